From an optimization exercise on the open Yosys and OpenROAD flow, aimed at small area and a short achievable clock period; shortcuts taken in it are not production practice.
At most, simulation tests tie the RTL to the original design; equivalence was not proved.
Runs are listed by start time; runs that overlapped did not see each other's results, and the first one shown may already differ from the original design.
Not every run is shown, and edits may drop behaviour that the tests do not exercise.
No functional check of the RTL was part of runs 1 to 10, 22, 24, 25, 37 and 39.

<file path="flow/design.v">
`timescale 1 ns / 1 ns
module Integrator
          (clk,
           reset,
           In,
           Out);
  input   clk;
  input   reset;
  input   signed [21:0] In;   
  output  signed [21:0] Out;   
  wire [10:0] Constant_out1;   
  wire signed [11:0] Product_cast;   
  wire signed [33:0] Product_mul_temp;   
  wire signed [32:0] Product_cast_1;   
  wire signed [20:0] Product_out1;   
  wire [10:0] Constant1_out1;   
  reg signed [21:0] Delay_out1;   
  wire [10:0] Constant2_out1;   
  wire signed [11:0] Product1_cast;   
  wire signed [33:0] Product1_mul_temp;   
  wire signed [32:0] Product1_cast_1;   
  wire signed [20:0] Product1_out1;   
  wire signed [31:0] Sum_add_cast;   
  wire signed [31:0] Sum_add_cast_1;   
  wire signed [31:0] Sum_add_temp;   
  wire signed [20:0] Sum_out1;   
  reg signed [21:0] Delay1_out1;   
  wire signed [11:0] Product2_cast;   
  wire signed [33:0] Product2_mul_temp;   
  wire signed [32:0] Product2_cast_1;   
  wire signed [20:0] Product2_out1;   
  wire signed [20:0] Sum2_out1;   
  wire signed [21:0] out_1;   
  reg signed [21:0] Delay2_reg [0:1];   
  wire signed [21:0] Delay2_reg_next [0:1];   
  wire signed [21:0] Delay2_out1;   
  wire signed [31:0] Sum1_add_cast;   
  wire signed [31:0] Sum1_add_cast_1;   
  wire signed [31:0] Sum1_add_temp;   
  assign Constant_out1 = 11'b00101101111;
  assign Product_cast = {1'b0, Constant_out1};
  assign Product_mul_temp = Product_cast * In;
  assign Product_cast_1 = Product_mul_temp[32:0];
  assign Product_out1 = Product_cast_1[20:0];
  assign Constant1_out1 = 11'b10100100010;
  always @(posedge clk or posedge reset)
    begin : Delay_process
      if (reset == 1'b1) begin
        Delay_out1 <= 22'sb0000000000000000000000;
	Delay1_out1 <= 22'sb0000000000000000000000;
        Delay2_reg[0] <= 22'sb0000000000000000000000;
        Delay2_reg[1] <= 22'sb0000000000000000000000;
      end
      else begin
        Delay_out1 <= In;
        Delay1_out1 <= Delay_out1;
        Delay2_reg[0] <= Delay2_reg_next[0];
        Delay2_reg[1] <= Delay2_reg_next[1];
      end
    end
  assign Constant2_out1 = 11'b00101101111;
  assign Product1_cast = {1'b0, Constant1_out1};
  assign Product1_mul_temp = Product1_cast * Delay_out1;
  assign Product1_cast_1 = Product1_mul_temp[32:0];
  assign Product1_out1 = Product1_cast_1[20:0];
  assign Sum_add_cast = {{11{Product_out1[20]}}, Product_out1};
  assign Sum_add_cast_1 = {{11{Product1_out1[20]}}, Product1_out1};
  assign Sum_add_temp = Sum_add_cast + Sum_add_cast_1;
  assign Sum_out1 = Sum_add_temp[20:0];
  assign Product2_cast = {1'b0, Constant2_out1};
  assign Product2_mul_temp = Product2_cast * Delay1_out1;
  assign Product2_cast_1 = Product2_mul_temp[32:0];
  assign Product2_out1 = Product2_cast_1[20:0];
  assign Sum2_out1 = Sum_out1 + Product2_out1;
  assign Delay2_out1 = Delay2_reg[1];
  assign Delay2_reg_next[0] = out_1;
  assign Delay2_reg_next[1] = Delay2_reg[0];
  assign Sum1_add_cast = {{11{Sum2_out1[20]}}, Sum2_out1};
  assign Sum1_add_cast_1 = {{10{Delay2_out1[21]}}, Delay2_out1};
  assign Sum1_add_temp = Sum1_add_cast + Sum1_add_cast_1;
  assign out_1 = Sum1_add_temp[21:0];
  assign Out = out_1;
endmodule   
</file>
<file path="flow/run.sh">
#!/bin/bash
# synth_recipe.tcl (not shown) runs the flow's synth.tcl, then flattens the netlist and writes it again
# the make line also repeats each setting of config.mk as NAME=value (left out here)
make -C /OpenROAD-flow-scripts/flow DESIGN_CONFIG=/design/flow/config.mk WORK_HOME=/design/flow/orfs CLKGATE_MAP_FILE= SYNTH_SCRIPT=/design/flow/synth_recipe.tcl finish
</file>
<file path="flow/config.mk">
export PLATFORM = sky130hd
export DESIGN_NAME = Integrator
export DESIGN_NICKNAME = Integrator
export VERILOG_FILES = /design/flow/design.v
export SDC_FILE = /design/flow/constraint.sdc
export NUM_CORES = 4
export LEC_CHECK = 0
export CAP_MARGIN = 20
export CORE_MARGIN = 2
export CORE_UTILIZATION = 40
export SLEW_MARGIN = 20
</file>
<file path="flow/constraint.sdc">
create_clock -name core_clock -period 14.0 [get_ports {clk}]
set_input_delay 2.8000 -clock core_clock [delete_from_list [all_inputs] [get_ports {clk}]]
set_output_delay 2.8000 -clock core_clock [all_outputs]
set_load 0.01 [all_outputs]
</file>
==> qor.json, run 1 <==
{
  "slowest_cell_on_the_critical_path": "sky130_fd_sc_hd__clkdlybuf4s50_1",
  "layout-drive-gt1-share_pct": 4.502,
  "cts.htree.levels": 3,
  "grtUsageTotal_pct": 17.23,
  "clkTransAtPathRegs_ns": 0.07,
  "report.final.hold_viol_count": 0,
  "clk-insertion-delay-late_ns": 0.36,
  "netlist-cell-type-count": 41,
  "finalCriticalPeriod_ns": 13.51,
  "holdBufCountCts": 0,
  "wire_per_inst_um": 15.19,
  "setup_ws_ns": 0.4883,
  "max_cap_violations": 0,
  "synth_fa_ha_area_share_pct": 55.45,
  "area_growth_pct": 12.09,
  "crit_path_start_kind": "primary input",
  "diodes": 0,
  "core-area_um2": 28700,
  "synth.ff_latch_count": 86,
  "nets_finish": 1561,
  "syn-cell-area_um2": 11670,
  "timing.final.crit_share_pct": 96.51,
  "crit_path_max_fanout": 4,
  "type_of_destination_of_the_critical_path": "output pin",
  "via_per_instance_ratio": 4.494,
  "initial_utilization_pct": 40.66,
  "n_fill_cell": 2753,
  "synth_compound_gate_area_share_pct": 5.908,
  "grt_start_max_net_pins": 58,
  "critical-path-max-stage-delay_ns": 0.59,
  "ys.warnings.count": 2,
  "dr.pass1.iters": 4,
  "vias": 6917,
  "status": "no timing/DRC/antenna violations",
  "worstMarginPinSlew_ns": 0.7430,
  "hold_path_class": "flop to flop",
  "pre_cts_ws_ns": 0.1458,
  "congestion_overflow_gr": 0,
  "final.setup.tns_ns": 0,
  "io_buffers": 44,
  "xor_xnor_share_of_the_synthesized_area_pct": 6.487,
  "synth.area.mux_share_pct": 0,
  "synth_edf_count": 0,
  "worst_slew_slack_as_a_fraction_of_its_limit_pct": 50.47,
  "max_freq_mhz": 74.01,
  "seq_area_um2": 2152,
  "core.rowCount": 62,
  "ctsLongestPathBuffers": 2,
  "yosysSeqAreaShare_pct": 18.44,
  "worst-endpoint-arrival_ns": 10.71,
  "synthCells": 1076,
  "critical-path-top-cell-by-count": "sky130_fd_sc_hd__fa_1",
  "dr.first_iter.drc_count": 216,
  "finalInstanceArea_um2": 13080,
  "synth_top_family_by_area": "adder cells",
  "ios": 46,
  "synth_area_per_cell_um2": 10.85,
  "antenna_left": 0,
  "height_of_the_die_um": 174.8,
  "cts-root-buf": "sky130_fd_sc_hd__clkbuf_16",
  "ys.flop_type": "sky130_fd_sc_hd__dfrtp_1",
  "path_class": "primary input to output pin",
  "combined_area_of_the_multi_input_logic_cells_um2": 8138,
  "tritoncts_num_sinks": 86,
  "yosys.area_share.simple_pct": 1.833,
  "dp.final_hpwl_um": 20260,
  "grt_pass1_wl_um": 40490,
  "placedInstanceArea_um2": 12730,
  "setup-violations-final": 0,
  "rsz0062_at_grt": "no",
  "worst_ep_required_time_ns": 11.20,
  "tritoncts_clock_tree": "done",
  "die-width_um": 174.8,
  "largest_register_ff_count": 44,
  "clock-skew-final_ns": 0.009220,
  "residual_drc": 0,
  "cts-buffers-inserted": 9,
  "timing_max_transition_violations_final": 0,
  "place.gp.congestion": 0.8438,
  "first_global_vias": 7639,
  "grt_antenna_before_repair": 0,
  "drt_wl_total_um": 23380,
  "die_area_um2": 30560,
  "synth_async_sr_flop_share_pct": 100.0
}
-- worst paths after layout --
kind	from	end	slack (ns)	cells past startpoint
min	Delay2_reg[0][15]	Delay2_reg[1][15]	0.34	0
max	In[2]	Out[20]	0.49	30
max in group asynchronous	reset	Delay_out1[3]	10.09	3
min in group asynchronous	reset	Delay2_reg[0][20]	2.79	2
max reg2reg	Delay_out1[1]	Delay2_reg[0][21]	4.42	37
min reg2reg	Delay2_reg[0][15]	Delay2_reg[1][15]	0.34	0
-- kinds of logic (layout without fill, tap and decap cells) --
| family | count (synthesis) | after routing |
|---|---|---|
| fa+ha+maj | 387 | 387 |
| buf+inv | 369 | 448 |
| compound gates | 106 | 106 |
| flops | 86 | 86 |
| xor+xnor | 83 | 83 |
| simple gates | 45 | 45 |
-- cell usage in the layout, fill, tap and decap left out, types with 2 or more instances in the layout --
cell type and count:
sky130_fd_sc_hd__a21boi_1 2, sky130_fd_sc_hd__inv_1 367, sky130_fd_sc_hd__ha_1 170, sky130_fd_sc_hd__dfrtp_1 86, sky130_fd_sc_hd__inv_6 3, sky130_fd_sc_hd__and3_1 2
sky130_fd_sc_hd__nand2_1 18, sky130_fd_sc_hd__dlymetal6s2s_1 5, sky130_fd_sc_hd__nor2_1 6, sky130_fd_sc_hd__a21oi_1 39, sky130_fd_sc_hd__nor3_1 5, sky130_fd_sc_hd__clkinv_2 3
sky130_fd_sc_hd__nand2b_1 5, sky130_fd_sc_hd__o21ai_0 12, sky130_fd_sc_hd__or2_2 2, sky130_fd_sc_hd__a211oi_1 3, sky130_fd_sc_hd__a31oi_1 3, sky130_fd_sc_hd__nor2b_1 5
sky130_fd_sc_hd__clkbuf_16 9, sky130_fd_sc_hd__xnor2_2 4, sky130_fd_sc_hd__xnor2_1 56, sky130_fd_sc_hd__a21o_1 13, sky130_fd_sc_hd__xor2_1 23, sky130_fd_sc_hd__o21bai_1 8
sky130_fd_sc_hd__o31ai_1 2, sky130_fd_sc_hd__fa_1 217, sky130_fd_sc_hd__a21oi_2 2, sky130_fd_sc_hd__bufinv_16 2, sky130_fd_sc_hd__clkdlybuf4s50_1 39, sky130_fd_sc_hd__buf_4 19
sky130_fd_sc_hd__o21ai_1 8
-- critical path, delay by kind of cell --
family | cells | cell delay, ns
XOR/XNOR | 2 | 0.43
adder cells (fa/ha/maj) | 9 | 3.78
AND/OR/NAND/NOR | 1 | 0.19
buffers and inverters | 7 | 1.50
AO/OA/AOI/OAI | 11 | 2.01
-- synthesized netlist by cell type (all sizes together) (2+ instances only) --
| master | n | area share, % |
|---|---|---|
| inv | 368 | 12 |
| fa | 217 | 37 |
| ha | 170 | 18 |
| dfrtp | 86 | 18 |
| xnor2 | 60 | 4.8 |
| a21oi | 42 | 2.0 |
| xor2 | 23 | 1.7 |
| o21ai | 21 | 0.93 |
| nand2 | 18 | 0.58 |
| a21o | 13 | 0.84 |
| o21bai | 8 | 0.51 |
| nor2 | 6 | 0.19 |
| nand2b | 5 | 0.27 |
| nor2b | 5 | 0.27 |
| nor3 | 5 | 0.21 |
| a211oi | 4 | 0.30 |
| a21boi | 3 | 0.19 |
| a31oi | 3 | 0.16 |
| and3 | 2 | 0.11 |
| o31ai | 2 | 0.13 |
| or2 | 2 | 0.11 |
-- what timing repair did --
| action | 4_1_cts | 5_1_grt |
|---|---|---|
| gates resized for setup | 0 | 6 |
| setup endpoints to repair | 0 | 3 |
| buffers inserted | 0 | 0 |
-- stage by stage --
stage | cells | util [%] | hold slack, ns
floorplan | 1076 | - | 0.3312
global placement | 1523 | 44.37 | 0.3318
detailed placement | 1523 | 44.37 | 0.3347
global route | 1539 | 45.58 | 0.3409
CTS | 1539 | 45.51 | 0.3444
finish | 1539 | 45.58 | 0.3406
-- metal layers --
metal	wire [um]	vias to the layer above	track usage (%)
li1	-	3345	-
met2	11470	63	28.16
met5	0	-	0
met1	10940	3490	24.25
met4	372	0	3.889
met3	599	19	2.763
-- cell type report --
type | count | share of cell area [%]
Tap cell | 384 | 3.673
Multi-Input combinational cell | 621 | 62.21
Timing Repair Buffer | 63 | 4.553
Sequential cell | 86 | 16.45
Clock inverter | 7 | 0.7843
Clock buffer | 9 | 1.722
Inverter | 369 | 10.61
Power of run 1 is left out: the tool's default activity adds up to more than one toggle a clock period on the data nets, which glitch-free logic cannot reach.
==> run 2: changes to the inputs <==
==> flow/design.v (replaced) <==
`timescale 1 ns / 1 ns
module Integrator
          (clk,
           reset,
           In,
           Out);
  input   clk;
  input   reset;
  input   signed [21:0] In;
  output  signed [21:0] Out;
  reg  [20:0] rk;
  reg  [20:0] u;
  reg  [21:0] y1;
  reg  [21:0] y2;
  wire [20:0] x = In[20:0];
  wire [20:0] p = {x[11:0], 9'b0} + {~x[13:0], 7'b0} + {~x[16:0], 4'b0} + ~x + rk;
  wire [21:0] y = {p[20], p} + y2;
  wire [20:0] ax = p + ~rk + 21'd146;
  wire [20:0] rk_next = {x[10:0], 10'b0} + {x[12:0], 8'b0} + {x[15:0], 5'b0} + {x[19:0], 1'b0} + u + 21'd145;
  always @(posedge clk or posedge reset) begin
    if (reset) begin
      rk <= 21'd145;
      u  <= 21'd0;
      y1 <= 22'd0;
      y2 <= 22'd0;
    end else begin
      rk <= rk_next;
      u  <= ax;
      y1 <= y;
      y2 <= y1;
    end
  end
  assign Out = y;
endmodule   
==> run 2 against run 1 <==
Still clean. Register-to-register slack improved by 4.0 ns. Synthesized cell count decreased by 26%. Final cell count is 27% lower. Global-route usage shrank 0.44 points. Fmax up 11%. Wire length is 26% lower.
==> qor.json, run 2 <==
{
  "critical_path.reg2reg.startpoint": "rk[7]",
  "cts-root-buf": "sky130_fd_sc_hd__clkbuf_16",
  "r2r.worst_path.cells": 22,
  "ys.flop_type": "sky130_fd_sc_hd__dfrtp_1",
  "path_class": "primary input to output pin",
  "yosysSeqAreaShare_pct": 25.62,
  "ys.warnings.count": 1,
  "worst_path_cell_chain": "clkdlybuf4s50_1 -> inv_1 -> fa_1 -> inv_1 -> fa_1 -> inv_1 -> fa_1 -> ha_1 -> and2_1 -> a22o_1 -> a311oi_2 -> nor2_1 -> xor2_1 -> ha_1 -> and3_1 -> nand3_1 -> a21boi_0 -> o21ai_0 -> o41ai_2 -> a221oi_2 -> xor2_1 -> clkdlybuf4s50_1",
  "ctsLongestPathBuffers": 2,
  "clock-skew-final_ns": 0.01072,
  "drt_wl_total_um": 17300,
  "cts-buffers-inserted": 9,
  "postCtsResizedCells": 0,
  "crit_path_max_fanout": 7,
  "report.final.hold_viol_count": 0,
  "synth_edf_count": 0,
  "synth_async_sr_flop_share_pct": 100.0,
  "rrSetupSlack_ns": 8.39,
  "timing.final.crit_share_pct": 87.04,
  "finalCriticalPeriod_ns": 12.19,
  "cts.htree.levels": 3,
  "max_cap_violations": 0,
  "mostFrequentLayoutCells": "129 x sky130_fd_sc_hd__ha_1, 115 x sky130_fd_sc_hd__inv_1, 83 x sky130_fd_sc_hd__dfrtp_1, 81 x sky130_fd_sc_hd__fa_1, 55 x sky130_fd_sc_hd__xnor2_1",
  "worstMarginPinSlew_ns": 0.7756,
  "setup-violations-final": 0,
  "type_of_destination_of_the_critical_path": "output pin",
  "dr.first_iter.drc_count": 236,
  "tritoncts_num_sinks": 86,
  "cts_setup_buffers": 0,
  "cell_types_with_the_highest_counts_after_synthesis": "129 x sky130_fd_sc_hd__ha_1, 116 x sky130_fd_sc_hd__inv_1, 83 x sky130_fd_sc_hd__dfrtp_1",
  "grtUsageTotal_pct": 16.79,
  "initial_utilization_pct": 40.42,
  "final_common_cell": "sky130_fd_sc_hd__ha_1",
  "ys_top_cells_by_area": "sky130_fd_sc_hd__dfrtp_1 25%, sky130_fd_sc_hd__fa_1 19%, sky130_fd_sc_hd__ha_1 19%",
  "antenna_left": 0,
  "slowest_cell_on_the_critical_path": "sky130_fd_sc_hd__clkdlybuf4s50_1",
  "layout-drive-gt1-share_pct": 5.862,
  "ios": 46,
  "clkTransAtPathRegs_ns": 0.06,
  "netlist-cell-type-count": 71,
  "synthCells": 791,
  "congestion_overflow_gr": 0,
  "area_growth_pct": 13.10,
  "post-synth-top-area-fraction_pct": 24.68,
  "die-width_um": 149.1,
  "core-area_um2": 20820,
  "clk-insertion-delay-late_ns": 0.35,
  "worst_ep_required_time_ns": 11.20,
  "place.gp.congestion": 0.8573,
  "hold_path_class": "flop to flop",
  "syn-cell-area_um2": 8416,
  "rsz0062_at_grt": "no",
  "post-synth-top-area-cell": "sky130_fd_sc_hd__dfrtp_1",
  "holdBufCountCts": 0,
  "hold_path_depth": 0,
  "status": "no timing/DRC/antenna violations",
  "diodes": 0,
  "synth_area_per_cell_um2": 10.64,
  "nets_finish": 1082,
  "via_per_instance_ratio": 4.991,
  "crit_path_start_kind": "primary input",
  "height_of_the_die_um": 149.1,
  "wire_per_inst_um": 15.33,
  "critical-path-max-stage-delay_ns": 0.84,
  "worst_slew_slack_as_a_fraction_of_its_limit_pct": 48.29,
  "first_global_vias": 5863,
  "worst_hold_startpoint": "y1[9]",
  "cell_with_the_most_instances_after_synthesis": "sky130_fd_sc_hd__ha_1",
  "io_buffers": 44,
  "dp.final_hpwl_um": 13830,
  "vias": 5630,
  "dr.pass1.iters": 4,
  "grt_pass1_wl_um": 28950,
  "worst-endpoint-arrival_ns": 9.39,
  "die_area_um2": 22220,
  "critical_path.reg2reg.endpoint": "u[20]",
  "final.setup.tns_ns": 0,
  "grt_antenna_before_repair": 0,
  "timing_max_transition_violations_final": 0,
  "tritoncts_clock_tree": "done",
  "residual_drc": 0,
  "max_freq_mhz": 82.06,
  "core.rowCount": 53,
  "grt_start_max_net_pins": 87,
  "worstHoldEndpoint": "y2[9]",
  "synth.ff_latch_count": 86
}
## run 2: changes by cell type after synthesis, sizes merged, moves of 7 or more
cell	delta
ha	-41
a21o	+8
inv	-252
nand3	+18
nand2	+8
fa	-136
o21a	+7
nor3	+14
nor2	+33
## run 2: cell families after synthesis
kind of cell / share of synthesized area, %
AOI/OAI and AO/OA: 13.04
DFF: 25.62
adders and majority gates: 38.45
and+or+nand+nor: 9.352
buffers and inverters: 5.219
xor gates and xnor gates: 8.326
## run 2: worst max-delay path, delay by kind of cell
| kind | cells | cell delay (ns) |
|---|---|---|
| AO/OA/AOI/OAI | 6 | 1.58 |
| XOR/XNOR | 2 | 0.44 |
| adder cells (fa/ha/maj) | 5 | 2.17 |
| buffers and inverters | 5 | 1.76 |
| AND/OR/NAND/NOR | 4 | 0.62 |
## run 2: final cells by class
| type | count | area, um2 |
|---|---|---|
| Tap cell | 275 | 344.1 |
| Timing Repair Buffer | 47 | 466.7 |
| Fill cell | 2025 | 11300 |
| Multi-Input combinational cell | 588 | 5821 |
| Sequential cell | 86 | 2156 |
| Inverter | 116 | 436.7 |
| Clock buffer | 12 | 246.5 |
| Clock inverter | 4 | 47.55 |
## run 2: per-layer routing
metal | track usage, % | vias up | share of wire (%)
met3 | 1.896 | 19 | 2.0
met2 | 25.41 | 74 | 43
met4 | 5.905 | 0 | 1.8
met5 | 0 | - | 0
li1 | - | 2815 | -
met1 | 24.95 | 2722 | 53
## run 2: through the flow
stage / area (um2) / util [%] / hold WS (ns) / worst slack, ns / cells
floorplan: 8416 / - / 0.3312 / 3.870 / 791
global placement: 9220 / 44.28 / 0.3313 / 1.773 / 1112
detailed placement: 9220 / 44.28 / 0.3347 / 1.779 / 1112
CTS: 9514 / 45.69 / 0.3490 / 1.687 / 1128
global route: 9518 / 45.71 / 0.3539 / 1.329 / 1128
finish: 9518 / 45.71 / 0.3461 / 1.814 / 1128
## run 2: how the worst max path moves through the flow
stage	from	to	slack, ns	cells past startpoint
floorplan	In[2]	Out[21]	3.87	20
global placement	In[4]	Out[21]	1.77	22
detailed placement	In[4]	Out[21]	1.78	22
CTS	In[4]	Out[21]	1.69	22
global route	In[4]	Out[21]	1.33	22
finish	In[4]	Out[21]	1.81	22
Power of run 2 is left out for the same reason.
==> run 3: changes to the inputs <==
==> flow/design.v (replaced) <==
`timescale 1 ns / 1 ns
module Integrator
          (clk,
           reset,
           In,
           Out);
  input   clk;
  input   reset;
  input   signed [21:0] In;
  output  signed [21:0] Out;
  reg  [20:0] x1;
  reg  [20:0] x2;
  reg  [21:0] y1;
  reg  [21:0] y2;
  wire [20:0] x = In[20:0];
  wire fs0 = 1'b1 ^ x1[0] ^ ~x2[1];
  wire fc0 = (1'b1 & x1[0]) | (1'b1 & ~x2[1]) | (x1[0] & ~x2[1]);
  wire fs1 = x1[1] ^ ~x2[2] ^ fc0;
  wire fc1 = (x1[1] & ~x2[2]) | (x1[1] & fc0) | (~x2[2] & fc0);
  wire fs2 = x1[2] ^ ~x2[3] ^ fc1;
  wire fc2 = (x1[2] & ~x2[3]) | (x1[2] & fc1) | (~x2[3] & fc1);
  wire fs3 = x1[3] ^ ~x2[0] ^ ~x2[4];
  wire fc3 = (x1[3] & ~x2[0]) | (x1[3] & ~x2[4]) | (~x2[0] & ~x2[4]);
  wire fs4 = fs3 ^ fc2 ^ ~x[0];
  wire fc4 = (fs3 & fc2) | (fs3 & ~x[0]) | (fc2 & ~x[0]);
  wire fs5 = 1'b1 ^ x1[0] ^ x1[4];
  wire fc5 = (1'b1 & x1[0]) | (1'b1 & x1[4]) | (x1[0] & x1[4]);
  wire fs6 = ~x2[1] ^ ~x2[5] ^ fc3;
  wire fc6 = (~x2[1] & ~x2[5]) | (~x2[1] & fc3) | (~x2[5] & fc3);
  wire fs7 = fs5 ^ fs6 ^ ~x[1];
  wire fc7 = (fs5 & fs6) | (fs5 & ~x[1]) | (fs6 & ~x[1]);
  wire fs8 = ~x[5] ^ fc4 ^ fs7;
  wire fc8 = (~x[5] & fc4) | (~x[5] & fs7) | (fc4 & fs7);
  wire fs9 = x1[1] ^ x1[5] ^ ~x2[2];
  wire fc9 = (x1[1] & x1[5]) | (x1[1] & ~x2[2]) | (x1[5] & ~x2[2]);
  wire fs10 = ~x2[6] ^ fc5 ^ fs9;
  wire fc10 = (~x2[6] & fc5) | (~x2[6] & fs9) | (fc5 & fs9);
  wire fs11 = fc6 ^ fs10 ^ ~x[2];
  wire fc11 = (fc6 & fs10) | (fc6 & ~x[2]) | (fs10 & ~x[2]);
  wire fs12 = ~x[6] ^ fc7 ^ fs11;
  wire fc12 = (~x[6] & fc7) | (~x[6] & fs11) | (fc7 & fs11);
  wire fs13 = x1[2] ^ x1[6] ^ ~x2[0];
  wire fc13 = (x1[2] & x1[6]) | (x1[2] & ~x2[0]) | (x1[6] & ~x2[0]);
  wire fs14 = ~x2[3] ^ ~x2[7] ^ fc9;
  wire fc14 = (~x2[3] & ~x2[7]) | (~x2[3] & fc9) | (~x2[7] & fc9);
  wire fs15 = fs13 ^ fc10 ^ fs14;
  wire fc15 = (fs13 & fc10) | (fs13 & fs14) | (fc10 & fs14);
  wire fs16 = x[0] ^ x[3] ^ x[7];
  wire fc16 = (x[0] & x[3]) | (x[0] & x[7]) | (x[3] & x[7]);
  wire fs17 = fs15 ^ fc11 ^ ~fs16;
  wire fc17 = (fs15 & fc11) | (fs15 & ~fs16) | (fc11 & ~fs16);
  wire fs18 = 1'b1 ^ x1[0] ^ x1[3];
  wire fc18 = (1'b1 & x1[0]) | (1'b1 & x1[3]) | (x1[0] & x1[3]);
  wire fs19 = x2[1] ^ x2[4] ^ x2[8];
  wire fc19 = (x2[1] & x2[4]) | (x2[1] & x2[8]) | (x2[4] & x2[8]);
  wire fs20 = x1[7] ^ fc13 ^ fs18;
  wire fc20 = (x1[7] & fc13) | (x1[7] & fs18) | (fc13 & fs18);
  wire fs21 = ~fs19 ^ fc14 ^ fs20;
  wire fc21 = (~fs19 & fc14) | (~fs19 & fs20) | (fc14 & fs20);
  wire fs22 = fc15 ^ fs21 ^ ~x[1];
  wire fc22 = (fc15 & fs21) | (fc15 & ~x[1]) | (fs21 & ~x[1]);
  wire fs23 = x[4] ^ x[8] ^ fc16;
  wire fc23 = (x[4] & x[8]) | (x[4] & fc16) | (x[8] & fc16);
  wire fs24 = fs22 ^ fc17 ^ ~fs23;
  wire fc24 = (fs22 & fc17) | (fs22 & ~fs23) | (fc17 & ~fs23);
  wire fs25 = x1[1] ^ x1[4] ^ x1[8];
  wire fc25 = (x1[1] & x1[4]) | (x1[1] & x1[8]) | (x1[4] & x1[8]);
  wire fs26 = x2[2] ^ x2[5] ^ x2[9];
  wire fc26 = (x2[2] & x2[5]) | (x2[2] & x2[9]) | (x2[5] & x2[9]);
  wire fs27 = x2[0] ^ fc18 ^ ~fc19;
  wire fc27 = (x2[0] & fc18) | (x2[0] & ~fc19) | (fc18 & ~fc19);
  wire fs28 = fs25 ^ fc20 ^ fs27;
  wire fc28 = (fs25 & fc20) | (fs25 & fs27) | (fc20 & fs27);
  wire fs29 = ~fs26 ^ fc21 ^ fs28;
  wire fc29 = (~fs26 & fc21) | (~fs26 & fs28) | (fc21 & fs28);
  wire fs30 = fs29 ^ x[0] ^ ~x[2];
  wire fc30 = (fs29 & x[0]) | (fs29 & ~x[2]) | (x[0] & ~x[2]);
  wire fs31 = ~x[5] ^ ~x[9] ^ fc22;
  wire fc31 = (~x[5] & ~x[9]) | (~x[5] & fc22) | (~x[9] & fc22);
  wire fs32 = fs30 ^ ~fc23 ^ fs31;
  wire fc32 = (fs30 & ~fc23) | (fs30 & fs31) | (~fc23 & fs31);
  wire fs33 = x1[0] ^ x1[2] ^ x1[5];
  wire fc33 = (x1[0] & x1[2]) | (x1[0] & x1[5]) | (x1[2] & x1[5]);
  wire fs34 = x1[9] ^ x2[1] ^ ~x2[3];
  wire fc34 = (x1[9] & x2[1]) | (x1[9] & ~x2[3]) | (x2[1] & ~x2[3]);
  wire fs35 = x2[6] ^ x2[10] ^ fc26;
  wire fc35 = (x2[6] & x2[10]) | (x2[6] & fc26) | (x2[10] & fc26);
  wire fs36 = fc25 ^ fs33 ^ fs34;
  wire fc36 = (fc25 & fs33) | (fc25 & fs34) | (fs33 & fs34);
  wire fs37 = fc27 ^ ~fs35 ^ fs36;
  wire fc37 = (fc27 & ~fs35) | (fc27 & fs36) | (~fs35 & fs36);
  wire fs38 = fc28 ^ fs37 ^ fc29;
  wire fc38 = (fc28 & fs37) | (fc28 & fc29) | (fs37 & fc29);
  wire fs39 = fs38 ^ x[1] ^ ~x[3];
  wire fc39 = (fs38 & x[1]) | (fs38 & ~x[3]) | (x[1] & ~x[3]);
  wire fs40 = ~x[6] ^ ~x[10] ^ fc30;
  wire fc40 = (~x[6] & ~x[10]) | (~x[6] & fc30) | (~x[10] & fc30);
  wire fs41 = fs39 ^ fc31 ^ fs40;
  wire fc41 = (fs39 & fc31) | (fs39 & fs40) | (fc31 & fs40);
  wire fs42 = x1[1] ^ x1[3] ^ x1[6];
  wire fc42 = (x1[1] & x1[3]) | (x1[1] & x1[6]) | (x1[3] & x1[6]);
  wire fs43 = x1[10] ^ x2[2] ^ ~x2[4];
  wire fc43 = (x1[10] & x2[2]) | (x1[10] & ~x2[4]) | (x2[2] & ~x2[4]);
  wire fs44 = ~x2[7] ^ ~x2[11] ^ fc33;
  wire fc44 = (~x2[7] & ~x2[11]) | (~x2[7] & fc33) | (~x2[11] & fc33);
  wire fs45 = fc34 ^ fs42 ^ fs43;
  wire fc45 = (fc34 & fs42) | (fc34 & fs43) | (fs42 & fs43);
  wire fs46 = ~fc35 ^ fc36 ^ fs44;
  wire fc46 = (~fc35 & fc36) | (~fc35 & fs44) | (fc36 & fs44);
  wire fs47 = fs45 ^ fc37 ^ fs46;
  wire fc47 = (fs45 & fc37) | (fs45 & fs46) | (fc37 & fs46);
  wire fs48 = fs47 ^ fc38 ^ x[2];
  wire fc48 = (fs47 & fc38) | (fs47 & x[2]) | (fc38 & x[2]);
  wire fs49 = x[4] ^ x[7] ^ x[11];
  wire fc49 = (x[4] & x[7]) | (x[4] & x[11]) | (x[7] & x[11]);
  wire fs50 = fc39 ^ fs48 ^ ~fs49;
  wire fc50 = (fc39 & fs48) | (fc39 & ~fs49) | (fs48 & ~fs49);
  wire fs51 = fc40 ^ fs50 ^ fc41;
  wire fc51 = (fc40 & fs50) | (fc40 & fc41) | (fs50 & fc41);
  wire fs52 = x1[2] ^ x1[4] ^ x1[7];
  wire fc52 = (x1[2] & x1[4]) | (x1[2] & x1[7]) | (x1[4] & x1[7]);
  wire fs53 = x1[11] ^ x2[3] ^ ~x2[5];
  wire fc53 = (x1[11] & x2[3]) | (x1[11] & ~x2[5]) | (x2[3] & ~x2[5]);
  wire fs54 = ~x2[8] ^ ~x2[12] ^ fc42;
  wire fc54 = (~x2[8] & ~x2[12]) | (~x2[8] & fc42) | (~x2[12] & fc42);
  wire fs55 = fc43 ^ fs52 ^ fs53;
  wire fc55 = (fc43 & fs52) | (fc43 & fs53) | (fs52 & fs53);
  wire fs56 = fc44 ^ fc45 ^ fs54;
  wire fc56 = (fc44 & fc45) | (fc44 & fs54) | (fc45 & fs54);
  wire fs57 = fs55 ^ fc46 ^ fs56;
  wire fc57 = (fs55 & fc46) | (fs55 & fs56) | (fc46 & fs56);
  wire fs58 = fc47 ^ fs57 ^ x[3];
  wire fc58 = (fc47 & fs57) | (fc47 & x[3]) | (fs57 & x[3]);
  wire fs59 = x[5] ^ x[8] ^ x[12];
  wire fc59 = (x[5] & x[8]) | (x[5] & x[12]) | (x[8] & x[12]);
  wire fs60 = fc48 ^ ~fc49 ^ fs58;
  wire fc60 = (fc48 & ~fc49) | (fc48 & fs58) | (~fc49 & fs58);
  wire fs61 = ~fs59 ^ fc50 ^ fs60;
  wire fc61 = (~fs59 & fc50) | (~fs59 & fs60) | (fc50 & fs60);
  wire fs62 = x1[3] ^ x1[5] ^ x1[8];
  wire fc62 = (x1[3] & x1[5]) | (x1[3] & x1[8]) | (x1[5] & x1[8]);
  wire fs63 = x1[12] ^ x2[4] ^ ~x2[6];
  wire fc63 = (x1[12] & x2[4]) | (x1[12] & ~x2[6]) | (x2[4] & ~x2[6]);
  wire fs64 = ~x2[9] ^ ~x2[13] ^ fc52;
  wire fc64 = (~x2[9] & ~x2[13]) | (~x2[9] & fc52) | (~x2[13] & fc52);
  wire fs65 = fc53 ^ fs62 ^ fs63;
  wire fc65 = (fc53 & fs62) | (fc53 & fs63) | (fs62 & fs63);
  wire fs66 = fc54 ^ fc55 ^ fs64;
  wire fc66 = (fc54 & fc55) | (fc54 & fs64) | (fc55 & fs64);
  wire fs67 = fs65 ^ fc56 ^ fs66;
  wire fc67 = (fs65 & fc56) | (fs65 & fs66) | (fc56 & fs66);
  wire fs68 = fc57 ^ fs67 ^ x[4];
  wire fc68 = (fc57 & fs67) | (fc57 & x[4]) | (fs67 & x[4]);
  wire fs69 = x[6] ^ x[9] ^ x[13];
  wire fc69 = (x[6] & x[9]) | (x[6] & x[13]) | (x[9] & x[13]);
  wire fs70 = fc58 ^ ~fc59 ^ fs68;
  wire fc70 = (fc58 & ~fc59) | (fc58 & fs68) | (~fc59 & fs68);
  wire fs71 = ~fs69 ^ fc60 ^ fs70;
  wire fc71 = (~fs69 & fc60) | (~fs69 & fs70) | (fc60 & fs70);
  wire fs72 = x1[4] ^ x1[6] ^ x1[9];
  wire fc72 = (x1[4] & x1[6]) | (x1[4] & x1[9]) | (x1[6] & x1[9]);
  wire fs73 = x1[13] ^ x2[5] ^ ~x2[7];
  wire fc73 = (x1[13] & x2[5]) | (x1[13] & ~x2[7]) | (x2[5] & ~x2[7]);
  wire fs74 = ~x2[10] ^ ~x2[14] ^ fc62;
  wire fc74 = (~x2[10] & ~x2[14]) | (~x2[10] & fc62) | (~x2[14] & fc62);
  wire fs75 = fc63 ^ fs72 ^ fs73;
  wire fc75 = (fc63 & fs72) | (fc63 & fs73) | (fs72 & fs73);
  wire fs76 = fc64 ^ fc65 ^ fs74;
  wire fc76 = (fc64 & fc65) | (fc64 & fs74) | (fc65 & fs74);
  wire fs77 = fs75 ^ fc66 ^ fs76;
  wire fc77 = (fs75 & fc66) | (fs75 & fs76) | (fc66 & fs76);
  wire fs78 = fc67 ^ fs77 ^ x[5];
  wire fc78 = (fc67 & fs77) | (fc67 & x[5]) | (fs77 & x[5]);
  wire fs79 = x[7] ^ x[10] ^ x[14];
  wire fc79 = (x[7] & x[10]) | (x[7] & x[14]) | (x[10] & x[14]);
  wire fs80 = fc68 ^ ~fc69 ^ fs78;
  wire fc80 = (fc68 & ~fc69) | (fc68 & fs78) | (~fc69 & fs78);
  wire fs81 = ~fs79 ^ fc70 ^ fs80;
  wire fc81 = (~fs79 & fc70) | (~fs79 & fs80) | (fc70 & fs80);
  wire fs82 = x1[5] ^ x1[7] ^ x1[10];
  wire fc82 = (x1[5] & x1[7]) | (x1[5] & x1[10]) | (x1[7] & x1[10]);
  wire fs83 = x1[14] ^ x2[6] ^ ~x2[8];
  wire fc83 = (x1[14] & x2[6]) | (x1[14] & ~x2[8]) | (x2[6] & ~x2[8]);
  wire fs84 = ~x2[11] ^ ~x2[15] ^ fc72;
  wire fc84 = (~x2[11] & ~x2[15]) | (~x2[11] & fc72) | (~x2[15] & fc72);
  wire fs85 = fc73 ^ fs82 ^ fs83;
  wire fc85 = (fc73 & fs82) | (fc73 & fs83) | (fs82 & fs83);
  wire fs86 = fc74 ^ fc75 ^ fs84;
  wire fc86 = (fc74 & fc75) | (fc74 & fs84) | (fc75 & fs84);
  wire fs87 = fs85 ^ fc76 ^ fs86;
  wire fc87 = (fs85 & fc76) | (fs85 & fs86) | (fc76 & fs86);
  wire fs88 = fc77 ^ fs87 ^ x[6];
  wire fc88 = (fc77 & fs87) | (fc77 & x[6]) | (fs87 & x[6]);
  wire fs89 = x[8] ^ x[11] ^ x[15];
  wire fc89 = (x[8] & x[11]) | (x[8] & x[15]) | (x[11] & x[15]);
  wire fs90 = fc78 ^ ~fc79 ^ fs88;
  wire fc90 = (fc78 & ~fc79) | (fc78 & fs88) | (~fc79 & fs88);
  wire fs91 = ~fs89 ^ fc80 ^ fs90;
  wire fc91 = (~fs89 & fc80) | (~fs89 & fs90) | (fc80 & fs90);
  wire fs92 = x1[6] ^ x1[8] ^ x1[11];
  wire fc92 = (x1[6] & x1[8]) | (x1[6] & x1[11]) | (x1[8] & x1[11]);
  wire fs93 = x1[15] ^ x2[7] ^ ~x2[9];
  wire fc93 = (x1[15] & x2[7]) | (x1[15] & ~x2[9]) | (x2[7] & ~x2[9]);
  wire fs94 = ~x2[12] ^ ~x2[16] ^ fc82;
  wire fc94 = (~x2[12] & ~x2[16]) | (~x2[12] & fc82) | (~x2[16] & fc82);
  wire fs95 = fc83 ^ fs92 ^ fs93;
  wire fc95 = (fc83 & fs92) | (fc83 & fs93) | (fs92 & fs93);
  wire fs96 = fc84 ^ fc85 ^ fs94;
  wire fc96 = (fc84 & fc85) | (fc84 & fs94) | (fc85 & fs94);
  wire fs97 = fs95 ^ fc86 ^ fs96;
  wire fc97 = (fs95 & fc86) | (fs95 & fs96) | (fc86 & fs96);
  wire fs98 = fc87 ^ fs97 ^ x[7];
  wire fc98 = (fc87 & fs97) | (fc87 & x[7]) | (fs97 & x[7]);
  wire fs99 = x[9] ^ x[12] ^ x[16];
  wire fc99 = (x[9] & x[12]) | (x[9] & x[16]) | (x[12] & x[16]);
  wire fs100 = fc88 ^ ~fc89 ^ fs98;
  wire fc100 = (fc88 & ~fc89) | (fc88 & fs98) | (~fc89 & fs98);
  wire fs101 = ~fs99 ^ fc90 ^ fs100;
  wire fc101 = (~fs99 & fc90) | (~fs99 & fs100) | (fc90 & fs100);
  wire fs102 = x1[7] ^ x1[9] ^ x1[12];
  wire fc102 = (x1[7] & x1[9]) | (x1[7] & x1[12]) | (x1[9] & x1[12]);
  wire fs103 = x1[16] ^ x2[8] ^ ~x2[10];
  wire fc103 = (x1[16] & x2[8]) | (x1[16] & ~x2[10]) | (x2[8] & ~x2[10]);
  wire fs104 = ~x2[13] ^ ~x2[17] ^ fc92;
  wire fc104 = (~x2[13] & ~x2[17]) | (~x2[13] & fc92) | (~x2[17] & fc92);
  wire fs105 = fc93 ^ fs102 ^ fs103;
  wire fc105 = (fc93 & fs102) | (fc93 & fs103) | (fs102 & fs103);
  wire fs106 = fc94 ^ fc95 ^ fs104;
  wire fc106 = (fc94 & fc95) | (fc94 & fs104) | (fc95 & fs104);
  wire fs107 = fs105 ^ fc96 ^ fs106;
  wire fc107 = (fs105 & fc96) | (fs105 & fs106) | (fc96 & fs106);
  wire fs108 = fc97 ^ fs107 ^ x[8];
  wire fc108 = (fc97 & fs107) | (fc97 & x[8]) | (fs107 & x[8]);
  wire fs109 = x[10] ^ x[13] ^ x[17];
  wire fc109 = (x[10] & x[13]) | (x[10] & x[17]) | (x[13] & x[17]);
  wire fs110 = fc98 ^ ~fc99 ^ fs108;
  wire fc110 = (fc98 & ~fc99) | (fc98 & fs108) | (~fc99 & fs108);
  wire fs111 = ~fs109 ^ fc100 ^ fs110;
  wire fc111 = (~fs109 & fc100) | (~fs109 & fs110) | (fc100 & fs110);
  wire fs112 = x1[8] ^ x1[10] ^ x1[13];
  wire fc112 = (x1[8] & x1[10]) | (x1[8] & x1[13]) | (x1[10] & x1[13]);
  wire fs113 = x1[17] ^ x2[9] ^ ~x2[11];
  wire fc113 = (x1[17] & x2[9]) | (x1[17] & ~x2[11]) | (x2[9] & ~x2[11]);
  wire fs114 = ~x2[14] ^ ~x2[18] ^ fc102;
  wire fc114 = (~x2[14] & ~x2[18]) | (~x2[14] & fc102) | (~x2[18] & fc102);
  wire fs115 = fc103 ^ fs112 ^ fs113;
  wire fc115 = (fc103 & fs112) | (fc103 & fs113) | (fs112 & fs113);
  wire fs116 = fc104 ^ fc105 ^ fs114;
  wire fc116 = (fc104 & fc105) | (fc104 & fs114) | (fc105 & fs114);
  wire fs117 = fs115 ^ fc106 ^ fs116;
  wire fc117 = (fs115 & fc106) | (fs115 & fs116) | (fc106 & fs116);
  wire fs118 = fc107 ^ fs117 ^ x[9];
  wire fc118 = (fc107 & fs117) | (fc107 & x[9]) | (fs117 & x[9]);
  wire fs119 = x[11] ^ x[14] ^ x[18];
  wire fc119 = (x[11] & x[14]) | (x[11] & x[18]) | (x[14] & x[18]);
  wire fs120 = fc108 ^ ~fc109 ^ fs118;
  wire fc120 = (fc108 & ~fc109) | (fc108 & fs118) | (~fc109 & fs118);
  wire fs121 = ~fs119 ^ fc110 ^ fs120;
  wire fc121 = (~fs119 & fc110) | (~fs119 & fs120) | (fc110 & fs120);
  wire fs122 = x1[9] ^ x1[11] ^ x1[14];
  wire fc122 = (x1[9] & x1[11]) | (x1[9] & x1[14]) | (x1[11] & x1[14]);
  wire fs123 = x1[18] ^ x2[10] ^ ~x2[12];
  wire fc123 = (x1[18] & x2[10]) | (x1[18] & ~x2[12]) | (x2[10] & ~x2[12]);
  wire fs124 = ~x2[15] ^ ~x2[19] ^ fc112;
  wire fc124 = (~x2[15] & ~x2[19]) | (~x2[15] & fc112) | (~x2[19] & fc112);
  wire fs125 = fc113 ^ fs122 ^ fs123;
  wire fc125 = (fc113 & fs122) | (fc113 & fs123) | (fs122 & fs123);
  wire fs126 = fc114 ^ fc115 ^ fs124;
  wire fc126 = (fc114 & fc115) | (fc114 & fs124) | (fc115 & fs124);
  wire fs127 = fs125 ^ fc116 ^ fs126;
  wire fc127 = (fs125 & fc116) | (fs125 & fs126) | (fc116 & fs126);
  wire fs128 = fc117 ^ fs127 ^ x[10];
  wire fc128 = (fc117 & fs127) | (fc117 & x[10]) | (fs127 & x[10]);
  wire fs129 = x[12] ^ x[15] ^ x[19];
  wire fc129 = (x[12] & x[15]) | (x[12] & x[19]) | (x[15] & x[19]);
  wire fs130 = fc118 ^ ~fc119 ^ fs128;
  wire fc130 = (fc118 & ~fc119) | (fc118 & fs128) | (~fc119 & fs128);
  wire fs131 = ~fs129 ^ fc120 ^ fs130;
  wire fc131 = (~fs129 & fc120) | (~fs129 & fs130) | (fc120 & fs130);
  wire fs132 = x1[10] ^ x1[12] ^ x1[15];
  wire fc132 = (x1[10] & x1[12]) | (x1[10] & x1[15]) | (x1[12] & x1[15]);
  wire fs133 = x1[19] ^ x2[11] ^ ~x2[13];
  wire fc133 = (x1[19] & x2[11]) | (x1[19] & ~x2[13]) | (x2[11] & ~x2[13]);
  wire fs134 = ~x2[16] ^ ~x2[20] ^ fc122;
  wire fc134 = (~x2[16] & ~x2[20]) | (~x2[16] & fc122) | (~x2[20] & fc122);
  wire fs135 = fc123 ^ fs132 ^ fs133;
  wire fc135 = (fc123 & fs132) | (fc123 & fs133) | (fs132 & fs133);
  wire fs136 = fc124 ^ fc125 ^ fs134;
  wire fc136 = (fc124 & fc125) | (fc124 & fs134) | (fc125 & fs134);
  wire fs137 = fs135 ^ fc126 ^ fs136;
  wire fc137 = (fs135 & fc126) | (fs135 & fs136) | (fc126 & fs136);
  wire fs138 = fc127 ^ fs137 ^ x[11];
  wire fc138 = (fc127 & fs137) | (fc127 & x[11]) | (fs137 & x[11]);
  wire fs139 = x[13] ^ x[16] ^ x[20];
  wire fc139 = (x[13] & x[16]) | (x[13] & x[20]) | (x[16] & x[20]);
  wire fs140 = fc128 ^ ~fc129 ^ fs138;
  wire fc140 = (fc128 & ~fc129) | (fc128 & fs138) | (~fc129 & fs138);
  wire fs141 = ~fs139 ^ fc130 ^ fs140;
  wire fc141 = (~fs139 & fc130) | (~fs139 & fs140) | (fc130 & fs140);
  wire [20:0] ts = {fc131, fc121, fc111, fc101, fc91, fc81, fc71, fc61, fc51, fs51, fc32, fc24, fs24, fc12, fc8, fs8, ~x[4], ~x[3], ~x[2], ~x[1], ~x[0]};
  wire [20:0] tc = {fs141, fs131, fs121, fs111, fs101, fs91, fs81, fs71, fs61, 1'b0, fs41, fs32, 1'b0, fs17, fs12, 1'b0, fs4, fs2, fs1, fs0, ~x2[0]};
  wire [21:0] rs = {y2[21], ts ^ tc ^ y2[20:0]};
  wire [21:0] rc = {(ts & tc) | (ts & y2[20:0]) | (tc & y2[20:0]), 1'b0};
  wire [21:0] sum = rs + rc;
  wire [20:0] low = {1'b0, ts[19:0]} + {1'b0, tc[19:0]};
  wire c20 = low[20];
  wire flip = (ts[20] ^ tc[20]) | (c20 ^ ts[20]);
  wire [21:0] y = {sum[21] ^ flip, sum[20:0]};
  always @(posedge clk or posedge reset) begin
    if (reset) begin
      x1 <= 21'd0;
      x2 <= 21'd0;
      y1 <= 22'd0;
      y2 <= 22'd0;
    end else begin
      x1 <= x;
      x2 <= x1;
      y1 <= y;
      y2 <= y1;
    end
  end
  assign Out = y;
endmodule   
==> run 3 against run 2 <==
Synthesized area fell by 12%. Setup slack better by 1.2 ns. Via count is 25% lower. Final area fell by 11%. Hold slack about the same. Final cell count decreased by 20%. Flip-flop and latch count did not move. Still clean.
==> qor.json, run 3 <==
{
  "status": "no timing/DRC/antenna violations",
  "critical-path-top-cell-by-count": "sky130_fd_sc_hd__fa_1",
  "core.rowCount": 49,
  "critical-path-max-stage-delay_ns": 0.63,
  "grt_start_max_net_pins": 56,
  "crit_path_start_kind": "primary input",
  "post-synth-top-area-cell": "sky130_fd_sc_hd__fa_1",
  "yosysSeqAreaShare_pct": 29.22,
  "die_area_um2": 19510,
  "cts-root-buf": "sky130_fd_sc_hd__clkbuf_16",
  "placedInstanceArea_um2": 8093,
  "type_of_destination_of_the_critical_path": "output pin",
  "ys.warnings.count": 1,
  "combined_area_of_the_multi_input_logic_cells_um2": 4526,
  "synth_async_sr_flop_share_pct": 100.0,
  "io_buffers": 44,
  "diodes": 0,
  "slowest_cell_on_the_critical_path": "sky130_fd_sc_hd__clkdlybuf4s50_1",
  "syn-cell-area_um2": 7365,
  "congestion_overflow_gr": 0,
  "hold_path_class": "flop to flop",
  "finalCriticalPeriod_ns": 11.02,
  "antenna_left": 0,
  "mostFrequentLayoutCells": "180 x sky130_fd_sc_hd__inv_1, 148 x sky130_fd_sc_hd__fa_1, 86 x sky130_fd_sc_hd__dfrtp_1, 44 x sky130_fd_sc_hd__ha_1, 44 x sky130_fd_sc_hd__clkdlybuf4s50_1",
  "critical_path.reg2reg.startpoint": "x2[1]",
  "worst_hold_startpoint": "y1[3]",
  "ios": 46,
  "final.setup.tns_ns": 0,
  "worst_path_cell_chain": "clkdlybuf4s50_1 -> inv_1 -> fa_1 -> fa_1 -> inv_1 -> fa_1 -> fa_1 -> inv_1 -> ha_1 -> nand3_1 -> a211oi_1 -> o31ai_2 -> a21oi_2 -> a221oi_2 -> o21ai_1 -> a31oi_1 -> xnor2_1 -> clkdlybuf4s50_1",
  "dr.first_iter.drc_count": 142,
  "path_class": "primary input to output pin",
  "vias": 4213,
  "worst-endpoint-arrival_ns": 8.22,
  "height_of_the_die_um": 139.7,
  "via_per_instance_ratio": 4.697,
  "residual_drc": 0,
  "die-width_um": 139.7,
  "netlist-cell-type-count": 43,
  "grt_pass1_wl_um": 26080,
  "dr.pass1.iters": 4,
  "first_global_vias": 4906,
  "drt_wl_total_um": 15000,
  "ctsLongestPathBuffers": 2,
  "area_growth_pct": 14.41,
  "ys.flop_type": "sky130_fd_sc_hd__dfrtp_1",
  "worst_slew_slack_as_a_fraction_of_its_limit_pct": 51.08,
  "clk-insertion-delay-late_ns": 0.35,
  "wire_per_inst_um": 16.72,
  "timing_max_transition_violations_final": 0,
  "synth_edf_count": 0,
  "cts.htree.levels": 3,
  "worst_ep_required_time_ns": 11.20,
  "crit_path_start": "In[3]",
  "critPathBufInv": 5,
  "cell_with_the_most_instances_after_synthesis": "sky130_fd_sc_hd__inv_1",
  "finalInstanceArea_um2": 8426,
  "dp.final_hpwl_um": 12720,
  "synthCells": 608,
  "pre_cts_ws_ns": 2.943,
  "cell_types_with_the_highest_counts_after_synthesis": "181 x sky130_fd_sc_hd__inv_1, 148 x sky130_fd_sc_hd__fa_1, 86 x sky130_fd_sc_hd__dfrtp_1",
  "clock-skew-final_ns": 0.004290,
  "synth.ff_latch_count": 86,
  "nets_finish": 879,
  "cts-buffers-inserted": 9,
  "ys_top_cells_by_area": "sky130_fd_sc_hd__fa_1 40%, sky130_fd_sc_hd__dfrtp_1 29%, sky130_fd_sc_hd__inv_1 9.2%",
  "report.final.hold_viol_count": 0,
  "cpLargestDelayFamily": "adder cells",
  "holdBufCountCts": 0,
  "tritoncts_clock_tree": "done",
  "grt_antenna_before_repair": 0,
  "synth_area_per_cell_um2": 12.11,
  "rsz0062_at_grt": "no",
  "setup_ws_ns": 2.981,
  "max_cap_violations": 0,
  "timing.final.crit_share_pct": 78.71,
  "final_common_cell": "sky130_fd_sc_hd__inv_1",
  "grtUsageTotal_pct": 17.37,
  "crit_path_max_fanout": 5,
  "seq_area_um2": 2152,
  "clkTransAtPathRegs_ns": 0.07,
  "layout-drive-gt1-share_pct": 3.892,
  "max_freq_mhz": 90.75,
  "tritoncts_num_sinks": 86,
  "postCtsResizedCells": 0,
  "n_fill_cell": 1668,
  "cts_setup_buffers": 0,
  "core-area_um2": 18020,
  "setup-violations-final": 0,
  "place.gp.congestion": 0.8767,
  "post-synth-top-area-fraction_pct": 40.23,
  "initial_utilization_pct": 40.86,
  "worstMarginPinSlew_ns": 0.7339
}
==> run 3: changes by cell type after synthesis, moves of 16 or more <==
cell | before | now
sky130_fd_sc_hd__inv_1 | 116 | 181
sky130_fd_sc_hd__nor2_1 | 38 | 13
sky130_fd_sc_hd__nor3_1 | 18 | 2
sky130_fd_sc_hd__a21oi_1 | 39 | 18
sky130_fd_sc_hd__xnor2_1 | 55 | 27
sky130_fd_sc_hd__xor2_1 | 25 | 7
sky130_fd_sc_hd__nand2_1 | 25 | 9
sky130_fd_sc_hd__ha_1 | 129 | 44
sky130_fd_sc_hd__fa_1 | 81 | 148
==> run 3: stage by stage <==
| step | instances | util [%] | hold slack (ns) |
|---|---|---|---|
| global route | 897 | 46.74 | 0.3528 |
| floorplan | 608 | - | 0.3312 |
| finish | 897 | 46.74 | 0.3456 |
| global placement | 881 | 44.90 | 0.3326 |
| CTS | 897 | 46.74 | 0.3467 |
| detailed placement | 881 | 44.90 | 0.3355 |
==> run 3: worst paths after layout <==
check	endpoint	slack [ns]	cells past startpoint
max	Out[21]	2.98	18
min	y2[3]	0.35	0
max reg2reg	y1[21]	7.00	23
min reg2reg	y2[3]	0.35	0
max in group asynchronous	x1[15]	10.08	3
min in group asynchronous	y1[8]	2.80	2
==> run 3: area by class of cell <==
| cell class | count | area share [%] |
|---|---|---|
| repair buffers | 45 | 5.316 |
| well taps | 229 | 3.401 |
| multi-input cells | 340 | 53.71 |
| clock inverters | 6 | 1.114 |
| inverters | 181 | 8.078 |
| clock buffers | 10 | 2.836 |
| flip-flops and latches | 86 | 25.54 |
==> run 3: cells by family after synthesis <==
logic type	Yosys count	share of synthesized area [%]
flip-flops	86	29.22
XOR/XNOR	34	4.044
multiplexers	2	0.2718
AO/OA/AOI/OAI	67	6.303
adder cells (fa/ha/maj)	192	47.71
buffers and inverters	182	9.327
AND/OR/NAND/NOR	45	3.126
==> run 3: layer usage <==
| metal | track usage [%] | wire (um) | vias to the layer above |
|---|---|---|---|
| li1 | - | - | 1929 |
| met1 | 23.41 | 6612 | 2201 |
| met2 | 28.93 | 7629 | 59 |
| met3 | 1.858 | 336 | 24 |
| met4 | 7.158 | 418 | 0 |
| met5 | 0 | 0 | - |
Power of run 3 is left out for the same reason.
==> run 4: changes to the inputs <==
--- a/flow/config.mk
+++ b/flow/config.mk
@@ -5,7 +5,9 @@
 export SDC_FILE = /design/flow/constraint.sdc
 export NUM_CORES = 4
 export LEC_CHECK = 0
+export ABC_CLOCK_PERIOD_IN_PS = 5000
 export CAP_MARGIN = 20
 export CORE_MARGIN = 2
 export CORE_UTILIZATION = 40
+export SETUP_SLACK_MARGIN = 5
 export SLEW_MARGIN = 20
==> run 4 against run 3 <==
Synthesized cell count is the same. Global-route usage grew 0.078 points. Fmax grew 14%. Count of clock-buffer cells in the layout is the same. Die area is the same. Synthesized area is the same. Largest cell class unchanged.
==> qor.json, run 4 <==
{
  "status": "no timing/DRC/antenna violations",
  "max_freq_mhz": 103.5,
  "worst-endpoint-arrival_ns": 6.86,
  "synthCells": 608,
  "initial_utilization_pct": 40.86,
  "layout-drive-gt1-share_pct": 23.72,
  "antenna_left": 0,
  "yosysSeqAreaShare_pct": 29.22,
  "type_of_destination_of_the_critical_path": "output pin",
  "crit_path_start": "In[3]",
  "dr.pass1.iters": 4,
  "critical_path.reg2reg.startpoint": "x2[1]",
  "finalCriticalPeriod_ns": 9.660,
  "first_global_vias": 5056,
  "cts-root-buf": "sky130_fd_sc_hd__clkbuf_16",
  "cpLargestDelayFamily": "adder cells",
  "ys_top_cells_by_area": "sky130_fd_sc_hd__fa_1 40%, sky130_fd_sc_hd__dfrtp_1 29%, sky130_fd_sc_hd__inv_1 9.2%",
  "clock-skew-final_ns": 0.006617,
  "syn-cell-area_um2": 7365,
  "holdBufCountCts": 0,
  "synth_edf_count": 0,
  "grt_antenna_before_repair": 0,
  "cts.htree.levels": 3,
  "crit_path_start_kind": "primary input",
  "die_area_um2": 19510,
  "worst_ep_required_time_ns": 11.20,
  "ios": 46,
  "area_growth_pct": 23.17,
  "io_buffers": 44,
  "hold_path_class": "flop to flop",
  "post-synth-top-area-fraction_pct": 40.23,
  "netlist-cell-type-count": 43,
  "tritoncts_num_sinks": 86,
  "cell_types_with_the_highest_counts_after_synthesis": "181 x sky130_fd_sc_hd__inv_1, 148 x sky130_fd_sc_hd__fa_1, 86 x sky130_fd_sc_hd__dfrtp_1",
  "dr.first_iter.drc_count": 132,
  "place.gp.congestion": 0.8524,
  "core-area_um2": 18020,
  "rsz0062_at_grt": "yes",
  "critPathBufInv": 4,
  "clk-insertion-delay-late_ns": 0.35,
  "diodes": 0,
  "path_class": "primary input to output pin",
  "timing_max_transition_violations_final": 0,
  "drt_wl_total_um": 15550,
  "synth_async_sr_flop_share_pct": 100.0,
  "max_cap_violations": 0,
  "grt_pass1_wl_um": 26520,
  "ys.warnings.count": 1,
  "die-width_um": 139.7,
  "ctsLongestPathBuffers": 2,
  "mostFrequentLayoutCells": "162 x sky130_fd_sc_hd__inv_1, 139 x sky130_fd_sc_hd__fa_1, 79 x sky130_fd_sc_hd__dfrtp_1, 35 x sky130_fd_sc_hd__buf_4, 30 x sky130_fd_sc_hd__ha_1",
  "vias": 4397,
  "synth.ff_latch_count": 86,
  "final.setup.tns_ns": 0,
  "cell_with_the_most_instances_after_synthesis": "sky130_fd_sc_hd__inv_1",
  "wire_per_inst_um": 16.66,
  "dp.final_hpwl_um": 12600,
  "grt_start_max_net_pins": 56,
  "worst_hold_startpoint": "y1[5]",
  "report.final.hold_viol_count": 0,
  "residual_drc": 0,
  "cts-buffers-inserted": 9,
  "tritoncts_clock_tree": "done",
  "critical-path-max-stage-delay_ns": 0.57,
  "timing.final.crit_share_pct": 69.00,
  "clkTransAtPathRegs_ns": 0.06,
  "crit_path_max_fanout": 4,
  "grtUsageTotal_pct": 17.45,
  "nets_finish": 915,
  "slowest_cell_on_the_critical_path": "sky130_fd_sc_hd__fa_2",
  "synth_area_per_cell_um2": 12.11,
  "congestion_overflow_gr": 0,
  "worst_slew_slack_as_a_fraction_of_its_limit_pct": 50.80,
  "final_common_cell": "sky130_fd_sc_hd__inv_1",
  "ys.flop_type": "sky130_fd_sc_hd__dfrtp_1",
  "final_core_utilization_pct": 50.33,
  "core.rowCount": 49,
  "worst_path_cell_chain": "buf_2 -> fa_2 -> inv_1 -> fa_1 -> fa_1 -> fa_1 -> inv_2 -> ha_4 -> nand3_4 -> a211oi_4 -> o31ai_4 -> a21oi_2 -> a221oi_4 -> o21ai_2 -> a31oi_2 -> xnor2_1 -> buf_2",
  "setup-violations-final": 0,
  "height_of_the_die_um": 139.7,
  "critical-path-top-cell-by-count": "sky130_fd_sc_hd__fa_1",
  "worstMarginPinSlew_ns": 0.7379,
  "post-synth-top-area-cell": "sky130_fd_sc_hd__fa_1",
  "via_per_instance_ratio": 4.713
}
==> run 4: cell counts after synthesis <==
No cell type changed its count.
==> run 4: layout make-up <==
class                   instances  area [um2]
flip-flops and latches         86        2161
inverters                     181       691.9
well taps                     229       286.5
fillers                      1565        8954
multi-input cells             340        4954
clock buffers                  10       229.0
clock inverters                 6       52.55
repair buffers                 81       696.9
==> run 4: what timing repair did <==
action,CTS,global route
pin swaps,41,28
setup endpoints to repair,17,15
gates cloned,0,0
resized for setup,164,50
buffers inserted,21,15
==> run 4: stage by stage <==
step / cell area [um2] / setup slack, ns / instances / hold slack, ns
floorplan: 7440 / 4.722 / 608 / 0.3312
global placement: 8168 / 3.215 / 881 / 0.3314
detailed placement: 8168 / 3.243 / 881 / 0.3347
CTS: 8797 / 4.282 / 918 / 0.3497
global route: 9071 / 4.171 / 933 / 0.3566
finish: 9071 / 4.340 / 933 / 0.3476
==> run 4: worst reg2reg max path, delay by kind of cell (launching register included) <==
kind,cells,cell delay [ns]
adders and majority gates,10,4.24
AOI/OAI and AO/OA,6,1.04
DFF,1,0.38
buffers and inverters,6,0.45
and+or+nand+nor,1,0.09
xor gates and xnor gates,1,0.15
==> run 4: logic make-up after synthesis <==
group                    count (synthesis)  share of synthesized area, %
buffers and inverters                  182                         9.327
flip-flops                              86                         29.22
adder cells (fa/ha/maj)                192                         47.71
XOR/XNOR                                34                         4.044
multiplexers                             2                        0.2718
AND/OR/NAND/NOR                         45                         3.126
AO/OA/AOI/OAI                           67                         6.303
==> run 4: metal layers <==
| metal | up-vias | wire length, um | GRT usage, % | part of all wire (%) |
|---|---|---|---|---|
| met3 | 26 | 246 | 1.445 | 1.6 |
| met1 | 2296 | 6796 | 24.07 | 44 |
| li1 | 2002 | - | - | - |
| met2 | 73 | 8061 | 29.11 | 52 |
| met5 | - | 0 | 0 | 0 |
| met4 | 0 | 444 | 6.474 | 2.9 |
==> run 4: worst paths after layout <==
check	end	slack (ns)	cells past startpoint
max	Out[21]	4.34	17
min	y2[5]	0.35	0
max reg2reg	y1[21]	7.56	24
min reg2reg	y2[5]	0.35	0
max in group asynchronous	x1[10]	10.02	3
min in group asynchronous	y1[7]	2.81	2
Power of run 4 is left out for the same reason.
==> run 5: changes to the inputs <==
==> flow/design.v (replaced) <==
`timescale 1 ns / 1 ns
module Integrator
          (clk,
           reset,
           In,
           Out);
  input   clk;
  input   reset;
  input   signed [21:0] In;
  output  signed [21:0] Out;
  reg  [20:0] x1;
  reg  [20:0] x2;
  reg  [21:0] y1;
  reg  [21:0] y2;
  wire [20:0] x = In[20:0];
  wire fs0, fc0;
  Integrator_fa u_fa0 (.a(1'b1), .b(x1[0]), .c(~x2[1]), .s(fs0), .co(fc0));
  wire fs1, fc1;
  Integrator_fa u_fa1 (.a(x1[1]), .b(~x2[2]), .c(fc0), .s(fs1), .co(fc1));
  wire fs2, fc2;
  Integrator_fa u_fa2 (.a(x1[2]), .b(~x2[3]), .c(fc1), .s(fs2), .co(fc2));
  wire fs3, fc3;
  Integrator_fa u_fa3 (.a(x1[3]), .b(~x2[0]), .c(~x2[4]), .s(fs3), .co(fc3));
  wire fs4, fc4;
  Integrator_fa u_fa4 (.a(fs3), .b(fc2), .c(~x[0]), .s(fs4), .co(fc4));
  wire fs5, fc5;
  Integrator_fa u_fa5 (.a(1'b1), .b(x1[0]), .c(x1[4]), .s(fs5), .co(fc5));
  wire fs6, fc6;
  Integrator_fa u_fa6 (.a(~x2[1]), .b(~x2[5]), .c(fc3), .s(fs6), .co(fc6));
  wire fs7, fc7;
  Integrator_fa u_fa7 (.a(fs5), .b(fs6), .c(~x[1]), .s(fs7), .co(fc7));
  wire fs8, fc8;
  Integrator_fa u_fa8 (.a(~x[5]), .b(fc4), .c(fs7), .s(fs8), .co(fc8));
  wire fs9, fc9;
  Integrator_fa u_fa9 (.a(x1[1]), .b(x1[5]), .c(~x2[2]), .s(fs9), .co(fc9));
  wire fs10, fc10;
  Integrator_fa u_fa10 (.a(~x2[6]), .b(fc5), .c(fs9), .s(fs10), .co(fc10));
  wire fs11, fc11;
  Integrator_fa u_fa11 (.a(fc6), .b(fs10), .c(~x[2]), .s(fs11), .co(fc11));
  wire fs12, fc12;
  Integrator_fa u_fa12 (.a(~x[6]), .b(fc7), .c(fs11), .s(fs12), .co(fc12));
  wire fs13, fc13;
  Integrator_fa u_fa13 (.a(x1[2]), .b(x1[6]), .c(~x2[0]), .s(fs13), .co(fc13));
  wire fs14, fc14;
  Integrator_fa u_fa14 (.a(~x2[3]), .b(~x2[7]), .c(fc9), .s(fs14), .co(fc14));
  wire fs15, fc15;
  Integrator_fa u_fa15 (.a(fs13), .b(fc10), .c(fs14), .s(fs15), .co(fc15));
  wire fs16, fc16;
  Integrator_fa u_fa16 (.a(fs15), .b(~x[0]), .c(~x[3]), .s(fs16), .co(fc16));
  wire fs17, fc17;
  Integrator_fa u_fa17 (.a(~x[7]), .b(fc11), .c(fs16), .s(fs17), .co(fc17));
  wire fs18, fc18;
  Integrator_fa u_fa18 (.a(1'b1), .b(x1[0]), .c(x1[3]), .s(fs18), .co(fc18));
  wire fs19, fc19;
  Integrator_fa u_fa19 (.a(x1[7]), .b(~x2[1]), .c(~x2[4]), .s(fs19), .co(fc19));
  wire fs20, fc20;
  Integrator_fa u_fa20 (.a(~x2[8]), .b(fc13), .c(fs18), .s(fs20), .co(fc20));
  wire fs21, fc21;
  Integrator_fa u_fa21 (.a(fs19), .b(fc14), .c(fs20), .s(fs21), .co(fc21));
  wire fs22, fc22;
  Integrator_fa u_fa22 (.a(fc15), .b(fs21), .c(~x[1]), .s(fs22), .co(fc22));
  wire fs23, fc23;
  Integrator_fa u_fa23 (.a(~x[4]), .b(~x[8]), .c(fc16), .s(fs23), .co(fc23));
  wire fs24, fc24;
  Integrator_fa u_fa24 (.a(fs22), .b(fc17), .c(fs23), .s(fs24), .co(fc24));
  wire fs25, fc25;
  Integrator_fa u_fa25 (.a(x1[1]), .b(x1[4]), .c(x1[8]), .s(fs25), .co(fc25));
  wire fs26, fc26;
  Integrator_fa u_fa26 (.a(x2[0]), .b(~x2[2]), .c(~x2[5]), .s(fs26), .co(fc26));
  wire fs27, fc27;
  Integrator_fa u_fa27 (.a(~x2[9]), .b(fc18), .c(fc19), .s(fs27), .co(fc27));
  wire fs28, fc28;
  Integrator_fa u_fa28 (.a(fs25), .b(fs26), .c(fc20), .s(fs28), .co(fc28));
  wire fs29, fc29;
  Integrator_fa u_fa29 (.a(fs27), .b(fc21), .c(fs28), .s(fs29), .co(fc29));
  wire fs30, fc30;
  Integrator_fa u_fa30 (.a(fs29), .b(x[0]), .c(~x[2]), .s(fs30), .co(fc30));
  wire fs31, fc31;
  Integrator_fa u_fa31 (.a(~x[5]), .b(~x[9]), .c(fc22), .s(fs31), .co(fc31));
  wire fs32, fc32;
  Integrator_fa u_fa32 (.a(fs30), .b(fc23), .c(fs31), .s(fs32), .co(fc32));
  wire fs33, fc33;
  Integrator_fa u_fa33 (.a(x1[0]), .b(x1[2]), .c(x1[5]), .s(fs33), .co(fc33));
  wire fs34, fc34;
  Integrator_fa u_fa34 (.a(x1[9]), .b(x2[1]), .c(~x2[3]), .s(fs34), .co(fc34));
  wire fs35, fc35;
  Integrator_fa u_fa35 (.a(~x2[6]), .b(~x2[10]), .c(fc25), .s(fs35), .co(fc35));
  wire fs36, fc36;
  Integrator_fa u_fa36 (.a(fc26), .b(fs33), .c(fs34), .s(fs36), .co(fc36));
  wire fs37, fc37;
  Integrator_fa u_fa37 (.a(fc27), .b(fs35), .c(fs36), .s(fs37), .co(fc37));
  wire fs38, fc38;
  Integrator_fa u_fa38 (.a(fc28), .b(fs37), .c(fc29), .s(fs38), .co(fc38));
  wire fs39, fc39;
  Integrator_fa u_fa39 (.a(fs38), .b(x[1]), .c(~x[3]), .s(fs39), .co(fc39));
  wire fs40, fc40;
  Integrator_fa u_fa40 (.a(~x[6]), .b(~x[10]), .c(fc30), .s(fs40), .co(fc40));
  wire fs41, fc41;
  Integrator_fa u_fa41 (.a(fs39), .b(fc31), .c(fs40), .s(fs41), .co(fc41));
  wire fs42, fc42;
  Integrator_fa u_fa42 (.a(x1[1]), .b(x1[3]), .c(x1[6]), .s(fs42), .co(fc42));
  wire fs43, fc43;
  Integrator_fa u_fa43 (.a(x1[10]), .b(x2[2]), .c(~x2[4]), .s(fs43), .co(fc43));
  wire fs44, fc44;
  Integrator_fa u_fa44 (.a(~x2[7]), .b(~x2[11]), .c(fc33), .s(fs44), .co(fc44));
  wire fs45, fc45;
  Integrator_fa u_fa45 (.a(fc34), .b(fs42), .c(fs43), .s(fs45), .co(fc45));
  wire fs46, fc46;
  Integrator_fa u_fa46 (.a(fc35), .b(fc36), .c(fs44), .s(fs46), .co(fc46));
  wire fs47, fc47;
  Integrator_fa u_fa47 (.a(fs45), .b(fc37), .c(fs46), .s(fs47), .co(fc47));
  wire fs48, fc48;
  Integrator_fa u_fa48 (.a(fs47), .b(fc38), .c(x[2]), .s(fs48), .co(fc48));
  wire fs49, fc49;
  Integrator_fa u_fa49 (.a(~x[4]), .b(~x[7]), .c(~x[11]), .s(fs49), .co(fc49));
  wire fs50, fc50;
  Integrator_fa u_fa50 (.a(fc39), .b(fs48), .c(fs49), .s(fs50), .co(fc50));
  wire fs51, fc51;
  Integrator_fa u_fa51 (.a(fc40), .b(fs50), .c(fc41), .s(fs51), .co(fc51));
  wire fs52, fc52;
  Integrator_fa u_fa52 (.a(x1[2]), .b(x1[4]), .c(x1[7]), .s(fs52), .co(fc52));
  wire fs53, fc53;
  Integrator_fa u_fa53 (.a(x1[11]), .b(x2[3]), .c(~x2[5]), .s(fs53), .co(fc53));
  wire fs54, fc54;
  Integrator_fa u_fa54 (.a(~x2[8]), .b(~x2[12]), .c(fc42), .s(fs54), .co(fc54));
  wire fs55, fc55;
  Integrator_fa u_fa55 (.a(fc43), .b(fs52), .c(fs53), .s(fs55), .co(fc55));
  wire fs56, fc56;
  Integrator_fa u_fa56 (.a(fc44), .b(fc45), .c(fs54), .s(fs56), .co(fc56));
  wire fs57, fc57;
  Integrator_fa u_fa57 (.a(fs55), .b(fc46), .c(fs56), .s(fs57), .co(fc57));
  wire fs58, fc58;
  Integrator_fa u_fa58 (.a(fc47), .b(fs57), .c(x[3]), .s(fs58), .co(fc58));
  wire fs59, fc59;
  Integrator_fa u_fa59 (.a(~x[5]), .b(~x[8]), .c(~x[12]), .s(fs59), .co(fc59));
  wire fs60, fc60;
  Integrator_fa u_fa60 (.a(fc48), .b(fc49), .c(fs58), .s(fs60), .co(fc60));
  wire fs61, fc61;
  Integrator_fa u_fa61 (.a(fs59), .b(fc50), .c(fs60), .s(fs61), .co(fc61));
  wire fs62, fc62;
  Integrator_fa u_fa62 (.a(x1[3]), .b(x1[5]), .c(x1[8]), .s(fs62), .co(fc62));
  wire fs63, fc63;
  Integrator_fa u_fa63 (.a(x1[12]), .b(x2[4]), .c(~x2[6]), .s(fs63), .co(fc63));
  wire fs64, fc64;
  Integrator_fa u_fa64 (.a(~x2[9]), .b(~x2[13]), .c(fc52), .s(fs64), .co(fc64));
  wire fs65, fc65;
  Integrator_fa u_fa65 (.a(fc53), .b(fs62), .c(fs63), .s(fs65), .co(fc65));
  wire fs66, fc66;
  Integrator_fa u_fa66 (.a(fc54), .b(fc55), .c(fs64), .s(fs66), .co(fc66));
  wire fs67, fc67;
  Integrator_fa u_fa67 (.a(fs65), .b(fc56), .c(fs66), .s(fs67), .co(fc67));
  wire fs68, fc68;
  Integrator_fa u_fa68 (.a(fc57), .b(fs67), .c(x[4]), .s(fs68), .co(fc68));
  wire fs69, fc69;
  Integrator_fa u_fa69 (.a(~x[6]), .b(~x[9]), .c(~x[13]), .s(fs69), .co(fc69));
  wire fs70, fc70;
  Integrator_fa u_fa70 (.a(fc58), .b(fc59), .c(fs68), .s(fs70), .co(fc70));
  wire fs71, fc71;
  Integrator_fa u_fa71 (.a(fs69), .b(fc60), .c(fs70), .s(fs71), .co(fc71));
  wire fs72, fc72;
  Integrator_fa u_fa72 (.a(x1[4]), .b(x1[6]), .c(x1[9]), .s(fs72), .co(fc72));
  wire fs73, fc73;
  Integrator_fa u_fa73 (.a(x1[13]), .b(x2[5]), .c(~x2[7]), .s(fs73), .co(fc73));
  wire fs74, fc74;
  Integrator_fa u_fa74 (.a(~x2[10]), .b(~x2[14]), .c(fc62), .s(fs74), .co(fc74));
  wire fs75, fc75;
  Integrator_fa u_fa75 (.a(fc63), .b(fs72), .c(fs73), .s(fs75), .co(fc75));
  wire fs76, fc76;
  Integrator_fa u_fa76 (.a(fc64), .b(fc65), .c(fs74), .s(fs76), .co(fc76));
  wire fs77, fc77;
  Integrator_fa u_fa77 (.a(fs75), .b(fc66), .c(fs76), .s(fs77), .co(fc77));
  wire fs78, fc78;
  Integrator_fa u_fa78 (.a(fc67), .b(fs77), .c(x[5]), .s(fs78), .co(fc78));
  wire fs79, fc79;
  Integrator_fa u_fa79 (.a(~x[7]), .b(~x[10]), .c(~x[14]), .s(fs79), .co(fc79));
  wire fs80, fc80;
  Integrator_fa u_fa80 (.a(fc68), .b(fc69), .c(fs78), .s(fs80), .co(fc80));
  wire fs81, fc81;
  Integrator_fa u_fa81 (.a(fs79), .b(fc70), .c(fs80), .s(fs81), .co(fc81));
  wire fs82, fc82;
  Integrator_fa u_fa82 (.a(x1[5]), .b(x1[7]), .c(x1[10]), .s(fs82), .co(fc82));
  wire fs83, fc83;
  Integrator_fa u_fa83 (.a(x1[14]), .b(x2[6]), .c(~x2[8]), .s(fs83), .co(fc83));
  wire fs84, fc84;
  Integrator_fa u_fa84 (.a(~x2[11]), .b(~x2[15]), .c(fc72), .s(fs84), .co(fc84));
  wire fs85, fc85;
  Integrator_fa u_fa85 (.a(fc73), .b(fs82), .c(fs83), .s(fs85), .co(fc85));
  wire fs86, fc86;
  Integrator_fa u_fa86 (.a(fc74), .b(fc75), .c(fs84), .s(fs86), .co(fc86));
  wire fs87, fc87;
  Integrator_fa u_fa87 (.a(fs85), .b(fc76), .c(fs86), .s(fs87), .co(fc87));
  wire fs88, fc88;
  Integrator_fa u_fa88 (.a(fc77), .b(fs87), .c(x[6]), .s(fs88), .co(fc88));
  wire fs89, fc89;
  Integrator_fa u_fa89 (.a(~x[8]), .b(~x[11]), .c(~x[15]), .s(fs89), .co(fc89));
  wire fs90, fc90;
  Integrator_fa u_fa90 (.a(fc78), .b(fc79), .c(fs88), .s(fs90), .co(fc90));
  wire fs91, fc91;
  Integrator_fa u_fa91 (.a(fs89), .b(fc80), .c(fs90), .s(fs91), .co(fc91));
  wire fs92, fc92;
  Integrator_fa u_fa92 (.a(x1[6]), .b(x1[8]), .c(x1[11]), .s(fs92), .co(fc92));
  wire fs93, fc93;
  Integrator_fa u_fa93 (.a(x1[15]), .b(x2[7]), .c(~x2[9]), .s(fs93), .co(fc93));
  wire fs94, fc94;
  Integrator_fa u_fa94 (.a(~x2[12]), .b(~x2[16]), .c(fc82), .s(fs94), .co(fc94));
  wire fs95, fc95;
  Integrator_fa u_fa95 (.a(fc83), .b(fs92), .c(fs93), .s(fs95), .co(fc95));
  wire fs96, fc96;
  Integrator_fa u_fa96 (.a(fc84), .b(fc85), .c(fs94), .s(fs96), .co(fc96));
  wire fs97, fc97;
  Integrator_fa u_fa97 (.a(fs95), .b(fc86), .c(fs96), .s(fs97), .co(fc97));
  wire fs98, fc98;
  Integrator_fa u_fa98 (.a(fc87), .b(fs97), .c(x[7]), .s(fs98), .co(fc98));
  wire fs99, fc99;
  Integrator_fa u_fa99 (.a(~x[9]), .b(~x[12]), .c(~x[16]), .s(fs99), .co(fc99));
  wire fs100, fc100;
  Integrator_fa u_fa100 (.a(fc88), .b(fc89), .c(fs98), .s(fs100), .co(fc100));
  wire fs101, fc101;
  Integrator_fa u_fa101 (.a(fs99), .b(fc90), .c(fs100), .s(fs101), .co(fc101));
  wire fs102, fc102;
  Integrator_fa u_fa102 (.a(x1[7]), .b(x1[9]), .c(x1[12]), .s(fs102), .co(fc102));
  wire fs103, fc103;
  Integrator_fa u_fa103 (.a(x1[16]), .b(x2[8]), .c(~x2[10]), .s(fs103), .co(fc103));
  wire fs104, fc104;
  Integrator_fa u_fa104 (.a(~x2[13]), .b(~x2[17]), .c(fc92), .s(fs104), .co(fc104));
  wire fs105, fc105;
  Integrator_fa u_fa105 (.a(fc93), .b(fs102), .c(fs103), .s(fs105), .co(fc105));
  wire fs106, fc106;
  Integrator_fa u_fa106 (.a(fc94), .b(fc95), .c(fs104), .s(fs106), .co(fc106));
  wire fs107, fc107;
  Integrator_fa u_fa107 (.a(fs105), .b(fc96), .c(fs106), .s(fs107), .co(fc107));
  wire fs108, fc108;
  Integrator_fa u_fa108 (.a(fc97), .b(fs107), .c(x[8]), .s(fs108), .co(fc108));
  wire fs109, fc109;
  Integrator_fa u_fa109 (.a(~x[10]), .b(~x[13]), .c(~x[17]), .s(fs109), .co(fc109));
  wire fs110, fc110;
  Integrator_fa u_fa110 (.a(fc98), .b(fc99), .c(fs108), .s(fs110), .co(fc110));
  wire fs111, fc111;
  Integrator_fa u_fa111 (.a(fs109), .b(fc100), .c(fs110), .s(fs111), .co(fc111));
  wire fs112, fc112;
  Integrator_fa u_fa112 (.a(x1[8]), .b(x1[10]), .c(x1[13]), .s(fs112), .co(fc112));
  wire fs113, fc113;
  Integrator_fa u_fa113 (.a(x1[17]), .b(x2[9]), .c(~x2[11]), .s(fs113), .co(fc113));
  wire fs114, fc114;
  Integrator_fa u_fa114 (.a(~x2[14]), .b(~x2[18]), .c(fc102), .s(fs114), .co(fc114));
  wire fs115, fc115;
  Integrator_fa u_fa115 (.a(fc103), .b(fs112), .c(fs113), .s(fs115), .co(fc115));
  wire fs116, fc116;
  Integrator_fa u_fa116 (.a(fc104), .b(fc105), .c(fs114), .s(fs116), .co(fc116));
  wire fs117, fc117;
  Integrator_fa u_fa117 (.a(fs115), .b(fc106), .c(fs116), .s(fs117), .co(fc117));
  wire fs118, fc118;
  Integrator_fa u_fa118 (.a(fc107), .b(fs117), .c(x[9]), .s(fs118), .co(fc118));
  wire fs119, fc119;
  Integrator_fa u_fa119 (.a(~x[11]), .b(~x[14]), .c(~x[18]), .s(fs119), .co(fc119));
  wire fs120, fc120;
  Integrator_fa u_fa120 (.a(fc108), .b(fc109), .c(fs118), .s(fs120), .co(fc120));
  wire fs121, fc121;
  Integrator_fa u_fa121 (.a(fs119), .b(fc110), .c(fs120), .s(fs121), .co(fc121));
  wire fs122, fc122;
  Integrator_fa u_fa122 (.a(x1[9]), .b(x1[11]), .c(x1[14]), .s(fs122), .co(fc122));
  wire fs123, fc123;
  Integrator_fa u_fa123 (.a(x1[18]), .b(x2[10]), .c(~x2[12]), .s(fs123), .co(fc123));
  wire fs124, fc124;
  Integrator_fa u_fa124 (.a(~x2[15]), .b(~x2[19]), .c(fc112), .s(fs124), .co(fc124));
  wire fs125, fc125;
  Integrator_fa u_fa125 (.a(fc113), .b(fs122), .c(fs123), .s(fs125), .co(fc125));
  wire fs126, fc126;
  Integrator_fa u_fa126 (.a(fc114), .b(fc115), .c(fs124), .s(fs126), .co(fc126));
  wire fs127, fc127;
  Integrator_fa u_fa127 (.a(fs125), .b(fc116), .c(fs126), .s(fs127), .co(fc127));
  wire fs128, fc128;
  Integrator_fa u_fa128 (.a(fc117), .b(fs127), .c(x[10]), .s(fs128), .co(fc128));
  wire fs129, fc129;
  Integrator_fa u_fa129 (.a(~x[12]), .b(~x[15]), .c(~x[19]), .s(fs129), .co(fc129));
  wire fs130, fc130;
  Integrator_fa u_fa130 (.a(fc118), .b(fc119), .c(fs128), .s(fs130), .co(fc130));
  wire fs131, fc131;
  Integrator_fa u_fa131 (.a(fs129), .b(fc120), .c(fs130), .s(fs131), .co(fc131));
  wire fs132, fc132;
  Integrator_fa u_fa132 (.a(x1[10]), .b(x1[12]), .c(x1[15]), .s(fs132), .co(fc132));
  wire fs133, fc133;
  Integrator_fa u_fa133 (.a(x1[19]), .b(x2[11]), .c(~x2[13]), .s(fs133), .co(fc133));
  wire fs134, fc134;
  Integrator_fa u_fa134 (.a(~x2[16]), .b(~x2[20]), .c(fc122), .s(fs134), .co(fc134));
  wire fs135, fc135;
  Integrator_fa u_fa135 (.a(fc123), .b(fs132), .c(fs133), .s(fs135), .co(fc135));
  wire fs136, fc136;
  Integrator_fa u_fa136 (.a(fc124), .b(fc125), .c(fs134), .s(fs136), .co(fc136));
  wire fs137, fc137;
  Integrator_fa u_fa137 (.a(fs135), .b(fc126), .c(fs136), .s(fs137), .co(fc137));
  wire fs138, fc138;
  Integrator_fa u_fa138 (.a(fc127), .b(fs137), .c(x[11]), .s(fs138), .co(fc138));
  wire fs139, fc139;
  Integrator_fa u_fa139 (.a(~x[13]), .b(~x[16]), .c(~x[20]), .s(fs139), .co(fc139));
  wire fs140, fc140;
  Integrator_fa u_fa140 (.a(fc128), .b(fc129), .c(fs138), .s(fs140), .co(fc140));
  wire fs141, fc141;
  Integrator_fa u_fa141 (.a(fs139), .b(fc130), .c(fs140), .s(fs141), .co(fc141));
  wire [20:0] ts = {fc131, fc121, fc111, fc101, fc91, fc81, fc71, fc61, fc51, fs51, fc32, fc24, fs24, fc12, fc8, fs8, ~x[4], ~x[3], ~x[2], ~x[1], ~x[0]};
  wire [20:0] tc = {fs141, fs131, fs121, fs111, fs101, fs91, fs81, fs71, fs61, 1'b0, fs41, fs32, 1'b0, fs17, fs12, 1'b0, fs4, fs2, fs1, fs0, ~x2[0]};
  wire [21:0] rs = {y2[21], ts ^ tc ^ y2[20:0]};
  wire [21:0] rc = {(ts & tc) | (ts & y2[20:0]) | (tc & y2[20:0]), 1'b0};
  wire [21:0] sum = rs + rc;
  wire [20:0] low = {1'b0, ts[19:0]} + {1'b0, tc[19:0]};
  wire c20 = low[20];
  wire flip = (ts[20] ^ tc[20]) | (c20 ^ ts[20]);
  wire [21:0] y = {sum[21] ^ flip, sum[20:0]};
  always @(posedge clk or posedge reset) begin
    if (reset) begin
      x1 <= 21'd0;
      x2 <= 21'd0;
      y1 <= 22'd0;
      y2 <= 22'd0;
    end else begin
      x1 <= x;
      x2 <= x1;
      y1 <= y;
      y2 <= y1;
    end
  end
  assign Out = y;
endmodule   
module Integrator_fa (a, b, c, s, co);
  input a, b, c;
  output s, co;
  assign s = a ^ b ^ c;
  assign co = (a & b) | (a & c) | (b & c);
endmodule
--- a/flow/config.mk
+++ b/flow/config.mk
@@ -5,9 +5,10 @@
 export SDC_FILE = /design/flow/constraint.sdc
 export NUM_CORES = 4
 export LEC_CHECK = 0
-export ABC_CLOCK_PERIOD_IN_PS = 5000
 export CAP_MARGIN = 20
 export CORE_MARGIN = 2
 export CORE_UTILIZATION = 40
 export SETUP_SLACK_MARGIN = 5
 export SLEW_MARGIN = 20
+export SYNTH_HIERARCHICAL = 1
+export SYNTH_MINIMUM_KEEP_SIZE = 0
==> run 5 against run 4 <==
Synthesized area is 3.0% lower. Final cell count is 6.4% lower. Setup slack better by 0.31 ns. Critical path depth shrank 1. Clock skew barely moved. Highest routed layer unchanged. Core utilization increased by 2.6 points. Count of clock-buffer cells in the layout up 4. First-iteration DRC count is 120% higher. Still clean. Wire length up 6.2%. Critical endpoint is now Out[20]. Hold slack hardly changed.
==> qor.json, run 5 <==
{
  "status": "no timing/DRC/antenna violations",
  "antenna_left": 0,
  "crit_path_start": "In[0]",
  "r2r.worst_path.cells": 40,
  "synthCells": 514,
  "vias": 4317,
  "syn-cell-area_um2": 7144,
  "dr.first_iter.drc_count": 285,
  "ctsLongestPathBuffers": 2,
  "path_class": "primary input to output pin",
  "worst_hold_startpoint": "y1[14]",
  "core.rowCount": 48,
  "worst-endpoint-arrival_ns": 6.55,
  "final_core_utilization_pct": 52.97,
  "critical_path.reg2reg.endpoint": "y1[10]",
  "final.setup.tns_ns": 0,
  "grt_pass1_wl_um": 27990,
  "synth.ff_latch_count": 86,
  "clkTransAtPathRegs_ns": 0.06,
  "post-synth-top-area-fraction_pct": 45.11,
  "dr.pass1.iters": 4,
  "diodes": 0,
  "cts.htree.levels": 3,
  "ys.flop_type": "sky130_fd_sc_hd__dfrtp_1",
  "crit_path_start_kind": "primary input",
  "type_of_destination_of_the_critical_path": "output pin",
  "timing.critical_path.to": "Out[20]",
  "worst_ep_required_time_ns": 11.20,
  "report.final.hold_viol_count": 0,
  "clock-skew-final_ns": 0.006828,
  "first_global_vias": 5083,
  "drt_wl_total_um": 16510,
  "placedInstanceArea_um2": 7936,
  "congestion_overflow_gr": 0,
  "rsz0062_at_grt": "yes",
  "residual_drc": 0,
  "synth_async_sr_flop_share_pct": 100.0,
  "wire_per_inst_um": 18.91,
  "max_freq_mhz": 107.0,
  "worst_slew_slack_as_a_fraction_of_its_limit_pct": 54.53,
  "timing_max_transition_violations_final": 0,
  "synth_area_per_cell_um2": 13.90,
  "io_buffers": 44,
  "worstMarginPinSlew_ns": 0.6820,
  "tritoncts_num_sinks": 86,
  "cts-root-buf": "sky130_fd_sc_hd__clkbuf_16",
  "grt_start_max_net_pins": 50,
  "synth_edf_count": 0,
  "holdBufCountCts": 0,
  "crit_path_max_fanout": 4,
  "core-area_um2": 17360,
  "instances_no_fill": 873,
  "height_of_the_die_um": 137.6,
  "final_common_cell": "sky130_fd_sc_hd__fa_1",
  "cell_types_with_the_highest_counts_after_synthesis": "161 x sky130_fd_sc_hd__fa_1, 86 x sky130_fd_sc_hd__dfrtp_1, 74 x sky130_fd_sc_hd__inv_1",
  "die_area_um2": 18950,
  "clk-insertion-delay-late_ns": 0.35,
  "setup-violations-final": 0,
  "mostFrequentLayoutCells": "137 x sky130_fd_sc_hd__fa_1, 79 x sky130_fd_sc_hd__dfrtp_1, 72 x sky130_fd_sc_hd__buf_4, 54 x sky130_fd_sc_hd__inv_1, 25 x sky130_fd_sc_hd__ha_1",
  "count_of_placed_standard_cells_including_taps": 781,
  "ys_top_cells_by_area": "sky130_fd_sc_hd__fa_1 45%, sky130_fd_sc_hd__dfrtp_1 30%, sky130_fd_sc_hd__ha_1 7.2%",
  "grt_antenna_before_repair": 0,
  "via_per_instance_ratio": 4.945,
  "cell_with_the_most_instances_after_synthesis": "sky130_fd_sc_hd__fa_1",
  "finalCriticalPeriod_ns": 9.348,
  "finalInstanceArea_um2": 9194,
  "post-synth-top-area-cell": "sky130_fd_sc_hd__fa_1",
  "tritoncts_clock_tree": "done",
  "netlist-cell-type-count": 45,
  "critical_path.reg2reg.startpoint": "x1[0]",
  "rrSetupSlack_ns": 5.21,
  "max_cap_violations": 0,
  "area_growth_pct": 28.69,
  "dp.final_hpwl_um": 12720,
  "yosysSeqAreaShare_pct": 30.12,
  "layout-drive-gt1-share_pct": 34.26,
  "hold_path_class": "flop to flop",
  "ios": 46,
  "ys.warnings.count": 7,
  "cts-buffers-inserted": 9,
  "die-width_um": 137.6,
  "grtUsageTotal_pct": 20.30,
  "nets_finish": 870,
  "timing.final.crit_share_pct": 66.77,
  "initial_utilization_pct": 41.16,
  "place.gp.congestion": 0.8660
}
[run 5: cell count changes after synthesis, moves of 5 or more]
cell                      delta
sky130_fd_sc_hd__a21oi_1     +6
sky130_fd_sc_hd__fa_1       +13
sky130_fd_sc_hd__inv_1     -107
sky130_fd_sc_hd__nand2_1     +5
sky130_fd_sc_hd__xnor2_1    -18
[run 5: worst max-delay path, stage by stage]
cell and delay, ns:
sky130_fd_sc_hd__buf_12 0.11, sky130_fd_sc_hd__buf_4 0.13, sky130_fd_sc_hd__inv_4 0.06, sky130_fd_sc_hd__fa_1 0.45, sky130_fd_sc_hd__fa_2 0.37, sky130_fd_sc_hd__fa_2 0.39
sky130_fd_sc_hd__fa_1 0.56, sky130_fd_sc_hd__ha_4 0.23, sky130_fd_sc_hd__a21o_1 0.17, sky130_fd_sc_hd__a21o_1 0.20, sky130_fd_sc_hd__a211oi_2 0.26, sky130_fd_sc_hd__o31a_4 0.24
sky130_fd_sc_hd__o21bai_4 0.08, sky130_fd_sc_hd__a31oi_4 0.21, sky130_fd_sc_hd__xnor2_2 0.14, sky130_fd_sc_hd__buf_2 0.15
[run 5: logic make-up (layout without fill, tap and decap cells)]
| group | count (synthesis) | count (layout) | share of synthesized area, % |
|---|---|---|---|
| adders and majority gates | 202 | 202 | 52.29 |
| DFF | 86 | 86 | 30.12 |
| buffers and inverters | 80 | 212 | 4.378 |
| AOI/OAI and AO/OA | 69 | 69 | 6.760 |
| and+or+nand+nor | 57 | 57 | 3.958 |
| xor gates and xnor gates | 16 | 16 | 1.962 |
| muxes | 3 | 3 | 0.4728 |
| other | 1 | 3 | 0.05249 |
[run 5: layout make-up]
cell class | count | area, um2
Clock buffer | 14 | 264.0
Clock inverter | 1 | 5.005
Fill cell | 1410 | 8163
Inverter | 75 | 312.8
Multi-Input combinational cell | 350 | 5170
Sequential cell | 86 | 2161
Tap cell | 225 | 281.5
Timing Repair Buffer | 122 | 999.7
[run 5: repair_timing]
item,CTS,global route
gates resized for setup,220,27
pin swaps,83,28
endpoints found under the setup margin,16,14
setup buffers,66,11
[run 5: worst min-delay path by stage]
stage,to,slack (ns),cells after the start
2_1_floorplan,x2[20],0.33,0
3_3_place_gp,y2[9],0.33,0
3_5_place_dp,y2[14],0.33,0
4_1_cts,y2[14],0.35,0
5_1_grt,x2[20],0.35,0
6_report,y2[14],0.35,0
[run 5: Yosys stat by module, one instance, submodules excluded]
module         flip-flops and latches  copies in the design  area [um2]  cells inside
Integrator_fa                       0                   142       20.02             1
Integrator                         86                     1        4302           372
[run 5: per-stage QoR]
step / hold slack, ns / setup WS (ns)
global route: 0.3549 / 4.518
detailed placement: 0.3347 / 3.314
finish: 0.3474 / 4.652
global placement: 0.3324 / 3.366
floorplan: 0.3312 / 4.937
CTS: 0.3488 / 4.674
[run 5: per-layer routing]
metal  track usage (%)  vias up  wire [um]
met5                 0        -          0
met4             5.670        0        247
met3             3.679       16        620
met2             33.53       88       8509
met1             27.73     2328       7132
li1                  -     1885          -
Power of run 5 is left out for the same reason.
==> run 6: changes to the inputs <==
--- a/flow/config.mk
+++ b/flow/config.mk
@@ -8,6 +8,9 @@
 export CAP_MARGIN = 20
 export CORE_MARGIN = 2
 export CORE_UTILIZATION = 40
+export CTS_BUF_LIST = sky130_fd_sc_hd__clkbuf_4 sky130_fd_sc_hd__clkbuf_8
+export CTS_CLUSTER_DIAMETER = 100
+export CTS_CLUSTER_SIZE = 30
 export SETUP_SLACK_MARGIN = 5
 export SLEW_MARGIN = 20
 export SYNTH_HIERARCHICAL = 1
==> run 6 against run 5 <==
Die area unchanged. Clock skew up 0.0050 ns. Hold slack better by 0.0085 ns. Register-to-register slack about the same. Fmax up 0.27%. Synthesized cell count unchanged. Core utilization down 0.27 points.
==> qor.json, run 6 <==
{
  "yosysSeqAreaShare_pct": 30.12,
  "worst_slew_slack_as_a_fraction_of_its_limit_pct": 54.05,
  "cts-root-buf": "sky130_fd_sc_hd__clkbuf_8",
  "path_class": "primary input to output pin",
  "final_common_cell": "sky130_fd_sc_hd__fa_1",
  "cell_types_with_the_highest_counts_after_synthesis": "161 x sky130_fd_sc_hd__fa_1, 86 x sky130_fd_sc_hd__dfrtp_1, 74 x sky130_fd_sc_hd__inv_1",
  "residual_drc": 0,
  "dr.pass1.iters": 4,
  "cell_with_the_most_instances_after_synthesis": "sky130_fd_sc_hd__fa_1",
  "cts.htree.levels": 3,
  "height_of_the_die_um": 137.6,
  "timing_max_transition_violations_final": 0,
  "layout-drive-gt1-share_pct": 37.12,
  "worst_ep_required_time_ns": 11.20,
  "finalCriticalPeriod_ns": 9.322,
  "place.gp.congestion": 0.8660,
  "final.setup.tns_ns": 0,
  "type_of_destination_of_the_critical_path": "output pin",
  "n_fill_cell": 1434,
  "diodes": 0,
  "io_buffers": 44,
  "wire_per_inst_um": 18.76,
  "grtUsageTotal_pct": 20.14,
  "core-area_um2": 17360,
  "mostFrequentLayoutCells": "127 x sky130_fd_sc_hd__fa_1, 76 x sky130_fd_sc_hd__buf_4, 75 x sky130_fd_sc_hd__dfrtp_1, 53 x sky130_fd_sc_hd__inv_1, 34 x sky130_fd_sc_hd__fa_2",
  "congestion_overflow_gr": 0,
  "ys.flop_type": "sky130_fd_sc_hd__dfrtp_1",
  "synth_edf_count": 0,
  "via_per_instance_ratio": 4.927,
  "dp.final_hpwl_um": 12720,
  "initial_utilization_pct": 41.16,
  "die-width_um": 137.6,
  "max_freq_mhz": 107.3,
  "crit_path_start_kind": "primary input",
  "grt_pass1_wl_um": 27920,
  "vias": 4321,
  "dr.first_iter.drc_count": 219,
  "status": "no timing/DRC/antenna violations",
  "core.rowCount": 48,
  "synth.ff_latch_count": 86,
  "cts-buffers-inserted": 9,
  "max_cap_violations": 0,
  "grt_antenna_before_repair": 0,
  "post-synth-top-area-fraction_pct": 45.11,
  "clock-skew-final_ns": 0.01181,
  "clkTransAtPathRegs_ns": 0.08,
  "syn-cell-area_um2": 7144,
  "netlist-cell-type-count": 45,
  "post-synth-top-area-cell": "sky130_fd_sc_hd__fa_1",
  "clk-insertion-delay-late_ns": 0.38,
  "area_growth_pct": 28.04,
  "report.final.hold_viol_count": 0,
  "ctsLongestPathBuffers": 2,
  "setup-violations-final": 0,
  "worst-endpoint-arrival_ns": 6.52,
  "ys.warnings.count": 7,
  "tritoncts_num_sinks": 86,
  "synth_async_sr_flop_share_pct": 100.0,
  "tritoncts_clock_tree": "done",
  "hold_path_class": "flop to flop",
  "drt_wl_total_um": 16450,
  "timing.final.crit_share_pct": 66.59,
  "synthCells": 514,
  "antenna_left": 0,
  "synth_area_per_cell_um2": 13.90,
  "crit_path_max_fanout": 4,
  "worstMarginPinSlew_ns": 0.6893,
  "ios": 46,
  "nets_finish": 874,
  "first_global_vias": 5073,
  "die_area_um2": 18950,
  "holdBufCountCts": 0,
  "rsz0062_at_grt": "yes",
  "grt_start_max_net_pins": 50,
  "ys_top_cells_by_area": "sky130_fd_sc_hd__fa_1 45%, sky130_fd_sc_hd__dfrtp_1 30%, sky130_fd_sc_hd__ha_1 7.2%"
}
-- run 6: cell counts after synthesis --
No cell type changed its count.
-- run 6: final timing paths --
| kind | depth (start not counted) | startpoint | slack [ns] | end |
|---|---|---|---|---|
| min in group asynchronous | 2 | reset | 2.80 | y1[10] |
| hold / removal | 0 | y1[12] | 0.36 | y2[12] |
| setup / recovery | 16 | In[0] | 4.68 | Out[20] |
| max in group asynchronous | 3 | reset | 10.06 | x1[10] |
| hold reg to reg | 0 | y1[12] | 0.36 | y2[12] |
| setup reg to reg | 41 | x1[6] | 5.20 | y1[10] |
-- run 6: cell type report --
cell class | count | area, um2 | area share [%]
inverters | 75 | 312.8 | 3.420
multi-input cells | 350 | 5179 | 56.61
clock inverters | 1 | 5.005 | 0.05471
well taps | 225 | 281.5 | 3.078
clock buffers | 14 | 173.9 | 1.901
repair buffers | 126 | 1030 | 11.26
flip-flops and latches | 86 | 2166 | 23.68
-- run 6: metrics by stage --
step | hold WS (ns) | utilization (%) | area (um2) | worst slack, ns | std cells
floorplan | 0.3312 | - | 7247 | 4.937 | 516
global placement | 0.3324 | 45.73 | 7936 | 3.366 | 781
detailed placement | 0.3347 | 45.73 | 7936 | 3.314 | 781
CTS | 0.3544 | 51.55 | 8947 | 4.674 | 864
global route | 0.3619 | 52.70 | 9148 | 4.521 | 877
finish | 0.3559 | 52.70 | 9148 | 4.678 | 877
-- run 6: worst max-delay path: stages --
cell,delay [ns]
sky130_fd_sc_hd__buf_12,0.11
sky130_fd_sc_hd__buf_4,0.12
sky130_fd_sc_hd__inv_2,0.08
sky130_fd_sc_hd__fa_1,0.45
sky130_fd_sc_hd__fa_2,0.36
sky130_fd_sc_hd__fa_2,0.37
sky130_fd_sc_hd__fa_1,0.56
sky130_fd_sc_hd__ha_4,0.23
sky130_fd_sc_hd__a21o_1,0.17
sky130_fd_sc_hd__a21o_1,0.20
sky130_fd_sc_hd__a211oi_2,0.26
sky130_fd_sc_hd__o31a_4,0.23
sky130_fd_sc_hd__o21bai_4,0.08
sky130_fd_sc_hd__a31oi_4,0.21
sky130_fd_sc_hd__xnor2_2,0.14
sky130_fd_sc_hd__buf_2,0.15
-- run 6: kinds of logic (layout without fill, tap and decap cells) --
group	count (synthesis)	after routing	synth area share, %
adders and majority gates	202	202	52.29
and+or+nand+nor	57	57	3.958
muxes	3	3	0.4728
other	1	3	0.05249
DFF	86	86	30.12
buffers and inverters	80	216	4.378
AOI/OAI and AO/OA	69	69	6.760
xor gates and xnor gates	16	16	1.962
-- run 6: modules after synthesis, one instance, submodules excluded --
module         cell area (um2)  flip-flops and latches  cells inside
Integrator                4302                      86           372
Integrator_fa            20.02                       0             1
-- run 6: layer usage --
| layer | GRT usage (%) | share of wire, % | vias up |
|---|---|---|---|
| li1 | - | - | 1898 |
| met1 | 27.36 | 42 | 2306 |
| met2 | 33.28 | 51 | 95 |
| met3 | 4.268 | 4.6 | 22 |
| met4 | 4.983 | 1.7 | 0 |
| met5 | 0 | 0 | - |
-- run 6: repair_timing --
| action | 4_1_cts | 5_1_grt |
|---|---|---|
| pin swaps | 87 | 42 |
| setup endpoints to repair | 16 | 14 |
| setup buffers | 68 | 13 |
| resized for setup | 230 | 30 |
Power of run 6 is left out for the same reason.
==> run 7: changes to the inputs <==
--- a/flow/config.mk
+++ b/flow/config.mk
@@ -11,7 +11,7 @@
 export CTS_BUF_LIST = sky130_fd_sc_hd__clkbuf_4 sky130_fd_sc_hd__clkbuf_8
 export CTS_CLUSTER_DIAMETER = 100
 export CTS_CLUSTER_SIZE = 30
-export SETUP_SLACK_MARGIN = 5
+export SETUP_SLACK_MARGIN = 4
 export SLEW_MARGIN = 20
 export SYNTH_HIERARCHICAL = 1
 export SYNTH_MINIMUM_KEEP_SIZE = 0
==> run 7 against run 6 <==
Still clean. Count of clock-buffer cells in the layout decreased by 5. Synthesized cell count unchanged. Core utilization is 5.9 points lower. Global-route usage decreased by 1.7 points. Sequential share of layout area rose by 2.8 points. Via count decreased by 8.5%. Hold slack got worse by 0.0039 ns. Setup slack worse by 0.55 ns.
==> qor.json, run 7 <==
{
  "status": "no timing/DRC/antenna violations",
  "synth_async_sr_flop_share_pct": 100.0,
  "layout-drive-gt1-share_pct": 10.98,
  "dp.final_hpwl_um": 12620,
  "yosys.area_share.simple_pct": 3.958,
  "synth.area.mux_share_pct": 0.4729,
  "setup-violations-final": 0,
  "final_common_cell": "sky130_fd_sc_hd__fa_1",
  "synth_edf_count": 0,
  "cell_types_with_the_highest_counts_after_synthesis": "161 x sky130_fd_sc_hd__fa_1, 86 x sky130_fd_sc_hd__dfrtp_1, 74 x sky130_fd_sc_hd__inv_1",
  "area_growth_pct": 13.68,
  "crit_path_max_fanout": 7,
  "timing.final.crit_share_pct": 70.51,
  "grt_start_max_net_pins": 50,
  "worst_slew_slack_as_a_fraction_of_its_limit_pct": 55.09,
  "tritoncts_clock_tree": "done",
  "synth_compound_gate_area_share_pct": 6.760,
  "cts.htree.levels": 3,
  "syn-cell-area_um2": 7144,
  "via_per_instance_ratio": 4.946,
  "synth_area_per_cell_um2": 13.90,
  "clock-skew-final_ns": 0.01752,
  "nets_finish": 795,
  "drt_wl_total_um": 14840,
  "yosysSeqAreaShare_pct": 30.12,
  "worstMarginPinSlew_ns": 0.6736,
  "report.final.hold_viol_count": 0,
  "place.gp.congestion": 0.8689,
  "post-synth-top-area-cell": "sky130_fd_sc_hd__fa_1",
  "residual_drc": 0,
  "cts-buffers-inserted": 9,
  "type_of_destination_of_the_critical_path": "output pin",
  "tritoncts_num_sinks": 86,
  "dr.pass1.iters": 4,
  "io_buffers": 44,
  "ys.flop_type": "sky130_fd_sc_hd__dfrtp_1",
  "ys.warnings.count": 7,
  "cell_with_the_most_instances_after_synthesis": "sky130_fd_sc_hd__fa_1",
  "synth_fa_ha_area_share_pct": 52.29,
  "grt_pass1_wl_um": 25390,
  "clk-insertion-delay-late_ns": 0.40,
  "grtUsageTotal_pct": 18.41,
  "post-synth-top-area-fraction_pct": 45.11,
  "initial_utilization_pct": 41.16,
  "congestion_overflow_gr": 0,
  "synth.ff_latch_count": 86,
  "synth_top_family_by_area": "adder cells",
  "core.rowCount": 48,
  "crit_path_start_kind": "primary input",
  "path_class": "primary input to output pin",
  "netlist-cell-type-count": 45,
  "xor_xnor_share_of_the_synthesized_area_pct": 1.961,
  "die-width_um": 137.6,
  "grt_antenna_before_repair": 0,
  "mostFrequentLayoutCells": "158 x sky130_fd_sc_hd__fa_1, 86 x sky130_fd_sc_hd__dfrtp_1, 67 x sky130_fd_sc_hd__inv_1, 34 x sky130_fd_sc_hd__ha_1, 25 x sky130_fd_sc_hd__clkdlybuf4s50_1",
  "height_of_the_die_um": 137.6,
  "hold_path_class": "flop to flop",
  "antenna_left": 0,
  "max_freq_mhz": 101.3,
  "worst-endpoint-arrival_ns": 7.07,
  "cts-root-buf": "sky130_fd_sc_hd__clkbuf_8",
  "holdBufCountCts": 0,
  "worst_ep_required_time_ns": 11.20,
  "first_global_vias": 4731,
  "dr.first_iter.drc_count": 181,
  "max_cap_violations": 0,
  "vias": 3952,
  "ys_top_cells_by_area": "sky130_fd_sc_hd__fa_1 45%, sky130_fd_sc_hd__dfrtp_1 30%, sky130_fd_sc_hd__ha_1 7.2%",
  "final.setup.tns_ns": 0,
  "finalCriticalPeriod_ns": 9.872,
  "core-area_um2": 17360,
  "synthCells": 514,
  "die_area_um2": 18950,
  "wire_per_inst_um": 18.57,
  "ios": 46,
  "ctsLongestPathBuffers": 2,
  "timing_max_transition_violations_final": 0,
  "clkTransAtPathRegs_ns": 0.10,
  "rsz0062_at_grt": "no",
  "diodes": 0,
  "hold_slack_ns": 0.3521
}
## run 7: cell counts after synthesis
Identical to the previous run, type by type.
## run 7: worst paths after layout
path	start	to	slack, ns	cells past startpoint
worst max-delay path	In[11]	Out[19]	4.13	15
worst min-delay path	y1[13]	y2[13]	0.35	0
worst max register to register	x1[0]	y1[19]	7.59	17
worst min register to register	y1[13]	y2[13]	0.35	0
max in group asynchronous	reset	x2[4]	10.14	3
min in group asynchronous	reset	y1[14]	2.80	2
## run 7: worst max-delay path: stages
cell                              delay, ns
sky130_fd_sc_hd__clkdlybuf4s50_1       0.54
sky130_fd_sc_hd__inv_2                 0.11
sky130_fd_sc_hd__fa_1                  0.40
sky130_fd_sc_hd__fa_1                  0.53
sky130_fd_sc_hd__fa_2                  0.47
sky130_fd_sc_hd__fa_1                  0.50
sky130_fd_sc_hd__ha_2                  0.32
sky130_fd_sc_hd__a21o_1                0.24
sky130_fd_sc_hd__a21o_1                0.19
sky130_fd_sc_hd__a21oi_1               0.14
sky130_fd_sc_hd__o21ai_0               0.11
sky130_fd_sc_hd__a21oi_1               0.24
sky130_fd_sc_hd__nand4b_1              0.16
sky130_fd_sc_hd__o311ai_2              0.12
sky130_fd_sc_hd__buf_2                 0.18
## run 7: per-stage QoR
stage | cells | instance area [um2] | setup slack [ns] | util [%]
after floorplan | 516 | 7152 | 4.799 | -
after global placement | 781 | 7851 | 3.325 | 45.24
after detailed placement | 781 | 7851 | 3.285 | 45.24
after CTS | 798 | 8095 | 3.987 | 46.64
after global routing | 799 | 8122 | 3.948 | 46.79
final | 799 | 8122 | 4.128 | 46.79
## run 7: what timing repair did
action	4_1_cts	5_1_grt
buffers inserted	1	1
resized for setup	41	23
pin swaps	2	5
setup endpoints to repair	11	7
## run 7: per-layer routing
metal | vias up | track usage [%] | routed length, um
met5 | - | 0 | 0
met4 | 0 | 5.498 | 238
met3 | 20 | 4.709 | 784
met2 | 94 | 29.16 | 7517
met1 | 2104 | 25.17 | 6295
li1 | 1734 | - | -
## run 7: cell families after synthesis
logic type | after synthesis
compound gates | 69
xor+xnor | 16
fa+ha+maj | 202
buf+inv | 80
flops | 86
mux | 3
other cells | 1
simple gates | 57
## run 7: per-module statistics from Yosys (local to each module, per instance)
module	cell area, um2	times used
Integrator	4302	1
Integrator_fa	20.02	142
## run 7: final cells by class
| class | instances | area, um2 |
|---|---|---|
| Clock buffer | 9 | 123.9 |
| Inverter | 75 | 282.8 |
| Fill cell | 1530 | 9235 |
| Sequential cell | 86 | 2152 |
| Timing Repair Buffer | 47 | 427.9 |
| Tap cell | 225 | 281.5 |
| Multi-Input combinational cell | 350 | 4778 |
| Clock inverter | 7 | 75.07 |
Power of run 7 is left out for the same reason.
==> run 8: changes to the inputs <==
--- a/flow/config.mk
+++ b/flow/config.mk
@@ -11,7 +11,7 @@
 export CTS_BUF_LIST = sky130_fd_sc_hd__clkbuf_4 sky130_fd_sc_hd__clkbuf_8
 export CTS_CLUSTER_DIAMETER = 100
 export CTS_CLUSTER_SIZE = 30
-export SETUP_SLACK_MARGIN = 4
+export SETUP_SLACK_MARGIN = 3
 export SLEW_MARGIN = 20
 export SYNTH_HIERARCHICAL = 1
 export SYNTH_MINIMUM_KEEP_SIZE = 0
==> run 8 against run 7 <==
Synthesized cell count is the same. Final cell count shrank 0.25%. First-iteration DRC count shrank 7.7%. Critical path type unchanged. Global-route usage shrank 0.18 points. Still clean on timing, DRC and antenna. Non-clock buffer count shrank 2.
==> qor.json, run 8 <==
{
  "residual_drc": 0,
  "area_growth_pct": 12.68,
  "height_of_the_die_um": 137.6,
  "first_global_vias": 4687,
  "worst_slew_slack_as_a_fraction_of_its_limit_pct": 54.84,
  "ys.warnings.count": 7,
  "wire_per_inst_um": 18.43,
  "timing_max_transition_violations_final": 0,
  "diodes": 0,
  "vias": 3936,
  "slowest_cell_on_the_critical_path": "sky130_fd_sc_hd__clkdlybuf4s50_1",
  "final_common_cell": "sky130_fd_sc_hd__fa_1",
  "grt_pass1_wl_um": 25150,
  "initial_utilization_pct": 41.16,
  "netlist-cell-type-count": 45,
  "cell_types_with_the_highest_counts_after_synthesis": "161 x sky130_fd_sc_hd__fa_1, 86 x sky130_fd_sc_hd__dfrtp_1, 74 x sky130_fd_sc_hd__inv_1",
  "cts_setup_buffers": 0,
  "type_of_destination_of_the_critical_path": "output pin",
  "dr.first_iter.drc_count": 167,
  "cts-buffers-inserted": 9,
  "core-area_um2": 17360,
  "worst-endpoint-arrival_ns": 7.91,
  "die_area_um2": 18950,
  "grt_antenna_before_repair": 0,
  "clock-skew-final_ns": 0.01588,
  "report.final.hold_viol_count": 0,
  "n_fill_cell": 1528,
  "tritoncts_num_sinks": 86,
  "nets_finish": 793,
  "holdBufCountCts": 0,
  "io_buffers": 44,
  "path_class": "primary input to output pin",
  "antenna_left": 0,
  "hold_path_class": "flop to flop",
  "core.rowCount": 48,
  "ctsLongestPathBuffers": 2,
  "via_per_instance_ratio": 4.939,
  "final.setup.tns_ns": 0,
  "grt_start_max_net_pins": 50,
  "post-synth-top-area-fraction_pct": 45.11,
  "status": "no timing/DRC/antenna violations",
  "clkTransAtPathRegs_ns": 0.10,
  "synth.ff_latch_count": 86,
  "setup-violations-final": 0,
  "layout-drive-gt1-share_pct": 5.594,
  "tritoncts_clock_tree": "done",
  "congestion_overflow_gr": 0,
  "die-width_um": 137.6,
  "ys.flop_type": "sky130_fd_sc_hd__dfrtp_1",
  "rsz0062_at_grt": "no",
  "worst_path_cell_chain": "clkdlybuf4s50_1 -> inv_1 -> fa_1 -> fa_1 -> fa_1 -> fa_1 -> fa_1 -> ha_1 -> a21o_1 -> a21o_1 -> a21oi_1 -> o21ai_0 -> a21oi_1 -> nand4b_1 -> o311ai_1 -> clkdlybuf4s50_1",
  "place.gp.congestion": 0.8689,
  "postCtsResizedCells": 0,
  "worst_ep_required_time_ns": 11.20,
  "cts-root-buf": "sky130_fd_sc_hd__clkbuf_8",
  "synth_area_per_cell_um2": 13.90,
  "max_freq_mhz": 93.39,
  "dp.final_hpwl_um": 12620,
  "critical-path-top-cell-by-count": "sky130_fd_sc_hd__fa_1",
  "crit_path_max_fanout": 7,
  "yosysSeqAreaShare_pct": 30.12,
  "cts.htree.levels": 3,
  "dr.pass1.iters": 4,
  "placedInstanceArea_um2": 7851,
  "grtUsageTotal_pct": 18.23,
  "finalInstanceArea_um2": 8050,
  "cell_with_the_most_instances_after_synthesis": "sky130_fd_sc_hd__fa_1",
  "ios": 46,
  "critical-path-max-stage-delay_ns": 0.61,
  "worstMarginPinSlew_ns": 0.6774,
  "timing.final.crit_share_pct": 76.49,
  "crit_path_start_kind": "primary input",
  "drt_wl_total_um": 14690,
  "finalCriticalPeriod_ns": 10.71,
  "ys_top_cells_by_area": "sky130_fd_sc_hd__fa_1 45%, sky130_fd_sc_hd__dfrtp_1 30%, sky130_fd_sc_hd__ha_1 7.2%",
  "synth_edf_count": 0,
  "mostFrequentLayoutCells": "161 x sky130_fd_sc_hd__fa_1, 86 x sky130_fd_sc_hd__dfrtp_1, 73 x sky130_fd_sc_hd__inv_1, 44 x sky130_fd_sc_hd__clkdlybuf4s50_1, 41 x sky130_fd_sc_hd__ha_1",
  "syn-cell-area_um2": 7144,
  "synthCells": 514,
  "clk-insertion-delay-late_ns": 0.40,
  "max_cap_violations": 0,
  "post-synth-top-area-cell": "sky130_fd_sc_hd__fa_1",
  "synth_async_sr_flop_share_pct": 100.0
}
## run 8: final cells by class
type / count / area [um2] / share of cell area (%)
sequential: 86 / 2152 / 26.73
clock inverter: 7 / 75.07 / 0.9325
tap: 225 / 281.5 / 3.497
timing repair buffer: 45 / 447.9 / 5.564
multi-input combinational: 350 / 4687 / 58.22
inverter: 75 / 282.8 / 3.513
clock buffer: 9 / 123.9 / 1.539
## run 8: metal layers
layer  track usage [%]  share of wire (%)  vias to the layer above
li1                  -                  -                     1735
met1             25.10                 44                     2115
met2             28.80                 50                       70
met3             4.709                4.5                       16
met4             5.097                1.5                        0
met5                 0                  0                        -
## run 8: cells by family after synthesis
logic type               count (synthesis)  share of synthesized area [%]
adder cells (fa/ha/maj)                202                          52.29
multiplexers                             3                         0.4728
AO/OA/AOI/OAI                           69                          6.760
other                                    1                        0.05249
AND/OR/NAND/NOR                         57                          3.958
buffers and inverters                   80                          4.378
XOR/XNOR                                16                          1.962
flip-flops                              86                          30.12
## run 8: critical path, delay by kind of cell
kind            cells  cell delay [ns]
buf+inv             3             1.37
compound gates      6             1.02
fa+ha+maj           6             2.60
simple gates        1             0.12
## run 8: per-module statistics from Yosys, one instance, submodules excluded
module / times used / cells
Integrator: 1 / 372
Integrator_fa: 142 / 1
## run 8: metrics by stage
stage | setup slack [ns] | hold WS (ns) | util, % | std cells
after floorplan | 4.799 | 0.3312 | - | 516
final | 3.292 | 0.3486 | 46.38 | 797
after global routing | 3.023 | 0.3519 | 46.38 | 797
after detailed placement | 3.285 | 0.3362 | 45.24 | 781
after global placement | 3.325 | 0.3327 | 45.24 | 781
after CTS | 3.276 | 0.3496 | 46.38 | 797
## run 8: final timing paths
check                            start       to  slack [ns]  cells past startpoint
min in group asynchronous        reset   y1[14]        2.79                      2
max in group asynchronous        reset    x2[4]       10.15                      3
worst min-delay path            y1[13]   y2[13]        0.35                      0
worst min register to register  y1[13]   y2[13]        0.35                      0
worst max-delay path             In[2]  Out[19]        3.29                     16
worst max register to register   x1[0]   y1[19]        7.57                     17
Power of run 8 is left out for the same reason.
==> run 9: changes to the inputs <==
--- a/flow/config.mk
+++ b/flow/config.mk
@@ -7,11 +7,11 @@
 export LEC_CHECK = 0
 export CAP_MARGIN = 20
 export CORE_MARGIN = 2
-export CORE_UTILIZATION = 40
+export CORE_UTILIZATION = 60
 export CTS_BUF_LIST = sky130_fd_sc_hd__clkbuf_4 sky130_fd_sc_hd__clkbuf_8
 export CTS_CLUSTER_DIAMETER = 100
 export CTS_CLUSTER_SIZE = 30
-export SETUP_SLACK_MARGIN = 3
+export SETUP_SLACK_MARGIN = 4.5
 export SLEW_MARGIN = 20
 export SYNTH_HIERARCHICAL = 1
 export SYNTH_MINIMUM_KEEP_SIZE = 0
==> run 9 against run 8 <==
Still clean on timing, DRC and antenna. Via count up 5.2%. Fmax up 14%. Final cell count down 6.3%. Critical path depth unchanged. Count of clock-buffer cells in the layout unchanged. Sequential share of layout area down 1.3 points. First-iteration DRC count up 26%. Critical endpoint unchanged. Highest routed layer unchanged.
==> qor.json, run 9 <==
{
  "status": "no timing/DRC/antenna violations",
  "layout-drive-gt1-share_pct": 25.66,
  "final_core_utilization_pct": 73.76,
  "io_buffers": 44,
  "grt_pass1_wl_um": 24780,
  "worst_hold_startpoint": "y1[19]",
  "synth.ff_latch_count": 86,
  "critical-path-max-stage-delay_ns": 0.53,
  "crit_path_max_fanout": 7,
  "antenna_left": 0,
  "residual_drc": 0,
  "rrSetupSlack_ns": 7.72,
  "diodes": 0,
  "ctsLongestPathBuffers": 2,
  "critical_path.reg2reg.startpoint": "x1[2]",
  "cell_types_with_the_highest_counts_after_synthesis": "161 x sky130_fd_sc_hd__fa_1, 86 x sky130_fd_sc_hd__dfrtp_1, 74 x sky130_fd_sc_hd__inv_1",
  "type_of_destination_of_the_critical_path": "output pin",
  "place.gp.congestion": 0.8966,
  "dr.pass1.iters": 15,
  "synth_edf_count": 0,
  "setup_ws_ns": 4.596,
  "worstHoldEndpoint": "y2[19]",
  "report.final.hold_viol_count": 0,
  "synthCells": 514,
  "max_cap_violations": 0,
  "timing.final.crit_share_pct": 67.17,
  "area_growth_pct": 18.90,
  "ys.warnings.count": 7,
  "clkTransAtPathRegs_ns": 0.10,
  "congestion_overflow_gr": 0,
  "clk-insertion-delay-late_ns": 0.39,
  "tritoncts_num_sinks": 86,
  "met1_track_usage_gr_pct": 35.21,
  "worst-endpoint-arrival_ns": 6.60,
  "die-width_um": 113.1,
  "height_of_the_die_um": 113.1,
  "critical-path-top-cell-by-count": "sky130_fd_sc_hd__fa_2",
  "cts.htree.levels": 3,
  "mostFrequentLayoutCells": "141 x sky130_fd_sc_hd__fa_1, 80 x sky130_fd_sc_hd__dfrtp_1, 55 x sky130_fd_sc_hd__inv_1, 34 x sky130_fd_sc_hd__buf_4, 25 x sky130_fd_sc_hd__ha_1",
  "slowest_cell_on_the_critical_path": "sky130_fd_sc_hd__fa_1",
  "post-synth-top-area-cell": "sky130_fd_sc_hd__fa_1",
  "core.rowCount": 39,
  "path_class": "primary input to output pin",
  "hold_path_class": "flop to flop",
  "cts-root-buf": "sky130_fd_sc_hd__clkbuf_8",
  "wire_per_inst_um": 20.26,
  "setup-violations-final": 0,
  "crit_path_start_kind": "primary input",
  "pre_cts_ws_ns": 3.198,
  "ios": 46,
  "final_common_cell": "sky130_fd_sc_hd__fa_1",
  "grt_start_max_net_pins": 52,
  "dp.final_hpwl_um": 12110,
  "worst_path_cell_chain": "buf_6 -> inv_2 -> fa_2 -> fa_1 -> fa_2 -> fa_2 -> fa_1 -> ha_4 -> a21o_1 -> a21o_1 -> a21oi_2 -> o21ai_2 -> a21oi_2 -> nand4b_1 -> o311ai_4 -> buf_2",
  "grtUsageTotal_pct": 26.36,
  "cts-buffers-inserted": 9,
  "first_global_vias": 4811,
  "grt_antenna_before_repair": 0,
  "met3_usage_pct": 4.446,
  "vias": 4139,
  "globalRoute.busiestLayer": "met2",
  "netlist-cell-type-count": 45,
  "worst_ep_required_time_ns": 11.20,
  "via_per_instance_ratio": 5.541,
  "ys.flop_type": "sky130_fd_sc_hd__dfrtp_1",
  "synth_area_per_cell_um2": 13.90,
  "ys_top_cells_by_area": "sky130_fd_sc_hd__fa_1 45%, sky130_fd_sc_hd__dfrtp_1 30%, sky130_fd_sc_hd__ha_1 7.2%",
  "syn-cell-area_um2": 7144,
  "worst_slew_slack_as_a_fraction_of_its_limit_pct": 55.32,
  "tritoncts_clock_tree": "done",
  "clock-skew-final_ns": 0.01831,
  "yosysSeqAreaShare_pct": 30.12,
  "n_fill_cell": 779,
  "max_freq_mhz": 106.3,
  "dr.first_iter.drc_count": 211,
  "rsz0062_at_grt": "yes",
  "final.setup.tns_ns": 0,
  "die_area_um2": 12800,
  "timing_max_transition_violations_final": 0,
  "met2_usage_pct": 44.87,
  "finalCriticalPeriod_ns": 9.404,
  "drt_wl_total_um": 15130,
  "holdBufCountCts": 0,
  "synth_async_sr_flop_share_pct": 100.0,
  "hold_path_depth": 0,
  "critical_path.reg2reg.endpoint": "y1[18]",
  "worstMarginPinSlew_ns": 0.6701,
  "nets_finish": 825,
  "r2r.worst_path.cells": 20,
  "hold_slack_ns": 0.3548,
  "post-synth-top-area-fraction_pct": 45.11,
  "core-area_um2": 11520,
  "cell_with_the_most_instances_after_synthesis": "sky130_fd_sc_hd__fa_1",
  "initial_utilization_pct": 62.04
}
-- run 9: cell families after synthesis --
kind of cell	synth area share (%)
multiplexers	0.4728
flip-flops	30.12
buffers and inverters	4.378
XOR/XNOR	1.962
AND/OR/NAND/NOR	3.958
AO/OA/AOI/OAI	6.760
adder cells (fa/ha/maj)	52.29
other	0.05249
-- run 9: layer usage --
metal / wire, um / vias up
met5: 0 / -
met4: 262 / 0
met3: 439 / 22
met2: 8268 / 84
met1: 6163 / 2234
li1: - / 1799
-- run 9: worst max-delay path by stage --
stage	start	to	slack, ns	cells past startpoint
final	In[2]	Out[19]	4.60	16
after global routing	In[4]	Out[19]	4.40	15
after CTS	x1[3]	Out[19]	4.38	18
after detailed placement	In[1]	Out[19]	3.20	16
after global placement	In[1]	Out[19]	3.30	16
after floorplan	In[2]	Out[19]	4.80	14
-- run 9: what timing repair did --
action / 4_1_cts / 5_1_grt
cloned: 0 / 0
setup endpoints to repair: 14 / 10
resized for setup: 116 / 52
pin swaps: 25 / 35
endpoints found under the hold margin: 0 / 0
setup buffers: 16 / 16
-- run 9: per-stage QoR --
stage	std cells	instance area, um2
6_report	747	8494
5_1_grt	747	8494
3_3_place_gp	699	7749
3_5_place_dp	699	7749
4_1_cts	731	8219
2_1_floorplan	516	7152
-- run 9: worst max-delay path: cells and delay by family --
kind / cells / cell delay, ns
buffers and inverters: 3 / 0.35
adder cells (fa/ha/maj): 6 / 2.30
AND/OR/NAND/NOR: 1 / 0.19
AO/OA/AOI/OAI: 6 / 0.95
-- run 9: area by class of cell --
| class | count | area, um2 | area share, % |
|---|---|---|---|
| clock buffers | 9 | 123.9 | 1.458 |
| flip-flops and latches | 86 | 2160 | 25.42 |
| well taps | 143 | 178.9 | 2.106 |
| clock inverters | 7 | 57.56 | 0.6776 |
| multi-input cells | 350 | 5052 | 59.48 |
| inverters | 75 | 285.3 | 3.358 |
| repair buffers | 77 | 636.9 | 7.497 |
-- run 9: per-module statistics from Yosys (local to each module, per instance) --
module / area, um2 / cells inside / times used / flip-flops and latches
Integrator: 4302 / 372 / 1 / 86
Integrator_fa: 20.02 / 1 / 142 / 0
Power of run 9 is left out for the same reason.
==> run 10: changes to the inputs <==
--- a/flow/config.mk
+++ b/flow/config.mk
@@ -11,7 +11,7 @@
 export CTS_BUF_LIST = sky130_fd_sc_hd__clkbuf_4 sky130_fd_sc_hd__clkbuf_8
 export CTS_CLUSTER_DIAMETER = 100
 export CTS_CLUSTER_SIZE = 30
-export SETUP_SLACK_MARGIN = 4.5
+export SETUP_SLACK_MARGIN = 4
 export SLEW_MARGIN = 20
 export SYNTH_HIERARCHICAL = 1
 export SYNTH_MINIMUM_KEEP_SIZE = 0
==> run 10 against run 9 <==
Count of clock-buffer cells in the layout did not move. Final area shrank 5.0%. Global-route usage fell by 0.73 points. Clock skew is 0.0010 ns higher. Non-clock buffer count is 25 lower. Synthesized area unchanged. Setup slack worse by 0.44 ns. Critical path type unchanged. Highest routed layer unchanged.
==> qor.json, run 10 <==
{
  "cts-buffers-inserted": 9,
  "final_common_cell": "sky130_fd_sc_hd__fa_1",
  "nets_finish": 800,
  "crit_path_start_kind": "primary input",
  "layout-drive-gt1-share_pct": 11.74,
  "dr.first_iter.drc_count": 221,
  "ys_top_cells_by_area": "sky130_fd_sc_hd__fa_1 45%, sky130_fd_sc_hd__dfrtp_1 30%, sky130_fd_sc_hd__ha_1 7.2%",
  "tritoncts_num_sinks": 86,
  "final.setup.tns_ns": 0,
  "height_of_the_die_um": 113.1,
  "hold_path_class": "flop to flop",
  "first_global_vias": 4711,
  "cell_with_the_most_instances_after_synthesis": "sky130_fd_sc_hd__fa_1",
  "synthCells": 514,
  "holdBufCountCts": 0,
  "grt_antenna_before_repair": 0,
  "netlist-cell-type-count": 45,
  "max_freq_mhz": 101.6,
  "ios": 46,
  "worst_ep_required_time_ns": 11.20,
  "crit_path_max_fanout": 6,
  "congestion_overflow_gr": 0,
  "cts-root-buf": "sky130_fd_sc_hd__clkbuf_8",
  "die-width_um": 113.1,
  "cts.htree.levels": 3,
  "grtUsageTotal_pct": 25.63,
  "synth_async_sr_flop_share_pct": 100.0,
  "worstMarginPinSlew_ns": 0.6746,
  "residual_drc": 0,
  "setup-violations-final": 0,
  "synth.ff_latch_count": 86,
  "worst_hold_startpoint": "y1[1]",
  "core-area_um2": 11520,
  "synth_edf_count": 0,
  "synth_area_per_cell_um2": 13.90,
  "dr.pass1.iters": 15,
  "critical_path.reg2reg.startpoint": "x1[3]",
  "clock-skew-final_ns": 0.01933,
  "timing.final.crit_share_pct": 70.29,
  "rrSetupSlack_ns": 7.35,
  "timing_max_transition_violations_final": 0,
  "grt_start_max_net_pins": 52,
  "post-synth-top-area-fraction_pct": 45.11,
  "place.gp.congestion": 0.8966,
  "initial_utilization_pct": 62.04,
  "status": "no timing/DRC/antenna violations",
  "area_growth_pct": 12.99,
  "clkTransAtPathRegs_ns": 0.09,
  "rsz0062_at_grt": "no",
  "diodes": 0,
  "syn-cell-area_um2": 7144,
  "io_buffers": 44,
  "crit_path_start": "In[12]",
  "path_class": "primary input to output pin",
  "ctsLongestPathBuffers": 2,
  "yosysSeqAreaShare_pct": 30.12,
  "cell_types_with_the_highest_counts_after_synthesis": "161 x sky130_fd_sc_hd__fa_1, 86 x sky130_fd_sc_hd__dfrtp_1, 74 x sky130_fd_sc_hd__inv_1",
  "die_area_um2": 12800,
  "report.final.hold_viol_count": 0,
  "tritoncts_clock_tree": "done",
  "mostFrequentLayoutCells": "160 x sky130_fd_sc_hd__fa_1, 86 x sky130_fd_sc_hd__dfrtp_1, 65 x sky130_fd_sc_hd__inv_1, 33 x sky130_fd_sc_hd__ha_1, 24 x sky130_fd_sc_hd__clkdlybuf4s50_1",
  "finalCriticalPeriod_ns": 9.841,
  "max_cap_violations": 0,
  "worst_slew_slack_as_a_fraction_of_its_limit_pct": 55.02,
  "core.rowCount": 39,
  "antenna_left": 0,
  "via_per_instance_ratio": 5.561,
  "vias": 4015,
  "post-synth-top-area-cell": "sky130_fd_sc_hd__fa_1",
  "ys.warnings.count": 7,
  "grt_pass1_wl_um": 24080,
  "wire_per_inst_um": 19.89,
  "type_of_destination_of_the_critical_path": "output pin",
  "worst-endpoint-arrival_ns": 7.04,
  "ys.flop_type": "sky130_fd_sc_hd__dfrtp_1",
  "dp.final_hpwl_um": 12110,
  "hold_slack_ns": 0.3545,
  "clk-insertion-delay-late_ns": 0.39,
  "drt_wl_total_um": 14360
}
## run 10: layout make-up
class | instances | area (um2)
timing repair buffer | 52 | 480.5
tap | 143 | 178.9
inverter | 75 | 282.8
fill | 835 | 3443
sequential | 86 | 2152
multi-input combinational | 350 | 4797
clock inverter | 7 | 57.56
clock buffer | 9 | 123.9
## run 10: per-layer routing
layer / GRT usage [%] / share of wire (%)
met5: 0 / 0
met4: 8.374 / 1.8
met3: 4.285 / 4.2
met2: 42.91 / 54
met1: 34.90 / 40
## run 10: final timing paths
path / endpoint / cells past startpoint
min in group asynchronous: y1[20] / 2
min: y2[1] / 0
min reg2reg: y2[1] / 0
max: Out[20] / 14
max reg2reg: y1[18] / 20
max in group asynchronous: y2[0] / 3
## run 10: critical path: stages
cell and delay (ns):
sky130_fd_sc_hd__clkdlybuf4s50_1 0.49, sky130_fd_sc_hd__inv_1 0.14, sky130_fd_sc_hd__fa_1 0.41, sky130_fd_sc_hd__fa_1 0.54, sky130_fd_sc_hd__fa_1 0.46, sky130_fd_sc_hd__fa_1 0.51, sky130_fd_sc_hd__ha_2 0.30, sky130_fd_sc_hd__a21o_1 0.20
sky130_fd_sc_hd__a21o_1 0.17, sky130_fd_sc_hd__a21o_1 0.19, sky130_fd_sc_hd__o21bai_4 0.19, sky130_fd_sc_hd__a31oi_4 0.21, sky130_fd_sc_hd__xnor2_2 0.14, sky130_fd_sc_hd__dlygate4sd2_1 0.29
## run 10: through the flow
step                      setup WS [ns]  instance area, um2  instances  utilization, %
final                             4.159                8073        722           70.10
after global routing              3.980                8073        722           70.10
after CTS                         3.924                7984        719           69.33
after detailed placement          3.198                7749        699           67.29
after global placement            3.303                7749        699           67.29
after floorplan                   4.799                7152        516               -
## run 10: cell families after synthesis
logic type	synth area share, %
compound gates	6.760
xor+xnor	1.962
fa+ha+maj	52.29
buf+inv	4.378
flops	30.12
mux	0.4728
other cells	0.05249
simple gates	3.958
## run 10: Yosys stat by module (local to each module, per instance)
module / flip-flops and latches / cell area (um2)
Integrator: 86 / 4302
Integrator_fa: 0 / 20.02
## run 10: repair_timing
item	in CTS	in global routing
setup buffers	4	3
gates resized for setup	38	29
setup endpoints to repair	11	8
pin swaps	3	6
Power of run 10 is left out for the same reason.
==> run 11: changes to the inputs <==
--- a/flow/design.v
+++ b/flow/design.v
@@ -299,13 +299,293 @@
   Integrator_fa u_fa141 (.a(fs139), .b(fc130), .c(fs140), .s(fs141), .co(fc141));
   wire [20:0] ts = {fc131, fc121, fc111, fc101, fc91, fc81, fc71, fc61, fc51, fs51, fc32, fc24, fs24, fc12, fc8, fs8, ~x[4], ~x[3], ~x[2], ~x[1], ~x[0]};
   wire [20:0] tc = {fs141, fs131, fs121, fs111, fs101, fs91, fs81, fs71, fs61, 1'b0, fs41, fs32, 1'b0, fs17, fs12, 1'b0, fs4, fs2, fs1, fs0, ~x2[0]};
-  wire [21:0] rs = {y2[21], ts ^ tc ^ y2[20:0]};
-  wire [21:0] rc = {(ts & tc) | (ts & y2[20:0]) | (tc & y2[20:0]), 1'b0};
-  wire [21:0] sum = rs + rc;
-  wire [20:0] low = {1'b0, ts[19:0]} + {1'b0, tc[19:0]};
-  wire c20 = low[20];
+  wire [21:0] ra = {y2[21], ts ^ tc ^ y2[20:0]};
+  wire [21:0] rb = {(ts & tc) | (ts & y2[20:0]) | (tc & y2[20:0]), 1'b0};
+  wire mp0 = ra[0] ^ rb[0];
+  wire mg0_0 = ra[0] & rb[0];
+  wire mt0_0 = mp0;
+  wire mp1 = ra[1] ^ rb[1];
+  wire mg1_0 = ra[1] & rb[1];
+  wire mt1_0 = mp1;
+  wire mp2 = ra[2] ^ rb[2];
+  wire mg2_0 = ra[2] & rb[2];
+  wire mt2_0 = mp2;
+  wire mp3 = ra[3] ^ rb[3];
+  wire mg3_0 = ra[3] & rb[3];
+  wire mt3_0 = mp3;
+  wire mp4 = ra[4] ^ rb[4];
+  wire mg4_0 = ra[4] & rb[4];
+  wire mt4_0 = mp4;
+  wire mp5 = ra[5] ^ rb[5];
+  wire mg5_0 = ra[5] & rb[5];
+  wire mt5_0 = mp5;
+  wire mp6 = ra[6] ^ rb[6];
+  wire mg6_0 = ra[6] & rb[6];
+  wire mt6_0 = mp6;
+  wire mp7 = ra[7] ^ rb[7];
+  wire mg7_0 = ra[7] & rb[7];
+  wire mt7_0 = mp7;
+  wire mp8 = ra[8] ^ rb[8];
+  wire mg8_0 = ra[8] & rb[8];
+  wire mt8_0 = mp8;
+  wire mp9 = ra[9] ^ rb[9];
+  wire mg9_0 = ra[9] & rb[9];
+  wire mt9_0 = mp9;
+  wire mp10 = ra[10] ^ rb[10];
+  wire mg10_0 = ra[10] & rb[10];
+  wire mt10_0 = mp10;
+  wire mp11 = ra[11] ^ rb[11];
+  wire mg11_0 = ra[11] & rb[11];
+  wire mt11_0 = mp11;
+  wire mp12 = ra[12] ^ rb[12];
+  wire mg12_0 = ra[12] & rb[12];
+  wire mt12_0 = mp12;
+  wire mp13 = ra[13] ^ rb[13];
+  wire mg13_0 = ra[13] & rb[13];
+  wire mt13_0 = mp13;
+  wire mp14 = ra[14] ^ rb[14];
+  wire mg14_0 = ra[14] & rb[14];
+  wire mt14_0 = mp14;
+  wire mp15 = ra[15] ^ rb[15];
+  wire mg15_0 = ra[15] & rb[15];
+  wire mt15_0 = mp15;
+  wire mp16 = ra[16] ^ rb[16];
+  wire mg16_0 = ra[16] & rb[16];
+  wire mt16_0 = mp16;
+  wire mp17 = ra[17] ^ rb[17];
+  wire mg17_0 = ra[17] & rb[17];
+  wire mt17_0 = mp17;
+  wire mp18 = ra[18] ^ rb[18];
+  wire mg18_0 = ra[18] & rb[18];
+  wire mt18_0 = mp18;
+  wire mp19 = ra[19] ^ rb[19];
+  wire mg19_0 = ra[19] & rb[19];
+  wire mt19_0 = mp19;
+  wire mp20 = ra[20] ^ rb[20];
+  wire mg20_0 = ra[20] & rb[20];
+  wire mt20_0 = mp20;
+  wire mp21 = ra[21] ^ rb[21];
+  wire mg21_0 = ra[21] & rb[21];
+  wire mt21_0 = mp21;
+  wire mg1_1 = mg1_0 | (mt1_0 & mg0_0);
+  wire mt1_1 = mt1_0 & mt0_0;
+  wire mg3_1 = mg3_0 | (mt3_0 & mg2_0);
+  wire mt3_1 = mt3_0 & mt2_0;
+  wire mg5_1 = mg5_0 | (mt5_0 & mg4_0);
+  wire mt5_1 = mt5_0 & mt4_0;
+  wire mg7_1 = mg7_0 | (mt7_0 & mg6_0);
+  wire mt7_1 = mt7_0 & mt6_0;
+  wire mg9_1 = mg9_0 | (mt9_0 & mg8_0);
+  wire mt9_1 = mt9_0 & mt8_0;
+  wire mg11_1 = mg11_0 | (mt11_0 & mg10_0);
+  wire mt11_1 = mt11_0 & mt10_0;
+  wire mg13_1 = mg13_0 | (mt13_0 & mg12_0);
+  wire mt13_1 = mt13_0 & mt12_0;
+  wire mg15_1 = mg15_0 | (mt15_0 & mg14_0);
+  wire mt15_1 = mt15_0 & mt14_0;
+  wire mg17_1 = mg17_0 | (mt17_0 & mg16_0);
+  wire mt17_1 = mt17_0 & mt16_0;
+  wire mg19_1 = mg19_0 | (mt19_0 & mg18_0);
+  wire mt19_1 = mt19_0 & mt18_0;
+  wire mg21_1 = mg21_0 | (mt21_0 & mg20_0);
+  wire mt21_1 = mt21_0 & mt20_0;
+  wire mg2_2 = mg2_0 | (mt2_0 & mg1_1);
+  wire mt2_2 = mt2_0 & mt1_1;
+  wire mg3_2 = mg3_1 | (mt3_1 & mg1_1);
+  wire mt3_2 = mt3_1 & mt1_1;
+  wire mg6_2 = mg6_0 | (mt6_0 & mg5_1);
+  wire mt6_2 = mt6_0 & mt5_1;
+  wire mg7_2 = mg7_1 | (mt7_1 & mg5_1);
+  wire mt7_2 = mt7_1 & mt5_1;
+  wire mg10_2 = mg10_0 | (mt10_0 & mg9_1);
+  wire mt10_2 = mt10_0 & mt9_1;
+  wire mg11_2 = mg11_1 | (mt11_1 & mg9_1);
+  wire mt11_2 = mt11_1 & mt9_1;
+  wire mg14_2 = mg14_0 | (mt14_0 & mg13_1);
+  wire mt14_2 = mt14_0 & mt13_1;
+  wire mg15_2 = mg15_1 | (mt15_1 & mg13_1);
+  wire mt15_2 = mt15_1 & mt13_1;
+  wire mg18_2 = mg18_0 | (mt18_0 & mg17_1);
+  wire mt18_2 = mt18_0 & mt17_1;
+  wire mg19_2 = mg19_1 | (mt19_1 & mg17_1);
+  wire mt19_2 = mt19_1 & mt17_1;
+  wire mg4_3 = mg4_0 | (mt4_0 & mg3_2);
+  wire mt4_3 = mt4_0 & mt3_2;
+  wire mg5_3 = mg5_1 | (mt5_1 & mg3_2);
+  wire mt5_3 = mt5_1 & mt3_2;
+  wire mg6_3 = mg6_2 | (mt6_2 & mg3_2);
+  wire mt6_3 = mt6_2 & mt3_2;
+  wire mg7_3 = mg7_2 | (mt7_2 & mg3_2);
+  wire mt7_3 = mt7_2 & mt3_2;
+  wire mg12_3 = mg12_0 | (mt12_0 & mg11_2);
+  wire mt12_3 = mt12_0 & mt11_2;
+  wire mg13_3 = mg13_1 | (mt13_1 & mg11_2);
+  wire mt13_3 = mt13_1 & mt11_2;
+  wire mg14_3 = mg14_2 | (mt14_2 & mg11_2);
+  wire mt14_3 = mt14_2 & mt11_2;
+  wire mg15_3 = mg15_2 | (mt15_2 & mg11_2);
+  wire mt15_3 = mt15_2 & mt11_2;
+  wire mg20_3 = mg20_0 | (mt20_0 & mg19_2);
+  wire mt20_3 = mt20_0 & mt19_2;
+  wire mg21_3 = mg21_1 | (mt21_1 & mg19_2);
+  wire mt21_3 = mt21_1 & mt19_2;
+  wire mg8_4 = mg8_0 | (mt8_0 & mg7_3);
+  wire mt8_4 = mt8_0 & mt7_3;
+  wire mg9_4 = mg9_1 | (mt9_1 & mg7_3);
+  wire mt9_4 = mt9_1 & mt7_3;
+  wire mg10_4 = mg10_2 | (mt10_2 & mg7_3);
+  wire mt10_4 = mt10_2 & mt7_3;
+  wire mg11_4 = mg11_2 | (mt11_2 & mg7_3);
+  wire mt11_4 = mt11_2 & mt7_3;
+  wire mg12_4 = mg12_3 | (mt12_3 & mg7_3);
+  wire mt12_4 = mt12_3 & mt7_3;
+  wire mg13_4 = mg13_3 | (mt13_3 & mg7_3);
+  wire mt13_4 = mt13_3 & mt7_3;
+  wire mg14_4 = mg14_3 | (mt14_3 & mg7_3);
+  wire mt14_4 = mt14_3 & mt7_3;
+  wire mg15_4 = mg15_3 | (mt15_3 & mg7_3);
+  wire mt15_4 = mt15_3 & mt7_3;
+  wire mg16_5 = mg16_0 | (mt16_0 & mg15_4);
+  wire mt16_5 = mt16_0 & mt15_4;
+  wire mg17_5 = mg17_1 | (mt17_1 & mg15_4);
+  wire mt17_5 = mt17_1 & mt15_4;
+  wire mg18_5 = mg18_2 | (mt18_2 & mg15_4);
+  wire mt18_5 = mt18_2 & mt15_4;
+  wire mg19_5 = mg19_2 | (mt19_2 & mg15_4);
+  wire mt19_5 = mt19_2 & mt15_4;
+  wire mg20_5 = mg20_3 | (mt20_3 & mg15_4);
+  wire mt20_5 = mt20_3 & mt15_4;
+  wire mg21_5 = mg21_3 | (mt21_3 & mg15_4);
+  wire mt21_5 = mt21_3 & mt15_4;
+  wire kp0 = ts[0] ^ tc[0];
+  wire kg0_0 = ts[0] & tc[0];
+  wire kt0_0 = kp0;
+  wire kp1 = ts[1] ^ tc[1];
+  wire kg1_0 = ts[1] & tc[1];
+  wire kt1_0 = kp1;
+  wire kp2 = ts[2] ^ tc[2];
+  wire kg2_0 = ts[2] & tc[2];
+  wire kt2_0 = kp2;
+  wire kp3 = ts[3] ^ tc[3];
+  wire kg3_0 = ts[3] & tc[3];
+  wire kt3_0 = kp3;
+  wire kp4 = ts[4] ^ tc[4];
+  wire kg4_0 = ts[4] & tc[4];
+  wire kt4_0 = kp4;
+  wire kp5 = ts[5] ^ tc[5];
+  wire kg5_0 = ts[5] & tc[5];
+  wire kt5_0 = kp5;
+  wire kp6 = ts[6] ^ tc[6];
+  wire kg6_0 = ts[6] & tc[6];
+  wire kt6_0 = kp6;
+  wire kp7 = ts[7] ^ tc[7];
+  wire kg7_0 = ts[7] & tc[7];
+  wire kt7_0 = kp7;
+  wire kp8 = ts[8] ^ tc[8];
+  wire kg8_0 = ts[8] & tc[8];
+  wire kt8_0 = kp8;
+  wire kp9 = ts[9] ^ tc[9];
+  wire kg9_0 = ts[9] & tc[9];
+  wire kt9_0 = kp9;
+  wire kp10 = ts[10] ^ tc[10];
+  wire kg10_0 = ts[10] & tc[10];
+  wire kt10_0 = kp10;
+  wire kp11 = ts[11] ^ tc[11];
+  wire kg11_0 = ts[11] & tc[11];
+  wire kt11_0 = kp11;
+  wire kp12 = ts[12] ^ tc[12];
+  wire kg12_0 = ts[12] & tc[12];
+  wire kt12_0 = kp12;
+  wire kp13 = ts[13] ^ tc[13];
+  wire kg13_0 = ts[13] & tc[13];
+  wire kt13_0 = kp13;
+  wire kp14 = ts[14] ^ tc[14];
+  wire kg14_0 = ts[14] & tc[14];
+  wire kt14_0 = kp14;
+  wire kp15 = ts[15] ^ tc[15];
+  wire kg15_0 = ts[15] & tc[15];
+  wire kt15_0 = kp15;
+  wire kp16 = ts[16] ^ tc[16];
+  wire kg16_0 = ts[16] & tc[16];
+  wire kt16_0 = kp16;
+  wire kp17 = ts[17] ^ tc[17];
+  wire kg17_0 = ts[17] & tc[17];
+  wire kt17_0 = kp17;
+  wire kp18 = ts[18] ^ tc[18];
+  wire kg18_0 = ts[18] & tc[18];
+  wire kt18_0 = kp18;
+  wire kp19 = ts[19] ^ tc[19];
+  wire kg19_0 = ts[19] & tc[19];
+  wire kt19_0 = kp19;
+  wire kg1_1 = kg1_0 | (kt1_0 & kg0_0);
+  wire kt1_1 = kt1_0 & kt0_0;
+  wire kg3_1 = kg3_0 | (kt3_0 & kg2_0);
+  wire kt3_1 = kt3_0 & kt2_0;
+  wire kg5_1 = kg5_0 | (kt5_0 & kg4_0);
+  wire kt5_1 = kt5_0 & kt4_0;
+  wire kg7_1 = kg7_0 | (kt7_0 & kg6_0);
+  wire kt7_1 = kt7_0 & kt6_0;
+  wire kg9_1 = kg9_0 | (kt9_0 & kg8_0);
+  wire kt9_1 = kt9_0 & kt8_0;
+  wire kg11_1 = kg11_0 | (kt11_0 & kg10_0);
+  wire kt11_1 = kt11_0 & kt10_0;
+  wire kg13_1 = kg13_0 | (kt13_0 & kg12_0);
+  wire kt13_1 = kt13_0 & kt12_0;
+  wire kg15_1 = kg15_0 | (kt15_0 & kg14_0);
+  wire kt15_1 = kt15_0 & kt14_0;
+  wire kg17_1 = kg17_0 | (kt17_0 & kg16_0);
+  wire kt17_1 = kt17_0 & kt16_0;
+  wire kg19_1 = kg19_0 | (kt19_0 & kg18_0);
+  wire kt19_1 = kt19_0 & kt18_0;
+  wire kg3_2 = kg3_1 | (kt3_1 & kg1_1);
+  wire kt3_2 = kt3_1 & kt1_1;
+  wire kg7_2 = kg7_1 | (kt7_1 & kg5_1);
+  wire kt7_2 = kt7_1 & kt5_1;
+  wire kg11_2 = kg11_1 | (kt11_1 & kg9_1);
+  wire kt11_2 = kt11_1 & kt9_1;
+  wire kg15_2 = kg15_1 | (kt15_1 & kg13_1);
+  wire kt15_2 = kt15_1 & kt13_1;
+  wire kg19_2 = kg19_1 | (kt19_1 & kg17_1);
+  wire kt19_2 = kt19_1 & kt17_1;
+  wire kg7_3 = kg7_2 | (kt7_2 & kg3_2);
+  wire kt7_3 = kt7_2 & kt3_2;
+  wire kg15_3 = kg15_2 | (kt15_2 & kg11_2);
+  wire kt15_3 = kt15_2 & kt11_2;
+  wire kg15_4 = kg15_3 | (kt15_3 & kg7_3);
+  wire kt15_4 = kt15_3 & kt7_3;
+  wire kg11_5 = kg11_2 | (kt11_2 & kg7_3);
+  wire kt11_5 = kt11_2 & kt7_3;
+  wire kg19_5 = kg19_2 | (kt19_2 & kg15_4);
+  wire kt19_5 = kt19_2 & kt15_4;
+  wire kg5_6 = kg5_1 | (kt5_1 & kg3_2);
+  wire kt5_6 = kt5_1 & kt3_2;
+  wire kg9_6 = kg9_1 | (kt9_1 & kg7_3);
+  wire kt9_6 = kt9_1 & kt7_3;
+  wire kg13_6 = kg13_1 | (kt13_1 & kg11_5);
+  wire kt13_6 = kt13_1 & kt11_5;
+  wire kg17_6 = kg17_1 | (kt17_1 & kg15_4);
+  wire kt17_6 = kt17_1 & kt15_4;
+  wire kg2_7 = kg2_0 | (kt2_0 & kg1_1);
+  wire kt2_7 = kt2_0 & kt1_1;
+  wire kg4_7 = kg4_0 | (kt4_0 & kg3_2);
+  wire kt4_7 = kt4_0 & kt3_2;
+  wire kg6_7 = kg6_0 | (kt6_0 & kg5_6);
+  wire kt6_7 = kt6_0 & kt5_6;
+  wire kg8_7 = kg8_0 | (kt8_0 & kg7_3);
+  wire kt8_7 = kt8_0 & kt7_3;
+  wire kg10_7 = kg10_0 | (kt10_0 & kg9_6);
+  wire kt10_7 = kt10_0 & kt9_6;
+  wire kg12_7 = kg12_0 | (kt12_0 & kg11_5);
+  wire kt12_7 = kt12_0 & kt11_5;
+  wire kg14_7 = kg14_0 | (kt14_0 & kg13_6);
+  wire kt14_7 = kt14_0 & kt13_6;
+  wire kg16_7 = kg16_0 | (kt16_0 & kg15_4);
+  wire kt16_7 = kt16_0 & kt15_4;
+  wire kg18_7 = kg18_0 | (kt18_0 & kg17_6);
+  wire kt18_7 = kt18_0 & kt17_6;
+  wire c20 = kg19_5;
   wire flip = (ts[20] ^ tc[20]) | (c20 ^ ts[20]);
-  wire [21:0] y = {sum[21] ^ flip, sum[20:0]};
+  wire [21:0] y = {(mp21 ^ mg20_5) ^ flip, (mp20 ^ mg19_5), (mp19 ^ mg18_5), (mp18 ^ mg17_5), (mp17 ^ mg16_5), (mp16 ^ mg15_4), (mp15 ^ mg14_4), (mp14 ^ mg13_4), (mp13 ^ mg12_4), (mp12 ^ mg11_4), (mp11 ^ mg10_4), (mp10 ^ mg9_4), (mp9 ^ mg8_4), (mp8 ^ mg7_3), (mp7 ^ mg6_3), (mp6 ^ mg5_3), (mp5 ^ mg4_3), (mp4 ^ mg3_2), (mp3 ^ mg2_2), (mp2 ^ mg1_1), (mp1 ^ mg0_0), (mp0)};
   always @(posedge clk or posedge reset) begin
     if (reset) begin
       x1 <= 21'd0;
--- a/flow/config.mk
+++ b/flow/config.mk
@@ -7,11 +7,11 @@
 export LEC_CHECK = 0
 export CAP_MARGIN = 20
 export CORE_MARGIN = 2
-export CORE_UTILIZATION = 60
+export CORE_UTILIZATION = 40
 export CTS_BUF_LIST = sky130_fd_sc_hd__clkbuf_4 sky130_fd_sc_hd__clkbuf_8
 export CTS_CLUSTER_DIAMETER = 100
 export CTS_CLUSTER_SIZE = 30
-export SETUP_SLACK_MARGIN = 4
+export SETUP_SLACK_MARGIN = 4.5
 export SLEW_MARGIN = 20
 export SYNTH_HIERARCHICAL = 1
 export SYNTH_MINIMUM_KEEP_SIZE = 0
==> run 11 against run 10 <==
Critical path depth up 3. Wire length down 1.2%. First-iteration DRC count down 48%. Count of clock-buffer cells in the layout unchanged. Fmax up 3.5%. Flip-flop and latch count unchanged. Via count down 7.2%. Final area up 3.3%. Die area up 43%. Synthesized area down 3.8%. Critical path type unchanged. Critical endpoint unchanged. Largest cell class unchanged.
==> qor.json, run 11 <==
{
  "place.gp.congestion": 0.8492,
  "worstMarginPinSlew_ns": 0.7040,
  "crit_path_start_kind": "primary input",
  "height_of_the_die_um": 135.1,
  "dr.pass1.iters": 4,
  "ys.warnings.count": 7,
  "yosysSeqAreaShare_pct": 31.30,
  "diodes": 0,
  "die-width_um": 135.1,
  "wire_per_inst_um": 18.27,
  "vias": 3727,
  "grt_start_max_net_pins": 54,
  "post-synth-top-area-cell": "sky130_fd_sc_hd__fa_1",
  "post-synth-top-area-fraction_pct": 47.75,
  "via_per_instance_ratio": 4.797,
  "placedInstanceArea_um2": 7592,
  "cts-root-buf": "sky130_fd_sc_hd__clkbuf_8",
  "synth_top_family_by_area": "adder cells",
  "report.final.hold_viol_count": 0,
  "die_area_um2": 18250,
  "layout-drive-gt1-share_pct": 27.83,
  "cell_types_with_the_highest_counts_after_synthesis": "164 x sky130_fd_sc_hd__fa_1, 86 x sky130_fd_sc_hd__dfrtp_1, 77 x sky130_fd_sc_hd__inv_1",
  "finalInstanceArea_um2": 8342,
  "ios": 46,
  "netlist-cell-type-count": 33,
  "grtUsageTotal_pct": 17.26,
  "dp.final_hpwl_um": 11470,
  "syn-cell-area_um2": 6875,
  "synth_fa_ha_area_share_pct": 55.21,
  "worst-endpoint-arrival_ns": 6.71,
  "rsz0062_at_grt": "yes",
  "area_growth_pct": 21.33,
  "nets_finish": 781,
  "dr.first_iter.drc_count": 114,
  "ys.flop_type": "sky130_fd_sc_hd__dfrtp_1",
  "drt_wl_total_um": 14200,
  "critical_path.reg2reg.startpoint": "x1[0]",
  "first_global_vias": 4404,
  "timing.critical_path.to": "Out[20]",
  "critical_path.reg2reg.endpoint": "y1[17]",
  "timing_max_transition_violations_final": 0,
  "final.setup.tns_ns": 0,
  "synth_async_sr_flop_share_pct": 100.0,
  "n_fill_cell": 1443,
  "xor_xnor_share_of_the_synthesized_area_pct": 2.293,
  "crit_path_start": "In[2]",
  "congestion_overflow_gr": 0,
  "tritoncts_clock_tree": "done",
  "count_of_placed_standard_cells_including_taps": 730,
  "path_class": "primary input to output pin",
  "core.rowCount": 47,
  "type_of_destination_of_the_critical_path": "output pin",
  "cell_with_the_most_instances_after_synthesis": "sky130_fd_sc_hd__fa_1",
  "max_freq_mhz": 105.2,
  "clkTransAtPathRegs_ns": 0.08,
  "worst_ep_required_time_ns": 11.20,
  "synth_compound_gate_area_share_pct": 4.386,
  "rrSetupSlack_ns": 7.82,
  "synth_edf_count": 0,
  "grt_antenna_before_repair": 0,
  "ys_top_cells_by_area": "sky130_fd_sc_hd__fa_1 48%, sky130_fd_sc_hd__dfrtp_1 31%, sky130_fd_sc_hd__ha_1 7.5%",
  "clk-insertion-delay-late_ns": 0.38,
  "synthCells": 465,
  "final_common_cell": "sky130_fd_sc_hd__fa_1",
  "residual_drc": 0,
  "timing.final.crit_share_pct": 67.91,
  "max_cap_violations": 0,
  "synth_area_per_cell_um2": 14.79,
  "grt_pass1_wl_um": 23190,
  "synth.area.mux_share_pct": 0,
  "hold_path_depth": 0,
  "ctsLongestPathBuffers": 2,
  "tritoncts_num_sinks": 86,
  "instances_no_fill": 777,
  "antenna_left": 0,
  "cts-buffers-inserted": 9,
  "worst_hold_startpoint": "y1[9]",
  "initial_utilization_pct": 41.17,
  "core-area_um2": 16700,
  "hold_path_class": "flop to flop",
  "worst_slew_slack_as_a_fraction_of_its_limit_pct": 53.07,
  "io_buffers": 44,
  "crit_path_max_fanout": 4,
  "clock-skew-final_ns": 0.007409,
  "setup-violations-final": 0,
  "synth.ff_latch_count": 86,
  "finalCriticalPeriod_ns": 9.507,
  "mostFrequentLayoutCells": "145 x sky130_fd_sc_hd__fa_1, 78 x sky130_fd_sc_hd__dfrtp_1, 56 x sky130_fd_sc_hd__inv_1, 29 x sky130_fd_sc_hd__ha_1, 29 x sky130_fd_sc_hd__buf_4",
  "cts.htree.levels": 3,
  "yosys.area_share.simple_pct": 2.329,
  "seq_area_um2": 2162,
  "combined_area_of_the_multi_input_logic_cells_um2": 4782,
  "status": "no timing/DRC/antenna violations",
  "r2r.worst_path.cells": 18
}
run 11: worst min path at each step:
stage | to | slack (ns)
after CTS | y2[9] | 0.36
after detailed placement | y2[17] | 0.34
after floorplan | x2[20] | 0.33
after global placement | y2[14] | 0.33
final | y2[9] | 0.35
after global routing | y2[0] | 0.36
run 11: kinds of logic after synthesis:
kind of cell | Yosys count
flip-flops | 86
XOR/XNOR | 18
other | 1
AO/OA/AOI/OAI | 45
AND/OR/NAND/NOR | 31
adder cells (fa/ha/maj) | 205
buffers and inverters | 79
run 11: per-stage QoR:
step	util [%]	worst slack, ns	hold slack, ns
final	49.95	4.493	0.3537
after global routing	49.95	4.356	0.3605
after CTS	48.01	4.397	0.3552
after detailed placement	45.46	3.128	0.3373
after global placement	45.46	3.149	0.3340
after floorplan	-	4.840	0.3312
run 11: area by class of cell:
| type | instances | area share [%] |
|---|---|---|
| clock buffer | 9 | 1.485 |
| clock inverter | 7 | 0.7050 |
| inverter | 77 | 3.660 |
| multi-input combinational | 302 | 57.33 |
| sequential | 86 | 25.92 |
| tap | 220 | 3.300 |
| timing repair buffer | 76 | 7.605 |
run 11: Yosys stat by module (local to each module, per instance):
module / flip-flops and latches / copies in the design / area, um2 / cells
Integrator: 86 / 1 / 4033 / 323
Integrator_fa: 0 / 142 / 20.02 / 1
run 11: critical path, stage by stage:
cell and delay (ns):
sky130_fd_sc_hd__buf_12 0.09, sky130_fd_sc_hd__inv_8 0.03, sky130_fd_sc_hd__fa_2 0.36, sky130_fd_sc_hd__fa_1 0.49
sky130_fd_sc_hd__fa_2 0.38, sky130_fd_sc_hd__fa_2 0.58, sky130_fd_sc_hd__ha_4 0.22, sky130_fd_sc_hd__ha_4 0.29
sky130_fd_sc_hd__and4_4 0.22, sky130_fd_sc_hd__a31oi_4 0.11, sky130_fd_sc_hd__buf_6 0.16, sky130_fd_sc_hd__buf_6 0.11
sky130_fd_sc_hd__o21ai_4 0.19, sky130_fd_sc_hd__a31o_4 0.22, sky130_fd_sc_hd__a21oi_2 0.08, sky130_fd_sc_hd__xnor2_2 0.21
sky130_fd_sc_hd__buf_2 0.16
run 11: what timing repair did:
action	in CTS	in global routing
hold buffers	0	0
gates cloned	0	0
pin swaps	23	39
setup buffers	9	22
resized for setup	120	75
setup endpoints to repair	14	13
run 11: per-layer routing:
| metal | GRT usage, % | share of wire (%) | vias up |
|---|---|---|---|
| li1 | - | - | 1605 |
| met1 | 23.45 | 43 | 2026 |
| met2 | 27.78 | 51 | 74 |
| met3 | 3.904 | 3.7 | 22 |
| met4 | 5.729 | 2.1 | 0 |
| met5 | 0 | 0 | - |
Power of run 11 is left out for the same reason.
==> run 12: changes to the inputs <==
--- a/flow/config.mk
+++ b/flow/config.mk
@@ -11,7 +11,7 @@
 export CTS_BUF_LIST = sky130_fd_sc_hd__clkbuf_4 sky130_fd_sc_hd__clkbuf_8
 export CTS_CLUSTER_DIAMETER = 100
 export CTS_CLUSTER_SIZE = 30
-export SETUP_SLACK_MARGIN = 4.5
+export SETUP_SLACK_MARGIN = 4
 export SLEW_MARGIN = 20
 export SYNTH_HIERARCHICAL = 1
 export SYNTH_MINIMUM_KEEP_SIZE = 0
==> run 12 against run 11 <==
Critical path depth is 2 lower. Sequential share of layout area grew 1.3 points. Final area is 5.1% lower. First-iteration DRC count up 32%. Core utilization shrank 2.6 points.
==> qor.json, run 12 <==
{
  "slowest_cell_on_the_critical_path": "sky130_fd_sc_hd__fa_1",
  "mostFrequentLayoutCells": "159 x sky130_fd_sc_hd__fa_1, 86 x sky130_fd_sc_hd__dfrtp_1, 64 x sky130_fd_sc_hd__inv_1, 36 x sky130_fd_sc_hd__ha_1, 24 x sky130_fd_sc_hd__clkdlybuf4s50_1",
  "critPathBufInv": 4,
  "worst-endpoint-arrival_ns": 6.97,
  "synthCells": 465,
  "max_freq_mhz": 102.3,
  "n_fill_cell": 1479,
  "path_class": "primary input to output pin",
  "timing_max_transition_violations_final": 0,
  "dr.first_iter.drc_count": 150,
  "height_of_the_die_um": 135.1,
  "place.gp.congestion": 0.8492,
  "synth.ff_latch_count": 86,
  "die-width_um": 135.1,
  "die_area_um2": 18250,
  "diodes": 0,
  "core.rowCount": 47,
  "post-synth-top-area-cell": "sky130_fd_sc_hd__fa_1",
  "rrSetupSlack_ns": 7.68,
  "status": "no timing/DRC/antenna violations",
  "ios": 46,
  "netlist-cell-type-count": 33,
  "clk-insertion-delay-late_ns": 0.38,
  "worstMarginPinSlew_ns": 0.7039,
  "cell_with_the_most_instances_after_synthesis": "sky130_fd_sc_hd__fa_1",
  "holdBufCountCts": 0,
  "ctsLongestPathBuffers": 2,
  "synth_edf_count": 0,
  "worstHoldEndpoint": "y2[9]",
  "cpLargestDelayFamily": "adder cells",
  "post-synth-top-area-fraction_pct": 47.75,
  "cell_types_with_the_highest_counts_after_synthesis": "164 x sky130_fd_sc_hd__fa_1, 86 x sky130_fd_sc_hd__dfrtp_1, 77 x sky130_fd_sc_hd__inv_1",
  "crit_path_start_kind": "primary input",
  "area_growth_pct": 15.10,
  "tritoncts_num_sinks": 86,
  "synth_area_per_cell_um2": 14.79,
  "timing.final.crit_share_pct": 69.81,
  "first_global_vias": 4370,
  "dr.pass1.iters": 4,
  "grt_start_max_net_pins": 54,
  "syn-cell-area_um2": 6875,
  "r2r.worst_path.cells": 18,
  "combined_area_of_the_multi_input_logic_cells_um2": 4531,
  "crit_path_start": "In[4]",
  "synth_async_sr_flop_share_pct": 100.0,
  "grt_antenna_before_repair": 0,
  "via_per_instance_ratio": 4.803,
  "layout-drive-gt1-share_pct": 12.95,
  "grt_pass1_wl_um": 23000,
  "crit_path_max_fanout": 4,
  "io_buffers": 44,
  "worst_ep_required_time_ns": 11.20,
  "hold_path_class": "flop to flop",
  "wire_per_inst_um": 18.02,
  "type_of_destination_of_the_critical_path": "output pin",
  "grtUsageTotal_pct": 17.11,
  "worst_hold_startpoint": "y1[9]",
  "cts-root-buf": "sky130_fd_sc_hd__clkbuf_8",
  "setup-violations-final": 0,
  "congestion_overflow_gr": 0,
  "clock-skew-final_ns": 0.007632,
  "yosysSeqAreaShare_pct": 31.30,
  "seq_area_um2": 2152,
  "dp.final_hpwl_um": 11470,
  "ys.warnings.count": 7,
  "cts.htree.levels": 3,
  "report.final.hold_viol_count": 0,
  "ys_top_cells_by_area": "sky130_fd_sc_hd__fa_1 48%, sky130_fd_sc_hd__dfrtp_1 31%, sky130_fd_sc_hd__ha_1 7.5%",
  "hold_path_depth": 0,
  "residual_drc": 0,
  "count_of_placed_standard_cells_including_taps": 730,
  "core-area_um2": 16700,
  "critical_path.reg2reg.startpoint": "x1[3]",
  "instances_no_fill": 753,
  "vias": 3617,
  "final_common_cell": "sky130_fd_sc_hd__fa_1",
  "worst_slew_slack_as_a_fraction_of_its_limit_pct": 53.07,
  "antenna_left": 0,
  "cts-buffers-inserted": 9,
  "drt_wl_total_um": 13570,
  "critical_path.reg2reg.endpoint": "y1[20]",
  "worst_path_cell_chain": "clkdlybuf4s15_2 -> inv_1 -> fa_1 -> fa_1 -> fa_2 -> ha_4 -> ha_4 -> a21oi_1 -> o21ai_0 -> a31oi_2 -> nor2b_2 -> buf_4 -> nor2_1 -> xnor2_1 -> clkdlybuf4s50_1",
  "finalCriticalPeriod_ns": 9.774,
  "nets_finish": 757,
  "ys.flop_type": "sky130_fd_sc_hd__dfrtp_1",
  "critical-path-max-stage-delay_ns": 0.58,
  "rsz0062_at_grt": "no",
  "final.setup.tns_ns": 0,
  "max_cap_violations": 0,
  "clkTransAtPathRegs_ns": 0.08,
  "initial_utilization_pct": 41.17,
  "tritoncts_clock_tree": "done"
}
run 12: per-module statistics from Yosys (local to each module, per instance):
module	cells	copies in the design	flip-flops and latches
Integrator	323	1	86
Integrator_fa	1	142	0
run 12: repair_timing:
item / 4_1_cts / 5_1_grt
endpoints found under the hold margin: 0 / 0
setup endpoints to repair: 11 / 8
gates resized for setup: 53 / 17
setup buffers: 6 / 1
pin swaps: 4 / 6
run 12: logic make-up after synthesis:
| group | share of synthesized area [%] |
|---|---|
| xor gates and xnor gates | 2.293 |
| other | 0.05454 |
| and+or+nand+nor | 2.329 |
| buffers and inverters | 4.422 |
| adders and majority gates | 55.21 |
| AOI/OAI and AO/OA | 4.386 |
| DFF | 31.30 |
run 12: worst max-delay path by stage:
stage | cells past startpoint | slack [ns] | to
2_1_floorplan | 14 | 4.84 | Out[17]
3_3_place_gp | 16 | 3.15 | Out[20]
3_5_place_dp | 16 | 3.13 | Out[20]
4_1_cts | 15 | 4.02 | Out[18]
5_1_grt | 16 | 4.03 | Out[20]
6_report | 15 | 4.23 | Out[13]
run 12: layout make-up:
class                           count  area share, %
Clock buffer                        9          1.565
Tap cell                          220          3.478
Clock inverter                      7         0.7431
Multi-Input combinational cell    302          57.25
Inverter                           77          3.668
Timing Repair Buffer               52          6.103
Sequential cell                    86          27.19
run 12: metrics by stage:
stage	cell area (um2)	hold WS, ns	util (%)	setup WS (ns)
6_report	7914	0.3535	47.39	4.226
2_1_floorplan	6883	0.3312	-	4.840
3_3_place_gp	7592	0.3340	45.46	3.149
5_1_grt	7914	0.3609	47.39	4.031
3_5_place_dp	7592	0.3373	45.46	3.128
4_1_cts	7893	0.3552	47.26	4.015
run 12: worst reg2reg max path, stage by stage, from the launching register on:
cell and delay (ns):
sky130_fd_sc_hd__dfrtp_1 0.57, sky130_fd_sc_hd__fa_1 0.50, sky130_fd_sc_hd__fa_1 0.46, sky130_fd_sc_hd__fa_1 0.40
sky130_fd_sc_hd__fa_1 0.42, sky130_fd_sc_hd__fa_1 0.47, sky130_fd_sc_hd__fa_1 0.46, sky130_fd_sc_hd__fa_1 0.58
sky130_fd_sc_hd__fa_2 0.47, sky130_fd_sc_hd__ha_4 0.30, sky130_fd_sc_hd__ha_4 0.21, sky130_fd_sc_hd__a21oi_1 0.13
sky130_fd_sc_hd__o21ai_0 0.12, sky130_fd_sc_hd__a31oi_2 0.28, sky130_fd_sc_hd__buf_4 0.17, sky130_fd_sc_hd__o21ai_2 0.07
sky130_fd_sc_hd__a31o_2 0.27, sky130_fd_sc_hd__a21oi_1 0.17, sky130_fd_sc_hd__xnor2_1 0.18
run 12: routing by layer:
metal | track usage, % | up-vias | routed length [um] | share of wire (%)
met4 | 5.729 | 0 | 274 | 2.0
met5 | 0 | - | 0 | 0
met2 | 27.47 | 72 | 6855 | 51
li1 | - | 1552 | - | -
met1 | 23.27 | 1974 | 5940 | 44
met3 | 3.904 | 19 | 499 | 3.7
Power of run 12 is left out for the same reason.
==> run 13: changes to the inputs <==
==> flow/flow/run.sh (new file) <==
#!/bin/bash
# Layout flow: the standard synthesis and ORFS layout (standard.sh), with
# one change: the input and output ports get plain buffer cells
# (buffer_ports -buffer_cell) instead of the delay cells buffer_ports picks by
# itself.  Each step's full output goes to a log file here.
set -euo pipefail
export BUFFER_PORTS_ARGS="-buffer_cell sky130_fd_sc_hd__buf_2"
bash standard.sh synth > run_synth.log 2>&1
bash standard.sh > run_layout.log 2>&1
==> flow/standard.sh (new file) <==
#!/bin/bash
# synth_recipe.tcl (not shown) runs the flow's synth.tcl, then flattens the netlist and writes it again
# the make line also repeats each setting of config.mk as NAME=value (left out here)
make -C /OpenROAD-flow-scripts/flow DESIGN_CONFIG=/design/flow/config.mk WORK_HOME=/design/flow/orfs CLKGATE_MAP_FILE= SYNTH_SCRIPT=/design/flow/synth_recipe.tcl "${@:-finish}"
removed: flow/run.sh
==> run 13 against run 12 <==
Final cell count shrank 0.80%. Register-to-register slack gained 0.02 ns. Hold slack is essentially flat. Still clean on timing, DRC and antenna. Critical path depth grew 1. Clock skew grew 0.0074 ns. Setup slack gained 0.023 ns. Fmax grew 0.24%. Largest cell class unchanged. Final area shrank 3.4%. Synthesized area is the same.
==> qor.json, run 13 <==
{
  "holdBufCountCts": 0,
  "dr.first_iter.drc_count": 173,
  "clkTransAtPathRegs_ns": 0.08,
  "synth_area_per_cell_um2": 14.79,
  "max_cap_violations": 0,
  "via_per_instance_ratio": 4.859,
  "grt_start_max_net_pins": 61,
  "setup-violations-final": 0,
  "ios": 46,
  "status": "no timing/DRC/antenna violations",
  "initial_utilization_pct": 41.17,
  "diodes": 0,
  "mostFrequentLayoutCells": "164 x sky130_fd_sc_hd__fa_1, 86 x sky130_fd_sc_hd__dfrtp_1, 75 x sky130_fd_sc_hd__inv_1, 44 x sky130_fd_sc_hd__buf_2, 40 x sky130_fd_sc_hd__ha_1",
  "worstMarginPinSlew_ns": 0.8062,
  "tritoncts_clock_tree": "done",
  "synthCells": 465,
  "clock-skew-final_ns": 0.01506,
  "synth_async_sr_flop_share_pct": 100.0,
  "congestion_overflow_gr": 0,
  "grt_antenna_before_repair": 0,
  "core.rowCount": 47,
  "io_buffers": 44,
  "yosysSeqAreaShare_pct": 31.30,
  "crit_path_max_fanout": 4,
  "max_freq_mhz": 102.6,
  "ys.warnings.count": 7,
  "height_of_the_die_um": 135.1,
  "dp.final_hpwl_um": 11510,
  "place.gp.congestion": 0.8604,
  "type_of_destination_of_the_critical_path": "output pin",
  "nets_finish": 751,
  "synth.ff_latch_count": 86,
  "timing.final.crit_share_pct": 69.65,
  "crit_path_start_kind": "primary input",
  "worst-endpoint-arrival_ns": 6.95,
  "layout-drive-gt1-share_pct": 14.42,
  "final.setup.tns_ns": 0,
  "rsz0062_at_grt": "no",
  "ys.flop_type": "sky130_fd_sc_hd__dfrtp_1",
  "report.final.hold_viol_count": 0,
  "finalInstanceArea_um2": 7649,
  "area_growth_pct": 11.25,
  "residual_drc": 0,
  "placedInstanceArea_um2": 7372,
  "ctsLongestPathBuffers": 2,
  "clk-insertion-delay-late_ns": 0.39,
  "netlist-cell-type-count": 33,
  "n_fill_cell": 1504,
  "post-synth-top-area-fraction_pct": 47.75,
  "setup_ws_ns": 4.249,
  "hold_path_class": "flop to flop",
  "worst_ep_required_time_ns": 11.20,
  "synth_edf_count": 0,
  "cts.htree.levels": 3,
  "ys_top_cells_by_area": "sky130_fd_sc_hd__fa_1 48%, sky130_fd_sc_hd__dfrtp_1 31%, sky130_fd_sc_hd__ha_1 7.5%",
  "vias": 3630,
  "seq_area_um2": 2152,
  "final_common_cell": "sky130_fd_sc_hd__fa_1",
  "tritoncts_num_sinks": 86,
  "syn-cell-area_um2": 6875,
  "grt_pass1_wl_um": 22490,
  "timing_max_transition_violations_final": 0,
  "wire_per_inst_um": 18.05,
  "cts-buffers-inserted": 9,
  "core-area_um2": 16700,
  "grtUsageTotal_pct": 16.86,
  "die_area_um2": 18250,
  "antenna_left": 0,
  "cts-root-buf": "sky130_fd_sc_hd__clkbuf_8",
  "die-width_um": 135.1,
  "cell_types_with_the_highest_counts_after_synthesis": "164 x sky130_fd_sc_hd__fa_1, 86 x sky130_fd_sc_hd__dfrtp_1, 77 x sky130_fd_sc_hd__inv_1",
  "pre_cts_ws_ns": 4.064,
  "first_global_vias": 4353,
  "path_class": "primary input to output pin",
  "drt_wl_total_um": 13480,
  "worst_slew_slack_as_a_fraction_of_its_limit_pct": 46.26,
  "rrSetupSlack_ns": 7.70,
  "post-synth-top-area-cell": "sky130_fd_sc_hd__fa_1",
  "dr.pass1.iters": 4,
  "combined_area_of_the_multi_input_logic_cells_um2": 4449,
  "cell_with_the_most_instances_after_synthesis": "sky130_fd_sc_hd__fa_1",
  "finalCriticalPeriod_ns": 9.751
}
[run 13: per-module statistics from Yosys (local to each module, per instance)]
module	cells	times used	flops+latches
Integrator_fa	1	142	0
Integrator	323	1	86
[run 13: path summary, 6_finish.rpt]
kind / from / to / depth (start not counted)
worst min-delay path: y1[7] / y2[7] / 0
worst max register to register: x1[3] / y1[20] / 17
worst min register to register: y1[7] / y2[7] / 0
worst max-delay path: In[2] / Out[20] / 16
min in group asynchronous: reset / y2[10] / 2
max in group asynchronous: reset / x1[17] / 3
[run 13: cell families (layout without fill, tap and decap cells)]
family	after synthesis	count (layout)	share of synthesized area [%]
AOI/OAI and AO/OA	45	45	4.386
DFF	86	86	31.30
and+or+nand+nor	31	31	2.329
xor gates and xnor gates	18	18	2.293
adders and majority gates	205	205	55.21
buffers and inverters	79	139	4.422
other	1	3	0.05454
[run 13: area by class of cell]
cell class | count | area share [%]
inverters | 77 | 3.795
repair buffers | 46 | 3.075
well taps | 220 | 3.599
clock buffers | 11 | 1.816
multi-input cells | 302 | 58.17
clock inverters | 5 | 1.407
flip-flops and latches | 86 | 28.14
[run 13: critical path, stage by stage]
cell and delay, ns:
sky130_fd_sc_hd__buf_2 0.20, sky130_fd_sc_hd__inv_2 0.10, sky130_fd_sc_hd__fa_1 0.41, sky130_fd_sc_hd__fa_1 0.47, sky130_fd_sc_hd__fa_1 0.39, sky130_fd_sc_hd__fa_1 0.49, sky130_fd_sc_hd__ha_1 0.34, sky130_fd_sc_hd__ha_4 0.27
sky130_fd_sc_hd__a21oi_1 0.12, sky130_fd_sc_hd__o21ai_0 0.11, sky130_fd_sc_hd__a31oi_2 0.29, sky130_fd_sc_hd__o21ai_2 0.15, sky130_fd_sc_hd__a31o_2 0.28, sky130_fd_sc_hd__a21oi_1 0.17, sky130_fd_sc_hd__xnor2_1 0.18, sky130_fd_sc_hd__buf_2 0.18
[run 13: metal layers]
metal,share of wire [%],vias to the layer above,GRT usage [%],wire [um]
met5,0,-,0,0
met4,2.3,0,6.539,308
met2,50,56,26.45,6710
li1,-,1548,-,-
met3,2.9,23,3.228,390
met1,45,2003,23.50,6072
[run 13: repair_timing]
action,CTS,global route
endpoints found under the setup margin,0,6
resized for setup,0,5
buffers inserted,0,1
[run 13: stage by stage]
stage	std cells	utilization [%]	hold slack [ns]
floorplan	467	-	0.3312
global placement	730	44.14	0.3345
detailed placement	730	44.14	0.3347
CTS	746	45.62	0.3569
global route	747	45.80	0.3615
finish	747	45.80	0.3537
Power of run 13 is left out for the same reason.
==> run 14: changes to the inputs <==
--- a/flow/config.mk
+++ b/flow/config.mk
@@ -11,7 +11,7 @@
 export CTS_BUF_LIST = sky130_fd_sc_hd__clkbuf_4 sky130_fd_sc_hd__clkbuf_8
 export CTS_CLUSTER_DIAMETER = 100
 export CTS_CLUSTER_SIZE = 30
-export SETUP_SLACK_MARGIN = 4
+export SETUP_SLACK_MARGIN = 5
 export SLEW_MARGIN = 20
 export SYNTH_HIERARCHICAL = 1
 export SYNTH_MINIMUM_KEEP_SIZE = 0
==> run 14 against run 13 <==
Sequential share of layout area shrank 2.9 points. Wire length increased by 5.7%. Flip-flop and latch count unchanged. Core utilization rose by 5.6 points. Register-to-register slack better by 0.19 ns. Highest routed layer unchanged. Setup slack gained 0.43 ns. Still clean. Clock skew is 0.0034 ns higher. Via count grew 6.1%.
==> qor.json, run 14 <==
{
  "clk-insertion-delay-late_ns": 0.39,
  "congestion_overflow_gr": 0,
  "yosysSeqAreaShare_pct": 31.30,
  "height_of_the_die_um": 135.1,
  "ios": 46,
  "n_fill_cell": 1428,
  "worst_hold_startpoint": "y1[13]",
  "synth_edf_count": 0,
  "synthCells": 465,
  "layout-drive-gt1-share_pct": 40.28,
  "hold_path_depth": 0,
  "cts.htree.levels": 3,
  "area_growth_pct": 24.73,
  "setup-violations-final": 0,
  "dr.pass1.iters": 4,
  "core.rowCount": 47,
  "worst_ep_required_time_ns": 11.20,
  "diodes": 0,
  "die_area_um2": 18250,
  "first_global_vias": 4585,
  "via_per_instance_ratio": 4.839,
  "vias": 3852,
  "timing.final.crit_share_pct": 66.57,
  "cts-root-buf": "sky130_fd_sc_hd__clkbuf_8",
  "netlist-cell-type-count": 33,
  "xor_xnor_share_of_the_synthesized_area_pct": 2.293,
  "final.setup.tns_ns": 0,
  "synth_async_sr_flop_share_pct": 100.0,
  "drt_wl_total_um": 14250,
  "antenna_left": 0,
  "ys.flop_type": "sky130_fd_sc_hd__dfrtp_1",
  "worstHoldEndpoint": "y2[13]",
  "finalCriticalPeriod_ns": 9.319,
  "dp.final_hpwl_um": 11430,
  "io_buffers": 44,
  "hold_path_class": "flop to flop",
  "clock-skew-final_ns": 0.01849,
  "die-width_um": 135.1,
  "final_core_utilization_pct": 51.35,
  "cell_with_the_most_instances_after_synthesis": "sky130_fd_sc_hd__fa_1",
  "syn-cell-area_um2": 6875,
  "grt_pass1_wl_um": 23560,
  "ys.warnings.count": 7,
  "tritoncts_clock_tree": "done",
  "type_of_destination_of_the_critical_path": "output pin",
  "ys_top_cells_by_area": "sky130_fd_sc_hd__fa_1 48%, sky130_fd_sc_hd__dfrtp_1 31%, sky130_fd_sc_hd__ha_1 7.5%",
  "r2r.worst_path.cells": 20,
  "worstMarginPinSlew_ns": 0.7064,
  "wire_per_inst_um": 17.90,
  "mostFrequentLayoutCells": "130 x sky130_fd_sc_hd__fa_1, 75 x sky130_fd_sc_hd__dfrtp_1, 56 x sky130_fd_sc_hd__inv_1, 52 x sky130_fd_sc_hd__buf_4, 34 x sky130_fd_sc_hd__fa_2",
  "synth.ff_latch_count": 86,
  "ctsLongestPathBuffers": 2,
  "max_freq_mhz": 107.3,
  "residual_drc": 0,
  "grt_antenna_before_repair": 0,
  "tritoncts_num_sinks": 86,
  "core-area_um2": 16700,
  "synth_area_per_cell_um2": 14.79,
  "post-synth-top-area-fraction_pct": 47.75,
  "nets_finish": 800,
  "crit_path_start_kind": "primary input",
  "synth_fa_ha_area_share_pct": 55.21,
  "status": "no timing/DRC/antenna violations",
  "yosys.area_share.simple_pct": 2.329,
  "max_cap_violations": 0,
  "grtUsageTotal_pct": 17.53,
  "post-synth-top-area-cell": "sky130_fd_sc_hd__fa_1",
  "worst_slew_slack_as_a_fraction_of_its_limit_pct": 52.91,
  "synth_top_family_by_area": "adder cells",
  "synth.area.mux_share_pct": 0,
  "dr.first_iter.drc_count": 89,
  "rsz0062_at_grt": "yes",
  "cell_types_with_the_highest_counts_after_synthesis": "164 x sky130_fd_sc_hd__fa_1, 86 x sky130_fd_sc_hd__dfrtp_1, 77 x sky130_fd_sc_hd__inv_1",
  "initial_utilization_pct": 41.17,
  "clkTransAtPathRegs_ns": 0.09,
  "report.final.hold_viol_count": 0,
  "place.gp.congestion": 0.8731,
  "crit_path_max_fanout": 3,
  "critical_path.reg2reg.startpoint": "x1[0]",
  "path_class": "primary input to output pin",
  "synth_compound_gate_area_share_pct": 4.386,
  "worst-endpoint-arrival_ns": 6.52,
  "rrSetupSlack_ns": 7.89,
  "critical_path.reg2reg.endpoint": "y1[15]",
  "grt_start_max_net_pins": 56,
  "final_common_cell": "sky130_fd_sc_hd__fa_1",
  "cts-buffers-inserted": 9,
  "timing_max_transition_violations_final": 0,
  "holdBufCountCts": 0
}
[run 14: area by class of cell]
type / count / area (um2) / area share, %
sequential: 86 / 2166 / 25.26
multi-input combinational: 302 / 4896 / 57.09
tap: 220 / 275.3 / 3.210
timing repair buffer: 95 / 695.7 / 8.112
clock buffer: 9 / 123.9 / 1.444
clock inverter: 7 / 85.08 / 0.9921
inverter: 77 / 334.1 / 3.896
[run 14: how the worst max path moves through the flow]
stage                       from      end  slack, ns  cells past startpoint
after floorplan            In[7]  Out[20]       5.01                     15
after global placement     In[2]  Out[20]       4.31                     16
after detailed placement   In[2]  Out[20]       4.26                     16
final                     In[11]  Out[21]       4.68                     15
after global routing      In[11]  Out[21]       4.57                     15
after CTS                  In[2]  Out[16]       4.63                     15
[run 14: metrics by stage]
| stage | setup WS [ns] | instances | area [um2] | hold WS [ns] |
|---|---|---|---|---|
| 6_report | 4.681 | 796 | 8576 | 0.3543 |
| 5_1_grt | 4.569 | 796 | 8576 | 0.3640 |
| 4_1_cts | 4.633 | 770 | 8178 | 0.3575 |
| 3_5_place_dp | 4.255 | 730 | 7430 | 0.3355 |
| 3_3_place_gp | 4.314 | 730 | 7430 | 0.3344 |
| 2_1_floorplan | 5.009 | 467 | 6940 | 0.3312 |
[run 14: worst max-delay path, cell delays in order]
cell	delay, ns
sky130_fd_sc_hd__buf_8	0.08
sky130_fd_sc_hd__clkinvlp_4	0.08
sky130_fd_sc_hd__buf_6	0.13
sky130_fd_sc_hd__fa_2	0.34
sky130_fd_sc_hd__fa_1	0.48
sky130_fd_sc_hd__fa_2	0.58
sky130_fd_sc_hd__ha_4	0.23
sky130_fd_sc_hd__a21oi_4	0.17
sky130_fd_sc_hd__o21ai_4	0.09
sky130_fd_sc_hd__a2111oi_4	0.33
sky130_fd_sc_hd__nand3b_1	0.24
sky130_fd_sc_hd__and3_4	0.24
sky130_fd_sc_hd__or3_4	0.37
sky130_fd_sc_hd__xnor2_2	0.19
sky130_fd_sc_hd__buf_2	0.16
[run 14: routing by layer]
layer / vias up / global-route usage [%] / share of wire [%]
li1: 1645 / - / -
met1: 2116 / 23.37 / 43
met2: 66 / 29.02 / 52
met3: 25 / 3.829 / 3.2
met4: 0 / 5.440 / 2.0
met5: - / 0 / 0
[run 14: logic make-up after synthesis]
logic type,after synthesis
fa+ha+maj,205
other cells,1
flops,86
buf+inv,79
compound gates,45
simple gates,31
xor+xnor,18
[run 14: Yosys stat by module (local to each module, per instance)]
module / copies in the design / cells
Integrator: 1 / 323
Integrator_fa: 142 / 1
[run 14: timing repair]
action,in CTS,in global routing
gates resized for setup,96,62
pin swaps,41,61
endpoints found under the setup margin,12,12
setup buffers,24,26
Power of run 14 is left out for the same reason.
==> run 15: changes to the inputs <==
--- a/flow/config.mk
+++ b/flow/config.mk
@@ -11,7 +11,7 @@
 export CTS_BUF_LIST = sky130_fd_sc_hd__clkbuf_4 sky130_fd_sc_hd__clkbuf_8
 export CTS_CLUSTER_DIAMETER = 100
 export CTS_CLUSTER_SIZE = 30
-export SETUP_SLACK_MARGIN = 5
+export SETUP_SLACK_MARGIN = 4.5
 export SLEW_MARGIN = 20
 export SYNTH_HIERARCHICAL = 1
 export SYNTH_MINIMUM_KEEP_SIZE = 0
==> run 15 against run 14 <==
Critical path depth rose by 1. Final cell count is 4.0% lower. Die area unchanged. Synthesized cell count stayed put. Core utilization down 3.5 points. Non-clock buffer count shrank 32. Clock skew is 0.0066 ns lower.
==> qor.json, run 15 <==
{
  "height_of_the_die_um": 135.1,
  "slowest_cell_on_the_critical_path": "sky130_fd_sc_hd__fa_2",
  "io_buffers": 44,
  "timing_max_transition_violations_final": 0,
  "worst_path_cell_chain": "buf_6 -> inv_2 -> fa_2 -> fa_1 -> fa_2 -> fa_2 -> ha_4 -> ha_4 -> and4_1 -> a31oi_2 -> buf_6 -> nor2b_4 -> a21oi_2 -> fa_2 -> inv_2 -> buf_6",
  "rsz0062_at_grt": "yes",
  "die_area_um2": 18250,
  "final_common_cell": "sky130_fd_sc_hd__fa_1",
  "core.rowCount": 47,
  "type_of_destination_of_the_critical_path": "output pin",
  "finalCriticalPeriod_ns": 9.462,
  "max_cap_violations": 0,
  "vias": 3740,
  "syn-cell-area_um2": 6875,
  "final.setup.tns_ns": 0,
  "hold_path_class": "flop to flop",
  "congestion_overflow_gr": 0,
  "setup-violations-final": 0,
  "ctsLongestPathBuffers": 2,
  "via_per_instance_ratio": 4.895,
  "synth_async_sr_flop_share_pct": 100.0,
  "synthCells": 465,
  "cell_with_the_most_instances_after_synthesis": "sky130_fd_sc_hd__fa_1",
  "instances_no_fill": 764,
  "path_class": "primary input to output pin",
  "grt_pass1_wl_um": 22810,
  "synth.ff_latch_count": 86,
  "n_fill_cell": 1472,
  "dr.first_iter.drc_count": 165,
  "worstMarginPinSlew_ns": 0.8031,
  "post-synth-top-area-cell": "sky130_fd_sc_hd__fa_1",
  "tritoncts_clock_tree": "done",
  "worst_slew_slack_as_a_fraction_of_its_limit_pct": 46.46,
  "die-width_um": 135.1,
  "clkTransAtPathRegs_ns": 0.08,
  "count_of_placed_standard_cells_including_taps": 730,
  "timing.final.crit_share_pct": 67.59,
  "worst-endpoint-arrival_ns": 6.66,
  "critical-path-top-cell-by-count": "sky130_fd_sc_hd__fa_2",
  "worst_ep_required_time_ns": 11.20,
  "grtUsageTotal_pct": 17.06,
  "initial_utilization_pct": 41.17,
  "yosysSeqAreaShare_pct": 31.30,
  "first_global_vias": 4409,
  "crit_path_start_kind": "primary input",
  "grt_antenna_before_repair": 0,
  "clk-insertion-delay-late_ns": 0.39,
  "cts-buffers-inserted": 9,
  "ys.flop_type": "sky130_fd_sc_hd__dfrtp_1",
  "cts-root-buf": "sky130_fd_sc_hd__clkbuf_8",
  "cell_types_with_the_highest_counts_after_synthesis": "164 x sky130_fd_sc_hd__fa_1, 86 x sky130_fd_sc_hd__dfrtp_1, 77 x sky130_fd_sc_hd__inv_1",
  "nets_finish": 768,
  "wire_per_inst_um": 18.15,
  "synth_edf_count": 0,
  "met1_track_usage_gr_pct": 23.33,
  "dr.pass1.iters": 4,
  "antenna_left": 0,
  "status": "no timing/DRC/antenna violations",
  "ios": 46,
  "core-area_um2": 16700,
  "met2_usage_pct": 27.21,
  "critical-path-max-stage-delay_ns": 0.58,
  "crit_path_max_fanout": 4,
  "mostFrequentLayoutCells": "151 x sky130_fd_sc_hd__fa_1, 80 x sky130_fd_sc_hd__dfrtp_1, 65 x sky130_fd_sc_hd__inv_1, 41 x sky130_fd_sc_hd__buf_2, 34 x sky130_fd_sc_hd__ha_1",
  "residual_drc": 0,
  "cts.htree.levels": 3,
  "ys_top_cells_by_area": "sky130_fd_sc_hd__fa_1 48%, sky130_fd_sc_hd__dfrtp_1 31%, sky130_fd_sc_hd__ha_1 7.5%",
  "clock-skew-final_ns": 0.01193,
  "globalRoute.busiestLayer": "met2",
  "layout-drive-gt1-share_pct": 24.82,
  "final_core_utilization_pct": 47.84,
  "post-synth-top-area-fraction_pct": 47.75,
  "drt_wl_total_um": 13860,
  "dp.final_hpwl_um": 11510,
  "met3_usage_pct": 3.341,
  "tritoncts_num_sinks": 86,
  "area_growth_pct": 16.21,
  "netlist-cell-type-count": 33,
  "grt_start_max_net_pins": 61,
  "max_freq_mhz": 105.7,
  "synth_area_per_cell_um2": 14.79,
  "diodes": 0,
  "report.final.hold_viol_count": 0,
  "place.gp.congestion": 0.8604,
  "ys.warnings.count": 7
}
-- run 15: routing by layer --
layer / wire length (um) / up-vias
li1: - / 1588
met2: 6951 / 88
met5: 0 / -
met3: 538 / 28
met1: 6004 / 2036
met4: 369 / 0
-- run 15: layout make-up --
class / count / area, um2 / share of cell area (%)
multi-input cells: 302 / 4608 / 57.67
well taps: 220 / 275.3 / 3.445
clock buffers: 11 / 138.9 / 1.738
clock inverters: 5 / 107.6 / 1.347
repair buffers: 63 / 392.9 / 4.917
flip-flops and latches: 86 / 2160 / 27.03
inverters: 77 / 307.8 / 3.852
-- run 15: modules after synthesis, one instance, submodules excluded --
module         copies in the design  flops+latches  cells inside  cell area (um2)
Integrator                        1             86           323             4033
Integrator_fa                   142              0             1            20.02
-- run 15: repair_timing --
item,in CTS,in global routing
endpoints found under the hold margin,0,0
cloned,0,0
setup endpoints to repair,9,7
pin swaps,10,16
setup buffers,9,9
hold buffers,0,0
gates resized for setup,36,25
-- run 15: final timing paths --
| check | slack [ns] | endpoint | startpoint | cells after the start |
|---|---|---|---|---|
| worst max-delay path | 4.54 | Out[16] | In[2] | 16 |
| worst min-delay path | 0.35 | y2[7] | y1[7] | 0 |
| worst max register to register | 7.82 | y1[16] | x1[0] | 17 |
| worst min register to register | 0.35 | y2[7] | y1[7] | 0 |
| max in group asynchronous | 10.41 | x1[6] | reset | 3 |
| min in group asynchronous | 2.40 | y2[10] | reset | 2 |
-- run 15: worst max-delay path: cells and delay by family --
kind	cells	cell delay, ns
and+or+nand+nor	2	0.33
adders and majority gates	7	2.83
buffers and inverters	5	0.50
AOI/OAI and AO/OA	2	0.18
-- run 15: through the flow --
step	hold WS, ns	area (um2)	worst slack (ns)
floorplan	0.3312	6883	4.840
global placement	0.3345	7372	4.124
detailed placement	0.3347	7372	4.064
CTS	0.3569	7820	4.502
global route	0.3619	7990	4.414
finish	0.3535	7990	4.538
-- run 15: logic make-up (layout without fill, tap and decap cells) --
family | count (synthesis) | in the layout | share of synthesized area, %
fa+ha+maj | 205 | 205 | 55.21
flops | 86 | 86 | 31.30
simple gates | 31 | 31 | 2.329
other cells | 1 | 3 | 0.05454
buf+inv | 79 | 156 | 4.422
xor+xnor | 18 | 18 | 2.293
compound gates | 45 | 45 | 4.386
Power of run 15 is left out for the same reason.
==> run 16: changes to the inputs <==
==> flow/config.mk (replaced) <==
export PLATFORM = sky130hd
export DESIGN_NAME = Integrator
export DESIGN_NICKNAME = Integrator
export VERILOG_FILES = /design/flow/design.v
export SDC_FILE = /design/flow/constraint.sdc
export NUM_CORES = 4
export LEC_CHECK = 0
export CAP_MARGIN = 0
export CORE_MARGIN = 2
export CORE_UTILIZATION = 40
export CTS_BUF_LIST = sky130_fd_sc_hd__clkbuf_4 sky130_fd_sc_hd__clkbuf_8
export CTS_CLUSTER_DIAMETER = 100
export CTS_CLUSTER_SIZE = 30
export SETUP_SLACK_MARGIN = 4
export SLEW_MARGIN = 0
export SYNTH_HIERARCHICAL = 1
export SYNTH_MINIMUM_KEEP_SIZE = 0
==> run 16 against run 15 <==
Global-route usage fell by 0.20 points. Synthesized cell count is the same. Core utilization fell by 2.0 points. Critical path depth is the same. Fmax shrank 3.0%. Highest routed layer unchanged. Die area is the same.
==> qor.json, run 16 <==
{
  "status": "no timing/DRC/antenna violations",
  "diodes": 0,
  "hold_path_depth": 0,
  "dp.final_hpwl_um": 11510,
  "final_common_cell": "sky130_fd_sc_hd__fa_1",
  "worst-endpoint-arrival_ns": 6.95,
  "die-width_um": 135.1,
  "worst_hold_startpoint": "y1[7]",
  "yosysSeqAreaShare_pct": 31.30,
  "core-area_um2": 16700,
  "max_cap_violations": 0,
  "cts.htree.levels": 3,
  "synthCells": 465,
  "cell_with_the_most_instances_after_synthesis": "sky130_fd_sc_hd__fa_1",
  "dr.first_iter.drc_count": 173,
  "crit_path_max_fanout": 4,
  "clkTransAtPathRegs_ns": 0.08,
  "post-synth-top-area-fraction_pct": 47.75,
  "critical_path.reg2reg.endpoint": "y1[20]",
  "crit_path_start_kind": "primary input",
  "timing_max_transition_violations_final": 0,
  "vias": 3630,
  "worst_ep_required_time_ns": 11.20,
  "via_per_instance_ratio": 4.859,
  "post-synth-top-area-cell": "sky130_fd_sc_hd__fa_1",
  "grt_pass1_wl_um": 22490,
  "ctsLongestPathBuffers": 2,
  "dr.pass1.iters": 4,
  "timing.final.crit_share_pct": 69.65,
  "residual_drc": 0,
  "worstMarginPinSlew_ns": 0.8062,
  "cts-buffers-inserted": 9,
  "nets_finish": 751,
  "max_freq_mhz": 102.6,
  "first_global_vias": 4353,
  "clk-insertion-delay-late_ns": 0.39,
  "mostFrequentLayoutCells": "164 x sky130_fd_sc_hd__fa_1, 86 x sky130_fd_sc_hd__dfrtp_1, 75 x sky130_fd_sc_hd__inv_1, 44 x sky130_fd_sc_hd__buf_2, 40 x sky130_fd_sc_hd__ha_1",
  "congestion_overflow_gr": 0,
  "synth_async_sr_flop_share_pct": 100.0,
  "netlist-cell-type-count": 33,
  "place.gp.congestion": 0.8604,
  "worstHoldEndpoint": "y2[7]",
  "critical_path.reg2reg.startpoint": "x1[3]",
  "worst_slew_slack_as_a_fraction_of_its_limit_pct": 46.26,
  "antenna_left": 0,
  "hold_path_class": "flop to flop",
  "syn-cell-area_um2": 6875,
  "drt_wl_total_um": 13480,
  "synth.ff_latch_count": 86,
  "cts-root-buf": "sky130_fd_sc_hd__clkbuf_8",
  "layout-drive-gt1-share_pct": 14.42,
  "initial_utilization_pct": 41.17,
  "ys.flop_type": "sky130_fd_sc_hd__dfrtp_1",
  "setup-violations-final": 0,
  "type_of_destination_of_the_critical_path": "output pin",
  "r2r.worst_path.cells": 17,
  "height_of_the_die_um": 135.1,
  "path_class": "primary input to output pin",
  "crit_path_start": "In[2]",
  "area_growth_pct": 11.25,
  "final.setup.tns_ns": 0,
  "core.rowCount": 47,
  "wire_per_inst_um": 18.05,
  "ys_top_cells_by_area": "sky130_fd_sc_hd__fa_1 48%, sky130_fd_sc_hd__dfrtp_1 31%, sky130_fd_sc_hd__ha_1 7.5%",
  "tritoncts_num_sinks": 86,
  "n_fill_cell": 1504,
  "ys.warnings.count": 7,
  "rrSetupSlack_ns": 7.70,
  "clock-skew-final_ns": 0.01506,
  "grtUsageTotal_pct": 16.86,
  "io_buffers": 44,
  "holdBufCountCts": 0,
  "cell_types_with_the_highest_counts_after_synthesis": "164 x sky130_fd_sc_hd__fa_1, 86 x sky130_fd_sc_hd__dfrtp_1, 77 x sky130_fd_sc_hd__inv_1",
  "rsz0062_at_grt": "no",
  "synth_edf_count": 0,
  "synth_area_per_cell_um2": 14.79,
  "tritoncts_clock_tree": "done",
  "report.final.hold_viol_count": 0,
  "grt_start_max_net_pins": 61,
  "ios": 46,
  "grt_antenna_before_repair": 0,
  "die_area_um2": 18250,
  "finalCriticalPeriod_ns": 9.751
}
==> run 16: per-module statistics from Yosys, one instance, submodules excluded <==
module         flip-flops and latches  times used  area (um2)
Integrator                         86           1        4033
Integrator_fa                       0         142       20.02
==> run 16: worst max path at each step <==
stage | to | cells after the start
after floorplan | Out[17] | 14
after global placement | Out[20] | 16
final | Out[20] | 16
after global routing | Out[20] | 16
after detailed placement | Out[20] | 16
after CTS | Out[20] | 16
==> run 16: kinds of logic after synthesis <==
| kind of cell | synth area share, % |
|---|---|
| other | 0.05454 |
| adders and majority gates | 55.21 |
| buffers and inverters | 4.422 |
| and+or+nand+nor | 2.329 |
| AOI/OAI and AO/OA | 4.386 |
| xor gates and xnor gates | 2.293 |
| DFF | 31.30 |
==> run 16: final cells by class <==
cell class	count	area, um2	share of cell area (%)
well taps	220	275.3	3.599
flip-flops and latches	86	2152	28.14
clock buffers	11	138.9	1.816
clock inverters	5	107.6	1.407
multi-input cells	302	4449	58.17
inverters	77	290.3	3.795
repair buffers	46	235.2	3.075
==> run 16: critical path, stage by stage <==
cell and delay (ns):
sky130_fd_sc_hd__buf_2 0.20, sky130_fd_sc_hd__inv_2 0.10, sky130_fd_sc_hd__fa_1 0.41, sky130_fd_sc_hd__fa_1 0.47
sky130_fd_sc_hd__fa_1 0.39, sky130_fd_sc_hd__fa_1 0.49, sky130_fd_sc_hd__ha_1 0.34, sky130_fd_sc_hd__ha_4 0.27
sky130_fd_sc_hd__a21oi_1 0.12, sky130_fd_sc_hd__o21ai_0 0.11, sky130_fd_sc_hd__a31oi_2 0.29, sky130_fd_sc_hd__o21ai_2 0.15
sky130_fd_sc_hd__a31o_2 0.28, sky130_fd_sc_hd__a21oi_1 0.17, sky130_fd_sc_hd__xnor2_1 0.18, sky130_fd_sc_hd__buf_2 0.18
==> run 16: metal layers <==
| metal | up-vias | routed length (um) | GRT usage (%) |
|---|---|---|---|
| li1 | 1548 | - | - |
| met1 | 2003 | 6072 | 23.50 |
| met2 | 56 | 6710 | 26.45 |
| met3 | 23 | 390 | 3.228 |
| met4 | 0 | 308 | 6.539 |
| met5 | - | 0 | 0 |
==> run 16: what timing repair did <==
item / in CTS / in global routing
gates resized for setup: 0 / 5
buffers inserted: 0 / 1
endpoints found under the setup margin: 0 / 6
==> run 16: through the flow <==
| stage | std cells | util, % | setup slack (ns) | hold WS, ns | cell area (um2) |
|---|---|---|---|---|---|
| finish | 747 | 45.80 | 4.249 | 0.3537 | 7649 |
| global route | 747 | 45.80 | 4.035 | 0.3615 | 7649 |
| CTS | 746 | 45.62 | 4.038 | 0.3569 | 7619 |
| detailed placement | 730 | 44.14 | 4.064 | 0.3347 | 7372 |
| global placement | 730 | 44.14 | 4.124 | 0.3345 | 7372 |
| floorplan | 467 | - | 4.840 | 0.3312 | 6883 |
Power of run 16 is left out for the same reason.
==> run 17: changes to the inputs <==
==> flow/flow/run.sh (replaced) <==
#!/bin/bash
# Layout flow: the standard synthesis and ORFS layout (standard.sh) with two
# changes to how the layout is made:
#  - the input and output ports get plain buffer cells (buffer_ports
#    -buffer_cell) instead of the delay cells buffer_ports picks by itself;
#  - clock tree synthesis adds no dummy loads (-dont_use_dummy_load); the
#    other CTS arguments are the ones ORFS builds from config.mk.
# Each step's full output goes to a log file here (ORFS keeps its own per-step
# logs under orfs/logs).
set -euo pipefail
export BUFFER_PORTS_ARGS="-buffer_cell sky130_fd_sc_hd__buf_2"
export CTS_ARGS="-sink_clustering_enable -repair_clock_nets -sink_clustering_size 30 -sink_clustering_max_diameter 100 -buf_list {sky130_fd_sc_hd__clkbuf_4 sky130_fd_sc_hd__clkbuf_8} -dont_use_dummy_load"
bash standard.sh synth > run_synth.log 2>&1
bash standard.sh > run_layout.log 2>&1
--- a/flow/config.mk
+++ b/flow/config.mk
@@ -5,13 +5,13 @@
 export SDC_FILE = /design/flow/constraint.sdc
 export NUM_CORES = 4
 export LEC_CHECK = 0
-export CAP_MARGIN = 0
+export CAP_MARGIN = 20
 export CORE_MARGIN = 2
 export CORE_UTILIZATION = 40
 export CTS_BUF_LIST = sky130_fd_sc_hd__clkbuf_4 sky130_fd_sc_hd__clkbuf_8
 export CTS_CLUSTER_DIAMETER = 100
 export CTS_CLUSTER_SIZE = 30
 export SETUP_SLACK_MARGIN = 4
-export SLEW_MARGIN = 0
+export SLEW_MARGIN = 20
 export SYNTH_HIERARCHICAL = 1
 export SYNTH_MINIMUM_KEEP_SIZE = 0
==> run 17 against run 16 <==
Clock skew grew 0.0093 ns. Final cell count shrank 0.94%. Setup slack lost 0.0026 ns. Sequential share of layout area grew 0.46 points. Count of clock-buffer cells in the layout shrank 2. Core utilization shrank 0.73 points. Synthesized cell count is the same. Still clean. Critical path depth is the same. Synthesized area is the same. Final area shrank 1.6%. Global-route usage shrank 0.11 points.
==> qor.json, run 17 <==
{
  "status": "no timing/DRC/antenna violations",
  "hold_path_class": "flop to flop",
  "netlist-cell-type-count": 33,
  "crit_path_start_kind": "primary input",
  "synth_async_sr_flop_share_pct": 100.0,
  "max_cap_violations": 0,
  "layout-drive-gt1-share_pct": 13.27,
  "type_of_destination_of_the_critical_path": "output pin",
  "ctsLongestPathBuffers": 2,
  "tritoncts_clock_tree": "done",
  "tritoncts_num_sinks": 86,
  "timing_max_transition_violations_final": 0,
  "clock-skew-final_ns": 0.02436,
  "rsz0062_at_grt": "no",
  "dp.final_hpwl_um": 11510,
  "critical_path.reg2reg.startpoint": "x1[3]",
  "worst_hold_startpoint": "y1[7]",
  "grt_antenna_before_repair": 0,
  "final_common_cell": "sky130_fd_sc_hd__fa_1",
  "final.setup.tns_ns": 0,
  "crit_path_start": "In[2]",
  "io_buffers": 44,
  "ys.flop_type": "sky130_fd_sc_hd__dfrtp_1",
  "yosysSeqAreaShare_pct": 31.30,
  "max_freq_mhz": 102.5,
  "cell_with_the_most_instances_after_synthesis": "sky130_fd_sc_hd__fa_1",
  "synth_edf_count": 0,
  "worst_path_cell_chain": "buf_2 -> inv_2 -> fa_1 -> fa_1 -> fa_1 -> fa_1 -> ha_1 -> ha_4 -> a21oi_1 -> o21ai_0 -> a31oi_2 -> o21ai_2 -> a31o_2 -> a21oi_1 -> xnor2_1 -> buf_2",
  "drt_wl_total_um": 13380,
  "initial_utilization_pct": 41.17,
  "critical_path.reg2reg.endpoint": "y1[21]",
  "worst_slew_slack_as_a_fraction_of_its_limit_pct": 46.45,
  "synthCells": 465,
  "congestion_overflow_gr": 0,
  "critical-path-max-stage-delay_ns": 0.49,
  "area_growth_pct": 9.463,
  "first_global_vias": 4310,
  "cts-buffers-inserted": 9,
  "finalCriticalPeriod_ns": 9.753,
  "residual_drc": 0,
  "worst-endpoint-arrival_ns": 6.95,
  "syn-cell-area_um2": 6875,
  "clk-insertion-delay-late_ns": 0.39,
  "timing.final.crit_share_pct": 69.67,
  "critical-path-top-cell-by-count": "sky130_fd_sc_hd__fa_1",
  "cell_types_with_the_highest_counts_after_synthesis": "164 x sky130_fd_sc_hd__fa_1, 86 x sky130_fd_sc_hd__dfrtp_1, 77 x sky130_fd_sc_hd__inv_1",
  "synth.ff_latch_count": 86,
  "report.final.hold_viol_count": 0,
  "antenna_left": 0,
  "core.rowCount": 47,
  "dr.first_iter.drc_count": 164,
  "synth_area_per_cell_um2": 14.79,
  "cts.htree.levels": 3,
  "setup-violations-final": 0,
  "worstMarginPinSlew_ns": 0.8032,
  "grt_pass1_wl_um": 22310,
  "core-area_um2": 16700,
  "timing.critical_path.to": "Out[20]",
  "height_of_the_die_um": 135.1,
  "clkTransAtPathRegs_ns": 0.06,
  "worst_ep_required_time_ns": 11.20,
  "place.gp.congestion": 0.8604,
  "dr.pass1.iters": 4,
  "diodes": 0,
  "die_area_um2": 18250,
  "crit_path_max_fanout": 4,
  "post-synth-top-area-fraction_pct": 47.75,
  "via_per_instance_ratio": 4.858,
  "mostFrequentLayoutCells": "164 x sky130_fd_sc_hd__fa_1, 86 x sky130_fd_sc_hd__dfrtp_1, 75 x sky130_fd_sc_hd__inv_1, 44 x sky130_fd_sc_hd__buf_2, 40 x sky130_fd_sc_hd__ha_1",
  "wire_per_inst_um": 18.07,
  "ys.warnings.count": 7,
  "path_class": "primary input to output pin",
  "grtUsageTotal_pct": 16.74,
  "final_core_utilization_pct": 45.06,
  "ios": 46,
  "cts-root-buf": "sky130_fd_sc_hd__clkbuf_8",
  "grt_start_max_net_pins": 61,
  "vias": 3595,
  "die-width_um": 135.1,
  "post-synth-top-area-cell": "sky130_fd_sc_hd__fa_1",
  "r2r.worst_path.cells": 16,
  "slowest_cell_on_the_critical_path": "sky130_fd_sc_hd__fa_1",
  "nets_finish": 751,
  "rrSetupSlack_ns": 7.70,
  "ys_top_cells_by_area": "sky130_fd_sc_hd__fa_1 48%, sky130_fd_sc_hd__dfrtp_1 31%, sky130_fd_sc_hd__ha_1 7.5%"
}
-- run 17: changes by cell type in the layout (fill, tap and decap cells not counted) --
cell	previous run	this run
sky130_fd_sc_hd__clkbuf_4	2	0
sky130_fd_sc_hd__bufinv_16	3	0
sky130_fd_sc_hd__clkinv_4	2	0
-- run 17: through the flow --
step / worst slack [ns] / hold WS [ns] / cell area (um2) / std cells
CTS: 4.038 / 0.3517 / 7496 / 739
floorplan: 4.840 / 0.3312 / 6883 / 467
global placement: 4.124 / 0.3345 / 7372 / 730
detailed placement: 4.064 / 0.3347 / 7372 / 730
finish: 4.247 / 0.3495 / 7526 / 740
global route: 4.036 / 0.3587 / 7526 / 740
-- run 17: routing by layer --
layer | track usage, % | share of wire, % | vias up
met3 | 3.191 | 3.0 | 20
met2 | 26.57 | 50 | 63
met1 | 23.32 | 45 | 1968
met5 | 0 | 0 | -
met4 | 5.961 | 1.9 | 0
li1 | - | - | 1544
-- run 17: per-module statistics from Yosys, one instance, submodules excluded --
| module | flops+latches | cells | area [um2] | times used |
|---|---|---|---|---|
| Integrator | 86 | 323 | 4033 | 1 |
| Integrator_fa | 0 | 1 | 20.02 | 142 |
-- run 17: worst min path at each step --
stage	end	cells after the start	slack [ns]
CTS	y2[0]	0	0.35
detailed placement	y2[18]	0	0.33
floorplan	x2[20]	0	0.33
global route	y2[10]	0	0.36
finish	y2[7]	0	0.35
global placement	y2[20]	0	0.33
-- run 17: layout make-up --
class,count,area [um2]
fillers,1519,9175
inverters,77,290.3
well taps,220,275.3
repair buffers,46,235.2
multi-input cells,302,4449
flip-flops and latches,86,2152
clock buffers,9,123.9
-- run 17: kinds of logic after synthesis --
| family | count (synthesis) | synth area share, % |
|---|---|---|
| AOI/OAI and AO/OA | 45 | 4.386 |
| other | 1 | 0.05454 |
| buffers and inverters | 79 | 4.422 |
| and+or+nand+nor | 31 | 2.329 |
| adders and majority gates | 205 | 55.21 |
| DFF | 86 | 31.30 |
| xor gates and xnor gates | 18 | 2.293 |
-- run 17: critical path, delay by kind of cell --
family	cells	cell delay [ns]
buffers and inverters	3	0.49
adder cells (fa/ha/maj)	6	2.37
XOR/XNOR	1	0.18
AO/OA/AOI/OAI	6	1.12
-- run 17: what timing repair did --
action / in CTS / in global routing
endpoints found under the setup margin: 0 / 6
gates resized for setup: 0 / 5
buffers inserted: 0 / 1
hold buffers: 0 / 0
Power of run 17 is left out for the same reason.
--- run 18: outline of the changes from run 17 ---
flow/design.v: 609 -> 1009 lines; modules unchanged: 1
  Integrator: edited, 602 -> 951 lines, not shown
  Integrator_ha: new, 6 lines, not shown
  Integrator_xor: new, 5 lines
  Integrator_maj: new, 5 lines
  Integrator_mux: new, 5 lines
  Integrator_aoi: new, 5 lines
  Integrator_inv: new, 5 lines
  Integrator_nand: new, 5 lines
  Integrator_nor: new, 5 lines
  Integrator_oai: new, 5 lines
  Integrator_xnor: new, 5 lines
==> module Integrator_xor as of run 18 <==
module Integrator_xor (a, b, y);
  input a, b;
  output y;
  assign y = a ^ b;
endmodule
==> module Integrator_maj as of run 18 <==
module Integrator_maj (a, b, c, y);
  input a, b, c;
  output y;
  assign y = (b & c) | (a & (b | c));
endmodule
==> module Integrator_mux as of run 18 <==
module Integrator_mux (s, a, b, y);
  input s, a, b;
  output y;
  assign y = s ? b : a;
endmodule
==> module Integrator_aoi as of run 18 <==
module Integrator_aoi (a, b, c, y);
  input a, b, c;
  output y;
  assign y = ~((a & b) | c);
endmodule
==> module Integrator_inv as of run 18 <==
module Integrator_inv (a, y);
  input a;
  output y;
  assign y = ~a;
endmodule
==> module Integrator_nand as of run 18 <==
module Integrator_nand (a, b, y);
  input a, b;
  output y;
  assign y = ~(a & b);
endmodule
==> module Integrator_nor as of run 18 <==
module Integrator_nor (a, b, y);
  input a, b;
  output y;
  assign y = ~(a | b);
endmodule
==> module Integrator_oai as of run 18 <==
module Integrator_oai (a, b, c, y);
  input a, b, c;
  output y;
  assign y = ~((a | b) & c);
endmodule
==> module Integrator_xnor as of run 18 <==
module Integrator_xnor (a, b, y);
  input a, b;
  output y;
  assign y = ~(a ^ b);
endmodule
==> run 18 against run 17 <==
Non-clock buffer count decreased by 1. Synthesized cell count up 20%. Clock skew is 0.0091 ns higher. Still clean on timing, DRC and antenna.
==> qor.json, run 18 <==
{
  "antenna_left": 0,
  "residual_drc": 0,
  "syn-cell-area_um2": 7025,
  "synthCells": 556,
  "die-width_um": 136.5,
  "core-area_um2": 17240,
  "worstMarginPinSlew_ns": 0.8128,
  "height_of_the_die_um": 136.5,
  "vias": 3859,
  "worstHoldEndpoint": "y2[2]",
  "rsz0062_at_grt": "no",
  "worst-endpoint-arrival_ns": 6.60,
  "core.rowCount": 48,
  "synth_async_sr_flop_share_pct": 100.0,
  "critical_path.reg2reg.endpoint": "y1[21]",
  "layout-drive-gt1-share_pct": 13.87,
  "hold_path_depth": 0,
  "highest_layer": "met4",
  "report.final.hold_viol_count": 0,
  "type_of_destination_of_the_critical_path": "output pin",
  "cell_types_with_the_highest_counts_after_synthesis": "160 x sky130_fd_sc_hd__fa_1, 86 x sky130_fd_sc_hd__dfrtp_1, 63 x sky130_fd_sc_hd__nor2_1",
  "grtUsageTotal_pct": 17.15,
  "worst_ep_required_time_ns": 11.20,
  "ys_top_cells_by_area": "sky130_fd_sc_hd__fa_1 46%, sky130_fd_sc_hd__dfrtp_1 31%, sky130_fd_sc_hd__xor2_1 4.4%",
  "crit_path_max_fanout": 5,
  "cts.htree.levels": 3,
  "dr.first_iter.drc_count": 132,
  "dr.pass1.iters": 5,
  "max_freq_mhz": 106.3,
  "rrSetupSlack_ns": 7.85,
  "worst_hold_startpoint": "y1[2]",
  "io_buffers": 44,
  "grt_start_max_net_pins": 55,
  "clock-skew-final_ns": 0.03343,
  "post-synth-top-area-cell": "sky130_fd_sc_hd__fa_1",
  "synth_edf_count": 0,
  "ios": 46,
  "critical_path.reg2reg.startpoint": "x1[3]",
  "worst_slew_slack_as_a_fraction_of_its_limit_pct": 45.45,
  "clk-insertion-delay-late_ns": 0.39,
  "hold_path_class": "flop to flop",
  "dp.final_hpwl_um": 11680,
  "ctsLongestPathBuffers": 2,
  "via_per_instance_ratio": 4.729,
  "detail_route.wirelength.met1_um": 5682,
  "post-synth-top-area-fraction_pct": 45.59,
  "synth_area_per_cell_um2": 12.64,
  "tritoncts_clock_tree": "done",
  "path_class": "flop to output pin",
  "met3_wirelength_um": 535,
  "first_global_vias": 4731,
  "crit_path_start_kind": "flop",
  "ys.flop_type": "sky130_fd_sc_hd__dfrtp_1",
  "final.setup.tns_ns": 0,
  "grt_pass1_wl_um": 23580,
  "r2r.worst_path.cells": 17,
  "cts-buffers-inserted": 9,
  "clkTransAtPathRegs_ns": 0.08,
  "timing.final.crit_share_pct": 67.17,
  "max_cap_violations": 0,
  "diodes": 0,
  "met2RoutedLength_um": 6873,
  "congestion_overflow_gr": 0,
  "mostFrequentLayoutCells": "160 x sky130_fd_sc_hd__fa_1, 86 x sky130_fd_sc_hd__dfrtp_1, 63 x sky130_fd_sc_hd__nor2_1, 60 x sky130_fd_sc_hd__inv_1, 53 x sky130_fd_sc_hd__nand2_1",
  "die_area_um2": 18640,
  "tritoncts_num_sinks": 86,
  "nets_finish": 780,
  "ys.warnings.count": 7,
  "final_common_cell": "sky130_fd_sc_hd__fa_1",
  "cts_setup_buffers": 0,
  "grt_antenna_before_repair": 0,
  "initial_utilization_pct": 40.76,
  "drt_wl_total_um": 13340,
  "area_growth_pct": 6.839,
  "status": "no timing/DRC/antenna violations",
  "finalCriticalPeriod_ns": 9.403,
  "place.gp.congestion": 0.8406,
  "holdBufCountCts": 0,
  "cts-root-buf": "sky130_fd_sc_hd__clkbuf_8",
  "setup-violations-final": 0,
  "synth.ff_latch_count": 86,
  "netlist-cell-type-count": 14,
  "cell_with_the_most_instances_after_synthesis": "sky130_fd_sc_hd__fa_1",
  "yosysSeqAreaShare_pct": 30.63,
  "postCtsResizedCells": 0,
  "timing_max_transition_violations_final": 0,
  "wire_per_inst_um": 16.34
}
==> run 18: changes by cell type after synthesis, sizes merged, moves of 4 or more <==
cell   delta
a21o      -4
xnor2     -4
nor2     +57
fa        -4
ha       -38
nand2    +45
nand3     -4
xor2     +29
inv      -16
buf      +20
a21oi     +4
o21ai    +26
==> run 18: Yosys stat by module (local to each module, per instance), a selection <==
module           cells  times used  cell area (um2)  flip-flops and latches
Integrator         156           1             2506                      86
Integrator_nand      1          53            3.754                       0
Integrator_xnor      1           8            8.758                       0
Integrator_fa        1         160            20.02                       0
Integrator_xor       1          35            8.758                       0
Integrator_aoi       1          26            8.758                       0
Integrator_nor       1          62            3.754                       0
Integrator_ha        1           3            12.51                       0
==> run 18: worst max path at each step <==
stage,start,end,slack [ns]
after floorplan,In[4],Out[18],5.19
after global placement,In[4],Out[20],4.71
after detailed placement,In[3],Out[21],4.62
after CTS,x1[3],Out[21],4.51
after global routing,x1[0],Out[21],4.21
final,x1[3],Out[21],4.60
==> run 18: kinds of logic after synthesis <==
group           share of synthesized area (%)
compound gates                          5.735
xor+xnor                                5.361
fa+ha+maj                               46.13
buf+inv                                 5.610
flops                                   30.63
other cells                            0.1069
simple gates                            6.429
==> run 18: per-layer routing <==
layer  up-vias  GRT usage [%]
met5         -              0
met4         0          5.266
met3        22          3.667
met2        66          29.08
met1      2047          22.19
li1       1724              -
==> run 18: area by class of cell <==
class                   count  area [um2]
multi-input cells         390        4491
well taps                 225       281.5
repair buffers             45       227.7
flip-flops and latches     86        2152
clock buffers               9       123.9
inverters                  61       230.2
fillers                  1627        9731
==> run 18: worst max-delay path: stages, from the launching register on <==
cell and delay [ns]:
sky130_fd_sc_hd__dfrtp_1 0.56, sky130_fd_sc_hd__fa_1 0.49, sky130_fd_sc_hd__fa_1 0.46, sky130_fd_sc_hd__fa_1 0.40, sky130_fd_sc_hd__fa_1 0.42, sky130_fd_sc_hd__fa_1 0.48, sky130_fd_sc_hd__fa_1 0.47, sky130_fd_sc_hd__fa_1 0.45
sky130_fd_sc_hd__fa_1 0.52, sky130_fd_sc_hd__fa_1 0.56, sky130_fd_sc_hd__nor2_1 0.08, sky130_fd_sc_hd__nor2_1 0.26, sky130_fd_sc_hd__nand2_1 0.11, sky130_fd_sc_hd__nor2_1 0.14, sky130_fd_sc_hd__a21oi_2 0.11, sky130_fd_sc_hd__inv_1 0.22
sky130_fd_sc_hd__a21oi_2 0.08, sky130_fd_sc_hd__xnor2_1 0.24, sky130_fd_sc_hd__buf_2 0.18
==> run 18: through the flow <==
step | utilization [%] | instances | instance area (um2) | hold slack (ns) | worst slack [ns]
floorplan | - | 559 | 7037 | 0.3312 | 5.187
global placement | 42.83 | 807 | 7382 | 0.3354 | 4.706
detailed placement | 42.83 | 807 | 7382 | 0.3347 | 4.615
CTS | 43.55 | 816 | 7506 | 0.3475 | 4.508
global route | 43.55 | 816 | 7506 | 0.3496 | 4.207
finish | 43.55 | 816 | 7506 | 0.3469 | 4.597
Power of run 18 is left out for the same reason.
==> run 19: too many edits to list; what changed since run 18 <==
flow/design.v: 1009 -> 967 lines; modules unchanged: 11
  Integrator: edited, 951 -> 909 lines, shown in part
==> module Integrator, changes in run 19, first 38 of 674 lines <==
@@ -8,296 +8,235 @@
   input   signed [21:0] In;
   output  signed [21:0] Out;
   reg  [20:0] x1;    
-  reg  [20:0] x2;    
+  reg  [20:0] v;     
+  reg         vc;    
   reg  [21:0] y1;    
   reg  [21:0] y2;    
   wire [20:0] x = In[20:0];
   wire ts0, tc0;
-  Integrator_fa u_fa0 (.a(1'b1), .b(x1[0]), .c(~x2[1]), .s(ts0), .co(tc0));
+  Integrator_fa u_fa0 (.a(1'b1), .b(~v[1]), .c(~v[5]), .s(ts0), .co(tc0));
   wire ts1, tc1;
-  Integrator_fa u_fa1 (.a(x1[1]), .b(~x2[2]), .c(tc0), .s(ts1), .co(tc1));
+  Integrator_fa u_fa1 (.a(~v[2]), .b(~v[6]), .c(tc0), .s(ts1), .co(tc1));
   wire ts2, tc2;
-  Integrator_fa u_fa2 (.a(x1[2]), .b(~x2[3]), .c(tc1), .s(ts2), .co(tc2));
+  Integrator_fa u_fa2 (.a(~v[0]), .b(~v[3]), .c(~v[7]), .s(ts2), .co(tc2));
   wire ts3, tc3;
-  Integrator_fa u_fa3 (.a(x1[3]), .b(~x2[0]), .c(~x2[4]), .s(ts3), .co(tc3));
+  Integrator_fa u_fa3 (.a(1'b1), .b(~v[1]), .c(~v[4]), .s(ts3), .co(tc3));
   wire ts4, tc4;
-  Integrator_fa u_fa4 (.a(ts3), .b(tc2), .c(~x[0]), .s(ts4), .co(tc4));
+  Integrator_fa u_fa4 (.a(~v[8]), .b(tc2), .c(ts3), .s(ts4), .co(tc4));
   wire ts5, tc5;
-  Integrator_fa u_fa5 (.a(1'b1), .b(x1[0]), .c(x1[4]), .s(ts5), .co(tc5));
+  Integrator_fa u_fa5 (.a(v[0]), .b(~v[2]), .c(~v[5]), .s(ts5), .co(tc5));
   wire ts6, tc6;
-  Integrator_fa u_fa6 (.a(~x2[1]), .b(~x2[5]), .c(tc3), .s(ts6), .co(tc6));
+  Integrator_fa u_fa6 (.a(~v[9]), .b(tc3), .c(ts5), .s(ts6), .co(tc6));
   wire ts7, tc7;
-  Integrator_fa u_fa7 (.a(ts5), .b(ts6), .c(~x[1]), .s(ts7), .co(tc7));
+  Integrator_fa u_fa7 (.a(v[1]), .b(~v[10]), .c(~v[3]), .s(ts7), .co(tc7));
   wire ts8, tc8;
-  Integrator_ha u_ha8 (.a(~x[5]), .b(tc4), .s(ts8), .co(tc8));
+  Integrator_fa u_fa8 (.a(~v[6]), .b(tc5), .c(ts7), .s(ts8), .co(tc8));
   wire ts9, tc9;
==> run 19 against run 18 <==
Register-to-register slack improved by 0.49 ns. Global-route usage decreased by 1.1 points. Via count decreased by 4.7%. Wire length decreased by 6.5%. Core utilization increased by 0.25 points. Hold slack improved by 0.0055 ns. Count of clock-buffer cells in the layout unchanged. First-iteration DRC count increased by 27%. Highest routed layer unchanged. Critical path depth decreased by 3. Critical path type is now primary input to output pin. Final cell count decreased by 0.98%. Clock skew decreased by 0.010 ns.
==> qor.json, run 19 <==
{
  "status": "no timing/DRC/antenna violations",
  "critical-path-max-stage-delay_ns": 0.66,
  "area_growth_pct": 7.191,
  "pre_cts_ws_ns": 4.495,
  "ys_top_cells_by_area": "sky130_fd_sc_hd__fa_1 41%, sky130_fd_sc_hd__dfrtp_1 32%, sky130_fd_sc_hd__xor2_1 4.5%",
  "ctsLongestPathBuffers": 2,
  "cts-root-buf": "sky130_fd_sc_hd__clkbuf_8",
  "grtUsageTotal_pct": 16.05,
  "critical_path_depth": 15,
  "worst_path_cell_chain": "buf_2 -> inv_1 -> fa_1 -> ha_1 -> ha_1 -> fa_1 -> nor2_1 -> nor2_1 -> nand2_1 -> o21ai_1 -> a21oi_2 -> inv_1 -> a21oi_2 -> xnor2_1 -> buf_2",
  "grt_start_max_net_pins": 54,
  "path_class": "primary input to output pin",
  "worst_ep_required_time_ns": 11.20,
  "dp.final_hpwl_um": 10730,
  "max_freq_mhz": 105.6,
  "holdBufCountCts": 0,
  "wire_per_inst_um": 15.43,
  "crit_path_start": "In[6]",
  "cts.htree.levels": 3,
  "setup-violations-final": 0,
  "initial_utilization_pct": 40.86,
  "height_of_the_die_um": 133.9,
  "dr.pass1.iters": 4,
  "vias": 3679,
  "cts-buffers-inserted": 9,
  "diodes": 0,
  "core-area_um2": 16520,
  "worst-endpoint-arrival_ns": 6.67,
  "final.setup.tns_ns": 0,
  "worst_slew_slack_as_a_fraction_of_its_limit_pct": 44.04,
  "nets_finish": 765,
  "synth.ff_latch_count": 87,
  "antenna_left": 0,
  "clk-insertion-delay-late_ns": 0.38,
  "core.rowCount": 47,
  "netlist-cell-type-count": 14,
  "r2r.worst_path.cells": 14,
  "slowest_cell_on_the_critical_path": "sky130_fd_sc_hd__o21ai_1",
  "synth_area_per_cell_um2": 12.28,
  "placedInstanceArea_um2": 7113,
  "post-synth-top-area-fraction_pct": 40.62,
  "clock-skew-final_ns": 0.02309,
  "synth_async_sr_flop_share_pct": 100.0,
  "residual_drc": 0,
  "timing.final.crit_share_pct": 67.67,
  "n_fill_cell": 1537,
  "dr.first_iter.drc_count": 168,
  "layout-drive-gt1-share_pct": 13.78,
  "report.final.hold_viol_count": 0,
  "crit_path_max_fanout": 7,
  "yosysSeqAreaShare_pct": 32.25,
  "hold_path_class": "flop to flop",
  "final_common_cell": "sky130_fd_sc_hd__fa_1",
  "die_area_um2": 17930,
  "cell_with_the_most_instances_after_synthesis": "sky130_fd_sc_hd__fa_1",
  "cpLargestDelayFamily": "adder cells",
  "setup_ws_ns": 4.527,
  "grt_pass1_wl_um": 21610,
  "io_buffers": 44,
  "congestion_overflow_gr": 0,
  "worstMarginPinSlew_ns": 0.8339,
  "synthCells": 550,
  "critPathBufInv": 4,
  "crit_path_start_kind": "primary input",
  "clkTransAtPathRegs_ns": 0.07,
  "finalCriticalPeriod_ns": 9.473,
  "via_per_instance_ratio": 4.553,
  "timing.critical_path.to": "Out[20]",
  "finalInstanceArea_um2": 7237,
  "tritoncts_clock_tree": "done",
  "cts_setup_buffers": 0,
  "place.gp.congestion": 0.8883,
  "type_of_destination_of_the_critical_path": "output pin",
  "tritoncts_num_sinks": 87,
  "cell_types_with_the_highest_counts_after_synthesis": "137 x sky130_fd_sc_hd__fa_1, 87 x sky130_fd_sc_hd__dfrtp_1, 64 x sky130_fd_sc_hd__inv_1",
  "post-synth-top-area-cell": "sky130_fd_sc_hd__fa_1",
  "postCtsResizedCells": 0,
  "critical_path.reg2reg.startpoint": "vc",
  "mostFrequentLayoutCells": "137 x sky130_fd_sc_hd__fa_1, 87 x sky130_fd_sc_hd__dfrtp_1, 63 x sky130_fd_sc_hd__inv_1, 63 x sky130_fd_sc_hd__nor2_1, 53 x sky130_fd_sc_hd__nand2_1",
  "drt_wl_total_um": 12470,
  "synth_edf_count": 0,
  "ys.flop_type": "sky130_fd_sc_hd__dfrtp_1",
  "syn-cell-area_um2": 6751,
  "grt_antenna_before_repair": 0,
  "die-width_um": 133.9,
  "ys.warnings.count": 7,
  "rsz0062_at_grt": "no",
  "timing_max_transition_violations_final": 0,
  "max_cap_violations": 0,
  "first_global_vias": 4279,
  "rrSetupSlack_ns": 8.34,
  "critical_path.reg2reg.endpoint": "y1[21]",
  "ios": 46
}
run 19: stage by stage:
| stage | instances | hold slack [ns] | utilization (%) |
|---|---|---|---|
| after floorplan | 556 | 0.3312 | - |
| after global placement | 799 | 0.3327 | 43.05 |
| after detailed placement | 799 | 0.3355 | 43.05 |
| after CTS | 808 | 0.3559 | 43.80 |
| after global routing | 808 | 0.3572 | 43.80 |
| final | 808 | 0.3524 | 43.80 |
run 19: cell type report:
cell class	instances	area (um2)	share of cell area, %
multi-input combinational	383	4192	57.92
sequential	87	2177	30.08
tap	220	275.3	3.804
inverter	64	241.5	3.337
timing repair buffer	45	227.7	3.147
clock buffer	9	123.9	1.712
run 19: worst reg2reg max path, stage by stage, from the launching register on:
cell	delay (ns)
sky130_fd_sc_hd__dfrtp_1	0.64
sky130_fd_sc_hd__fa_1	0.54
sky130_fd_sc_hd__fa_1	0.47
sky130_fd_sc_hd__fa_1	0.40
sky130_fd_sc_hd__fa_1	0.43
sky130_fd_sc_hd__fa_1	0.57
sky130_fd_sc_hd__fa_1	0.43
sky130_fd_sc_hd__fa_1	0.49
sky130_fd_sc_hd__fa_1	0.57
sky130_fd_sc_hd__nand2_1	0.09
sky130_fd_sc_hd__o21ai_1	0.36
sky130_fd_sc_hd__a21oi_2	0.11
sky130_fd_sc_hd__o21ai_1	0.18
sky130_fd_sc_hd__a21oi_2	0.05
sky130_fd_sc_hd__xnor2_1	0.24
run 19: modules after synthesis, one instance, submodules excluded:
module | flip-flops and latches | cells
Integrator_nand | 0 | 1
Integrator_aoi | 0 | 1
Integrator_ha | 0 | 1
Integrator | 87 | 163
Integrator_xor | 0 | 1
Integrator_fa | 0 | 1
Integrator_xnor | 0 | 1
Integrator_oai | 0 | 1
Integrator_nor | 0 | 1
Integrator_inv | 0 | 1
run 19: worst min-delay path by stage:
stage	start	to	slack (ns)	cells past startpoint
2_1_floorplan	y1[0]	y2[0]	0.33	0
3_3_place_gp	y1[0]	y2[0]	0.33	0
3_5_place_dp	y1[11]	y2[11]	0.34	0
4_1_cts	y1[16]	y2[16]	0.36	0
5_1_grt	y1[16]	y2[16]	0.36	0
6_report	y1[16]	y2[16]	0.35	0
run 19: metal layers:
layer  global-route usage, %  vias to the layer above  wire length, um
li1                        -                     1723                -
met1                   21.01                     1898             5474
met2                   27.26                       47             6441
met3                   3.477                       11              397
met4                   4.255                        0              157
met5                       0                        -                0
run 19: logic make-up (layout without fill, tap and decap cells):
kind of cell	after synthesis	count (layout)	share of synthesized area, %
and+or+nand+nor	118	118	6.616
DFF	87	87	32.25
buffers and inverters	86	118	6.004
other	2	8	0.1112
AOI/OAI and AO/OA	61	61	5.967
xor gates and xnor gates	45	45	5.838
adders and majority gates	151	151	43.22
Power of run 19 is left out for the same reason.
==> run 20: changes to the inputs <==
--- a/flow/config.mk
+++ b/flow/config.mk
@@ -11,7 +11,7 @@
 export CTS_BUF_LIST = sky130_fd_sc_hd__clkbuf_4 sky130_fd_sc_hd__clkbuf_8
 export CTS_CLUSTER_DIAMETER = 100
 export CTS_CLUSTER_SIZE = 30
-export SETUP_SLACK_MARGIN = 4
+export SETUP_SLACK_MARGIN = 5
 export SLEW_MARGIN = 20
 export SYNTH_HIERARCHICAL = 1
 export SYNTH_MINIMUM_KEEP_SIZE = 0
==> run 20 against run 19 <==
Highest routed layer unchanged. Clock skew down 0.0027 ns. Hold slack gained 0.0012 ns. Flip-flop and latch count unchanged. Via count up 5.6%. Sequential share of layout area decreased by 2.3 points. Count of clock-buffer cells in the layout stayed put. Non-clock buffer count rose by 44. Final area rose by 8.3%. Critical path depth increased by 1. Final cell count rose by 5.4%. Synthesized cell count stayed put. Critical path type unchanged.
==> qor.json, run 20 <==
{
  "timing_max_transition_violations_final": 0,
  "via_per_instance_ratio": 4.561,
  "synth_area_per_cell_um2": 12.28,
  "n_fill_cell": 1487,
  "layout-drive-gt1-share_pct": 28.32,
  "area_growth_pct": 16.05,
  "clock-skew-final_ns": 0.02035,
  "place.gp.congestion": 0.8883,
  "max_freq_mhz": 109.3,
  "critical-path-max-stage-delay_ns": 0.57,
  "hold_path_depth": 0,
  "worst_path_cell_chain": "buf_8 -> clkinvlp_4 -> buf_6 -> fa_2 -> fa_2 -> fa_2 -> fa_2 -> nor2_2 -> nor2_2 -> a21oi_2 -> o21ai_1 -> a21oi_2 -> inv_2 -> a21oi_4 -> xnor2_2 -> buf_2",
  "ys.flop_type": "sky130_fd_sc_hd__dfrtp_1",
  "seq_area_um2": 2177,
  "antenna_left": 0,
  "dp.final_hpwl_um": 10730,
  "path_class": "primary input to output pin",
  "cts-buffers-inserted": 9,
  "die-width_um": 133.9,
  "core.rowCount": 47,
  "crit_path_start_kind": "primary input",
  "post-synth-top-area-cell": "sky130_fd_sc_hd__fa_1",
  "cell_with_the_most_instances_after_synthesis": "sky130_fd_sc_hd__fa_1",
  "synth.ff_latch_count": 87,
  "finalCriticalPeriod_ns": 9.153,
  "worst_slew_slack_as_a_fraction_of_its_limit_pct": 56.30,
  "rrSetupSlack_ns": 8.28,
  "grtUsageTotal_pct": 16.71,
  "nets_finish": 809,
  "worstHoldEndpoint": "y2[16]",
  "cts.htree.levels": 3,
  "height_of_the_die_um": 133.9,
  "netlist-cell-type-count": 14,
  "critical_path.reg2reg.startpoint": "vc",
  "clkTransAtPathRegs_ns": 0.07,
  "crit_path_start": "In[9]",
  "hold_path_class": "flop to flop",
  "critical_path.reg2reg.endpoint": "y1[16]",
  "vias": 3886,
  "worstMarginPinSlew_ns": 0.6554,
  "holdBufCountCts": 0,
  "final.setup.tns_ns": 0,
  "synthCells": 550,
  "cell_types_with_the_highest_counts_after_synthesis": "137 x sky130_fd_sc_hd__fa_1, 87 x sky130_fd_sc_hd__dfrtp_1, 64 x sky130_fd_sc_hd__inv_1",
  "status": "no timing/DRC/antenna violations",
  "io_buffers": 44,
  "die_area_um2": 17930,
  "synth_edf_count": 0,
  "setup-violations-final": 0,
  "dr.first_iter.drc_count": 141,
  "mostFrequentLayoutCells": "125 x sky130_fd_sc_hd__fa_1, 87 x sky130_fd_sc_hd__dfrtp_1, 52 x sky130_fd_sc_hd__inv_1, 50 x sky130_fd_sc_hd__nand2_1, 49 x sky130_fd_sc_hd__nor2_1",
  "drt_wl_total_um": 13310,
  "cpLargestDelayFamily": "adder cells",
  "core-area_um2": 16520,
  "diodes": 0,
  "initial_utilization_pct": 40.86,
  "final_common_cell": "sky130_fd_sc_hd__fa_1",
  "critical-path-top-cell-by-count": "sky130_fd_sc_hd__fa_2",
  "wire_per_inst_um": 15.62,
  "ys.warnings.count": 7,
  "grt_pass1_wl_um": 22560,
  "worst_ep_required_time_ns": 11.20,
  "residual_drc": 0,
  "critPathBufInv": 5,
  "cts-root-buf": "sky130_fd_sc_hd__clkbuf_8",
  "type_of_destination_of_the_critical_path": "output pin",
  "report.final.hold_viol_count": 0,
  "worst_hold_startpoint": "y1[16]",
  "ctsLongestPathBuffers": 2,
  "clk-insertion-delay-late_ns": 0.38,
  "timing.final.crit_share_pct": 65.38,
  "r2r.worst_path.cells": 17,
  "syn-cell-area_um2": 6751,
  "ios": 46,
  "yosysSeqAreaShare_pct": 32.25,
  "slowest_cell_on_the_critical_path": "sky130_fd_sc_hd__fa_2",
  "final_core_utilization_pct": 47.41,
  "max_cap_violations": 0,
  "crit_path_max_fanout": 4,
  "grt_antenna_before_repair": 0,
  "ys_top_cells_by_area": "sky130_fd_sc_hd__fa_1 41%, sky130_fd_sc_hd__dfrtp_1 32%, sky130_fd_sc_hd__xor2_1 4.5%",
  "first_global_vias": 4458,
  "dr.pass1.iters": 4,
  "post-synth-top-area-fraction_pct": 40.62,
  "worst-endpoint-arrival_ns": 6.35,
  "synth_async_sr_flop_share_pct": 100.0,
  "tritoncts_clock_tree": "done",
  "tritoncts_num_sinks": 87,
  "rsz0062_at_grt": "yes",
  "grt_start_max_net_pins": 54,
  "combined_area_of_the_multi_input_logic_cells_um2": 4374,
  "congestion_overflow_gr": 0
}
-- run 20: worst max path at each step --
stage,end,slack [ns],depth (start not counted)
floorplan,Out[18],5.17,14
global placement,Out[20],4.67,15
detailed placement,Out[21],4.49,15
CTS,Out[21],4.81,15
global route,Out[18],4.66,16
finish,Out[21],4.85,16
-- run 20: cells by family after synthesis --
group / Yosys count / synth area share (%)
simple gates: 118 / 6.616
flops: 87 / 32.25
buf+inv: 86 / 6.004
other cells: 2 / 0.1112
xor+xnor: 45 / 5.838
compound gates: 61 / 5.967
fa+ha+maj: 151 / 43.22
-- run 20: repair_timing --
| item | CTS | global route |
|---|---|---|
| endpoints found under the setup margin | 13 | 13 |
| resized for setup | 42 | 32 |
| pin swaps | 28 | 27 |
| buffers inserted | 24 | 20 |
-- run 20: metal layers --
layer	track usage [%]	wire length (um)	share of wire [%]
met5	0	0	0
met4	4.137	170	1.3
met3	3.628	455	3.4
met2	28.86	7044	53
met1	21.57	5635	42
-- run 20: final cells by class --
| class | count | area share (%) |
|---|---|---|
| well taps | 220 | 3.513 |
| clock buffers | 9 | 1.581 |
| multi-input cells | 383 | 55.83 |
| flip-flops and latches | 87 | 27.79 |
| repair buffers | 89 | 7.745 |
| inverters | 64 | 3.545 |
-- run 20: Yosys stat by module (local to each module, per instance), a selection --
module / cell area (um2) / cells inside / flip-flops and latches
Integrator: 2567 / 163 / 87
Integrator_fa: 20.02 / 1 / 0
Integrator_ha: 12.51 / 1 / 0
Integrator_xnor: 8.758 / 1 / 0
Integrator_aoi: 8.758 / 1 / 0
Integrator_inv: 3.754 / 1 / 0
-- run 20: per-stage QoR --
step	hold slack, ns	setup WS (ns)	std cells	instance area, um2
floorplan	0.3312	5.172	556	6774
global placement	0.3327	4.668	799	7113
detailed placement	0.3355	4.495	799	7113
CTS	0.3559	4.808	832	7569
global route	0.3572	4.664	852	7835
finish	0.3536	4.847	852	7835
Power of run 20 is left out for the same reason.
==> run 21: changes to the inputs <==
--- a/flow/config.mk
+++ b/flow/config.mk
@@ -11,7 +11,7 @@
 export CTS_BUF_LIST = sky130_fd_sc_hd__clkbuf_4 sky130_fd_sc_hd__clkbuf_8
 export CTS_CLUSTER_DIAMETER = 100
 export CTS_CLUSTER_SIZE = 30
-export SETUP_SLACK_MARGIN = 5
+export SETUP_SLACK_MARGIN = 4.8
 export SLEW_MARGIN = 20
 export SYNTH_HIERARCHICAL = 1
 export SYNTH_MINIMUM_KEEP_SIZE = 0
==> run 21 against run 20 <==
Flip-flop and latch count is the same. Die area stayed put. Still clean on timing, DRC and antenna. Final area down 1.5%. Core utilization fell by 0.70 points. Synthesized area unchanged. Via count down 0.21%. Clock skew up 0.0034 ns. Count of clock-buffer cells in the layout did not move. Final cell count down 1.5%. Global-route usage shrank 0.25 points. Wire length decreased by 0.68%.
==> qor.json, run 21 <==
{
  "met3_wirelength_um": 528,
  "clkTransAtPathRegs_ns": 0.07,
  "critical-path-top-cell-by-count": "sky130_fd_sc_hd__fa_2",
  "rsz0062_at_grt": "yes",
  "max_cap_violations": 0,
  "worst_hold_startpoint": "y1[16]",
  "mostFrequentLayoutCells": "125 x sky130_fd_sc_hd__fa_1, 87 x sky130_fd_sc_hd__dfrtp_1, 55 x sky130_fd_sc_hd__inv_1, 50 x sky130_fd_sc_hd__nand2_1, 48 x sky130_fd_sc_hd__nor2_1",
  "met2RoutedLength_um": 6951,
  "core.rowCount": 47,
  "place.gp.congestion": 0.8883,
  "grt_pass1_wl_um": 22220,
  "vias": 3878,
  "synth_edf_count": 0,
  "via_per_instance_ratio": 4.622,
  "worst-endpoint-arrival_ns": 6.36,
  "layout-drive-gt1-share_pct": 25.69,
  "crit_path_max_fanout": 4,
  "finalCriticalPeriod_ns": 9.160,
  "holdBufCountCts": 0,
  "congestion_overflow_gr": 0,
  "grt_antenna_before_repair": 0,
  "die_area_um2": 17930,
  "timing.final.crit_share_pct": 65.43,
  "critical_path.reg2reg.startpoint": "vc",
  "wire_per_inst_um": 15.75,
  "critical-path-max-stage-delay_ns": 0.53,
  "count_of_placed_standard_cells_including_taps": 799,
  "synthCells": 550,
  "cell_with_the_most_instances_after_synthesis": "sky130_fd_sc_hd__fa_1",
  "status": "no timing/DRC/antenna violations",
  "ys.flop_type": "sky130_fd_sc_hd__dfrtp_1",
  "ys_top_cells_by_area": "sky130_fd_sc_hd__fa_1 41%, sky130_fd_sc_hd__dfrtp_1 32%, sky130_fd_sc_hd__xor2_1 4.5%",
  "worst_path_cell_chain": "buf_6 -> clkinvlp_4 -> buf_4 -> fa_2 -> fa_2 -> ha_1 -> fa_2 -> nor2_4 -> o21ai_4 -> a21oi_2 -> o21ai_1 -> a21oi_2 -> inv_2 -> a21oi_4 -> xnor2_2 -> buf_2",
  "post-synth-top-area-cell": "sky130_fd_sc_hd__fa_1",
  "grt_start_max_net_pins": 54,
  "synth_async_sr_flop_share_pct": 100.0,
  "worstMarginPinSlew_ns": 0.6568,
  "ys.warnings.count": 7,
  "setup-violations-final": 0,
  "cts-buffers-inserted": 9,
  "initial_utilization_pct": 40.86,
  "timing_max_transition_violations_final": 0,
  "cts.htree.levels": 3,
  "type_of_destination_of_the_critical_path": "output pin",
  "dp.final_hpwl_um": 10730,
  "slowest_cell_on_the_critical_path": "sky130_fd_sc_hd__fa_2",
  "residual_drc": 0,
  "io_buffers": 44,
  "syn-cell-area_um2": 6751,
  "first_global_vias": 4413,
  "final.setup.tns_ns": 0,
  "height_of_the_die_um": 133.9,
  "clk-insertion-delay-late_ns": 0.38,
  "yosysSeqAreaShare_pct": 32.25,
  "hold_path_depth": 0,
  "path_class": "primary input to output pin",
  "ios": 46,
  "synth_area_per_cell_um2": 12.28,
  "netlist-cell-type-count": 14,
  "cell_types_with_the_highest_counts_after_synthesis": "137 x sky130_fd_sc_hd__fa_1, 87 x sky130_fd_sc_hd__dfrtp_1, 64 x sky130_fd_sc_hd__inv_1",
  "final_common_cell": "sky130_fd_sc_hd__fa_1",
  "crit_path_start": "In[9]",
  "worst_ep_required_time_ns": 11.20,
  "tritoncts_num_sinks": 87,
  "hold_path_class": "flop to flop",
  "antenna_left": 0,
  "core-area_um2": 16520,
  "highest_layer": "met4",
  "post-synth-top-area-fraction_pct": 40.62,
  "report.final.hold_viol_count": 0,
  "clock-skew-final_ns": 0.02374,
  "r2r.worst_path.cells": 16,
  "drt_wl_total_um": 13210,
  "dr.first_iter.drc_count": 139,
  "cts-root-buf": "sky130_fd_sc_hd__clkbuf_8",
  "grtUsageTotal_pct": 16.46,
  "instances_no_fill": 839,
  "die-width_um": 133.9,
  "dr.pass1.iters": 4,
  "crit_path_start_kind": "primary input",
  "area_growth_pct": 14.34,
  "ctsLongestPathBuffers": 2,
  "max_freq_mhz": 109.2,
  "tritoncts_clock_tree": "done",
  "synth.ff_latch_count": 87,
  "diodes": 0,
  "detail_route.wirelength.met1_um": 5554,
  "worst_slew_slack_as_a_fraction_of_its_limit_pct": 56.22,
  "nets_finish": 796
}
## run 21: cell counts after synthesis
No cell type changed its count.
## run 21: timing repair
item / in CTS / in global routing
gates resized for setup: 28 / 42
setup endpoints to repair: 9 / 11
buffers inserted: 20 / 11
pin swaps: 20 / 16
## run 21: cells by family after synthesis
| logic type | Yosys count | synth area share (%) |
|---|---|---|
| buffers and inverters | 86 | 6.004 |
| adder cells (fa/ha/maj) | 151 | 43.22 |
| AO/OA/AOI/OAI | 61 | 5.967 |
| other | 2 | 0.1112 |
| AND/OR/NAND/NOR | 118 | 6.616 |
| flip-flops | 87 | 32.25 |
| XOR/XNOR | 45 | 5.838 |
## run 21: layer usage
layer / up-vias / GRT usage, %
li1: 1782 / -
met1: 1998 / 21.31
met5: - / 0
met3: 15 / 3.628
met2: 83 / 28.29
met4: 0 / 4.137
## run 21: critical path: cells and delay by family
kind,cells,cell delay [ns]
compound gates,5,0.75
xor+xnor,1,0.15
fa+ha+maj,4,1.81
buf+inv,5,0.69
simple gates,1,0.17
## run 21: path summary, 6_finish.rpt
| path | slack, ns | end |
|---|---|---|
| min in group asynchronous | 2.47 | y2[18] |
| min reg2reg | 0.35 | y2[16] |
| min | 0.35 | y2[16] |
| max in group asynchronous | 10.47 | v[6] |
| max | 4.84 | Out[21] |
| max reg2reg | 8.40 | y1[16] |
## run 21: through the flow
stage | hold WS, ns | setup WS (ns) | util [%] | instance area (um2)
after global routing | 0.3572 | 4.669 | 46.72 | 7720
after floorplan | 0.3312 | 5.172 | - | 6774
after global placement | 0.3327 | 4.668 | 43.05 | 7113
final | 0.3524 | 4.840 | 46.72 | 7720
after CTS | 0.3559 | 4.801 | 45.29 | 7483
after detailed placement | 0.3355 | 4.495 | 43.05 | 7113
## run 21: Yosys stat by module, one instance, submodules excluded, a selection
| module | cells inside | cell area [um2] | flip-flops and latches |
|---|---|---|---|
| Integrator_ha | 1 | 12.51 | 0 |
| Integrator_xnor | 1 | 8.758 | 0 |
| Integrator_nor | 1 | 3.754 | 0 |
| Integrator | 163 | 2567 | 87 |
| Integrator_oai | 1 | 5.005 | 0 |
| Integrator_nand | 1 | 3.754 | 0 |
| Integrator_fa | 1 | 20.02 | 0 |
## run 21: final cells by class
class	instances	area, um2
clock buffers	9	123.9
fillers	1493	8805
inverters	64	267.8
multi-input cells	383	4378
flip-flops and latches	87	2177
well taps	220	275.3
repair buffers	76	498.0
Power of run 21 is left out for the same reason.
## Run 22: large edit since run 21, in outline
flow/design.v: 967 -> 981 lines; modules unchanged: 11
  Integrator: edited, 909 -> 923 lines, shown in part
==> module Integrator, changes in run 22, first 41 of 662 lines <==
@@ -512,341 +512,355 @@
   wire t_158;
   Integrator_nand u_t_158 (.a(t_127), .b(t_125), .y(t_158));
   wire g_159;
-  Integrator_oai u_g_159 (.a(mt4_54), .b(g_132), .c(mg4_53), .y(g_159));
-  wire n_160;
-  Integrator_inv u_n_160 (.a(g_132), .y(n_160));
+  Integrator_aoi u_g_159 (.a(t_111), .b(n_131), .c(g_110), .y(g_159));
+  wire g_160;
+  Integrator_aoi u_g_160 (.a(t_119), .b(g_116), .c(g_118), .y(g_160));
   wire g_161;
-  Integrator_aoi u_g_161 (.a(t_113), .b(n_160), .c(g_112), .y(g_161));
-  wire g_162;
-  Integrator_oai u_g_162 (.a(t_138), .b(g_132), .c(g_137), .y(g_162));
+  Integrator_oai u_g_161 (.a(mt4_54), .b(g_132), .c(mg4_53), .y(g_161));
+  wire n_162;
+  Integrator_inv u_n_162 (.a(g_132), .y(n_162));
   wire g_163;
-  Integrator_oai u_g_163 (.a(t_140), .b(g_132), .c(g_139), .y(g_163));
-  wire t_164;
-  Integrator_nor u_t_164 (.a(t_140), .b(t_134), .y(t_164));
+  Integrator_aoi u_g_163 (.a(t_113), .b(n_162), .c(g_112), .y(g_163));
+  wire g_164;
+  Integrator_oai u_g_164 (.a(t_138), .b(g_159), .c(g_137), .y(g_164));
   wire g_165;
-  Integrator_oai u_g_165 (.a(mt12_78), .b(g_145), .c(mg12_77), .y(g_165));
+  Integrator_oai u_g_165 (.a(t_140), .b(g_159), .c(g_139), .y(g_165));
   wire t_166;
-  Integrator_nor u_t_166 (.a(mt12_78), .b(t_146), .y(t_166));
-  wire n_167;
-  Integrator_inv u_n_167 (.a(g_145), .y(n_167));
-  wire g_168;
-  Integrator_aoi u_g_168 (.a(t_121), .b(n_167), .c(g_120), .y(g_168));
+  Integrator_nor u_t_166 (.a(t_140), .b(t_134), .y(t_166));
+  wire g_167;
+  Integrator_oai u_g_167 (.a(mt12_78), .b(g_145), .c(mg12_77), .y(g_167));
+  wire t_168;
+  Integrator_nor u_t_168 (.a(mt12_78), .b(t_146), .y(t_168));
   wire n_169;
-  Integrator_inv u_n_169 (.a(t_146), .y(n_169));
-  wire t_170;
--- a/flow/config.mk
+++ b/flow/config.mk
@@ -11,7 +11,7 @@
 export CTS_BUF_LIST = sky130_fd_sc_hd__clkbuf_4 sky130_fd_sc_hd__clkbuf_8
 export CTS_CLUSTER_DIAMETER = 100
 export CTS_CLUSTER_SIZE = 30
-export SETUP_SLACK_MARGIN = 4.8
+export SETUP_SLACK_MARGIN = 4
 export SLEW_MARGIN = 20
 export SYNTH_HIERARCHICAL = 1
 export SYNTH_MINIMUM_KEEP_SIZE = 0
==> run 22 against run 21 <==
Synthesized area increased by 0.48%. Flip-flop and latch count stayed put. Synthesized cell count rose by 0.91%. Via count shrank 2.4%. Wire length down 2.6%. Count of clock-buffer cells in the layout unchanged. Clock skew grew 0.0039 ns. Core utilization fell by 2.9 points. First-iteration DRC count is 34% higher. Hold slack got worse by 0.0082 ns. Highest routed layer unchanged. Setup slack worse by 0.28 ns. Die area up 0.46%.
==> qor.json, run 22 <==
{
  "status": "no timing/DRC/antenna violations",
  "ys.flop_type": "sky130_fd_sc_hd__dfrtp_1",
  "ys.warnings.count": 7,
  "cts-root-buf": "sky130_fd_sc_hd__clkbuf_8",
  "wire_per_inst_um": 15.84,
  "area_growth_pct": 7.156,
  "diodes": 0,
  "rsz0062_at_grt": "no",
  "grt_pass1_wl_um": 22580,
  "synth_edf_count": 0,
  "post-synth-top-area-fraction_pct": 40.43,
  "worst_ep_required_time_ns": 11.20,
  "finalInstanceArea_um2": 7269,
  "die-width_um": 134.2,
  "synth_async_sr_flop_share_pct": 100.0,
  "finalCriticalPeriod_ns": 9.435,
  "dr.pass1.iters": 4,
  "detail_route.wirelength.met1_um": 5964,
  "drt_wl_total_um": 12880,
  "nets_finish": 770,
  "grtUsageTotal_pct": 16.45,
  "max_freq_mhz": 106.0,
  "height_of_the_die_um": 134.2,
  "synthCells": 555,
  "max_cap_violations": 0,
  "crit_path_max_fanout": 4,
  "dp.final_hpwl_um": 11110,
  "via_per_instance_ratio": 4.653,
  "first_global_vias": 4322,
  "highest_layer": "met4",
  "clkTransAtPathRegs_ns": 0.08,
  "holdBufCountCts": 0,
  "syn-cell-area_um2": 6784,
  "postCtsResizedCells": 0,
  "tritoncts_num_sinks": 87,
  "ctsLongestPathBuffers": 2,
  "clk-insertion-delay-late_ns": 0.37,
  "synth_area_per_cell_um2": 12.22,
  "io_buffers": 44,
  "residual_drc": 0,
  "type_of_destination_of_the_critical_path": "output pin",
  "worstMarginPinSlew_ns": 0.7401,
  "cell_with_the_most_instances_after_synthesis": "sky130_fd_sc_hd__fa_1",
  "cell_types_with_the_highest_counts_after_synthesis": "137 x sky130_fd_sc_hd__fa_1, 87 x sky130_fd_sc_hd__dfrtp_1, 64 x sky130_fd_sc_hd__inv_1",
  "worst-endpoint-arrival_ns": 6.64,
  "ios": 46,
  "place.gp.congestion": 0.8674,
  "final_common_cell": "sky130_fd_sc_hd__fa_1",
  "r2r.worst_path.cells": 14,
  "report.final.hold_viol_count": 0,
  "placedInstanceArea_um2": 7146,
  "antenna_left": 0,
  "synth.ff_latch_count": 87,
  "final_core_utilization_pct": 43.84,
  "met3_wirelength_um": 470,
  "cts.htree.levels": 3,
  "dr.first_iter.drc_count": 186,
  "cts_setup_buffers": 0,
  "core-area_um2": 16580,
  "crit_path_start_kind": "primary input",
  "timing_max_transition_violations_final": 0,
  "post-synth-top-area-cell": "sky130_fd_sc_hd__fa_1",
  "yosysSeqAreaShare_pct": 32.09,
  "final.setup.tns_ns": 0,
  "netlist-cell-type-count": 14,
  "timing.final.crit_share_pct": 67.39,
  "setup-violations-final": 0,
  "initial_utilization_pct": 40.91,
  "path_class": "primary input to output pin",
  "instances_no_fill": 813,
  "vias": 3783,
  "count_of_placed_standard_cells_including_taps": 804,
  "clock-skew-final_ns": 0.02766,
  "grt_antenna_before_repair": 0,
  "die_area_um2": 18020,
  "congestion_overflow_gr": 0,
  "grt_start_max_net_pins": 60,
  "ys_top_cells_by_area": "sky130_fd_sc_hd__fa_1 40%, sky130_fd_sc_hd__dfrtp_1 32%, sky130_fd_sc_hd__xor2_1 4.6%",
  "hold_path_class": "flop to flop",
  "core.rowCount": 47,
  "worst_slew_slack_as_a_fraction_of_its_limit_pct": 50.66,
  "hold_path_depth": 0,
  "cts-buffers-inserted": 9,
  "met2RoutedLength_um": 6203,
  "mostFrequentLayoutCells": "137 x sky130_fd_sc_hd__fa_1, 87 x sky130_fd_sc_hd__dfrtp_1, 63 x sky130_fd_sc_hd__inv_1, 63 x sky130_fd_sc_hd__nor2_1, 53 x sky130_fd_sc_hd__nand2_1",
  "tritoncts_clock_tree": "done",
  "layout-drive-gt1-share_pct": 14.00
}
run 22: cell types whose count changed after synthesis, sizes merged:
| cell | before | now |
|---|---|---|
| xnor2 | 10 | 9 |
| o21ai | 35 | 38 |
| a21oi | 26 | 28 |
| xor2 | 35 | 36 |
run 22: cell type report:
| type | instances | area (um2) |
|---|---|---|
| repair buffers | 45 | 227.7 |
| inverters | 64 | 241.5 |
| fillers | 1570 | 9314 |
| clock buffers | 9 | 123.9 |
| multi-input cells | 388 | 4224 |
| flip-flops and latches | 87 | 2177 |
| well taps | 220 | 275.3 |
run 22: through the flow:
stage          hold slack, ns  worst slack (ns)
6_report               0.3442             4.565
5_1_grt                0.3583             4.219
4_1_cts                0.3502             4.550
3_5_place_dp           0.3347             4.587
3_3_place_gp           0.3317             4.620
2_1_floorplan          0.3312             5.158
run 22: kinds of logic (layout without fill, tap and decap cells):
family                   count (synthesis)  count (layout)  share of synthesized area, %
AO/OA/AOI/OAI                           66              66                         6.418
XOR/XNOR                                45              45                         5.810
adder cells (fa/ha/maj)                151             151                         43.01
buffers and inverters                   86             118                         5.976
flip-flops                              87              87                         32.09
other                                    2               8                        0.1107
AND/OR/NAND/NOR                        118             118                         6.584
run 22: path summary, 6_finish.rpt:
check	from	end	slack, ns
max	In[6]	Out[18]	4.56
min	y1[8]	y2[8]	0.34
max reg2reg	vc	y1[21]	8.31
min reg2reg	y1[8]	y2[8]	0.34
max in group asynchronous	reset	x1[5]	10.42
min in group asynchronous	reset	y1[13]	2.44
run 22: critical path, cell delays in order:
cell	delay [ns]
sky130_fd_sc_hd__buf_2	0.13
sky130_fd_sc_hd__inv_1	0.23
sky130_fd_sc_hd__fa_1	0.48
sky130_fd_sc_hd__fa_1	0.53
sky130_fd_sc_hd__fa_1	0.48
sky130_fd_sc_hd__fa_1	0.58
sky130_fd_sc_hd__nor2_1	0.08
sky130_fd_sc_hd__nor2_1	0.27
sky130_fd_sc_hd__nand2_1	0.13
sky130_fd_sc_hd__nor2_1	0.21
sky130_fd_sc_hd__a21oi_2	0.11
sky130_fd_sc_hd__inv_1	0.13
sky130_fd_sc_hd__a21oi_2	0.07
sky130_fd_sc_hd__xnor2_1	0.23
sky130_fd_sc_hd__buf_2	0.17
run 22: Yosys stat by module (local to each module, per instance):
| module | area (um2) | copies in the design | cells | flops+latches |
|---|---|---|---|---|
| Integrator | 2567 | 1 | 163 | 87 |
| Integrator_aoi | 8.758 | 28 | 1 | 0 |
| Integrator_fa | 20.02 | 137 | 1 | 0 |
| Integrator_ha | 12.51 | 13 | 1 | 0 |
| Integrator_inv | 3.754 | 18 | 1 | 0 |
| Integrator_nand | 3.754 | 53 | 1 | 0 |
| Integrator_nor | 3.754 | 62 | 1 | 0 |
| Integrator_oai | 5.005 | 38 | 1 | 0 |
| Integrator_xnor | 8.758 | 7 | 1 | 0 |
| Integrator_xor | 8.758 | 36 | 1 | 0 |
run 22: per-layer routing:
metal | vias to the layer above | global-route usage (%)
met5 | - | 0
met4 | 0 | 5.029
met3 | 17 | 4.006
met2 | 64 | 25.82
met1 | 1966 | 22.86
li1 | 1736 | -
Power of run 22 is left out for the same reason.
## Run 23: large edit since run 22, in outline
flow/design.v: 981 -> 975 lines; modules unchanged: 11
  Integrator: edited, 923 -> 917 lines, shown in part
==> module Integrator, changes in run 23, first 41 of 669 lines <==
@@ -512,355 +512,349 @@
   wire t_158;
   Integrator_nand u_t_158 (.a(t_127), .b(t_125), .y(t_158));
   wire g_159;
-  Integrator_aoi u_g_159 (.a(t_111), .b(n_131), .c(g_110), .y(g_159));
-  wire g_160;
-  Integrator_aoi u_g_160 (.a(t_119), .b(g_116), .c(g_118), .y(g_160));
+  Integrator_oai u_g_159 (.a(mt4_54), .b(g_132), .c(mg4_53), .y(g_159));
+  wire n_160;
+  Integrator_inv u_n_160 (.a(g_132), .y(n_160));
   wire g_161;
-  Integrator_oai u_g_161 (.a(mt4_54), .b(g_132), .c(mg4_53), .y(g_161));
-  wire n_162;
-  Integrator_inv u_n_162 (.a(g_132), .y(n_162));
+  Integrator_aoi u_g_161 (.a(t_113), .b(n_160), .c(g_112), .y(g_161));
+  wire g_162;
+  Integrator_oai u_g_162 (.a(t_138), .b(g_132), .c(g_137), .y(g_162));
   wire g_163;
-  Integrator_aoi u_g_163 (.a(t_113), .b(n_162), .c(g_112), .y(g_163));
-  wire g_164;
-  Integrator_oai u_g_164 (.a(t_138), .b(g_159), .c(g_137), .y(g_164));
+  Integrator_oai u_g_163 (.a(t_140), .b(g_132), .c(g_139), .y(g_163));
+  wire t_164;
+  Integrator_nor u_t_164 (.a(t_140), .b(t_134), .y(t_164));
   wire g_165;
-  Integrator_oai u_g_165 (.a(t_140), .b(g_159), .c(g_139), .y(g_165));
+  Integrator_oai u_g_165 (.a(mt12_78), .b(g_145), .c(mg12_77), .y(g_165));
   wire t_166;
-  Integrator_nor u_t_166 (.a(t_140), .b(t_134), .y(t_166));
-  wire g_167;
-  Integrator_oai u_g_167 (.a(mt12_78), .b(g_145), .c(mg12_77), .y(g_167));
-  wire t_168;
-  Integrator_nor u_t_168 (.a(mt12_78), .b(t_146), .y(t_168));
+  Integrator_nor u_t_166 (.a(mt12_78), .b(t_146), .y(t_166));
+  wire n_167;
+  Integrator_inv u_n_167 (.a(g_145), .y(n_167));
+  wire g_168;
+  Integrator_aoi u_g_168 (.a(t_121), .b(n_167), .c(g_120), .y(g_168));
   wire n_169;
-  Integrator_inv u_n_169 (.a(g_145), .y(n_169));
-  wire g_170;
==> run 23 against run 22 <==
Still clean. Wire length fell by 5.0%. Synthesized cell count down 0.54%. First-iteration DRC count shrank 38%. Final cell count is 0.37% lower. Global-route usage shrank 0.58 points. Core utilization barely moved. Fmax increased by 0.55%. Synthesized area fell by 0.33%. Flip-flop and latch count is the same. Register-to-register slack improved by 0.08 ns. Via count fell by 1.2%. Largest cell class unchanged.
==> qor.json, run 23 <==
{
  "clock-skew-final_ns": 0.03663,
  "synth_area_per_cell_um2": 12.25,
  "hold_slack_ns": 0.3467,
  "setup-violations-final": 0,
  "grt_pass1_wl_um": 21810,
  "nets_finish": 767,
  "worst_ep_required_time_ns": 11.20,
  "worstMarginPinSlew_ns": 0.7005,
  "seq_area_um2": 2177,
  "instances_no_fill": 810,
  "final_common_cell": "sky130_fd_sc_hd__fa_1",
  "rrSetupSlack_ns": 8.39,
  "finalCriticalPeriod_ns": 9.384,
  "dr.first_iter.drc_count": 116,
  "vias": 3739,
  "ios": 46,
  "area_growth_pct": 7.180,
  "synth_edf_count": 0,
  "critical-path-max-stage-delay_ns": 0.57,
  "first_global_vias": 4331,
  "ys_top_cells_by_area": "sky130_fd_sc_hd__fa_1 41%, sky130_fd_sc_hd__dfrtp_1 32%, sky130_fd_sc_hd__xor2_1 4.7%",
  "syn-cell-area_um2": 6761,
  "type_of_destination_of_the_critical_path": "output pin",
  "antenna_left": 0,
  "core-area_um2": 16520,
  "clk-insertion-delay-late_ns": 0.38,
  "synth_async_sr_flop_share_pct": 100.0,
  "cts_setup_buffers": 0,
  "n_fill_cell": 1534,
  "worst_slew_slack_as_a_fraction_of_its_limit_pct": 52.98,
  "slowest_cell_on_the_critical_path": "sky130_fd_sc_hd__fa_1",
  "cts.htree.levels": 3,
  "final.setup.tns_ns": 0,
  "worst_path_cell_chain": "buf_2 -> inv_1 -> fa_1 -> fa_1 -> fa_1 -> fa_1 -> nor2_1 -> nor2_1 -> nand2_1 -> nor2_1 -> a21oi_2 -> o21ai_1 -> xor2_1 -> buf_2",
  "cell_types_with_the_highest_counts_after_synthesis": "137 x sky130_fd_sc_hd__fa_1, 87 x sky130_fd_sc_hd__dfrtp_1, 64 x sky130_fd_sc_hd__inv_1",
  "yosysSeqAreaShare_pct": 32.20,
  "io_buffers": 44,
  "tritoncts_clock_tree": "done",
  "timing.final.crit_share_pct": 67.03,
  "netlist-cell-type-count": 14,
  "cell_with_the_most_instances_after_synthesis": "sky130_fd_sc_hd__fa_1",
  "ys.warnings.count": 7,
  "post-synth-top-area-cell": "sky130_fd_sc_hd__fa_1",
  "place.gp.congestion": 0.8682,
  "diodes": 0,
  "report.final.hold_viol_count": 0,
  "max_freq_mhz": 106.6,
  "grt_antenna_before_repair": 0,
  "residual_drc": 0,
  "combined_area_of_the_multi_input_logic_cells_um2": 4202,
  "initial_utilization_pct": 40.92,
  "cpLargestDelayFamily": "adder cells",
  "tritoncts_num_sinks": 87,
  "dr.pass1.iters": 4,
  "path_class": "primary input to output pin",
  "grt_start_max_net_pins": 49,
  "congestion_overflow_gr": 0,
  "via_per_instance_ratio": 4.616,
  "max_cap_violations": 0,
  "cts-root-buf": "sky130_fd_sc_hd__clkbuf_8",
  "rsz0062_at_grt": "no",
  "layout-drive-gt1-share_pct": 13.73,
  "hold_path_class": "flop to flop",
  "grtUsageTotal_pct": 15.87,
  "ctsLongestPathBuffers": 2,
  "holdBufCountCts": 0,
  "cts-buffers-inserted": 9,
  "timing_max_transition_violations_final": 0,
  "critPathBufInv": 3,
  "dp.final_hpwl_um": 10820,
  "post-synth-top-area-fraction_pct": 40.56,
  "die_area_um2": 17960,
  "crit_path_start_kind": "primary input",
  "die-width_um": 134.0,
  "status": "no timing/DRC/antenna violations",
  "count_of_placed_standard_cells_including_taps": 801,
  "postCtsResizedCells": 0,
  "synth.ff_latch_count": 87,
  "synthCells": 552,
  "height_of_the_die_um": 134.0,
  "final_core_utilization_pct": 43.86,
  "critical-path-top-cell-by-count": "sky130_fd_sc_hd__fa_1",
  "clkTransAtPathRegs_ns": 0.06,
  "worst-endpoint-arrival_ns": 6.58,
  "drt_wl_total_um": 12240,
  "ys.flop_type": "sky130_fd_sc_hd__dfrtp_1",
  "core.rowCount": 47,
  "crit_path_max_fanout": 4,
  "wire_per_inst_um": 15.11,
  "mostFrequentLayoutCells": "137 x sky130_fd_sc_hd__fa_1, 87 x sky130_fd_sc_hd__dfrtp_1, 63 x sky130_fd_sc_hd__inv_1, 63 x sky130_fd_sc_hd__nor2_1, 53 x sky130_fd_sc_hd__nand2_1"
}
-- run 23: modules after synthesis, one instance, submodules excluded, a selection --
module	copies in the design	area (um2)	flops+latches	cells
Integrator_xnor	7	8.758	0	1
Integrator_xor	36	8.758	0	1
Integrator_oai	37	5.005	0	1
Integrator_fa	137	20.02	0	1
Integrator_nor	62	3.754	0	1
Integrator_nand	53	3.754	0	1
-- run 23: cells by family after synthesis --
kind of cell	share of synthesized area [%]
AOI/OAI and AO/OA	6.107
xor gates and xnor gates	5.829
adders and majority gates	43.15
buffers and inverters	5.996
DFF	32.20
other	0.1111
and+or+nand+nor	6.606
-- run 23: path summary, 6_finish.rpt --
kind	startpoint	to	depth (start not counted)
hold / removal	y1[1]	y2[1]	0
hold reg to reg	y1[1]	y2[1]	0
setup reg to reg	vc	y1[19]	15
max in group asynchronous	reset	x1[0]	3
setup / recovery	In[9]	Out[19]	14
min in group asynchronous	reset	y1[18]	2
-- run 23: layer usage --
metal / global-route usage (%) / vias to the layer above / routed length [um]
met2: 26.64 / 60 / 6276
met4: 4.211 / 0 / 183
met1: 21.07 / 1948 / 5302
met3: 3.515 / 11 / 474
li1: - / 1720 / -
met5: 0 / - / 0
-- run 23: cell type report --
cell class                 count  share of cell area, %
multi-input combinational    385                  57.98
clock buffer                   9                  1.709
timing repair buffer          45                  3.142
sequential                    87                  30.04
tap                          220                  3.798
inverter                      64                  3.332
-- run 23: per-stage QoR --
stage | setup slack, ns | cell area [um2]
floorplan | 5.175 | 6784
global placement | 4.655 | 7123
detailed placement | 4.632 | 7123
CTS | 4.618 | 7247
global route | 4.353 | 7247
finish | 4.616 | 7247
Power of run 23 is left out for the same reason.
--- run 24: outline of the changes from run 23 ---
flow/design.v: 975 -> 933 lines; modules unchanged: 11
  Integrator: edited, 917 -> 875 lines, shown in part
==> module Integrator as of run 24, first 47 of 875 lines <==
module Integrator
          (clk,
           reset,
           In,
           Out);
  input   clk;
  input   reset;
  input   signed [21:0] In;
  output  signed [21:0] Out;
  reg  [20:0] x1;    
  reg  [20:0] v;     
  reg         vc;    
  reg  [21:0] y1;    
  reg  [21:0] y2;    
  wire [20:0] x = In[20:0];
  wire ts0, tc0;
  Integrator_fa u_fa0 (.a(1'b1), .b(~v[1]), .c(~v[5]), .s(ts0), .co(tc0));
  wire ts1, tc1;
  Integrator_fa u_fa1 (.a(~v[2]), .b(~v[6]), .c(tc0), .s(ts1), .co(tc1));
  wire ts2, tc2;
  Integrator_fa u_fa2 (.a(~v[0]), .b(~v[3]), .c(~v[7]), .s(ts2), .co(tc2));
  wire ts3, tc3;
  Integrator_fa u_fa3 (.a(1'b1), .b(~v[1]), .c(~v[4]), .s(ts3), .co(tc3));
  wire ts4, tc4;
  Integrator_fa u_fa4 (.a(~v[8]), .b(tc2), .c(ts3), .s(ts4), .co(tc4));
  wire ts5, tc5;
  Integrator_fa u_fa5 (.a(v[0]), .b(~v[2]), .c(~v[5]), .s(ts5), .co(tc5));
  wire ts6, tc6;
  Integrator_fa u_fa6 (.a(~v[9]), .b(tc3), .c(ts5), .s(ts6), .co(tc6));
  wire ts7, tc7;
  Integrator_fa u_fa7 (.a(v[1]), .b(~v[10]), .c(~v[3]), .s(ts7), .co(tc7));
  wire ts8, tc8;
  Integrator_fa u_fa8 (.a(~v[6]), .b(tc5), .c(ts7), .s(ts8), .co(tc8));
  wire ts9, tc9;
  Integrator_fa u_fa9 (.a(v[2]), .b(vc), .c(x1[0]), .s(ts9), .co(tc9));
  wire ts10, tc10;
  Integrator_fa u_fa10 (.a(~v[11]), .b(~v[4]), .c(~v[7]), .s(ts10), .co(tc10));
  wire ts11, tc11;
  Integrator_fa u_fa11 (.a(tc7), .b(ts10), .c(ts9), .s(ts11), .co(tc11));
  wire ts12, tc12;
  Integrator_fa u_fa12 (.a(v[3]), .b(vc), .c(x1[1]), .s(ts12), .co(tc12));
  wire ts13, tc13;
  Integrator_fa u_fa13 (.a(~v[12]), .b(~v[5]), .c(~v[8]), .s(ts13), .co(tc13));
  wire ts14, tc14;
  Integrator_fa u_fa14 (.a(tc10), .b(tc9), .c(ts12), .s(ts14), .co(tc14));
  wire ts15, tc15;
  Integrator_fa u_fa15 (.a(ts13), .b(tc11), .c(ts14), .s(ts15), .co(tc15));
==> run 24 against run 23 <==
Still clean on timing, DRC and antenna. Non-clock buffer count did not move. First-iteration DRC count rose by 12%. Global-route usage rose by 0.28 points. Hold slack improved by 0.00093 ns. Clock skew rose by 0.0053 ns. Final area fell by 0.16%. Count of clock-buffer cells in the layout did not move. Wire length rose by 3.6%. Fmax fell by 0.41%. Setup slack got worse by 0.038 ns. Via count rose by 1.0%. Die area fell by 0.16%. Largest cell class unchanged. Highest routed layer unchanged.
==> qor.json, run 24 <==
{
  "status": "no timing/DRC/antenna violations",
  "cts-root-buf": "sky130_fd_sc_hd__clkbuf_8",
  "timing_max_transition_violations_final": 0,
  "first_global_vias": 4319,
  "ys.flop_type": "sky130_fd_sc_hd__dfrtp_1",
  "rsz0062_at_grt": "no",
  "synth.ff_latch_count": 87,
  "height_of_the_die_um": 133.9,
  "synth.area.mux_share_pct": 0,
  "area_growth_pct": 7.192,
  "residual_drc": 0,
  "dr.first_iter.drc_count": 130,
  "path_class": "primary input to output pin",
  "synth_edf_count": 0,
  "cts.htree.levels": 3,
  "setup-violations-final": 0,
  "dp.final_hpwl_um": 11060,
  "synth_async_sr_flop_share_pct": 100.0,
  "max_cap_violations": 0,
  "max_freq_mhz": 106.1,
  "n_fill_cell": 1544,
  "worst_slew_slack_as_a_fraction_of_its_limit_pct": 51.07,
  "worst_ep_required_time_ns": 11.20,
  "clkTransAtPathRegs_ns": 0.06,
  "crit_path_start_kind": "primary input",
  "report.final.hold_viol_count": 0,
  "io_buffers": 44,
  "core-area_um2": 16520,
  "core.rowCount": 47,
  "die_area_um2": 17930,
  "cell_types_with_the_highest_counts_after_synthesis": "137 x sky130_fd_sc_hd__fa_1, 87 x sky130_fd_sc_hd__dfrtp_1, 63 x sky130_fd_sc_hd__nor2_1",
  "tritoncts_clock_tree": "done",
  "holdBufCountCts": 0,
  "netlist-cell-type-count": 14,
  "die-width_um": 133.9,
  "ys_top_cells_by_area": "sky130_fd_sc_hd__fa_1 41%, sky130_fd_sc_hd__dfrtp_1 32%, sky130_fd_sc_hd__xor2_1 4.7%",
  "congestion_overflow_gr": 0,
  "postCtsResizedCells": 0,
  "tritoncts_num_sinks": 87,
  "finalCriticalPeriod_ns": 9.422,
  "drt_wl_total_um": 12670,
  "final.setup.tns_ns": 0,
  "final_common_cell": "sky130_fd_sc_hd__fa_1",
  "worstMarginPinSlew_ns": 0.7290,
  "ys.warnings.count": 7,
  "timing.final.crit_share_pct": 67.30,
  "dr.pass1.iters": 4,
  "layout-drive-gt1-share_pct": 13.61,
  "cell_with_the_most_instances_after_synthesis": "sky130_fd_sc_hd__fa_1",
  "grt_pass1_wl_um": 21860,
  "vias": 3777,
  "synth_top_family_by_area": "adder cells",
  "nets_finish": 765,
  "syn-cell-area_um2": 6750,
  "synthCells": 550,
  "post-synth-top-area-fraction_pct": 40.63,
  "clk-insertion-delay-late_ns": 0.39,
  "clock-skew-final_ns": 0.04196,
  "synth_compound_gate_area_share_pct": 6.061,
  "cts-buffers-inserted": 9,
  "initial_utilization_pct": 40.85,
  "ctsLongestPathBuffers": 2,
  "grt_antenna_before_repair": 0,
  "ios": 46,
  "xor_xnor_share_of_the_synthesized_area_pct": 5.839,
  "cts_setup_buffers": 0,
  "wire_per_inst_um": 15.69,
  "type_of_destination_of_the_critical_path": "output pin",
  "rrSetupSlack_ns": 8.37,
  "yosysSeqAreaShare_pct": 32.25,
  "synth_area_per_cell_um2": 12.27,
  "post-synth-top-area-cell": "sky130_fd_sc_hd__fa_1",
  "worst-endpoint-arrival_ns": 6.62,
  "mostFrequentLayoutCells": "137 x sky130_fd_sc_hd__fa_1, 87 x sky130_fd_sc_hd__dfrtp_1, 63 x sky130_fd_sc_hd__nor2_1, 61 x sky130_fd_sc_hd__inv_1, 53 x sky130_fd_sc_hd__nand2_1",
  "diodes": 0,
  "hold_path_class": "flop to flop",
  "place.gp.congestion": 0.8632,
  "yosys.area_share.simple_pct": 6.617,
  "crit_path_max_fanout": 4,
  "antenna_left": 0,
  "via_per_instance_ratio": 4.675,
  "synth_fa_ha_area_share_pct": 43.23,
  "grtUsageTotal_pct": 16.15,
  "grt_start_max_net_pins": 53
}
[run 24: changes by cell type after synthesis]
| cell | delta |
|---|---|
| sky130_fd_sc_hd__inv_1 | -2 |
| sky130_fd_sc_hd__a21oi_2 | -1 |
| sky130_fd_sc_hd__o21ai_1 | +1 |
[run 24: Yosys stat by module (local to each module, per instance), excerpt]
module | flip-flops and latches | area [um2]
Integrator_aoi | 0 | 8.758
Integrator_inv | 0 | 3.754
Integrator_ha | 0 | 12.51
Integrator_xor | 0 | 8.758
Integrator_xnor | 0 | 8.758
Integrator | 87 | 2567
[run 24: critical path, cell delays in order]
cell                      delay, ns
sky130_fd_sc_hd__buf_2         0.14
sky130_fd_sc_hd__inv_1         0.26
sky130_fd_sc_hd__fa_1          0.49
sky130_fd_sc_hd__fa_1          0.51
sky130_fd_sc_hd__fa_1          0.46
sky130_fd_sc_hd__fa_1          0.56
sky130_fd_sc_hd__nor2_1        0.07
sky130_fd_sc_hd__nor2_1        0.24
sky130_fd_sc_hd__nand2_1       0.12
sky130_fd_sc_hd__nor2_1        0.21
sky130_fd_sc_hd__a21oi_2       0.12
sky130_fd_sc_hd__o21ai_1       0.20
sky130_fd_sc_hd__xor2_1        0.27
sky130_fd_sc_hd__buf_2         0.19
[run 24: cell families after synthesis]
logic type / count (synthesis)
fa+ha+maj: 151
simple gates: 118
flops: 87
compound gates: 63
buf+inv: 84
other cells: 2
xor+xnor: 45
[run 24: layer usage]
metal  GRT usage (%)  wire length [um]
met3           3.477               515
met5               0                 0
met4           4.078               146
met1           21.75              5510
met2           26.89              6502
[run 24: layout make-up]
class / instances / area (um2) / area share [%]
Clock buffer: 9 / 123.9 / 1.712
Inverter: 62 / 234.0 / 3.234
Tap cell: 220 / 275.3 / 3.804
Sequential cell: 87 / 2177 / 30.09
Multi-Input combinational cell: 385 / 4198 / 58.01
Timing Repair Buffer: 45 / 227.7 / 3.147
[run 24: metrics by stage]
| step | util [%] | area, um2 | hold WS, ns | setup WS [ns] | instances |
|---|---|---|---|---|---|
| floorplan | - | 6773 | 0.3312 | 5.175 | 556 |
| global placement | 43.04 | 7112 | 0.3323 | 4.659 | 799 |
| detailed placement | 43.04 | 7112 | 0.3363 | 4.582 | 799 |
| CTS | 43.79 | 7236 | 0.3510 | 4.569 | 808 |
| global route | 43.79 | 7236 | 0.3551 | 4.317 | 808 |
| finish | 43.79 | 7236 | 0.3477 | 4.578 | 808 |
[run 24: worst paths after layout]
path / depth (start not counted) / end / start
setup / recovery: 14 / Out[17] / In[6]
hold / removal: 0 / y2[9] / y1[9]
setup reg to reg: 15 / y1[17] / vc
hold reg to reg: 0 / y2[9] / y1[9]
max in group asynchronous: 3 / v[0] / reset
min in group asynchronous: 2 / y1[17] / reset
Power of run 24 is left out for the same reason.
==> run 25: changes to the inputs <==
--- a/flow/flow/run.sh
+++ b/flow/flow/run.sh
@@ -8,7 +8,7 @@
 # Each step's full output goes to a log file here (ORFS keeps its own per-step
 # logs under orfs/logs).
 set -euo pipefail
-export BUFFER_PORTS_ARGS="-buffer_cell sky130_fd_sc_hd__buf_2"
+export BUFFER_PORTS_ARGS="-buffer_cell sky130_fd_sc_hd__buf_1"
 export CTS_ARGS="-sink_clustering_enable -repair_clock_nets -sink_clustering_size 30 -sink_clustering_max_diameter 100 -buf_list {sky130_fd_sc_hd__clkbuf_4 sky130_fd_sc_hd__clkbuf_8} -dont_use_dummy_load"
 bash standard.sh synth > run_synth.log 2>&1
 bash standard.sh > run_layout.log 2>&1
==> run 25 against run 24 <==
Flip-flop and latch count is the same. Synthesized area unchanged. Critical path type unchanged. Highest routed layer unchanged. Final area is 0.76% lower. Wire length rose by 0.25%. Hold slack got worse by 0.017 ns. Critical path depth unchanged. Still clean. Non-clock buffer count unchanged.
==> qor.json, run 25 <==
{
  "critical-path-top-cell-by-count": "sky130_fd_sc_hd__fa_1",
  "die-width_um": 133.9,
  "tritoncts_num_sinks": 87,
  "cell_types_with_the_highest_counts_after_synthesis": "137 x sky130_fd_sc_hd__fa_1, 87 x sky130_fd_sc_hd__dfrtp_1, 63 x sky130_fd_sc_hd__nor2_1",
  "dp.final_hpwl_um": 11080,
  "final.setup.tns_ns": 0,
  "worst_slew_slack_as_a_fraction_of_its_limit_pct": 55.60,
  "worstMarginPinSlew_ns": 0.6660,
  "status": "no timing/DRC/antenna violations",
  "finalCriticalPeriod_ns": 9.526,
  "worst_path_cell_chain": "buf_1 -> inv_1 -> fa_1 -> fa_1 -> fa_1 -> fa_1 -> nor2_1 -> nor2_1 -> nand2_1 -> nor2_1 -> a21oi_2 -> o21ai_1 -> xor2_1 -> buf_1",
  "rsz0062_at_grt": "no",
  "postCtsResizedCells": 0,
  "timing_max_transition_violations_final": 0,
  "grt_start_max_net_pins": 54,
  "timing.final.crit_share_pct": 68.04,
  "io_buffers": 44,
  "post-synth-top-area-fraction_pct": 40.63,
  "congestion_overflow_gr": 0,
  "critical-path-max-stage-delay_ns": 0.58,
  "synth_edf_count": 0,
  "worst-endpoint-arrival_ns": 6.73,
  "core.rowCount": 47,
  "core-area_um2": 16520,
  "cts.htree.levels": 3,
  "report.final.hold_viol_count": 0,
  "yosysSeqAreaShare_pct": 32.25,
  "dr.first_iter.drc_count": 166,
  "grtUsageTotal_pct": 16.30,
  "met3_usage_pct": 3.628,
  "max_freq_mhz": 105.0,
  "clock-skew-final_ns": 0.04099,
  "final_common_cell": "sky130_fd_sc_hd__fa_1",
  "globalRoute.busiestLayer": "met2",
  "holdBufCountCts": 0,
  "ys_top_cells_by_area": "sky130_fd_sc_hd__fa_1 41%, sky130_fd_sc_hd__dfrtp_1 32%, sky130_fd_sc_hd__xor2_1 4.7%",
  "crit_path_start_kind": "primary input",
  "cpLargestDelayFamily": "adder cells",
  "ys.warnings.count": 7,
  "netlist-cell-type-count": 14,
  "cts-root-buf": "sky130_fd_sc_hd__clkbuf_8",
  "ctsLongestPathBuffers": 2,
  "type_of_destination_of_the_critical_path": "output pin",
  "first_global_vias": 4436,
  "met1_track_usage_gr_pct": 22.01,
  "grt_antenna_before_repair": 0,
  "dr.pass1.iters": 4,
  "diodes": 0,
  "ys.flop_type": "sky130_fd_sc_hd__dfrtp_1",
  "drt_wl_total_um": 12710,
  "residual_drc": 0,
  "tritoncts_clock_tree": "done",
  "clkTransAtPathRegs_ns": 0.09,
  "met2_usage_pct": 26.35,
  "worst_ep_required_time_ns": 11.20,
  "grt_pass1_wl_um": 22330,
  "vias": 3766,
  "area_growth_pct": 6.376,
  "place.gp.congestion": 0.8635,
  "hold_path_class": "flop to flop",
  "synth_area_per_cell_um2": 12.27,
  "critPathBufInv": 3,
  "slowest_cell_on_the_critical_path": "sky130_fd_sc_hd__fa_1",
  "crit_path_max_fanout": 4,
  "cell_with_the_most_instances_after_synthesis": "sky130_fd_sc_hd__fa_1",
  "rrSetupSlack_ns": 8.38,
  "cts-buffers-inserted": 9,
  "initial_utilization_pct": 40.85,
  "nets_finish": 765,
  "clk-insertion-delay-late_ns": 0.39,
  "antenna_left": 0,
  "synthCells": 550,
  "mostFrequentLayoutCells": "137 x sky130_fd_sc_hd__fa_1, 87 x sky130_fd_sc_hd__dfrtp_1, 63 x sky130_fd_sc_hd__nor2_1, 61 x sky130_fd_sc_hd__inv_1, 53 x sky130_fd_sc_hd__nand2_1",
  "via_per_instance_ratio": 4.661,
  "height_of_the_die_um": 133.9,
  "synth_async_sr_flop_share_pct": 100.0,
  "synth.ff_latch_count": 87,
  "post-synth-top-area-cell": "sky130_fd_sc_hd__fa_1",
  "cts_setup_buffers": 0,
  "n_fill_cell": 1556,
  "die_area_um2": 17930,
  "wire_per_inst_um": 15.73,
  "syn-cell-area_um2": 6750,
  "path_class": "primary input to output pin",
  "setup-violations-final": 0,
  "max_cap_violations": 0,
  "layout-drive-gt1-share_pct": 6.122,
  "ios": 46
}
run 25: cell types whose count changed in the layout (fill, tap and decap cells not counted):
cell and delta:
sky130_fd_sc_hd__buf_1 +44, sky130_fd_sc_hd__buf_2 -44
run 25: worst paths after layout:
| kind | from | endpoint | depth (start not counted) |
|---|---|---|---|
| hold / removal | y1[17] | y2[17] | 0 |
| min in group asynchronous | reset | y1[18] | 2 |
| setup / recovery | In[2] | Out[17] | 14 |
| max in group asynchronous | reset | y1[1] | 3 |
| hold reg to reg | y1[17] | y2[17] | 0 |
| setup reg to reg | vc | y1[17] | 15 |
run 25: stage by stage:
step                      hold WS (ns)  utilization (%)  std cells  area [um2]  setup slack, ns
after detailed placement        0.3364            42.70        799        7057            4.499
after global routing            0.3486            43.45        808        7181            4.187
after floorplan                 0.3312                -        556        6773            5.175
after CTS                       0.3436            43.45        808        7181            4.490
after global placement          0.3316            42.70        799        7057            4.559
final                           0.3309            43.45        808        7181            4.474
run 25: layout make-up:
cell class                      instances  area (um2)  area share, %
Multi-Input combinational cell        385        4198          58.46
Sequential cell                        87        2177          30.32
Tap cell                              220       275.3          3.833
Inverter                               62       234.0          3.258
Timing Repair Buffer                   45       172.7          2.405
Clock buffer                            9       123.9          1.725
run 25: Yosys stat by module (local to each module, per instance):
module           flip-flops and latches  area [um2]  times used
Integrator_oai                        0       5.005          38
Integrator_ha                         0       12.51          13
Integrator_aoi                        0       8.758          25
Integrator_nor                        0       3.754          62
Integrator_nand                       0       3.754          53
Integrator_fa                         0       20.02         137
Integrator_inv                        0       3.754          16
Integrator                           87        2567           1
Integrator_xnor                       0       8.758           7
Integrator_xor                        0       8.758          36
run 25: worst register-to-register path: stages, from the launching register on:
cell and delay [ns]:
sky130_fd_sc_hd__dfrtp_1 0.63, sky130_fd_sc_hd__fa_1 0.51, sky130_fd_sc_hd__fa_1 0.46, sky130_fd_sc_hd__fa_1 0.40, sky130_fd_sc_hd__fa_1 0.47, sky130_fd_sc_hd__ha_1 0.33
sky130_fd_sc_hd__fa_1 0.57, sky130_fd_sc_hd__fa_1 0.46, sky130_fd_sc_hd__fa_1 0.56, sky130_fd_sc_hd__nor2_1 0.07, sky130_fd_sc_hd__nor2_1 0.16, sky130_fd_sc_hd__nand2_1 0.10
sky130_fd_sc_hd__nor2_1 0.21, sky130_fd_sc_hd__a21oi_2 0.11, sky130_fd_sc_hd__o21ai_1 0.19, sky130_fd_sc_hd__xor2_1 0.27
run 25: cells by family (layout without fill, tap and decap cells):
| logic type | Yosys count | after routing | share of synthesized area, % |
|---|---|---|---|
| AO/OA/AOI/OAI | 63 | 63 | 6.061 |
| XOR/XNOR | 45 | 45 | 5.839 |
| adder cells (fa/ha/maj) | 151 | 151 | 43.23 |
| buffers and inverters | 84 | 116 | 5.894 |
| flip-flops | 87 | 87 | 32.25 |
| other | 2 | 8 | 0.1113 |
| AND/OR/NAND/NOR | 118 | 118 | 6.617 |
run 25: metal layers:
layer	routed length, um	share of wire, %
met1	5584	44
met2	6408	50
met3	463	3.6
met4	250	2.0
met5	0	0
Power of run 25 is left out for the same reason.
==> run 26: changes to the inputs <==
==> flow/design.v: back to that of run 23 <==
--- a/flow/flow/run.sh
+++ b/flow/flow/run.sh
@@ -8,7 +8,7 @@
 # Each step's full output goes to a log file here (ORFS keeps its own per-step
 # logs under orfs/logs).
 set -euo pipefail
-export BUFFER_PORTS_ARGS="-buffer_cell sky130_fd_sc_hd__buf_1"
+export BUFFER_PORTS_ARGS="-buffer_cell sky130_fd_sc_hd__buf_2"
 export CTS_ARGS="-sink_clustering_enable -repair_clock_nets -sink_clustering_size 30 -sink_clustering_max_diameter 100 -buf_list {sky130_fd_sc_hd__clkbuf_4 sky130_fd_sc_hd__clkbuf_8} -dont_use_dummy_load"
 bash standard.sh synth > run_synth.log 2>&1
 bash standard.sh > run_layout.log 2>&1
--- a/flow/config.mk
+++ b/flow/config.mk
@@ -7,10 +7,11 @@
 export LEC_CHECK = 0
 export CAP_MARGIN = 20
 export CORE_MARGIN = 2
-export CORE_UTILIZATION = 40
+export CORE_UTILIZATION = 55
 export CTS_BUF_LIST = sky130_fd_sc_hd__clkbuf_4 sky130_fd_sc_hd__clkbuf_8
 export CTS_CLUSTER_DIAMETER = 100
 export CTS_CLUSTER_SIZE = 30
+export PLACE_DENSITY = 0.8
 export SETUP_SLACK_MARGIN = 4
 export SLEW_MARGIN = 20
 export SYNTH_HIERARCHICAL = 1
==> run 26 against run 25 <==
Critical path depth is the same. Still clean. Critical path type unchanged. Largest cell class unchanged. Flip-flop and latch count is the same. Synthesized area grew 0.17%. Via count grew 2.0%.
==> qor.json, run 26 <==
{
  "worst_slew_slack_as_a_fraction_of_its_limit_pct": 47.07,
  "setup-violations-final": 0,
  "grt_pass1_wl_um": 21820,
  "netlist-cell-type-count": 14,
  "antenna_left": 0,
  "final_common_cell": "sky130_fd_sc_hd__fa_1",
  "ys.flop_type": "sky130_fd_sc_hd__dfrtp_1",
  "synth_area_per_cell_um2": 12.25,
  "postCtsResizedCells": 0,
  "core-area_um2": 12010,
  "die-width_um": 114.9,
  "grt_antenna_before_repair": 0,
  "final.setup.tns_ns": 0,
  "timing.final.crit_share_pct": 67.52,
  "vias": 3840,
  "clkTransAtPathRegs_ns": 0.07,
  "max_freq_mhz": 105.8,
  "cts-buffers-inserted": 9,
  "critical_path.reg2reg.startpoint": "vc",
  "critical-path-top-cell-by-count": "sky130_fd_sc_hd__fa_1",
  "cts_setup_buffers": 0,
  "worst_hold_startpoint": "y1[11]",
  "first_global_vias": 4398,
  "type_of_destination_of_the_critical_path": "output pin",
  "place.gp.congestion": 0.8667,
  "grt_start_max_net_pins": 88,
  "synth_async_sr_flop_share_pct": 100.0,
  "hold_path_class": "flop to flop",
  "crit_path_max_fanout": 4,
  "synth_compound_gate_area_share_pct": 6.107,
  "worst_path_cell_chain": "buf_2 -> inv_1 -> fa_1 -> fa_1 -> fa_1 -> fa_1 -> nor2_1 -> nor2_1 -> nand2_1 -> nor2_1 -> a21oi_2 -> o21ai_1 -> xor2_1 -> buf_2",
  "report.final.hold_viol_count": 0,
  "crit_path_start": "In[6]",
  "cell_with_the_most_instances_after_synthesis": "sky130_fd_sc_hd__fa_1",
  "rsz0062_at_grt": "no",
  "timing_max_transition_violations_final": 0,
  "crit_path_start_kind": "primary input",
  "height_of_the_die_um": 114.9,
  "initial_utilization_pct": 56.29,
  "clock-skew-final_ns": 0.02396,
  "io_buffers": 44,
  "synth_edf_count": 0,
  "worst_ep_required_time_ns": 11.20,
  "synth.area.mux_share_pct": 0,
  "finalCriticalPeriod_ns": 9.452,
  "dr.first_iter.drc_count": 208,
  "drt_wl_total_um": 12570,
  "slowest_cell_on_the_critical_path": "sky130_fd_sc_hd__fa_1",
  "cts-root-buf": "sky130_fd_sc_hd__clkbuf_8",
  "max_cap_violations": 0,
  "ios": 46,
  "dp.final_hpwl_um": 10710,
  "ys_top_cells_by_area": "sky130_fd_sc_hd__fa_1 41%, sky130_fd_sc_hd__dfrtp_1 32%, sky130_fd_sc_hd__xor2_1 4.7%",
  "residual_drc": 0,
  "cell_types_with_the_highest_counts_after_synthesis": "137 x sky130_fd_sc_hd__fa_1, 87 x sky130_fd_sc_hd__dfrtp_1, 64 x sky130_fd_sc_hd__inv_1",
  "core.rowCount": 40,
  "status": "no timing/DRC/antenna violations",
  "dr.pass1.iters": 4,
  "synth_top_family_by_area": "adder cells",
  "holdBufCountCts": 0,
  "xor_xnor_share_of_the_synthesized_area_pct": 5.829,
  "post-synth-top-area-fraction_pct": 40.56,
  "nets_finish": 767,
  "via_per_instance_ratio": 5.210,
  "ctsLongestPathBuffers": 2,
  "clk-insertion-delay-late_ns": 0.38,
  "tritoncts_clock_tree": "done",
  "syn-cell-area_um2": 6761,
  "yosysSeqAreaShare_pct": 32.20,
  "critical-path-max-stage-delay_ns": 0.58,
  "ys.warnings.count": 7,
  "worstMarginPinSlew_ns": 0.7940,
  "diodes": 0,
  "synth.ff_latch_count": 87,
  "path_class": "primary input to output pin",
  "cts.htree.levels": 3,
  "congestion_overflow_gr": 0,
  "tritoncts_num_sinks": 87,
  "rrSetupSlack_ns": 8.29,
  "layout-drive-gt1-share_pct": 13.73,
  "area_growth_pct": 5.885,
  "grtUsageTotal_pct": 22.21,
  "synthCells": 552,
  "wire_per_inst_um": 17.05,
  "yosys.area_share.simple_pct": 6.606,
  "synth_fa_ha_area_share_pct": 43.15,
  "post-synth-top-area-cell": "sky130_fd_sc_hd__fa_1",
  "mostFrequentLayoutCells": "137 x sky130_fd_sc_hd__fa_1, 87 x sky130_fd_sc_hd__dfrtp_1, 63 x sky130_fd_sc_hd__inv_1, 63 x sky130_fd_sc_hd__nor2_1, 53 x sky130_fd_sc_hd__nand2_1",
  "worst-endpoint-arrival_ns": 6.65,
  "die_area_um2": 13200,
  "n_fill_cell": 933
}
==> run 26: cells by family after synthesis <==
group	Yosys count
DFF	87
buffers and inverters	86
and+or+nand+nor	118
AOI/OAI and AO/OA	63
xor gates and xnor gates	45
other	2
adders and majority gates	151
==> run 26: critical path, delay by kind of cell <==
family | cells | cell delay, ns
AO/OA/AOI/OAI | 2 | 0.31
adder cells (fa/ha/maj) | 4 | 2.09
AND/OR/NAND/NOR | 4 | 0.66
buffers and inverters | 3 | 0.54
XOR/XNOR | 1 | 0.25
==> run 26: layout make-up <==
cell class / count / area (um2) / area share [%]
Clock buffer: 9 / 123.9 / 1.730
Inverter: 64 / 241.5 / 3.373
Multi-Input combinational cell: 385 / 4202 / 58.69
Sequential cell: 87 / 2177 / 30.41
Tap cell: 147 / 183.9 / 2.569
Timing Repair Buffer: 45 / 231.5 / 3.233
==> run 26: metrics by stage <==
stage / hold WS (ns) / cell area [um2] / utilization, % / setup WS (ns) / std cells
global placement: 0.3324 / 7032 / 58.54 / 4.685 / 728
CTS: 0.3528 / 7156 / 59.57 / 4.565 / 737
finish: 0.3506 / 7159 / 59.60 / 4.548 / 737
detailed placement: 0.3347 / 7032 / 58.54 / 4.591 / 728
floorplan: 0.3312 / 6784 / - / 5.175 / 558
global route: 0.3597 / 7159 / 59.60 / 4.327 / 737
==> run 26: worst paths after layout <==
| path | end | depth (start not counted) |
|---|---|---|
| min reg2reg | y2[11] | 0 |
| min in group asynchronous | y1[7] | 3 |
| max reg2reg | y1[21] | 14 |
| min | y2[11] | 0 |
| max | Out[17] | 14 |
| max in group asynchronous | y1[1] | 3 |
==> run 26: per-layer routing <==
layer | global-route usage, % | vias to the layer above | wire [um]
li1 | - | 1719 | -
met1 | 30.40 | 2037 | 5330
met2 | 36.51 | 76 | 6598
met3 | 5.851 | 8 | 554
met4 | 4.739 | 0 | 85
met5 | 0 | - | 0
==> run 26: modules after synthesis, one instance, submodules excluded <==
module,copies in the design,area [um2]
Integrator,1,2567
Integrator_aoi,26,8.758
Integrator_fa,137,20.02
Integrator_ha,13,12.51
Integrator_inv,18,3.754
Integrator_nand,53,3.754
Integrator_nor,62,3.754
Integrator_oai,37,5.005
Integrator_xnor,7,8.758
Integrator_xor,36,8.758
Power of run 26 is left out for the same reason.
==> run 27: changes to the inputs <==
==> flow/flow/run.sh (replaced) <==
#!/bin/bash
# Layout flow: the standard synthesis and ORFS layout (standard.sh) with
# these changes to how the layout is made:
#  - the input and output ports get plain buffer cells (buffer_ports
#    -buffer_cell) instead of the delay cells buffer_ports picks by itself;
#  - clock tree synthesis adds no dummy loads (-dont_use_dummy_load); the
#    other CTS arguments are the ones ORFS builds from config.mk;
#  - after synthesis, the a21oi_2 gates are set to a21oi_1 (downsize.tcl).
# Each step's full output goes to a log file here (ORFS keeps its own per-step
# logs under orfs/logs).
set -euo pipefail
export BUFFER_PORTS_ARGS="-buffer_cell sky130_fd_sc_hd__buf_2"
export CTS_ARGS="-sink_clustering_enable -repair_clock_nets -sink_clustering_size 30 -sink_clustering_max_diameter 100 -buf_list {sky130_fd_sc_hd__clkbuf_4 sky130_fd_sc_hd__clkbuf_8} -dont_use_dummy_load"
bash standard.sh synth > run_synth.log 2>&1
RESULTS="$PWD/orfs/results/$FLOW_PLATFORM/Integrator/base"
# the liberty files the flow uses, so that replace_cell knows the cells
LIBS=$(make -s -C "$FLOW_HOME" DESIGN_CONFIG="$PWD/config.mk" WORK_HOME="$PWD/orfs" print-LIB_FILES 2>/dev/null | sed -n 's/^LIB_FILES: *//p')
[ -n "$LIBS" ] || LIBS="$FLOW_HOME/platforms/$FLOW_PLATFORM/lib/sky130_fd_sc_hd__tt_025C_1v80.lib"
{ for l in $LIBS; do echo "read_liberty $l"; done; cat flow/downsize.tcl; } > downsize_run.tcl
RESULTS="$RESULTS" openroad -no_init -exit downsize_run.tcl > run_downsize.log 2>&1
bash standard.sh > run_layout.log 2>&1
==> flow/flow/downsize.tcl (new file) <==
# Put the prefix adder's and-or-invert gates back at their smallest drive
# strength (synthesis maps that one gate module to the x2 size); the
# resizer may size any of them up again where timing needs it.
read_db $::env(RESULTS)/1_synth.odb
set n 0
foreach inst [get_cells -hierarchical *] {
  set ref [get_property $inst ref_name]
  if {$ref eq "sky130_fd_sc_hd__a21oi_2"} {
    replace_cell $inst [get_lib_cells */sky130_fd_sc_hd__a21oi_1]
    incr n
  }
}
puts "downsized $n cells"
write_db $::env(RESULTS)/1_synth.odb
--- a/flow/config.mk
+++ b/flow/config.mk
@@ -7,11 +7,11 @@
 export LEC_CHECK = 0
 export CAP_MARGIN = 20
 export CORE_MARGIN = 2
-export CORE_UTILIZATION = 55
+export CORE_UTILIZATION = 40
 export CTS_BUF_LIST = sky130_fd_sc_hd__clkbuf_4 sky130_fd_sc_hd__clkbuf_8
 export CTS_CLUSTER_DIAMETER = 100
 export CTS_CLUSTER_SIZE = 30
-export PLACE_DENSITY = 0.8
+export PLACE_DENSITY = 0.85
 export SETUP_SLACK_MARGIN = 4
 export SLEW_MARGIN = 20
 export SYNTH_HIERARCHICAL = 1
==> run 27 against run 26 <==
Core utilization is 16 points lower. Register-to-register slack hardly changed. Synthesized area is 1.4% lower.
==> qor.json, run 27 <==
{
  "status": "no timing/DRC/antenna violations",
  "initial_utilization_pct": 40.62,
  "place.gp.congestion": 0.8696,
  "report.final.hold_viol_count": 0,
  "timing_max_transition_violations_final": 0,
  "placedInstanceArea_um2": 7025,
  "ys.warnings.count": 7,
  "cts-root-buf": "sky130_fd_sc_hd__clkbuf_8",
  "critical-path-max-stage-delay_ns": 0.60,
  "critical_path.reg2reg.startpoint": "vc",
  "path_class": "primary input to output pin",
  "detail_route.wirelength.met1_um": 5237,
  "area_growth_pct": 7.285,
  "wire_per_inst_um": 15.91,
  "die-width_um": 133.1,
  "max_freq_mhz": 104.7,
  "tritoncts_num_sinks": 87,
  "postCtsResizedCells": 0,
  "grtUsageTotal_pct": 16.52,
  "clkTransAtPathRegs_ns": 0.07,
  "antenna_left": 0,
  "critical-path-top-cell-by-count": "sky130_fd_sc_hd__fa_1",
  "max_cap_violations": 0,
  "nets_finish": 767,
  "diodes": 0,
  "ios": 46,
  "clk-insertion-delay-late_ns": 0.39,
  "highest_layer": "met4",
  "synthCells": 552,
  "die_area_um2": 17710,
  "hold_slack_ns": 0.3411,
  "seq_area_um2": 2177,
  "crit_path_start_kind": "primary input",
  "cts_setup_buffers": 0,
  "dp.final_hpwl_um": 11150,
  "core-area_um2": 16410,
  "vias": 3817,
  "congestion_overflow_gr": 0,
  "core.rowCount": 47,
  "dr.first_iter.drc_count": 207,
  "setup_ws_ns": 4.450,
  "height_of_the_die_um": 133.1,
  "clock-skew-final_ns": 0.03635,
  "crit_path_max_fanout": 4,
  "cts.htree.levels": 3,
  "mostFrequentLayoutCells": "137 x sky130_fd_sc_hd__fa_1, 87 x sky130_fd_sc_hd__dfrtp_1, 63 x sky130_fd_sc_hd__inv_1, 63 x sky130_fd_sc_hd__nor2_1, 53 x sky130_fd_sc_hd__nand2_1",
  "layout-drive-gt1-share_pct": 9.322,
  "setup-violations-final": 0,
  "grt_pass1_wl_um": 21970,
  "type_of_destination_of_the_critical_path": "output pin",
  "grt_antenna_before_repair": 0,
  "finalInstanceArea_um2": 7149,
  "slowest_cell_on_the_critical_path": "sky130_fd_sc_hd__fa_1",
  "combined_area_of_the_multi_input_logic_cells_um2": 4104,
  "rrSetupSlack_ns": 8.28,
  "drt_wl_total_um": 12890,
  "final_common_cell": "sky130_fd_sc_hd__fa_1",
  "via_per_instance_ratio": 4.712,
  "worst_hold_startpoint": "y1[9]",
  "final.setup.tns_ns": 0,
  "holdBufCountCts": 0,
  "met2RoutedLength_um": 6647,
  "dr.pass1.iters": 4,
  "r2r.worst_path.cells": 16,
  "grt_start_max_net_pins": 54,
  "critical_path.reg2reg.endpoint": "y1[18]",
  "hold_path_depth": 0,
  "n_fill_cell": 1447,
  "worst-endpoint-arrival_ns": 6.75,
  "worstMarginPinSlew_ns": 0.6566,
  "met3_wirelength_um": 538,
  "worst_slew_slack_as_a_fraction_of_its_limit_pct": 56.23,
  "rsz0062_at_grt": "no",
  "io_buffers": 44,
  "worst_path_cell_chain": "buf_2 -> inv_1 -> fa_1 -> fa_1 -> fa_1 -> fa_1 -> nor2_1 -> nor2_1 -> a21oi_1 -> o21ai_1 -> a21oi_1 -> inv_1 -> a21oi_1 -> xnor2_1 -> buf_2",
  "worstHoldEndpoint": "y2[9]",
  "hold_path_class": "flop to flop",
  "worst_ep_required_time_ns": 11.20,
  "synth_area_per_cell_um2": 12.07,
  "syn-cell-area_um2": 6664,
  "timing.final.crit_share_pct": 68.22,
  "pre_cts_ws_ns": 4.517,
  "residual_drc": 0,
  "finalCriticalPeriod_ns": 9.550,
  "tritoncts_clock_tree": "done",
  "cts-buffers-inserted": 9,
  "first_global_vias": 4387,
  "ctsLongestPathBuffers": 2
}
==> run 27: worst max-delay path: cells and delay by family <==
kind            cells  cell delay (ns)
compound gates      4             0.90
xor+xnor            1             0.17
fa+ha+maj           4             1.99
buf+inv             4             0.65
simple gates        2             0.24
==> run 27: final cells by class <==
class / instances / share of cell area (%)
multi-input cells: 385 / 57.40
flip-flops and latches: 87 / 30.45
well taps: 220 / 3.850
inverters: 64 / 3.378
repair buffers: 45 / 3.185
clock buffers: 9 / 1.733
==> run 27: worst max-delay path by stage <==
stage          start      end  slack (ns)
3_3_place_gp   In[2]  Out[18]        4.58
4_1_cts        In[2]  Out[18]        4.48
6_report       In[2]  Out[18]        4.45
5_1_grt        In[2]  Out[18]        4.19
3_5_place_dp   In[2]  Out[18]        4.52
2_1_floorplan  In[5]  Out[18]        5.14
==> run 27: through the flow <==
stage	cells	utilization, %
5_1_grt	810	43.58
2_1_floorplan	558	-
6_report	810	43.58
3_5_place_dp	801	42.82
4_1_cts	810	43.58
3_3_place_gp	801	42.82
==> run 27: layer usage <==
metal	global-route usage (%)	vias to the layer above
met2	27.37	95
met4	7.646	0
met3	3.908	34
li1	-	1724
met5	0	-
met1	20.64	1964
Power of run 27 is left out for the same reason.
==> run 28: changes to the inputs <==
==> flow/flow/run.sh (replaced) <==
#!/bin/bash
# Layout flow: the standard synthesis and ORFS layout (standard.sh) with two
# changes to how the layout is made:
#  - the input and output ports get plain buffer cells (buffer_ports
#    -buffer_cell) instead of the delay cells buffer_ports picks by itself;
#  - clock tree synthesis adds no dummy loads (-dont_use_dummy_load); the
#    other CTS arguments are the ones ORFS builds from config.mk.
# Each step's full output goes to a log file here (ORFS keeps its own per-step
# logs under orfs/logs).
set -euo pipefail
export BUFFER_PORTS_ARGS="-buffer_cell sky130_fd_sc_hd__buf_2"
export CTS_ARGS="-sink_clustering_enable -repair_clock_nets -sink_clustering_size 30 -sink_clustering_max_diameter 100 -buf_list {sky130_fd_sc_hd__clkbuf_4 sky130_fd_sc_hd__clkbuf_8} -dont_use_dummy_load"
bash standard.sh synth > run_synth.log 2>&1
bash standard.sh > run_layout.log 2>&1
--- a/flow/config.mk
+++ b/flow/config.mk
@@ -12,7 +12,7 @@
 export CTS_CLUSTER_DIAMETER = 100
 export CTS_CLUSTER_SIZE = 30
 export PLACE_DENSITY = 0.85
-export SETUP_SLACK_MARGIN = 4
+export SETUP_SLACK_MARGIN = 4.6
 export SLEW_MARGIN = 20
 export SYNTH_HIERARCHICAL = 1
 export SYNTH_MINIMUM_KEEP_SIZE = 0
removed: flow/flow/downsize.tcl
==> run 28 against run 27 <==
Synthesized cell count stayed put. Highest routed layer unchanged. Critical path type unchanged. Flip-flop and latch count stayed put. Global-route usage is 0.073 points lower.
==> qor.json, run 28 <==
{
  "status": "no timing/DRC/antenna violations",
  "antenna_left": 0,
  "nets_finish": 777,
  "timing_max_transition_violations_final": 0,
  "drt_wl_total_um": 13300,
  "worstMarginPinSlew_ns": 0.8042,
  "yosysSeqAreaShare_pct": 32.20,
  "clock-skew-final_ns": 0.02367,
  "syn-cell-area_um2": 6761,
  "wire_per_inst_um": 16.20,
  "cell_types_with_the_highest_counts_after_synthesis": "137 x sky130_fd_sc_hd__fa_1, 87 x sky130_fd_sc_hd__dfrtp_1, 64 x sky130_fd_sc_hd__inv_1",
  "n_fill_cell": 1405,
  "tritoncts_num_sinks": 87,
  "via_per_instance_ratio": 4.782,
  "initial_utilization_pct": 40.92,
  "synth_edf_count": 0,
  "seq_area_um2": 2177,
  "clkTransAtPathRegs_ns": 0.08,
  "cts-root-buf": "sky130_fd_sc_hd__clkbuf_8",
  "vias": 3926,
  "report.final.hold_viol_count": 0,
  "congestion_overflow_gr": 0,
  "max_cap_violations": 0,
  "worst_slew_slack_as_a_fraction_of_its_limit_pct": 46.38,
  "layout-drive-gt1-share_pct": 18.83,
  "die_area_um2": 17960,
  "ys_top_cells_by_area": "sky130_fd_sc_hd__fa_1 41%, sky130_fd_sc_hd__dfrtp_1 32%, sky130_fd_sc_hd__xor2_1 4.7%",
  "netlist-cell-type-count": 14,
  "residual_drc": 0,
  "synth_async_sr_flop_share_pct": 100.0,
  "combined_area_of_the_multi_input_logic_cells_um2": 4284,
  "place.gp.congestion": 0.8554,
  "rsz0062_at_grt": "yes",
  "finalCriticalPeriod_ns": 9.246,
  "grt_pass1_wl_um": 22520,
  "holdBufCountCts": 0,
  "final_common_cell": "sky130_fd_sc_hd__fa_1",
  "dr.pass1.iters": 4,
  "cts.htree.levels": 3,
  "worst_ep_required_time_ns": 11.20,
  "mostFrequentLayoutCells": "132 x sky130_fd_sc_hd__fa_1, 87 x sky130_fd_sc_hd__dfrtp_1, 59 x sky130_fd_sc_hd__inv_1, 56 x sky130_fd_sc_hd__nor2_1, 52 x sky130_fd_sc_hd__nand2_1",
  "synth_area_per_cell_um2": 12.25,
  "type_of_destination_of_the_critical_path": "output pin",
  "cts-buffers-inserted": 9,
  "first_global_vias": 4417,
  "ys.flop_type": "sky130_fd_sc_hd__dfrtp_1",
  "die-width_um": 134.0,
  "ctsLongestPathBuffers": 2,
  "hold_path_class": "flop to flop",
  "core-area_um2": 16520,
  "hold_slack_ns": 0.3426,
  "core.rowCount": 47,
  "io_buffers": 44,
  "cell_with_the_most_instances_after_synthesis": "sky130_fd_sc_hd__fa_1",
  "max_freq_mhz": 108.2,
  "synthCells": 552,
  "height_of_the_die_um": 134.0,
  "grt_antenna_before_repair": 1,
  "dp.final_hpwl_um": 10850,
  "worst-endpoint-arrival_ns": 6.45,
  "grt_start_max_net_pins": 88,
  "final.setup.tns_ns": 0,
  "synth.ff_latch_count": 87,
  "path_class": "primary input to output pin",
  "post-synth-top-area-cell": "sky130_fd_sc_hd__fa_1",
  "setup-violations-final": 0,
  "timing.final.crit_share_pct": 66.04,
  "clk-insertion-delay-late_ns": 0.37,
  "area_growth_pct": 9.826,
  "ys.warnings.count": 7,
  "tritoncts_clock_tree": "done",
  "ios": 46,
  "crit_path_max_fanout": 4,
  "crit_path_start_kind": "primary input",
  "post-synth-top-area-fraction_pct": 40.56,
  "grtUsageTotal_pct": 16.45,
  "dr.first_iter.drc_count": 223
}
## run 28: final cells by class
cell class / count / share of cell area, %
Timing Repair Buffer: 55 / 4.128
Multi-Input combinational cell: 385 / 57.69
Tap cell: 220 / 3.707
Clock buffer: 9 / 1.668
Inverter: 64 / 3.454
Antenna cell: 1 / 0.03370
Sequential cell: 87 / 29.32
## run 28: per-layer routing
layer | track usage, % | part of all wire [%] | vias to the layer above
li1 | - | - | 1750
met1 | 21.55 | 40 | 2053
met5 | 0 | 0 | -
met4 | 6.433 | 2.7 | 0
met2 | 27.09 | 52 | 104
met3 | 3.439 | 4.6 | 19
## run 28: cells by family after synthesis
logic type	after synthesis	share of synthesized area (%)
adders and majority gates	151	43.15
and+or+nand+nor	118	6.606
DFF	87	32.20
buffers and inverters	86	5.996
AOI/OAI and AO/OA	63	6.107
xor gates and xnor gates	45	5.829
other	2	0.1111
## run 28: Yosys stat by module (local to each module, per instance)
module           area (um2)  times used  flops+latches
Integrator             2567           1             87
Integrator_fa         20.02         137              0
Integrator_ha         12.51          13              0
Integrator_aoi        8.758          26              0
Integrator_xnor       8.758           7              0
Integrator_xor        8.758          36              0
Integrator_oai        5.005          37              0
Integrator_inv        3.754          18              0
Integrator_nand       3.754          53              0
Integrator_nor        3.754          62              0
## run 28: what timing repair did
| action | CTS | global route |
|---|---|---|
| setup endpoints to repair | 1 | 6 |
| buffers inserted | 0 | 10 |
| resized for setup | 3 | 24 |
| endpoints found under the hold margin | 0 | 0 |
| pin swaps | 0 | 7 |
## run 28: worst paths after layout
kind / from / to / slack, ns / cells past startpoint
worst min-delay path: y1[19] / y2[19] / 0.34 / 0
worst min register to register: y1[19] / y2[19] / 0.34 / 0
min in group asynchronous: reset / y1[9] / 2.61 / 3
max in group asynchronous: reset / y2[14] / 10.79 / 3
worst max register to register: vc / y1[20] / 8.23 / 16
worst max-delay path: In[2] / Out[20] / 4.75 / 14
## run 28: critical path: stages
cell and delay, ns:
sky130_fd_sc_hd__buf_2 0.13, sky130_fd_sc_hd__clkinvlp_4 0.17, sky130_fd_sc_hd__fa_1 0.46, sky130_fd_sc_hd__fa_1 0.43, sky130_fd_sc_hd__fa_1 0.53, sky130_fd_sc_hd__fa_1 0.58, sky130_fd_sc_hd__nand2_1 0.10, sky130_fd_sc_hd__o21ai_2 0.27
sky130_fd_sc_hd__a21oi_4 0.11, sky130_fd_sc_hd__o21ai_2 0.17, sky130_fd_sc_hd__a21oi_2 0.07, sky130_fd_sc_hd__o21ai_1 0.19, sky130_fd_sc_hd__xor2_1 0.23, sky130_fd_sc_hd__buf_2 0.17
## run 28: through the flow
stage | cells | area [um2] | utilization [%] | setup WS (ns)
2_1_floorplan | 558 | 6784 | - | 5.175
3_3_place_gp | 801 | 7123 | 43.11 | 4.704
3_5_place_dp | 801 | 7123 | 43.11 | 4.628
4_1_cts | 810 | 7257 | 43.92 | 4.636
5_1_grt | 821 | 7426 | 44.94 | 4.569
6_report | 821 | 7426 | 44.94 | 4.754
Power of run 28 is left out for the same reason.
==> run 29: changes to the inputs <==
--- a/flow/config.mk
+++ b/flow/config.mk
@@ -12,7 +12,7 @@
 export CTS_CLUSTER_DIAMETER = 100
 export CTS_CLUSTER_SIZE = 30
 export PLACE_DENSITY = 0.85
-export SETUP_SLACK_MARGIN = 4.6
+export SETUP_SLACK_MARGIN = 4
 export SLEW_MARGIN = 20
 export SYNTH_HIERARCHICAL = 1
 export SYNTH_MINIMUM_KEEP_SIZE = 0
==> run 29 against run 28 <==
Die area stayed put. Core utilization is 1.0 points lower. Hold slack hardly changed. Fmax is 1.3% lower. Wire length is 3.0% lower. Critical path depth is 1 higher. Setup slack worse by 0.12 ns. Non-clock buffer count is 10 lower. Highest routed layer unchanged.
==> qor.json, run 29 <==
{
  "ys.warnings.count": 7,
  "post-synth-top-area-cell": "sky130_fd_sc_hd__fa_1",
  "ios": 46,
  "r2r.worst_path.cells": 15,
  "pre_cts_ws_ns": 4.628,
  "yosysSeqAreaShare_pct": 32.20,
  "worst_hold_startpoint": "y1[19]",
  "synth_compound_gate_area_share_pct": 6.107,
  "synth_fa_ha_area_share_pct": 43.15,
  "timing.final.crit_share_pct": 66.88,
  "cts_setup_buffers": 0,
  "cts-buffers-inserted": 9,
  "die_area_um2": 17960,
  "type_of_destination_of_the_critical_path": "output pin",
  "timing_max_transition_violations_final": 0,
  "critical_path.reg2reg.startpoint": "vc",
  "area_growth_pct": 7.272,
  "dr.pass1.iters": 4,
  "status": "no timing/DRC/antenna violations",
  "max_freq_mhz": 106.8,
  "postCtsResizedCells": 0,
  "ys_top_cells_by_area": "sky130_fd_sc_hd__fa_1 41%, sky130_fd_sc_hd__dfrtp_1 32%, sky130_fd_sc_hd__xor2_1 4.7%",
  "tritoncts_num_sinks": 87,
  "ctsLongestPathBuffers": 2,
  "netlist-cell-type-count": 14,
  "wire_per_inst_um": 15.91,
  "layout-drive-gt1-share_pct": 13.73,
  "setup_ws_ns": 4.636,
  "grt_antenna_before_repair": 1,
  "cell_with_the_most_instances_after_synthesis": "sky130_fd_sc_hd__fa_1",
  "synth.ff_latch_count": 87,
  "grtUsageTotal_pct": 16.45,
  "die-width_um": 134.0,
  "dp.final_hpwl_um": 10850,
  "post-synth-top-area-fraction_pct": 40.56,
  "core.rowCount": 47,
  "worst_slew_slack_as_a_fraction_of_its_limit_pct": 45.97,
  "synth_top_family_by_area": "adder cells",
  "drt_wl_total_um": 12900,
  "dr.first_iter.drc_count": 225,
  "crit_path_start_kind": "primary input",
  "congestion_overflow_gr": 0,
  "final.setup.tns_ns": 0,
  "synth_edf_count": 0,
  "height_of_the_die_um": 134.0,
  "synthCells": 552,
  "clock-skew-final_ns": 0.02371,
  "place.gp.congestion": 0.8554,
  "syn-cell-area_um2": 6761,
  "io_buffers": 44,
  "holdBufCountCts": 0,
  "cts-root-buf": "sky130_fd_sc_hd__clkbuf_8",
  "core-area_um2": 16520,
  "ys.flop_type": "sky130_fd_sc_hd__dfrtp_1",
  "critical_path.reg2reg.endpoint": "y1[17]",
  "crit_path_max_fanout": 4,
  "hold_path_depth": 0,
  "yosys.area_share.simple_pct": 6.606,
  "hold_slack_ns": 0.3421,
  "first_global_vias": 4426,
  "synth_async_sr_flop_share_pct": 100.0,
  "report.final.hold_viol_count": 0,
  "synth.area.mux_share_pct": 0,
  "xor_xnor_share_of_the_synthesized_area_pct": 5.829,
  "synth_area_per_cell_um2": 12.25,
  "rrSetupSlack_ns": 8.35,
  "hold_path_class": "flop to flop",
  "vias": 3841,
  "setup-violations-final": 0,
  "grt_pass1_wl_um": 22540,
  "worst-endpoint-arrival_ns": 6.56,
  "rsz0062_at_grt": "no",
  "final_common_cell": "sky130_fd_sc_hd__fa_1",
  "tritoncts_clock_tree": "done",
  "initial_utilization_pct": 40.92,
  "residual_drc": 0,
  "max_cap_violations": 0,
  "worstMarginPinSlew_ns": 0.8105,
  "finalCriticalPeriod_ns": 9.364,
  "mostFrequentLayoutCells": "137 x sky130_fd_sc_hd__fa_1, 87 x sky130_fd_sc_hd__dfrtp_1, 63 x sky130_fd_sc_hd__inv_1, 63 x sky130_fd_sc_hd__nor2_1, 53 x sky130_fd_sc_hd__nand2_1",
  "antenna_left": 0,
  "cell_types_with_the_highest_counts_after_synthesis": "137 x sky130_fd_sc_hd__fa_1, 87 x sky130_fd_sc_hd__dfrtp_1, 64 x sky130_fd_sc_hd__inv_1",
  "nets_finish": 767,
  "worstHoldEndpoint": "y2[19]",
  "clk-insertion-delay-late_ns": 0.37,
  "n_fill_cell": 1434,
  "clkTransAtPathRegs_ns": 0.08,
  "grt_start_max_net_pins": 88,
  "via_per_instance_ratio": 4.736,
  "path_class": "primary input to output pin",
  "worst_ep_required_time_ns": 11.20,
  "cts.htree.levels": 3
}
==> run 29: cell counts after synthesis <==
Identical to the previous run, type by type.
==> run 29: worst max-delay path by stage <==
| stage | startpoint | slack, ns | to | cells after the start |
|---|---|---|---|---|
| after global placement | In[6] | 4.70 | Out[18] | 15 |
| final | In[13] | 4.64 | Out[18] | 15 |
| after detailed placement | In[13] | 4.63 | Out[20] | 14 |
| after floorplan | In[13] | 5.17 | Out[18] | 14 |
| after CTS | In[13] | 4.59 | Out[18] | 15 |
| after global routing | In[13] | 4.33 | Out[19] | 14 |
==> run 29: layer usage <==
| layer | GRT usage [%] | wire length (um) | vias to the layer above |
|---|---|---|---|
| li1 | - | - | 1730 |
| met1 | 21.52 | 5337 | 1993 |
| met3 | 3.439 | 562 | 22 |
| met2 | 27.15 | 6673 | 96 |
| met4 | 6.433 | 327 | 0 |
| met5 | 0 | 0 | - |
==> run 29: through the flow <==
stage / instances / utilization [%] / instance area [um2]
after floorplan: 558 / - / 6784
after global placement: 801 / 43.11 / 7123
after detailed placement: 801 / 43.11 / 7123
after CTS: 810 / 43.86 / 7247
after global routing: 811 / 43.89 / 7253
final: 811 / 43.89 / 7253
==> run 29: cell type report <==
class / count / area (um2) / area share [%]
multi-input combinational: 385 / 4202 / 57.93
clock buffer: 9 / 123.9 / 1.708
inverter: 64 / 241.5 / 3.329
sequential: 87 / 2177 / 30.02
antenna: 1 / 2.502 / 0.03450
tap: 220 / 275.3 / 3.795
timing repair buffer: 45 / 231.5 / 3.191
==> run 29: cell families (layout without fill, tap and decap cells) <==
kind of cell    count (synthesis)  count (layout)
fa+ha+maj                     151             151
simple gates                  118             118
flops                          87              87
buf+inv                        86             118
compound gates                 63              63
xor+xnor                       45              45
other cells                     2               9
==> run 29: worst max-delay path, cell delays in order <==
cell and delay [ns]:
sky130_fd_sc_hd__buf_2 0.11, sky130_fd_sc_hd__inv_1 0.26, sky130_fd_sc_hd__fa_1 0.47, sky130_fd_sc_hd__fa_1 0.52
sky130_fd_sc_hd__fa_1 0.49, sky130_fd_sc_hd__fa_1 0.59, sky130_fd_sc_hd__nor2_1 0.07, sky130_fd_sc_hd__nor2_1 0.25
sky130_fd_sc_hd__nand2_1 0.11, sky130_fd_sc_hd__o21ai_1 0.24, sky130_fd_sc_hd__a21oi_2 0.08, sky130_fd_sc_hd__inv_1 0.13
sky130_fd_sc_hd__a21oi_2 0.06, sky130_fd_sc_hd__xnor2_1 0.22, sky130_fd_sc_hd__buf_2 0.17
==> run 29: per-module statistics from Yosys, one instance, submodules excluded, a selection <==
| module | flops+latches | cells | area (um2) | copies in the design |
|---|---|---|---|---|
| Integrator | 87 | 163 | 2567 | 1 |
| Integrator_aoi | 0 | 1 | 8.758 | 26 |
| Integrator_ha | 0 | 1 | 12.51 | 13 |
| Integrator_inv | 0 | 1 | 3.754 | 18 |
| Integrator_nand | 0 | 1 | 3.754 | 53 |
| Integrator_oai | 0 | 1 | 5.005 | 37 |
| Integrator_xor | 0 | 1 | 8.758 | 36 |
Power of run 29 is left out for the same reason.
==> run 30: changes to the inputs <==
--- a/flow/flow/run.sh
+++ b/flow/flow/run.sh
@@ -9,6 +9,6 @@
 # logs under orfs/logs).
 set -euo pipefail
 export BUFFER_PORTS_ARGS="-buffer_cell sky130_fd_sc_hd__buf_2"
-export CTS_ARGS="-sink_clustering_enable -repair_clock_nets -sink_clustering_size 30 -sink_clustering_max_diameter 100 -buf_list {sky130_fd_sc_hd__clkbuf_4 sky130_fd_sc_hd__clkbuf_8} -dont_use_dummy_load"
+export CTS_ARGS="-sink_clustering_enable -repair_clock_nets -sink_clustering_size 40 -sink_clustering_max_diameter 150 -buf_list {sky130_fd_sc_hd__clkbuf_4 sky130_fd_sc_hd__clkbuf_8} -dont_use_dummy_load"
 bash standard.sh synth > run_synth.log 2>&1
 bash standard.sh > run_layout.log 2>&1
--- a/flow/config.mk
+++ b/flow/config.mk
@@ -9,8 +9,8 @@
 export CORE_MARGIN = 2
 export CORE_UTILIZATION = 40
 export CTS_BUF_LIST = sky130_fd_sc_hd__clkbuf_4 sky130_fd_sc_hd__clkbuf_8
-export CTS_CLUSTER_DIAMETER = 100
-export CTS_CLUSTER_SIZE = 30
+export CTS_CLUSTER_DIAMETER = 150
+export CTS_CLUSTER_SIZE = 40
 export PLACE_DENSITY = 0.85
 export SETUP_SLACK_MARGIN = 4
 export SLEW_MARGIN = 20
==> run 30 against run 29 <==
Non-clock buffer count unchanged. Synthesized cell count did not move. Core utilization unchanged. Final area unchanged.
==> qor.json, run 30 <==
{
  "post-synth-top-area-cell": "sky130_fd_sc_hd__fa_1",
  "post-synth-top-area-fraction_pct": 40.56,
  "die_area_um2": 17960,
  "place.gp.congestion": 0.8554,
  "tritoncts_num_sinks": 87,
  "area_growth_pct": 7.272,
  "mostFrequentLayoutCells": "137 x sky130_fd_sc_hd__fa_1, 87 x sky130_fd_sc_hd__dfrtp_1, 63 x sky130_fd_sc_hd__inv_1, 63 x sky130_fd_sc_hd__nor2_1, 53 x sky130_fd_sc_hd__nand2_1",
  "cell_with_the_most_instances_after_synthesis": "sky130_fd_sc_hd__fa_1",
  "cell_types_with_the_highest_counts_after_synthesis": "137 x sky130_fd_sc_hd__fa_1, 87 x sky130_fd_sc_hd__dfrtp_1, 64 x sky130_fd_sc_hd__inv_1",
  "initial_utilization_pct": 40.92,
  "cpLargestDelayFamily": "adder cells",
  "wire_per_inst_um": 15.91,
  "final_core_utilization_pct": 43.89,
  "nets_finish": 767,
  "synth_area_per_cell_um2": 12.25,
  "antenna_left": 0,
  "tritoncts_clock_tree": "done",
  "synth_edf_count": 0,
  "rsz0062_at_grt": "no",
  "ios": 46,
  "setup_ws_ns": 4.636,
  "congestion_overflow_gr": 0,
  "ys.warnings.count": 7,
  "height_of_the_die_um": 134.0,
  "clock-skew-final_ns": 0.02371,
  "dr.first_iter.drc_count": 225,
  "vias": 3841,
  "critPathBufInv": 4,
  "hold_path_class": "flop to flop",
  "type_of_destination_of_the_critical_path": "output pin",
  "combined_area_of_the_multi_input_logic_cells_um2": 4202,
  "ys.flop_type": "sky130_fd_sc_hd__dfrtp_1",
  "cts-root-buf": "sky130_fd_sc_hd__clkbuf_8",
  "synthCells": 552,
  "worst-endpoint-arrival_ns": 6.56,
  "critical-path-max-stage-delay_ns": 0.59,
  "ys_top_cells_by_area": "sky130_fd_sc_hd__fa_1 41%, sky130_fd_sc_hd__dfrtp_1 32%, sky130_fd_sc_hd__xor2_1 4.7%",
  "residual_drc": 0,
  "clk-insertion-delay-late_ns": 0.37,
  "worst_slew_slack_as_a_fraction_of_its_limit_pct": 45.97,
  "final.setup.tns_ns": 0,
  "timing_max_transition_violations_final": 0,
  "worst_path_cell_chain": "buf_2 -> inv_1 -> fa_1 -> fa_1 -> fa_1 -> fa_1 -> nor2_1 -> nor2_1 -> nand2_1 -> o21ai_1 -> a21oi_2 -> inv_1 -> a21oi_2 -> xnor2_1 -> buf_2",
  "grtUsageTotal_pct": 16.45,
  "final_common_cell": "sky130_fd_sc_hd__fa_1",
  "setup-violations-final": 0,
  "cts_setup_buffers": 0,
  "dp.final_hpwl_um": 10850,
  "cts.htree.levels": 3,
  "report.final.hold_viol_count": 0,
  "yosysSeqAreaShare_pct": 32.20,
  "netlist-cell-type-count": 14,
  "syn-cell-area_um2": 6761,
  "timing.final.crit_share_pct": 66.88,
  "io_buffers": 44,
  "synth.ff_latch_count": 87,
  "slowest_cell_on_the_critical_path": "sky130_fd_sc_hd__fa_1",
  "path_class": "primary input to output pin",
  "dr.pass1.iters": 4,
  "critical-path-top-cell-by-count": "sky130_fd_sc_hd__fa_1",
  "max_freq_mhz": 106.8,
  "finalCriticalPeriod_ns": 9.364,
  "crit_path_max_fanout": 4,
  "first_global_vias": 4426,
  "worstMarginPinSlew_ns": 0.8105,
  "core-area_um2": 16520,
  "seq_area_um2": 2177,
  "grt_antenna_before_repair": 1,
  "grt_start_max_net_pins": 88,
  "via_per_instance_ratio": 4.736,
  "clkTransAtPathRegs_ns": 0.08,
  "postCtsResizedCells": 0,
  "drt_wl_total_um": 12900,
  "max_cap_violations": 0,
  "die-width_um": 134.0,
  "synth_async_sr_flop_share_pct": 100.0,
  "pre_cts_ws_ns": 4.628,
  "crit_path_start_kind": "primary input",
  "status": "no timing/DRC/antenna violations",
  "ctsLongestPathBuffers": 2,
  "holdBufCountCts": 0,
  "worst_ep_required_time_ns": 11.20,
  "core.rowCount": 47,
  "grt_pass1_wl_um": 22540,
  "layout-drive-gt1-share_pct": 13.73,
  "n_fill_cell": 1434,
  "cts-buffers-inserted": 9
}
-- run 30: final cells by class --
| class | count | share of cell area, % |
|---|---|---|
| antenna | 1 | 0.03450 |
| clock buffer | 9 | 1.708 |
| inverter | 64 | 3.329 |
| multi-input combinational | 385 | 57.93 |
| sequential | 87 | 30.02 |
| tap | 220 | 3.795 |
| timing repair buffer | 45 | 3.191 |
-- run 30: metrics by stage --
| step | cell area, um2 | hold slack (ns) | cells |
|---|---|---|---|
| floorplan | 6784 | 0.3312 | 558 |
| global placement | 7123 | 0.3316 | 801 |
| detailed placement | 7123 | 0.3356 | 801 |
| CTS | 7247 | 0.3435 | 810 |
| global route | 7253 | 0.3487 | 811 |
| finish | 7253 | 0.3421 | 811 |
-- run 30: routing by layer --
metal  share of wire, %  vias to the layer above  GRT usage, %
li1                   -                     1730             -
met1                 41                     1993         21.52
met2                 52                       96         27.15
met3                4.4                       22         3.439
met4                2.5                        0         6.433
met5                  0                        -             0
-- run 30: worst paths after layout --
| kind | startpoint | end | slack [ns] | cells after the start |
|---|---|---|---|---|
| setup / recovery | In[13] | Out[18] | 4.64 | 15 |
| hold / removal | y1[19] | y2[19] | 0.34 | 0 |
| setup reg to reg | vc | y1[17] | 8.35 | 15 |
| hold reg to reg | y1[19] | y2[19] | 0.34 | 0 |
| max in group asynchronous | reset | y2[14] | 10.78 | 3 |
| min in group asynchronous | reset | y1[9] | 2.63 | 3 |
-- run 30: Yosys stat by module, one instance, submodules excluded --
module           cell area, um2  flops+latches  copies in the design
Integrator_xor            8.758              0                    36
Integrator_aoi            8.758              0                    26
Integrator                 2567             87                     1
Integrator_xnor           8.758              0                     7
Integrator_nor            3.754              0                    62
Integrator_inv            3.754              0                    18
Integrator_fa             20.02              0                   137
Integrator_oai            5.005              0                    37
Integrator_nand           3.754              0                    53
Integrator_ha             12.51              0                    13
-- run 30: logic make-up (layout without fill, tap and decap cells) --
| family | Yosys count | count (layout) | share of synthesized area, % |
|---|---|---|---|
| compound gates | 63 | 63 | 6.107 |
| xor+xnor | 45 | 45 | 5.829 |
| fa+ha+maj | 151 | 151 | 43.15 |
| buf+inv | 86 | 118 | 5.996 |
| flops | 87 | 87 | 32.20 |
| other cells | 2 | 9 | 0.1111 |
| simple gates | 118 | 118 | 6.606 |
Power of run 30 is left out for the same reason.
==> run 31: changes to the inputs <==
--- a/flow/flow/run.sh
+++ b/flow/flow/run.sh
@@ -9,6 +9,6 @@
 # logs under orfs/logs).
 set -euo pipefail
 export BUFFER_PORTS_ARGS="-buffer_cell sky130_fd_sc_hd__buf_2"
-export CTS_ARGS="-sink_clustering_enable -repair_clock_nets -sink_clustering_size 40 -sink_clustering_max_diameter 150 -buf_list {sky130_fd_sc_hd__clkbuf_4 sky130_fd_sc_hd__clkbuf_8} -dont_use_dummy_load"
+export CTS_ARGS="-sink_clustering_enable -repair_clock_nets -sink_clustering_size 30 -sink_clustering_max_diameter 100 -buf_list {sky130_fd_sc_hd__clkbuf_4 sky130_fd_sc_hd__clkbuf_8} -dont_use_dummy_load"
 bash standard.sh synth > run_synth.log 2>&1
 bash standard.sh > run_layout.log 2>&1
--- a/flow/config.mk
+++ b/flow/config.mk
@@ -9,9 +9,9 @@
 export CORE_MARGIN = 2
 export CORE_UTILIZATION = 40
 export CTS_BUF_LIST = sky130_fd_sc_hd__clkbuf_4 sky130_fd_sc_hd__clkbuf_8
-export CTS_CLUSTER_DIAMETER = 150
-export CTS_CLUSTER_SIZE = 40
-export PLACE_DENSITY = 0.85
+export CTS_CLUSTER_DIAMETER = 100
+export CTS_CLUSTER_SIZE = 30
+export PLACE_DENSITY = 0.93
 export SETUP_SLACK_MARGIN = 4
 export SLEW_MARGIN = 20
 export SYNTH_HIERARCHICAL = 1
==> run 31 against run 30 <==
Setup slack lost 0.078 ns. Count of clock-buffer cells in the layout is the same. Via count grew 1.4%. Global-route usage grew 0.83 points. Non-clock buffer count is the same. Die area is the same. Final area is essentially flat. Register-to-register slack lost 0.13 ns. Synthesized area is the same. Critical endpoint unchanged.
==> qor.json, run 31 <==
{
  "final.setup.tns_ns": 0,
  "cts_setup_buffers": 0,
  "cts.htree.levels": 3,
  "wire_per_inst_um": 17.06,
  "mostFrequentLayoutCells": "137 x sky130_fd_sc_hd__fa_1, 87 x sky130_fd_sc_hd__dfrtp_1, 63 x sky130_fd_sc_hd__inv_1, 63 x sky130_fd_sc_hd__nor2_1, 53 x sky130_fd_sc_hd__nand2_1",
  "critical_path.reg2reg.endpoint": "y1[18]",
  "dr.pass1.iters": 4,
  "max_cap_violations": 0,
  "grt_start_max_net_pins": 56,
  "place.gp.congestion": 0.8739,
  "cts-buffers-inserted": 9,
  "ys.warnings.count": 7,
  "ys.flop_type": "sky130_fd_sc_hd__dfrtp_1",
  "ys_top_cells_by_area": "sky130_fd_sc_hd__fa_1 41%, sky130_fd_sc_hd__dfrtp_1 32%, sky130_fd_sc_hd__xor2_1 4.7%",
  "xor_xnor_share_of_the_synthesized_area_pct": 5.829,
  "finalCriticalPeriod_ns": 9.442,
  "via_per_instance_ratio": 4.800,
  "height_of_the_die_um": 134.0,
  "dr.first_iter.drc_count": 243,
  "type_of_destination_of_the_critical_path": "output pin",
  "grt_pass1_wl_um": 23490,
  "cell_types_with_the_highest_counts_after_synthesis": "137 x sky130_fd_sc_hd__fa_1, 87 x sky130_fd_sc_hd__dfrtp_1, 64 x sky130_fd_sc_hd__inv_1",
  "r2r.worst_path.cells": 16,
  "synth_area_per_cell_um2": 12.25,
  "final_common_cell": "sky130_fd_sc_hd__fa_1",
  "critPathBufInv": 4,
  "holdBufCountCts": 0,
  "cpLargestDelayFamily": "adder cells",
  "tritoncts_clock_tree": "done",
  "yosysSeqAreaShare_pct": 32.20,
  "setup-violations-final": 0,
  "synth_edf_count": 0,
  "area_growth_pct": 7.217,
  "netlist-cell-type-count": 14,
  "critical_path_depth": 15,
  "seq_area_um2": 2177,
  "synth_top_family_by_area": "adder cells",
  "core-area_um2": 16520,
  "first_global_vias": 4565,
  "syn-cell-area_um2": 6761,
  "vias": 3893,
  "timing.critical_path.to": "Out[18]",
  "crit_path_start_kind": "primary input",
  "report.final.hold_viol_count": 0,
  "rrSetupSlack_ns": 8.22,
  "die-width_um": 134.0,
  "post-synth-top-area-fraction_pct": 40.56,
  "status": "no timing/DRC/antenna violations",
  "dp.final_hpwl_um": 11610,
  "cell_with_the_most_instances_after_synthesis": "sky130_fd_sc_hd__fa_1",
  "worst-endpoint-arrival_ns": 6.64,
  "antenna_left": 0,
  "worst_slew_slack_as_a_fraction_of_its_limit_pct": 52.88,
  "synthCells": 552,
  "crit_path_start": "In[6]",
  "io_buffers": 44,
  "worst_path_cell_chain": "buf_2 -> inv_1 -> fa_1 -> fa_1 -> fa_1 -> fa_1 -> nor2_1 -> nor2_1 -> nand2_1 -> nor2_1 -> a21oi_2 -> inv_1 -> a21oi_2 -> xnor2_1 -> buf_2",
  "synth_compound_gate_area_share_pct": 6.107,
  "postCtsResizedCells": 0,
  "combined_area_of_the_multi_input_logic_cells_um2": 4202,
  "grtUsageTotal_pct": 17.28,
  "grt_antenna_before_repair": 1,
  "timing.final.crit_share_pct": 67.44,
  "hold_path_class": "flop to flop",
  "n_fill_cell": 1442,
  "initial_utilization_pct": 40.92,
  "ctsLongestPathBuffers": 2,
  "worst_ep_required_time_ns": 11.20,
  "critical-path-top-cell-by-count": "sky130_fd_sc_hd__fa_1",
  "synth_async_sr_flop_share_pct": 100.0,
  "critical-path-max-stage-delay_ns": 0.59,
  "crit_path_max_fanout": 4,
  "slowest_cell_on_the_critical_path": "sky130_fd_sc_hd__fa_1",
  "synth.ff_latch_count": 87,
  "max_freq_mhz": 105.9,
  "timing_max_transition_violations_final": 0,
  "rsz0062_at_grt": "no",
  "clkTransAtPathRegs_ns": 0.08,
  "synth.area.mux_share_pct": 0,
  "synth_fa_ha_area_share_pct": 43.15,
  "tritoncts_num_sinks": 87,
  "path_class": "primary input to output pin",
  "clk-insertion-delay-late_ns": 0.37,
  "core.rowCount": 47,
  "residual_drc": 0,
  "layout-drive-gt1-share_pct": 13.73,
  "drt_wl_total_um": 13830,
  "worstMarginPinSlew_ns": 0.7068,
  "yosys.area_share.simple_pct": 6.606,
  "cts-root-buf": "sky130_fd_sc_hd__clkbuf_8",
  "ios": 46,
  "nets_finish": 767,
  "clock-skew-final_ns": 0.02397,
  "die_area_um2": 17960,
  "critical_path.reg2reg.startpoint": "vc",
  "post-synth-top-area-cell": "sky130_fd_sc_hd__fa_1",
  "congestion_overflow_gr": 0
}
## run 31: cell types whose count changed in the layout (fill, tap and decap cells not counted)
cell / before / now
sky130_fd_sc_hd__buf_4: 0 / 1
sky130_fd_sc_hd__buf_6: 1 / 0
## run 31: final cells by class
class	instances	share of cell area, %
flip-flops and latches	87	30.03
well taps	220	3.797
multi-input cells	385	57.96
diodes	1	0.03452
inverters	64	3.331
clock buffers	9	1.709
repair buffers	45	3.141
## run 31: through the flow
stage	util, %	cell area, um2	worst slack [ns]	std cells	hold WS (ns)
after floorplan	-	6784	5.175	558	0.3312
after global placement	43.11	7123	4.696	801	0.3317
after detailed placement	43.11	7123	4.595	801	0.3358
after CTS	43.86	7247	4.544	810	0.3527
after global routing	43.87	7249	4.317	811	0.3521
final	43.87	7249	4.558	811	0.3486
## run 31: kinds of logic after synthesis
group | after synthesis
buffers and inverters | 86
other | 2
adder cells (fa/ha/maj) | 151
XOR/XNOR | 45
AO/OA/AOI/OAI | 63
AND/OR/NAND/NOR | 118
flip-flops | 87
## run 31: worst min-delay path by stage
stage / start / endpoint / depth (start not counted) / slack (ns)
2_1_floorplan: y1[0] / y2[0] / 0 / 0.33
3_3_place_gp: y1[10] / y2[10] / 0 / 0.33
3_5_place_dp: y1[11] / y2[11] / 0 / 0.34
4_1_cts: y1[11] / y2[11] / 0 / 0.35
5_1_grt: y1[4] / y2[4] / 0 / 0.35
6_report: y1[4] / y2[4] / 0 / 0.35
## run 31: metal layers
metal / part of all wire [%] / wire [um] / track usage, % / up-vias
met5: 0 / 0 / 0 / -
met4: 3.3 / 454 / 6.842 / 0
met3: 2.8 / 382 / 2.834 / 32
met2: 54 / 7421 / 30.57 / 101
met1: 40 / 5575 / 21.28 / 2036
li1: - / - / - / 1724
## run 31: worst reg2reg max path: stages, from the launching register on
cell and delay, ns:
sky130_fd_sc_hd__dfrtp_1 0.67, sky130_fd_sc_hd__fa_1 0.53, sky130_fd_sc_hd__fa_1 0.46, sky130_fd_sc_hd__fa_1 0.42
sky130_fd_sc_hd__fa_1 0.49, sky130_fd_sc_hd__ha_1 0.33, sky130_fd_sc_hd__fa_1 0.57, sky130_fd_sc_hd__fa_1 0.49
sky130_fd_sc_hd__fa_1 0.57, sky130_fd_sc_hd__nor2_1 0.07, sky130_fd_sc_hd__nor2_1 0.17, sky130_fd_sc_hd__nand2_1 0.10
sky130_fd_sc_hd__nor2_1 0.22, sky130_fd_sc_hd__a21oi_2 0.12, sky130_fd_sc_hd__inv_1 0.13, sky130_fd_sc_hd__a21oi_2 0.07
sky130_fd_sc_hd__xnor2_1 0.27
## run 31: modules after synthesis, one instance, submodules excluded
| module | cells inside | area, um2 | flops+latches | times used |
|---|---|---|---|---|
| Integrator | 163 | 2567 | 87 | 1 |
| Integrator_aoi | 1 | 8.758 | 0 | 26 |
| Integrator_xor | 1 | 8.758 | 0 | 36 |
| Integrator_nor | 1 | 3.754 | 0 | 62 |
| Integrator_nand | 1 | 3.754 | 0 | 53 |
| Integrator_xnor | 1 | 8.758 | 0 | 7 |
| Integrator_fa | 1 | 20.02 | 0 | 137 |
| Integrator_ha | 1 | 12.51 | 0 | 13 |
| Integrator_oai | 1 | 5.005 | 0 | 37 |
| Integrator_inv | 1 | 3.754 | 0 | 18 |
Power of run 31 is left out for the same reason.
==> run 32: too many edits to list; what changed since run 31 <==
flow/design.v: 975 -> 937 lines; modules unchanged: 11
  Integrator: edited, 917 -> 873 lines, shown in part
  Integrator_han: new, 6 lines
==> module Integrator as of run 32, first 46 of 873 lines <==
module Integrator
          (clk,
           reset,
           In,
           Out);
  input   clk;
  input   reset;
  input   signed [21:0] In;
  output  signed [21:0] Out;
  reg  [20:0] x1;    
  reg  [20:0] v;     
  reg         vc;    
  reg  [21:0] y1;    
  reg  [21:0] y2;    
  wire [20:0] x = In[20:0];
  wire ts0, tc0;
  Integrator_fa u_fa0 (.a(1'b1), .b(~v[1]), .c(~v[5]), .s(ts0), .co(tc0));
  wire ts1, tc1;
  Integrator_fa u_fa1 (.a(~v[2]), .b(~v[6]), .c(tc0), .s(ts1), .co(tc1));
  wire ts2, tc2;
  Integrator_fa u_fa2 (.a(~v[0]), .b(~v[3]), .c(~v[7]), .s(ts2), .co(tc2));
  wire ts3, tc3;
  Integrator_fa u_fa3 (.a(1'b1), .b(~v[1]), .c(~v[4]), .s(ts3), .co(tc3));
  wire ts4, tc4;
  Integrator_fa u_fa4 (.a(~v[8]), .b(tc2), .c(ts3), .s(ts4), .co(tc4));
  wire ts5, tc5;
  Integrator_fa u_fa5 (.a(v[0]), .b(~v[2]), .c(~v[5]), .s(ts5), .co(tc5));
  wire ts6, tc6;
  Integrator_fa u_fa6 (.a(~v[9]), .b(tc3), .c(ts5), .s(ts6), .co(tc6));
  wire ts7, tc7;
  Integrator_fa u_fa7 (.a(v[1]), .b(~v[10]), .c(~v[3]), .s(ts7), .co(tc7));
  wire ts8, tc8;
  Integrator_fa u_fa8 (.a(~v[6]), .b(tc5), .c(ts7), .s(ts8), .co(tc8));
  wire ts9, tc9;
  Integrator_fa u_fa9 (.a(v[2]), .b(vc), .c(x1[0]), .s(ts9), .co(tc9));
  wire ts10, tc10;
  Integrator_fa u_fa10 (.a(~v[11]), .b(~v[4]), .c(~v[7]), .s(ts10), .co(tc10));
  wire ts11, tc11;
  Integrator_fa u_fa11 (.a(tc7), .b(ts10), .c(ts9), .s(ts11), .co(tc11));
  wire ts12, tc12;
  Integrator_fa u_fa12 (.a(v[3]), .b(vc), .c(x1[1]), .s(ts12), .co(tc12));
  wire ts13, tc13;
  Integrator_fa u_fa13 (.a(~v[12]), .b(~v[5]), .c(~v[8]), .s(ts13), .co(tc13));
  wire ts14, tc14;
  Integrator_fa u_fa14 (.a(tc10), .b(tc9), .c(ts12), .s(ts14), .co(tc14));
  wire ts15, tc15;
==> module Integrator_han as of run 32 <==
module Integrator_han (a, b, s, co);
  input a, b;
  output s, co;
  assign s = ~(a ^ b);
  assign co = a | b;
endmodule
--- a/flow/config.mk
+++ b/flow/config.mk
@@ -11,7 +11,7 @@
 export CTS_BUF_LIST = sky130_fd_sc_hd__clkbuf_4 sky130_fd_sc_hd__clkbuf_8
 export CTS_CLUSTER_DIAMETER = 100
 export CTS_CLUSTER_SIZE = 30
-export PLACE_DENSITY = 0.93
+export PLACE_DENSITY = 0.85
 export SETUP_SLACK_MARGIN = 4
 export SLEW_MARGIN = 20
 export SYNTH_HIERARCHICAL = 1
==> run 32 against run 31 <==
Count of clock-buffer cells in the layout unchanged. Clock skew down 0.0016 ns. Final cell count down 0.49%. Core utilization down 0.22 points. Critical path depth unchanged. First-iteration DRC count down 19%. Sequential share of layout area up 0.15 points. Largest cell class unchanged.
==> qor.json, run 32 <==
{
  "tritoncts_clock_tree": "done",
  "path_class": "primary input to output pin",
  "rrSetupSlack_ns": 8.37,
  "ys.flop_type": "sky130_fd_sc_hd__dfrtp_1",
  "yosysSeqAreaShare_pct": 32.36,
  "height_of_the_die_um": 133.7,
  "cts-root-buf": "sky130_fd_sc_hd__clkbuf_8",
  "synthCells": 549,
  "ctsLongestPathBuffers": 2,
  "synth_area_per_cell_um2": 12.25,
  "critical-path-top-cell-by-count": "sky130_fd_sc_hd__fa_1",
  "crit_path_start_kind": "primary input",
  "nets_finish": 764,
  "core.rowCount": 47,
  "post-synth-top-area-fraction_pct": 40.77,
  "die-width_um": 133.7,
  "max_freq_mhz": 106.7,
  "status": "no timing/DRC/antenna violations",
  "cell_types_with_the_highest_counts_after_synthesis": "137 x sky130_fd_sc_hd__fa_1, 87 x sky130_fd_sc_hd__dfrtp_1, 68 x sky130_fd_sc_hd__nor2_1",
  "area_growth_pct": 7.216,
  "n_fill_cell": 1425,
  "grt_pass1_wl_um": 22290,
  "postCtsResizedCells": 0,
  "setup-violations-final": 0,
  "vias": 3827,
  "worst_path_cell_chain": "buf_2 -> inv_1 -> fa_1 -> fa_1 -> fa_1 -> fa_1 -> nor2_1 -> nor2_1 -> a21oi_2 -> o21ai_1 -> a21oi_2 -> inv_1 -> a21oi_2 -> xnor2_1 -> buf_2",
  "dp.final_hpwl_um": 11030,
  "max_cap_violations": 0,
  "grt_start_max_net_pins": 56,
  "final_common_cell": "sky130_fd_sc_hd__fa_1",
  "io_buffers": 44,
  "drt_wl_total_um": 12780,
  "congestion_overflow_gr": 0,
  "seq_area_um2": 2177,
  "clk-insertion-delay-late_ns": 0.37,
  "synth_edf_count": 0,
  "netlist-cell-type-count": 14,
  "grt_antenna_before_repair": 1,
  "grtUsageTotal_pct": 16.41,
  "antenna_left": 0,
  "syn-cell-area_um2": 6728,
  "cell_with_the_most_instances_after_synthesis": "sky130_fd_sc_hd__fa_1",
  "clkTransAtPathRegs_ns": 0.06,
  "synth_async_sr_flop_share_pct": 100.0,
  "critPathBufInv": 4,
  "critical-path-max-stage-delay_ns": 0.61,
  "rsz0062_at_grt": "no",
  "dr.pass1.iters": 4,
  "crit_path_max_fanout": 5,
  "cts.htree.levels": 3,
  "ios": 46,
  "hold_path_class": "flop to flop",
  "worst_ep_required_time_ns": 11.20,
  "finalCriticalPeriod_ns": 9.376,
  "core-area_um2": 16520,
  "wire_per_inst_um": 15.84,
  "worst-endpoint-arrival_ns": 6.58,
  "post-synth-top-area-cell": "sky130_fd_sc_hd__fa_1",
  "timing.final.crit_share_pct": 66.97,
  "synth.ff_latch_count": 87,
  "timing_max_transition_violations_final": 0,
  "diodes": 0,
  "initial_utilization_pct": 40.71,
  "die_area_um2": 17870,
  "cts-buffers-inserted": 9,
  "first_global_vias": 4484,
  "cpLargestDelayFamily": "adder cells",
  "tritoncts_num_sinks": 87,
  "layout-drive-gt1-share_pct": 12.78,
  "mostFrequentLayoutCells": "137 x sky130_fd_sc_hd__fa_1, 87 x sky130_fd_sc_hd__dfrtp_1, 68 x sky130_fd_sc_hd__nor2_1, 60 x sky130_fd_sc_hd__inv_1, 48 x sky130_fd_sc_hd__nand2_1",
  "worstMarginPinSlew_ns": 0.6922,
  "ys_top_cells_by_area": "sky130_fd_sc_hd__fa_1 41%, sky130_fd_sc_hd__dfrtp_1 32%, sky130_fd_sc_hd__xor2_1 4.7%",
  "combined_area_of_the_multi_input_logic_cells_um2": 4179,
  "dr.first_iter.drc_count": 197,
  "residual_drc": 0,
  "cts_setup_buffers": 0,
  "worst_slew_slack_as_a_fraction_of_its_limit_pct": 53.54,
  "clock-skew-final_ns": 0.02237,
  "ys.warnings.count": 7,
  "final.setup.tns_ns": 0,
  "report.final.hold_viol_count": 0,
  "holdBufCountCts": 0,
  "type_of_destination_of_the_critical_path": "output pin",
  "slowest_cell_on_the_critical_path": "sky130_fd_sc_hd__fa_1",
  "place.gp.congestion": 0.8817,
  "via_per_instance_ratio": 4.742
}
-- run 32: cell types whose count changed in the layout (fill, tap and decap cells not counted), sizes merged --
| cell | previous run | this run |
|---|---|---|
| a21oi | 26 | 20 |
| diode | 1 | 0 |
| inv | 63 | 60 |
| nand2 | 53 | 48 |
| nor2 | 63 | 68 |
| o21ai | 37 | 43 |
-- run 32: area by class of cell --
class	instances	area share, %
multi-input cells	385	57.94
flip-flops and latches	87	30.18
repair buffers	45	3.157
clock buffers	9	1.717
well taps	220	3.816
inverters	61	3.192
-- run 32: through the flow --
stage	setup WS [ns]	util (%)	instances	area [um2]	hold WS, ns
after global placement	4.714	42.90	798	7089	0.3332
after floorplan	5.184	-	555	6750	0.3312
after CTS	4.620	43.65	807	7213	0.3528
final	4.624	43.65	807	7213	0.3494
after global routing	4.319	43.65	807	7213	0.3654
after detailed placement	4.629	42.90	798	7089	0.3355
-- run 32: kinds of logic (layout without fill, tap and decap cells) --
| logic type | Yosys count | count (layout) | share of synthesized area (%) |
|---|---|---|---|
| buf+inv | 83 | 115 | 5.858 |
| xor+xnor | 45 | 45 | 5.858 |
| fa+ha+maj | 151 | 151 | 43.37 |
| compound gates | 63 | 63 | 5.803 |
| simple gates | 118 | 118 | 6.639 |
| flops | 87 | 87 | 32.36 |
| other cells | 2 | 8 | 0.1116 |
-- run 32: modules after synthesis (local to each module, per instance) --
module,cells inside,flops+latches
Integrator_xnor,1,0
Integrator_fa,1,0
Integrator,163,87
Integrator_ha,1,0
Integrator_aoi,1,0
Integrator_inv,1,0
Integrator_nand,1,0
Integrator_nor,1,0
Integrator_oai,1,0
Integrator_xor,1,0
-- run 32: path summary, 6_finish.rpt --
| path | to | from | cells past startpoint |
|---|---|---|---|
| max in group asynchronous | x1[3] | reset | 3 |
| max reg2reg | y1[17] | vc | 15 |
| min | y2[21] | y1[21] | 0 |
| min in group asynchronous | y1[7] | reset | 2 |
| min reg2reg | y2[21] | y1[21] | 0 |
| max | Out[19] | In[5] | 15 |
-- run 32: worst reg2reg max path, stage by stage, from the launching register on --
cell and delay [ns]:
sky130_fd_sc_hd__dfrtp_1 0.66, sky130_fd_sc_hd__fa_1 0.53, sky130_fd_sc_hd__fa_1 0.46, sky130_fd_sc_hd__fa_1 0.41, sky130_fd_sc_hd__fa_1 0.49, sky130_fd_sc_hd__ha_1 0.33, sky130_fd_sc_hd__fa_1 0.57, sky130_fd_sc_hd__fa_1 0.47
sky130_fd_sc_hd__fa_1 0.57, sky130_fd_sc_hd__nor2_1 0.07, sky130_fd_sc_hd__nor2_1 0.17, sky130_fd_sc_hd__nand2_1 0.10, sky130_fd_sc_hd__nor2_1 0.20, sky130_fd_sc_hd__a21oi_2 0.11, sky130_fd_sc_hd__o21ai_1 0.21, sky130_fd_sc_hd__xor2_1 0.20
-- run 32: routing by layer --
metal  global-route usage (%)  share of wire, %  routed length, um
met1                    20.99                40               5121
met3                    2.854               4.0                509
met5                        0             0.086                 11
met4                    7.329               3.5                443
met2                    27.55                52               6694
Power of run 32 is left out for the same reason.
--- run 33: outline of the changes from run 32 ---
flow/design.v: 937 -> 937 lines; modules unchanged: 12
  Integrator: edited, 873 -> 867 lines, not shown
  Integrator_fa1: new, 6 lines
==> module Integrator_fa1 as of run 33 <==
module Integrator_fa1 (a, b, s, co);
  input a, b;
  output s, co;
  assign s = ~(a ^ b);
  assign co = a | b;
endmodule
--- a/flow/flow/run.sh
+++ b/flow/flow/run.sh
@@ -9,6 +9,6 @@
 # logs under orfs/logs).
 set -euo pipefail
 export BUFFER_PORTS_ARGS="-buffer_cell sky130_fd_sc_hd__buf_2"
-export CTS_ARGS="-sink_clustering_enable -repair_clock_nets -sink_clustering_size 30 -sink_clustering_max_diameter 100 -buf_list {sky130_fd_sc_hd__clkbuf_4 sky130_fd_sc_hd__clkbuf_8} -dont_use_dummy_load"
+export CTS_ARGS="-sink_clustering_enable -repair_clock_nets -sink_clustering_size 12 -sink_clustering_max_diameter 60 -root_buf sky130_fd_sc_hd__clkbuf_8 -buf_list {sky130_fd_sc_hd__clkbuf_4} -dont_use_dummy_load"
 bash standard.sh synth > run_synth.log 2>&1
 bash standard.sh > run_layout.log 2>&1
--- a/flow/config.mk
+++ b/flow/config.mk
@@ -9,8 +9,8 @@
 export CORE_MARGIN = 2
 export CORE_UTILIZATION = 40
 export CTS_BUF_LIST = sky130_fd_sc_hd__clkbuf_4 sky130_fd_sc_hd__clkbuf_8
-export CTS_CLUSTER_DIAMETER = 100
-export CTS_CLUSTER_SIZE = 30
+export CTS_CLUSTER_DIAMETER = 60
+export CTS_CLUSTER_SIZE = 12
 export PLACE_DENSITY = 0.85
 export SETUP_SLACK_MARGIN = 4
 export SLEW_MARGIN = 20
==> run 33 against run 32 <==
Still clean on timing, DRC and antenna. Synthesized area is 0.17% lower. Flip-flop and latch count did not move. Die area down 0.16%. Critical path type unchanged.
==> qor.json, run 33 <==
{
  "wire_per_inst_um": 15.47,
  "max_cap_violations": 0,
  "worst-endpoint-arrival_ns": 6.57,
  "postCtsResizedCells": 0,
  "status": "no timing/DRC/antenna violations",
  "clock-skew-final_ns": 0.02413,
  "mostFrequentLayoutCells": "133 x sky130_fd_sc_hd__fa_1, 87 x sky130_fd_sc_hd__dfrtp_1, 74 x sky130_fd_sc_hd__inv_1, 66 x sky130_fd_sc_hd__nor2_1, 48 x sky130_fd_sc_hd__nand2_1",
  "grt_pass1_wl_um": 21760,
  "cts.htree.levels": 3,
  "ys_top_cells_by_area": "sky130_fd_sc_hd__fa_1 40%, sky130_fd_sc_hd__dfrtp_1 32%, sky130_fd_sc_hd__xor2_1 4.6%",
  "n_fill_cell": 1433,
  "ys.flop_type": "sky130_fd_sc_hd__dfrtp_1",
  "final.setup.tns_ns": 0,
  "report.final.hold_viol_count": 0,
  "place.gp.congestion": 0.8652,
  "cell_types_with_the_highest_counts_after_synthesis": "133 x sky130_fd_sc_hd__fa_1, 87 x sky130_fd_sc_hd__dfrtp_1, 75 x sky130_fd_sc_hd__inv_1",
  "crit_path_start_kind": "primary input",
  "cell_with_the_most_instances_after_synthesis": "sky130_fd_sc_hd__fa_1",
  "tritoncts_clock_tree": "done",
  "timing_max_transition_violations_final": 0,
  "worst_ep_required_time_ns": 11.20,
  "holdBufCountCts": 0,
  "antenna_left": 0,
  "critical-path-top-cell-by-count": "sky130_fd_sc_hd__fa_1",
  "ios": 46,
  "ys.warnings.count": 7,
  "setup-violations-final": 0,
  "ctsLongestPathBuffers": 2,
  "die_area_um2": 17840,
  "vias": 3793,
  "clkTransAtPathRegs_ns": 0.06,
  "crit_path_max_fanout": 5,
  "path_class": "primary input to output pin",
  "cts_setup_buffers": 0,
  "slowest_cell_on_the_critical_path": "sky130_fd_sc_hd__fa_1",
  "post-synth-top-area-cell": "sky130_fd_sc_hd__fa_1",
  "height_of_the_die_um": 133.6,
  "synthCells": 556,
  "die-width_um": 133.6,
  "diodes": 0,
  "residual_drc": 0,
  "core.rowCount": 47,
  "dr.pass1.iters": 4,
  "initial_utilization_pct": 40.65,
  "rrSetupSlack_ns": 8.33,
  "nets_finish": 765,
  "layout-drive-gt1-share_pct": 12.76,
  "hold_path_class": "flop to flop",
  "yosysSeqAreaShare_pct": 32.41,
  "grtUsageTotal_pct": 15.88,
  "grt_start_max_net_pins": 88,
  "area_growth_pct": 6.949,
  "cpLargestDelayFamily": "adder cells",
  "worst_path_cell_chain": "buf_2 -> inv_1 -> fa_1 -> fa_1 -> fa_1 -> fa_1 -> nor2_1 -> nor2_1 -> a21oi_2 -> o21ai_1 -> a21oi_2 -> inv_1 -> a21oi_2 -> xnor2_1 -> buf_2",
  "first_global_vias": 4402,
  "io_buffers": 44,
  "core-area_um2": 16520,
  "critical-path-max-stage-delay_ns": 0.62,
  "congestion_overflow_gr": 0,
  "netlist-cell-type-count": 13,
  "worstMarginPinSlew_ns": 0.7904,
  "post-synth-top-area-fraction_pct": 39.64,
  "synth_area_per_cell_um2": 12.08,
  "type_of_destination_of_the_critical_path": "output pin",
  "combined_area_of_the_multi_input_logic_cells_um2": 4093,
  "synth_async_sr_flop_share_pct": 100.0,
  "cts-root-buf": "sky130_fd_sc_hd__clkbuf_8",
  "via_per_instance_ratio": 4.694,
  "cts-buffers-inserted": 9,
  "rsz0062_at_grt": "no",
  "syn-cell-area_um2": 6716,
  "dp.final_hpwl_um": 10660,
  "max_freq_mhz": 106.7,
  "finalCriticalPeriod_ns": 9.370,
  "worst_slew_slack_as_a_fraction_of_its_limit_pct": 47.30,
  "synth.ff_latch_count": 87,
  "timing.final.crit_share_pct": 66.93,
  "synth_edf_count": 0,
  "tritoncts_num_sinks": 87,
  "seq_area_um2": 2177,
  "grt_antenna_before_repair": 0,
  "dr.first_iter.drc_count": 182,
  "clk-insertion-delay-late_ns": 0.37,
  "final_common_cell": "sky130_fd_sc_hd__fa_1",
  "drt_wl_total_um": 12500,
  "critPathBufInv": 4
}
run 33: cell count changes in the layout (fill, tap and decap cells not counted), sizes merged:
cell	previous run	this run
nor2	68	66
xor2	36	35
ha	14	18
fa	137	133
conb	8	0
o21ai	43	41
inv	60	74
run 33: cell families (layout without fill, tap and decap cells):
kind of cell	after synthesis	count (layout)	synth area share, %
and+or+nand+nor	116	116	6.539
xor gates and xnor gates	44	44	5.738
buffers and inverters	97	129	6.651
DFF	87	87	32.41
adders and majority gates	151	151	43.00
AOI/OAI and AO/OA	61	61	5.663
run 33: final timing paths:
path / startpoint / end / cells past startpoint
worst max-delay path: In[9] / Out[19] / 15
worst min-delay path: y1[11] / y2[11] / 0
worst max register to register: vc / y1[18] / 15
worst min register to register: y1[11] / y2[11] / 0
max in group asynchronous: reset / v[0] / 3
min in group asynchronous: reset / y1[5] / 3
run 33: modules after synthesis (local to each module, per instance):
module           flops+latches  copies in the design
Integrator_fa1               0                     3
Integrator_nor               0                    65
Integrator                  87                     1
Integrator_inv               0                    17
Integrator_xnor              0                     7
Integrator_nand              0                    48
Integrator_aoi               0                    20
Integrator_oai               0                    41
Integrator_xor               0                    35
Integrator_fa                0                   133
Integrator_ha                0                    14
run 33: routing by layer:
layer  vias up  share of wire, %  track usage [%]
li1       1727                 -                -
met1      1949                41            20.42
met2        94                52            27.12
met3        23               4.9            2.702
met4         0               2.2            6.028
met5         -                 0                0
run 33: final cells by class:
type | count | share of cell area [%]
timing repair buffer | 45 | 3.222
clock buffer | 9 | 1.724
inverter | 75 | 3.937
multi-input combinational | 372 | 56.98
tap | 220 | 3.832
sequential | 87 | 30.31
run 33: stage by stage:
step	setup slack, ns	hold slack, ns	cell area, um2	util [%]	std cells
after floorplan	5.184	0.3312	6716	-	556
after global placement	4.703	0.3329	7056	42.70	799
after detailed placement	4.606	0.3355	7056	42.70	799
after CTS	4.583	0.3451	7179	43.45	808
after global routing	4.314	0.3615	7183	43.47	808
final	4.630	0.3505	7183	43.47	808
Power of run 33 is left out for the same reason.
==> run 34: changes to the inputs <==
--- a/flow/flow/run.sh
+++ b/flow/flow/run.sh
@@ -9,6 +9,6 @@
 # logs under orfs/logs).
 set -euo pipefail
 export BUFFER_PORTS_ARGS="-buffer_cell sky130_fd_sc_hd__buf_2"
-export CTS_ARGS="-sink_clustering_enable -repair_clock_nets -sink_clustering_size 12 -sink_clustering_max_diameter 60 -root_buf sky130_fd_sc_hd__clkbuf_8 -buf_list {sky130_fd_sc_hd__clkbuf_4} -dont_use_dummy_load"
+export CTS_ARGS="-sink_clustering_enable -repair_clock_nets -sink_clustering_size 30 -sink_clustering_max_diameter 100 -buf_list {sky130_fd_sc_hd__clkbuf_4 sky130_fd_sc_hd__clkbuf_8} -dont_use_dummy_load"
 bash standard.sh synth > run_synth.log 2>&1
 bash standard.sh > run_layout.log 2>&1
--- a/flow/config.mk
+++ b/flow/config.mk
@@ -9,8 +9,8 @@
 export CORE_MARGIN = 2
 export CORE_UTILIZATION = 40
 export CTS_BUF_LIST = sky130_fd_sc_hd__clkbuf_4 sky130_fd_sc_hd__clkbuf_8
-export CTS_CLUSTER_DIAMETER = 60
-export CTS_CLUSTER_SIZE = 12
+export CTS_CLUSTER_DIAMETER = 100
+export CTS_CLUSTER_SIZE = 30
 export PLACE_DENSITY = 0.85
 export SETUP_SLACK_MARGIN = 4
 export SLEW_MARGIN = 20
==> run 34 against run 33 <==
Still clean on timing, DRC and antenna. Wire length unchanged. Count of clock-buffer cells in the layout unchanged. Final area unchanged. Die area unchanged. Critical path type unchanged.
==> qor.json, run 34 <==
{
  "ios": 46,
  "max_cap_violations": 0,
  "r2r.worst_path.cells": 15,
  "nets_finish": 765,
  "crit_path_start": "In[9]",
  "die_area_um2": 17840,
  "post-synth-top-area-cell": "sky130_fd_sc_hd__fa_1",
  "netlist-cell-type-count": 13,
  "cts_setup_buffers": 0,
  "io_buffers": 44,
  "status": "no timing/DRC/antenna violations",
  "ys.warnings.count": 7,
  "hold_path_class": "flop to flop",
  "ys_top_cells_by_area": "sky130_fd_sc_hd__fa_1 40%, sky130_fd_sc_hd__dfrtp_1 32%, sky130_fd_sc_hd__xor2_1 4.6%",
  "dr.first_iter.drc_count": 182,
  "n_fill_cell": 1433,
  "area_growth_pct": 6.949,
  "worst_hold_startpoint": "y1[11]",
  "worst_path_cell_chain": "buf_2 -> inv_1 -> fa_1 -> fa_1 -> fa_1 -> fa_1 -> nor2_1 -> nor2_1 -> a21oi_2 -> o21ai_1 -> a21oi_2 -> inv_1 -> a21oi_2 -> xnor2_1 -> buf_2",
  "critical-path-top-cell-by-count": "sky130_fd_sc_hd__fa_1",
  "holdBufCountCts": 0,
  "cts-buffers-inserted": 9,
  "core.rowCount": 47,
  "setup-violations-final": 0,
  "synth_edf_count": 0,
  "initial_utilization_pct": 40.65,
  "combined_area_of_the_multi_input_logic_cells_um2": 4093,
  "synth_async_sr_flop_share_pct": 100.0,
  "hold_path_depth": 0,
  "layout-drive-gt1-share_pct": 12.76,
  "wire_per_inst_um": 15.47,
  "path_class": "primary input to output pin",
  "critical_path.reg2reg.startpoint": "vc",
  "critical-path-max-stage-delay_ns": 0.62,
  "place.gp.congestion": 0.8652,
  "first_global_vias": 4402,
  "max_freq_mhz": 106.7,
  "worst_ep_required_time_ns": 11.20,
  "clk-insertion-delay-late_ns": 0.37,
  "die-width_um": 133.6,
  "mostFrequentLayoutCells": "133 x sky130_fd_sc_hd__fa_1, 87 x sky130_fd_sc_hd__dfrtp_1, 74 x sky130_fd_sc_hd__inv_1, 66 x sky130_fd_sc_hd__nor2_1, 48 x sky130_fd_sc_hd__nand2_1",
  "clock-skew-final_ns": 0.02413,
  "crit_path_start_kind": "primary input",
  "congestion_overflow_gr": 0,
  "postCtsResizedCells": 0,
  "worstMarginPinSlew_ns": 0.7904,
  "synth.ff_latch_count": 87,
  "pre_cts_ws_ns": 4.606,
  "finalCriticalPeriod_ns": 9.370,
  "ys.flop_type": "sky130_fd_sc_hd__dfrtp_1",
  "syn-cell-area_um2": 6716,
  "timing_max_transition_violations_final": 0,
  "slowest_cell_on_the_critical_path": "sky130_fd_sc_hd__fa_1",
  "core-area_um2": 16520,
  "tritoncts_clock_tree": "done",
  "timing.final.crit_share_pct": 66.93,
  "clkTransAtPathRegs_ns": 0.06,
  "cts.htree.levels": 3,
  "yosysSeqAreaShare_pct": 32.41,
  "seq_area_um2": 2177,
  "residual_drc": 0,
  "grt_antenna_before_repair": 0,
  "dp.final_hpwl_um": 10660,
  "synthCells": 556,
  "cell_types_with_the_highest_counts_after_synthesis": "133 x sky130_fd_sc_hd__fa_1, 87 x sky130_fd_sc_hd__dfrtp_1, 75 x sky130_fd_sc_hd__inv_1",
  "dr.pass1.iters": 4,
  "diodes": 0,
  "synth_area_per_cell_um2": 12.08,
  "rsz0062_at_grt": "no",
  "crit_path_max_fanout": 5,
  "ctsLongestPathBuffers": 2,
  "worst_slew_slack_as_a_fraction_of_its_limit_pct": 47.30,
  "cts-root-buf": "sky130_fd_sc_hd__clkbuf_8",
  "count_of_placed_standard_cells_including_taps": 799,
  "vias": 3793,
  "final_common_cell": "sky130_fd_sc_hd__fa_1",
  "grt_start_max_net_pins": 88,
  "grtUsageTotal_pct": 15.88,
  "via_per_instance_ratio": 4.694,
  "grt_pass1_wl_um": 21760,
  "post-synth-top-area-fraction_pct": 39.64,
  "drt_wl_total_um": 12500,
  "report.final.hold_viol_count": 0,
  "cell_with_the_most_instances_after_synthesis": "sky130_fd_sc_hd__fa_1",
  "final_core_utilization_pct": 43.47,
  "height_of_the_die_um": 133.6,
  "antenna_left": 0,
  "tritoncts_num_sinks": 87,
  "instances_no_fill": 808,
  "setup_ws_ns": 4.630,
  "final.setup.tns_ns": 0,
  "type_of_destination_of_the_critical_path": "output pin",
  "worst-endpoint-arrival_ns": 6.57
}
## run 34: cell counts after synthesis
Identical to the previous run, type by type.
## run 34: cells by family after synthesis
kind of cell	share of synthesized area (%)
compound gates	5.663
xor+xnor	5.738
fa+ha+maj	43.00
buf+inv	6.651
flops	32.41
simple gates	6.539
## run 34: through the flow
step	instance area, um2	hold WS, ns
floorplan	6716	0.3312
global placement	7056	0.3329
detailed placement	7056	0.3355
CTS	7179	0.3451
global route	7183	0.3615
finish	7183	0.3505
## run 34: path summary, 6_finish.rpt
check / endpoint / slack (ns)
setup / recovery: Out[19] / 4.63
hold / removal: y2[11] / 0.35
setup reg to reg: y1[18] / 8.33
hold reg to reg: y2[11] / 0.35
max in group asynchronous: v[0] / 10.80
min in group asynchronous: y1[5] / 2.64
## run 34: layout make-up
type / count / share of cell area [%]
Tap cell: 220 / 3.832
Timing Repair Buffer: 45 / 3.222
Multi-Input combinational cell: 372 / 56.98
Inverter: 75 / 3.937
Sequential cell: 87 / 30.31
Clock buffer: 9 / 1.724
## run 34: modules after synthesis, one instance, submodules excluded, a selection
module	cells	copies in the design	cell area, um2
Integrator_nand	1	48	3.754
Integrator_ha	1	14	12.51
Integrator_nor	1	65	3.754
Integrator_fa1	5	3	27.53
Integrator_aoi	1	20	8.758
Integrator_xor	1	35	8.758
Integrator_oai	1	41	5.005
Integrator_xnor	1	7	8.758
## run 34: routing by layer
| metal | share of wire (%) | GRT usage [%] |
|---|---|---|
| met1 | 41 | 20.42 |
| met2 | 52 | 27.12 |
| met3 | 4.9 | 2.702 |
| met4 | 2.2 | 6.028 |
| met5 | 0 | 0 |
## run 34: worst max-delay path: cells and delay by family
| family | cells | cell delay, ns |
|---|---|---|
| and+or+nand+nor | 2 | 0.29 |
| buffers and inverters | 4 | 0.62 |
| xor gates and xnor gates | 1 | 0.15 |
| adders and majority gates | 4 | 2.01 |
| AOI/OAI and AO/OA | 4 | 0.71 |
Power of run 34 is left out for the same reason.
--- run 35: outline of the changes from run 34 ---
flow/design.v: 937 -> 929 lines; modules unchanged: 13
  Integrator: edited, 867 -> 859 lines, shown in part
==> module Integrator, changes in run 35, first 32 of 340 lines <==
@@ -32,211 +32,203 @@
   wire ts8, tc8;
   Integrator_fa u_fa8 (.a(~v[6]), .b(tc5), .c(ts7), .s(ts8), .co(tc8));
   wire ts9, tc9;
-  Integrator_fa u_fa9 (.a(v[2]), .b(vc), .c(x1[0]), .s(ts9), .co(tc9));
+  Integrator_fa u_fa9 (.a(v[2]), .b(x1[0]), .c(~v[11]), .s(ts9), .co(tc9));
   wire ts10, tc10;
-  Integrator_fa u_fa10 (.a(~v[11]), .b(~v[4]), .c(~v[7]), .s(ts10), .co(tc10));
+  Integrator_fa u_fa10 (.a(~v[4]), .b(~v[7]), .c(tc7), .s(ts10), .co(tc10));
   wire ts11, tc11;
-  Integrator_fa u_fa11 (.a(tc7), .b(ts10), .c(ts9), .s(ts11), .co(tc11));
+  Integrator_fa u_fa11 (.a(ts9), .b(tc8), .c(ts10), .s(ts11), .co(tc11));
   wire ts12, tc12;
-  Integrator_fa u_fa12 (.a(v[3]), .b(vc), .c(x1[1]), .s(ts12), .co(tc12));
+  Integrator_fa u_fa12 (.a(v[3]), .b(x1[1]), .c(~v[12]), .s(ts12), .co(tc12));
   wire ts13, tc13;
-  Integrator_fa u_fa13 (.a(~v[12]), .b(~v[5]), .c(~v[8]), .s(ts13), .co(tc13));
+  Integrator_fa u_fa13 (.a(~v[5]), .b(~v[8]), .c(tc9), .s(ts13), .co(tc13));
   wire ts14, tc14;
-  Integrator_fa u_fa14 (.a(tc10), .b(tc9), .c(ts12), .s(ts14), .co(tc14));
+  Integrator_fa u_fa14 (.a(ts12), .b(tc10), .c(ts13), .s(ts14), .co(tc14));
   wire ts15, tc15;
-  Integrator_fa u_fa15 (.a(ts13), .b(tc11), .c(ts14), .s(ts15), .co(tc15));
+  Integrator_fa u_fa15 (.a(v[4]), .b(x1[2]), .c(~v[13]), .s(ts15), .co(tc15));
   wire ts16, tc16;
-  Integrator_fa u_fa16 (.a(v[4]), .b(vc), .c(x1[2]), .s(ts16), .co(tc16));
+  Integrator_fa u_fa16 (.a(~v[6]), .b(~v[9]), .c(tc12), .s(ts16), .co(tc16));
   wire ts17, tc17;
-  Integrator_fa u_fa17 (.a(~v[13]), .b(~v[6]), .c(~v[9]), .s(ts17), .co(tc17));
+  Integrator_fa u_fa17 (.a(ts15), .b(tc13), .c(ts16), .s(ts17), .co(tc17));
   wire ts18, tc18;
-  Integrator_fa u_fa18 (.a(tc12), .b(tc13), .c(ts16), .s(ts18), .co(tc18));
==> run 35 against run 34 <==
Wire length up 0.22%. Count of clock-buffer cells in the layout unchanged. Final cell count shrank 0.37%. Core utilization is 0.14 points lower. Synthesized area down 1.1%. Via count rose by 0.42%. Clock skew increased by 0.0062 ns. Die area fell by 1.0%. Fmax shrank 0.43%. Critical path depth unchanged. Register-to-register slack got worse by 0.73 ns.
==> qor.json, run 35 <==
{
  "r2r.worst_path.cells": 17,
  "grt_antenna_before_repair": 1,
  "grtUsageTotal_pct": 16.10,
  "netlist-cell-type-count": 13,
  "cell_with_the_most_instances_after_synthesis": "sky130_fd_sc_hd__fa_1",
  "post-synth-top-area-cell": "sky130_fd_sc_hd__fa_1",
  "grt_start_max_net_pins": 66,
  "timing.final.crit_share_pct": 67.22,
  "die-width_um": 132.9,
  "n_fill_cell": 1428,
  "worst_path_cell_chain": "buf_2 -> inv_1 -> fa_1 -> fa_1 -> fa_1 -> fa_1 -> nor2_1 -> nor2_1 -> a21oi_2 -> o21ai_1 -> a21oi_2 -> inv_1 -> a21oi_2 -> xnor2_1 -> buf_2",
  "cts-buffers-inserted": 9,
  "initial_utilization_pct": 40.49,
  "worst_ep_required_time_ns": 11.20,
  "worst_slew_slack_as_a_fraction_of_its_limit_pct": 45.64,
  "ys.warnings.count": 7,
  "congestion_overflow_gr": 0,
  "timing_max_transition_violations_final": 0,
  "report.final.hold_viol_count": 0,
  "ctsLongestPathBuffers": 2,
  "tritoncts_clock_tree": "done",
  "synthCells": 552,
  "worstMarginPinSlew_ns": 0.8154,
  "worst_hold_startpoint": "y1[5]",
  "antenna_left": 0,
  "dp.final_hpwl_um": 10690,
  "crit_path_max_fanout": 5,
  "combined_area_of_the_multi_input_logic_cells_um2": 4020,
  "cts.htree.levels": 3,
  "hold_path_depth": 0,
  "path_class": "primary input to output pin",
  "finalCriticalPeriod_ns": 9.410,
  "synth_area_per_cell_um2": 12.04,
  "cts-root-buf": "sky130_fd_sc_hd__clkbuf_8",
  "ys_top_cells_by_area": "sky130_fd_sc_hd__fa_1 39%, sky130_fd_sc_hd__dfrtp_1 33%, sky130_fd_sc_hd__xor2_1 4.6%",
  "tritoncts_num_sinks": 87,
  "worstHoldEndpoint": "y2[5]",
  "grt_pass1_wl_um": 21860,
  "place.gp.congestion": 0.8497,
  "vias": 3809,
  "drt_wl_total_um": 12530,
  "type_of_destination_of_the_critical_path": "output pin",
  "final.setup.tns_ns": 0,
  "nets_finish": 757,
  "height_of_the_die_um": 132.9,
  "io_buffers": 44,
  "max_cap_violations": 0,
  "globalRoute.busiestLayer": "met2",
  "met2_usage_pct": 28.09,
  "clock-skew-final_ns": 0.03035,
  "critical_path.reg2reg.startpoint": "x1[1]",
  "crit_path_start_kind": "primary input",
  "synth.ff_latch_count": 87,
  "die_area_um2": 17660,
  "wire_per_inst_um": 15.56,
  "max_freq_mhz": 106.3,
  "mostFrequentLayoutCells": "130 x sky130_fd_sc_hd__fa_1, 87 x sky130_fd_sc_hd__dfrtp_1, 74 x sky130_fd_sc_hd__inv_1, 66 x sky130_fd_sc_hd__nor2_1, 48 x sky130_fd_sc_hd__nand2_1",
  "met3_usage_pct": 3.410,
  "dr.first_iter.drc_count": 213,
  "rrSetupSlack_ns": 7.60,
  "worst-endpoint-arrival_ns": 6.61,
  "post-synth-top-area-fraction_pct": 39.17,
  "synth_edf_count": 0,
  "holdBufCountCts": 0,
  "layout-drive-gt1-share_pct": 12.84,
  "dr.pass1.iters": 4,
  "rsz0062_at_grt": "no",
  "yosysSeqAreaShare_pct": 32.77,
  "hold_path_class": "flop to flop",
  "first_global_vias": 4443,
  "synth_async_sr_flop_share_pct": 100.0,
  "clk-insertion-delay-late_ns": 0.38,
  "via_per_instance_ratio": 4.732,
  "final_common_cell": "sky130_fd_sc_hd__fa_1",
  "ios": 46,
  "ys.flop_type": "sky130_fd_sc_hd__dfrtp_1",
  "slowest_cell_on_the_critical_path": "sky130_fd_sc_hd__fa_1",
  "clkTransAtPathRegs_ns": 0.06,
  "cell_types_with_the_highest_counts_after_synthesis": "130 x sky130_fd_sc_hd__fa_1, 87 x sky130_fd_sc_hd__dfrtp_1, 75 x sky130_fd_sc_hd__inv_1",
  "postCtsResizedCells": 0,
  "area_growth_pct": 7.006,
  "critical_path.reg2reg.endpoint": "v[15]",
  "critical-path-top-cell-by-count": "sky130_fd_sc_hd__fa_1",
  "seq_area_um2": 2177,
  "critical-path-max-stage-delay_ns": 0.60,
  "cts_setup_buffers": 0,
  "status": "no timing/DRC/antenna violations",
  "core-area_um2": 16410,
  "residual_drc": 0,
  "core.rowCount": 47,
  "syn-cell-area_um2": 6644,
  "setup-violations-final": 0,
  "met1_track_usage_gr_pct": 20.20
}
[run 35: how the worst max path moves through the flow]
stage / start / endpoint / cells after the start
after CTS: In[9] / Out[19] / 15
after global placement: In[2] / Out[19] / 15
final: In[9] / Out[19] / 15
after global routing: In[9] / Out[19] / 15
after detailed placement: In[9] / Out[19] / 15
after floorplan: In[5] / Out[19] / 14
[run 35: through the flow]
stage,utilization (%),cells,worst slack [ns],hold WS (ns),area (um2)
after floorplan,-,552,5.172,0.3312,6644
after global placement,42.56,795,4.709,0.3322,6983
after detailed placement,42.56,795,4.617,0.3355,6983
after CTS,43.32,804,4.581,0.3516,7107
after global routing,43.33,805,4.307,0.3554,7109
final,43.33,805,4.590,0.3485,7109
[run 35: per-layer routing]
metal,wire length (um),vias to the layer above
met5,0,-
met4,243,0
met3,415,21
met2,6620,74
met1,5245,1998
li1,-,1716
[run 35: cell type report]
class	count	share of cell area, %
Inverter	75	3.977
Sequential cell	87	30.62
Antenna cell	1	0.03520
Multi-Input combinational cell	368	56.55
Timing Repair Buffer	45	3.203
Tap cell	220	3.872
Clock buffer	9	1.742
[run 35: modules after synthesis, one instance, submodules excluded]
module	area, um2	cells	times used	flops+latches
Integrator_aoi	8.758	1	20	0
Integrator_oai	5.005	1	41	0
Integrator_ha	12.51	1	13	0
Integrator_fa	20.02	1	130	0
Integrator_fa1	27.53	5	3	0
Integrator_xnor	8.758	1	7	0
Integrator	2560	161	1	87
Integrator_nand	3.754	1	48	0
Integrator_xor	8.758	1	35	0
Integrator_inv	3.754	1	17	0
Integrator_nor	3.754	1	65	0
[run 35: cell families (layout without fill, tap and decap cells)]
logic type               Yosys count  count (layout)  share of synthesized area (%)
adder cells (fa/ha/maj)          147             147                          42.37
XOR/XNOR                          44              44                          5.800
flip-flops                        87              87                          32.77
buffers and inverters             97             129                          6.723
other                              0               1                              0
AND/OR/NAND/NOR                  116             116                          6.610
AO/OA/AOI/OAI                     61              61                          5.725
[run 35: worst max-delay path, delay by kind of cell]
kind	cells	cell delay (ns)
AOI/OAI and AO/OA	4	0.74
buffers and inverters	4	0.63
and+or+nand+nor	2	0.29
adders and majority gates	4	2.01
xor gates and xnor gates	1	0.15
Power of run 35 is left out for the same reason.
==> run 36: changes to the inputs <==
--- a/flow/design.v
+++ b/flow/design.v
@@ -15,13 +15,15 @@
   reg  [21:0] y2;    
   wire [20:0] x = In[20:0];
   wire ts0, tc0;
-  Integrator_fa1 u_fa0 (.a(~v[1]), .b(~v[5]), .s(ts0), .co(tc0));
+  Integrator_xnor1 u_fa0s (.a(~v[1]), .b(~v[5]), .y(ts0));
+  Integrator_or1 u_fa0c (.a(~v[1]), .b(~v[5]), .y(tc0));
   wire ts1, tc1;
   Integrator_fa u_fa1 (.a(~v[2]), .b(~v[6]), .c(tc0), .s(ts1), .co(tc1));
   wire ts2, tc2;
   Integrator_fa u_fa2 (.a(~v[0]), .b(~v[3]), .c(~v[7]), .s(ts2), .co(tc2));
   wire ts3, tc3;
-  Integrator_fa1 u_fa3 (.a(~v[1]), .b(~v[4]), .s(ts3), .co(tc3));
+  Integrator_xnor1 u_fa3s (.a(~v[1]), .b(~v[4]), .y(ts3));
+  Integrator_or1 u_fa3c (.a(~v[1]), .b(~v[4]), .y(tc3));
   wire ts4, tc4;
   Integrator_fa u_fa4 (.a(~v[8]), .b(tc2), .c(ts3), .s(ts4), .co(tc4));
   wire ts5, tc5;
@@ -103,7 +105,8 @@
   wire ts43, tc43;
   Integrator_fa u_fa43 (.a(ts41), .b(tc39), .c(ts42), .s(ts43), .co(tc43));
   wire ts44, tc44;
-  Integrator_fa1 u_fa44 (.a(~v[1]), .b(~x[1]), .s(ts44), .co(tc44));
+  Integrator_xnor1 u_fa44s (.a(~v[1]), .b(~x[1]), .y(ts44));
+  Integrator_or1 u_fa44c (.a(~v[1]), .b(~x[1]), .y(tc44));
   wire ts45, tc45;
   Integrator_ha u_ha45 (.a(~v[2]), .b(~x[2]), .s(ts45), .co(tc45));
   wire ts46, tc46;
@@ -864,11 +867,15 @@
   assign s = a ^ b ^ c;
   assign co = (a & b) | (a & c) | (b & c);
 endmodule
-module Integrator_fa1 (a, b, s, co);
+module Integrator_xnor1 (a, b, y);
   input a, b;
-  output s, co;
-  assign s = ~(a ^ b);
-  assign co = a | b;
+  output y;
+  assign y = ~(a ^ b);
+endmodule
+module Integrator_or1 (a, b, y);
+  input a, b;
+  output y;
+  assign y = a | b;
 endmodule
 module Integrator_ha (a, b, s, co);
   input a, b;
==> run 36 against run 35 <==
Final cell count shrank 1.7%. Synthesized area shrank 0.56%. Clock skew fell by 0.0074 ns. Critical path type unchanged. Still clean. Register-to-register slack improved by 0.10 ns.
==> qor.json, run 36 <==
{
  "dp.final_hpwl_um": 10360,
  "die_area_um2": 17560,
  "mostFrequentLayoutCells": "130 x sky130_fd_sc_hd__fa_1, 87 x sky130_fd_sc_hd__dfrtp_1, 66 x sky130_fd_sc_hd__nor2_1, 62 x sky130_fd_sc_hd__inv_1, 48 x sky130_fd_sc_hd__nand2_1",
  "worst_slew_slack_as_a_fraction_of_its_limit_pct": 53.11,
  "synthCells": 543,
  "tritoncts_num_sinks": 87,
  "cts-root-buf": "sky130_fd_sc_hd__clkbuf_8",
  "status": "no timing/DRC/antenna violations",
  "vias": 3661,
  "clkTransAtPathRegs_ns": 0.06,
  "cts.htree.levels": 3,
  "postCtsResizedCells": 0,
  "count_of_placed_standard_cells_including_taps": 782,
  "critical-path-top-cell-by-count": "sky130_fd_sc_hd__fa_1",
  "cts-buffers-inserted": 9,
  "worst_path_cell_chain": "buf_2 -> inv_1 -> fa_1 -> fa_1 -> fa_1 -> fa_1 -> nor2_1 -> nor2_1 -> a21oi_2 -> o21ai_1 -> a21oi_2 -> inv_1 -> a21oi_2 -> xnor2_1 -> buf_2",
  "syn-cell-area_um2": 6606,
  "finalCriticalPeriod_ns": 9.333,
  "tritoncts_clock_tree": "done",
  "ios": 46,
  "dr.first_iter.drc_count": 210,
  "final_common_cell": "sky130_fd_sc_hd__fa_1",
  "congestion_overflow_gr": 0,
  "diodes": 0,
  "height_of_the_die_um": 132.5,
  "place.gp.congestion": 0.8561,
  "n_fill_cell": 1465,
  "met1_track_usage_gr_pct": 20.49,
  "worstMarginPinSlew_ns": 0.7034,
  "core.rowCount": 46,
  "ys_top_cells_by_area": "sky130_fd_sc_hd__fa_1 39%, sky130_fd_sc_hd__dfrtp_1 33%, sky130_fd_sc_hd__xor2_1 4.6%",
  "timing_max_transition_violations_final": 0,
  "crit_path_start": "In[9]",
  "critical-path-max-stage-delay_ns": 0.59,
  "report.final.hold_viol_count": 0,
  "initial_utilization_pct": 41.29,
  "synth_async_sr_flop_share_pct": 100.0,
  "holdBufCountCts": 0,
  "layout-drive-gt1-share_pct": 13.04,
  "post-synth-top-area-cell": "sky130_fd_sc_hd__fa_1",
  "critical_path.reg2reg.endpoint": "v[15]",
  "grt_antenna_before_repair": 0,
  "hold_path_class": "flop to flop",
  "instances_no_fill": 791,
  "ys.flop_type": "sky130_fd_sc_hd__dfrtp_1",
  "worst_ep_required_time_ns": 11.20,
  "grtUsageTotal_pct": 15.49,
  "nets_finish": 745,
  "synth_area_per_cell_um2": 12.17,
  "netlist-cell-type-count": 14,
  "yosysSeqAreaShare_pct": 32.95,
  "crit_path_max_fanout": 5,
  "met2_usage_pct": 26.71,
  "dr.pass1.iters": 4,
  "core-area_um2": 16000,
  "cell_with_the_most_instances_after_synthesis": "sky130_fd_sc_hd__fa_1",
  "grt_pass1_wl_um": 21140,
  "residual_drc": 0,
  "clk-insertion-delay-late_ns": 0.36,
  "rsz0062_at_grt": "no",
  "cell_types_with_the_highest_counts_after_synthesis": "130 x sky130_fd_sc_hd__fa_1, 87 x sky130_fd_sc_hd__dfrtp_1, 66 x sky130_fd_sc_hd__nor2_1",
  "type_of_destination_of_the_critical_path": "output pin",
  "met3_usage_pct": 2.222,
  "synth_edf_count": 0,
  "first_global_vias": 4257,
  "critical_path.reg2reg.startpoint": "x1[1]",
  "slowest_cell_on_the_critical_path": "sky130_fd_sc_hd__fa_1",
  "timing.final.crit_share_pct": 66.67,
  "setup-violations-final": 0,
  "rrSetupSlack_ns": 7.70,
  "max_freq_mhz": 107.1,
  "clock-skew-final_ns": 0.02300,
  "max_cap_violations": 0,
  "final.setup.tns_ns": 0,
  "r2r.worst_path.cells": 17,
  "cts_setup_buffers": 0,
  "path_class": "primary input to output pin",
  "crit_path_start_kind": "primary input",
  "post-synth-top-area-fraction_pct": 39.39,
  "io_buffers": 44,
  "worst-endpoint-arrival_ns": 6.53,
  "via_per_instance_ratio": 4.628,
  "area_growth_pct": 6.932,
  "synth.ff_latch_count": 87,
  "globalRoute.busiestLayer": "met2",
  "ys.warnings.count": 7,
  "wire_per_inst_um": 15.32,
  "drt_wl_total_um": 12120,
  "timing.critical_path.to": "Out[19]",
  "die-width_um": 132.5,
  "antenna_left": 0,
  "ctsLongestPathBuffers": 2,
  "grt_start_max_net_pins": 57
}
-- run 36: cell count changes after synthesis, sizes merged --
cell / previous run / this run
inv: 75 / 63
ha: 17 / 14
or2: 0 / 3
xnor2: 9 / 12
-- run 36: stage by stage --
stage / hold slack [ns] / worst slack, ns / cell area [um2] / utilization, %
floorplan: 0.3312 / 5.172 / 6606 / -
global placement: 0.3330 / 4.675 / 6940 / 43.38
detailed placement: 0.3347 / 4.687 / 6940 / 43.38
CTS: 0.3508 / 4.648 / 7064 / 44.15
global route: 0.3533 / 4.351 / 7064 / 44.15
finish: 0.3489 / 4.667 / 7064 / 44.15
-- run 36: cell families after synthesis --
| logic type | count (synthesis) | synth area share (%) |
|---|---|---|
| AOI/OAI and AO/OA | 61 | 5.758 |
| xor gates and xnor gates | 47 | 6.231 |
| adders and majority gates | 144 | 42.05 |
| and+or+nand+nor | 119 | 6.932 |
| buffers and inverters | 85 | 6.080 |
| DFF | 87 | 32.95 |
-- run 36: metal layers --
layer | vias to the layer above | part of all wire [%]
li1 | 1691 | -
met1 | 1902 | 44
met2 | 49 | 52
met3 | 19 | 2.0
met4 | 0 | 2.1
met5 | - | 0
-- run 36: how the worst min path moves through the flow --
| stage | start | endpoint | cells after the start |
|---|---|---|---|
| 2_1_floorplan | y1[0] | y2[0] | 0 |
| 3_3_place_gp | y1[10] | y2[10] | 0 |
| 3_5_place_dp | y1[19] | y2[19] | 0 |
| 4_1_cts | y1[11] | y2[11] | 0 |
| 5_1_grt | y1[17] | y2[17] | 0 |
| 6_report | y1[11] | y2[11] | 0 |
-- run 36: final cells by class --
cell class / count / area [um2] / share of cell area (%)
flip-flops and latches: 87 / 2177 / 30.82
multi-input cells: 371 / 4028 / 57.01
repair buffers: 45 / 227.7 / 3.224
inverters: 63 / 237.7 / 3.365
clock buffers: 9 / 123.9 / 1.753
well taps: 216 / 270.3 / 3.826
-- run 36: worst max-delay path: cells and delay by family --
kind	cells	cell delay, ns
AO/OA/AOI/OAI	4	0.69
XOR/XNOR	1	0.15
adder cells (fa/ha/maj)	4	1.96
buffers and inverters	4	0.62
AND/OR/NAND/NOR	2	0.29
-- run 36: modules after synthesis (local to each module, per instance) --
module            area (um2)  flops+latches
Integrator_nor         3.754              0
Integrator_nand        3.754              0
Integrator_ha          12.51              0
Integrator_xor         8.758              0
Integrator              2560             87
Integrator_aoi         8.758              0
Integrator_xnor1       8.758              0
Integrator_or1         6.256              0
Integrator_fa          20.02              0
Integrator_inv         3.754              0
Integrator_oai         5.005              0
Integrator_xnor        8.758              0
Power of run 36 is left out for the same reason.
==> run 37: too many edits to list; what changed since run 36 <==
flow/design.v: 936 -> 944 lines; modules unchanged: 14
  Integrator: edited, 862 -> 870 lines, shown in part
==> module Integrator, changes in run 37, first 40 of 570 lines <==
@@ -495,311 +495,319 @@
   wire t_152;
   Integrator_nand u_t_152 (.a(t_123), .b(t_121), .y(t_152));
   wire g_153;
-  Integrator_oai u_g_153 (.a(mt4_54), .b(g_128), .c(mg4_53), .y(g_153));
+  Integrator_aoi u_g_153 (.a(t_107), .b(n_127), .c(g_106), .y(g_153));
   wire g_154;
-  Integrator_oai u_g_154 (.a(n_131), .b(g_128), .c(n_129), .y(g_154));
-  wire n_155;
-  Integrator_inv u_n_155 (.a(g_128), .y(n_155));
+  Integrator_aoi u_g_154 (.a(t_115), .b(g_112), .c(g_114), .y(g_154));
+  wire g_155;
+  Integrator_oai u_g_155 (.a(mt4_54), .b(g_128), .c(mg4_53), .y(g_155));
   wire g_156;
-  Integrator_aoi u_g_156 (.a(t_132), .b(n_155), .c(g_130), .y(g_156));
-  wire g_157;
-  Integrator_oai u_g_157 (.a(t_134), .b(g_128), .c(g_133), .y(g_157));
+  Integrator_oai u_g_156 (.a(n_131), .b(g_128), .c(n_129), .y(g_156));
+  wire n_157;
+  Integrator_inv u_n_157 (.a(g_153), .y(n_157));
   wire g_158;
-  Integrator_oai u_g_158 (.a(mt12_78), .b(g_139), .c(mg12_77), .y(g_158));
-  wire t_159;
-  Integrator_nor u_t_159 (.a(mt12_78), .b(t_140), .y(t_159));
+  Integrator_aoi u_g_158 (.a(t_132), .b(n_157), .c(g_130), .y(g_158));
+  wire g_159;
+  Integrator_oai u_g_159 (.a(t_134), .b(g_153), .c(g_133), .y(g_159));
   wire g_160;
-  Integrator_oai u_g_160 (.a(n_143), .b(g_139), .c(n_141), .y(g_160));
+  Integrator_oai u_g_160 (.a(mt12_78), .b(g_139), .c(mg12_77), .y(g_160));
   wire t_161;
-  Integrator_nor u_t_161 (.a(n_143), .b(t_140), .y(t_161));
-  wire n_162;
-  Integrator_inv u_n_162 (.a(t_144), .y(n_162));
-  wire n_163;
-  Integrator_inv u_n_163 (.a(g_142), .y(n_163));
-  wire g_164;
-  Integrator_oai u_g_164 (.a(n_162), .b(g_139), .c(n_163), .y(g_164));
-  wire t_165;
-  Integrator_nor u_t_165 (.a(n_162), .b(t_140), .y(t_165));
==> run 37 against run 36 <==
Still clean on timing, DRC and antenna. Critical path depth is 1 lower. Synthesized area rose by 0.40%. Via count rose by 3.5%. Die area increased by 0.39%. Sequential share of layout area decreased by 0.15 points.
==> qor.json, run 37 <==
{
  "mostFrequentLayoutCells": "130 x sky130_fd_sc_hd__fa_1, 87 x sky130_fd_sc_hd__dfrtp_1, 66 x sky130_fd_sc_hd__nor2_1, 63 x sky130_fd_sc_hd__inv_1, 48 x sky130_fd_sc_hd__nand2_1",
  "io_buffers": 44,
  "cts.htree.levels": 3,
  "worstMarginPinSlew_ns": 0.7978,
  "max_cap_violations": 0,
  "type_of_destination_of_the_critical_path": "output pin",
  "grtUsageTotal_pct": 16.48,
  "initial_utilization_pct": 40.43,
  "netlist-cell-type-count": 14,
  "tritoncts_clock_tree": "done",
  "synth_async_sr_flop_share_pct": 100.0,
  "ys.flop_type": "sky130_fd_sc_hd__dfrtp_1",
  "status": "no timing/DRC/antenna violations",
  "synth.ff_latch_count": 87,
  "clock-skew-final_ns": 0.02976,
  "vias": 3789,
  "clk-insertion-delay-late_ns": 0.38,
  "worst_ep_required_time_ns": 11.20,
  "congestion_overflow_gr": 0,
  "rsz0062_at_grt": "no",
  "via_per_instance_ratio": 4.742,
  "final_common_cell": "sky130_fd_sc_hd__fa_1",
  "yosysSeqAreaShare_pct": 32.82,
  "finalCriticalPeriod_ns": 9.441,
  "timing.final.crit_share_pct": 67.43,
  "cts-root-buf": "sky130_fd_sc_hd__clkbuf_8",
  "height_of_the_die_um": 132.8,
  "synth_area_per_cell_um2": 12.13,
  "synth_edf_count": 0,
  "crit_path_start_kind": "primary input",
  "final.setup.tns_ns": 0,
  "die-width_um": 132.8,
  "layout-drive-gt1-share_pct": 13.30,
  "residual_drc": 0,
  "clkTransAtPathRegs_ns": 0.08,
  "ios": 46,
  "cell_types_with_the_highest_counts_after_synthesis": "130 x sky130_fd_sc_hd__fa_1, 87 x sky130_fd_sc_hd__dfrtp_1, 66 x sky130_fd_sc_hd__nor2_1",
  "wire_per_inst_um": 16.11,
  "postCtsResizedCells": 0,
  "post-synth-top-area-fraction_pct": 39.24,
  "cell_with_the_most_instances_after_synthesis": "sky130_fd_sc_hd__fa_1",
  "report.final.hold_viol_count": 0,
  "diodes": 0,
  "core-area_um2": 16410,
  "grt_pass1_wl_um": 22040,
  "holdBufCountCts": 0,
  "tritoncts_num_sinks": 87,
  "worst-endpoint-arrival_ns": 6.64,
  "timing_max_transition_violations_final": 0,
  "ys_top_cells_by_area": "sky130_fd_sc_hd__fa_1 39%, sky130_fd_sc_hd__dfrtp_1 33%, sky130_fd_sc_hd__xor2_1 4.5%",
  "grt_antenna_before_repair": 0,
  "grt_start_max_net_pins": 88,
  "first_global_vias": 4408,
  "nets_finish": 749,
  "place.gp.congestion": 0.8473,
  "max_freq_mhz": 105.9,
  "dp.final_hpwl_um": 10900,
  "core.rowCount": 47,
  "cts-buffers-inserted": 9,
  "antenna_left": 0,
  "cts_setup_buffers": 0,
  "setup-violations-final": 0,
  "ctsLongestPathBuffers": 2,
  "post-synth-top-area-cell": "sky130_fd_sc_hd__fa_1",
  "dr.pass1.iters": 4,
  "syn-cell-area_um2": 6633,
  "worst_slew_slack_as_a_fraction_of_its_limit_pct": 46.81,
  "crit_path_max_fanout": 5,
  "hold_path_class": "flop to flop",
  "die_area_um2": 17630,
  "path_class": "primary input to output pin",
  "drt_wl_total_um": 12870,
  "ys.warnings.count": 7,
  "synthCells": 547,
  "area_growth_pct": 7.036,
  "dr.first_iter.drc_count": 188
}
## run 37: cell types whose count changed after synthesis
cell	change
sky130_fd_sc_hd__o21ai_1	+1
sky130_fd_sc_hd__a21oi_2	+2
sky130_fd_sc_hd__xor2_1	-1
sky130_fd_sc_hd__xnor2_1	+1
sky130_fd_sc_hd__inv_1	+1
## run 37: metrics by stage
stage               instance area (um2)  cells  hold slack, ns  setup WS, ns  util [%]
floorplan                          6633    547          0.3312         5.134         -
global placement                   6972    790          0.3327         4.653     42.49
detailed placement                 6972    790          0.3363         4.598     42.49
CTS                                7096    799          0.3495         4.578     43.25
global route                       7099    799          0.3561         4.379     43.27
finish                             7099    799          0.3488         4.559     43.27
## run 37: per-module statistics from Yosys, one instance, submodules excluded
module | cells inside | area [um2] | copies in the design | flops+latches
Integrator_inv | 1 | 3.754 | 18 | 0
Integrator_ha | 1 | 12.51 | 13 | 0
Integrator_nor | 1 | 3.754 | 65 | 0
Integrator_nand | 1 | 3.754 | 48 | 0
Integrator_xnor | 1 | 8.758 | 8 | 0
Integrator_aoi | 1 | 8.758 | 22 | 0
Integrator_oai | 1 | 5.005 | 42 | 0
Integrator_or1 | 1 | 6.256 | 3 | 0
Integrator_xnor1 | 1 | 8.758 | 3 | 0
Integrator_xor | 1 | 8.758 | 34 | 0
Integrator | 161 | 2560 | 1 | 87
Integrator_fa | 1 | 20.02 | 130 | 0
## run 37: cells by family (layout without fill, tap and decap cells)
logic type / Yosys count / count (layout) / synth area share [%]
adder cells (fa/ha/maj): 144 / 144 / 41.88
AND/OR/NAND/NOR: 119 / 119 / 6.904
AO/OA/AOI/OAI: 64 / 64 / 6.074
buffers and inverters: 86 / 118 / 6.112
XOR/XNOR: 47 / 47 / 6.206
flip-flops: 87 / 87 / 32.82
## run 37: cell type report
type                    instances  area [um2]
fillers                      1467        9308
repair buffers                 45       231.5
clock buffers                   9       123.9
well taps                     220       275.3
inverters                      64       241.5
multi-input cells             374        4050
flip-flops and latches         87        2177
## run 37: critical path, stage by stage
cell	delay, ns
sky130_fd_sc_hd__buf_2	0.12
sky130_fd_sc_hd__inv_1	0.22
sky130_fd_sc_hd__fa_1	0.48
sky130_fd_sc_hd__fa_1	0.40
sky130_fd_sc_hd__fa_1	0.55
sky130_fd_sc_hd__fa_1	0.58
sky130_fd_sc_hd__nor2_1	0.09
sky130_fd_sc_hd__nor2_1	0.25
sky130_fd_sc_hd__nand2_1	0.18
sky130_fd_sc_hd__nor2_1	0.26
sky130_fd_sc_hd__a21oi_2	0.12
sky130_fd_sc_hd__o21ai_1	0.19
sky130_fd_sc_hd__xor2_1	0.22
sky130_fd_sc_hd__buf_2	0.17
## run 37: layer usage
metal | wire, um | global-route usage [%] | part of all wire, %
met1 | 5319 | 20.47 | 41
met2 | 6630 | 27.43 | 52
met3 | 504 | 4.138 | 3.9
met4 | 416 | 7.228 | 3.2
met5 | 0 | 0 | 0
## run 37: final timing paths
check,startpoint,endpoint,slack [ns],depth (start not counted)
min,y1[10],y2[10],0.35,0
min reg2reg,y1[10],y2[10],0.35,0
max reg2reg,x1[1],v[15],7.54,17
max,In[9],Out[18],4.56,14
min in group asynchronous,reset,y1[9],2.63,3
max in group asynchronous,reset,v[20],10.81,3
Power of run 37 is left out for the same reason.
==> run 38: changes to the inputs <==
==> flow/design.v: back to that of run 36 <==
--- a/flow/config.mk
+++ b/flow/config.mk
@@ -12,7 +12,7 @@
 export CTS_CLUSTER_DIAMETER = 100
 export CTS_CLUSTER_SIZE = 30
 export PLACE_DENSITY = 0.85
-export SETUP_SLACK_MARGIN = 4
+export SETUP_SLACK_MARGIN = 4.7
 export SLEW_MARGIN = 20
 export SYNTH_HIERARCHICAL = 1
 export SYNTH_MINIMUM_KEEP_SIZE = 0
==> run 38 against run 37 <==
Still clean. Global-route usage is 0.97 points lower. Synthesized cell count is 0.73% lower. Count of clock-buffer cells in the layout stayed put. Final cell count is 1.1% higher. Setup slack better by 0.17 ns. Final area is 4.4% higher. Wire length is 2.1% higher. First-iteration DRC count is 31% higher. Register-to-register slack better by 0.14 ns. Die area is 0.38% lower. Non-clock buffer count is 17 higher. Synthesized area is 0.40% lower. Critical endpoint is now Out[15].
==> qor.json, run 38 <==
{
  "clkTransAtPathRegs_ns": 0.07,
  "pre_cts_ws_ns": 4.687,
  "netlist-cell-type-count": 14,
  "wire_per_inst_um": 16.26,
  "post-synth-top-area-cell": "sky130_fd_sc_hd__fa_1",
  "highest_layer": "met4",
  "critical_path.reg2reg.endpoint": "v[15]",
  "critical-path-max-stage-delay_ns": 0.66,
  "first_global_vias": 4263,
  "rrSetupSlack_ns": 7.68,
  "detail_route.wirelength.met1_um": 5528,
  "area_growth_pct": 12.23,
  "hold_path_class": "flop to flop",
  "ys_top_cells_by_area": "sky130_fd_sc_hd__fa_1 39%, sky130_fd_sc_hd__dfrtp_1 33%, sky130_fd_sc_hd__xor2_1 4.6%",
  "critical_path.reg2reg.startpoint": "x1[1]",
  "tritoncts_clock_tree": "done",
  "antenna_left": 0,
  "n_fill_cell": 1396,
  "seq_area_um2": 2177,
  "core.rowCount": 46,
  "ctsLongestPathBuffers": 2,
  "synth_edf_count": 0,
  "cts-buffers-inserted": 9,
  "layout-drive-gt1-share_pct": 22.47,
  "core-area_um2": 16000,
  "worst_slew_slack_as_a_fraction_of_its_limit_pct": 51.91,
  "post-synth-top-area-fraction_pct": 39.39,
  "critical-path-top-cell-by-count": "sky130_fd_sc_hd__fa_2",
  "synthCells": 543,
  "io_buffers": 44,
  "max_freq_mhz": 107.8,
  "ys.flop_type": "sky130_fd_sc_hd__dfrtp_1",
  "type_of_destination_of_the_critical_path": "output pin",
  "setup_ws_ns": 4.725,
  "path_class": "primary input to output pin",
  "residual_drc": 0,
  "status": "no timing/DRC/antenna violations",
  "critPathBufInv": 5,
  "grtUsageTotal_pct": 15.51,
  "slowest_cell_on_the_critical_path": "sky130_fd_sc_hd__fa_2",
  "crit_path_start_kind": "primary input",
  "max_cap_violations": 0,
  "worst-endpoint-arrival_ns": 6.47,
  "cell_with_the_most_instances_after_synthesis": "sky130_fd_sc_hd__fa_1",
  "crit_path_start": "In[12]",
  "r2r.worst_path.cells": 17,
  "die-width_um": 132.5,
  "dr.pass1.iters": 4,
  "rsz0062_at_grt": "yes",
  "timing_max_transition_violations_final": 0,
  "timing.critical_path.to": "Out[15]",
  "grt_start_max_net_pins": 57,
  "initial_utilization_pct": 41.29,
  "mostFrequentLayoutCells": "121 x sky130_fd_sc_hd__fa_1, 87 x sky130_fd_sc_hd__dfrtp_1, 55 x sky130_fd_sc_hd__inv_1, 53 x sky130_fd_sc_hd__nor2_1, 45 x sky130_fd_sc_hd__nand2_1",
  "met3_wirelength_um": 363,
  "drt_wl_total_um": 13140,
  "final_common_cell": "sky130_fd_sc_hd__fa_1",
  "diodes": 0,
  "cts.htree.levels": 3,
  "cts-root-buf": "sky130_fd_sc_hd__clkbuf_8",
  "ys.warnings.count": 7,
  "cell_types_with_the_highest_counts_after_synthesis": "130 x sky130_fd_sc_hd__fa_1, 87 x sky130_fd_sc_hd__dfrtp_1, 66 x sky130_fd_sc_hd__nor2_1",
  "holdBufCountCts": 0,
  "height_of_the_die_um": 132.5,
  "via_per_instance_ratio": 4.762,
  "crit_path_max_fanout": 4,
  "final.setup.tns_ns": 0,
  "synth_area_per_cell_um2": 12.17,
  "synth.ff_latch_count": 87,
  "finalCriticalPeriod_ns": 9.275,
  "ios": 46,
  "clock-skew-final_ns": 0.02523,
  "worst_ep_required_time_ns": 11.20,
  "critical_path_depth": 15,
  "yosysSeqAreaShare_pct": 32.95,
  "dp.final_hpwl_um": 10360,
  "setup-violations-final": 0,
  "synth_async_sr_flop_share_pct": 100.0,
  "clk-insertion-delay-late_ns": 0.37,
  "nets_finish": 762,
  "place.gp.congestion": 0.8561,
  "grt_pass1_wl_um": 21160,
  "report.final.hold_viol_count": 0,
  "tritoncts_num_sinks": 87,
  "grt_antenna_before_repair": 0,
  "cpLargestDelayFamily": "adder cells",
  "timing.final.crit_share_pct": 66.25,
  "die_area_um2": 17560,
  "worst_path_cell_chain": "buf_8 -> clkinvlp_4 -> fa_1 -> fa_2 -> fa_2 -> fa_2 -> nor2_4 -> nor2_4 -> inv_1 -> nor2_1 -> inv_1 -> o21ai_1 -> a21oi_2 -> xnor2_2 -> buf_2",
  "worstMarginPinSlew_ns": 0.7214,
  "syn-cell-area_um2": 6606,
  "dr.first_iter.drc_count": 247,
  "combined_area_of_the_multi_input_logic_cells_um2": 4205,
  "congestion_overflow_gr": 0,
  "vias": 3848,
  "met2RoutedLength_um": 6910
}
run 38: cell types whose count changed after synthesis:
| cell | previous run | this run |
|---|---|---|
| sky130_fd_sc_hd__a21oi_2 | 22 | 20 |
| sky130_fd_sc_hd__inv_1 | 64 | 63 |
| sky130_fd_sc_hd__o21ai_1 | 42 | 41 |
| sky130_fd_sc_hd__xnor2_1 | 13 | 12 |
| sky130_fd_sc_hd__xor2_1 | 34 | 35 |
run 38: worst min path at each step:
stage,from,end,cells after the start
final,y1[11],y2[11],0
after global routing,y1[17],y2[17],0
after CTS,y1[11],y2[11],0
after detailed placement,y1[19],y2[19],0
after global placement,y1[10],y2[10],0
after floorplan,y1[0],y2[0],0
run 38: kinds of logic after synthesis:
group           count (synthesis)  share of synthesized area, %
compound gates                 61                         5.758
xor+xnor                       47                         6.231
fa+ha+maj                     144                         42.05
buf+inv                        85                         6.080
flops                          87                         32.95
simple gates                  119                         6.932
run 38: metrics by stage:
| stage | instances | hold slack (ns) | utilization (%) | area, um2 |
|---|---|---|---|---|
| 4_1_cts | 792 | 0.3508 | 44.21 | 7074 |
| 2_1_floorplan | 543 | 0.3312 | - | 6606 |
| 6_report | 808 | 0.3496 | 46.34 | 7415 |
| 5_1_grt | 808 | 0.3534 | 46.34 | 7415 |
| 3_3_place_gp | 782 | 0.3330 | 43.38 | 6940 |
| 3_5_place_dp | 782 | 0.3347 | 43.38 | 6940 |
run 38: routing by layer:
layer / up-vias / track usage [%]
met5: - / 0
met4: 0 / 4.540
met3: 24 / 2.222
met2: 87 / 26.83
met1: 1999 / 20.46
li1: 1738 / -
run 38: cell type report:
cell class / instances / share of cell area, %
well taps: 216 / 3.645
clock buffers: 9 / 1.671
flip-flops and latches: 87 / 29.36
multi-input cells: 371 / 56.72
repair buffers: 62 / 5.096
inverters: 63 / 3.510
run 38: repair_timing:
item                       4_1_cts  5_1_grt
setup buffers                    1       16
gates resized for setup          1       59
setup endpoints to repair        5        8
gates cloned                     0        0
pin swaps                        1       14
run 38: per-module statistics from Yosys, one instance, submodules excluded, a selection:
module            flops+latches  copies in the design
Integrator                   87                     1
Integrator_xnor               0                     7
Integrator_xnor1              0                     3
Integrator_aoi                0                    20
Integrator_xor                0                    35
Integrator_or1                0                     3
Integrator_oai                0                    41
Integrator_nor                0                    65
Integrator_nand               0                    48
Power of run 38 is left out for the same reason.
## Run 39: large edit since run 38, in outline
flow/design.v: 936 -> 890 lines; modules unchanged: 14
  Integrator: edited, 862 -> 816 lines, shown in part
==> module Integrator, changes in run 39, first 44 of 658 lines <==
@@ -440,366 +440,320 @@
   Integrator_oai u_g_124 (.a(mt21_105), .b(mg20_101), .c(mg21_104), .y(g_124));
   wire t_125;
   Integrator_nor u_t_125 (.a(mt21_105), .b(mt20_102), .y(t_125));
-  wire g_126;
-  Integrator_oai u_g_126 (.a(mt2_48), .b(mg1_44), .c(mg2_47), .y(g_126));
-  wire n_127;
-  Integrator_inv u_n_127 (.a(mg1_44), .y(n_127));
+  wire n_126;
+  Integrator_inv u_n_126 (.a(mg1_44), .y(n_126));
+  wire g_127;
+  Integrator_aoi u_g_127 (.a(t_107), .b(n_126), .c(g_106), .y(g_127));
   wire g_128;
-  Integrator_aoi u_g_128 (.a(t_107), .b(n_127), .c(g_106), .y(g_128));
-  wire n_129;
-  Integrator_inv u_n_129 (.a(g_108), .y(n_129));
+  Integrator_aoi u_g_128 (.a(t_111), .b(g_108), .c(g_110), .y(g_128));
+  wire t_129;
+  Integrator_nand u_t_129 (.a(t_111), .b(t_109), .y(t_129));
   wire g_130;
-  Integrator_oai u_g_130 (.a(mt6_60), .b(n_129), .c(mg6_59), .y(g_130));
-  wire n_131;
-  Integrator_inv u_n_131 (.a(t_109), .y(n_131));
-  wire t_132;
-  Integrator_nor u_t_132 (.a(mt6_60), .b(n_131), .y(t_132));
-  wire g_133;
-  Integrator_aoi u_g_133 (.a(t_111), .b(g_108), .c(g_110), .y(g_133));
-  wire t_134;
-  Integrator_nand u_t_134 (.a(t_111), .b(t_109), .y(t_134));
-  wire n_135;
-  Integrator_inv u_n_135 (.a(g_112), .y(n_135));
-  wire g_136;
-  Integrator_oai u_g_136 (.a(mt10_72), .b(n_135), .c(mg10_71), .y(g_136));
-  wire n_137;
-  Integrator_inv u_n_137 (.a(t_113), .y(n_137));
-  wire t_138;
-  Integrator_nor u_t_138 (.a(mt10_72), .b(n_137), .y(t_138));
-  wire g_139;
-  Integrator_aoi u_g_139 (.a(t_115), .b(g_112), .c(g_114), .y(g_139));
-  wire t_140;
-  Integrator_nand u_t_140 (.a(t_115), .b(t_113), .y(t_140));
-  wire n_141;
-  Integrator_inv u_n_141 (.a(g_116), .y(n_141));
-  wire g_142;
--- a/flow/config.mk
+++ b/flow/config.mk
@@ -12,7 +12,7 @@
 export CTS_CLUSTER_DIAMETER = 100
 export CTS_CLUSTER_SIZE = 30
 export PLACE_DENSITY = 0.85
-export SETUP_SLACK_MARGIN = 4.7
+export SETUP_SLACK_MARGIN = 4
 export SLEW_MARGIN = 20
 export SYNTH_HIERARCHICAL = 1
 export SYNTH_MINIMUM_KEEP_SIZE = 0
==> run 39 against run 38 <==
Still clean on timing, DRC and antenna. Core utilization fell by 2.5 points. Sequential share of layout area rose by 1.9 points. Critical path depth rose by 1. Largest cell class unchanged.
==> qor.json, run 39 <==
{
  "antenna_left": 0,
  "dr.first_iter.drc_count": 182,
  "worstMarginPinSlew_ns": 0.8056,
  "post-synth-top-area-fraction_pct": 40.08,
  "hold_slack_ns": 0.3480,
  "synth_async_sr_flop_share_pct": 100.0,
  "path_class": "primary input to output pin",
  "die_area_um2": 17270,
  "rsz0062_at_grt": "no",
  "area_growth_pct": 7.129,
  "synth_fa_ha_area_share_pct": 42.77,
  "tritoncts_clock_tree": "done",
  "via_per_instance_ratio": 4.769,
  "worst-endpoint-arrival_ns": 6.69,
  "worst_path_cell_chain": "buf_2 -> inv_1 -> fa_1 -> fa_1 -> fa_1 -> fa_1 -> nand2_1 -> o21ai_1 -> a21oi_2 -> o21ai_1 -> a21oi_2 -> o21ai_1 -> inv_1 -> o21ai_1 -> xor2_1 -> buf_2",
  "yosys.area_share.simple_pct": 6.647,
  "dp.final_hpwl_um": 10280,
  "die-width_um": 131.4,
  "report.final.hold_viol_count": 0,
  "height_of_the_die_um": 131.4,
  "holdBufCountCts": 0,
  "layout-drive-gt1-share_pct": 12.86,
  "critPathBufInv": 4,
  "yosysSeqAreaShare_pct": 33.53,
  "clock-skew-final_ns": 0.02336,
  "io_buffers": 44,
  "post-synth-top-area-cell": "sky130_fd_sc_hd__fa_1",
  "cpLargestDelayFamily": "adder cells",
  "setup-violations-final": 0,
  "core.rowCount": 46,
  "synth.area.mux_share_pct": 0,
  "synthCells": 520,
  "cts_setup_buffers": 0,
  "cell_with_the_most_instances_after_synthesis": "sky130_fd_sc_hd__fa_1",
  "grtUsageTotal_pct": 15.76,
  "clkTransAtPathRegs_ns": 0.06,
  "synth_top_family_by_area": "adder cells",
  "status": "no timing/DRC/antenna violations",
  "cts-root-buf": "sky130_fd_sc_hd__clkbuf_8",
  "grt_pass1_wl_um": 21180,
  "wire_per_inst_um": 16.10,
  "ctsLongestPathBuffers": 2,
  "max_cap_violations": 0,
  "netlist-cell-type-count": 14,
  "postCtsResizedCells": 0,
  "worst_slew_slack_as_a_fraction_of_its_limit_pct": 46.29,
  "initial_utilization_pct": 40.88,
  "vias": 3672,
  "nets_finish": 722,
  "ys.flop_type": "sky130_fd_sc_hd__dfrtp_1",
  "worst_ep_required_time_ns": 11.20,
  "hold_path_class": "flop to flop",
  "cts-buffers-inserted": 9,
  "crit_path_start_kind": "primary input",
  "xor_xnor_share_of_the_synthesized_area_pct": 6.339,
  "type_of_destination_of_the_critical_path": "output pin",
  "grt_antenna_before_repair": 1,
  "first_global_vias": 4217,
  "congestion_overflow_gr": 0,
  "ys_top_cells_by_area": "sky130_fd_sc_hd__fa_1 40%, sky130_fd_sc_hd__dfrtp_1 34%, sky130_fd_sc_hd__xor2_1 5.1%",
  "finalCriticalPeriod_ns": 9.489,
  "dr.pass1.iters": 5,
  "tritoncts_num_sinks": 87,
  "n_fill_cell": 1453,
  "max_freq_mhz": 105.4,
  "place.gp.congestion": 0.8396,
  "critical-path-max-stage-delay_ns": 0.58,
  "crit_path_max_fanout": 4,
  "synth_compound_gate_area_share_pct": 4.933,
  "synth.ff_latch_count": 87,
  "residual_drc": 0,
  "core-area_um2": 15890,
  "synth_area_per_cell_um2": 12.49,
  "grt_start_max_net_pins": 66,
  "drt_wl_total_um": 12390,
  "cell_types_with_the_highest_counts_after_synthesis": "130 x sky130_fd_sc_hd__fa_1, 87 x sky130_fd_sc_hd__dfrtp_1, 59 x sky130_fd_sc_hd__nor2_1",
  "slowest_cell_on_the_critical_path": "sky130_fd_sc_hd__fa_1",
  "cts.htree.levels": 3,
  "ys.warnings.count": 7,
  "mostFrequentLayoutCells": "130 x sky130_fd_sc_hd__fa_1, 87 x sky130_fd_sc_hd__dfrtp_1, 59 x sky130_fd_sc_hd__nor2_1, 55 x sky130_fd_sc_hd__inv_1, 48 x sky130_fd_sc_hd__nand2_1",
  "synth_edf_count": 0,
  "final_common_cell": "sky130_fd_sc_hd__fa_1",
  "clk-insertion-delay-late_ns": 0.36,
  "syn-cell-area_um2": 6494,
  "final.setup.tns_ns": 0,
  "ios": 46,
  "timing.final.crit_share_pct": 67.78,
  "timing_max_transition_violations_final": 0
}
## run 39: cell type report
class	count	area, um2	share of cell area, %
Sequential cell	87	2177	31.30
Clock buffer	9	123.9	1.781
Tap cell	216	270.3	3.885
Inverter	56	211.5	3.040
Timing Repair Buffer	45	227.7	3.273
Multi-Input combinational cell	355	3941	56.65
Antenna cell	2	5.005	0.07194
## run 39: worst register-to-register path, stage by stage, from the launching register on
cell and delay (ns):
sky130_fd_sc_hd__dfrtp_1 0.41, sky130_fd_sc_hd__inv_1 0.08, sky130_fd_sc_hd__ha_1 0.13, sky130_fd_sc_hd__inv_1 0.04, sky130_fd_sc_hd__fa_1 0.38, sky130_fd_sc_hd__fa_1 0.41, sky130_fd_sc_hd__fa_1 0.39, sky130_fd_sc_hd__fa_1 0.38
sky130_fd_sc_hd__fa_1 0.40, sky130_fd_sc_hd__fa_1 0.39, sky130_fd_sc_hd__fa_1 0.42, sky130_fd_sc_hd__fa_1 0.40, sky130_fd_sc_hd__fa_1 0.41, sky130_fd_sc_hd__fa_1 0.41, sky130_fd_sc_hd__fa_1 0.41, sky130_fd_sc_hd__fa_1 0.39
sky130_fd_sc_hd__fa_1 0.39, sky130_fd_sc_hd__fa_1 0.43
## run 39: metrics by stage
stage	std cells	worst slack [ns]	utilization [%]	instance area, um2
after floorplan	520	5.111	-	6494
after CTS	768	4.520	43.76	6952
after detailed placement	759	4.554	42.98	6828
final	770	4.511	43.79	6957
after global routing	769	4.247	43.78	6954
after global placement	759	4.630	42.98	6828
## run 39: cell families after synthesis
kind of cell             after synthesis
AO/OA/AOI/OAI                         52
XOR/XNOR                              47
adder cells (fa/ha/maj)              144
buffers and inverters                 78
flip-flops                            87
AND/OR/NAND/NOR                      112
## run 39: metal layers
layer	wire, um	vias to the layer above	GRT usage, %
li1	-	1620	-
met1	5277	1914	20.79
met2	6236	104	26.21
met3	415	34	2.199
met4	465	0	6.884
met5	0	-	0
## run 39: path summary, 6_finish.rpt
| kind | from | slack [ns] | cells past startpoint | endpoint |
|---|---|---|---|---|
| min in group asynchronous | reset | 2.42 | 2 | y1[0] |
| worst max-delay path | In[8] | 4.51 | 16 | Out[21] |
| worst max register to register | x1[1] | 7.64 | 17 | v[15] |
| max in group asynchronous | reset | 10.46 | 3 | v[1] |
| worst min register to register | y1[4] | 0.35 | 0 | y2[4] |
| worst min-delay path | y1[4] | 0.35 | 0 | y2[4] |
## run 39: per-module statistics from Yosys, one instance, submodules excluded, a selection
module	flip-flops and latches	cells	area (um2)
Integrator	87	161	2560
Integrator_fa	0	1	20.02
Integrator_aoi	0	1	8.758
Integrator_or1	0	1	6.256
Integrator_oai	0	1	5.005
Integrator_nor	0	1	3.754
Power of run 39 is left out for the same reason.
==> run 40: too many edits to list; what changed since run 39 <==
flow/design.v: 890 -> 874 lines; modules unchanged: 14
  Integrator: edited, 816 -> 800 lines, shown in part
==> module Integrator, changes in run 40, first 44 of 540 lines <==
@@ -460,300 +460,284 @@
   Integrator_aoi u_g_134 (.a(t_123), .b(g_120), .c(g_122), .y(g_134));
   wire t_135;
   Integrator_nand u_t_135 (.a(t_123), .b(t_121), .y(t_135));
-  wire n_136;
-  Integrator_inv u_n_136 (.a(g_127), .y(n_136));
+  wire g_136;
+  Integrator_oai u_g_136 (.a(t_129), .b(g_127), .c(g_128), .y(g_136));
   wire g_137;
-  Integrator_aoi u_g_137 (.a(t_109), .b(n_136), .c(g_108), .y(g_137));
-  wire g_138;
-  Integrator_oai u_g_138 (.a(t_129), .b(g_127), .c(g_128), .y(g_138));
-  wire n_139;
-  Integrator_inv u_n_139 (.a(t_117), .y(n_139));
+  Integrator_oai u_g_137 (.a(t_133), .b(g_130), .c(g_132), .y(g_137));
+  wire t_138;
+  Integrator_nor u_t_138 (.a(t_133), .b(t_131), .y(t_138));
+  wire g_139;
+  Integrator_aoi u_g_139 (.a(t_138), .b(g_136), .c(g_137), .y(g_139));
   wire n_140;
-  Integrator_inv u_n_140 (.a(g_116), .y(n_140));
+  Integrator_inv u_n_140 (.a(g_136), .y(n_140));
   wire g_141;
-  Integrator_oai u_g_141 (.a(n_139), .b(g_130), .c(n_140), .y(g_141));
-  wire t_142;
-  Integrator_nor u_t_142 (.a(n_139), .b(t_131), .y(t_142));
-  wire g_143;
-  Integrator_oai u_g_143 (.a(t_133), .b(g_130), .c(g_132), .y(g_143));
-  wire t_144;
-  Integrator_nor u_t_144 (.a(t_133), .b(t_131), .y(t_144));
-  wire n_145;
-  Integrator_inv u_n_145 (.a(t_125), .y(n_145));
-  wire n_146;
-  Integrator_inv u_n_146 (.a(g_124), .y(n_146));
-  wire g_147;
-  Integrator_oai u_g_147 (.a(n_145), .b(g_134), .c(n_146), .y(g_147));
-  wire t_148;
-  Integrator_nor u_t_148 (.a(n_145), .b(t_135), .y(t_148));
+  Integrator_oai u_g_141 (.a(t_131), .b(n_140), .c(g_130), .y(g_141));
+  wire g_142;
+  Integrator_oai u_g_142 (.a(t_135), .b(g_139), .c(g_134), .y(g_142));
+  wire n_143;
+  Integrator_inv u_n_143 (.a(g_127), .y(n_143));
+  wire g_144;
==> run 40 against run 39 <==
Global-route usage fell by 0.11 points. Final area is 0.22% lower. Hold slack better by 0.00098 ns. Setup slack improved by 0.053 ns. First-iteration DRC count is 6.0% higher. Critical path depth did not move. Die area down 0.24%. Wire length shrank 2.3%.
==> qor.json, run 40 <==
{
  "grtUsageTotal_pct": 15.65,
  "drt_wl_total_um": 12110,
  "layout-drive-gt1-share_pct": 12.96,
  "netlist-cell-type-count": 14,
  "final_common_cell": "sky130_fd_sc_hd__fa_1",
  "critical-path-top-cell-by-count": "sky130_fd_sc_hd__fa_1",
  "cell_with_the_most_instances_after_synthesis": "sky130_fd_sc_hd__fa_1",
  "critical_path_depth": 16,
  "worstMarginPinSlew_ns": 0.8297,
  "timing.final.crit_share_pct": 67.40,
  "cell_types_with_the_highest_counts_after_synthesis": "130 x sky130_fd_sc_hd__fa_1, 87 x sky130_fd_sc_hd__dfrtp_1, 58 x sky130_fd_sc_hd__nor2_1",
  "antenna_left": 0,
  "hold_path_depth": 0,
  "cts-root-buf": "sky130_fd_sc_hd__clkbuf_8",
  "place.gp.congestion": 0.8347,
  "finalCriticalPeriod_ns": 9.436,
  "grt_antenna_before_repair": 1,
  "type_of_destination_of_the_critical_path": "output pin",
  "area_growth_pct": 7.166,
  "ctsLongestPathBuffers": 2,
  "crit_path_start": "In[5]",
  "cts_setup_buffers": 0,
  "residual_drc": 0,
  "crit_path_max_fanout": 4,
  "core-area_um2": 15830,
  "wire_per_inst_um": 15.82,
  "worst_slew_slack_as_a_fraction_of_its_limit_pct": 44.69,
  "dr.pass1.iters": 4,
  "dp.final_hpwl_um": 10220,
  "core.rowCount": 46,
  "yosysSeqAreaShare_pct": 33.61,
  "synth_edf_count": 0,
  "dr.first_iter.drc_count": 193,
  "die-width_um": 131.3,
  "ys_top_cells_by_area": "sky130_fd_sc_hd__fa_1 40%, sky130_fd_sc_hd__dfrtp_1 34%, sky130_fd_sc_hd__xor2_1 5.1%",
  "ios": 46,
  "n_fill_cell": 1391,
  "critical-path-max-stage-delay_ns": 0.57,
  "worst_ep_required_time_ns": 11.20,
  "max_freq_mhz": 106.0,
  "rsz0062_at_grt": "no",
  "hold_path_class": "flop to flop",
  "setup-violations-final": 0,
  "post-synth-top-area-fraction_pct": 40.18,
  "cts.htree.levels": 3,
  "hold_slack_ns": 0.3490,
  "congestion_overflow_gr": 0,
  "timing_max_transition_violations_final": 0,
  "synth_area_per_cell_um2": 12.55,
  "rrSetupSlack_ns": 7.59,
  "mostFrequentLayoutCells": "130 x sky130_fd_sc_hd__fa_1, 87 x sky130_fd_sc_hd__dfrtp_1, 58 x sky130_fd_sc_hd__nor2_1, 53 x sky130_fd_sc_hd__inv_1, 48 x sky130_fd_sc_hd__nand2_1",
  "synthCells": 516,
  "holdBufCountCts": 0,
  "max_cap_violations": 0,
  "synth_async_sr_flop_share_pct": 100.0,
  "syn-cell-area_um2": 6477,
  "cpLargestDelayFamily": "adder cells",
  "critPathBufInv": 4,
  "height_of_the_die_um": 131.3,
  "clkTransAtPathRegs_ns": 0.06,
  "nets_finish": 718,
  "ys.flop_type": "sky130_fd_sc_hd__dfrtp_1",
  "clk-insertion-delay-late_ns": 0.37,
  "final.setup.tns_ns": 0,
  "postCtsResizedCells": 0,
  "clock-skew-final_ns": 0.03057,
  "met3_wirelength_um": 536,
  "via_per_instance_ratio": 4.667,
  "cts-buffers-inserted": 9,
  "tritoncts_clock_tree": "done",
  "die_area_um2": 17230,
  "detail_route.wirelength.met1_um": 5012,
  "post-synth-top-area-cell": "sky130_fd_sc_hd__fa_1",
  "path_class": "primary input to output pin",
  "worst_path_cell_chain": "buf_2 -> inv_1 -> fa_1 -> fa_1 -> fa_1 -> fa_1 -> nor2_1 -> nor2_1 -> nand2_1 -> nor2_1 -> a21oi_2 -> o21ai_1 -> inv_1 -> o21ai_1 -> xor2_1 -> buf_2",
  "report.final.hold_viol_count": 0,
  "status": "no timing/DRC/antenna violations",
  "seq_area_um2": 2177,
  "critical_path.reg2reg.startpoint": "x1[1]",
  "initial_utilization_pct": 40.92,
  "io_buffers": 44,
  "slowest_cell_on_the_critical_path": "sky130_fd_sc_hd__fa_1",
  "vias": 3570,
  "first_global_vias": 4224,
  "met2RoutedLength_um": 6285,
  "worst-endpoint-arrival_ns": 6.64,
  "timing.critical_path.to": "Out[21]",
  "grt_pass1_wl_um": 21080,
  "tritoncts_num_sinks": 87,
  "crit_path_start_kind": "primary input",
  "highest_layer": "met4",
  "critical_path.reg2reg.endpoint": "v[15]",
  "grt_start_max_net_pins": 88,
  "r2r.worst_path.cells": 17,
  "synth.ff_latch_count": 87,
  "ys.warnings.count": 7,
  "combined_area_of_the_multi_input_logic_cells_um2": 3933
}
## run 40: cell count changes after synthesis
| cell | delta |
|---|---|
| sky130_fd_sc_hd__inv_1 | -2 |
| sky130_fd_sc_hd__o21ai_1 | -1 |
| sky130_fd_sc_hd__nor2_1 | -1 |
## run 40: through the flow
stage                     area (um2)  worst slack (ns)  std cells  util (%)
after global routing            6942             4.257        765     43.86
after global placement          6812             4.606        755     43.04
after CTS                       6935             4.533        764     43.82
final                           6942             4.564        765     43.86
after floorplan                 6477             5.093        516         -
after detailed placement        6812             4.566        755     43.04
## run 40: worst min path at each step
stage / slack (ns) / startpoint / end
3_5_place_dp: 0.33 / y1[13] / y2[13]
6_report: 0.35 / y1[13] / y2[13]
3_3_place_gp: 0.33 / y1[13] / y2[13]
4_1_cts: 0.35 / y1[13] / y2[13]
2_1_floorplan: 0.33 / y1[0] / y2[0]
5_1_grt: 0.35 / y1[11] / y2[11]
## run 40: modules after synthesis, one instance, submodules excluded
module	cells	cell area [um2]
Integrator	161	2560
Integrator_fa	1	20.02
Integrator_ha	1	12.51
Integrator_aoi	1	8.758
Integrator_xnor	1	8.758
Integrator_xnor1	1	8.758
Integrator_xor	1	8.758
Integrator_or1	1	6.256
Integrator_oai	1	5.005
Integrator_inv	1	3.754
Integrator_nand	1	3.754
Integrator_nor	1	3.754
## run 40: cell type report
| cell class | count | share of cell area (%) |
|---|---|---|
| Inverter | 54 | 2.938 |
| Sequential cell | 87 | 31.36 |
| Multi-Input combinational cell | 353 | 56.65 |
| Clock buffer | 9 | 1.784 |
| Antenna cell | 1 | 0.03605 |
| Timing Repair Buffer | 45 | 3.335 |
| Tap cell | 216 | 3.893 |
## run 40: worst reg2reg max path: cells and delay by family (launching register included)
kind	cells	cell delay [ns]
adder cells (fa/ha/maj)	15	5.78
buffers and inverters	2	0.12
flip-flops	1	0.41
## run 40: cells by family after synthesis
| group | synth area share [%] |
|---|---|
| AOI/OAI and AO/OA | 4.868 |
| adders and majority gates | 42.88 |
| and+or+nand+nor | 6.606 |
| buffers and inverters | 5.679 |
| DFF | 33.61 |
| xor gates and xnor gates | 6.355 |
## run 40: layer usage
metal	vias to the layer above	global-route usage (%)
met3	24	3.318
li1	1618	-
met1	1849	19.88
met2	79	26.37
met4	0	6.220
met5	-	0
Power of run 40 is left out for the same reason.
==> run 41: changes to the inputs <==
==> flow/flow/run.sh (replaced) <==
#!/bin/bash
# Layout flow: the standard synthesis and ORFS layout (standard.sh) with
# these changes to how the layout is made:
#  - the input and output ports get plain buffer cells (buffer_ports
#    -buffer_cell) instead of the delay cells buffer_ports picks by itself;
#  - clock tree synthesis adds no dummy loads (-dont_use_dummy_load); the
#    other CTS arguments are the ones ORFS builds from config.mk;
#  - between synthesis and floorplan, resize.tcl sizes a few gates by the
#    synthesized netlist's timing (and-or-invert gates off the critical paths
#    down, inverters with three or more loads on them up); registers untouched.
# Each step's full output goes to a log file here (ORFS keeps its own per-step
# logs under orfs/logs).
set -euo pipefail
export BUFFER_PORTS_ARGS="-buffer_cell sky130_fd_sc_hd__buf_2"
export CTS_ARGS="-sink_clustering_enable -repair_clock_nets -sink_clustering_size 30 -sink_clustering_max_diameter 100 -buf_list {sky130_fd_sc_hd__clkbuf_4 sky130_fd_sc_hd__clkbuf_8} -dont_use_dummy_load"
bash standard.sh synth > run_synth.log 2>&1
RESULTS="$PWD/orfs/results/$FLOW_PLATFORM/Integrator/base"
# the liberty files the flow uses
LIBS=$(make -s -C "$FLOW_HOME" DESIGN_CONFIG="$PWD/config.mk" WORK_HOME="$PWD/orfs" print-LIB_FILES 2>/dev/null | sed -n "s/^LIB_FILES: *//p" || true)
[ -n "$LIBS" ] || LIBS="$FLOW_HOME/platforms/$FLOW_PLATFORM/lib/sky130_fd_sc_hd__tt_025C_1v80.lib"
{ for l in $LIBS; do echo "read_liberty $l"; done; cat flow/resize.tcl; } > resize_run.tcl
RESULTS="$RESULTS" openroad -no_init -exit resize_run.tcl > run_resize.log 2>&1
bash standard.sh > run_layout.log 2>&1
==> flow/flow/resize.tcl (new file) <==
# Size a few gates by the synthesized netlist's timing (no wires yet):
# and-or-invert gates off the critical paths go to their smallest size, and
# inverters with three or more loads on the critical paths go one size up.
read_db $::env(RESULTS)/1_synth.odb
read_sdc $::env(RESULTS)/1_synth.sdc
set wns [sta::worst_slack_cmd max]
set down 0
set up 0
foreach inst [get_cells -hierarchical *] {
  set ref [get_property $inst ref_name]
  set name [get_property $inst full_name]
  if {$ref eq "sky130_fd_sc_hd__a21oi_2"} {
    set s [get_property [get_pins $name/Y] slack_max]
    if {$s > $wns * 1e9 + 0.35} {
      replace_cell $inst [get_lib_cells */sky130_fd_sc_hd__a21oi_1]
      incr down
    }
  } elseif {$ref eq "sky130_fd_sc_hd__inv_1"} {
    set pin [get_pins $name/Y]
    set loads [llength [get_pins -of_objects [get_nets -of_objects $pin] -filter "direction==input"]]
    set s [get_property $pin slack_max]
    if {$loads >= 3 && $s < $wns * 1e9 + 0.2} {
      replace_cell $inst [get_lib_cells */sky130_fd_sc_hd__inv_2]
      incr up
    }
  }
}
puts "wns $wns: $down gates sized down, $up inverters sized up"
write_db $::env(RESULTS)/1_synth.odb
==> run 41 against run 40 <==
Still clean on timing, DRC and antenna. Clock skew down 0.0050 ns. Count of clock-buffer cells in the layout stayed put. Global-route usage decreased by 0.10 points. Flip-flop and latch count did not move. Critical path type unchanged. Critical endpoint unchanged. Highest routed layer unchanged.
==> qor.json, run 41 <==
{
  "grt_start_max_net_pins": 88,
  "yosysSeqAreaShare_pct": 33.61,
  "ctsLongestPathBuffers": 2,
  "final_core_utilization_pct": 43.62,
  "syn-cell-area_um2": 6440,
  "setup_ws_ns": 4.671,
  "postCtsResizedCells": 0,
  "rrSetupSlack_ns": 7.61,
  "synth_edf_count": 0,
  "holdBufCountCts": 0,
  "first_global_vias": 4094,
  "die-width_um": 130.9,
  "io_buffers": 44,
  "xor_xnor_share_of_the_synthesized_area_pct": 6.355,
  "synth_compound_gate_area_share_pct": 4.868,
  "timing.final.crit_share_pct": 66.63,
  "finalCriticalPeriod_ns": 9.329,
  "cts_setup_buffers": 0,
  "antenna_left": 0,
  "dr.first_iter.drc_count": 129,
  "globalRoute.busiestLayer": "met2",
  "r2r.worst_path.cells": 17,
  "tritoncts_num_sinks": 87,
  "met2_usage_pct": 25.15,
  "dp.final_hpwl_um": 9913,
  "mostFrequentLayoutCells": "130 x sky130_fd_sc_hd__fa_1, 87 x sky130_fd_sc_hd__dfrtp_1, 58 x sky130_fd_sc_hd__nor2_1, 48 x sky130_fd_sc_hd__nand2_1, 44 x sky130_fd_sc_hd__buf_2",
  "nets_finish": 718,
  "clk-insertion-delay-late_ns": 0.37,
  "ys_top_cells_by_area": "sky130_fd_sc_hd__fa_1 40%, sky130_fd_sc_hd__dfrtp_1 34%, sky130_fd_sc_hd__xor2_1 5.1%",
  "worst_ep_required_time_ns": 11.20,
  "post-synth-top-area-cell": "sky130_fd_sc_hd__fa_1",
  "initial_utilization_pct": 40.69,
  "critical-path-max-stage-delay_ns": 0.57,
  "synth_async_sr_flop_share_pct": 100.0,
  "residual_drc": 0,
  "grtUsageTotal_pct": 15.55,
  "crit_path_max_fanout": 4,
  "met3_usage_pct": 3.868,
  "synth.area.mux_share_pct": 0,
  "rsz0062_at_grt": "no",
  "drt_wl_total_um": 11800,
  "cts-root-buf": "sky130_fd_sc_hd__clkbuf_8",
  "via_per_instance_ratio": 4.601,
  "cts-buffers-inserted": 9,
  "cts.htree.levels": 3,
  "cell_types_with_the_highest_counts_after_synthesis": "130 x sky130_fd_sc_hd__fa_1, 87 x sky130_fd_sc_hd__dfrtp_1, 58 x sky130_fd_sc_hd__nor2_1",
  "max_freq_mhz": 107.2,
  "congestion_overflow_gr": 0,
  "met1_track_usage_gr_pct": 20.17,
  "die_area_um2": 17130,
  "critical_path_depth": 16,
  "core.rowCount": 46,
  "synth_fa_ha_area_share_pct": 42.88,
  "synth_chip_area_um2": 6477,
  "synthCells": 516,
  "hold_path_depth": 0,
  "worst_slew_slack_as_a_fraction_of_its_limit_pct": 48.03,
  "area_growth_pct": 7.208,
  "cpLargestDelayFamily": "adder cells",
  "pre_cts_ws_ns": 4.676,
  "clock-skew-final_ns": 0.02558,
  "type_of_destination_of_the_critical_path": "output pin",
  "slowest_cell_on_the_critical_path": "sky130_fd_sc_hd__fa_1",
  "core-area_um2": 15830,
  "height_of_the_die_um": 130.9,
  "yosys.area_share.simple_pct": 6.606,
  "netlist-cell-type-count": 14,
  "ys.flop_type": "sky130_fd_sc_hd__dfrtp_1",
  "vias": 3520,
  "count_of_placed_standard_cells_including_taps": 755,
  "place.gp.congestion": 0.8273,
  "grt_pass1_wl_um": 19800,
  "ios": 46,
  "path_class": "primary input to output pin",
  "synth_area_per_cell_um2": 12.48,
  "layout-drive-gt1-share_pct": 13.32,
  "tritoncts_clock_tree": "done",
  "crit_path_start_kind": "primary input",
  "worstMarginPinSlew_ns": 0.7796,
  "max_cap_violations": 0,
  "critPathBufInv": 4,
  "synth.ff_latch_count": 87,
  "final.setup.tns_ns": 0,
  "hold_path_class": "flop to flop",
  "wire_per_inst_um": 15.42,
  "dr.pass1.iters": 4,
  "final_common_cell": "sky130_fd_sc_hd__fa_1",
  "post-synth-top-area-fraction_pct": 40.18,
  "grt_antenna_before_repair": 1,
  "cell_with_the_most_instances_after_synthesis": "sky130_fd_sc_hd__fa_1",
  "timing_max_transition_violations_final": 0,
  "ys.warnings.count": 7,
  "worst_path_cell_chain": "buf_2 -> inv_2 -> fa_1 -> fa_1 -> fa_1 -> fa_1 -> nand2_1 -> o21ai_1 -> a21oi_2 -> o21ai_1 -> a21oi_2 -> o21ai_1 -> inv_1 -> o21ai_1 -> xor2_1 -> buf_2",
  "synth_top_family_by_area": "adder cells",
  "setup-violations-final": 0,
  "report.final.hold_viol_count": 0,
  "instances_no_fill": 765,
  "worst-endpoint-arrival_ns": 6.53,
  "status": "no timing/DRC/antenna violations",
  "clkTransAtPathRegs_ns": 0.06
}
[run 41: cell types whose count changed in the layout (fill, tap and decap cells not counted)]
cell / before / now
sky130_fd_sc_hd__a21oi_1: 0 / 10
sky130_fd_sc_hd__inv_2: 0 / 12
sky130_fd_sc_hd__a21oi_2: 16 / 6
sky130_fd_sc_hd__inv_1: 53 / 41
[run 41: worst reg2reg max path, delay by kind of cell, from the launching register on]
kind                     cells  cell delay (ns)
adder cells (fa/ha/maj)     15             5.74
flip-flops                   1             0.41
buffers and inverters        2             0.12
[run 41: cell families (layout without fill, tap and decap cells)]
group           after synthesis  count (layout)
fa+ha+maj                   144             144
simple gates                111             111
flops                        87              87
buf+inv                      76             108
compound gates               51              51
xor+xnor                     47              47
other cells                   0               1
[run 41: worst paths after layout]
kind | start | endpoint
worst max-delay path | In[5] | Out[21]
worst max register to register | x1[1] | v[15]
worst min register to register | y1[12] | y2[12]
worst min-delay path | y1[12] | y2[12]
max in group asynchronous | reset | x1[16]
min in group asynchronous | reset | v[5]
[run 41: final cells by class]
cell class,instances,area [um2]
fillers,1378,8924
multi-input cells,353,3895
flip-flops and latches,87,2177
well taps,216,270.3
repair buffers,45,231.5
inverters,54,203.9
clock buffers,9,123.9
diodes,1,2.502
[run 41: per-module statistics from Yosys, one instance, submodules excluded, excerpt]
module,cells inside,cell area [um2]
Integrator_fa,1,20.02
Integrator_xnor1,1,8.758
Integrator_or1,1,6.256
Integrator_nor,1,3.754
Integrator_inv,1,3.754
Integrator_nand,1,3.754
Integrator_ha,1,12.51
Integrator_xor,1,8.758
Integrator_aoi,1,8.758
Integrator_oai,1,5.005
[run 41: metrics by stage]
step | instance area, um2 | hold WS, ns
3_3_place_gp | 6774 | 0.3319
5_1_grt | 6904 | 0.3545
3_5_place_dp | 6774 | 0.3347
4_1_cts | 6898 | 0.3490
6_report | 6904 | 0.3479
2_1_floorplan | 6440 | 0.3312
[run 41: per-layer routing]
metal	share of wire [%]	vias up
met1	43	1817
met3	3.3	22
li1	-	1617
met4	2.7	0
met5	0	-
met2	51	64
Power of run 41 is left out for the same reason.
==> run 42: changes to the inputs <==
--- a/flow/flow/run.sh
+++ b/flow/flow/run.sh
@@ -7,7 +7,7 @@
 #    other CTS arguments are the ones ORFS builds from config.mk;
 #  - between synthesis and floorplan, resize.tcl sizes a few gates by the
 #    synthesized netlist's timing (and-or-invert gates off the critical paths
-#    down, inverters with three or more loads on them up); registers untouched.
+#    down, inverters and gates with several loads on them up); registers untouched.
 # Each step's full output goes to a log file here (ORFS keeps its own per-step
 # logs under orfs/logs).
 set -euo pipefail
==> flow/flow/resize.tcl (replaced) <==
# Size a few gates by the synthesized netlist's timing (no wires yet):
# and-or-invert gates off the critical paths go to their smallest size, and
# inverters and two-input gates with several loads on the critical paths go
# one size up.
read_db $::env(RESULTS)/1_synth.odb
read_sdc $::env(RESULTS)/1_synth.sdc
set wns [expr {[sta::worst_slack_cmd max] * 1e9}]
set down 0
set up 0
# cell -> {bigger cell, minimum loads, slack window}
array set upsize {
  sky130_fd_sc_hd__inv_1    {sky130_fd_sc_hd__inv_2    2 0.3}
  sky130_fd_sc_hd__nor2_1   {sky130_fd_sc_hd__nor2_2   3 0.2}
  sky130_fd_sc_hd__nand2_1  {sky130_fd_sc_hd__nand2_2  3 0.2}
  sky130_fd_sc_hd__o21ai_1  {sky130_fd_sc_hd__o21ai_2  3 0.2}
}
foreach inst [get_cells -hierarchical *] {
  set ref [get_property $inst ref_name]
  set name [get_property $inst full_name]
  if {$ref eq "sky130_fd_sc_hd__a21oi_2"} {
    set s [get_property [get_pins $name/Y] slack_max]
    if {$s > $wns + 0.35} {
      replace_cell $inst [get_lib_cells */sky130_fd_sc_hd__a21oi_1]
      incr down
    }
  } elseif {[info exists upsize($ref)]} {
    lassign $upsize($ref) big minloads window
    set pin [get_pins $name/Y]
    set loads [llength [get_pins -of_objects [get_nets -of_objects $pin] -filter "direction==input"]]
    set s [get_property $pin slack_max]
    if {$loads >= $minloads && $s < $wns + $window} {
      replace_cell $inst [get_lib_cells */$big]
      incr up
    }
  }
}
puts "wns $wns: $down gates sized down, $up gates sized up"
write_db $::env(RESULTS)/1_synth.odb
==> run 42 against run 41 <==
Still clean. Synthesized cell count unchanged. Hold slack got worse by 0.0011 ns. Global-route usage increased by 0.79 points. Setup slack got worse by 0.055 ns. Non-clock buffer count unchanged. Sequential share of layout area unchanged. Critical endpoint unchanged. Largest cell class unchanged.
==> qor.json, run 42 <==
{
  "status": "no timing/DRC/antenna violations",
  "holdBufCountCts": 0,
  "nets_finish": 718,
  "core.rowCount": 46,
  "r2r.worst_path.cells": 17,
  "hold_slack_ns": 0.3468,
  "detail_route.wirelength.met1_um": 5120,
  "clock-skew-final_ns": 0.02768,
  "layout-drive-gt1-share_pct": 13.69,
  "hold_path_depth": 0,
  "antenna_left": 0,
  "setup_ws_ns": 4.617,
  "height_of_the_die_um": 130.9,
  "crit_path_max_fanout": 4,
  "cts-buffers-inserted": 9,
  "met3_wirelength_um": 512,
  "ctsLongestPathBuffers": 2,
  "rrSetupSlack_ns": 7.63,
  "die-width_um": 130.9,
  "drt_wl_total_um": 12220,
  "die_area_um2": 17130,
  "mostFrequentLayoutCells": "130 x sky130_fd_sc_hd__fa_1, 87 x sky130_fd_sc_hd__dfrtp_1, 58 x sky130_fd_sc_hd__nor2_1, 48 x sky130_fd_sc_hd__nand2_1, 44 x sky130_fd_sc_hd__buf_2",
  "netlist-cell-type-count": 14,
  "grt_antenna_before_repair": 1,
  "post-synth-top-area-cell": "sky130_fd_sc_hd__fa_1",
  "congestion_overflow_gr": 0,
  "cts_setup_buffers": 0,
  "final_common_cell": "sky130_fd_sc_hd__fa_1",
  "worst_hold_startpoint": "y1[12]",
  "finalCriticalPeriod_ns": 9.383,
  "met2RoutedLength_um": 6234,
  "worstMarginPinSlew_ns": 0.7872,
  "hold_path_class": "flop to flop",
  "worst_ep_required_time_ns": 11.20,
  "ys_top_cells_by_area": "sky130_fd_sc_hd__fa_1 40%, sky130_fd_sc_hd__dfrtp_1 34%, sky130_fd_sc_hd__xor2_1 5.1%",
  "type_of_destination_of_the_critical_path": "output pin",
  "max_cap_violations": 0,
  "synth_edf_count": 0,
  "grt_pass1_wl_um": 20770,
  "critical_path.reg2reg.endpoint": "v[15]",
  "io_buffers": 44,
  "first_global_vias": 4080,
  "dr.first_iter.drc_count": 180,
  "synth_async_sr_flop_share_pct": 100.0,
  "finalInstanceArea_um2": 6904,
  "synthCells": 516,
  "report.final.hold_viol_count": 0,
  "grt_start_max_net_pins": 88,
  "timing.final.crit_share_pct": 67.02,
  "critical_path.reg2reg.startpoint": "x1[1]",
  "pre_cts_ws_ns": 4.607,
  "tritoncts_clock_tree": "done",
  "area_growth_pct": 7.208,
  "place.gp.congestion": 0.8294,
  "rsz0062_at_grt": "no",
  "synth_area_per_cell_um2": 12.48,
  "worstHoldEndpoint": "y2[12]",
  "grtUsageTotal_pct": 16.34,
  "dp.final_hpwl_um": 10380,
  "cell_types_with_the_highest_counts_after_synthesis": "130 x sky130_fd_sc_hd__fa_1, 87 x sky130_fd_sc_hd__dfrtp_1, 58 x sky130_fd_sc_hd__nor2_1",
  "worst-endpoint-arrival_ns": 6.58,
  "placedInstanceArea_um2": 6774,
  "via_per_instance_ratio": 4.644,
  "cts-root-buf": "sky130_fd_sc_hd__clkbuf_8",
  "crit_path_start_kind": "primary input",
  "dr.pass1.iters": 4,
  "ios": 46,
  "synth_chip_area_um2": 6477,
  "residual_drc": 0,
  "max_freq_mhz": 106.6,
  "syn-cell-area_um2": 6440,
  "initial_utilization_pct": 40.69,
  "clkTransAtPathRegs_ns": 0.06,
  "wire_per_inst_um": 15.97,
  "path_class": "primary input to output pin",
  "synth.ff_latch_count": 87,
  "ys.flop_type": "sky130_fd_sc_hd__dfrtp_1",
  "core-area_um2": 15830,
  "timing_max_transition_violations_final": 0,
  "worst_slew_slack_as_a_fraction_of_its_limit_pct": 47.52,
  "final.setup.tns_ns": 0,
  "clk-insertion-delay-late_ns": 0.38,
  "tritoncts_num_sinks": 87,
  "cts.htree.levels": 3,
  "setup-violations-final": 0,
  "ys.warnings.count": 7,
  "vias": 3553,
  "post-synth-top-area-fraction_pct": 40.18,
  "postCtsResizedCells": 0,
  "highest_layer": "met4",
  "cell_with_the_most_instances_after_synthesis": "sky130_fd_sc_hd__fa_1",
  "yosysSeqAreaShare_pct": 33.61
}
-- run 42: cell families (layout without fill, tap and decap cells) --
kind of cell / count (synthesis) / count (layout) / share of synthesized area, %
xor gates and xnor gates: 47 / 47 / 6.355
DFF: 87 / 87 / 33.61
AOI/OAI and AO/OA: 51 / 51 / 4.868
buffers and inverters: 76 / 108 / 5.679
other: 0 / 1 / 0
adders and majority gates: 144 / 144 / 42.88
and+or+nand+nor: 111 / 111 / 6.606
-- run 42: final cells by class --
type	instances	area (um2)
diodes	1	2.502
inverters	54	203.9
repair buffers	45	231.5
multi-input cells	353	3895
clock buffers	9	123.9
fillers	1387	8924
flip-flops and latches	87	2177
well taps	216	270.3
-- run 42: Yosys stat by module, one instance, submodules excluded, a selection --
module / flip-flops and latches / copies in the design / cells inside / cell area, um2
Integrator_nand: 0 / 48 / 1 / 3.754
Integrator_ha: 0 / 13 / 1 / 12.51
Integrator_or1: 0 / 3 / 1 / 6.256
Integrator_oai: 0 / 35 / 1 / 5.005
Integrator_xor: 0 / 38 / 1 / 8.758
Integrator_aoi: 0 / 16 / 1 / 8.758
Integrator_xnor: 0 / 4 / 1 / 8.758
Integrator_inv: 0 / 8 / 1 / 3.754
-- run 42: how the worst max path moves through the flow --
| stage | startpoint | endpoint | slack [ns] | cells after the start |
|---|---|---|---|---|
| floorplan | In[12] | Out[21] | 5.14 | 15 |
| global placement | In[5] | Out[21] | 4.71 | 16 |
| detailed placement | In[5] | Out[21] | 4.61 | 16 |
| CTS | In[5] | Out[21] | 4.59 | 16 |
| global route | In[5] | Out[21] | 4.31 | 16 |
| finish | In[5] | Out[21] | 4.62 | 16 |
-- run 42: layer usage --
metal  vias to the layer above  track usage [%]
li1                       1613                -
met1                      1830            21.26
met2                        83            27.14
met3                        27            3.339
met4                         0            6.508
met5                         -                0
-- run 42: critical path, stage by stage --
cell and delay (ns):
sky130_fd_sc_hd__buf_2 0.13, sky130_fd_sc_hd__inv_2 0.15, sky130_fd_sc_hd__fa_1 0.48, sky130_fd_sc_hd__fa_1 0.55, sky130_fd_sc_hd__fa_1 0.48, sky130_fd_sc_hd__fa_1 0.57
sky130_fd_sc_hd__nor2_1 0.08, sky130_fd_sc_hd__nor2_1 0.17, sky130_fd_sc_hd__nand2_1 0.10, sky130_fd_sc_hd__o21ai_1 0.16, sky130_fd_sc_hd__a21oi_2 0.08, sky130_fd_sc_hd__o21ai_1 0.24
sky130_fd_sc_hd__inv_1 0.07, sky130_fd_sc_hd__o21ai_1 0.16, sky130_fd_sc_hd__xor2_1 0.20, sky130_fd_sc_hd__buf_2 0.17
-- run 42: metrics by stage --
stage / instances / util [%]
detailed placement: 755 / 42.80
finish: 765 / 43.62
global placement: 755 / 42.80
CTS: 764 / 43.58
global route: 765 / 43.62
floorplan: 516 / -
Power of run 42 is left out for the same reason.
==> run 43: changes to the inputs <==
--- a/flow/flow/resize.tcl
+++ b/flow/flow/resize.tcl
@@ -9,10 +9,10 @@
 set up 0
 # cell -> {bigger cell, minimum loads, slack window}
 array set upsize {
-  sky130_fd_sc_hd__inv_1    {sky130_fd_sc_hd__inv_2    2 0.3}
+  sky130_fd_sc_hd__inv_1    {sky130_fd_sc_hd__inv_2    2 0.5}
   sky130_fd_sc_hd__nor2_1   {sky130_fd_sc_hd__nor2_2   3 0.2}
   sky130_fd_sc_hd__nand2_1  {sky130_fd_sc_hd__nand2_2  3 0.2}
-  sky130_fd_sc_hd__o21ai_1  {sky130_fd_sc_hd__o21ai_2  3 0.2}
+  sky130_fd_sc_hd__o21ai_1  {sky130_fd_sc_hd__o21ai_2  2 0.3}
 }
 foreach inst [get_cells -hierarchical *] {
   set ref [get_property $inst ref_name]
==> run 43 against run 42 <==
Critical path depth is the same. Die area grew 0.22%. Largest cell class unchanged. Critical path type unchanged. Flip-flop and latch count is the same.
==> qor.json, run 43 <==
{
  "status": "no timing/DRC/antenna violations",
  "die_area_um2": 17170,
  "setup-violations-final": 0,
  "worst_slew_slack_as_a_fraction_of_its_limit_pct": 46.43,
  "post-synth-top-area-cell": "sky130_fd_sc_hd__fa_1",
  "area_growth_pct": 7.152,
  "holdBufCountCts": 0,
  "nets_finish": 718,
  "synthCells": 516,
  "r2r.worst_path.cells": 17,
  "ios": 46,
  "max_cap_violations": 0,
  "synth.ff_latch_count": 87,
  "synth_edf_count": 0,
  "ys_top_cells_by_area": "sky130_fd_sc_hd__fa_1 40%, sky130_fd_sc_hd__dfrtp_1 34%, sky130_fd_sc_hd__xor2_1 5.1%",
  "dr.pass1.iters": 4,
  "cts-root-buf": "sky130_fd_sc_hd__clkbuf_8",
  "postCtsResizedCells": 0,
  "timing.final.crit_share_pct": 66.81,
  "finalCriticalPeriod_ns": 9.354,
  "post-synth-top-area-fraction_pct": 40.18,
  "clk-insertion-delay-late_ns": 0.38,
  "crit_path_max_fanout": 4,
  "initial_utilization_pct": 40.78,
  "timing_max_transition_violations_final": 0,
  "final_common_cell": "sky130_fd_sc_hd__fa_1",
  "cell_with_the_most_instances_after_synthesis": "sky130_fd_sc_hd__fa_1",
  "clkTransAtPathRegs_ns": 0.06,
  "place.gp.congestion": 0.8220,
  "synth_area_per_cell_um2": 12.51,
  "pre_cts_ws_ns": 4.666,
  "synth_chip_area_um2": 6477,
  "drt_wl_total_um": 12090,
  "critical_path.reg2reg.startpoint": "x1[1]",
  "grt_start_max_net_pins": 88,
  "tritoncts_num_sinks": 87,
  "layout-drive-gt1-share_pct": 15.69,
  "grt_pass1_wl_um": 20870,
  "dr.first_iter.drc_count": 153,
  "wire_per_inst_um": 15.83,
  "netlist-cell-type-count": 14,
  "height_of_the_die_um": 131.0,
  "worst-endpoint-arrival_ns": 6.55,
  "worstMarginPinSlew_ns": 0.8035,
  "worst_ep_required_time_ns": 11.20,
  "report.final.hold_viol_count": 0,
  "first_global_vias": 4161,
  "timing.critical_path.to": "Out[19]",
  "ctsLongestPathBuffers": 2,
  "tritoncts_clock_tree": "done",
  "final.setup.tns_ns": 0,
  "critical_path.reg2reg.endpoint": "v[15]",
  "cts_setup_buffers": 0,
  "crit_path_start_kind": "primary input",
  "ys.warnings.count": 7,
  "die-width_um": 131.0,
  "clock-skew-final_ns": 0.03261,
  "cts-buffers-inserted": 9,
  "hold_path_class": "flop to flop",
  "io_buffers": 44,
  "cts.htree.levels": 3,
  "ys.flop_type": "sky130_fd_sc_hd__dfrtp_1",
  "mostFrequentLayoutCells": "130 x sky130_fd_sc_hd__fa_1, 87 x sky130_fd_sc_hd__dfrtp_1, 58 x sky130_fd_sc_hd__nor2_1, 48 x sky130_fd_sc_hd__nand2_1, 44 x sky130_fd_sc_hd__buf_2",
  "congestion_overflow_gr": 0,
  "syn-cell-area_um2": 6455,
  "diodes": 0,
  "core-area_um2": 15830,
  "residual_drc": 0,
  "cell_types_with_the_highest_counts_after_synthesis": "130 x sky130_fd_sc_hd__fa_1, 87 x sky130_fd_sc_hd__dfrtp_1, 58 x sky130_fd_sc_hd__nor2_1",
  "path_class": "primary input to output pin",
  "max_freq_mhz": 106.9,
  "grt_antenna_before_repair": 0,
  "core.rowCount": 46,
  "dp.final_hpwl_um": 10250,
  "setup_ws_ns": 4.646,
  "rrSetupSlack_ns": 7.66,
  "yosysSeqAreaShare_pct": 33.61,
  "synth_async_sr_flop_share_pct": 100.0,
  "type_of_destination_of_the_critical_path": "output pin",
  "vias": 3571,
  "antenna_left": 0,
  "grtUsageTotal_pct": 16.37,
  "crit_path_start": "In[2]",
  "via_per_instance_ratio": 4.674,
  "rsz0062_at_grt": "no"
}
[run 43: cell families after synthesis]
| kind of cell | synth area share, % |
|---|---|
| xor gates and xnor gates | 6.355 |
| AOI/OAI and AO/OA | 4.868 |
| and+or+nand+nor | 6.606 |
| buffers and inverters | 5.679 |
| adders and majority gates | 42.88 |
| DFF | 33.61 |
[run 43: layout make-up]
cell class,count,area (um2)
clock buffer,9,123.9
fill,1430,8911
inverter,54,203.9
multi-input combinational,353,3910
sequential,87,2177
tap,216,270.3
timing repair buffer,45,231.5
[run 43: worst min-delay path by stage]
stage	startpoint	endpoint	slack, ns	depth (start not counted)
2_1_floorplan	y1[0]	y2[0]	0.33	0
3_3_place_gp	y1[17]	y2[17]	0.33	0
3_5_place_dp	y1[13]	y2[13]	0.33	0
4_1_cts	y1[13]	y2[13]	0.35	0
5_1_grt	y1[11]	y2[11]	0.35	0
6_report	y1[11]	y2[11]	0.35	0
[run 43: worst max-delay path, stage by stage]
cell	delay (ns)
sky130_fd_sc_hd__buf_2	0.13
sky130_fd_sc_hd__inv_2	0.10
sky130_fd_sc_hd__fa_1	0.52
sky130_fd_sc_hd__fa_1	0.42
sky130_fd_sc_hd__fa_1	0.58
sky130_fd_sc_hd__fa_1	0.49
sky130_fd_sc_hd__nor2_1	0.16
sky130_fd_sc_hd__nor2_1	0.09
sky130_fd_sc_hd__a21oi_2	0.17
sky130_fd_sc_hd__o21ai_1	0.10
sky130_fd_sc_hd__a21oi_2	0.24
sky130_fd_sc_hd__inv_2	0.08
sky130_fd_sc_hd__a21oi_2	0.17
sky130_fd_sc_hd__o21ai_1	0.12
sky130_fd_sc_hd__xor2_1	0.21
sky130_fd_sc_hd__buf_2	0.17
[run 43: stage by stage]
stage	utilization (%)	cells	hold WS [ns]	cell area, um2
3_3_place_gp	42.89	755	0.3321	6789
2_1_floorplan	-	516	0.3312	6455
4_1_cts	43.68	764	0.3488	6913
6_report	43.70	764	0.3471	6917
5_1_grt	43.70	764	0.3548	6917
3_5_place_dp	42.89	755	0.3347	6789
[run 43: modules after synthesis, one instance, submodules excluded]
module	times used	cells inside
Integrator_nor	57	1
Integrator_nand	48	1
Integrator_ha	13	1
Integrator_aoi	16	1
Integrator_inv	8	1
Integrator_or1	3	1
Integrator_xnor	4	1
Integrator_fa	130	1
Integrator	1	161
Integrator_xor	38	1
Integrator_xnor1	3	1
Integrator_oai	35	1
[run 43: per-layer routing]
metal | vias to the layer above | wire length [um] | GRT usage [%]
met5 | - | 0 | 0
met3 | 21 | 435 | 4.031
met1 | 1858 | 5152 | 21.22
met2 | 77 | 6299 | 27.64
met4 | 0 | 206 | 4.568
li1 | 1615 | - | -
Power of run 43 is left out for the same reason.

re-timing with driven ports:
The results above use ideal ports. As a check the final layouts listed here were re-extracted and re-timed, cells and wires unchanged. Step 1, drivers: a clkbuf_16 drives clk and a buf_2 each remaining input, both assumed. Step 2 times the ports against the registers' clock, not the clock port: input delays grow and output delays shrink by t, the midpoint of the rising clock arrivals with the driver on. a / b / c = no drivers / after step 1 / after step 2; a / b = the first two.
run | shift t [ns] | setup WS [ns] | worst slew at a driven data input, ns
run 1 | 0.403 | 0.488 / 0.463 / 0.463 | 0.04
run 2 | 0.381 | 1.814 / 1.783 / 1.783 | 0.04
run 3 | 0.385 | 2.981 / 2.950 / 2.950 | 0.04
run 4 | 0.378 | 4.340 / 4.292 / 4.292 | 0.07
run 5 | 0.389 | 4.652 / 4.601 / 4.537 | 0.07
run 6 | 0.410 | 4.678 / 4.615 / 4.546 | 0.07
run 7 | 0.422 | 4.128 / 4.098 / 4.098 | 0.04
run 8 | 0.424 | 3.292 / 3.265 / 3.265 | 0.04
run 9 | 0.419 | 4.596 / 4.552 / 4.552 | 0.04
run 10 | 0.418 | 4.159 / 4.133 / 4.133 | 0.04
run 11 | 0.411 | 4.493 / 4.425 / 4.425 | 0.07
run 12 | 0.410 | 4.226 / 4.201 / 4.201 | 0.04
run 13 | 0.422 | 4.249 / 4.229 / 4.229 | 0.03
run 14 | 0.420 | 4.681 / 4.625 / 4.625 | 0.07
run 15 | 0.420 | 4.538 / 4.486 / 4.486 | 0.05
run 16 | 0.422 | 4.249 / 4.229 / 4.229 | 0.03
run 17 | 0.409 | 4.247 / 4.226 / 4.226 | 0.03
run 18 | 0.405 | 4.597 / 4.563 / 4.630 | 0.03
run 19 | 0.402 | 4.527 / 4.504 / 4.504 | 0.04
run 20 | 0.403 | 4.847 / 4.786 / 4.786 | 0.06
run 21 | 0.402 | 4.840 / 4.791 / 4.791 | 0.05
run 22 | 0.399 | 4.565 / 4.542 / 4.542 | 0.04
run 23 | 0.402 | 4.616 / 4.598 / 4.598 | 0.04
run 24 | 0.411 | 4.578 / 4.557 / 4.557 | 0.03
run 25 | 0.406 | 4.474 / 4.446 / 4.446 | 0.04
run 26 | 0.401 | 4.548 / 4.529 / 4.529 | 0.03
run 27 | 0.413 | 4.450 / 4.424 / 4.424 | 0.04
run 28 | 0.395 | 4.754 / 4.686 / 4.686 | 0.06
run 29 | 0.394 | 4.636 / 4.610 / 4.610 | 0.06
run 30 | 0.394 | 4.636 / 4.610 / 4.610 | 0.06
run 31 | 0.390 | 4.558 / 4.530 / 4.530 | 0.07
run 32 | 0.399 | 4.624 / 4.593 / 4.593 | 0.06
run 33 | 0.394 | 4.630 / 4.597 / 4.597 | 0.06
run 34 | 0.394 | 4.630 / 4.597 / 4.597 | 0.06
run 35 | 0.395 | 4.590 / 4.569 / 4.569 | 0.05
run 36 | 0.378 | 4.667 / 4.635 / 4.635 | 0.07
run 37 | 0.406 | 4.559 / 4.522 / 4.522 | 0.07
run 38 | 0.384 | 4.725 / 4.644 / 4.644 | 0.08
run 39 | 0.383 | 4.511 / 4.489 / 4.489 | 0.06
run 40 | 0.386 | 4.564 / 4.543 / 4.543 | 0.05
run 41 | 0.396 | 4.671 / 4.644 / 4.644 | 0.06
run 42 | 0.397 | 4.617 / 4.587 / 4.587 | 0.06
run 43 | 0.395 | 4.646 / 4.613 / 4.613 | 0.06
After both steps every run listed still meets setup and hold. For run 6, which loses most, drivers alone change the setup slack by -0.063 ns; drivers and shift together by -0.132 ns.
